What follows belongs to an exercise in optimizing a design on an open flow for a short achievable clock period and few clock cycles; a production flow would make more cautious choices. Where RTL was checked, it was by simulation tests only, not by an equivalence proof against the original. The runs stand in the order in which they began. Some may have run side by side, so a run need not build on the results above it, and the first need not be the original design. The series may have gaps, and a smaller design here may also do less where the tests do not look. For runs 2 to 4, 6 to 9, 11 to 20, 22, 23 and 26 to 29, only the layout was checked, not whether the RTL still works. No activity file was given, so power comes from the tool's default toggle rates.

==> design/flow/design.v <==
module dff (q, d, clk, rst);
    output         q;
    input          d;
    input          clk;
    input          rst;
    reg            state;
    assign q = state;
    always @(posedge clk) begin
      state <= rst? 1'b0 : d;
    end
endmodule
module not1 (in1,out);
input in1;
output out;
assign out = ~in1;
endmodule
module nand2 (in1,in2,out);
input in1,in2;
output out;
assign out = ~(in1 & in2);
endmodule
module mux2_1(InA,InB,S,Out);
   input InA,InB,S;
   output Out;
   wire   a1,a2,n1;
   not1 n5(S,n1);
   nand2 n4(InA,n1,a1);
   nand2 n2(InB,S,a2);
   nand2 n3(a1,a2,Out);
endmodule
module register (q, d, clk, rst, we);
   parameter WIDTHreg = 16;
   input [WIDTHreg-1:0] d;
   input               clk, rst, we;
   output [WIDTHreg-1:0] q;
   wire [WIDTHreg-1:0]   enabledIn;
   mux2_1 mux[WIDTHreg-1:0] (.InA (q), .InB(d), .S({WIDTHreg{we}}), .Out(enabledIn));
   dff file[WIDTHreg-1:0] (.q(q), .d(enabledIn), .clk({WIDTHreg{clk}}), .rst({WIDTHreg{rst}}));
endmodule
module rf (
           read1data, read2data, err,
           clk, rst, read1regsel, read2regsel, writeregsel, writedata, write
           );
   parameter WIDTH = 16;
   input clk, rst;
   input [2:0] read1regsel;
   input [2:0] read2regsel;
   input [2:0] writeregsel;
   input [(WIDTH-1):0] writedata;
   input        write;
   output [(WIDTH-1):0] read1data;
   output [(WIDTH-1):0] read2data;
   output        err;
   wire [(WIDTH-1):0] readData0, readData1, readData2, readData3, readData4, readData5, readData6, readData7;
   wire [(WIDTH-1):0] writeData0, writeData1, writeData2, writeData3, writeData4, writeData5, writeData6, writeData7;
   reg [(WIDTH-1):0] outData1, outData2;
   assign read1data = outData1;
   assign read2data = outData2; 
   register my_regs0 (.d(writeData0), .q(readData0), .clk(clk), .rst(rst), .we(1'b1));
   register my_regs1 (.d(writeData1), .q(readData1), .clk(clk), .rst(rst), .we(1'b1));
   register my_regs2 (.d(writeData2), .q(readData2), .clk(clk), .rst(rst), .we(1'b1));
   register my_regs3 (.d(writeData3), .q(readData3), .clk(clk), .rst(rst), .we(1'b1));
   register my_regs4 (.d(writeData4), .q(readData4), .clk(clk), .rst(rst), .we(1'b1));
   register my_regs5 (.d(writeData5), .q(readData5), .clk(clk), .rst(rst), .we(1'b1));
   register my_regs6 (.d(writeData6), .q(readData6), .clk(clk), .rst(rst), .we(1'b1));
   register my_regs7 (.d(writeData7), .q(readData7), .clk(clk), .rst(rst), .we(1'b1));
   assign writeData0 = (write & (writeregsel == 3'b000)) ? writedata : readData0;
   assign writeData1 = (write & (writeregsel == 3'b001)) ? writedata : readData1;
   assign writeData2 = (write & (writeregsel == 3'b010)) ? writedata : readData2;
   assign writeData3 = (write & (writeregsel == 3'b011)) ? writedata : readData3;
   assign writeData4 = (write & (writeregsel == 3'b100)) ? writedata : readData4;
   assign writeData5 = (write & (writeregsel == 3'b101)) ? writedata : readData5;
   assign writeData6 = (write & (writeregsel == 3'b110)) ? writedata : readData6;
   assign writeData7 = (write & (writeregsel == 3'b111)) ? writedata : readData7; 
   always @ (read1regsel, readData0, readData1, readData2, readData3, readData4, readData5,
             readData6, readData7) begin
     case (read1regsel)
       3'b000: outData1 = readData0;
       3'b001: outData1 = readData1; 
       3'b010: outData1 = readData2;  	   
       3'b011: outData1 = readData3; 
       3'b100: outData1 = readData4;  
       3'b101: outData1 = readData5;
       3'b110: outData1 = readData6;
       3'b111: outData1 = readData7;
     endcase  
   end
   always @ (read2regsel, readData0, readData1, readData2, readData3, readData4, readData5,
             readData6, readData7) begin
     case (read2regsel)
       3'b000: outData2 = readData0;
       3'b001: outData2 = readData1; 
       3'b010: outData2 = readData2;  	   
       3'b011: outData2 = readData3; 
       3'b100: outData2 = readData4;  
       3'b101: outData2 = readData5;
       3'b110: outData2 = readData6;
       3'b111: outData2 = readData7;
     endcase  
   end
endmodule
module add1(
            A,
            B,
            CI,
            Sum,
            P,
            G
            );
   input A, B, CI;
   output Sum, G, P;
   assign Sum = A ^ B ^ CI;
   assign G   = A & B;
   assign P   = A | B;
endmodule  
module cla_logic(
                 CI,
                 P,
                 G,
                 C,
                 Ggroup,
                 Pgroup);
   input CI;
   input [3:0] P, G;
   output [4:1] C;
   output       Ggroup, Pgroup;
   assign C[1] = G[0] | P[0] & CI;
   assign C[2] = G[1] | P[1] & C[1];
   assign C[3] = G[2] | P[2] & C[2];
   assign C[4] = G[3] | P[3] & C[3];
   assign Ggroup = G[3] | P[3]&G[2] | P[3]&P[2]&G[1] | P[3]&P[2]&P[1]&G[0];
   assign Pgroup = P[3]&P[2]&P[1]&P[0];
endmodule  
module add4(
            A,                   
            B,                   
            CI,                  
            Sum,                 
            CO,                  
            Pgroup,              
            Ggroup               
            );
   input [3:0] A, B;
   input       CI;
   output [3:0] Sum;
   output       CO, Ggroup, Pgroup;
   wire [3:0]   G, P;
   wire [4:1]   C;
   add1 a0(A[0], B[0],   CI, Sum[0], P[0], G[0]);
   add1 a1(A[1], B[1], C[1], Sum[1], P[1], G[1]);
   add1 a2(A[2], B[2], C[2], Sum[2], P[2], G[2]);
   add1 a3(A[3], B[3], C[3], Sum[3], P[3], G[3]);   
   cla_logic clo (CI, P, G, C, Ggroup, Pgroup);
   assign CO = C[4];
endmodule  
module add16(
            A,                   
            B,                   
            CI,                  
            Sum,                 
            CO,                  
            Ggroup,              
            Pgroup               
            );
   input [15:0] A, B;
   input       CI;
   output [15:0] Sum;
   output       CO, Ggroup, Pgroup;
   wire [3:0]   G, P;
   wire [4:1]   C;
   wire [3:0]   COX;              
   add4 a0 (A[3:0],   B[3:0],     CI, Sum[3:0],   COX[0], P[0], G[0]);
   add4 a1 (A[7:4],   B[7:4],   C[1], Sum[7:4],   COX[1], P[1], G[1]);
   add4 a2 (A[11:8],  B[11:8],  C[2], Sum[11:8],  COX[2], P[2], G[2]);
   add4 a3 (A[15:12], B[15:12], C[3], Sum[15:12], COX[3], P[3], G[3]);   
   cla_logic clo (CI, P, G, C, Ggroup, Pgroup);
   assign CO = C[4];
endmodule  
module mux16_2_1(
                 in1,            
                 in2,            
                 s,              
                 out             
                 );
   input [15:0] in1, in2;
   input        s;
   output [15:0] out;
   assign out = s ? in2 : in1;
endmodule  
module shift1(
              in,                
              op,                
              out
              );
   input [15:0] in;
   input [1:0]  op;
   output reg [15:0] out;
   parameter OP_ROL = 0;             
   parameter OP_SLL = 1;             
   parameter OP_ROR = 2;             
   parameter OP_ASR = 3;             
   always @(*) begin
      case (op)
        OP_ROL: begin
           out[15:1] = in[14:0];
           out[0]    = in[15];
        end
        OP_SLL: begin
           out[15:1] = in[14:0];
           out[0]    = 0;
        end
        OP_ROR: begin
           out[14:0] = in[15:1];
           out[15]   = in[0];
        end
        OP_ASR: begin
           out[14:0] = in[15:1];
           out[15]   = in[15];
        end        
      endcase  
   end
endmodule  
module shift2(
              in,                
              op,                
              out
              );
   input [15:0] in;
   input [1:0]  op;
   output reg [15:0] out;
   parameter OP_ROL = 0;             
   parameter OP_SLL = 1;             
   parameter OP_ROR = 2;             
   parameter OP_ASR = 3;             
   always @(*) begin
      case (op)
        OP_ROL: begin
           out[15:2] = in[13:0];
           out[1:0]  = in[15:14];
        end
        OP_SLL: begin
           out[15:2] = in[13:0];
           out[1:0]  = 0;
        end
        OP_ROR: begin
           out[13:0]  = in[15:2];
           out[15:14] = in[1:0];
        end
        OP_ASR: begin
           out[13:0] = in[15:2];
           out[15]   = in[15];
           out[14]   = in[15];
        end        
      endcase  
   end
endmodule  
module shift4(
              in,                
              op,                
              out
              );
   input [15:0] in;
   input [1:0]  op;
   output reg [15:0] out;
   parameter OP_ROL = 0;             
   parameter OP_SLL = 1;             
   parameter OP_ROR = 2;             
   parameter OP_ASR = 3;             
   always @(*) begin
      case (op)
        OP_ROL: begin
           out[15:4] = in[11:0];
           out[3:0]  = in[15:12];
        end
        OP_SLL: begin
           out[15:4] = in[11:0];
           out[3:0]  = 0;
        end
        OP_ROR: begin
           out[11:0]  = in[15:4];
           out[15:12] = in[3:0];
        end
        OP_ASR: begin
           out[11:0] = in[15:4];
           out[15]   = in[15];
           out[14]   = in[15];
           out[13]   = in[15];
           out[12]   = in[15];
        end        
      endcase  
   end
endmodule  
module shift8(
              in,                
              op,                
              out
              );
   input [15:0] in;
   input [1:0]  op;
   output reg [15:0] out;
   parameter OP_ROL = 0;             
   parameter OP_SLL = 1;             
   parameter OP_ROR = 2;             
   parameter OP_ASR = 3;             
   always @(*) begin
      case (op)
        OP_ROL: begin
           out[15:8] = in[7:0];
           out[7:0]  = in[15:8];
        end
        OP_SLL: begin
           out[15:8] = in[7:0];
           out[7:0]  = 0;
        end
        OP_ROR: begin
           out[7:0]  = in[15:8];
           out[15:8] = in[7:0];
        end
        OP_ASR: begin
           out[7:0] = in[15:8];
           out[15]   = in[15];
           out[14]   = in[15];
           out[13]   = in[15];
           out[12]   = in[15];
           out[11]   = in[15];
           out[10]   = in[15];
           out[9]    = in[15];
           out[8]    = in[15];                                 
        end        
      endcase  
   end
endmodule  
module shift16(
               In,               
               Cnt,              
               Op,               
               Out               
               );
   input [15:0] In;
   input [3:0]  Cnt;
   input [1:0]  Op;
   output [15:0] Out;
   wire [15:0] l3, sl3,          
               l2, sl2,          
               l1, sl1,          
               l0, sl0;          
   shift8 s8 (l3, Op, sl3);
   shift4 s4 (l2, Op, sl2);
   shift2 s2 (l1, Op, sl1);
   shift1 s1 (l0, Op, sl0);
   assign l3 = In;
   mux16_2_1 m3 (l3, sl3, Cnt[3], l2);
   mux16_2_1 m2 (l2, sl2, Cnt[2], l1);
   mux16_2_1 m1 (l1, sl1, Cnt[1], l0);
   mux16_2_1 m0 (l0, sl0, Cnt[0], Out);   
endmodule  
module btr_calc(Rs, Rd);
input[15:0] Rs;
output[15:0] Rd;
assign Rd[15] = Rs[0];
assign Rd[14] = Rs[1];
assign Rd[13] = Rs[2];
assign Rd[12] = Rs[3];
assign Rd[11] = Rs[4];
assign Rd[10] = Rs[5];
assign Rd[9] = Rs[6];
assign Rd[8] = Rs[7];
assign Rd[7] = Rs[8];
assign Rd[6] = Rs[9];
assign Rd[5] = Rs[10];
assign Rd[4] = Rs[11];
assign Rd[3] = Rs[12];
assign Rd[2] = Rs[13];
assign Rd[1] = Rs[14];
assign Rd[0] = Rs[15];
endmodule
module ALU (
            A,                   
            B,                   
            Op,                  
            sign,                
            Out,                 
            OFL,                 
            Zero                 
            );
   input [15:0] A, B;
   input [4:0]  Op;
   input        sign;
   output reg [15:0] Out;
   output            OFL, Zero;
   parameter ADD   = 0;
   parameter SUB   = 1;
   parameter OR    = 2;
   parameter AND   = 3;
   parameter ROL   = 4;
   parameter SLL   = 5;
   parameter ROR   = 6;
   parameter SRA   = 7;
   parameter ST    = 8;
   parameter LD    = 9;
   parameter STU   = 10;
   parameter BTR   = 11;
   parameter SEQ   = 12;
   parameter SLT   = 13;
   parameter SLE   = 14;
   parameter SCO   = 15;
   parameter BEQZ  = 16;
   parameter BNEZ  = 17;
   parameter BLTZ  = 18;
   parameter LBI   = 19;
   parameter SLBI  = 20;
   parameter JINST = 21;
   parameter JAL   = 22;
   parameter JR    = 23;
   parameter JALR  = 24;
   parameter RET   = 25;
   parameter SIIC  = 26;
   parameter RTI   = 27;
   parameter NOP   = 28;
   parameter HALT  = 29;
   wire signed [15:0] opA;
   wire signed [15:0] opB;
   wire [15:0]        shifter_Out;
   reg [1:0]          shifter_op;
   wire [15:0]        add_Sum;
   wire               add_CO, add_P, add_G;
   wire [15:0]        btr_rd;              
   wire               OFL_signed, OFL_unsigned;
   shift16 shifter (opA, opB[3:0], shifter_op, shifter_Out); 
   add16   adder   (.A(opA),
                    .B(opB),
                    .CI(Cin),
                    .Sum(add_Sum), 
                    .CO(add_CO), 
                    .Ggroup(add_G),
                    .Pgroup(add_P));
   btr_calc btr(.Rs(opA), .Rd(btr_rd));
   wire               sub = (Op == SUB);
   assign opA = sub ? B     : A;
   assign opB = sub ? ~A    : B;
   assign Cin = sub ? 1'b1  : 1'b0;
   assign OFL_signed = ( opA[15] &  opB[15] & ~add_Sum[15]) |   
                       (~opA[15] & ~opB[15] &  add_Sum[15]);    
   assign OFL_unsigned = add_CO;
   assign OFL = sign ? OFL_signed : OFL_unsigned;
   assign Zero = (opA == 16'h0000) ? 1'b1 : 1'b0;		 
   always @ (Op, add_Sum, add_CO, shifter_Out, opA, opB, btr_rd) begin
      shifter_op = 2'b00;
      case (Op)
        ADD   : Out = add_Sum;
        SUB   : Out = add_Sum;
        ROR   : begin
	   shifter_op = 2'b10;
	   Out = shifter_Out;
	end	
        SRA   : begin
	   shifter_op = 2'b11;
	   Out = shifter_Out;
	end
	ROL   : begin
	   shifter_op = 2'b00;
	   Out = shifter_Out;
	end
	SLL   : begin
	   shifter_op = 2'b01;
	   Out = shifter_Out;
	end
	OR    : Out = opA | opB;
        AND   : Out = opA & opB;
	LD    : Out = add_Sum;
	ST    : Out = add_Sum; 
	STU   : Out = add_Sum;
	BTR   : Out = btr_rd;
	SEQ   : Out = (opA == opB) ? 16'h0001 : 16'h0000;
	SLT   : Out = opA < opB;
	SLE   : Out = opA <= opB;
	BLTZ  : Out = (opA[15]) ? 16'hFFFF : 16'h0000;	 
	SCO   : Out = add_CO;
	LBI   : Out = opB;
	SLBI  : Out = {opA[7:0], 8'b0} | opB;
	JR    : Out = add_Sum;
	JALR  : Out = add_Sum;
	RET   : Out = opB;		 
	SIIC  : Out = 16'b0; 	 
        RTI   : Out = 16'b0;		 
	NOP   : Out = 16'b0;		 
	HALT  : Out = 16'b0;		 
        default:
          Out = 16'hbada;
      endcase
   end
endmodule  
module alu_op_decode (instr, alu_op);
input [15:0] instr;
output [4:0] alu_op;
parameter ADD   = 0;
parameter SUB   = 1;
parameter OR    = 2;
parameter AND   = 3;
parameter ROL   = 4;
parameter SLL   = 5;
parameter ROR   = 6;
parameter SRA   = 7;
parameter ST    = 8;
parameter LD    = 9;
parameter STU   = 10;
parameter BTR   = 11;
parameter SEQ   = 12;
parameter SLT   = 13;
parameter SLE   = 14;
parameter SCO   = 15;
parameter BEQZ  = 16;
parameter BNEZ  = 17;
parameter BLTZ  = 18;
parameter LBI   = 19;
parameter SLBI  = 20;
parameter JINST = 21;
parameter JAL   = 22;
parameter JR    = 23;
parameter JALR  = 24;
parameter RET   = 25;
parameter SIIC  = 26;
parameter RTI   = 27;
parameter NOP   = 28;
parameter HALT  = 29;
reg [4:0] op;
wire [6:0] instr_op;
assign instr_op = {instr[15:11], instr[1:0]};
assign alu_op = op;
always @ (*) begin
	casex (instr_op)
	7'b1101100 : op = ADD;
	7'b1101101 : op = SUB;
	7'b1101110 : op = OR;
	7'b1101111 : op = AND;
	7'b1101000 : op = ROL;
	7'b1101001 : op = SLL;
	7'b1101010 : op = ROR;
	7'b1101011 : op = SRA;
	7'b00000xx : op = HALT;
	7'b00001xx : op = NOP;
	7'b01000xx : op = ADD;
	7'b01001xx : op = SUB;
	7'b01010xx : op = OR;
	7'b01011xx : op = AND;
	7'b10100xx : op = ROL;
	7'b10101xx : op = SLL;
	7'b10110xx : op = ROR;
	7'b10111xx : op = SRA;
	7'b10000xx : op = ST;
	7'b10001xx : op = LD;
	7'b10011xx : op = STU;
	7'b11001xx : op = BTR;
	7'b11100xx : op = SEQ;
	7'b11101xx : op = SLT;
	7'b11110xx : op = SLE;
	7'b11111xx : op = SCO;
	7'b01100xx : op = BEQZ;
	7'b01101xx : op = BNEZ;
	7'b01111xx : op = BLTZ;
	7'b11000xx : op = LBI;
	7'b10010xx : op = SLBI;
	7'b00100xx : op = JINST;
	7'b00101xx : op = JR;
	7'b00110xx : op = JAL;
	7'b00111xx : op = JALR;
	7'b01110xx : op = RET;
	7'b00010xx : op = SIIC;
	7'b00011xx : op = RTI;
	default	  : op = 5'b11111;
	endcase
end
endmodule
module alu_operand_decode (instr, rsVal, rtVal, opA, opB);
   input [15:0] instr;
   input [15:0] rsVal;
   input [15:0] rtVal;
   output [15:0] opA;
   output [15:0] opB;
   reg [15:0]    opBVal;
   wire [6:0]    op;
   assign opA = rsVal;
   assign opB = opBVal;
   assign op = {instr[15:11], instr[1:0]};
   always @ (*) begin
      casex (op)
	7'b1101100 :  
	  opBVal = rtVal;
	7'b1101101 :  
	  opBVal = rtVal;
	7'b1101110 :  
	  opBVal = rtVal;
	7'b1101111 :  
	  opBVal = rtVal;
	7'b1101000 :  
	  opBVal = rtVal;
	7'b1101001 :  
	  opBVal = rtVal;
	7'b1101010 :  
	  opBVal = rtVal;
	7'b1101011 :  
	  opBVal = rtVal;
	7'b00000xx :  
	  opBVal = 16'b0;	 
	7'b00001xx :  
	  opBVal = 16'b0;	 
	7'b01000xx :  
	  opBVal = {{11{instr[4]}}, instr[4:0]};  
	7'b01001xx :  
	  opBVal = {{11{instr[4]}}, instr[4:0]};  
	7'b01010xx :  
	  opBVal = {11'b0, instr[4:0]};		 
	7'b01011xx :  
	  opBVal = {11'b0, instr[4:0]};		 
	7'b10100xx :  
	  opBVal = {11'b0, instr[4:0]};		 
	7'b10101xx :  
	  opBVal = {11'b0, instr[4:0]};		 
	7'b10110xx :  
	  opBVal = {11'b0, instr[4:0]};		 
	7'b10111xx :  
	  opBVal = {11'b0, instr[4:0]};		 
	7'b10000xx :  
	  opBVal = {{11{instr[4]}}, instr[4:0]};  
	7'b10001xx :  
	  opBVal = {{11{instr[4]}}, instr[4:0]};  
	7'b10011xx :  
	  opBVal = {{11{instr[4]}}, instr[4:0]};  
	7'b11001xx :  
	  opBVal = 16'b1;	 
	7'b11100xx :  
	  opBVal = rtVal;
	7'b11101xx :  
	  opBVal = rtVal;
	7'b11110xx :  
	  opBVal = rtVal;
	7'b11111xx :  
	  opBVal = rtVal;
	7'b01100xx :  
	  opBVal = {{8{instr[7]}}, instr[7:0]};		 
	7'b01101xx :  
	  opBVal = {{8{instr[7]}}, instr[7:0]};		 
	7'b01111xx :  
	  opBVal = {{8{instr[7]}}, instr[7:0]};		 
	7'b11000xx :  
	  opBVal = {{8{instr[7]}}, instr[7:0]};		 
	7'b10010xx :  
	  opBVal = {8'b0, instr[7:0]};					 
	7'b00100xx :  
	  opBVal = {{5{instr[10]}}, instr[10:0]};	 
	7'b00101xx :  
	  opBVal = {{8{instr[7]}}, instr[7:0]};		 
	7'b00110xx :  
	  opBVal = {{5{instr[10]}}, instr [10:0]};  
	7'b00111xx :  
	  opBVal = {{8{instr[7]}}, instr[7:0]};		 
	7'b01110xx :  
	  opBVal = rtVal;
	7'b00010xx :  
	  opBVal = 16'b0;   
	7'b00011xx :  
	  opBVal = 16'b0;   
	default	  : opBVal = 16'b1;	
      endcase
   end
endmodule
module alu_destination_decode (instr, rd, we_reg);
   input [15:0] instr;
   output reg [2:0] rd;
   output reg       we_reg;
   wire [2:0]       rd_imm, rd_reg, rd_ld_imm;
   assign rd_imm = instr[7:5];
   assign rd_reg = instr[4:2];
   assign rd_ld_imm = instr[10:8];
   wire [6:0]       op;
   assign op = {instr[15:11], instr[1:0]};
   always @ (*) begin
      casex (op)
	7'b1101100 : begin  
	   rd = rd_reg;
	   we_reg = 1'b1;
	end
	7'b1101101 : begin  
	   rd = rd_reg;
	   we_reg = 1'b1;
	end
	7'b1101110 : begin  
	   rd = rd_reg;
	   we_reg = 1'b1;
	end
	7'b1101111 : begin 
	   rd = rd_reg;
	   we_reg = 1'b1;
	end
	7'b1101000 : begin  
	   rd = rd_reg;
	   we_reg = 1'b1;
	end
	7'b1101001 : begin  
	   rd = rd_reg;
	   we_reg = 1'b1;
        end
	7'b1101010 : begin  
	   rd = rd_reg;
	   we_reg = 1'b1;
	end
	7'b1101011 : begin 
	   rd = rd_reg;
	   we_reg = 1'b1;
        end
	7'b11100xx : begin  
	   rd = rd_reg;
	   we_reg = 1'b1;
        end
	7'b11101xx : begin 
	   rd = rd_reg;
	   we_reg = 1'b1;
        end
	7'b11110xx : begin 
	   rd = rd_reg;
           we_reg = 1'b1;
	end
	7'b11111xx : begin  
	   rd = rd_reg;
	   we_reg = 1'b1;
        end
	7'b11001xx : begin  
	   rd = rd_reg;
           we_reg = 1'b1;
	end
	7'b01000xx : begin  
	   rd = rd_imm;
	   we_reg = 1'b1;
        end
	7'b01001xx : begin 
	   rd = rd_imm;
           we_reg = 1'b1;
        end
	7'b01010xx : begin 
	   rd = rd_imm;
	   we_reg = 1'b1;
        end
	7'b01011xx : begin  
	   rd = rd_imm;
           we_reg = 1'b1;
        end
	7'b10100xx : begin  
	   rd = rd_imm;
           we_reg = 1'b1;
        end
	7'b10101xx : begin  
	   rd = rd_imm;
           we_reg = 1'b1;
        end
	7'b10110xx : begin  
	   rd = rd_imm;
           we_reg = 1'b1;
	end
	7'b10111xx : begin  
	   rd = rd_imm;
 	   we_reg = 1'b1;
        end
	7'b10001xx : begin  
	   rd = rd_imm;
	   we_reg = 1'b1;
        end
	7'b11000xx : begin  
	   rd = rd_ld_imm;
	   we_reg = 1'b1;
	end
	7'b10010xx : begin 
	   rd = rd_ld_imm;
	   we_reg = 1'b1;
	end
	7'b00110xx : begin  
	   rd = 3'd7;
	   we_reg = 1'b1;
	end
	7'b00111xx : begin  
	   rd = 3'd7;
	   we_reg = 1'b1;
	end
  	7'b10011xx : begin  
	   rd = rd_ld_imm;
	   we_reg = 1'b1;
	end
	7'b10000xx : begin  
           rd = 3'd0;
           we_reg = 1'b0;
        end
	7'b01100xx : begin  
           rd = 3'd0;
	   we_reg = 1'b0;
        end
	7'b01101xx : begin  
           rd = 3'd0;
	   we_reg = 1'b0;
        end
	7'b01111xx : begin  
           rd = 3'd0;
	   we_reg = 1'b0;
        end
	7'b00100xx : begin  
           rd = 3'd0;
	   we_reg = 1'b0;
        end
	7'b00101xx : begin  
           rd = 3'd0;
	   we_reg = 1'b0;
        end
	7'b01110xx : begin  
           rd = 3'd0;
	   we_reg = 1'b0;
        end
	7'b00010xx : begin  
           rd = 3'd0;
	   we_reg = 1'b0;
        end
	7'b00011xx : begin  
           rd = 3'd0;
	   we_reg = 1'b0;
        end
	7'b00000xx : begin  
           rd = 3'd0;
	   we_reg = 1'b0;
        end
	7'b00001xx : begin  
           rd = 3'd0;
	   we_reg = 1'b0;
        end
	default	  : begin
           rd = 3'd0;
           we_reg = 1'b0;
        end
      endcase
   end
endmodule
module branch_logic (op, zero, top_alu, bt);
   input [4:0] op;
   input       zero;
   input       top_alu;
   output reg  bt;
   parameter BEQZ = 5'b01100;
   parameter BNEZ = 5'b01101;
   parameter BLTZ = 5'b01111;
   parameter JUMP = 5'b00100;
   parameter JR   = 5'b00101;
   parameter JAL  = 5'b00110;
   parameter JALR = 5'b00111;
   parameter RET  = 5'b01110;
   always@(*) begin
      case (op)
	BEQZ : bt = (zero == 1'b1) ? 1'b1 : 1'b0;
	BNEZ : bt = (zero == 1'b1) ? 1'b0 : 1'b1;
	BLTZ : bt = (zero == 1'b0 && top_alu == 1'b1) ? 1'b1 : 1'b0;
        JUMP : bt = 1;
        JR   : bt = 1;
        JAL  : bt = 1;
        JALR : bt = 1;
        RET  : bt = 1;
        default : bt = 0;
      endcase
   end
endmodule
module brj_addr_calc (instr, next_pc, dest_addr);
   input [15:0] instr;
   input [15:0] next_pc;
   output [15:0] dest_addr;
   wire [4:0]    op;
   wire          co, G, P;
   reg [15:0]    sextVal;
   assign op = instr[15:11];
   add16 add (.A(sextVal), .B(next_pc), .CI(1'b0), .Sum(dest_addr), .CO(co), .Ggroup(G), .Pgroup (P));
   always @ (*) begin
      case (op)
	5'b01100 : begin   
	   sextVal = {{8{instr[7]}}, instr[7:0]};		
	end
	5'b01101 : begin   
	   sextVal = {{8{instr[7]}}, instr[7:0]}; 
	end
	5'b01111 : begin	 
	   sextVal = {{8{instr[7]}}, instr[7:0]};
	end
	5'b00100 : begin	 
	   sextVal = {{5{instr[10]}}, instr[10:0]};
	end
	5'b00110 : begin   
	   sextVal = {{5{instr[10]}}, instr[10:0]};
	end
	default :  begin
	   sextVal = 16'b0;
	end			
      endcase
   end
endmodule
module next_pc_addr (instr, pc_inc, alu_out, brj_dest, bt, stall, next_pc, pc);
   input [15:0] instr;
   input [15:0] pc_inc;
   input [15:0] pc;
   input [15:0] alu_out;
   input [15:0] brj_dest;
   input        bt;
   input        stall;
   output [15:0] next_pc;
   wire [4:0]        op;
   reg [15:0] br_pc;
   assign op = instr[15:11];
   assign next_pc = (stall & ~bt) ? pc : br_pc; 
   always @ (*) begin
         case (op)
	   5'b01100 : begin	 
	      br_pc = (bt == 1'b1) ? brj_dest : pc_inc;
	   end
	   5'b01101 : begin   
	      br_pc = (bt == 1'b1) ? brj_dest : pc_inc;
	   end
	   5'b01111 : begin   
	      br_pc = (bt == 1'b1) ? brj_dest : pc_inc;
	   end
	   5'b00100 : begin   
	      br_pc = brj_dest;	
	   end
	   5'b00101 : begin   
	      br_pc = alu_out;
	   end
	   5'b00110 : begin   
	      br_pc = brj_dest;
	   end
	   5'b00111 : begin   
	      br_pc = alu_out;
	   end
	   5'b01110 : begin   
	      br_pc = alu_out;
	   end
	   5'b00011 : begin   
	      br_pc = alu_out;
	   end
	   default : begin
	      br_pc = pc_inc;
	   end
         endcase  
   end
endmodule
module mem_decode_logic (instr, e_mem, wr_mem, halt);
   input [15:0] instr;
   output reg   halt;		 
   output reg   e_mem;
   output reg   wr_mem;
   wire [6:0]   op;
   assign op = {instr[15:11], instr[1:0]};
   always @ (*) begin
      casex (op)
	7'b10001xx : begin  
	   wr_mem = 1'b0;
	   e_mem = 1'b1;
	   halt = 1'b0;
        end
	7'b10011xx : begin 
	   wr_mem = 1'b1;
	   e_mem = 1'b1;
	   halt = 1'b0;
	end
	7'b10000xx : begin  
	   wr_mem = 1'b1;
           e_mem = 1'b1;
	   halt = 1'b0;
	end 
	7'b00000xx : begin  
	   wr_mem = 1'b0;
	   e_mem = 1'b0;
	   halt = 1'b1;
        end      
	default	  : begin
	   e_mem = 1'b0;
	   wr_mem = 1'b0;
	   halt = 1'b0;
        end
      endcase
   end
endmodule
module dest_data_decode (instr, next_pc, alu_out, mem_out, rdata);
   input [15:0] instr;
   input [15:0] next_pc;
   input [15:0] alu_out;
   input [15:0] mem_out;
   output reg [15:0] rdata;
   wire [6:0]        op; 
   assign op = {instr[15:11], instr[1:0]};
   always @ (*) begin
      casex (op)
	7'b1101100 :  
	  rdata = alu_out;
	7'b1101101 :  
	  rdata = alu_out;
	7'b1101110 :  
	  rdata = alu_out;
	7'b1101111 :  
	  rdata = alu_out;
	7'b1101000 :  
	  rdata = alu_out;
	7'b1101001 :  
	  rdata = alu_out;
	7'b1101010 :  
	  rdata = alu_out;
	7'b1101011 :  
	  rdata = alu_out;
	7'b11100xx :  
	  rdata = alu_out;
	7'b11101xx :  
	  rdata = alu_out;
	7'b11110xx :  
	  rdata = alu_out;
	7'b11111xx :  
	  rdata = alu_out;
	7'b11001xx :  
	  rdata = alu_out;
	7'b01000xx :  
	  rdata = alu_out;
	7'b01001xx :  
	  rdata = alu_out;
	7'b01010xx :  
	  rdata = alu_out;
	7'b01011xx :  
	  rdata = alu_out;
	7'b10100xx :  
	  rdata = alu_out;
	7'b10101xx :  
	  rdata = alu_out;
	7'b10110xx :  
	  rdata = alu_out;
	7'b10111xx :  
	  rdata = alu_out;
	7'b10001xx :  
	  rdata = mem_out;
	7'b11000xx :  
	  rdata = alu_out;
	7'b10010xx :  
	  rdata = alu_out;
	7'b00110xx :  
	  rdata = next_pc;
	7'b00111xx :  
	  rdata = next_pc;
	7'b10011xx :  
	  rdata = alu_out;   
	default	  : rdata = 16'b0;
      endcase
   end
endmodule
module proc(
	    clk,
	    rst,
	    imem_rdata,
	    dmem_rdata,
	    imem_addr,
	    dmem_addr,
	    dmem_wdata,
	    dmem_en,
	    dmem_wr,
	    halt
	    );
   input clk;
   input rst;
   input [15:0] imem_rdata;    
   input [15:0] dmem_rdata;    
   output [15:0] imem_addr;
   output [15:0] dmem_addr;
   output [15:0] dmem_wdata;
   output        dmem_en;
   output        dmem_wr;
   output        halt;
   wire          IF_mem_done, IF_mem_stall;
   assign IF_mem_done = 1'b1;
   assign IF_mem_stall = 1'b0;
   wire   stall;
   wire [15:0] IF_instr, IF_pc_inc;
   wire [15:0] IF_pc, IF_next_pc;  
   wire [15:0] ID_instr, ID_pc_inc;
   wire [15:0] ID_rf_rd1, ID_rf_rd2;
   wire [2:0]  ID_rf_ws;
   wire        ID_rf_wr;
   wire [2:0]  ID_rf_rs1, ID_rf_rs2;  
   wire [15:0] EX_instr, EX_pc_inc, EX_rf_rd2, EX_rf_rd1;
   wire [2:0]  EX_rf_ws;
   wire        EX_rf_wr;
   wire [15:0] EX_alu_out, EX_brj_dest_addr;
   wire        EX_bt;
   wire        EX_alu_ofl, EX_alu_zero;
   wire [15:0] EX_alu_op1, EX_alu_op2;
   wire [4:0]  EX_alu_op;
   wire [15:0] MEM_instr, MEM_pc_inc, MEM_alu_out, MEM_rf_rd2;
   wire [2:0]  MEM_rf_ws;
   wire        MEM_rf_wr;
   wire [15:0] MEM_mem_out;
   wire        MEM_we_mem, MEM_wr_mem, MEM_halt;
   wire [15:0] WB_instr, WB_pc_inc, WB_mem_out, WB_alu_out;
   wire [2:0]  WB_rf_ws;
   wire        WB_rf_wr;
   wire [15:0] WB_rf_wd;
   add16 incpc (.A(16'd2), 
		.B(IF_pc),
		.CI (1'b0), 
		.Sum(IF_pc_inc), 
		.CO(), 
		.Ggroup(), 
		.Pgroup()
		);
   next_pc_addr npca (
                      .instr(EX_instr),  
		      .pc_inc(IF_pc_inc),  
		      .alu_out(EX_alu_out),  
		      .brj_dest(EX_brj_dest_addr),  
		      .bt(EX_bt),                   
                      .stall(stall),
                      .pc(IF_pc),
                      .next_pc(IF_next_pc)
		      );
   assign imem_addr = IF_pc;
   assign IF_instr = imem_rdata;
   register pc_reg(.q(IF_pc), 
                   .d(IF_next_pc), 
                   .clk(clk),
                   .rst(rst),
                   .we(1'b1));
   wire [15:0] IF_instr_in;
   wire [15:0] ID_instr_out;
   wire [15:0] IF_pc_inc_in;
   assign stall = IF_mem_stall || !IF_mem_done || 
                  ((ID_rf_rs1 == EX_rf_ws) && EX_rf_wr && (EX_instr[15:11] == 5'b10001))  ||
                  ((ID_rf_rs2 == EX_rf_ws) && EX_rf_wr && (EX_instr[15:11] == 5'b10001));
   assign forwardExDecRs1 = ((ID_rf_rs1 == EX_rf_ws) && EX_rf_wr && (EX_instr != 5'b10001));   
   assign forwardExDecRs2 = ((ID_rf_rs2 == EX_rf_ws) && EX_rf_wr && (EX_instr != 5'b10001));
   assign forwardMemDecRs1 = ((ID_rf_rs1 == MEM_rf_ws) && MEM_rf_wr);
   assign forwardMemDecRs2 = ((ID_rf_rs2 == MEM_rf_ws) && MEM_rf_wr);
   assign forwardWbDecRs1 = ((ID_rf_rs1 == WB_rf_ws) && WB_rf_wr);
   assign forwardWbDecRs2 = ((ID_rf_rs2 == WB_rf_ws) && WB_rf_wr);
   assign IF_instr_in = (rst | EX_bt) ? 16'h0800 :           
                        stall ? ID_instr_out : IF_instr;   
   assign ID_instr = (stall | EX_bt) ? 16'h0800 : ID_instr_out;      
   assign IF_pc_inc_in = stall ? ID_pc_inc : IF_pc_inc;
   register IF_ID_instr  (.d(IF_instr_in),   .q(ID_instr_out), .clk(clk), .rst(1'b0), .we(1'b1));  
   register IF_ID_pc_inc (.d(IF_pc_inc_in),  .q(ID_pc_inc), .clk(clk), .rst(rst), .we(1'b1));   
   assign ID_rf_rs1 = ID_instr_out[10:8];   
   assign ID_rf_rs2 = (ID_instr_out[15:11] != 5'b01110) ? ID_instr_out[7:5] : 3'd7;  
   wire [15:0] ID_rf_rd1f, ID_rf_rd2f;  
   assign ID_rf_rd1f = forwardExDecRs1 ? EX_alu_out : 
                       (forwardMemDecRs1 && MEM_instr[15:11] == 5'b10001) ? MEM_mem_out :
                       forwardMemDecRs1 ? MEM_alu_out : 
                       forwardWbDecRs1 ? WB_rf_wd : ID_rf_rd1;
   assign ID_rf_rd2f = forwardExDecRs2 ? EX_alu_out :
                       (forwardMemDecRs2 && MEM_instr[15:11] == 5'b10001) ? MEM_mem_out : 
                       forwardMemDecRs2 ? MEM_alu_out : 
                       forwardWbDecRs2 ? WB_rf_wd : ID_rf_rd2;
   alu_destination_decode add(
                              .instr(ID_instr),
                              .rd(ID_rf_ws),
			      .we_reg (ID_rf_wr)
                              );
   wire [15:0] ID_instr_in;
   assign ID_instr_in = rst ? 16'h0800 : ID_instr;
   register #(.WIDTHreg(3)) ID_EX_rf_ws  (.d(ID_rf_ws),      .q(EX_rf_ws), .clk(clk), .rst(rst), .we(1'b1));
   register #(.WIDTHreg(1)) ID_EX_rf_wr  (.d(ID_rf_wr),      .q(EX_rf_wr), .clk(clk), .rst(rst), .we(1'b1));
   register ID_EX_instr  (.d(ID_instr_in),   .q(EX_instr), .clk(clk), .rst(1'b0), .we(1'b1));  
   register ID_EX_pc_inc (.d(ID_pc_inc),  .q(EX_pc_inc), .clk(clk), .rst(rst), .we(1'b1));
   register ID_EX_rf_rd1 (.d(ID_rf_rd1f), .q(EX_rf_rd1), .clk(clk), .rst(rst), .we(1'b1));      
   register ID_EX_rf_rd2 (.d(ID_rf_rd2f), .q(EX_rf_rd2), .clk(clk), .rst(rst), .we(1'b1));   
   alu_operand_decode aopd(
                           .instr(EX_instr),
                           .rsVal(EX_rf_rd1),
                           .rtVal(EX_rf_rd2),
                           .opA(EX_alu_op1),
                           .opB(EX_alu_op2)
                           );   
   alu_op_decode aod (
                      .instr(EX_instr),
                      .alu_op(EX_alu_op));
   ALU alu(
           .A(EX_alu_op1),
           .B(EX_alu_op2),
           .Op(EX_alu_op),
           .sign(1'b1),
           .Out(EX_alu_out),
           .OFL(EX_alu_ofl),
           .Zero(EX_alu_zero)
           );
   branch_logic bl (
                    .op(EX_instr[15:11]), 
		    .zero(EX_alu_zero), 
		    .top_alu(EX_alu_out[15]),
		    .bt(EX_bt));
   brj_addr_calc bac (
                      .instr(EX_instr), 
		      .next_pc(EX_pc_inc),
		      .dest_addr(EX_brj_dest_addr)); 
   wire        EX_rf_wr_in;
   wire [15:0] EX_instr_in;
   assign EX_rf_wr_in = rst ? 0 : EX_rf_wr;
   assign EX_instr_in = rst ? 16'h0800 : EX_instr;
   register EX_MEM_instr   (.d(EX_instr_in),   .q(MEM_instr), .clk(clk), .rst(1'b0), .we(1'b1));  
   register EX_MEM_pc_inc  (.d(EX_pc_inc),  .q(MEM_pc_inc), .clk(clk), .rst(rst), .we(1'b1));
   register EX_MEM_alu_out (.d(EX_alu_out), .q(MEM_alu_out), .clk(clk), .rst(rst), .we(1'b1));
   register #(.WIDTHreg(3)) EX_MEM_rf_ws  (.d(EX_rf_ws),   .q(MEM_rf_ws), .clk(clk), .rst(rst), .we(1'b1));
   register #(.WIDTHreg(1)) EX_MEM_rf_wr  (.d(EX_rf_wr_in),   .q(MEM_rf_wr), .clk(clk), .rst(1'b0), .we(1'b1));  
   register EX_MEM_rf_rd2  (.d(EX_rf_rd2), .q(MEM_rf_rd2), .clk(clk), .rst(rst), .we(1'b1));
   mem_decode_logic mdl (
                         .instr(MEM_instr),
			 .e_mem(MEM_we_mem),
			 .wr_mem(MEM_wr_mem),
			 .halt(MEM_halt)
			 );
   assign dmem_addr = MEM_alu_out;
   assign dmem_wdata = MEM_rf_rd2;
   assign dmem_en = MEM_we_mem;
   assign dmem_wr = MEM_wr_mem;
   assign MEM_mem_out = dmem_rdata;
   wire        MEM_rf_wr_in;
   assign MEM_rf_wr_in = rst ? 0 : MEM_rf_wr;
   assign halt = MEM_instr[15:11] == 5'b00000;
   register MEM_WB_instr  (.d(MEM_instr),   .q(WB_instr), .clk(clk), .rst(rst), .we(1'b1));
   register MEM_WB_pc_inc (.d(MEM_pc_inc),  .q(WB_pc_inc), .clk(clk), .rst(rst), .we(1'b1));
   register MEM_WB_alu_out(.d(MEM_alu_out), .q(WB_alu_out), .clk(clk), .rst(rst), .we(1'b1));
   register MEM_WB_mem_out(.d(MEM_mem_out), .q(WB_mem_out), .clk(clk), .rst(rst), .we(1'b1));
   register #(.WIDTHreg(3)) MEM_WB_rf_ws  (.d(MEM_rf_ws),   .q(WB_rf_ws), .clk(clk), .rst(rst), .we(1'b1));
   register #(.WIDTHreg(1)) MEM_WB_rf_wr  (.d(MEM_rf_wr_in),   .q(WB_rf_wr), .clk(clk), .rst(1'b0), .we(1'b1));  
   dest_data_decode ddd (
                         .instr(WB_instr), 
			 .next_pc(WB_pc_inc), 
			 .alu_out(WB_alu_out), 
			 .mem_out(WB_mem_out),
			 .rdata (WB_rf_wd)
                         );       
   rf rf(
         .err(),
         .clk(clk),
         .rst(rst),
         .read1regsel(ID_rf_rs1),   
         .read2regsel(ID_rf_rs2),   
         .writeregsel(WB_rf_ws),  
         .writedata(WB_rf_wd),    
         .write(WB_rf_wr),        
         .read1data(ID_rf_rd1),  
         .read2data(ID_rf_rd2)   
         );
endmodule  
==> design/flow/run.sh <==
#!/bin/bash
# synth_recipe.tcl (not shown) runs the flow's synth.tcl, then flattens the netlist and writes it again
# the make line also repeats each setting of config.mk as NAME=value (left out here)
make -C /OpenROAD-flow-scripts/flow DESIGN_CONFIG=/design/flow/config.mk WORK_HOME=/design/flow/orfs CLKGATE_MAP_FILE= SYNTH_SCRIPT=/design/flow/synth_recipe.tcl finish
==> design/flow/config.mk <==
export PLATFORM = sky130hd
export DESIGN_NAME = proc
export DESIGN_NICKNAME = proc
export VERILOG_FILES = /design/flow/design.v
export SDC_FILE = /design/flow/constraint.sdc
export NUM_CORES = 4
export LEC_CHECK = 0
export CAP_MARGIN = 20
export CORE_MARGIN = 2
export CORE_UTILIZATION = 40
export SLEW_MARGIN = 20
==> design/flow/constraint.sdc <==
create_clock -name core_clock -period 8.0 [get_ports {clk}]
set_input_delay 1.6000 -clock core_clock [delete_from_list [all_inputs] [get_ports {clk}]]
set_output_delay 1.6000 -clock core_clock [all_outputs]
set_load 0.01 [all_outputs]
==> results.toml, run 1 <==
[clocking]
ctsLongestPathBuffers = 3
cts.sink_count = 358
clkSlewWorstSetupHoldPaths_ns = 0.06
cts_tree = "done"
h-tree-depth = 2
clk_latency_ns = 0.58
postCtsSetupBuffers = 0
root_buffer = "clkbuf_16"
cts_resized = 0
cts_buffers = 41
hold_buffers = 0

[worst_setup_path]
critPathArrivalTime_ns = 7.88
end_kind = "register"
worstPathRequired_ns = 8.41
timing.rr.end = "pc_reg.file[6].state"
cpMaxStageDelayCell = "dfxtp_1"
crit_chain = "nor2b_1, o2bb2ai_1, a211oi_1, a211o_1, buf_4, o31ai_1, and2_1, ha_1, or4_1, nor4_2, nor2_1, fa_1, fa_1, fa_1, o221ai_1, a221oi_1, nand2_1, nor4_2, o22ai_1"
start_kind = "register"
reg2reg_depth = 19
crit_fanout = 34
rrSetupSlack_ns = 0.53
critical_path_buf_inv_count = 1
crit_type = "register to register"
r2r-start = "ID_EX_instr.file[12].state"
critPathMaxStageDelay_ns = 0.99
crit_family = "compound AO/OA/AOI/OAI gates"
cpMostUsedCell = "fa_1"

[global_routing]
grt_pass1_vias = 21460
grt_pass1_wl_um = 145100
antenna_found_initial = 0
grt_max_degree = 190
grt.total_usage = 0.3229
gr-total-overflow = 0

[timing]
finalCritPeriodShare = 0.9341
grt_setup_unrepaired = "false"
setup_violations = 0
post-route-min-period_ns = 7.473
fin_ws_ns = 0.5274
fmax_ghz = 0.1338
finalSetupTns_ns = 0
slew_headroom = 0.1659
finClkSkew_ns = 0.02842
worst_pin_slew_ns = 1.249
hold_viol = 0
final_max_slew_viol_count = 0

[die]
start_util = 0.4062
die_h_um = 243.8
io_pins = 85
die_width_um = 243.8
design.core.area_mm2 = 0.05660
rows = 87
fp.dieArea_mm2 = 0.05942

[synth]
syn_area_mm2 = 0.02299
ys_warn_count = 23
yosysTopAreaCell = "dfxtp_1"
synth_cells = 2872
yosys-top-cells-count = "dfxtp_1 (358), nor2_1 (337), nand2_1 (244)"
synth_flop_cell = "dfxtp_1"
yosysTopAreaCellShare = 0.3117
syn_area_per_cell_um2 = 8.006
synth_edf_count = 0
synthTopCellsByArea = "dfxtp_1 (31%), nor2_1 (5.5%), a211oi_1 (5.2%), ha_1 (4.4%), a21oi_1 (4.1%)"
ys_seq_area_frac = 0.3117
ys_types = 105
synth_most_common_cell = "dfxtp_1"
async_flop_share = 0
synth_seq_cells = 358

[drt]
wire_per_inst_um = 27.42
ant_nets = 0
drcViolationCount = 0
num_vias = 22420
first_iter_violations = 2341
via_per_inst = 6.260
wirelength_um = 98180
first_pass_iters = 5

[worst_hold_path]
whs_path_depth = 1
hp-class = "register to register"
min_to = "MEM_WB_pc_inc.file[0].state"
hp-start = "EX_MEM_pc_inc.file[0].state"

[job]
maxCapViolCount = 0

[pwr]
ir_drop_uv = 143.7
power.density_mw_per_mm2 = 188.9
power_leakage_nw = 9.041

[final_layout]
syn_to_final_growth_pct = 11.23
drive_gt1_frac = 0.1023
finalNetCount = 2934
fill_cells = 5725

[placement]
gp_congestion = 1.035
hpwl_um = 72150
dp_slack_ns = 0.7706
portBuffers = 84

[run_status]
outcome = "no timing/DRC/antenna violations"
==> per-layer routing <==
metal  track usage  vias up  share of wire
met4        0.2157        0          0.076
met1        0.4120    10870           0.41
li1              -    10190              -
met5             0        -              0
met2        0.5107     1080           0.45
met3       0.04131      285          0.067
==> logic make-up (layout without fill, tap and decap cells) <==
group / count (synthesis) / in the layout / share of synthesized area
AOI/OAI and AO/OA: 893 / 893 / 0.2679
xor gates and xnor gates: 34 / 34 / 0.01295
adders and majority gates: 103 / 103 / 0.06323
buffers and inverters: 393 / 345 / 0.07814
DFF: 358 / 358 / 0.3117
muxes: 138 / 138 / 0.06851
other: 0 / 1 / 0
and+or+nand+nor: 953 / 953 / 0.1976
==> power breakdown <==
part | internal [mW] | switching, mW
Combinational | 0.313 | 0.635
Clock | 1.15 | 0.787
Sequential | 1.85 | 0.0911
Total | 3.32 | 1.51
==> worst max-delay path by stage <==
stage	from	slack (ns)	cells after the start	endpoint
after floorplan	ID_EX_instr.file[15].state	1.93	28	ID_EX_rf_rd1.file[15].state
after global placement	ID_EX_instr.file[12].state	0.88	20	pc_reg.file[6].state
after detailed placement	ID_EX_instr.file[12].state	0.77	20	pc_reg.file[6].state
after CTS	ID_EX_instr.file[12].state	0.72	19	ID_EX_rf_rd1.file[6].state
after global routing	ID_EX_instr.file[12].state	0.10	23	pc_reg.file[14].state
final	ID_EX_instr.file[12].state	0.53	19	pc_reg.file[6].state
==> cell usage in the layout (no fill, tap or decap), types with 15 or more instances in the layout <==
| cell | count |
|---|---|
| dfxtp_1 | 355 |
| nor2_1 | 330 |
| nand2_1 | 244 |
| a21oi_1 | 186 |
| a211oi_1 | 157 |
| o21ai_0 | 154 |
| nor2b_1 | 123 |
| inv_1 | 96 |
| mux2i_1 | 91 |
| buf_4 | 88 |
| clkdlybuf4s50_1 | 83 |
| ha_1 | 81 |
| o22ai_1 | 59 |
| o211ai_1 | 45 |
| clkbuf_16 | 42 |
| nor3_1 | 38 |
| nand3_1 | 35 |
| mux2_2 | 35 |
| a31oi_1 | 34 |
| and2_1 | 27 |
| nor4_1 | 24 |
| xnor2_1 | 22 |
| fa_1 | 22 |
| nand4_1 | 21 |
| nand2b_1 | 19 |
| or2_2 | 17 |
| o31ai_1 | 17 |
| o221ai_1 | 17 |
| a222oi_1 | 16 |
| a22oi_1 | 15 |
==> layout make-up <==
type / count / area (µm²) / area share
Clock inverter: 14 / 188.9 / 0.007387
Inverter: 100 / 375.4 / 0.01468
Timing Repair Buffer: 175 / 1551 / 0.06066
Antenna cell: 1 / 2.502 / 0.00009784
Sequential cell: 358 / 7171 / 0.2804
Clock buffer: 56 / 1204 / 0.04706
Tap cell: 756 / 945.9 / 0.03698
Multi-Input combinational cell: 2121 / 14140 / 0.5528
==> stage by stage <==
stage / utilization / area (µm²) / instances / power, mW / hold slack [ns]
2_1_floorplan: - / 22990 / 2872 / 2.517 / 0.4138
3_3_place_gp: 0.4269 / 24160 / 3509 / 2.899 / 0.4339
3_5_place_dp: 0.4271 / 24170 / 3510 / 2.895 / 0.4249
4_1_cts: 0.4517 / 25570 / 3580 / 4.820 / 0.4382
5_1_grt: 0.4518 / 25570 / 3580 / 4.976 / 0.4607
6_report: 0.4519 / 25580 / 3581 / 4.831 / 0.4369
Testbench counts, summed over its fixed seeds: cycles 103,417.
==> inputs of run 2 (changes only) <==
--- a/design/flow/design.v
+++ b/design/flow/design.v
@@ -1063,4 +1063,4 @@
    input rst;
-   input [15:0] imem_rdata;    
-   input [15:0] dmem_rdata;    
+   input [15:0] imem_rdata;
+   input [15:0] dmem_rdata;
    output [15:0] imem_addr;
@@ -1071,174 +1071,205 @@
    output        halt;
-   wire          IF_mem_done, IF_mem_stall;
-   assign IF_mem_done = 1'b1;
-   assign IF_mem_stall = 1'b0;
-   wire   stall;
-   wire [15:0] IF_instr, IF_pc_inc;
-   wire [15:0] IF_pc, IF_next_pc;  
-   wire [15:0] ID_instr, ID_pc_inc;
-   wire [15:0] ID_rf_rd1, ID_rf_rd2;
-   wire [2:0]  ID_rf_ws;
-   wire        ID_rf_wr;
-   wire [2:0]  ID_rf_rs1, ID_rf_rs2;  
-   wire [15:0] EX_instr, EX_pc_inc, EX_rf_rd2, EX_rf_rd1;
-   wire [2:0]  EX_rf_ws;
-   wire        EX_rf_wr;
-   wire [15:0] EX_alu_out, EX_brj_dest_addr;
-   wire        EX_bt;
-   wire        EX_alu_ofl, EX_alu_zero;
-   wire [15:0] EX_alu_op1, EX_alu_op2;
-   wire [4:0]  EX_alu_op;
-   wire [15:0] MEM_instr, MEM_pc_inc, MEM_alu_out, MEM_rf_rd2;
-   wire [2:0]  MEM_rf_ws;
-   wire        MEM_rf_wr;
-   wire [15:0] MEM_mem_out;
-   wire        MEM_we_mem, MEM_wr_mem, MEM_halt;
-   wire [15:0] WB_instr, WB_pc_inc, WB_mem_out, WB_alu_out;
-   wire [2:0]  WB_rf_ws;
-   wire        WB_rf_wr;
-   wire [15:0] WB_rf_wd;
-   add16 incpc (.A(16'd2), 
-		.B(IF_pc),
-		.CI (1'b0), 
-		.Sum(IF_pc_inc), 
-		.CO(), 
-		.Ggroup(), 
-		.Pgroup()
-		);
-   next_pc_addr npca (
-                      .instr(EX_instr),  
-		      .pc_inc(IF_pc_inc),  
-		      .alu_out(EX_alu_out),  
-		      .brj_dest(EX_brj_dest_addr),  
-		      .bt(EX_bt),                   
-                      .stall(stall),
-                      .pc(IF_pc),
-                      .next_pc(IF_next_pc)
-		      );
-   assign imem_addr = IF_pc;
-   assign IF_instr = imem_rdata;
-   register pc_reg(.q(IF_pc), 
-                   .d(IF_next_pc), 
-                   .clk(clk),
-                   .rst(rst),
-                   .we(1'b1));
-   wire [15:0] IF_instr_in;
-   wire [15:0] ID_instr_out;
-   wire [15:0] IF_pc_inc_in;
-   assign stall = IF_mem_stall || !IF_mem_done || 
-                  ((ID_rf_rs1 == EX_rf_ws) && EX_rf_wr && (EX_instr[15:11] == 5'b10001))  ||
-                  ((ID_rf_rs2 == EX_rf_ws) && EX_rf_wr && (EX_instr[15:11] == 5'b10001));
-   assign forwardExDecRs1 = ((ID_rf_rs1 == EX_rf_ws) && EX_rf_wr && (EX_instr != 5'b10001));   
-   assign forwardExDecRs2 = ((ID_rf_rs2 == EX_rf_ws) && EX_rf_wr && (EX_instr != 5'b10001));
-   assign forwardMemDecRs1 = ((ID_rf_rs1 == MEM_rf_ws) && MEM_rf_wr);
-   assign forwardMemDecRs2 = ((ID_rf_rs2 == MEM_rf_ws) && MEM_rf_wr);
-   assign forwardWbDecRs1 = ((ID_rf_rs1 == WB_rf_ws) && WB_rf_wr);
-   assign forwardWbDecRs2 = ((ID_rf_rs2 == WB_rf_ws) && WB_rf_wr);
-   assign IF_instr_in = (rst | EX_bt) ? 16'h0800 :           
-                        stall ? ID_instr_out : IF_instr;   
-   assign ID_instr = (stall | EX_bt) ? 16'h0800 : ID_instr_out;      
-   assign IF_pc_inc_in = stall ? ID_pc_inc : IF_pc_inc;
-   register IF_ID_instr  (.d(IF_instr_in),   .q(ID_instr_out), .clk(clk), .rst(1'b0), .we(1'b1));  
-   register IF_ID_pc_inc (.d(IF_pc_inc_in),  .q(ID_pc_inc), .clk(clk), .rst(rst), .we(1'b1));   
-   assign ID_rf_rs1 = ID_instr_out[10:8];   
-   assign ID_rf_rs2 = (ID_instr_out[15:11] != 5'b01110) ? ID_instr_out[7:5] : 3'd7;  
-   wire [15:0] ID_rf_rd1f, ID_rf_rd2f;  
-   assign ID_rf_rd1f = forwardExDecRs1 ? EX_alu_out : 
-                       (forwardMemDecRs1 && MEM_instr[15:11] == 5'b10001) ? MEM_mem_out :
-                       forwardMemDecRs1 ? MEM_alu_out : 
-                       forwardWbDecRs1 ? WB_rf_wd : ID_rf_rd1;
-   assign ID_rf_rd2f = forwardExDecRs2 ? EX_alu_out :
-                       (forwardMemDecRs2 && MEM_instr[15:11] == 5'b10001) ? MEM_mem_out : 
-                       forwardMemDecRs2 ? MEM_alu_out : 
-                       forwardWbDecRs2 ? WB_rf_wd : ID_rf_rd2;
-   alu_destination_decode add(
-                              .instr(ID_instr),
-                              .rd(ID_rf_ws),
-			      .we_reg (ID_rf_wr)
-                              );
-   wire [15:0] ID_instr_in;
-   assign ID_instr_in = rst ? 16'h0800 : ID_instr;
-   register #(.WIDTHreg(3)) ID_EX_rf_ws  (.d(ID_rf_ws),      .q(EX_rf_ws), .clk(clk), .rst(rst), .we(1'b1));
-   register #(.WIDTHreg(1)) ID_EX_rf_wr  (.d(ID_rf_wr),      .q(EX_rf_wr), .clk(clk), .rst(rst), .we(1'b1));
-   register ID_EX_instr  (.d(ID_instr_in),   .q(EX_instr), .clk(clk), .rst(1'b0), .we(1'b1));  
-   register ID_EX_pc_inc (.d(ID_pc_inc),  .q(EX_pc_inc), .clk(clk), .rst(rst), .we(1'b1));
-   register ID_EX_rf_rd1 (.d(ID_rf_rd1f), .q(EX_rf_rd1), .clk(clk), .rst(rst), .we(1'b1));      
-   register ID_EX_rf_rd2 (.d(ID_rf_rd2f), .q(EX_rf_rd2), .clk(clk), .rst(rst), .we(1'b1));   
-   alu_operand_decode aopd(
-                           .instr(EX_instr),
-                           .rsVal(EX_rf_rd1),
-                           .rtVal(EX_rf_rd2),
-                           .opA(EX_alu_op1),
-                           .opB(EX_alu_op2)
-                           );   
-   alu_op_decode aod (
-                      .instr(EX_instr),
-                      .alu_op(EX_alu_op));
-   ALU alu(
-           .A(EX_alu_op1),
-           .B(EX_alu_op2),
-           .Op(EX_alu_op),
-           .sign(1'b1),
-           .Out(EX_alu_out),
-           .OFL(EX_alu_ofl),
-           .Zero(EX_alu_zero)
-           );
-   branch_logic bl (
-                    .op(EX_instr[15:11]), 
-		    .zero(EX_alu_zero), 
-		    .top_alu(EX_alu_out[15]),
-		    .bt(EX_bt));
-   brj_addr_calc bac (
-                      .instr(EX_instr), 
-		      .next_pc(EX_pc_inc),
-		      .dest_addr(EX_brj_dest_addr)); 
-   wire        EX_rf_wr_in;
-   wire [15:0] EX_instr_in;
-   assign EX_rf_wr_in = rst ? 0 : EX_rf_wr;
-   assign EX_instr_in = rst ? 16'h0800 : EX_instr;
-   register EX_MEM_instr   (.d(EX_instr_in),   .q(MEM_instr), .clk(clk), .rst(1'b0), .we(1'b1));  
-   register EX_MEM_pc_inc  (.d(EX_pc_inc),  .q(MEM_pc_inc), .clk(clk), .rst(rst), .we(1'b1));
-   register EX_MEM_alu_out (.d(EX_alu_out), .q(MEM_alu_out), .clk(clk), .rst(rst), .we(1'b1));
-   register #(.WIDTHreg(3)) EX_MEM_rf_ws  (.d(EX_rf_ws),   .q(MEM_rf_ws), .clk(clk), .rst(rst), .we(1'b1));
-   register #(.WIDTHreg(1)) EX_MEM_rf_wr  (.d(EX_rf_wr_in),   .q(MEM_rf_wr), .clk(clk), .rst(1'b0), .we(1'b1));  
-   register EX_MEM_rf_rd2  (.d(EX_rf_rd2), .q(MEM_rf_rd2), .clk(clk), .rst(rst), .we(1'b1));
-   mem_decode_logic mdl (
-                         .instr(MEM_instr),
-			 .e_mem(MEM_we_mem),
-			 .wr_mem(MEM_wr_mem),
-			 .halt(MEM_halt)
-			 );
-   assign dmem_addr = MEM_alu_out;
-   assign dmem_wdata = MEM_rf_rd2;
-   assign dmem_en = MEM_we_mem;
-   assign dmem_wr = MEM_wr_mem;
-   assign MEM_mem_out = dmem_rdata;
-   wire        MEM_rf_wr_in;
-   assign MEM_rf_wr_in = rst ? 0 : MEM_rf_wr;
-   assign halt = MEM_instr[15:11] == 5'b00000;
-   register MEM_WB_instr  (.d(MEM_instr),   .q(WB_instr), .clk(clk), .rst(rst), .we(1'b1));
-   register MEM_WB_pc_inc (.d(MEM_pc_inc),  .q(WB_pc_inc), .clk(clk), .rst(rst), .we(1'b1));
-   register MEM_WB_alu_out(.d(MEM_alu_out), .q(WB_alu_out), .clk(clk), .rst(rst), .we(1'b1));
-   register MEM_WB_mem_out(.d(MEM_mem_out), .q(WB_mem_out), .clk(clk), .rst(rst), .we(1'b1));
-   register #(.WIDTHreg(3)) MEM_WB_rf_ws  (.d(MEM_rf_ws),   .q(WB_rf_ws), .clk(clk), .rst(rst), .we(1'b1));
-   register #(.WIDTHreg(1)) MEM_WB_rf_wr  (.d(MEM_rf_wr_in),   .q(WB_rf_wr), .clk(clk), .rst(1'b0), .we(1'b1));  
-   dest_data_decode ddd (
-                         .instr(WB_instr), 
-			 .next_pc(WB_pc_inc), 
-			 .alu_out(WB_alu_out), 
-			 .mem_out(WB_mem_out),
-			 .rdata (WB_rf_wd)
-                         );       
-   rf rf(
-         .err(),
-         .clk(clk),
-         .rst(rst),
-         .read1regsel(ID_rf_rs1),   
-         .read2regsel(ID_rf_rs2),   
-         .writeregsel(WB_rf_ws),  
-         .writedata(WB_rf_wd),    
-         .write(WB_rf_wr),        
-         .read1data(ID_rf_rd1),  
-         .read2data(ID_rf_rd2)   
-         );
-endmodule  
+   localparam OP_HALT = 5'b00000, OP_J = 5'b00100, OP_JR = 5'b00101, OP_JAL = 5'b00110,
+              OP_JALR = 5'b00111, OP_BEQZ = 5'b01100, OP_BNEZ = 5'b01101, OP_RET = 5'b01110,
+              OP_BLTZ = 5'b01111, OP_ST = 5'b10000, OP_LD = 5'b10001, OP_SLBI = 5'b10010,
+              OP_STU = 5'b10011, OP_LBI = 5'b11000, OP_BTR = 5'b11001, OP_SHR = 5'b11010,
+              OP_ALR = 5'b11011, OP_SEQ = 5'b11100, OP_SLT = 5'b11101, OP_SLE = 5'b11110,
+              OP_SCO = 5'b11111;
+   reg [15:0] pc;
+   reg [15:0] ras;            
+   reg        ras_v;
+   reg        d_v;
+   reg [15:0] d_ins, d_pc2, d_tgt;
+   reg        d_pt;           
+   reg        e_wr, e_ld, e_st, e_halt, e_jr, e_ret, e_beqz, e_bnez, e_bltz, e_pt;
+   reg [2:0]  e_dst;
+   reg [15:0] e_A, e_B, e_S, e_C, e_tgt;
+   reg        e_inv, e_cin;
+   reg        e_s_sum, e_s_or, e_s_and, e_s_sh, e_s_btr, e_s_seq, e_s_lt, e_s_sco, e_s_imm, e_s_link;
+   reg        e_lbi;
+   reg [1:0]  e_shop;
+   reg        m_wr, m_ld, m_en, m_we, m_halt;
+   reg [2:0]  m_dst;
+   reg [15:0] m_res, m_S;
+   reg [15:0] rf [0:7];
+   wire       stall;
+   wire       e_redir;
+   wire [15:0] e_rtgt;
+   wire [15:0] e_res;
+   wire [15:0] fi = imem_rdata;
+   wire [4:0]  fop = fi[15:11];
+   wire [15:0] pc2 = pc + 16'd2;
+   wire [15:0] t11 = pc2 + {{5{fi[10]}}, fi[10:0]};
+   wire [15:0] t8  = pc2 + {{8{fi[7]}}, fi[7:0]};
+   wire        f_isj   = (fop == OP_J) | (fop == OP_JAL);
+   wire        f_isbr  = (fop == OP_BEQZ) | (fop == OP_BNEZ) | (fop == OP_BLTZ);
+   wire        f_isret = (fop == OP_RET);
+   wire        f_iscall = (fop == OP_JAL) | (fop == OP_JALR);
+   wire        f_brt   = f_isbr & (fi[7] | (fop == OP_BNEZ));
+   wire [15:0] f_next  = f_isj ? t11 : f_brt ? t8 : (f_isret & ras_v) ? ras : pc2;
+   always @(posedge clk) begin
+      if (rst)
+        pc <= 16'd0;
+      else if (e_redir)
+        pc <= e_rtgt;
+      else if (!stall)
+        pc <= f_next;
+   end
+   always @(posedge clk) begin
+      if (rst)
+        ras_v <= 1'b0;
+      else if (f_iscall) begin
+         ras_v <= 1'b1;
+         ras <= pc2;
+      end
+   end
+   always @(posedge clk) begin
+      if (rst | e_redir)
+        d_v <= 1'b0;
+      else if (!stall)
+        d_v <= 1'b1;
+      if (!stall) begin
+         d_ins <= fi;
+         d_pc2 <= pc2;
+         d_tgt <= f_isret ? ras : t8;
+         d_pt  <= f_isret ? ras_v : f_brt;
+      end
+   end
+   assign imem_addr = pc;
+   wire [4:0] dop = d_ins[15:11];
+   wire [2:0] rs = d_ins[10:8];
+   wire [2:0] rt = d_ins[7:5];
+   wire [2:0] rd = d_ins[4:2];
+   wire d_rfmt = (dop == OP_BTR) | (dop == OP_SHR) | (dop == OP_ALR) | (dop[4:2] == 3'b111);
+   wire d_ifmt = (dop[4:2] == 3'b010) | (dop[4:2] == 3'b101) | (dop == OP_LD);
+   wire d_sfmt = (dop == OP_LBI) | (dop == OP_SLBI) | (dop == OP_STU);
+   wire d_call = (dop == OP_JAL) | (dop == OP_JALR);
+   wire d_wr   = d_rfmt | d_ifmt | d_sfmt | d_call;
+   wire [2:0] d_dst = d_call ? 3'd7 : d_sfmt ? rs : d_ifmt ? rt : rd;
+   wire d_isret = (dop == OP_RET);
+   wire d_st    = (dop == OP_ST) | (dop == OP_STU);
+   wire d_ld    = (dop == OP_LD);
+   wire d_jr    = (dop == OP_JR) | (dop == OP_JALR);
+   wire d_br    = (dop == OP_BEQZ) | (dop == OP_BNEZ) | (dop == OP_BLTZ);
+   wire d_lbi   = (dop == OP_LBI);
+   wire d_usea  = d_isret | d_jr | d_br | d_st | d_ld | (dop == OP_SLBI) |
+                  (dop[4:2] == 3'b010) | (dop[4:2] == 3'b101) | d_rfmt;
+   wire d_uset  = (dop == OP_SHR) | (dop == OP_ALR) | (dop[4:2] == 3'b111) | d_st;
+   wire d_immb  = ~((dop == OP_SHR) | (dop == OP_ALR) | (dop[4:2] == 3'b111));
+   wire [2:0] asel = d_isret ? 3'd7 : rs;
+   assign stall = d_v & e_ld & ((d_usea & (asel == e_dst)) | (d_uset & (rt == e_dst)));
+   wire [15:0] sx5 = {{11{d_ins[4]}}, d_ins[4:0]};
+   wire [15:0] zx5 = {11'd0, d_ins[4:0]};
+   wire [15:0] sx8 = {{8{d_ins[7]}}, d_ins[7:0]};
+   wire [15:0] zx8 = {8'd0, d_ins[7:0]};
+   reg  [15:0] d_imm;
+   always @(*) begin
+      case (dop)
+        5'b01000, 5'b01001, OP_ST, OP_LD, OP_STU: d_imm = sx5;
+        OP_LBI, OP_JR, OP_JALR:                   d_imm = sx8;
+        OP_SLBI:                                  d_imm = zx8;
+        OP_RET:                                   d_imm = 16'd0;
+        default:                                  d_imm = zx5;
+      endcase
+   end
+   wire [15:0] m_val = m_ld ? dmem_rdata : m_res;
+   wire a_fe = e_wr & (e_dst == asel);
+   wire a_fm = m_wr & (m_dst == asel);
+   wire t_fe = e_wr & (e_dst == rt);
+   wire t_fm = m_wr & (m_dst == rt);
+   wire [15:0] a_val = a_fe ? e_res : a_fm ? m_val : rf[asel];
+   wire [15:0] t_val = t_fe ? e_res : t_fm ? m_val : rf[rt];
+   wire d_addi = (dop == 5'b01000);
+   wire d_subi = (dop == 5'b01001);
+   wire d_alr  = (dop == OP_ALR);
+   wire d_sub  = d_subi | (d_alr & (d_ins[1:0] == 2'b01));
+   wire d_cmp  = (dop == OP_SLT) | (dop == OP_SLE);
+   wire d_sum  = d_addi | d_sub | (d_alr & (d_ins[1:0] == 2'b00)) | d_ld | d_st;
+   wire d_or   = (dop == 5'b01010) | (d_alr & (d_ins[1:0] == 2'b10));
+   wire d_and  = (dop == 5'b01011) | (d_alr & (d_ins[1:0] == 2'b11));
+   wire d_sh   = (dop[4:2] == 3'b101) | (dop == OP_SHR);
+   wire [1:0] d_shop = (dop == OP_SHR) ? d_ins[1:0] : dop[1:0];
+   wire d_go = d_v & ~stall & ~e_redir;
+   always @(posedge clk) begin
+      if (rst | ~d_go) begin
+         e_wr <= 1'b0; e_ld <= 1'b0; e_st <= 1'b0; e_halt <= 1'b0; e_jr <= 1'b0; e_ret <= 1'b0;
+         e_beqz <= 1'b0; e_bnez <= 1'b0; e_bltz <= 1'b0;
+      end else begin
+         e_wr <= d_wr; e_ld <= d_ld; e_st <= d_st; e_halt <= (dop == OP_HALT);
+         e_jr <= d_jr; e_ret <= d_isret;
+         e_beqz <= (dop == OP_BEQZ); e_bnez <= (dop == OP_BNEZ); e_bltz <= (dop == OP_BLTZ);
+      end
+      e_dst <= d_dst;
+      e_A <= a_val;
+      e_B <= d_immb ? d_imm : t_val;
+      e_S <= t_val;
+      e_C <= d_pc2;
+      e_tgt <= d_tgt;
+      e_pt <= d_pt;
+      e_inv <= d_sub | d_cmp;
+      e_cin <= d_sub | (dop == OP_SLE);
+      e_s_sum <= d_sum; e_s_or <= d_or; e_s_and <= d_and; e_s_sh <= d_sh;
+      e_s_btr <= (dop == OP_BTR); e_s_seq <= (dop == OP_SEQ); e_s_lt <= d_cmp;
+      e_s_sco <= (dop == OP_SCO); e_s_imm <= d_lbi | (dop == OP_SLBI); e_s_link <= d_call;
+      e_lbi <= d_lbi;
+      e_shop <= d_shop;
+   end
+   wire [15:0] ax = e_A ^ {16{e_inv}};
+   wire [16:0] s17 = {1'b0, e_B} + {1'b0, ax} + {16'd0, e_cin};
+   wire [15:0] sum = s17[15:0];
+   wire        c16 = s17[16];
+   wire        c15 = sum[15] ^ e_B[15] ^ ax[15];
+   wire        lx = ~e_B[15];
+   wire        ly = ~ax[15];
+   wire        lt = (lx & ly) | ((lx ^ ly) & c15);
+   wire        eq = (e_A == e_B);
+   wire [3:0]  n = e_B[3:0];
+   wire [31:0] rl = {e_A, e_A} << n;
+   wire [31:0] rr = {e_A, e_A} >> n;
+   wire [15:0] sll = e_A << n;
+   wire [15:0] sra = $signed(e_A) >>> n;
+   reg  [15:0] shv;
+   always @(*) begin
+      case (e_shop)
+        2'b00: shv = rl[31:16];
+        2'b01: shv = sll;
+        2'b10: shv = rr[15:0];
+        default: shv = sra;
+      endcase
+   end
+   wire [15:0] btr;
+   genvar gi;
+   generate for (gi = 0; gi < 16; gi = gi + 1) begin : g_btr
+      assign btr[gi] = e_A[15-gi];
+   end endgenerate
+   wire [15:0] immv = {e_lbi ? e_B[15:8] : e_A[7:0], e_B[7:0]};
+   assign e_res = ({16{e_s_sum}} & sum) | ({16{e_s_or}} & (e_A | e_B)) | ({16{e_s_and}} & (e_A & e_B)) |
+                  ({16{e_s_sh}} & shv) | ({16{e_s_btr}} & btr) | ({16{e_s_imm}} & immv) |
+                  ({16{e_s_link}} & e_C) |
+                  {15'd0, (e_s_seq & eq) | (e_s_lt & lt) | (e_s_sco & c16)};
+   wire a_zero = (e_A == 16'd0);
+   wire taken  = (e_beqz & a_zero) | (e_bnez & ~a_zero) | (e_bltz & e_A[15]);
+   wire br_mis = (e_beqz | e_bnez | e_bltz) & (taken ^ e_pt);
+   wire ret_mis = e_ret & ~(e_pt & (e_A == e_tgt));
+   assign e_redir = br_mis | e_jr | ret_mis;
+   assign e_rtgt = (e_jr | e_ret) ? sum : taken ? e_tgt : e_C;
+   always @(posedge clk) begin
+      if (rst) begin
+         m_wr <= 1'b0; m_ld <= 1'b0; m_en <= 1'b0; m_we <= 1'b0; m_halt <= 1'b0;
+      end else begin
+         m_wr <= e_wr; m_ld <= e_ld; m_en <= e_ld | e_st; m_we <= e_st; m_halt <= e_halt;
+      end
+      m_dst <= e_dst;
+      m_res <= e_res;
+      m_S <= e_S;
+   end
+   always @(posedge clk) begin
+      if (m_wr)
+        rf[m_dst] <= m_val;
+   end
+   assign dmem_addr = m_res;
+   assign dmem_wdata = m_S;
+   assign dmem_en = m_en;
+   assign dmem_wr = m_we;
+   assign halt = m_halt;
+endmodule
--- a/design/flow/config.mk
+++ b/design/flow/config.mk
@@ -7,2 +7,3 @@
 export LEC_CHECK = 0
+export ABC_CLOCK_PERIOD_IN_PS = 2500
 export CAP_MARGIN = 20
@@ -10,2 +11,4 @@
 export CORE_UTILIZATION = 40
+export SETUP_SLACK_MARGIN = 5.0
 export SLEW_MARGIN = 20
+export TNS_END_PERCENT = 100
==> run 2 against run 1 <==
  * Clock-buffer cell count up 3
  * Die area down 12%
  * Final area up 1.2%
  * Area after synthesis down 12%
  * Largest power group unchanged
  * Sequential power up 17%
  * First-iteration DRC count down 15%
  * Worst hold slack worse by 0.12 ns
  * Critical path type is now input pin to register
==> results.toml, run 2 <==
[timing]
post-route-min-period_ns = 3.414
hold_viol = 0
slew_headroom = 0.2439
grt_setup_unrepaired = "true"
setup_violations = 0
finClkSkew_ns = 0.02688
worst_pin_slew_ns = 1.133
finalCritPeriodShare = 0.4267
finalSetupTns_ns = 0
fmax_ghz = 0.2930
final_max_slew_viol_count = 0
whs_ns = 0.3204

[synth]
synth_edf_count = 193
async_flop_share = 0
ys_types = 82
ys_warn_count = 1
synth_flop_cell = "edfxtp_1"
synth_cells = 1899
syn_area_per_cell_um2 = 10.66
ys_seq_area_frac = 0.4533
yosysTopAreaCell = "edfxtp_1"
synth_seq_cells = 362
synth_most_common_cell = "edfxtp_1"
syn_area_mm2 = 0.02025
synthTopCellsByArea = "edfxtp_1 (29%), dfxtp_1 (17%), mux4_2 (7.8%), mux2i_1 (5.1%), ha_1 (4.4%)"
yosys-top-cells-count = "edfxtp_1 (193), nand2_1 (181), dfxtp_1 (169)"
yosysTopAreaCellShare = 0.2862

[die]
rows = 82
die_h_um = 229.0
start_util = 0.4044
design.core.area_mm2 = 0.05007
die_width_um = 229.0
fp.dieArea_mm2 = 0.05243
io_pins = 85

[worst_setup_path]
crit_fanout = 3
critPathMaxStageDelay_ns = 0.49
cpMaxStageDelayCell = "or4b_4"
critPathArrivalTime_ns = 3.88
start_kind = "input pin"
crit_chain = "buf_8, ha_4, fa_2, a211oi_4, o21ai_2, a31oi_4, nand2b_4, a21oi_2, or4b_4, a21oi_2, nor4_2, o31ai_1"
crit_type = "input pin to register"
cpMostUsedCell = "a21oi_2"
worstPathRequired_ns = 8.47
end_kind = "register"

[final_layout]
utilization = 0.5168
final_cell_mix = "edfxtp_1 (193), nand2_1 (171), buf_4 (151), dfxtp_1 (145), nor2_1 (116)"
final_common_cell = "edfxtp_1"
drive_gt1_frac = 0.2809
stdcell_count = 2783
fill_cells = 4447
multi_input_area_mm2 = 0.01159
regMostFlops = "rf"
largest_register_ffs = 128
final_cell_area_mm2 = 0.02587
final-seq-area_mm2 = 0.009231
finalNetCount = 2189
syn_to_final_growth_pct = 27.79
num_antenna_cells = 0

[clocking]
cts.sink_count = 362
root_buffer = "clkbuf_16"
ctsLongestPathBuffers = 3
clk_latency_ns = 0.57
clkSlewWorstSetupHoldPaths_ns = 0.07
cts_buffers = 39
h-tree-depth = 2
cts_tree = "done"
hold_buffers = 0

[placement]
detailed_place.area_mm2 = 0.02195
gp_congestion = 0.9294
portBuffers = 84
hpwl_um = 44510
dp_cells = 2557

[pwr]
power.density_mw_per_mm2 = 220.6
ir_drop_uv = 190.0
p_sw_frac = 0.3127
p_int_mw = 3.923
seqPwrFrac = 0.398
p_clk_frac = 0.318
combPwrFrac = 0.284
power_leakage_nw = 10.27
power_switching_mw = 1.785

[drt]
ant_nets = 0
first_pass_iters = 6
first_iter_violations = 1990
via_per_inst = 6.115
num_vias = 17020
drcViolationCount = 0
wire_per_inst_um = 25.14
wirelength_um = 69960

[global_routing]
grt.total_usage = 0.2570
grt_max_degree = 57
antenna_found_initial = 0
grt_pass1_vias = 16010
grt_pass1_wl_um = 102300
gr-total-overflow = 0

[job]
maxCapViolCount = 0

[run_status]
outcome = "no timing/DRC/antenna violations"

[worst_hold_path]
hp-class = "register to register"
[run 2: changes by cell type in the layout (fill, tap and decap cells not counted), moves of 96 or more]
cell / delta
a211oi_1: -143
edfxtp_1: +193
a21oi_1: -122
nor2_1: -214
nor2b_1: -96
dfxtp_1: -210
[run 2: power by group through the flow]
stage               logic (mW)  registers (mW)  clock network [mW]
CTS                       1.43            2.27                1.84
global placement          1.20            2.30                   0
detailed placement        1.22            2.31                   0
finish                    1.62            2.27                1.82
floorplan                0.805            2.26                   0
global route              1.71            2.28                1.90
[run 2: cell type report]
type	instances	area share
sequential	362	0.3568
clock inverter	12	0.004691
tap	672	0.03250
inverter	74	0.01151
timing repair buffer	280	0.1013
multi-input combinational	1324	0.4481
clock buffer	59	0.04512
[run 2: layer usage]
metal	vias up	GRT usage	share of wire
li1	7504	-	-
met1	8337	0.3648	0.42
met2	977	0.3846	0.44
met3	199	0.05005	0.098
met4	0	0.1051	0.044
met5	-	0	0
[run 2: kinds of logic (layout without fill, tap and decap cells)]
logic type / Yosys count / after routing / share of synthesized area
flip-flops: 362 / 362 / 0.4533
buffers and inverters: 214 / 425 / 0.04147
AND/OR/NAND/NOR: 483 / 483 / 0.1101
adder cells (fa/ha/maj): 75 / 75 / 0.04734
AO/OA/AOI/OAI: 463 / 464 / 0.1575
multiplexers: 212 / 212 / 0.1510
XOR/XNOR: 90 / 90 / 0.03930
[run 2: what timing repair did]
| item | in CTS | in global routing |
|---|---|---|
| pin swaps | 82 | 75 |
| buffers inserted | 90 | 61 |
| gates resized for setup | 296 | 120 |
| gates cloned | 4 | 0 |
| endpoints found under the setup margin | 221 | 89 |
[run 2: stage by stage]
| step | worst slack [ns] | power (mW) |
|---|---|---|
| after floorplan | 4.080 | 3.068 |
| after global placement | 3.218 | 3.509 |
| after detailed placement | 3.233 | 3.525 |
| after CTS | 4.589 | 5.541 |
| after global routing | 4.464 | 5.892 |
| final | 4.587 | 5.708 |
[run 2: worst paths after layout]
path	start	to	slack, ns	cells past startpoint
setup / recovery	imem_rdata[0]	pc[12]	4.59	12
hold / removal	e_S[3]	m_S[3]	0.32	0
setup reg to reg	pc[4]	pc[13]	4.68	17
hold reg to reg	e_S[3]	m_S[3]	0.32	0
[run 2: critical path: cells and delay by family]
| family | cells | cell delay (ns) |
|---|---|---|
| adder cells (fa/ha/maj) | 2 | 0.52 |
| buffers and inverters | 1 | 0.10 |
| AND/OR/NAND/NOR | 3 | 0.70 |
| AO/OA/AOI/OAI | 6 | 0.95 |
==> inputs of run 3 (changes only) <==
--- a/design/flow/config.mk
+++ b/design/flow/config.mk
@@ -7,3 +7,3 @@
 export LEC_CHECK = 0
-export ABC_CLOCK_PERIOD_IN_PS = 2500
+export ABC_CLOCK_PERIOD_IN_PS = 3000
 export CAP_MARGIN = 20
@@ -11,3 +11,3 @@
 export CORE_UTILIZATION = 40
-export SETUP_SLACK_MARGIN = 5.0
+export SETUP_SLACK_MARGIN = 4.0
 export SLEW_MARGIN = 20
==> run 3 against run 2 <==
  * Non-clock buffer count is 146 lower
  * Still clean on timing, DRC and antenna
  * Maximum frequency is 13% lower
  * Combinational power is 25% lower
  * Sequential share of layout area is 3.7 points higher
  * Global-route usage is 0.92 points lower
  * Clock power hardly changed
  * Area after synthesis stayed put
  * Register-to-register slack worse by 0.62 ns
  * Highest routed layer unchanged
  * Critical path type is now register to register
  * Utilization is 5.0 points lower
==> results.toml, run 3 <==
[final_layout]
drive_gt1_frac = 0.1469
final_common_cell = "edfxtp_1"
fill_cells = 4646
largest_register_ffs = 128
stdcell_count = 2639
multi_input_area_mm2 = 0.01047
final_cell_mix = "edfxtp_1 (193), nand2_1 (180), dfxtp_1 (165), nor2_1 (120), mux2i_1 (104)"
final-seq-area_mm2 = 0.009184
num_antenna_cells = 0
regMostFlops = "rf"
finalNetCount = 2043
syn_to_final_growth_pct = 15.33
utilization = 0.4664

[worst_setup_path]
worstPathRequired_ns = 8.45
crit_family = "compound AO/OA/AOI/OAI gates"
cpMaxStageDelayCell = "o31ai_1"
crit_chain = "buf_4, clkinv_2, mux2_2, nand2_1, o31a_1, nor2_1, o31ai_1, nand2_1, mux2_2, a221o_1"
end_kind = "register"
critPathArrivalTime_ns = 4.40
start_kind = "register"
crit_type = "register to register"
critical_path_buf_inv_count = 2
crit_fanout = 47
critPathMaxStageDelay_ns = 0.76

[timing]
grt_setup_unrepaired = "true"
fmax_ghz = 0.2536
post-route-min-period_ns = 3.943
finalCritPeriodShare = 0.4929
worst_pin_slew_ns = 1.152
hold_viol = 0
slew_headroom = 0.2312
final_max_slew_viol_count = 0
setup_violations = 0
finClkSkew_ns = 0.03125
finalSetupTns_ns = 0

[die]
die_width_um = 229.0
rows = 82
fp.dieArea_mm2 = 0.05243
io_pins = 85
start_util = 0.4044
die_h_um = 229.0
design.core.area_mm2 = 0.05007

[synth]
synth_compound_area_frac = 0.1575
yosys-top-cells-count = "edfxtp_1 (193), nand2_1 (181), dfxtp_1 (169)"
synth.area.mux_share = 0.1510
syn_area_mm2 = 0.02025
synthXorXnorAreaFrac = 0.03930
synth_most_common_cell = "edfxtp_1"
synth-simple-area-share = 0.1101
syn_area_per_cell_um2 = 10.66
yosysTopAreaCellShare = 0.2862
synth_top_family_by_area = "compound AO/OA/AOI/OAI gates"
synth_edf_count = 193
synthTopCellsByArea = "edfxtp_1 (29%), dfxtp_1 (17%), mux4_2 (7.8%), mux2i_1 (5.1%), ha_1 (4.4%)"
ys_seq_area_frac = 0.4533
async_flop_share = 0
synth_flop_cell = "edfxtp_1"
ys_types = 82
synth_fa_ha_area_frac = 0.04734
yosysTopAreaCell = "edfxtp_1"
ys_warn_count = 1
synth_seq_cells = 362
synth_cells = 1899

[pwr]
power_switching_mw = 1.635
power_leakage_nw = 9.010
total_power_mw = 5.362
p_sw_frac = 0.3049
p_clk_frac = 0.344
combPwrFrac = 0.228
power.density_mw_per_mm2 = 229.6
seqPwrFrac = 0.428
p_int_mw = 3.727
ir_drop_uv = 152.4

[clocking]
cts_buffers = 40
hold_buffers = 0
clkSlewWorstSetupHoldPaths_ns = 0.06
cts.sink_count = 362
root_buffer = "clkbuf_16"
ctsLongestPathBuffers = 3
cts_tree = "done"
h-tree-depth = 2
clk_latency_ns = 0.58

[placement]
dp_cells = 2560
portBuffers = 84
gp_congestion = 0.9216
hpwl_um = 45250

[run_status]
outcome = "no timing/DRC/antenna violations"

[worst_hold_path]
hp-class = "register to register"

[global_routing]
grt_max_degree = 61
grt_use_met2 = 0.3682
grt_pass1_vias = 15390
grt_pass1_wl_um = 99040
gr-usage-met1 = 0.3702
grt_use_met3 = 0.03972
antenna_found_initial = 1
gr-total-overflow = 0
grt-busiest-layer = "met1"
grt.total_usage = 0.2478

[drt]
first_iter_violations = 1904
first_pass_iters = 5
wire_per_inst_um = 25.07
num_vias = 16110
ant_nets = 0
wirelength_um = 66160
via_per_inst = 6.103
drcViolationCount = 0

[job]
maxCapViolCount = 0
run 3: cell families (layout without fill, tap and decap cells):
| group | Yosys count | after routing |
|---|---|---|
| compound gates | 463 | 463 |
| fa+ha+maj | 75 | 75 |
| simple gates | 483 | 483 |
| xor+xnor | 90 | 90 |
| flops | 362 | 362 |
| mux | 212 | 212 |
| buf+inv | 214 | 282 |
run 3: worst paths after layout:
path | from | to | slack (ns) | cells past startpoint
min | e_S[15] | m_S[15] | 0.33 | 0
min reg2reg | e_S[15] | m_S[15] | 0.33 | 0
max | e_B[2] | e_B[5] | 4.06 | 10
max reg2reg | e_B[2] | e_B[5] | 4.06 | 10
run 3: repair_timing:
| item | CTS | global route |
|---|---|---|
| pin swaps | 5 | 5 |
| setup endpoints to repair | 41 | 21 |
| buffers inserted | 3 | 2 |
| gates resized for setup | 15 | 30 |
run 3: power groups by stage:
stage | Clock (mW) | Combinational (mW) | Sequential [mW]
finish | 1.85 | 1.22 | 2.29
global route | 1.95 | 1.32 | 2.31
CTS | 1.87 | 1.19 | 2.29
detailed placement | 0 | 1.17 | 2.33
global placement | 0 | 1.16 | 2.32
floorplan | 0 | 0.773 | 2.26
run 3: worst register-to-register path, cell delays in order (launching register included):
cell and delay [ns]:
dfxtp_1 0.31, buf_4 0.46, clkinv_2 0.59, mux2_2 0.45, nand2_1 0.07, o31a_1 0.13, nor2_1 0.04, o31ai_1 0.76
nand2_1 0.32, mux2_2 0.40, a221o_1 0.31
run 3: metrics by stage:
stage	setup slack (ns)	hold slack, ns	instance area, µm²
global placement	3.160	0.3117	21790
CTS	4.004	0.3260	23200
floorplan	4.051	0.3096	20290
global route	3.954	0.3370	23350
finish	4.057	0.3267	23350
detailed placement	3.089	0.3128	21790
run 3: layout make-up:
type / count / share of cell area
multi-input combinational: 1323 / 0.4486
sequential: 362 / 0.3933
timing repair buffer: 134 / 0.05300
clock buffer: 60 / 0.05107
tap: 672 / 0.03601
inverter: 74 / 0.01206
clock inverter: 14 / 0.006001
run 3: routing by layer:
layer | vias up | part of all wire | wire length [µm]
met2 | 804 | 0.43 | 28640
met5 | - | 0 | 0
met1 | 7990 | 0.46 | 30140
met4 | 0 | 0.027 | 1784
met3 | 115 | 0.085 | 5593
li1 | 7198 | - | -
==> inputs of run 4 (changes only) <==
--- a/design/flow/design.v
+++ b/design/flow/design.v
@@ -1083,17 +1083,13 @@
    reg        d_pt;           
-   reg        e_wr, e_ld, e_st, e_halt, e_jr, e_ret, e_beqz, e_bnez, e_bltz, e_pt;
-   reg [2:0]  e_dst;
-   reg [15:0] e_A, e_B, e_S, e_C, e_tgt;
-   reg        e_inv, e_cin;
-   reg        e_s_sum, e_s_or, e_s_and, e_s_sh, e_s_btr, e_s_seq, e_s_lt, e_s_sco, e_s_imm, e_s_link;
-   reg        e_lbi;
-   reg [1:0]  e_shop;
-   reg        m_wr, m_ld, m_en, m_we, m_halt;
-   reg [2:0]  m_dst;
-   reg [15:0] m_res, m_S;
+   reg        x_wr, x_ld, x_en, x_we, x_halt, x_beqz, x_bnez, x_bltz, x_pt, x_ev;
+   reg [2:0]  x_dst;
+   reg [15:0] x_A, x_B, x_S, x_addr, x_early, x_ebyp, x_pc2, x_tgt;
+   reg        x_inv, x_cin;
+   reg        x_s_sum, x_s_or, x_s_and, x_s_sh, x_s_btr, x_s_seq, x_s_lt, x_s_sco, x_s_imm,
+              x_s_early;
+   reg        x_lbi;
+   reg [1:0]  x_shop;
    reg [15:0] rf [0:7];
-   wire       stall;
-   wire       e_redir;
-   wire [15:0] e_rtgt;
-   wire [15:0] e_res;
+   wire        stall, x_redir, d_redir;
+   wire [15:0] x_rtgt, agu, x_res;
    wire [15:0] fi = imem_rdata;
@@ -1101,10 +1097,19 @@
    wire [15:0] pc2 = pc + 16'd2;
-   wire [15:0] t11 = pc2 + {{5{fi[10]}}, fi[10:0]};
-   wire [15:0] t8  = pc2 + {{8{fi[7]}}, fi[7:0]};
-   wire        f_isj   = (fop == OP_J) | (fop == OP_JAL);
-   wire        f_isbr  = (fop == OP_BEQZ) | (fop == OP_BNEZ) | (fop == OP_BLTZ);
-   wire        f_isret = (fop == OP_RET);
+   wire [8:0]  lo8 = {1'b0, pc2[7:0]} + {1'b0, fi[7:0]};
+   wire [7:0]  h8p = pc2[15:8] + 8'd1;
+   wire [7:0]  h8m = pc2[15:8] - 8'd1;
+   wire [15:0] t8 = {(lo8[8] & ~fi[7]) ? h8p : (~lo8[8] & fi[7]) ? h8m : pc2[15:8], lo8[7:0]};
+   wire [11:0] lo11 = {1'b0, pc2[10:0]} + {1'b0, fi[10:0]};
+   wire [4:0]  h5p = pc2[15:11] + 5'd1;
+   wire [4:0]  h5m = pc2[15:11] - 5'd1;
+   wire [15:0] t11 = {(lo11[11] & ~fi[10]) ? h5p : (~lo11[11] & fi[10]) ? h5m : pc2[15:11], lo11[10:0]};
+   wire        f_isj    = (fop == OP_J) | (fop == OP_JAL);
+   wire        f_isbr   = (fop == OP_BEQZ) | (fop == OP_BNEZ) | (fop == OP_BLTZ);
+   wire        f_isret  = (fop == OP_RET);
    wire        f_iscall = (fop == OP_JAL) | (fop == OP_JALR);
-   wire        f_brt   = f_isbr & (fi[7] | (fop == OP_BNEZ));
-   wire [15:0] f_next  = f_isj ? t11 : f_brt ? t8 : (f_isret & ras_v) ? ras : pc2;
+   wire        f_brt    = f_isbr & (fi[7] | (fop == OP_BNEZ));
+   wire        f_take   = f_isj | f_brt;
+   wire [15:0] f_tt     = f_isj ? t11 : t8;
+   wire [15:0] p_other  = x_redir ? x_rtgt : d_redir ? agu : stall ? pc : (f_isret & ras_v) ? ras : pc2;
+   wire        p_usef   = f_take & ~x_redir & ~d_redir & ~stall;
    always @(posedge clk) begin
@@ -1112,6 +1117,4 @@
         pc <= 16'd0;
-      else if (e_redir)
-        pc <= e_rtgt;
-      else if (!stall)
-        pc <= f_next;
+      else
+        pc <= p_usef ? f_tt : p_other;
    end
@@ -1126,3 +1129,3 @@
    always @(posedge clk) begin
-      if (rst | e_redir)
+      if (rst | x_redir | d_redir)
         d_v <= 1'b0;
@@ -1150,12 +1153,10 @@
    wire d_st    = (dop == OP_ST) | (dop == OP_STU);
+   wire d_stu   = (dop == OP_STU);
    wire d_ld    = (dop == OP_LD);
    wire d_jr    = (dop == OP_JR) | (dop == OP_JALR);
-   wire d_br    = (dop == OP_BEQZ) | (dop == OP_BNEZ) | (dop == OP_BLTZ);
    wire d_lbi   = (dop == OP_LBI);
-   wire d_usea  = d_isret | d_jr | d_br | d_st | d_ld | (dop == OP_SLBI) |
-                  (dop[4:2] == 3'b010) | (dop[4:2] == 3'b101) | d_rfmt;
-   wire d_uset  = (dop == OP_SHR) | (dop == OP_ALR) | (dop[4:2] == 3'b111) | d_st;
-   wire d_immb  = ~((dop == OP_SHR) | (dop == OP_ALR) | (dop[4:2] == 3'b111));
+   wire d_slbi  = (dop == OP_SLBI);
+   wire d_rrr   = (dop == OP_SHR) | (dop == OP_ALR) | (dop[4:2] == 3'b111);
+   wire d_agu   = d_ld | d_st | d_jr;
    wire [2:0] asel = d_isret ? 3'd7 : rs;
-   assign stall = d_v & e_ld & ((d_usea & (asel == e_dst)) | (d_uset & (rt == e_dst)));
    wire [15:0] sx5 = {{11{d_ins[4]}}, d_ins[4:0]};
@@ -1170,3 +1171,2 @@
         OP_SLBI:                                  d_imm = zx8;
-        OP_RET:                                   d_imm = 16'd0;
         default:                                  d_imm = zx5;
@@ -1174,61 +1174,71 @@
    end
-   wire [15:0] m_val = m_ld ? dmem_rdata : m_res;
-   wire a_fe = e_wr & (e_dst == asel);
-   wire a_fm = m_wr & (m_dst == asel);
-   wire t_fe = e_wr & (e_dst == rt);
-   wire t_fm = m_wr & (m_dst == rt);
-   wire [15:0] a_val = a_fe ? e_res : a_fm ? m_val : rf[asel];
-   wire [15:0] t_val = t_fe ? e_res : t_fm ? m_val : rf[rt];
-   wire d_addi = (dop == 5'b01000);
-   wire d_subi = (dop == 5'b01001);
-   wire d_alr  = (dop == OP_ALR);
-   wire d_sub  = d_subi | (d_alr & (d_ins[1:0] == 2'b01));
+   wire a_fx = x_wr & (x_dst == asel);
+   wire t_fx = x_wr & (x_dst == rt);
+   wire [15:0] a_rf = rf[asel];
+   wire [15:0] t_rf = rf[rt];
+   wire [15:0] a_val = a_fx ? x_res : a_rf;
+   wire [15:0] t_val = t_fx ? x_res : t_rf;
+   wire b_fx = x_wr & (x_dst == rs);
+   wire [15:0] base = b_fx ? x_ebyp : rf[rs];
+   wire        base_ok = ~b_fx | x_ev;
+   wire [15:0] sum_b = base + d_imm;
+   wire r7_fx = x_wr & (x_dst == 3'd7);
+   wire [15:0] r7 = r7_fx ? x_ebyp : rf[7];
+   wire        r7_ok = ~r7_fx | x_ev;
+   assign agu = d_isret ? r7 : sum_b;
+   assign stall = d_v & ((d_agu & ~base_ok) | (d_isret & ~r7_ok));
+   wire ret_hit = d_pt & (r7 == d_tgt);
+   assign d_redir = d_v & ~stall & ~x_redir & (d_jr | (d_isret & ~ret_hit));
+   wire d_sub  = (dop == 5'b01001) | ((dop == OP_ALR) & (d_ins[1:0] == 2'b01));
    wire d_cmp  = (dop == OP_SLT) | (dop == OP_SLE);
-   wire d_sum  = d_addi | d_sub | (d_alr & (d_ins[1:0] == 2'b00)) | d_ld | d_st;
-   wire d_or   = (dop == 5'b01010) | (d_alr & (d_ins[1:0] == 2'b10));
-   wire d_and  = (dop == 5'b01011) | (d_alr & (d_ins[1:0] == 2'b11));
+   wire d_sum  = (dop == 5'b01000) | d_sub | ((dop == OP_ALR) & (d_ins[1:0] == 2'b00));
+   wire d_or   = (dop == 5'b01010) | ((dop == OP_ALR) & (d_ins[1:0] == 2'b10));
+   wire d_and  = (dop == 5'b01011) | ((dop == OP_ALR) & (d_ins[1:0] == 2'b11));
    wire d_sh   = (dop[4:2] == 3'b101) | (dop == OP_SHR);
    wire [1:0] d_shop = (dop == OP_SHR) ? d_ins[1:0] : dop[1:0];
-   wire d_go = d_v & ~stall & ~e_redir;
+   wire d_go = d_v & ~stall & ~x_redir;
    always @(posedge clk) begin
       if (rst | ~d_go) begin
-         e_wr <= 1'b0; e_ld <= 1'b0; e_st <= 1'b0; e_halt <= 1'b0; e_jr <= 1'b0; e_ret <= 1'b0;
-         e_beqz <= 1'b0; e_bnez <= 1'b0; e_bltz <= 1'b0;
+         x_wr <= 1'b0; x_ld <= 1'b0; x_en <= 1'b0; x_we <= 1'b0; x_halt <= 1'b0;
+         x_beqz <= 1'b0; x_bnez <= 1'b0; x_bltz <= 1'b0;
       end else begin
-         e_wr <= d_wr; e_ld <= d_ld; e_st <= d_st; e_halt <= (dop == OP_HALT);
-         e_jr <= d_jr; e_ret <= d_isret;
-         e_beqz <= (dop == OP_BEQZ); e_bnez <= (dop == OP_BNEZ); e_bltz <= (dop == OP_BLTZ);
+         x_wr <= d_wr; x_ld <= d_ld; x_en <= d_ld | d_st; x_we <= d_st; x_halt <= (dop == OP_HALT);
+         x_beqz <= (dop == OP_BEQZ); x_bnez <= (dop == OP_BNEZ); x_bltz <= (dop == OP_BLTZ);
       end
-      e_dst <= d_dst;
-      e_A <= a_val;
-      e_B <= d_immb ? d_imm : t_val;
-      e_S <= t_val;
-      e_C <= d_pc2;
-      e_tgt <= d_tgt;
-      e_pt <= d_pt;
-      e_inv <= d_sub | d_cmp;
-      e_cin <= d_sub | (dop == OP_SLE);
-      e_s_sum <= d_sum; e_s_or <= d_or; e_s_and <= d_and; e_s_sh <= d_sh;
-      e_s_btr <= (dop == OP_BTR); e_s_seq <= (dop == OP_SEQ); e_s_lt <= d_cmp;
-      e_s_sco <= (dop == OP_SCO); e_s_imm <= d_lbi | (dop == OP_SLBI); e_s_link <= d_call;
-      e_lbi <= d_lbi;
-      e_shop <= d_shop;
+      x_dst <= d_dst;
+      x_A <= a_val;
+      x_B <= d_rrr ? t_val : d_imm;
+      x_S <= t_val;
+      x_addr <= sum_b;
+      x_early <= d_stu ? sum_b : d_call ? d_pc2 : sx8;
+      x_ebyp <= d_stu ? sum_b : d_call ? d_pc2 : d_lbi ? sx8 : {base[7:0], d_ins[7:0]};
+      x_ev <= d_stu | d_call | d_lbi | (d_slbi & base_ok);
+      x_pc2 <= d_pc2;
+      x_tgt <= d_tgt;
+      x_pt <= d_pt;
+      x_inv <= d_sub | d_cmp;
+      x_cin <= d_sub | (dop == OP_SLE);
+      x_s_sum <= d_sum; x_s_or <= d_or; x_s_and <= d_and; x_s_sh <= d_sh;
+      x_s_btr <= (dop == OP_BTR); x_s_seq <= (dop == OP_SEQ); x_s_lt <= d_cmp;
+      x_s_sco <= (dop == OP_SCO); x_s_imm <= d_slbi; x_s_early <= d_stu | d_call | d_lbi;
+      x_lbi <= d_lbi;
+      x_shop <= d_shop;
    end
-   wire [15:0] ax = e_A ^ {16{e_inv}};
-   wire [16:0] s17 = {1'b0, e_B} + {1'b0, ax} + {16'd0, e_cin};
+   wire [15:0] ax = x_A ^ {16{x_inv}};
+   wire [16:0] s17 = {1'b0, x_B} + {1'b0, ax} + {16'd0, x_cin};
    wire [15:0] sum = s17[15:0];
    wire        c16 = s17[16];
-   wire        c15 = sum[15] ^ e_B[15] ^ ax[15];
-   wire        lx = ~e_B[15];
+   wire        c15 = sum[15] ^ x_B[15] ^ ax[15];
+   wire        lx = ~x_B[15];
    wire        ly = ~ax[15];
    wire        lt = (lx & ly) | ((lx ^ ly) & c15);
-   wire        eq = (e_A == e_B);
-   wire [3:0]  n = e_B[3:0];
-   wire [31:0] rl = {e_A, e_A} << n;
-   wire [31:0] rr = {e_A, e_A} >> n;
-   wire [15:0] sll = e_A << n;
-   wire [15:0] sra = $signed(e_A) >>> n;
+   wire        eq = (x_A == x_B);
+   wire [3:0]  n = x_B[3:0];
+   wire [31:0] rl = {x_A, x_A} << n;
+   wire [31:0] rr = {x_A, x_A} >> n;
+   wire [15:0] sll = x_A << n;
+   wire [15:0] sra = $signed(x_A) >>> n;
    reg  [15:0] shv;
    always @(*) begin
-      case (e_shop)
+      case (x_shop)
         2'b00: shv = rl[31:16];
@@ -1242,34 +1252,21 @@
    generate for (gi = 0; gi < 16; gi = gi + 1) begin : g_btr
-      assign btr[gi] = e_A[15-gi];
+      assign btr[gi] = x_A[15-gi];
    end endgenerate
-   wire [15:0] immv = {e_lbi ? e_B[15:8] : e_A[7:0], e_B[7:0]};
-   assign e_res = ({16{e_s_sum}} & sum) | ({16{e_s_or}} & (e_A | e_B)) | ({16{e_s_and}} & (e_A & e_B)) |
-                  ({16{e_s_sh}} & shv) | ({16{e_s_btr}} & btr) | ({16{e_s_imm}} & immv) |
-                  ({16{e_s_link}} & e_C) |
-                  {15'd0, (e_s_seq & eq) | (e_s_lt & lt) | (e_s_sco & c16)};
-   wire a_zero = (e_A == 16'd0);
-   wire taken  = (e_beqz & a_zero) | (e_bnez & ~a_zero) | (e_bltz & e_A[15]);
-   wire br_mis = (e_beqz | e_bnez | e_bltz) & (taken ^ e_pt);
-   wire ret_mis = e_ret & ~(e_pt & (e_A == e_tgt));
-   assign e_redir = br_mis | e_jr | ret_mis;
-   assign e_rtgt = (e_jr | e_ret) ? sum : taken ? e_tgt : e_C;
-   always @(posedge clk) begin
-      if (rst) begin
-         m_wr <= 1'b0; m_ld <= 1'b0; m_en <= 1'b0; m_we <= 1'b0; m_halt <= 1'b0;
-      end else begin
-         m_wr <= e_wr; m_ld <= e_ld; m_en <= e_ld | e_st; m_we <= e_st; m_halt <= e_halt;
-      end
-      m_dst <= e_dst;
-      m_res <= e_res;
-      m_S <= e_S;
-   end
-   always @(posedge clk) begin
-      if (m_wr)
-        rf[m_dst] <= m_val;
-   end
-   assign dmem_addr = m_res;
-   assign dmem_wdata = m_S;
-   assign dmem_en = m_en;
-   assign dmem_wr = m_we;
-   assign halt = m_halt;
+   assign x_res = ({16{x_s_sum}} & sum) | ({16{x_s_or}} & (x_A | x_B)) | ({16{x_s_and}} & (x_A & x_B)) |
+                  ({16{x_s_sh}} & shv) | ({16{x_s_btr}} & btr) | ({16{x_s_imm}} & {x_A[7:0], x_B[7:0]}) |
+                  ({16{x_s_early}} & x_early) | ({16{x_ld}} & dmem_rdata) |
+                  {15'd0, (x_s_seq & eq) | (x_s_lt & lt) | (x_s_sco & c16)};
+   wire a_zero = (x_A == 16'd0);
+   wire taken  = (x_beqz & a_zero) | (x_bnez & ~a_zero) | (x_bltz & x_A[15]);
+   assign x_redir = (x_beqz | x_bnez | x_bltz) & (taken ^ x_pt);
+   assign x_rtgt = taken ? x_tgt : x_pc2;
+   always @(posedge clk) begin
+      if (x_wr)
+        rf[x_dst] <= x_res;
+   end
+   assign dmem_addr = x_addr;
+   assign dmem_wdata = x_S;
+   assign dmem_en = x_en;
+   assign dmem_wr = x_we;
+   assign halt = x_halt;
 endmodule
--- a/design/flow/config.mk
+++ b/design/flow/config.mk
@@ -7,3 +7,3 @@
 export LEC_CHECK = 0
-export ABC_CLOCK_PERIOD_IN_PS = 3000
+export ABC_CLOCK_PERIOD_IN_PS = 2500
 export CAP_MARGIN = 20
@@ -11,3 +11,3 @@
 export CORE_UTILIZATION = 40
-export SETUP_SLACK_MARGIN = 4.0
+export SETUP_SLACK_MARGIN = 5.0
 export SLEW_MARGIN = 20
==> run 4 against run 3 <==
  * Sequential power about the same
  * Maximum frequency fell by 4.2%
  * Clock power increased by 7%
  * Global-route usage is 9.2 points higher
  * Sequential share of layout area fell by 11 points
  * Critical endpoint is now x_B[0]
==> results.toml, run 4 <==
[clocking]
h-tree-depth = 2
cts_tree = "done"
cts.sink_count = 351
ctsLongestPathBuffers = 3
hold_buffers = 0
cts_buffers = 41
clkSlewWorstSetupHoldPaths_ns = 0.06
clk_latency_ns = 0.59
root_buffer = "clkbuf_16"

[final_layout]
largest_register_ffs = 128
final_common_cell = "nand2_1"
syn_to_final_growth_pct = 34.98
final_cell_mix = "nand2_1 (228), buf_4 (221), edfxtp_1 (193), mux4_2 (166), dfxtp_1 (135)"
multi_input_area_mm2 = 0.01641
drive_gt1_frac = 0.3750
final-seq-area_mm2 = 0.009010
finalNetCount = 2713
regMostFlops = "rf"
fill_cells = 4946

[drt]
via_per_inst = 6.624
wire_per_inst_um = 31.24
wirelength_um = 106300
ant_nets = 0
first_iter_violations = 3147
drcViolationCount = 0
wl_met2_um = 47040
wl_met1_um = 40040
dr_wl_met3_um = 11410
num_vias = 22540
first_pass_iters = 6
highest_layer = "met4"

[worst_setup_path]
crit_type = "register to register"
worstPathRequired_ns = 8.47
rrSetupSlack_ns = 3.88
critPathArrivalTime_ns = 4.59
crit_fanout = 8
end_kind = "register"
endpoint = "x_B[0]"
timing.rr.end = "x_B[0]"
start_kind = "register"
reg2reg_depth = 14

[pwr]
power.density_mw_per_mm2 = 202.8
combPwrFrac = 0.345
ir_drop_uv = 131.8
p_clk_frac = 0.303
power_leakage_nw = 12.35
power_switching_mw = 2.223
p_int_mw = 4.300
p_sw_frac = 0.3408
seqPwrFrac = 0.352

[global_routing]
gr-total-overflow = 0
grt_pass1_vias = 21750
grt_max_degree = 60
grt.total_usage = 0.3394
grt_pass1_wl_um = 151500
antenna_found_initial = 3

[timing]
worst_pin_slew_ns = 1.148
setup_violations = 0
finalSetupTns_ns = 0
fmax_ghz = 0.2429
post-route-min-period_ns = 4.117
slew_headroom = 0.2303
hold_viol = 0
final_max_slew_viol_count = 0
grt_setup_unrepaired = "true"
finalCritPeriodShare = 0.5146
finClkSkew_ns = 0.03265
whs_ns = 0.3860

[synth]
synth_cells = 2284
async_flop_share = 0
synth_most_common_cell = "nand2_1"
syn_area_per_cell_um2 = 10.43
yosys-top-cells-count = "nand2_1 (251), edfxtp_1 (193), mux4_2 (166)"
synth.area.mux_share = 0.2214
yosysTopAreaCellShare = 0.2433
ys_seq_area_frac = 0.3760
synth_fa_ha_area_frac = 0.04569
ys_warn_count = 1
synth_edf_count = 193
synth_top_family_by_area = "multiplexers"
yosysTopAreaCell = "edfxtp_1"
synthTopCellsByArea = "edfxtp_1 (24%), mux4_2 (16%), dfxtp_1 (13%), mux2i_1 (4.6%), ha_1 (4.1%)"
synth_compound_area_frac = 0.1537
syn_area_mm2 = 0.02382
ys_types = 87
synth_seq_cells = 351
synthXorXnorAreaFrac = 0.03492
synth_flop_cell = "edfxtp_1"
synth-simple-area-share = 0.1281

[job]
maxCapViolCount = 0

[die]
io_pins = 85
design.core.area_mm2 = 0.05891
die_h_um = 248.1
fp.dieArea_mm2 = 0.06153
die_width_um = 248.1
start_util = 0.4044
rows = 89

[placement]
gp_congestion = 0.9942
hpwl_um = 72880
portBuffers = 84

[worst_hold_path]
hp-class = "register to register"

[run_status]
outcome = "no timing/DRC/antenna violations"
## run 4: cell types whose count changed in the layout (fill, tap and decap cells not counted), moves of 40 or more
cell             before  now
nand2_1             180  228
mux4_2               70  166
buf_4                47  221
clkdlybuf4s50_1      82   24
buf_6                 1   74
xor2_1               53   13
dlygate4sd2_1         0   52
## run 4: cells by family after synthesis
| logic type | after synthesis |
|---|---|
| xor gates and xnor gates | 95 |
| AOI/OAI and AO/OA | 539 |
| DFF | 351 |
| and+or+nand+nor | 662 |
| buffers and inverters | 240 |
| muxes | 312 |
| adders and majority gates | 85 |
## run 4: area by class of cell
cell class / count / share of cell area
Antenna cell: 1 / 0.00007782
Clock buffer: 54 / 0.03533
Clock inverter: 22 / 0.008599
Inverter: 91 / 0.01214
Multi-Input combinational cell: 1698 / 0.5102
Sequential cell: 351 / 0.2802
Tap cell: 773 / 0.03008
Timing Repair Buffer: 413 / 0.1234
## run 4: power groups by stage
stage	sequential, mW	clock (mW)	combinational [mW]
2_1_floorplan	2.25	0	1.03
3_3_place_gp	2.33	0	1.57
3_5_place_dp	2.33	0	1.57
4_1_cts	2.28	1.99	1.98
5_1_grt	2.30	2.06	2.35
6_report	2.30	1.98	2.25
## run 4: critical path, cell delays in order (launching register included)
cell	delay [ns]
dfxtp_4	0.40
buf_12	0.15
buf_6	0.18
mux4_2	0.55
buf_4	0.18
mux4_2	0.45
mux2i_1	0.33
mux2i_1	0.13
a21bo_2	0.28
o2bb2ai_1	0.15
a21oi_1	0.44
nand4_1	0.17
buf_6	0.16
a21o_1	0.17
mux2_4	0.26
## run 4: how the worst min path moves through the flow
stage	endpoint	from	slack, ns	cells after the start
2_1_floorplan	x_pc2[0]	d_pc2[0]	0.35	0
3_3_place_gp	x_pc2[0]	d_pc2[0]	0.37	0
3_5_place_dp	x_pc2[0]	d_pc2[0]	0.37	0
4_1_cts	x_pc2[0]	d_pc2[0]	0.39	0
5_1_grt	x_pc2[0]	d_pc2[0]	0.41	0
6_report	x_pc2[0]	d_pc2[0]	0.39	0
## run 4: routing by layer
metal	up-vias	track usage
met2	1562	0.5241
met5	-	0
met1	11180	0.4387
met4	0	0.2001
met3	377	0.07412
li1	9418	-
## run 4: through the flow
stage | instances | power [mW] | setup slack, ns | utilization | cell area, µm²
6_report | 3403 | 6.522 | 3.883 | 0.5459 | 32160
5_1_grt | 3402 | 6.718 | 3.830 | 0.5459 | 32160
4_1_cts | 3347 | 6.259 | 3.903 | 0.5238 | 30860
3_5_place_dp | 3042 | 3.901 | 2.491 | 0.4383 | 25820
3_3_place_gp | 3042 | 3.897 | 2.483 | 0.4383 | 25820
2_1_floorplan | 2284 | 3.277 | 3.980 | - | 24460
## run 4: timing repair
item / CTS / global route
pin swaps: 121 / 105
setup buffers: 218 / 54
endpoints found under the setup margin: 356 / 278
cloned: 11 / 1
hold endpoints to repair: 0 / 0
resized for setup: 447 / 194
==> inputs of run 5 (changes only) <==
--- a/design/flow/design.v
+++ b/design/flow/design.v
@@ -1083,13 +1083,17 @@
    reg        d_pt;           
-   reg        x_wr, x_ld, x_en, x_we, x_halt, x_beqz, x_bnez, x_bltz, x_pt, x_ev;
-   reg [2:0]  x_dst;
-   reg [15:0] x_A, x_B, x_S, x_addr, x_early, x_ebyp, x_pc2, x_tgt;
-   reg        x_inv, x_cin;
-   reg        x_s_sum, x_s_or, x_s_and, x_s_sh, x_s_btr, x_s_seq, x_s_lt, x_s_sco, x_s_imm,
-              x_s_early;
-   reg        x_lbi;
-   reg [1:0]  x_shop;
+   reg        e_wr, e_ld, e_st, e_halt, e_jr, e_ret, e_beqz, e_bnez, e_bltz, e_pt;
+   reg [2:0]  e_dst;
+   reg [15:0] e_A, e_B, e_S, e_C, e_tgt;
+   reg        e_inv, e_cin;
+   reg        e_s_sum, e_s_or, e_s_and, e_s_sh, e_s_btr, e_s_seq, e_s_lt, e_s_sco, e_s_imm, e_s_link;
+   reg        e_lbi;
+   reg [1:0]  e_shop;
+   reg        m_wr, m_ld, m_en, m_we, m_halt;
+   reg [2:0]  m_dst;
+   reg [15:0] m_res, m_S;
    reg [15:0] rf [0:7];
-   wire        stall, x_redir, d_redir;
-   wire [15:0] x_rtgt, agu, x_res;
+   wire       stall;
+   wire       e_redir;
+   wire [15:0] e_rtgt;
+   wire [15:0] e_res;
    wire [15:0] fi = imem_rdata;
@@ -1097,19 +1101,10 @@
    wire [15:0] pc2 = pc + 16'd2;
-   wire [8:0]  lo8 = {1'b0, pc2[7:0]} + {1'b0, fi[7:0]};
-   wire [7:0]  h8p = pc2[15:8] + 8'd1;
-   wire [7:0]  h8m = pc2[15:8] - 8'd1;
-   wire [15:0] t8 = {(lo8[8] & ~fi[7]) ? h8p : (~lo8[8] & fi[7]) ? h8m : pc2[15:8], lo8[7:0]};
-   wire [11:0] lo11 = {1'b0, pc2[10:0]} + {1'b0, fi[10:0]};
-   wire [4:0]  h5p = pc2[15:11] + 5'd1;
-   wire [4:0]  h5m = pc2[15:11] - 5'd1;
-   wire [15:0] t11 = {(lo11[11] & ~fi[10]) ? h5p : (~lo11[11] & fi[10]) ? h5m : pc2[15:11], lo11[10:0]};
-   wire        f_isj    = (fop == OP_J) | (fop == OP_JAL);
-   wire        f_isbr   = (fop == OP_BEQZ) | (fop == OP_BNEZ) | (fop == OP_BLTZ);
-   wire        f_isret  = (fop == OP_RET);
+   wire [15:0] t11 = pc2 + {{5{fi[10]}}, fi[10:0]};
+   wire [15:0] t8  = pc2 + {{8{fi[7]}}, fi[7:0]};
+   wire        f_isj   = (fop == OP_J) | (fop == OP_JAL);
+   wire        f_isbr  = (fop == OP_BEQZ) | (fop == OP_BNEZ) | (fop == OP_BLTZ);
+   wire        f_isret = (fop == OP_RET);
    wire        f_iscall = (fop == OP_JAL) | (fop == OP_JALR);
-   wire        f_brt    = f_isbr & (fi[7] | (fop == OP_BNEZ));
-   wire        f_take   = f_isj | f_brt;
-   wire [15:0] f_tt     = f_isj ? t11 : t8;
-   wire [15:0] p_other  = x_redir ? x_rtgt : d_redir ? agu : stall ? pc : (f_isret & ras_v) ? ras : pc2;
-   wire        p_usef   = f_take & ~x_redir & ~d_redir & ~stall;
+   wire        f_brt   = f_isbr & (fi[7] | (fop == OP_BNEZ));
+   wire [15:0] f_next  = f_isj ? t11 : f_brt ? t8 : (f_isret & ras_v) ? ras : pc2;
    always @(posedge clk) begin
@@ -1117,4 +1112,6 @@
         pc <= 16'd0;
-      else
-        pc <= p_usef ? f_tt : p_other;
+      else if (e_redir)
+        pc <= e_rtgt;
+      else if (!stall)
+        pc <= f_next;
    end
@@ -1129,3 +1126,3 @@
    always @(posedge clk) begin
-      if (rst | x_redir | d_redir)
+      if (rst | e_redir)
         d_v <= 1'b0;
@@ -1153,10 +1150,12 @@
    wire d_st    = (dop == OP_ST) | (dop == OP_STU);
-   wire d_stu   = (dop == OP_STU);
    wire d_ld    = (dop == OP_LD);
    wire d_jr    = (dop == OP_JR) | (dop == OP_JALR);
+   wire d_br    = (dop == OP_BEQZ) | (dop == OP_BNEZ) | (dop == OP_BLTZ);
    wire d_lbi   = (dop == OP_LBI);
-   wire d_slbi  = (dop == OP_SLBI);
-   wire d_rrr   = (dop == OP_SHR) | (dop == OP_ALR) | (dop[4:2] == 3'b111);
-   wire d_agu   = d_ld | d_st | d_jr;
+   wire d_usea  = d_isret | d_jr | d_br | d_st | d_ld | (dop == OP_SLBI) |
+                  (dop[4:2] == 3'b010) | (dop[4:2] == 3'b101) | d_rfmt;
+   wire d_uset  = (dop == OP_SHR) | (dop == OP_ALR) | (dop[4:2] == 3'b111) | d_st;
+   wire d_immb  = ~((dop == OP_SHR) | (dop == OP_ALR) | (dop[4:2] == 3'b111));
    wire [2:0] asel = d_isret ? 3'd7 : rs;
+   assign stall = d_v & e_ld & ((d_usea & (asel == e_dst)) | (d_uset & (rt == e_dst)));
    wire [15:0] sx5 = {{11{d_ins[4]}}, d_ins[4:0]};
@@ -1171,2 +1170,3 @@
         OP_SLBI:                                  d_imm = zx8;
+        OP_RET:                                   d_imm = 16'd0;
         default:                                  d_imm = zx5;
@@ -1174,71 +1174,62 @@
    end
-   wire a_fx = x_wr & (x_dst == asel);
-   wire t_fx = x_wr & (x_dst == rt);
-   wire [15:0] a_rf = rf[asel];
-   wire [15:0] t_rf = rf[rt];
-   wire [15:0] a_val = a_fx ? x_res : a_rf;
-   wire [15:0] t_val = t_fx ? x_res : t_rf;
-   wire b_fx = x_wr & (x_dst == rs);
-   wire [15:0] base = b_fx ? x_ebyp : rf[rs];
-   wire        base_ok = ~b_fx | x_ev;
-   wire [15:0] sum_b = base + d_imm;
-   wire r7_fx = x_wr & (x_dst == 3'd7);
-   wire [15:0] r7 = r7_fx ? x_ebyp : rf[7];
-   wire        r7_ok = ~r7_fx | x_ev;
-   assign agu = d_isret ? r7 : sum_b;
-   assign stall = d_v & ((d_agu & ~base_ok) | (d_isret & ~r7_ok));
-   wire ret_hit = d_pt & (r7 == d_tgt);
-   assign d_redir = d_v & ~stall & ~x_redir & (d_jr | (d_isret & ~ret_hit));
-   wire d_sub  = (dop == 5'b01001) | ((dop == OP_ALR) & (d_ins[1:0] == 2'b01));
+   wire [15:0] m_val = m_ld ? dmem_rdata : m_res;
+   wire a_fe = e_wr & (e_dst == asel);
+   wire a_fm = m_wr & (m_dst == asel);
+   wire t_fe = e_wr & (e_dst == rt);
+   wire t_fm = m_wr & (m_dst == rt);
+   wire [15:0] a_val = a_fe ? e_res : a_fm ? m_val : rf[asel];
+   wire [15:0] t_val = t_fe ? e_res : t_fm ? m_val : rf[rt];
+   wire d_addi = (dop == 5'b01000);
+   wire d_subi = (dop == 5'b01001);
+   wire d_alr  = (dop == OP_ALR);
+   wire d_sub  = d_subi | (d_alr & (d_ins[1:0] == 2'b01));
    wire d_cmp  = (dop == OP_SLT) | (dop == OP_SLE);
-   wire d_sum  = (dop == 5'b01000) | d_sub | ((dop == OP_ALR) & (d_ins[1:0] == 2'b00));
-   wire d_or   = (dop == 5'b01010) | ((dop == OP_ALR) & (d_ins[1:0] == 2'b10));
-   wire d_and  = (dop == 5'b01011) | ((dop == OP_ALR) & (d_ins[1:0] == 2'b11));
+   wire d_sum  = d_addi | d_sub | (d_alr & (d_ins[1:0] == 2'b00)) | d_ld | d_st;
+   wire d_or   = (dop == 5'b01010) | (d_alr & (d_ins[1:0] == 2'b10));
+   wire d_and  = (dop == 5'b01011) | (d_alr & (d_ins[1:0] == 2'b11));
    wire d_sh   = (dop[4:2] == 3'b101) | (dop == OP_SHR);
    wire [1:0] d_shop = (dop == OP_SHR) ? d_ins[1:0] : dop[1:0];
-   wire d_go = d_v & ~stall & ~x_redir;
+   wire d_go = d_v & ~stall & ~e_redir;
    always @(posedge clk) begin
       if (rst | ~d_go) begin
-         x_wr <= 1'b0; x_ld <= 1'b0; x_en <= 1'b0; x_we <= 1'b0; x_halt <= 1'b0;
-         x_beqz <= 1'b0; x_bnez <= 1'b0; x_bltz <= 1'b0;
+         e_wr <= 1'b0; e_ld <= 1'b0; e_st <= 1'b0; e_halt <= 1'b0; e_jr <= 1'b0; e_ret <= 1'b0;
+         e_beqz <= 1'b0; e_bnez <= 1'b0; e_bltz <= 1'b0;
       end else begin
-         x_wr <= d_wr; x_ld <= d_ld; x_en <= d_ld | d_st; x_we <= d_st; x_halt <= (dop == OP_HALT);
-         x_beqz <= (dop == OP_BEQZ); x_bnez <= (dop == OP_BNEZ); x_bltz <= (dop == OP_BLTZ);
+         e_wr <= d_wr; e_ld <= d_ld; e_st <= d_st; e_halt <= (dop == OP_HALT);
+         e_jr <= d_jr; e_ret <= d_isret;
+         e_beqz <= (dop == OP_BEQZ); e_bnez <= (dop == OP_BNEZ); e_bltz <= (dop == OP_BLTZ);
       end
-      x_dst <= d_dst;
-      x_A <= a_val;
-      x_B <= d_rrr ? t_val : d_imm;
-      x_S <= t_val;
-      x_addr <= sum_b;
-      x_early <= d_stu ? sum_b : d_call ? d_pc2 : sx8;
-      x_ebyp <= d_stu ? sum_b : d_call ? d_pc2 : d_lbi ? sx8 : {base[7:0], d_ins[7:0]};
-      x_ev <= d_stu | d_call | d_lbi | (d_slbi & base_ok);
-      x_pc2 <= d_pc2;
-      x_tgt <= d_tgt;
-      x_pt <= d_pt;
-      x_inv <= d_sub | d_cmp;
-      x_cin <= d_sub | (dop == OP_SLE);
-      x_s_sum <= d_sum; x_s_or <= d_or; x_s_and <= d_and; x_s_sh <= d_sh;
-      x_s_btr <= (dop == OP_BTR); x_s_seq <= (dop == OP_SEQ); x_s_lt <= d_cmp;
-      x_s_sco <= (dop == OP_SCO); x_s_imm <= d_slbi; x_s_early <= d_stu | d_call | d_lbi;
-      x_lbi <= d_lbi;
-      x_shop <= d_shop;
+      e_dst <= d_dst;
+      e_A <= a_val;
+      e_B <= d_immb ? d_imm : t_val;
+      e_S <= t_val;
+      e_C <= d_pc2;
+      e_tgt <= d_tgt;
+      e_pt <= d_pt;
+      e_inv <= d_sub | d_cmp;
+      e_cin <= d_sub | (dop == OP_SLE);
+      e_s_sum <= d_sum; e_s_or <= d_or; e_s_and <= d_and; e_s_sh <= d_sh;
+      e_s_btr <= (dop == OP_BTR); e_s_seq <= (dop == OP_SEQ); e_s_lt <= d_cmp;
+      e_s_sco <= (dop == OP_SCO); e_s_imm <= d_lbi | (dop == OP_SLBI); e_s_link <= d_call;
+      e_lbi <= d_lbi;
+      e_shop <= d_shop;
    end
-   wire [15:0] ax = x_A ^ {16{x_inv}};
-   wire [16:0] s17 = {1'b0, x_B} + {1'b0, ax} + {16'd0, x_cin};
+   wire [15:0] ax = e_A ^ {16{e_inv}};
+   wire [16:0] s17 = {1'b0, e_B} + {1'b0, ax} + {16'd0, e_cin};
    wire [15:0] sum = s17[15:0];
    wire        c16 = s17[16];
-   wire        c15 = sum[15] ^ x_B[15] ^ ax[15];
-   wire        lx = ~x_B[15];
+   wire        c15 = sum[15] ^ e_B[15] ^ ax[15];
+   wire        lx = ~e_B[15];
    wire        ly = ~ax[15];
    wire        lt = (lx & ly) | ((lx ^ ly) & c15);
-   wire        eq = (x_A == x_B);
-   wire [3:0]  n = x_B[3:0];
-   wire [31:0] rl = {x_A, x_A} << n;
-   wire [31:0] rr = {x_A, x_A} >> n;
-   wire [15:0] sll = x_A << n;
-   wire [15:0] sra = $signed(x_A) >>> n;
+   wire        eq = (e_A == e_B);
+   wire [3:0]  n = e_B[3:0];
+   wire [31:0] rl = {e_A, e_A} << n;
+   wire [31:0] rr = {e_A, e_A} >> n;
+   wire [15:0] sll = e_A << n;
+   wire [31:0] sra32 = {{16{e_A[15]}}, e_A} >> n;
+   wire [15:0] sra = sra32[15:0];
    reg  [15:0] shv;
    always @(*) begin
-      case (x_shop)
+      case (e_shop)
         2'b00: shv = rl[31:16];
@@ -1252,21 +1243,34 @@
    generate for (gi = 0; gi < 16; gi = gi + 1) begin : g_btr
-      assign btr[gi] = x_A[15-gi];
+      assign btr[gi] = e_A[15-gi];
    end endgenerate
-   assign x_res = ({16{x_s_sum}} & sum) | ({16{x_s_or}} & (x_A | x_B)) | ({16{x_s_and}} & (x_A & x_B)) |
-                  ({16{x_s_sh}} & shv) | ({16{x_s_btr}} & btr) | ({16{x_s_imm}} & {x_A[7:0], x_B[7:0]}) |
-                  ({16{x_s_early}} & x_early) | ({16{x_ld}} & dmem_rdata) |
-                  {15'd0, (x_s_seq & eq) | (x_s_lt & lt) | (x_s_sco & c16)};
-   wire a_zero = (x_A == 16'd0);
-   wire taken  = (x_beqz & a_zero) | (x_bnez & ~a_zero) | (x_bltz & x_A[15]);
-   assign x_redir = (x_beqz | x_bnez | x_bltz) & (taken ^ x_pt);
-   assign x_rtgt = taken ? x_tgt : x_pc2;
-   always @(posedge clk) begin
-      if (x_wr)
-        rf[x_dst] <= x_res;
-   end
-   assign dmem_addr = x_addr;
-   assign dmem_wdata = x_S;
-   assign dmem_en = x_en;
-   assign dmem_wr = x_we;
-   assign halt = x_halt;
+   wire [15:0] immv = {e_lbi ? e_B[15:8] : e_A[7:0], e_B[7:0]};
+   assign e_res = ({16{e_s_sum}} & sum) | ({16{e_s_or}} & (e_A | e_B)) | ({16{e_s_and}} & (e_A & e_B)) |
+                  ({16{e_s_sh}} & shv) | ({16{e_s_btr}} & btr) | ({16{e_s_imm}} & immv) |
+                  ({16{e_s_link}} & e_C) |
+                  {15'd0, (e_s_seq & eq) | (e_s_lt & lt) | (e_s_sco & c16)};
+   wire a_zero = (e_A == 16'd0);
+   wire taken  = (e_beqz & a_zero) | (e_bnez & ~a_zero) | (e_bltz & e_A[15]);
+   wire br_mis = (e_beqz | e_bnez | e_bltz) & (taken ^ e_pt);
+   wire ret_mis = e_ret & ~(e_pt & (e_A == e_tgt));
+   assign e_redir = br_mis | e_jr | ret_mis;
+   assign e_rtgt = (e_jr | e_ret) ? sum : taken ? e_tgt : e_C;
+   always @(posedge clk) begin
+      if (rst) begin
+         m_wr <= 1'b0; m_ld <= 1'b0; m_en <= 1'b0; m_we <= 1'b0; m_halt <= 1'b0;
+      end else begin
+         m_wr <= e_wr; m_ld <= e_ld; m_en <= e_ld | e_st; m_we <= e_st; m_halt <= e_halt;
+      end
+      m_dst <= e_dst;
+      m_res <= e_res;
+      m_S <= e_S;
+   end
+   always @(posedge clk) begin
+      if (m_wr)
+        rf[m_dst] <= m_val;
+   end
+   assign dmem_addr = m_res;
+   assign dmem_wdata = m_S;
+   assign dmem_en = m_en;
+   assign dmem_wr = m_we;
+   assign halt = m_halt;
 endmodule
==> run 5 against run 4 <==
  * Utilization down 5.2 points
  * Largest cell class unchanged
  * Worst hold slack worse by 0.059 ns
  * Non-clock buffer count down 190
==> results.toml, run 5 <==
[run_status]
outcome = "no timing/DRC/antenna violations"

[final_layout]
stdcell_count = 2792
finalNetCount = 2189
drive_gt1_frac = 0.2311
largest_register_ffs = 128
final_common_cell = "edfxtp_1"
syn_to_final_growth_pct = 22.39
regMostFlops = "rf"
final_cell_area_mm2 = 0.02535
num_antenna_cells = 0
final_cell_mix = "edfxtp_1 (193), nand2_1 (170), dfxtp_1 (144), mux2i_1 (120), buf_4 (114)"

[synth]
yosysTopAreaCell = "edfxtp_1"
synth_most_common_cell = "edfxtp_1"
syn_area_per_cell_um2 = 10.61
syn_area_mm2 = 0.02071
ys_types = 85
synth_cells = 1952
yosysTopAreaCellShare = 0.2798
synth_seq_cells = 362
synth_flop_cell = "edfxtp_1"
async_flop_share = 0
yosys-top-cells-count = "edfxtp_1 (193), nand2_1 (171), dfxtp_1 (169)"
ys_seq_area_frac = 0.4431
synthTopCellsByArea = "edfxtp_1 (28%), dfxtp_1 (16%), mux4_2 (7.2%), mux2i_1 (6.0%), ha_1 (4.3%)"
ys_warn_count = 1
synth_edf_count = 193

[timing]
worst_pin_slew_ns = 1.134
finClkSkew_ns = 0.01546
post-route-min-period_ns = 3.526
slew_headroom = 0.2432
grt_setup_unrepaired = "true"
hold_viol = 0
whs_ns = 0.3269
finalSetupTns_ns = 0
finalCritPeriodShare = 0.4408
setup_violations = 0
fmax_ghz = 0.2836
final_max_slew_viol_count = 0

[die]
design.core.area_mm2 = 0.05130
fp.dieArea_mm2 = 0.05362
rows = 83
die_h_um = 231.6
start_util = 0.4038
die_width_um = 231.6
io_pins = 85

[worst_setup_path]
r2r-start = "pc[6]"
rrSetupSlack_ns = 4.59
worstPathRequired_ns = 8.43
reg2reg_depth = 12
end_kind = "register"
start_kind = "input pin"
crit_fanout = 3
timing.rr.end = "pc[15]"
critPathArrivalTime_ns = 3.96
crit_type = "input pin to register"

[clocking]
clk_latency_ns = 0.56
hold_buffers = 0
cts.sink_count = 362
ctsLongestPathBuffers = 3
cts_tree = "done"
root_buffer = "clkbuf_16"
cts_buffers = 39
clkSlewWorstSetupHoldPaths_ns = 0.06
h-tree-depth = 2

[global_routing]
grt_pass1_wl_um = 106600
grt.total_usage = 0.2637
grt_max_degree = 49
gr-total-overflow = 0
antenna_found_initial = 0
grt_pass1_vias = 16660

[placement]
hpwl_um = 48330
portBuffers = 84
gp_congestion = 0.9614
detailed_place.area_mm2 = 0.02240
dp_cells = 2629

[drt]
wirelength_um = 72300
ant_nets = 0
first_pass_iters = 6
via_per_inst = 6.245
drcViolationCount = 0
num_vias = 17440
first_iter_violations = 1971
wire_per_inst_um = 25.89

[pwr]
ir_drop_uv = 171.4
power_leakage_nw = 10.06
power_switching_mw = 1.746
p_sw_frac = 0.3128
p_int_mw = 3.834
p_clk_frac = 0.324
seqPwrFrac = 0.409
combPwrFrac = 0.267
power.density_mw_per_mm2 = 220.1

[worst_hold_path]
hp-class = "register to register"
min_to = "m_S[5]"
hp-start = "e_S[5]"
whs_path_depth = 0

[job]
maxCapViolCount = 0
run 5: cell types whose count changed after synthesis, moves of 14 or more:
cell	delta
o211ai_1	+15
mux2i_1	+14
o221ai_1	+14
mux4_2	-100
nand3_1	-18
nor2_1	-51
xor2_1	+18
a21oi_1	-16
nand2_1	-80
nor3_1	-16
xnor2_1	-30
a31oi_1	-18
inv_1	-16
run 5: repair_timing:
action	in CTS	in global routing
setup endpoints to repair	216	122
gates resized for setup	219	79
pin swaps	32	53
gates cloned	3	0
buffers inserted	49	39
run 5: area by class of cell:
cell class / count / area, µm²
Inverter: 73 / 292.8
Multi-Input combinational cell: 1382 / 11660
Timing Repair Buffer: 223 / 2017
Clock inverter: 18 / 162.7
Tap cell: 680 / 850.8
Fill cell: 4663 / 25950
Sequential cell: 362 / 9245
Clock buffer: 54 / 1126
run 5: worst max path at each step:
stage,start,cells after the start,slack [ns],to
after floorplan,imem_rdata[0],9,4.11,pc[14]
after global placement,imem_rdata[7],9,3.29,pc[14]
after detailed placement,imem_rdata[7],9,3.26,pc[13]
after CTS,imem_rdata[0],10,4.52,pc[14]
after global routing,imem_rdata[0],11,4.41,pc[12]
final,imem_rdata[0],11,4.47,pc[12]
run 5: power by group through the flow:
stage          logic [mW]  clock network (mW)  registers [mW]
2_1_floorplan       0.833                   0            2.26
3_3_place_gp         1.25                   0            2.32
3_5_place_dp         1.26                   0            2.32
4_1_cts              1.37                1.82            2.28
5_1_grt              1.58                1.90            2.29
6_report             1.49                1.81            2.28
run 5: cells by family after synthesis:
| logic type | after synthesis | synth area share |
|---|---|---|
| AND/OR/NAND/NOR | 498 | 0.1142 |
| XOR/XNOR | 83 | 0.03510 |
| flip-flops | 362 | 0.4431 |
| multiplexers | 236 | 0.1572 |
| AO/OA/AOI/OAI | 490 | 0.1637 |
| adder cells (fa/ha/maj) | 74 | 0.04579 |
| buffers and inverters | 209 | 0.04083 |
run 5: stage by stage:
step	power, mW	utilization	setup WS [ns]
2_1_floorplan	3.097	-	4.107
3_5_place_dp	3.581	0.4367	3.255
5_1_grt	5.773	0.4941	4.407
4_1_cts	5.473	0.4818	4.519
3_3_place_gp	3.568	0.4367	3.287
6_report	5.580	0.4941	4.474
run 5: critical path, cell delays in order:
cell	delay [ns]
buf_6	0.10
ha_4	0.16
fa_2	0.33
a21o_1	0.23
a221oi_4	0.36
a21oi_4	0.12
buf_12	0.15
a311oi_4	0.26
xnor2_1	0.17
a2111oi_2	0.09
a2111oi_0	0.39
run 5: per-layer routing:
metal,share of wire,track usage
met1,0.43,0.3715
met2,0.44,0.3955
met3,0.096,0.05426
met4,0.039,0.1056
met5,0,0
Testbench counts for the RTL of run 5, summed over its fixed seeds: cycles 93,145.
==> inputs of run 6 (changes only) <==
--- a/design/flow/design.v
+++ b/design/flow/design.v
@@ -1072,3 +1072,4 @@
    localparam OP_HALT = 5'b00000, OP_J = 5'b00100, OP_JR = 5'b00101, OP_JAL = 5'b00110,
-              OP_JALR = 5'b00111, OP_BEQZ = 5'b01100, OP_BNEZ = 5'b01101, OP_RET = 5'b01110,
+              OP_JALR = 5'b00111, OP_ADDI = 5'b01000, OP_SUBI = 5'b01001, OP_ORI = 5'b01010,
+              OP_ANDI = 5'b01011, OP_BEQZ = 5'b01100, OP_BNEZ = 5'b01101, OP_RET = 5'b01110,
               OP_BLTZ = 5'b01111, OP_ST = 5'b10000, OP_LD = 5'b10001, OP_SLBI = 5'b10010,
@@ -1081,19 +1082,18 @@
    reg        d_v;
-   reg [15:0] d_ins, d_pc2, d_tgt;
+   reg [2:0]  d_rs, d_rt, d_dst;
+   reg [7:0]  d_i8;
+   reg [15:0] d_imm, d_pc2, d_tgt;
    reg        d_pt;           
-   reg        e_wr, e_ld, e_st, e_halt, e_jr, e_ret, e_beqz, e_bnez, e_bltz, e_pt;
-   reg [2:0]  e_dst;
-   reg [15:0] e_A, e_B, e_S, e_C, e_tgt;
-   reg        e_inv, e_cin;
-   reg        e_s_sum, e_s_or, e_s_and, e_s_sh, e_s_btr, e_s_seq, e_s_lt, e_s_sco, e_s_imm, e_s_link;
-   reg        e_lbi;
-   reg [1:0]  e_shop;
-   reg        m_wr, m_ld, m_en, m_we, m_halt;
-   reg [2:0]  m_dst;
-   reg [15:0] m_res, m_S;
+   reg        d_wr, d_rrr, d_agu, d_ret, d_jr, d_ld, d_st, d_stu, d_lbi, d_slbi, d_call, d_halt;
+   reg        d_beqz, d_bnez, d_bltz;
+   reg        d_sum, d_sub, d_or, d_and, d_shl, d_shr, d_rot, d_btr, d_seq, d_slt, d_sle, d_sco;
+   reg        x_wr, x_ld, x_en, x_we, x_halt, x_beqz, x_bnez, x_bltz, x_pt, x_ev;
+   reg [2:0]  x_dst;
+   reg [15:0] x_A, x_B, x_S, x_addr, x_early, x_ebyp, x_pc2, x_tgt;
+   reg        x_sub;
+   reg        x_s_sum, x_s_or, x_s_and, x_s_shl, x_s_shr, x_s_btr, x_s_seq, x_s_slt, x_s_sle,
+              x_s_sco, x_s_slbi, x_s_early, x_rot;
    reg [15:0] rf [0:7];
-   wire       stall;
-   wire       e_redir;
-   wire [15:0] e_rtgt;
-   wire [15:0] e_res;
+   wire        stall, x_redir, d_redir;
+   wire [15:0] x_rtgt, agu, x_res;
    wire [15:0] fi = imem_rdata;
@@ -1101,10 +1101,19 @@
    wire [15:0] pc2 = pc + 16'd2;
-   wire [15:0] t11 = pc2 + {{5{fi[10]}}, fi[10:0]};
-   wire [15:0] t8  = pc2 + {{8{fi[7]}}, fi[7:0]};
-   wire        f_isj   = (fop == OP_J) | (fop == OP_JAL);
-   wire        f_isbr  = (fop == OP_BEQZ) | (fop == OP_BNEZ) | (fop == OP_BLTZ);
-   wire        f_isret = (fop == OP_RET);
+   wire [8:0]  lo8 = {1'b0, pc2[7:0]} + {1'b0, fi[7:0]};
+   wire [7:0]  h8p = pc2[15:8] + 8'd1;
+   wire [7:0]  h8m = pc2[15:8] - 8'd1;
+   wire [15:0] t8 = {(lo8[8] & ~fi[7]) ? h8p : (~lo8[8] & fi[7]) ? h8m : pc2[15:8], lo8[7:0]};
+   wire [11:0] lo11 = {1'b0, pc2[10:0]} + {1'b0, fi[10:0]};
+   wire [4:0]  h5p = pc2[15:11] + 5'd1;
+   wire [4:0]  h5m = pc2[15:11] - 5'd1;
+   wire [15:0] t11 = {(lo11[11] & ~fi[10]) ? h5p : (~lo11[11] & fi[10]) ? h5m : pc2[15:11], lo11[10:0]};
+   wire        f_isj    = (fop == OP_J) | (fop == OP_JAL);
+   wire        f_isbr   = (fop == OP_BEQZ) | (fop == OP_BNEZ) | (fop == OP_BLTZ);
+   wire        f_isret  = (fop == OP_RET);
    wire        f_iscall = (fop == OP_JAL) | (fop == OP_JALR);
-   wire        f_brt   = f_isbr & (fi[7] | (fop == OP_BNEZ));
-   wire [15:0] f_next  = f_isj ? t11 : f_brt ? t8 : (f_isret & ras_v) ? ras : pc2;
+   wire        f_brt    = f_isbr & (fi[7] | (fop == OP_BNEZ));
+   wire        f_take   = f_isj | f_brt;
+   wire [15:0] f_tt     = f_isj ? t11 : t8;
+   wire [15:0] p_other  = x_redir ? x_rtgt : d_redir ? agu : stall ? pc : (f_isret & ras_v) ? ras : pc2;
+   wire        p_usef   = f_take & ~x_redir & ~d_redir & ~stall;
    always @(posedge clk) begin
@@ -1112,6 +1121,4 @@
         pc <= 16'd0;
-      else if (e_redir)
-        pc <= e_rtgt;
-      else if (!stall)
-        pc <= f_next;
+      else
+        pc <= p_usef ? f_tt : p_other;
    end
@@ -1125,4 +1132,22 @@
    end
+   assign imem_addr = pc;
+   wire f_alr  = (fop == OP_ALR);
+   wire f_rfmt = (fop == OP_BTR) | (fop == OP_SHR) | f_alr | (fop[4:2] == 3'b111);
+   wire f_ifmt = (fop[4:2] == 3'b010) | (fop[4:2] == 3'b101) | (fop == OP_LD);
+   wire f_sfmt = (fop == OP_LBI) | (fop == OP_SLBI) | (fop == OP_STU);
+   wire [2:0] f_dst = f_iscall ? 3'd7 : f_sfmt ? fi[10:8] : f_ifmt ? fi[7:5] : fi[4:2];
+   wire f_shi  = (fop[4:2] == 3'b101);
+   wire f_shr_r = (fop == OP_SHR);
+   wire [1:0] f_shop = f_shr_r ? fi[1:0] : fop[1:0];
+   reg  [15:0] f_imm;
+   always @(*) begin
+      case (fop)
+        OP_ADDI, OP_SUBI, OP_ST, OP_LD, OP_STU: f_imm = {{11{fi[4]}}, fi[4:0]};
+        OP_LBI, OP_JR, OP_JALR:                 f_imm = {{8{fi[7]}}, fi[7:0]};
+        OP_SLBI:                                f_imm = {8'd0, fi[7:0]};
+        default:                                f_imm = {11'd0, fi[4:0]};
+      endcase
+   end
    always @(posedge clk) begin
-      if (rst | e_redir)
+      if (rst | x_redir | d_redir)
         d_v <= 1'b0;
@@ -1131,111 +1156,100 @@
       if (!stall) begin
-         d_ins <= fi;
-         d_pc2 <= pc2;
-         d_tgt <= f_isret ? ras : t8;
-         d_pt  <= f_isret ? ras_v : f_brt;
+         d_rs   <= fi[10:8];
+         d_rt   <= fi[7:5];
+         d_i8   <= fi[7:0];
+         d_dst  <= f_dst;
+         d_imm  <= f_imm;
+         d_pc2  <= pc2;
+         d_tgt  <= f_isret ? ras : t8;
+         d_pt   <= f_isret ? ras_v : f_brt;
+         d_wr   <= f_rfmt | f_ifmt | f_sfmt | f_iscall;
+         d_rrr  <= f_shr_r | f_alr | (fop[4:2] == 3'b111);
+         d_agu  <= (fop == OP_LD) | (fop == OP_ST) | (fop == OP_STU) | (fop == OP_JR) | (fop == OP_JALR);
+         d_ret  <= f_isret;
+         d_jr   <= (fop == OP_JR) | (fop == OP_JALR);
+         d_ld   <= (fop == OP_LD);
+         d_st   <= (fop == OP_ST) | (fop == OP_STU);
+         d_stu  <= (fop == OP_STU);
+         d_lbi  <= (fop == OP_LBI);
+         d_slbi <= (fop == OP_SLBI);
+         d_call <= f_iscall;
+         d_halt <= (fop == OP_HALT);
+         d_beqz <= (fop == OP_BEQZ);
+         d_bnez <= (fop == OP_BNEZ);
+         d_bltz <= (fop == OP_BLTZ);
+         d_sub  <= (fop == OP_SUBI) | (f_alr & (fi[1:0] == 2'b01));
+         d_sum  <= (fop == OP_ADDI) | (fop == OP_SUBI) | (f_alr & ~fi[1]);
+         d_or   <= (fop == OP_ORI) | (f_alr & (fi[1:0] == 2'b10));
+         d_and  <= (fop == OP_ANDI) | (f_alr & (fi[1:0] == 2'b11));
+         d_shl  <= (f_shi | f_shr_r) & ~f_shop[1];
+         d_shr  <= (f_shi | f_shr_r) & f_shop[1];
+         d_rot  <= ~f_shop[0];
+         d_btr  <= (fop == OP_BTR);
+         d_seq  <= (fop == OP_SEQ);
+         d_slt  <= (fop == OP_SLT);
+         d_sle  <= (fop == OP_SLE);
+         d_sco  <= (fop == OP_SCO);
       end
    end
-   assign imem_addr = pc;
-   wire [4:0] dop = d_ins[15:11];
-   wire [2:0] rs = d_ins[10:8];
-   wire [2:0] rt = d_ins[7:5];
-   wire [2:0] rd = d_ins[4:2];
-   wire d_rfmt = (dop == OP_BTR) | (dop == OP_SHR) | (dop == OP_ALR) | (dop[4:2] == 3'b111);
-   wire d_ifmt = (dop[4:2] == 3'b010) | (dop[4:2] == 3'b101) | (dop == OP_LD);
-   wire d_sfmt = (dop == OP_LBI) | (dop == OP_SLBI) | (dop == OP_STU);
-   wire d_call = (dop == OP_JAL) | (dop == OP_JALR);
-   wire d_wr   = d_rfmt | d_ifmt | d_sfmt | d_call;
-   wire [2:0] d_dst = d_call ? 3'd7 : d_sfmt ? rs : d_ifmt ? rt : rd;
-   wire d_isret = (dop == OP_RET);
-   wire d_st    = (dop == OP_ST) | (dop == OP_STU);
-   wire d_ld    = (dop == OP_LD);
-   wire d_jr    = (dop == OP_JR) | (dop == OP_JALR);
-   wire d_br    = (dop == OP_BEQZ) | (dop == OP_BNEZ) | (dop == OP_BLTZ);
-   wire d_lbi   = (dop == OP_LBI);
-   wire d_usea  = d_isret | d_jr | d_br | d_st | d_ld | (dop == OP_SLBI) |
-                  (dop[4:2] == 3'b010) | (dop[4:2] == 3'b101) | d_rfmt;
-   wire d_uset  = (dop == OP_SHR) | (dop == OP_ALR) | (dop[4:2] == 3'b111) | d_st;
-   wire d_immb  = ~((dop == OP_SHR) | (dop == OP_ALR) | (dop[4:2] == 3'b111));
-   wire [2:0] asel = d_isret ? 3'd7 : rs;
-   assign stall = d_v & e_ld & ((d_usea & (asel == e_dst)) | (d_uset & (rt == e_dst)));
-   wire [15:0] sx5 = {{11{d_ins[4]}}, d_ins[4:0]};
-   wire [15:0] zx5 = {11'd0, d_ins[4:0]};
-   wire [15:0] sx8 = {{8{d_ins[7]}}, d_ins[7:0]};
-   wire [15:0] zx8 = {8'd0, d_ins[7:0]};
-   reg  [15:0] d_imm;
-   always @(*) begin
-      case (dop)
-        5'b01000, 5'b01001, OP_ST, OP_LD, OP_STU: d_imm = sx5;
-        OP_LBI, OP_JR, OP_JALR:                   d_imm = sx8;
-        OP_SLBI:                                  d_imm = zx8;
-        OP_RET:                                   d_imm = 16'd0;
-        default:                                  d_imm = zx5;
-      endcase
-   end
-   wire [15:0] m_val = m_ld ? dmem_rdata : m_res;
-   wire a_fe = e_wr & (e_dst == asel);
-   wire a_fm = m_wr & (m_dst == asel);
-   wire t_fe = e_wr & (e_dst == rt);
-   wire t_fm = m_wr & (m_dst == rt);
-   wire [15:0] a_val = a_fe ? e_res : a_fm ? m_val : rf[asel];
-   wire [15:0] t_val = t_fe ? e_res : t_fm ? m_val : rf[rt];
-   wire d_addi = (dop == 5'b01000);
-   wire d_subi = (dop == 5'b01001);
-   wire d_alr  = (dop == OP_ALR);
-   wire d_sub  = d_subi | (d_alr & (d_ins[1:0] == 2'b01));
-   wire d_cmp  = (dop == OP_SLT) | (dop == OP_SLE);
-   wire d_sum  = d_addi | d_sub | (d_alr & (d_ins[1:0] == 2'b00)) | d_ld | d_st;
-   wire d_or   = (dop == 5'b01010) | (d_alr & (d_ins[1:0] == 2'b10));
-   wire d_and  = (dop == 5'b01011) | (d_alr & (d_ins[1:0] == 2'b11));
-   wire d_sh   = (dop[4:2] == 3'b101) | (dop == OP_SHR);
-   wire [1:0] d_shop = (dop == OP_SHR) ? d_ins[1:0] : dop[1:0];
-   wire d_go = d_v & ~stall & ~e_redir;
+   wire        a_fx = x_wr & (x_dst == d_rs);
+   wire        t_fx = x_wr & (x_dst == d_rt);
+   wire [15:0] a_rf = rf[d_rs];
+   wire [15:0] t_rf = rf[d_rt];
+   wire [15:0] a_val = a_fx ? x_res : a_rf;
+   wire [15:0] t_val = t_fx ? x_res : t_rf;
+   wire        b_fx = d_rrr & t_fx;
+   wire [15:0] b_oth = d_rrr ? t_rf : d_imm;
+   wire [15:0] base = a_fx ? x_ebyp : a_rf;
+   wire        base_ok = ~a_fx | x_ev;
+   wire [15:0] sum_b = base + d_imm;
+   wire        r7_fx = x_wr & (x_dst == 3'd7);
+   wire [15:0] r7 = r7_fx ? x_ebyp : rf[7];
+   wire        r7_ok = ~r7_fx | x_ev;
+   assign agu = d_ret ? r7 : sum_b;
+   assign stall = d_v & ((d_agu & ~base_ok) | (d_ret & ~r7_ok));
+   wire ret_hit = d_pt & (r7 == d_tgt);
+   assign d_redir = d_v & ~stall & ~x_redir & (d_jr | (d_ret & ~ret_hit));
+   wire d_go = d_v & ~stall & ~x_redir;
    always @(posedge clk) begin
       if (rst | ~d_go) begin
-         e_wr <= 1'b0; e_ld <= 1'b0; e_st <= 1'b0; e_halt <= 1'b0; e_jr <= 1'b0; e_ret <= 1'b0;
-         e_beqz <= 1'b0; e_bnez <= 1'b0; e_bltz <= 1'b0;
+         x_wr <= 1'b0; x_ld <= 1'b0; x_en <= 1'b0; x_we <= 1'b0; x_halt <= 1'b0;
+         x_beqz <= 1'b0; x_bnez <= 1'b0; x_bltz <= 1'b0;
       end else begin
-         e_wr <= d_wr; e_ld <= d_ld; e_st <= d_st; e_halt <= (dop == OP_HALT);
-         e_jr <= d_jr; e_ret <= d_isret;
-         e_beqz <= (dop == OP_BEQZ); e_bnez <= (dop == OP_BNEZ); e_bltz <= (dop == OP_BLTZ);
+         x_wr <= d_wr; x_ld <= d_ld; x_en <= d_ld | d_st; x_we <= d_st; x_halt <= d_halt;
+         x_beqz <= d_beqz; x_bnez <= d_bnez; x_bltz <= d_bltz;
       end
-      e_dst <= d_dst;
-      e_A <= a_val;
-      e_B <= d_immb ? d_imm : t_val;
-      e_S <= t_val;
-      e_C <= d_pc2;
-      e_tgt <= d_tgt;
-      e_pt <= d_pt;
-      e_inv <= d_sub | d_cmp;
-      e_cin <= d_sub | (dop == OP_SLE);
-      e_s_sum <= d_sum; e_s_or <= d_or; e_s_and <= d_and; e_s_sh <= d_sh;
-      e_s_btr <= (dop == OP_BTR); e_s_seq <= (dop == OP_SEQ); e_s_lt <= d_cmp;
-      e_s_sco <= (dop == OP_SCO); e_s_imm <= d_lbi | (dop == OP_SLBI); e_s_link <= d_call;
-      e_lbi <= d_lbi;
-      e_shop <= d_shop;
+      x_dst <= d_dst;
+      x_A <= a_val;
+      x_B <= b_fx ? x_res : b_oth;
+      x_S <= t_val;
+      x_addr <= sum_b;
+      x_early <= d_stu ? sum_b : d_call ? d_pc2 : d_imm;
+      x_ebyp <= d_stu ? sum_b : d_call ? d_pc2 : d_lbi ? d_imm : {base[7:0], d_i8};
+      x_ev <= d_stu | d_call | d_lbi | (d_slbi & base_ok);
+      x_pc2 <= d_pc2;
+      x_tgt <= d_tgt;
+      x_pt <= d_pt;
+      x_sub <= d_sub;
+      x_s_sum <= d_sum | d_sco; x_s_or <= d_or; x_s_and <= d_and;
+      x_s_shl <= d_shl; x_s_shr <= d_shr; x_rot <= d_rot;
+      x_s_btr <= d_btr; x_s_seq <= d_seq; x_s_slt <= d_slt; x_s_sle <= d_sle;
+      x_s_sco <= d_sco; x_s_slbi <= d_slbi; x_s_early <= d_stu | d_call | d_lbi;
    end
-   wire [15:0] ax = e_A ^ {16{e_inv}};
-   wire [16:0] s17 = {1'b0, e_B} + {1'b0, ax} + {16'd0, e_cin};
+   wire [15:0] ax = x_A ^ {16{x_sub}};
+   wire [16:0] s17 = {1'b0, x_B} + {1'b0, ax} + {16'd0, x_sub};
    wire [15:0] sum = s17[15:0];
    wire        c16 = s17[16];
-   wire        c15 = sum[15] ^ e_B[15] ^ ax[15];
-   wire        lx = ~e_B[15];
-   wire        ly = ~ax[15];
-   wire        lt = (lx & ly) | ((lx ^ ly) & c15);
-   wire        eq = (e_A == e_B);
-   wire [3:0]  n = e_B[3:0];
-   wire [31:0] rl = {e_A, e_A} << n;
-   wire [31:0] rr = {e_A, e_A} >> n;
-   wire [15:0] sll = e_A << n;
-   wire [31:0] sra32 = {{16{e_A[15]}}, e_A} >> n;
-   wire [15:0] sra = sra32[15:0];
-   reg  [15:0] shv;
-   always @(*) begin
-      case (e_shop)
-        2'b00: shv = rl[31:16];
-        2'b01: shv = sll;
-        2'b10: shv = rr[15:0];
-        default: shv = sra;
-      endcase
-   end
+   wire        ult = (x_A[14:0] < x_B[14:0]);
+   wire        eq  = (x_A == x_B);
+   wire        slt = (x_A[15] & ~x_B[15]) | (~(x_A[15] ^ x_B[15]) & ult);
+   wire [3:0]  n = x_B[3:0];
+   wire [15:0] l0 = n[0] ? {x_A[14:0], x_rot ? x_A[15]    : 1'b0}  : x_A;
+   wire [15:0] l1 = n[1] ? {l0[13:0],  x_rot ? l0[15:14]  : 2'b0}  : l0;
+   wire [15:0] l2 = n[2] ? {l1[11:0],  x_rot ? l1[15:12]  : 4'b0}  : l1;
+   wire [15:0] l3 = n[3] ? {l2[7:0],   x_rot ? l2[15:8]   : 8'b0}  : l2;
+   wire        sg = x_A[15];
+   wire [15:0] r0 = n[0] ? {x_rot ? x_A[0]   : sg,       x_A[15:1]} : x_A;
+   wire [15:0] r1 = n[1] ? {x_rot ? r0[1:0]  : {2{sg}},  r0[15:2]}  : r0;
+   wire [15:0] r2 = n[2] ? {x_rot ? r1[3:0]  : {4{sg}},  r1[15:4]}  : r1;
+   wire [15:0] r3 = n[3] ? {x_rot ? r2[7:0]  : {8{sg}},  r2[15:8]}  : r2;
    wire [15:0] btr;
@@ -1243,34 +1257,23 @@
    generate for (gi = 0; gi < 16; gi = gi + 1) begin : g_btr
-      assign btr[gi] = e_A[15-gi];
+      assign btr[gi] = x_A[15-gi];
    end endgenerate
-   wire [15:0] immv = {e_lbi ? e_B[15:8] : e_A[7:0], e_B[7:0]};
-   assign e_res = ({16{e_s_sum}} & sum) | ({16{e_s_or}} & (e_A | e_B)) | ({16{e_s_and}} & (e_A & e_B)) |
-                  ({16{e_s_sh}} & shv) | ({16{e_s_btr}} & btr) | ({16{e_s_imm}} & immv) |
-                  ({16{e_s_link}} & e_C) |
-                  {15'd0, (e_s_seq & eq) | (e_s_lt & lt) | (e_s_sco & c16)};
-   wire a_zero = (e_A == 16'd0);
-   wire taken  = (e_beqz & a_zero) | (e_bnez & ~a_zero) | (e_bltz & e_A[15]);
-   wire br_mis = (e_beqz | e_bnez | e_bltz) & (taken ^ e_pt);
-   wire ret_mis = e_ret & ~(e_pt & (e_A == e_tgt));
-   assign e_redir = br_mis | e_jr | ret_mis;
-   assign e_rtgt = (e_jr | e_ret) ? sum : taken ? e_tgt : e_C;
-   always @(posedge clk) begin
-      if (rst) begin
-         m_wr <= 1'b0; m_ld <= 1'b0; m_en <= 1'b0; m_we <= 1'b0; m_halt <= 1'b0;
-      end else begin
-         m_wr <= e_wr; m_ld <= e_ld; m_en <= e_ld | e_st; m_we <= e_st; m_halt <= e_halt;
-      end
-      m_dst <= e_dst;
-      m_res <= e_res;
-      m_S <= e_S;
-   end
-   always @(posedge clk) begin
-      if (m_wr)
-        rf[m_dst] <= m_val;
-   end
-   assign dmem_addr = m_res;
-   assign dmem_wdata = m_S;
-   assign dmem_en = m_en;
-   assign dmem_wr = m_we;
-   assign halt = m_halt;
+   wire [15:0] sum_m = x_s_sco ? {15'd0, c16} : sum;
+   assign x_res = ({16{x_s_sum}} & sum_m) | ({16{x_s_or}} & (x_A | x_B)) | ({16{x_s_and}} & (x_A & x_B)) |
+                  ({16{x_s_shl}} & l3) | ({16{x_s_shr}} & r3) | ({16{x_s_btr}} & btr) |
+                  ({16{x_s_slbi}} & {x_A[7:0], x_B[7:0]}) |
+                  ({16{x_s_early}} & x_early) | ({16{x_ld}} & dmem_rdata) |
+                  {15'd0, (x_s_seq & eq) | (x_s_slt & slt) | (x_s_sle & (slt | eq))};
+   wire a_zero = (x_A == 16'd0);
+   wire taken  = (x_beqz & a_zero) | (x_bnez & ~a_zero) | (x_bltz & x_A[15]);
+   assign x_redir = (x_beqz | x_bnez | x_bltz) & (taken ^ x_pt);
+   assign x_rtgt = taken ? x_tgt : x_pc2;
+   always @(posedge clk) begin
+      if (x_wr)
+        rf[x_dst] <= x_res;
+   end
+   assign dmem_addr = x_addr;
+   assign dmem_wdata = x_S;
+   assign dmem_en = x_en;
+   assign dmem_wr = x_we;
+   assign halt = x_halt;
 endmodule
==> run 6 against run 5 <==
  * Still clean on timing, DRC and antenna
  * Clock skew rose by 0.0061 ns
  * Area after synthesis rose by 11%
  * Maximum frequency fell by 10%
  * Critical path type is now register to register
==> results.toml, run 6 <==
[run_status]
outcome = "no timing/DRC/antenna violations"

[final_layout]
fill_cells = 4910
largest_register_ffs = 128
final-seq-area_mm2 = 0.01027
regMostFlops = "rf"
finalNetCount = 2488
final_cell_mix = "edfxtp_1 (222), buf_4 (184), nand2_1 (160), dfxtp_1 (142), nor2_1 (124)"
syn_to_final_growth_pct = 29.65
drive_gt1_frac = 0.3293
final_common_cell = "edfxtp_1"
multi_input_area_mm2 = 0.01344

[clocking]
clk_latency_ns = 0.59
clkSlewWorstSetupHoldPaths_ns = 0.07
root_buffer = "clkbuf_16"
cts_buffers = 44
cts.sink_count = 398
h-tree-depth = 2
hold_buffers = 0
ctsLongestPathBuffers = 3
cts_tree = "done"

[synth]
async_flop_share = 0
synth_seq_cells = 398
synth_most_common_cell = "edfxtp_1"
synth_edf_count = 222
synthTopCellsByArea = "edfxtp_1 (29%), dfxtp_1 (15%), mux4_2 (8.0%), ha_1 (5.1%), mux2i_1 (4.8%)"
ys_warn_count = 1
syn_area_mm2 = 0.02298
syn_area_per_cell_um2 = 10.90
ys_seq_area_frac = 0.4434
yosysTopAreaCell = "edfxtp_1"
synth_cells = 2108
synth_flop_cell = "edfxtp_1"
yosys-top-cells-count = "edfxtp_1 (222), nand2_1 (185), dfxtp_1 (176)"
yosysTopAreaCellShare = 0.2901
ys_types = 106

[worst_hold_path]
hp-class = "register to register"
whs_path_depth = 0

[pwr]
p_sw_frac = 0.3191
power_leakage_nw = 12.02
seqPwrFrac = 0.393
total_power_mw = 6.514
p_clk_frac = 0.319
power.density_mw_per_mm2 = 218.6
power_switching_mw = 2.079
p_int_mw = 4.435
combPwrFrac = 0.288
ir_drop_uv = 149.3

[placement]
portBuffers = 84
gp_congestion = 0.9486
dp_slack_ns = 2.955
hpwl_um = 57360

[die]
start_util = 0.4060
design.core.area_mm2 = 0.05660
die_width_um = 243.7
die_h_um = 243.7
fp.dieArea_mm2 = 0.05939
io_pins = 85
rows = 87

[drt]
drcViolationCount = 0
via_per_inst = 6.177
wirelength_um = 86270
wire_per_inst_um = 27.37
first_pass_iters = 6
ant_nets = 0
first_iter_violations = 2482
num_vias = 19470

[worst_setup_path]
worstPathRequired_ns = 8.48
crit_type = "register to register"
critPathArrivalTime_ns = 4.39
reg2reg_depth = 16
crit_fanout = 6
end_kind = "register"
start_kind = "register"

[timing]
final_max_slew_viol_count = 0
finalSetupTns_ns = 0
fin_ws_ns = 4.082
post-route-min-period_ns = 3.918
setup_violations = 0
grt_setup_unrepaired = "true"
worst_pin_slew_ns = 1.055
slew_headroom = 0.2968
fmax_ghz = 0.2552
hold_viol = 0
finalCritPeriodShare = 0.4898
finClkSkew_ns = 0.02153
whs_ns = 0.3381

[global_routing]
grt_pass1_vias = 18530
grt.total_usage = 0.2795
grt_max_degree = 70
antenna_found_initial = 2
grt_pass1_wl_um = 123600
gr-total-overflow = 0

[job]
maxCapViolCount = 0
[run 6: cell types whose count changed after synthesis, moves of 15 or more]
cell	change
o21ai_0	+29
mux4_2	+16
a22o_1	-15
nor2b_1	-18
o211ai_1	-26
clkbuf_1	-16
o21a_1	+18
inv_1	+28
edfxtp_1	+29
nor2_1	+25
mux2_2	-17
ha_1	+23
[run 6: metal layers]
layer	up-vias	GRT usage	share of wire
met1	9672	0.3841	0.41
li1	8419	-	-
met2	1177	0.4391	0.46
met5	-	0	0
met4	0	0.1187	0.042
met3	202	0.04274	0.090
[run 6: cell type report]
type,instances,area share
antenna,3,0.0002519
clock buffer,58,0.04115
tap,756,0.03174
timing repair inverter,2,0.0004199
inverter,102,0.01411
sequential,398,0.3447
clock inverter,24,0.008104
timing repair buffer,337,0.1084
multi-input combinational,1472,0.4511
[run 6: path summary, 6_finish.rpt]
| kind | start | end | slack, ns |
|---|---|---|---|
| max | register | pc[14] | 4.08 |
| min | d_and | x_s_and | 0.34 |
| max reg2reg | register | pc[14] | 4.08 |
| min reg2reg | d_and | x_s_and | 0.34 |
[run 6: logic make-up (layout without fill, tap and decap cells)]
kind of cell	after synthesis	in the layout	share of synthesized area
xor gates and xnor gates	91	91	0.03582
muxes	232	234	0.1544
buffers and inverters	241	523	0.04840
AOI/OAI and AO/OA	511	511	0.1510
DFF	398	398	0.4434
other	0	3	0
and+or+nand+nor	537	538	0.1128
adders and majority gates	98	98	0.05422
[run 6: per-stage QoR]
step                      utilization  cells  cell area [µm²]
after floorplan                     -   2108            23200
after global placement         0.4326   2850            24480
after detailed placement       0.4326   2850            24480
after CTS                      0.4996   3052            28280
after global routing           0.5263   3149            29790
final                          0.5264   3152            29800
[run 6: critical path, stage by stage, from the launching register on]
cell and delay (ns):
dfxtp_4 0.44, mux4_2 0.54, mux2i_4 0.25, nand2_4 0.09, o21ai_4 0.08, inv_2 0.08, ha_4 0.17, inv_2 0.05
fa_2 0.24, nor2b_4 0.05, o31a_1 0.35, o2111a_1 0.29, or3_4 0.40, a211o_1 0.32, nor3_2 0.21, a22oi_2 0.12
o211a_1 0.12
[run 6: power groups by stage]
stage	sequential [mW]	combinational, mW	clock (mW)
2_1_floorplan	2.52	0.892	0
3_3_place_gp	2.60	1.34	0
3_5_place_dp	2.60	1.35	0
4_1_cts	2.56	1.62	2.10
5_1_grt	2.57	1.97	2.19
6_report	2.56	1.88	2.08
[run 6: what timing repair did]
| action | CTS | global route |
|---|---|---|
| gates resized for setup | 412 | 182 |
| cloned | 10 | 2 |
| setup endpoints to repair | 396 | 170 |
| setup buffers | 110 | 95 |
| pin swaps | 76 | 89 |
==> inputs of run 7 (changes only) <==
--- a/design/flow/config.mk
+++ b/design/flow/config.mk
@@ -7,3 +7,3 @@
 export LEC_CHECK = 0
-export ABC_CLOCK_PERIOD_IN_PS = 2500
+export ABC_CLOCK_PERIOD_IN_PS = 1500
 export CAP_MARGIN = 20
==> run 7 against run 6 <==
  * Maximum frequency is the same
  * Still clean on timing, DRC and antenna
  * Clock power is essentially flat
  * Die area is the same
  * First-iteration DRC count is the same
  * Largest cell class unchanged
  * Highest routed layer unchanged
==> results.toml, run 7 <==
[drt]
first_pass_iters = 6
drcViolationCount = 0
highest_layer = "met4"
dr_wl_met3_um = 7766
wl_met2_um = 39650
ant_nets = 0
via_per_inst = 6.177
wire_per_inst_um = 27.37
wirelength_um = 86270
wl_met1_um = 35240
num_vias = 19470
first_iter_violations = 2482

[final_layout]
syn_to_final_growth_pct = 29.65
final_common_cell = "edfxtp_1"
regMostFlops = "rf"
utilization = 0.5264
multi_input_area_mm2 = 0.01344
drive_gt1_frac = 0.3293
finalNetCount = 2488
final_cell_mix = "edfxtp_1 (222), buf_4 (184), nand2_1 (160), dfxtp_1 (142), nor2_1 (124)"
final-seq-area_mm2 = 0.01027
fill_cells = 4910
largest_register_ffs = 128
stdcell_count = 3152

[synth]
syn_area_mm2 = 0.02298
syn_area_per_cell_um2 = 10.90
yosysTopAreaCell = "edfxtp_1"
yosysTopAreaCellShare = 0.2901
synth_edf_count = 222
ys_warn_count = 1
ys_seq_area_frac = 0.4434
async_flop_share = 0
synth_flop_cell = "edfxtp_1"
yosys-top-cells-count = "edfxtp_1 (222), nand2_1 (185), dfxtp_1 (176)"
synthTopCellsByArea = "edfxtp_1 (29%), dfxtp_1 (15%), mux4_2 (8.0%), ha_1 (5.1%), mux2i_1 (4.8%)"
synth_cells = 2108
ys_types = 106
synth_most_common_cell = "edfxtp_1"
synth_seq_cells = 398

[die]
die_h_um = 243.7
rows = 87
start_util = 0.4060
io_pins = 85
design.core.area_mm2 = 0.05660
fp.dieArea_mm2 = 0.05939
die_width_um = 243.7

[timing]
slew_headroom = 0.2968
post-route-min-period_ns = 3.918
grt_setup_unrepaired = "true"
setup_violations = 0
hold_viol = 0
fmax_ghz = 0.2552
finalCritPeriodShare = 0.4898
fin_ws_ns = 4.082
final_max_slew_viol_count = 0
worst_pin_slew_ns = 1.055
finalSetupTns_ns = 0
finClkSkew_ns = 0.02153

[pwr]
ir_drop_uv = 149.3
power.density_mw_per_mm2 = 218.6
power_leakage_nw = 12.02

[placement]
hpwl_um = 57360
gp_congestion = 0.9486
dp_slack_ns = 2.955
dp_cells = 2850
portBuffers = 84

[clocking]
root_buffer = "clkbuf_16"
clkSlewWorstSetupHoldPaths_ns = 0.07
h-tree-depth = 2
clk_latency_ns = 0.59
cts_buffers = 44
cts.sink_count = 398
ctsLongestPathBuffers = 3
cts_tree = "done"

[global_routing]
grt_max_degree = 70
gr-total-overflow = 0
antenna_found_initial = 2
grt_pass1_vias = 18530
grt_pass1_wl_um = 123600
grt.total_usage = 0.2795

[worst_setup_path]
start_kind = "register"
end_kind = "register"
crit_fanout = 6
critPathArrivalTime_ns = 4.39
crit_type = "register to register"
worstPathRequired_ns = 8.48

[run_status]
outcome = "no timing/DRC/antenna violations"

[worst_hold_path]
hp-class = "register to register"

[job]
maxCapViolCount = 0
==> run 7: cell counts after synthesis <==
Identical to the previous run, type by type.
==> run 7: where the power goes <==
group | total (mW) | internal (mW) | switching (mW) | leakage [nW]
sequential | 2.56 | 2.38 | 0.183 | 3.70
combinational | 1.88 | 0.841 | 1.03 | 7.60
clock | 2.08 | 1.22 | 0.861 | 0.715
==> run 7: worst max-delay path: stages, from the launching register on <==
cell	delay [ns]
dfxtp_4	0.44
mux4_2	0.54
mux2i_4	0.25
nand2_4	0.09
o21ai_4	0.08
inv_2	0.08
ha_4	0.17
inv_2	0.05
fa_2	0.24
nor2b_4	0.05
o31a_1	0.35
o2111a_1	0.29
or3_4	0.40
a211o_1	0.32
nor3_2	0.21
a22oi_2	0.12
o211a_1	0.12
==> run 7: path summary, 6_finish.rpt <==
| path | startpoint | endpoint | depth (start not counted) | slack, ns |
|---|---|---|---|---|
| hold reg to reg | d_and | x_s_and | 0 | 0.34 |
| hold / removal | d_and | x_s_and | 0 | 0.34 |
| setup reg to reg | register | pc[14] | 16 | 4.08 |
| setup / recovery | register | pc[14] | 16 | 4.08 |
==> run 7: final cells by class <==
type                            instances  area share
Timing Repair Buffer                  337      0.1084
Timing Repair inverter                  2   0.0004199
Clock inverter                         24    0.008104
Tap cell                              756     0.03174
Sequential cell                       398      0.3447
Multi-Input combinational cell       1472      0.4511
Antenna cell                            3   0.0002519
Inverter                              102     0.01411
Clock buffer                           58     0.04115
==> run 7: stage by stage <==
stage / power, mW / cell area [µm²] / hold slack, ns
3_3_place_gp: 3.933 / 24480 / 0.3313
3_5_place_dp: 3.948 / 24480 / 0.3269
5_1_grt: 6.731 / 29790 / 0.3491
2_1_floorplan: 3.412 / 23200 / 0.3233
4_1_cts: 6.274 / 28280 / 0.3364
6_report: 6.514 / 29800 / 0.3381
==> run 7: timing repair <==
action,in CTS,in global routing
resized for setup,412,182
setup buffers,110,95
hold buffers,0,0
cloned,10,2
setup endpoints to repair,396,170
pin swaps,76,89
==> run 7: logic make-up after synthesis <==
| logic type | after synthesis | share of synthesized area |
|---|---|---|
| buf+inv | 241 | 0.04840 |
| flops | 398 | 0.4434 |
| simple gates | 537 | 0.1128 |
| compound gates | 511 | 0.1510 |
| xor+xnor | 91 | 0.03582 |
| fa+ha+maj | 98 | 0.05422 |
| mux | 232 | 0.1544 |
==> run 7: metal layers <==
| layer | global-route usage | vias up |
|---|---|---|
| li1 | - | 8419 |
| met1 | 0.3841 | 9672 |
| met2 | 0.4391 | 1177 |
| met3 | 0.04274 | 202 |
| met4 | 0.1187 | 0 |
| met5 | 0 | - |
==> inputs of run 8 (changes only) <==
--- a/design/flow/design.v
+++ b/design/flow/design.v
@@ -1096,2 +1096,6 @@
    reg [15:0] rf [0:7];
+   reg [15:0] d_rfa, d_rft;   
+   reg        w_wr;           
+   reg [2:0]  w_dst;
+   reg [15:0] w_res;
    wire        stall, x_redir, d_redir;
@@ -1116,4 +1120,9 @@
    wire [15:0] f_tt     = f_isj ? t11 : t8;
-   wire [15:0] p_other  = x_redir ? x_rtgt : d_redir ? agu : stall ? pc : (f_isret & ras_v) ? ras : pc2;
-   wire        p_usef   = f_take & ~x_redir & ~d_redir & ~stall;
+   wire [15:0] f_seq    = (f_isret & ras_v) ? ras : pc2;
+   wire        s_x = x_redir;
+   wire        s_d = d_redir & ~x_redir;
+   wire        s_h = stall & ~x_redir;
+   wire        s_n = ~x_redir & ~d_redir & ~stall;
+   wire [15:0] pc_next = ({16{s_x}} & x_rtgt) | ({16{s_d}} & agu) | ({16{s_h}} & pc) |
+                         ({16{s_n & f_take}} & f_tt) | ({16{s_n & ~f_take}} & f_seq);
    always @(posedge clk) begin
@@ -1122,3 +1131,3 @@
       else
-        pc <= p_usef ? f_tt : p_other;
+        pc <= pc_next;
    end
@@ -1151,2 +1160,6 @@
    always @(posedge clk) begin
+      d_rfa <= rf[stall ? d_rs : fi[10:8]];
+      d_rft <= rf[stall ? d_rt : fi[7:5]];
+   end
+   always @(posedge clk) begin
       if (rst | x_redir | d_redir)
@@ -1195,4 +1208,4 @@
    wire        t_fx = x_wr & (x_dst == d_rt);
-   wire [15:0] a_rf = rf[d_rs];
-   wire [15:0] t_rf = rf[d_rt];
+   wire [15:0] a_rf = (w_wr & (w_dst == d_rs)) ? w_res : d_rfa;
+   wire [15:0] t_rf = (w_wr & (w_dst == d_rt)) ? w_res : d_rft;
    wire [15:0] a_val = a_fx ? x_res : a_rf;
@@ -1203,3 +1216,6 @@
    wire        base_ok = ~a_fx | x_ev;
-   wire [15:0] sum_b = base + d_imm;
+   wire [8:0]  alo = {1'b0, base[7:0]} + {1'b0, d_imm[7:0]};
+   wire [7:0]  ahp = base[15:8] + 8'd1;
+   wire [7:0]  ahm = base[15:8] - 8'd1;
+   wire [15:0] sum_b = {(alo[8] & ~d_imm[15]) ? ahp : (~alo[8] & d_imm[15]) ? ahm : base[15:8], alo[7:0]};
    wire        r7_fx = x_wr & (x_dst == 3'd7);
@@ -1273,2 +1289,10 @@
    end
+   always @(posedge clk) begin
+      if (rst)
+        w_wr <= 1'b0;
+      else
+        w_wr <= x_wr;
+      w_dst <= x_dst;
+      w_res <= x_res;
+   end
    assign dmem_addr = x_addr;
--- a/design/flow/config.mk
+++ b/design/flow/config.mk
@@ -7,3 +7,3 @@
 export LEC_CHECK = 0
-export ABC_CLOCK_PERIOD_IN_PS = 1500
+export ABC_CLOCK_PERIOD_IN_PS = 2500
 export CAP_MARGIN = 20
==> run 8 against run 7 <==
  * Worst hold slack better by 0.0012 ns
  * Critical endpoint is now pc[11]
  * Final area increased by 10%
  * Maximum frequency fell by 4.6%
  * Combinational power grew 12%
  * Non-clock buffer count up 33
  * Critical path depth up 1
==> results.toml, run 8 <==
[worst_setup_path]
critPathArrivalTime_ns = 4.58
worstPathRequired_ns = 8.47
start_kind = "register"
crit_fanout = 5
cpMaxStageDelayCell = "or4_4"
timing.rr.end = "pc[11]"
rrSetupSlack_ns = 3.89
critPathMaxStageDelay_ns = 0.55
crit_chain = "xor2_1, or4_4, buf_6, buf_6, mux2i_4, a21oi_4, fa_2, a21oi_4, o21bai_4, nor4_4, buf_4, buf_6, o21ai_4, o31ai_4, xor2_2, o211ai_1, o21ai_1"
reg2reg_depth = 17
cpMostUsedCell = "buf_6"
r2r-start = "d_rs[0]"
end_kind = "register"
crit_type = "register to register"

[global_routing]
grt_use_met3 = 0.04652
grt.total_usage = 0.2940
gr-usage-met1 = 0.3979
gr-total-overflow = 0
grt-busiest-layer = "met2"
grt_pass1_vias = 21290
antenna_found_initial = 0
grt_max_degree = 55
grt_pass1_wl_um = 138400
grt_use_met2 = 0.4648

[synth]
yosysTopAreaCell = "edfxtp_1"
ys_types = 84
synth_seq_cells = 448
yosys-top-cells-count = "nand2_1 (414), dfxtp_1 (229), edfxtp_1 (219)"
synth_top_family_by_area = "compound AO/OA/AOI/OAI gates"
synth_compound_area_frac = 0.1624
synth.area.mux_share = 0.08617
yosysTopAreaCellShare = 0.2719
synth-simple-area-share = 0.1555
syn_area_per_cell_um2 = 9.730
synth_fa_ha_area_frac = 0.04852
synth_edf_count = 219
ys_seq_area_frac = 0.4614
synthXorXnorAreaFrac = 0.03828
async_flop_share = 0
synth_most_common_cell = "nand2_1"
synth_flop_cell = "dfxtp_1"
synthTopCellsByArea = "edfxtp_1 (27%), dfxtp_1 (19%), nand2_1 (6.4%), ha_1 (4.6%), mux2i_1 (4.4%)"
ys_warn_count = 1
synth_cells = 2486
syn_area_mm2 = 0.02419

[final_layout]
multi_input_area_mm2 = 0.01422
num_antenna_cells = 0
fill_cells = 4933
regMostFlops = "rf"
largest_register_ffs = 128
final_common_cell = "nand2_1"
drive_gt1_frac = 0.3059
syn_to_final_growth_pct = 35.96
finalNetCount = 2883
final_cell_mix = "nand2_1 (364), edfxtp_1 (219), dfxtp_1 (197), buf_4 (160), nor2_1 (117)"
final-seq-area_mm2 = 0.01124

[drt]
num_vias = 22590
wirelength_um = 98630
first_iter_violations = 3131
wire_per_inst_um = 27.55
drcViolationCount = 0
via_per_inst = 6.309
first_pass_iters = 9
ant_nets = 0

[timing]
finalCritPeriodShare = 0.5134
fmax_ghz = 0.2435
setup_violations = 0
worst_pin_slew_ns = 1.099
finClkSkew_ns = 0.03874
whs_ns = 0.3393
hold_viol = 0
finalSetupTns_ns = 0
post-route-min-period_ns = 4.107
final_max_slew_viol_count = 0
grt_setup_unrepaired = "true"
fin_ws_ns = 3.893
slew_headroom = 0.2637

[pwr]
power_leakage_nw = 13.51
ir_drop_uv = 194.8
p_sw_frac = 0.3228
p_int_mw = 4.928
power.density_mw_per_mm2 = 221.2
power_switching_mw = 2.349
combPwrFrac = 0.288
p_clk_frac = 0.315
seqPwrFrac = 0.396

[die]
start_util = 0.4030
rows = 90
die_h_um = 249.9
design.core.area_mm2 = 0.06002
die_width_um = 249.9
io_pins = 85
fp.dieArea_mm2 = 0.06246

[run_status]
outcome = "no timing/DRC/antenna violations"

[worst_hold_path]
min_to = "x_dst[1]"
whs_path_depth = 0
hp-start = "d_dst[1]"
hp-class = "register to register"

[clocking]
hold_buffers = 0
ctsLongestPathBuffers = 3
cts.sink_count = 448
root_buffer = "clkbuf_16"
h-tree-depth = 2
clkSlewWorstSetupHoldPaths_ns = 0.06
cts_tree = "done"
clk_latency_ns = 0.61
cts_buffers = 50

[placement]
hpwl_um = 58520
portBuffers = 84
gp_congestion = 0.9742
dp_slack_ns = 2.779

[job]
maxCapViolCount = 0
run 8: kinds of logic after synthesis:
| logic type | after synthesis |
|---|---|
| and+or+nand+nor | 826 |
| DFF | 448 |
| AOI/OAI and AO/OA | 576 |
| buffers and inverters | 268 |
| adders and majority gates | 92 |
| muxes | 172 |
| xor gates and xnor gates | 104 |
run 8: repair_timing:
action,CTS,global route
gates cloned,26,15
setup endpoints to repair,464,237
pin swaps,133,134
endpoints found under the hold margin,0,0
gates resized for setup,533,239
setup buffers,159,52
run 8: final cells by class:
| class | instances | area share |
|---|---|---|
| repair inverters | 12 | 0.005212 |
| clock buffers | 67 | 0.04219 |
| multi-input cells | 1774 | 0.4323 |
| inverters | 101 | 0.01514 |
| well taps | 782 | 0.02975 |
| flip-flops and latches | 448 | 0.3416 |
| clock inverters | 26 | 0.007266 |
| repair buffers | 370 | 0.1265 |
run 8: worst max path at each step:
stage / start / end / slack [ns] / depth (start not counted)
after global placement: x_dst[0] / d_rft[3] / 3.01 / 11
after detailed placement: x_dst[0] / d_rft[10] / 2.78 / 11
after CTS: w_dst[1] / pc[12] / 3.83 / 15
after floorplan: d_rs[2] / pc[9] / 4.27 / 17
after global routing: imem_rdata[10] / pc[15] / 3.82 / 9
final: d_rs[0] / pc[11] / 3.89 / 17
run 8: worst max-delay path, delay by kind of cell, from the launching register on:
family          cells  cell delay (ns)
compound gates      7             1.23
flops               1             0.46
buf+inv             4             0.55
mux                 1             0.26
fa+ha+maj           1             0.41
xor+xnor            2             0.36
simple gates        2             0.70
run 8: power by group through the flow:
| stage | sequential (mW) | clock (mW) | combinational (mW) |
|---|---|---|---|
| 3_3_place_gp | 2.90 | 0 | 1.41 |
| 4_1_cts | 2.87 | 2.30 | 1.83 |
| 6_report | 2.88 | 2.30 | 2.10 |
| 3_5_place_dp | 2.90 | 0 | 1.43 |
| 5_1_grt | 2.90 | 2.39 | 2.20 |
| 2_1_floorplan | 2.82 | 0 | 0.946 |
run 8: metal layers:
| metal | part of all wire | wire (µm) |
|---|---|---|
| met1 | 0.40 | 38970 |
| met2 | 0.45 | 44110 |
| met3 | 0.10 | 9996 |
| met4 | 0.056 | 5548 |
| met5 | 0 | 0 |
run 8: per-stage QoR:
step / std cells / power [mW] / instance area (µm²) / utilization
after global routing: 3580 / 7.488 / 32890 / 0.5480
after global placement: 3234 / 4.315 / 25970 / 0.4326
final: 3580 / 7.276 / 32890 / 0.5480
after CTS: 3512 / 7.003 / 31230 / 0.5203
after detailed placement: 3234 / 4.337 / 25970 / 0.4328
after floorplan: 2486 / 3.761 / 24530 / -
==> inputs of run 9 (changes only) <==
--- a/design/flow/config.mk
+++ b/design/flow/config.mk
@@ -11,3 +11,3 @@
 export CORE_UTILIZATION = 40
-export SETUP_SLACK_MARGIN = 5.0
+export SETUP_SLACK_MARGIN = 4.6
 export SLEW_MARGIN = 20
==> run 9 against run 8 <==
  * Still clean
  * Area after synthesis unchanged
  * Flip-flop and latch count unchanged
  * Clock-buffer cell count rose by 9
  * Combinational power down 21%
  * Non-clock buffer count decreased by 161
  * Critical endpoint is now pc[12]
==> results.toml, run 9 <==
[global_routing]
grt_max_degree = 66
grt_pass1_vias = 19610
grt_pass1_wl_um = 126200
grt.total_usage = 0.2658
antenna_found_initial = 3
gr-total-overflow = 0

[pwr]
power.density_mw_per_mm2 = 237.2
ir_drop_uv = 151.3
power_leakage_nw = 11.92

[final_layout]
final_common_cell = "nand2_1"
num_antenna_cells = 0
final_cell_mix = "nand2_1 (406), edfxtp_1 (219), dfxtp_1 (212), nor2_1 (128), buf_4 (102)"
stdcell_count = 3406
syn_to_final_growth_pct = 20.99
regMostFlops = "rf"
drive_gt1_frac = 0.1867
largest_register_ffs = 128
finalNetCount = 2709
utilization = 0.4876

[timing]
fmax_ghz = 0.2487
fin_ws_ns = 3.980
final_max_slew_viol_count = 0
whs_ns = 0.3385
slew_headroom = 0.2579
finClkSkew_ns = 0.03476
finalCritPeriodShare = 0.5025
post-route-min-period_ns = 4.020
hold_viol = 0
worst_pin_slew_ns = 1.111
setup_violations = 0
finalSetupTns_ns = 0
grt_setup_unrepaired = "true"

[worst_setup_path]
crit_fanout = 7
end_kind = "register"
crit_type = "register to register"
reg2reg_depth = 16
worstPathRequired_ns = 8.47
critPathArrivalTime_ns = 4.49
start_kind = "register"
rrSetupSlack_ns = 3.98

[synth]
synth_cells = 2486
synthTopCellsByArea = "edfxtp_1 (27%), dfxtp_1 (19%), nand2_1 (6.4%), ha_1 (4.6%), mux2i_1 (4.4%)"
yosysTopAreaCell = "edfxtp_1"
syn_area_per_cell_um2 = 9.730
synth_most_common_cell = "nand2_1"
ys_seq_area_frac = 0.4614
synth_flop_cell = "dfxtp_1"
synth_edf_count = 219
async_flop_share = 0
yosys-top-cells-count = "nand2_1 (414), dfxtp_1 (229), edfxtp_1 (219)"
syn_area_mm2 = 0.02419
ys_warn_count = 1
yosysTopAreaCellShare = 0.2719
ys_types = 84
synth_seq_cells = 448

[clocking]
ctsLongestPathBuffers = 3
h-tree-depth = 2
cts.sink_count = 448
clk_latency_ns = 0.61
root_buffer = "clkbuf_16"
cts_tree = "done"
cts_buffers = 49
clkSlewWorstSetupHoldPaths_ns = 0.06
hold_buffers = 0

[drt]
wirelength_um = 86790
first_pass_iters = 8
wire_per_inst_um = 25.48
drcViolationCount = 0
via_per_inst = 6.129
num_vias = 20880
first_iter_violations = 2661
ant_nets = 0
dr_wl_met3_um = 7522
wl_met2_um = 39550
highest_layer = "met4"
wl_met1_um = 35880

[die]
die_width_um = 249.9
die_h_um = 249.9
rows = 90
design.core.area_mm2 = 0.06002
fp.dieArea_mm2 = 0.06246
start_util = 0.4030
io_pins = 85

[worst_hold_path]
whs_path_depth = 0
hp-class = "register to register"

[placement]
hpwl_um = 58050
portBuffers = 84
dp_slack_ns = 2.681
gp_congestion = 0.9536
dp_cells = 3232

[run_status]
outcome = "no timing/DRC/antenna violations"

[job]
maxCapViolCount = 0
[run 9: cell counts after synthesis]
No cell type changed its count.
[run 9: cell type report]
cell class | instances | area [µm²]
clock buffers | 76 | 1534
repair buffers | 209 | 1926
multi-input cells | 1774 | 13020
well taps | 782 | 978.4
inverters | 101 | 415.4
clock inverters | 16 | 191.4
fillers | 5478 | 30750
flip-flops and latches | 448 | 11200
[run 9: where the power goes]
group          leakage, nW  total, mW  switching [mW]  internal (mW)
sequential            4.10       2.88           0.221           2.66
clock                0.852       2.40           0.971           1.43
combinational         6.96       1.66           0.968          0.695
total                 11.9       6.94            2.16           4.78
[run 9: worst max-delay path, cell delays in order (launching register included)]
cell,delay [ns]
dfxtp_4,0.36
xor2_4,0.18
or4_4,0.63
mux2i_4,0.24
a21oi_2,0.09
ha_2,0.22
fa_2,0.42
a21oi_4,0.19
o21bai_4,0.09
nor4_2,0.13
buf_4,0.18
o211ai_1,0.14
nor2_1,0.23
a31oi_4,0.07
xnor2_2,0.23
o211ai_1,0.32
o221ai_1,0.19
[run 9: cell families (layout without fill, tap and decap cells)]
group                    count (synthesis)  in the layout  share of synthesized area
XOR/XNOR                               104            104                    0.03828
buffers and inverters                  268            402                    0.04774
AO/OA/AOI/OAI                          576            576                     0.1624
adder cells (fa/ha/maj)                 92             92                    0.04852
AND/OR/NAND/NOR                        826            829                     0.1555
flip-flops                             448            448                     0.4614
multiplexers                           172            173                    0.08617
[run 9: timing repair]
action                                  CTS  global route
setup buffers                            40            36
endpoints found under the setup margin  326           150
gates resized for setup                 147           132
endpoints found under the hold margin     0             0
pin swaps                                37            42
cloned                                    4             2
[run 9: path summary, 6_finish.rpt]
| kind | start | end |
|---|---|---|
| hold reg to reg | d_dst[2] | x_dst[2] |
| setup / recovery | d_rs[2] | pc[12] |
| setup reg to reg | d_rs[2] | pc[12] |
| hold / removal | d_dst[2] | x_dst[2] |
[run 9: through the flow]
step	power [mW]	area (µm²)
finish	6.941	29270
global route	7.164	29270
CTS	6.803	28420
detailed placement	4.310	25810
global placement	4.284	25800
floorplan	3.739	24350
[run 9: metal layers]
layer | vias up | global-route usage
met4 | 0 | 0.1088
li1 | 9228 | -
met1 | 10250 | 0.3627
met3 | 225 | 0.04234
met2 | 1172 | 0.4206
met5 | - | 0
==> inputs of run 10 (changes only) <==
--- a/design/flow/design.v
+++ b/design/flow/design.v
@@ -1097,2 +1097,3 @@
    reg [15:0] d_rfa, d_rft;   
+   reg        fa_x, ft_x, fa_w, ft_w, f7_x;  
    reg        w_wr;           
@@ -1101,2 +1102,3 @@
    wire        stall, x_redir, d_redir;
+   wire        d_go = d_v & ~stall & ~x_redir;
    wire [15:0] x_rtgt, agu, x_res;
@@ -1159,5 +1161,13 @@
    end
+   wire [2:0] n_rs = stall ? d_rs : fi[10:8];
+   wire [2:0] n_rt = stall ? d_rt : fi[7:5];
+   wire       n_xw = d_go & d_wr;
    always @(posedge clk) begin
-      d_rfa <= rf[stall ? d_rs : fi[10:8]];
-      d_rft <= rf[stall ? d_rt : fi[7:5]];
+      d_rfa <= rf[n_rs];
+      d_rft <= rf[n_rt];
+      fa_x <= n_xw & (d_dst == n_rs);
+      ft_x <= n_xw & (d_dst == n_rt);
+      f7_x <= n_xw & (d_dst == 3'd7);
+      fa_w <= x_wr & (x_dst == n_rs);
+      ft_w <= x_wr & (x_dst == n_rt);
    end
@@ -1206,6 +1216,6 @@
    end
-   wire        a_fx = x_wr & (x_dst == d_rs);
-   wire        t_fx = x_wr & (x_dst == d_rt);
-   wire [15:0] a_rf = (w_wr & (w_dst == d_rs)) ? w_res : d_rfa;
-   wire [15:0] t_rf = (w_wr & (w_dst == d_rt)) ? w_res : d_rft;
+   wire        a_fx = fa_x;
+   wire        t_fx = ft_x;
+   wire [15:0] a_rf = fa_w ? w_res : d_rfa;
+   wire [15:0] t_rf = ft_w ? w_res : d_rft;
    wire [15:0] a_val = a_fx ? x_res : a_rf;
@@ -1216,7 +1226,4 @@
    wire        base_ok = ~a_fx | x_ev;
-   wire [8:0]  alo = {1'b0, base[7:0]} + {1'b0, d_imm[7:0]};
-   wire [7:0]  ahp = base[15:8] + 8'd1;
-   wire [7:0]  ahm = base[15:8] - 8'd1;
-   wire [15:0] sum_b = {(alo[8] & ~d_imm[15]) ? ahp : (~alo[8] & d_imm[15]) ? ahm : base[15:8], alo[7:0]};
-   wire        r7_fx = x_wr & (x_dst == 3'd7);
+   wire [15:0] sum_b = base + d_imm;
+   wire        r7_fx = f7_x;
    wire [15:0] r7 = r7_fx ? x_ebyp : rf[7];
@@ -1227,3 +1234,2 @@
    assign d_redir = d_v & ~stall & ~x_redir & (d_jr | (d_ret & ~ret_hit));
-   wire d_go = d_v & ~stall & ~x_redir;
    always @(posedge clk) begin
--- a/design/flow/config.mk
+++ b/design/flow/config.mk
@@ -11,3 +11,3 @@
 export CORE_UTILIZATION = 40
-export SETUP_SLACK_MARGIN = 4.6
+export SETUP_SLACK_MARGIN = 5.0
 export SLEW_MARGIN = 20
==> run 10 against run 9 <==
  * Sequential share of layout area is 1.7 points lower
  * Still clean on timing, DRC and antenna
  * Cell count is 3.8% higher
  * First-iteration DRC count is 19% lower
  * Non-clock buffer count is 79 higher
==> results.toml, run 10 <==
[run_status]
outcome = "no timing/DRC/antenna violations"

[die]
rows = 89
fp.dieArea_mm2 = 0.06210
die_width_um = 249.2
die_h_um = 249.2
design.core.area_mm2 = 0.05924
io_pins = 85
start_util = 0.4059

[global_routing]
grt.total_usage = 0.2776
grt_pass1_vias = 20360
grt_pass1_wl_um = 131400
grt_max_degree = 78
antenna_found_initial = 5
gr-total-overflow = 0

[worst_hold_path]
hp-class = "register to register"
hp-start = "d_sub"

[timing]
finalCritPeriodShare = 0.4153
grt_setup_unrepaired = "true"
fmax_ghz = 0.3010
final_max_slew_viol_count = 0
setup_violations = 0
hold_viol = 0
slew_headroom = 0.2917
post-route-min-period_ns = 3.322
finClkSkew_ns = 0.02130
worst_pin_slew_ns = 1.061
finalSetupTns_ns = 0

[clocking]
clk_latency_ns = 0.60
ctsLongestPathBuffers = 3
cts_tree = "done"
hold_buffers = 0
h-tree-depth = 2
clkSlewWorstSetupHoldPaths_ns = 0.06
cts_buffers = 50
root_buffer = "clkbuf_16"
cts.sink_count = 449

[placement]
portBuffers = 84
hpwl_um = 58540
gp_congestion = 0.9632

[worst_setup_path]
worstPathRequired_ns = 8.47
crit_fanout = 4
critPathArrivalTime_ns = 3.79
end_kind = "register"
r2r-start = "pc[1]"
start_kind = "input pin"
crit_type = "input pin to register"
cp-startpoint = "imem_rdata[0]"

[synth]
yosys-top-cells-count = "nand2_1 (414), dfxtp_1 (230), edfxtp_1 (219)"
ys_seq_area_frac = 0.4649
synth_edf_count = 219
yosysTopAreaCell = "edfxtp_1"
synth_cells = 2537
synth_flop_cell = "dfxtp_1"
syn_area_per_cell_um2 = 9.479
ys_types = 80
syn_area_mm2 = 0.02405
yosysTopAreaCellShare = 0.2735
ys_warn_count = 1
synth_most_common_cell = "nand2_1"
async_flop_share = 0
synth_seq_cells = 449
synthTopCellsByArea = "edfxtp_1 (27%), dfxtp_1 (19%), nand2_1 (6.5%), ha_1 (4.9%), mux2i_1 (4.8%)"

[pwr]
ir_drop_uv = 192.4
power_leakage_nw = 12.43
total_power_mw = 7.211
power.density_mw_per_mm2 = 234.4

[drt]
first_pass_iters = 5
via_per_inst = 6.047
wire_per_inst_um = 25.41
first_iter_violations = 2149
wirelength_um = 89790
num_vias = 21370
ant_nets = 0
drcViolationCount = 0

[final_layout]
final_common_cell = "nand2_1"
final_cell_mix = "nand2_1 (409), edfxtp_1 (219), dfxtp_1 (207), nand3_1 (192), buf_4 (152)"
num_antenna_cells = 0
fill_cells = 5288
drive_gt1_frac = 0.2329
syn_to_final_growth_pct = 27.90
finalNetCount = 2851
regMostFlops = "rf"
largest_register_ffs = 128

[job]
maxCapViolCount = 0
-- run 10: changes by cell type in the layout (fill, tap and decap cells not counted), sizes merged, moves of 28 or more --
| cell | change |
|---|---|
| a211oi | +29 |
| nand3 | +167 |
| a31oi | -44 |
| a21oi | +39 |
| and3 | -66 |
| a311oi | -28 |
| a21o | -36 |
| clkdlybuf4s50 | -59 |
| dlygate4sd2 | +53 |
| buf | +80 |
-- run 10: final cells by class --
class	count	area (µm²)	share of cell area
repair inverters	7	48.80	0.001586
clock buffers	74	1495	0.04861
flip-flops and latches	449	11240	0.3655
multi-input cells	1819	13510	0.4394
clock inverters	19	183.9	0.005980
well taps	773	967.2	0.03144
repair buffers	288	2864	0.09311
inverters	105	442.9	0.01440
-- run 10: repair_timing --
action | CTS | global route
endpoints found under the setup margin | 439 | 202
pin swaps | 69 | 84
buffers inserted | 69 | 67
cloned | 14 | 6
gates resized for setup | 371 | 190
-- run 10: cell families (layout without fill, tap and decap cells) --
kind of cell    Yosys count  in the layout  synth area share
simple gates            921            924            0.1768
compound gates          542            542            0.1445
flops                   449            449            0.4649
buf+inv                 272            493           0.04516
mux                     161            161           0.08226
fa+ha+maj                97             97           0.05140
xor+xnor                 95             95           0.03491
-- run 10: routing by layer --
layer | up-vias | global-route usage | wire length, µm
met5 | - | 0 | 27
met4 | 4 | 0.09105 | 3444
met3 | 219 | 0.04242 | 7988
met2 | 1162 | 0.4492 | 41360
met1 | 10510 | 0.3805 | 36980
li1 | 9475 | - | -
-- run 10: worst paths after layout --
check | endpoint | slack, ns | depth (start not counted)
worst max-delay path | pc[14] | 4.68 | 14
worst min-delay path | x_sub | 0.35 | 0
worst max register to register | pc[14] | 4.75 | 15
worst min register to register | x_sub | 0.35 | 0
-- run 10: metrics by stage --
stage	hold slack, ns	cell area, µm²	cells	setup slack (ns)	util
global route	0.3667	30760	3534	4.586	0.5192
floorplan	0.3233	24290	2537	4.322	-
global placement	0.3360	25870	3285	3.035	0.4367
finish	0.3454	30760	3534	4.678	0.5192
CTS	0.3494	29300	3461	4.758	0.4947
detailed placement	0.3352	25870	3285	2.976	0.4368
-- run 10: report_power, final --
group          internal, mW  total, mW  switching, mW
logic                 0.839       1.99           1.15
clock network          1.39       2.36          0.973
registers              2.68       2.86          0.179
-- run 10: worst max-delay path: stages --
cell and delay, ns:
buf_8 0.08, ha_4 0.13, inv_2 0.03, fa_2 0.37, nor2b_4 0.15, buf_4 0.13
o31ai_4 0.06, a211oi_2 0.21, buf_4 0.19, nand3_1 0.17, a221oi_2 0.28, a21o_1 0.13
xnor2_1 0.13, o22ai_1 0.13
Testbench counts for the RTL of run 10, summed over its fixed seeds: cycles 87,344.
==> inputs of run 11 (changes only) <==
--- a/design/flow/design.v
+++ b/design/flow/design.v
@@ -1092,3 +1092,3 @@
    reg [15:0] x_A, x_B, x_S, x_addr, x_early, x_ebyp, x_pc2, x_tgt;
-   reg        x_sub;
+   reg        x_sub, x_isadd;
    reg        x_s_sum, x_s_or, x_s_and, x_s_shl, x_s_shr, x_s_btr, x_s_seq, x_s_slt, x_s_sle,
@@ -1103,2 +1103,4 @@
    wire        d_go = d_v & ~stall & ~x_redir;
+   wire        d_bres, d_bmis, d_jrr;
+   wire [15:0] d_btgt;
    wire [15:0] x_rtgt, agu, x_res;
@@ -1124,6 +1126,7 @@
    wire        s_x = x_redir;
-   wire        s_d = d_redir & ~x_redir;
+   wire        s_d = d_v & ~stall & ~x_redir & d_jrr;
+   wire        s_b = d_v & ~stall & ~x_redir & d_bmis;
    wire        s_h = stall & ~x_redir;
    wire        s_n = ~x_redir & ~d_redir & ~stall;
-   wire [15:0] pc_next = ({16{s_x}} & x_rtgt) | ({16{s_d}} & agu) | ({16{s_h}} & pc) |
+   wire [15:0] pc_next = ({16{s_x}} & x_rtgt) | ({16{s_d}} & agu) | ({16{s_b}} & d_btgt) | ({16{s_h}} & pc) |
                          ({16{s_n & f_take}} & f_tt) | ({16{s_n & ~f_take}} & f_seq);
@@ -1233,3 +1236,2 @@
    wire ret_hit = d_pt & (r7 == d_tgt);
-   assign d_redir = d_v & ~stall & ~x_redir & (d_jr | (d_ret & ~ret_hit));
    always @(posedge clk) begin
@@ -1240,3 +1242,3 @@
          x_wr <= d_wr; x_ld <= d_ld; x_en <= d_ld | d_st; x_we <= d_st; x_halt <= d_halt;
-         x_beqz <= d_beqz; x_bnez <= d_bnez; x_bltz <= d_bltz;
+         x_beqz <= d_beqz & ~d_bres; x_bnez <= d_bnez & ~d_bres; x_bltz <= d_bltz & ~d_bres;
       end
@@ -1254,2 +1256,3 @@
       x_sub <= d_sub;
+      x_isadd <= d_sum;
       x_s_sum <= d_sum | d_sco; x_s_or <= d_or; x_s_and <= d_and;
@@ -1303,2 +1306,15 @@
    end
+   wire [15:0] zx_p = x_B ^ ax;
+   wire [15:0] zx_o = x_B | ax;
+   wire        zx_add = (zx_p == {zx_o[14:0], x_sub});
+   wire        d_zero = base_ok ? (base == 16'd0) : zx_add;
+   wire        d_neg  = base_ok & base[15];
+   wire        d_rok  = base_ok | (x_isadd & ~d_bltz);
+   wire        d_isbr = d_beqz | d_bnez | d_bltz;
+   wire        d_tk   = (d_beqz & d_zero) | (d_bnez & ~d_zero) | (d_bltz & d_neg);
+   assign d_bres = d_isbr & d_rok;
+   assign d_bmis = d_bres & (d_tk ^ d_pt);
+   assign d_btgt = d_tk ? d_tgt : d_pc2;
+   assign d_jrr  = d_jr | (d_ret & ~ret_hit);
+   assign d_redir = d_v & ~stall & ~x_redir & (d_jrr | d_bmis);
    assign dmem_addr = x_addr;
==> run 11 against run 10 <==
  * Register-to-register slack worse by 0.28 ns
  * Die area up 3.0%
  * Flip-flop and latch count up 2
  * Non-clock buffer count up 21
  * Clock power down 4%
  * Synthesized cell count up 4.5%
  * Clock skew up 0.0060 ns
  * Cell count up 3.9%
  * Largest power group unchanged
  * Clock-buffer cell count down 9
  * Sequential share of layout area down 1.4 points
==> results.toml, run 11 <==
[synth]
synth_edf_count = 219
synth_flop_cell = "dfxtp_1"
syn_area_per_cell_um2 = 9.347
yosysTopAreaCellShare = 0.2654
syn_area_mm2 = 0.02478
ys_warn_count = 1
ys_types = 82
synth_cells = 2651
ys_seq_area_frac = 0.4528
yosysTopAreaCell = "edfxtp_1"
synth_seq_cells = 451
async_flop_share = 0
yosys-top-cells-count = "nand2_1 (445), dfxtp_1 (232), edfxtp_1 (219)"
synth_most_common_cell = "nand2_1"
synthTopCellsByArea = "edfxtp_1 (27%), dfxtp_1 (19%), nand2_1 (6.7%), mux2i_1 (5.8%), ha_1 (5.5%)"

[timing]
setup_violations = 0
grt_setup_unrepaired = "true"
whs_ns = 0.3450
fmax_ghz = 0.2830
finalSetupTns_ns = 0
final_max_slew_viol_count = 0
finClkSkew_ns = 0.02727
finalCritPeriodShare = 0.4418
worst_pin_slew_ns = 1.174
hold_viol = 0
post-route-min-period_ns = 3.534
slew_headroom = 0.2162

[placement]
gp_congestion = 0.9960
portBuffers = 84
hpwl_um = 62770
detailed_place.area_mm2 = 0.02659

[worst_setup_path]
critPathArrivalTime_ns = 4.00
crit_fanout = 6
cpMostUsedCell = "o21ai_1"
end_kind = "register"
critical_path_buf_inv_count = 3
worstPathRequired_ns = 8.46
crit_chain = "buf_8, ha_4, inv_4, fa_2, nor2b_4, o2111ai_2, and4_4, nor3_4, buf_4, mux2i_1, o21ai_1, and3_1, o21ai_1, a41oi_1"
cpMaxStageDelayCell = "fa_2"
start_kind = "input pin"
crit_family = "simple AND/OR/NAND/NOR gates"
critPathMaxStageDelay_ns = 0.38
crit_type = "input pin to register"

[clocking]
hold_buffers = 0
cts_tree = "done"
clkSlewWorstSetupHoldPaths_ns = 0.06
cts.sink_count = 451
h-tree-depth = 2
ctsLongestPathBuffers = 3
clk_latency_ns = 0.60
root_buffer = "clkbuf_16"
cts_buffers = 49

[global_routing]
grt_pass1_wl_um = 138100
grt.total_usage = 0.2881
antenna_found_initial = 4
gr-total-overflow = 0
grt_max_degree = 76
grt_pass1_vias = 21250

[pwr]
power_leakage_nw = 13.12
power.density_mw_per_mm2 = 230.8
ir_drop_uv = 178.3

[job]
maxCapViolCount = 0

[die]
design.core.area_mm2 = 0.06148
rows = 91
die_h_um = 252.9
die_width_um = 252.9
start_util = 0.4030
fp.dieArea_mm2 = 0.06396
io_pins = 85

[worst_hold_path]
hp-class = "register to register"

[final_layout]
largest_register_ffs = 128
syn_to_final_growth_pct = 29.94
utilization = 0.5237
final_cell_mix = "nand2_1 (434), edfxtp_1 (219), dfxtp_1 (201), nand3_1 (198), buf_4 (140)"
final_cell_area_mm2 = 0.03220
finalNetCount = 2991
num_antenna_cells = 0
final_common_cell = "nand2_1"
regMostFlops = "rf"
drive_gt1_frac = 0.2439

[drt]
ant_nets = 0
wire_per_inst_um = 25.89
highest_layer = "met5"
first_iter_violations = 2303
dr_wl_met3_um = 7434
wl_met1_um = 39200
first_pass_iters = 6
wirelength_um = 95080
wl_met2_um = 44040
num_vias = 22190
drcViolationCount = 0
via_per_inst = 6.042

[run_status]
outcome = "no timing/DRC/antenna violations"
-- run 11: cell count changes in the layout (fill, tap and decap cells not counted), moves of 17 or more --
cell,change
mux2i_1,+27
nand2_1,+25
a21oi_1,-51
o21ai_0,+21
xnor2_1,+17
buf_6,+18
-- run 11: worst reg2reg max path, stage by stage, from the launching register on --
cell	delay, ns
dfxtp_4	0.39
buf_4	0.17
nor2b_1	0.05
a211oi_1	0.66
o2111ai_1	0.30
nor4_2	0.52
a2111o_1	0.26
and3_4	0.29
buf_6	0.12
buf_6	0.13
nor3_4	0.07
buf_4	0.14
a2111oi_4	0.28
nor2_1	0.06
-- run 11: final timing paths --
check | end | slack [ns] | cells after the start | from
setup / recovery | pc[14] | 4.47 | 14 | imem_rdata[0]
hold reg to reg | x_s_sle | 0.35 | 0 | d_sle
setup reg to reg | pc[7] | 4.47 | 13 | fa_w
hold / removal | x_s_sle | 0.35 | 0 | d_sle
-- run 11: cell type report --
cell class / count / area [µm²]
clock buffers: 65 / 1336
inverters: 119 / 526.8
repair inverters: 6 / 45.04
flip-flops and latches: 451 / 11300
clock inverters: 23 / 245.2
fillers: 5346 / 29290
well taps: 790 / 988.4
repair buffers: 309 / 3138
multi-input cells: 1909 / 14610
-- run 11: cell families after synthesis --
| group | Yosys count | share of synthesized area |
|---|---|---|
| and+or+nand+nor | 962 | 0.1769 |
| adders and majority gates | 114 | 0.05827 |
| DFF | 451 | 0.4528 |
| xor gates and xnor gates | 108 | 0.03817 |
| buffers and inverters | 294 | 0.04706 |
| AOI/OAI and AO/OA | 528 | 0.1399 |
| muxes | 194 | 0.08695 |
-- run 11: what timing repair did --
action / 4_1_cts / 5_1_grt
setup endpoints to repair: 369 / 200
pin swaps: 98 / 99
buffers inserted: 108 / 58
resized for setup: 472 / 187
gates cloned: 13 / 3
-- run 11: stage by stage --
step / worst slack (ns) / power [mW] / instances
floorplan: 4.125 / 3.903 / 2651
global placement: 3.128 / 4.547 / 3401
detailed placement: 3.101 / 4.563 / 3402
CTS: 4.448 / 7.174 / 3611
global route: 4.355 / 7.692 / 3672
finish: 4.466 / 7.432 / 3672
-- run 11: where the power goes --
group	switching (mW)	leakage (nW)	total (mW)	internal, mW
Combinational	1.26	8.21	2.23	0.974
Sequential	0.229	4.13	2.93	2.70
Clock	0.959	0.778	2.27	1.31
Total	2.45	13.1	7.43	4.99
-- run 11: layer usage --
metal / vias to the layer above / global-route usage
met3: 244 / 0.04215
met1: 10950 / 0.3883
met5: - / 0
li1: 9867 / -
met2: 1126 / 0.4673
met4: 4 / 0.1112
==> inputs of run 12 (changes only) <==
--- a/design/flow/design.v
+++ b/design/flow/design.v
@@ -1109,10 +1109,4 @@
    wire [15:0] pc2 = pc + 16'd2;
-   wire [8:0]  lo8 = {1'b0, pc2[7:0]} + {1'b0, fi[7:0]};
-   wire [7:0]  h8p = pc2[15:8] + 8'd1;
-   wire [7:0]  h8m = pc2[15:8] - 8'd1;
-   wire [15:0] t8 = {(lo8[8] & ~fi[7]) ? h8p : (~lo8[8] & fi[7]) ? h8m : pc2[15:8], lo8[7:0]};
-   wire [11:0] lo11 = {1'b0, pc2[10:0]} + {1'b0, fi[10:0]};
-   wire [4:0]  h5p = pc2[15:11] + 5'd1;
-   wire [4:0]  h5m = pc2[15:11] - 5'd1;
-   wire [15:0] t11 = {(lo11[11] & ~fi[10]) ? h5p : (~lo11[11] & fi[10]) ? h5m : pc2[15:11], lo11[10:0]};
+   wire [15:0] f_tt;          
+   wisc_ftgt ftgt (.pc2(pc2), .fi(fi), .tgt(f_tt));
    wire        f_isj    = (fop == OP_J) | (fop == OP_JAL);
@@ -1123,3 +1117,2 @@
    wire        f_take   = f_isj | f_brt;
-   wire [15:0] f_tt     = f_isj ? t11 : t8;
    wire [15:0] f_seq    = (f_isret & ras_v) ? ras : pc2;
@@ -1130,4 +1123,6 @@
    wire        s_n = ~x_redir & ~d_redir & ~stall;
-   wire [15:0] pc_next = ({16{s_x}} & x_rtgt) | ({16{s_d}} & agu) | ({16{s_b}} & d_btgt) | ({16{s_h}} & pc) |
-                         ({16{s_n & f_take}} & f_tt) | ({16{s_n & ~f_take}} & f_seq);
+   wire [15:0] pc_rest = ({16{s_x}} & x_rtgt) | ({16{s_d}} & agu) | ({16{s_b}} & d_btgt) | ({16{s_h}} & pc) |
+                         ({16{s_n}} & f_seq);
+   wire [15:0] pc_next;
+   wisc_mux16 pcmux (.s(s_n & f_take), .a(f_tt), .b(pc_rest), .y(pc_next));
    always @(posedge clk) begin
@@ -1188,3 +1183,3 @@
          d_pc2  <= pc2;
-         d_tgt  <= f_isret ? ras : t8;
+         d_tgt  <= f_isret ? ras : f_tt;
          d_pt   <= f_isret ? ras_v : f_brt;
@@ -1223,9 +1218,12 @@
    wire [15:0] t_rf = ft_w ? w_res : d_rft;
-   wire [15:0] a_val = a_fx ? x_res : a_rf;
-   wire [15:0] t_val = t_fx ? x_res : t_rf;
+   wire [15:0] a_val, t_val, b_val;
+   wisc_mux16 amux (.s(a_fx), .a(x_res), .b(a_rf), .y(a_val));
+   wisc_mux16 tmux (.s(t_fx), .a(x_res), .b(t_rf), .y(t_val));
    wire        b_fx = d_rrr & t_fx;
    wire [15:0] b_oth = d_rrr ? t_rf : d_imm;
+   wisc_mux16 bmux (.s(b_fx), .a(x_res), .b(b_oth), .y(b_val));
    wire [15:0] base = a_fx ? x_ebyp : a_rf;
    wire        base_ok = ~a_fx | x_ev;
-   wire [15:0] sum_b = base + d_imm;
+   wire [15:0] sum_b;
+   wisc_add16 aadd (.a(base), .b(d_imm), .ci(1'b0), .s(sum_b), .co());
    wire        r7_fx = f7_x;
@@ -1246,3 +1244,3 @@
       x_A <= a_val;
-      x_B <= b_fx ? x_res : b_oth;
+      x_B <= b_val;
       x_S <= t_val;
@@ -1263,5 +1261,5 @@
    wire [15:0] ax = x_A ^ {16{x_sub}};
-   wire [16:0] s17 = {1'b0, x_B} + {1'b0, ax} + {16'd0, x_sub};
-   wire [15:0] sum = s17[15:0];
-   wire        c16 = s17[16];
+   wire [15:0] sum;
+   wire        c16;
+   wisc_add16 xadd (.a(x_B), .b(ax), .ci(x_sub), .s(sum), .co(c16));
    wire        ult = (x_A[14:0] < x_B[14:0]);
@@ -1325 +1323,28 @@
 endmodule
+module wisc_add16 (a, b, ci, s, co);
+   input [15:0] a, b;
+   input        ci;
+   output [15:0] s;
+   output        co;
+   assign {co, s} = {1'b0, a} + {1'b0, b} + {16'd0, ci};
+endmodule
+module wisc_mux16 (s, a, b, y);
+   input        s;
+   input [15:0] a, b;
+   output [15:0] y;
+   assign y = s ? a : b;
+endmodule
+module wisc_ftgt (pc2, fi, tgt);
+   input [15:0] pc2, fi;
+   output [15:0] tgt;
+   wire        isj = (fi[15:13] == 3'b001) & ~fi[11];
+   wire [8:0]  lo8 = {1'b0, pc2[7:0]} + {1'b0, fi[7:0]};
+   wire [7:0]  h8p = pc2[15:8] + 8'd1;
+   wire [7:0]  h8m = pc2[15:8] - 8'd1;
+   wire [15:0] t8 = {(lo8[8] & ~fi[7]) ? h8p : (~lo8[8] & fi[7]) ? h8m : pc2[15:8], lo8[7:0]};
+   wire [11:0] lo11 = {1'b0, pc2[10:0]} + {1'b0, fi[10:0]};
+   wire [4:0]  h5p = pc2[15:11] + 5'd1;
+   wire [4:0]  h5m = pc2[15:11] - 5'd1;
+   wire [15:0] t11 = {(lo11[11] & ~fi[10]) ? h5p : (~lo11[11] & fi[10]) ? h5m : pc2[15:11], lo11[10:0]};
+   assign tgt = isj ? t11 : t8;
+endmodule
--- a/design/flow/config.mk
+++ b/design/flow/config.mk
@@ -7,3 +7,3 @@
 export LEC_CHECK = 0
-export ABC_CLOCK_PERIOD_IN_PS = 2500
+export ABC_CLOCK_PERIOD_IN_PS = 10
 export CAP_MARGIN = 20
@@ -13,2 +13,3 @@
 export SLEW_MARGIN = 20
+export SYNTH_HIERARCHICAL = 1
 export TNS_END_PERCENT = 100
==> run 12 against run 11 <==
  * Still clean
  * Die area rose by 3.4%
  * Final area rose by 1.7%
  * Via count down 1.8%
  * Clock skew grew 0.017 ns
  * Worst setup slack got worse by 0.51 ns
  * Flip-flop and latch count rose by 1
  * Largest cell class unchanged
  * Largest power group unchanged
==> results.toml, run 12 <==
[timing]
worst_pin_slew_ns = 1.133
fmax_ghz = 0.2475
setup_violations = 0
post-route-min-period_ns = 4.040
hold_viol = 0
finalSetupTns_ns = 0
slew_headroom = 0.2437
grt_setup_unrepaired = "true"
finalCritPeriodShare = 0.5050
final_max_slew_viol_count = 0
finClkSkew_ns = 0.04401

[clocking]
cts_tree = "done"
cts_buffers = 49
root_buffer = "clkbuf_16"
ctsLongestPathBuffers = 3
hold_buffers = 0
h-tree-depth = 2
clkSlewWorstSetupHoldPaths_ns = 0.06
cts.sink_count = 452
clk_latency_ns = 0.61

[die]
fp.dieArea_mm2 = 0.06610
design.core.area_mm2 = 0.06320
io_pins = 85
rows = 92
start_util = 0.4055
die_width_um = 257.1
die_h_um = 257.1

[pwr]
power_leakage_nw = 13.19
ir_drop_uv = 155.0
power.density_mw_per_mm2 = 235.8
total_power_mw = 7.725

[final_layout]
finalNetCount = 2950
final-seq-area_mm2 = 0.01134
drive_gt1_frac = 0.2782
largest_register_ffs = 128
fill_cells = 5441
utilization = 0.5184
final_cell_mix = "nand2_1 (409), edfxtp_1 (219), nand3_1 (204), dfxtp_1 (194), nor2_1 (126)"
regMostFlops = "rf"
final_common_cell = "nand2_1"
multi_input_area_mm2 = 0.01542
syn_to_final_growth_pct = 27.85
num_antenna_cells = 0

[job]
maxCapViolCount = 0

[drt]
via_per_inst = 5.905
ant_nets = 0
num_vias = 21780
first_pass_iters = 6
first_iter_violations = 2411
wirelength_um = 95450
wire_per_inst_um = 25.87
drcViolationCount = 0

[worst_setup_path]
start_kind = "register"
reg2reg_depth = 17
crit_family = "compound AO/OA/AOI/OAI gates"
crit_chain = "buf_6, mux2_4, mux2i_2, inv_1, fa_2, fa_2, a21o_4, a311oi_4, nor3_2, or2_4, xor2_4, nor2_1, a21oi_1, a21oi_2, o211ai_2, mux2_4, nor2b_1"
cp-startpoint = "fa_w"
crit_type = "register to register"
crit_cells = 17
crit_fanout = 3
r2r-start = "fa_w"
critical_path_buf_inv_count = 2
worstPathRequired_ns = 8.48
cpMaxStageDelayCell = "dfxtp_4"
critPathMaxStageDelay_ns = 0.40
end_kind = "register"
critPathArrivalTime_ns = 4.52

[synth]
ys_warn_count = 7
synth_cells = 2654
syn_area_mm2 = 0.02562
syn_area_per_cell_um2 = 9.655

[global_routing]
grt_pass1_wl_um = 139100
grt_pass1_vias = 21150
gr-total-overflow = 0
grt_max_degree = 76
grt.total_usage = 0.2766
antenna_found_initial = 3

[worst_hold_path]
hp-start = "d_or"
hp-class = "register to register"
whs_path_depth = 0

[placement]
hpwl_um = 64200
gp_congestion = 0.9644
portBuffers = 84

[run_status]
outcome = "no timing/DRC/antenna violations"
## run 12: power by group
group / internal (mW) / total [mW] / switching (mW)
combinational: 1.08 / 2.33 / 1.25
sequential: 2.72 / 2.99 / 0.273
clock: 1.41 / 2.41 / 0.994
## run 12: final cells by class
type,instances,share of cell area
multi-input cells,1936,0.4706
clock buffers,66,0.04400
flip-flops and latches,452,0.3462
inverters,93,0.01142
repair buffers,270,0.08658
well taps,846,0.03231
clock inverters,26,0.008860
## run 12: what timing repair did
item,CTS,global route
resized for setup,448,169
setup endpoints to repair,461,279
setup buffers,91,48
pin swaps,80,80
cloned,6,3
## run 12: stage by stage
step	area, µm²	hold WS [ns]	setup WS (ns)	std cells
6_report	32760	0.3392	3.960	3689
5_1_grt	32760	0.3469	3.903	3689
3_3_place_gp	27420	0.3291	3.092	3449
4_1_cts	31580	0.3394	4.009	3638
2_1_floorplan	26050	0.3232	4.008	2654
3_5_place_dp	27430	0.3278	3.089	3449
## run 12: final timing paths
check | slack, ns | endpoint
min reg2reg | 0.34 | x_s_or
min | 0.34 | x_s_or
max | 3.96 | pc[12]
max reg2reg | 3.96 | pc[12]
## run 12: layer usage
metal  GRT usage  vias to the layer above  routed length, µm
met2      0.4549                     1031              44670
met5           0                        -                  0
met1      0.3771                    10790              40750
met4     0.09593                        0               3665
met3     0.03172                      189               6365
li1            -                     9778                  -
==> inputs of run 13 (changes only) <==
--- a/design/flow/design.v
+++ b/design/flow/design.v
@@ -1092,3 +1092,3 @@
    reg [15:0] x_A, x_B, x_S, x_addr, x_early, x_ebyp, x_pc2, x_tgt;
-   reg        x_sub, x_isadd;
+   reg        x_sub;
    reg        x_s_sum, x_s_or, x_s_and, x_s_shl, x_s_shr, x_s_btr, x_s_seq, x_s_slt, x_s_sle,
@@ -1097,2 +1097,4 @@
    reg [15:0] d_rfa, d_rft;   
+   reg        d_rfa_z;        
+   reg        x_zok, x_ebyp_z, x_ebyp_n;  
    reg        fa_x, ft_x, fa_w, ft_w, f7_x;  
@@ -1109,4 +1111,10 @@
    wire [15:0] pc2 = pc + 16'd2;
-   wire [15:0] f_tt;          
-   wisc_ftgt ftgt (.pc2(pc2), .fi(fi), .tgt(f_tt));
+   wire [8:0]  lo8 = {1'b0, pc2[7:0]} + {1'b0, fi[7:0]};
+   wire [7:0]  h8p = pc2[15:8] + 8'd1;
+   wire [7:0]  h8m = pc2[15:8] - 8'd1;
+   wire [15:0] t8 = {(lo8[8] & ~fi[7]) ? h8p : (~lo8[8] & fi[7]) ? h8m : pc2[15:8], lo8[7:0]};
+   wire [11:0] lo11 = {1'b0, pc2[10:0]} + {1'b0, fi[10:0]};
+   wire [4:0]  h5p = pc2[15:11] + 5'd1;
+   wire [4:0]  h5m = pc2[15:11] - 5'd1;
+   wire [15:0] t11 = {(lo11[11] & ~fi[10]) ? h5p : (~lo11[11] & fi[10]) ? h5m : pc2[15:11], lo11[10:0]};
    wire        f_isj    = (fop == OP_J) | (fop == OP_JAL);
@@ -1117,2 +1125,3 @@
    wire        f_take   = f_isj | f_brt;
+   wire [15:0] f_tt     = f_isj ? t11 : t8;
    wire [15:0] f_seq    = (f_isret & ras_v) ? ras : pc2;
@@ -1123,6 +1132,4 @@
    wire        s_n = ~x_redir & ~d_redir & ~stall;
-   wire [15:0] pc_rest = ({16{s_x}} & x_rtgt) | ({16{s_d}} & agu) | ({16{s_b}} & d_btgt) | ({16{s_h}} & pc) |
-                         ({16{s_n}} & f_seq);
-   wire [15:0] pc_next;
-   wisc_mux16 pcmux (.s(s_n & f_take), .a(f_tt), .b(pc_rest), .y(pc_next));
+   wire [15:0] pc_next = ({16{s_x}} & x_rtgt) | ({16{s_d}} & agu) | ({16{s_b}} & d_btgt) | ({16{s_h}} & pc) |
+                         ({16{s_n & f_take}} & f_tt) | ({16{s_n & ~f_take}} & f_seq);
    always @(posedge clk) begin
@@ -1164,2 +1171,3 @@
       d_rfa <= rf[n_rs];
+      d_rfa_z <= (rf[n_rs] == 16'd0);
       d_rft <= rf[n_rt];
@@ -1183,3 +1191,3 @@
          d_pc2  <= pc2;
-         d_tgt  <= f_isret ? ras : f_tt;
+         d_tgt  <= f_isret ? ras : t8;
          d_pt   <= f_isret ? ras_v : f_brt;
@@ -1218,12 +1226,9 @@
    wire [15:0] t_rf = ft_w ? w_res : d_rft;
-   wire [15:0] a_val, t_val, b_val;
-   wisc_mux16 amux (.s(a_fx), .a(x_res), .b(a_rf), .y(a_val));
-   wisc_mux16 tmux (.s(t_fx), .a(x_res), .b(t_rf), .y(t_val));
+   wire [15:0] a_val = a_fx ? x_res : a_rf;
+   wire [15:0] t_val = t_fx ? x_res : t_rf;
    wire        b_fx = d_rrr & t_fx;
    wire [15:0] b_oth = d_rrr ? t_rf : d_imm;
-   wisc_mux16 bmux (.s(b_fx), .a(x_res), .b(b_oth), .y(b_val));
    wire [15:0] base = a_fx ? x_ebyp : a_rf;
    wire        base_ok = ~a_fx | x_ev;
-   wire [15:0] sum_b;
-   wisc_add16 aadd (.a(base), .b(d_imm), .ci(1'b0), .s(sum_b), .co());
+   wire [15:0] sum_b = base + d_imm;
    wire        r7_fx = f7_x;
@@ -1244,3 +1249,3 @@
       x_A <= a_val;
-      x_B <= b_val;
+      x_B <= b_fx ? x_res : b_oth;
       x_S <= t_val;
@@ -1250,2 +1255,5 @@
       x_ev <= d_stu | d_call | d_lbi | (d_slbi & base_ok);
+      x_zok <= d_call | d_lbi | (d_slbi & base_ok);
+      x_ebyp_z <= d_call ? (d_pc2 == 16'd0) : d_lbi ? (d_imm == 16'd0) : ({base[7:0], d_i8} == 16'd0);
+      x_ebyp_n <= d_call ? d_pc2[15] : d_lbi ? d_imm[15] : base[7];
       x_pc2 <= d_pc2;
@@ -1254,3 +1262,2 @@
       x_sub <= d_sub;
-      x_isadd <= d_sum;
       x_s_sum <= d_sum | d_sco; x_s_or <= d_or; x_s_and <= d_and;
@@ -1261,5 +1268,5 @@
    wire [15:0] ax = x_A ^ {16{x_sub}};
-   wire [15:0] sum;
-   wire        c16;
-   wisc_add16 xadd (.a(x_B), .b(ax), .ci(x_sub), .s(sum), .co(c16));
+   wire [16:0] s17 = {1'b0, x_B} + {1'b0, ax} + {16'd0, x_sub};
+   wire [15:0] sum = s17[15:0];
+   wire        c16 = s17[16];
    wire        ult = (x_A[14:0] < x_B[14:0]);
@@ -1304,8 +1311,5 @@
    end
-   wire [15:0] zx_p = x_B ^ ax;
-   wire [15:0] zx_o = x_B | ax;
-   wire        zx_add = (zx_p == {zx_o[14:0], x_sub});
-   wire        d_zero = base_ok ? (base == 16'd0) : zx_add;
-   wire        d_neg  = base_ok & base[15];
-   wire        d_rok  = base_ok | (x_isadd & ~d_bltz);
+   wire        d_zero = a_fx ? x_ebyp_z : fa_w ? (w_res == 16'd0) : d_rfa_z;
+   wire        d_neg  = a_fx ? x_ebyp_n : fa_w ? w_res[15] : d_rfa[15];
+   wire        d_rok  = ~a_fx | x_zok;
    wire        d_isbr = d_beqz | d_bnez | d_bltz;
@@ -1323,28 +1327 @@
 endmodule
-module wisc_add16 (a, b, ci, s, co);
-   input [15:0] a, b;
-   input        ci;
-   output [15:0] s;
-   output        co;
-   assign {co, s} = {1'b0, a} + {1'b0, b} + {16'd0, ci};
-endmodule
-module wisc_mux16 (s, a, b, y);
-   input        s;
-   input [15:0] a, b;
-   output [15:0] y;
-   assign y = s ? a : b;
-endmodule
-module wisc_ftgt (pc2, fi, tgt);
-   input [15:0] pc2, fi;
-   output [15:0] tgt;
-   wire        isj = (fi[15:13] == 3'b001) & ~fi[11];
-   wire [8:0]  lo8 = {1'b0, pc2[7:0]} + {1'b0, fi[7:0]};
-   wire [7:0]  h8p = pc2[15:8] + 8'd1;
-   wire [7:0]  h8m = pc2[15:8] - 8'd1;
-   wire [15:0] t8 = {(lo8[8] & ~fi[7]) ? h8p : (~lo8[8] & fi[7]) ? h8m : pc2[15:8], lo8[7:0]};
-   wire [11:0] lo11 = {1'b0, pc2[10:0]} + {1'b0, fi[10:0]};
-   wire [4:0]  h5p = pc2[15:11] + 5'd1;
-   wire [4:0]  h5m = pc2[15:11] - 5'd1;
-   wire [15:0] t11 = {(lo11[11] & ~fi[10]) ? h5p : (~lo11[11] & fi[10]) ? h5m : pc2[15:11], lo11[10:0]};
-   assign tgt = isj ? t11 : t8;
-endmodule
--- a/design/flow/config.mk
+++ b/design/flow/config.mk
@@ -7,3 +7,3 @@
 export LEC_CHECK = 0
-export ABC_CLOCK_PERIOD_IN_PS = 10
+export ABC_CLOCK_PERIOD_IN_PS = 2500
 export CAP_MARGIN = 20
@@ -13,3 +13,2 @@
 export SLEW_MARGIN = 20
-export SYNTH_HIERARCHICAL = 1
 export TNS_END_PERCENT = 100
==> run 13 against run 12 <==
  * Via count rose by 4.6%
  * Highest routed layer unchanged
  * Cell count rose by 0.89%
  * Die area fell by 2.8%
  * Largest power group unchanged
  * Final area rose by 0.90%
  * Power fell by 2.0%
  * Clock power barely moved
  * Clock-buffer cell count rose by 12
  * Area after synthesis fell by 2.9%
==> results.toml, run 13 <==
[global_routing]
grt_pass1_wl_um = 141500
grt_max_degree = 77
grt.total_usage = 0.2953
antenna_found_initial = 1
gr-total-overflow = 0
grt_pass1_vias = 21740

[pwr]
total_power_mw = 7.573
power.density_mw_per_mm2 = 229.1
power_leakage_nw = 13.42
ir_drop_uv = 174.0

[final_layout]
final_common_cell = "nand2_1"
multi_input_area_mm2 = 0.01484
fill_cells = 5275
regMostFlops = "rf"
finalNetCount = 2974
num_antenna_cells = 0
drive_gt1_frac = 0.2749
final_cell_mix = "nand2_1 (369), edfxtp_1 (219), dfxtp_1 (202), buf_4 (180), nand3_1 (150)"
final-seq-area_mm2 = 0.01128
largest_register_ffs = 128
final_cell_area_mm2 = 0.03306
syn_to_final_growth_pct = 32.84
utilization = 0.5366

[timing]
setup_violations = 0
worst_pin_slew_ns = 1.100
finalSetupTns_ns = 0
finalCritPeriodShare = 0.4354
hold_viol = 0
post-route-min-period_ns = 3.483
finClkSkew_ns = 0.03607
slew_headroom = 0.2625
whs_ns = 0.3499
fmax_ghz = 0.2871
final_max_slew_viol_count = 0
grt_setup_unrepaired = "true"

[synth]
synth_most_common_cell = "nand2_1"
yosysTopAreaCell = "edfxtp_1"
synth_seq_cells = 450
yosysTopAreaCellShare = 0.2643
ys_types = 98
synth_cells = 2597
syn_area_per_cell_um2 = 9.582
async_flop_share = 0
synthTopCellsByArea = "edfxtp_1 (26%), dfxtp_1 (19%), nand2_1 (5.7%), mux2i_1 (5.1%), ha_1 (4.7%)"
synth_edf_count = 219
yosys-top-cells-count = "nand2_1 (381), dfxtp_1 (231), edfxtp_1 (219)"
ys_warn_count = 1
ys_seq_area_frac = 0.4501
synth_flop_cell = "dfxtp_1"
syn_area_mm2 = 0.02488

[worst_setup_path]
rrSetupSlack_ns = 4.55
cpMostUsedCell = "buf_12"
r2r-start = "fa_w"
crit_fanout = 4
crit_chain = "buf_12, ha_4, inv_2, fa_2, nor2b_4, o2111ai_4, buf_12, a31oi_4, buf_6, nand4_1, a2bb2oi_2, mux2i_1, and3_1, o41a_1"
end_kind = "register"
critPathMaxStageDelay_ns = 0.36
critical_path_buf_inv_count = 4
crit_family = "compound AO/OA/AOI/OAI gates"
critPathArrivalTime_ns = 3.97
crit_type = "input pin to register"
reg2reg_depth = 15
cpMaxStageDelayCell = "fa_2"
start_kind = "input pin"
timing.rr.end = "pc[15]"
worstPathRequired_ns = 8.49

[clocking]
clkSlewWorstSetupHoldPaths_ns = 0.06
cts_buffers = 50
hold_buffers = 0
cts_tree = "done"
cts.sink_count = 450
clk_latency_ns = 0.62
h-tree-depth = 2
root_buffer = "clkbuf_16"
ctsLongestPathBuffers = 3

[die]
die_h_um = 253.4
io_pins = 85
design.core.area_mm2 = 0.06160
fp.dieArea_mm2 = 0.06422
start_util = 0.4040
die_width_um = 253.4
rows = 91

[placement]
gp_congestion = 0.9406
hpwl_um = 63180
detailed_place.area_mm2 = 0.02666
portBuffers = 84

[drt]
first_pass_iters = 6
wirelength_um = 98020
num_vias = 22790
drcViolationCount = 0
via_per_inst = 6.124
ant_nets = 0
first_iter_violations = 2788
wire_per_inst_um = 26.34

[worst_hold_path]
whs_path_depth = 0
hp-class = "register to register"
hp-start = "d_sle"
min_to = "x_s_sle"

[run_status]
outcome = "no timing/DRC/antenna violations"

[job]
maxCapViolCount = 0
-- run 13: what timing repair did --
item	CTS	global route
pin swaps	106	102
gates resized for setup	476	233
buffers inserted	138	79
setup endpoints to repair	459	173
endpoints found under the hold margin	0	0
gates cloned	14	2
-- run 13: kinds of logic after synthesis --
family | count (synthesis) | synth area share
multiplexers | 173 | 0.08518
adder cells (fa/ha/maj) | 97 | 0.04968
AO/OA/AOI/OAI | 602 | 0.1663
XOR/XNOR | 91 | 0.03278
AND/OR/NAND/NOR | 902 | 0.1704
buffers and inverters | 282 | 0.04556
flip-flops | 450 | 0.4501
-- run 13: worst max-delay path by stage --
stage / start / to / slack, ns / cells past startpoint
after global placement: imem_rdata[10] / d_rfa_z / 2.97 / 9
after CTS: imem_rdata[0] / pc[14] / 4.45 / 12
after global routing: imem_rdata[0] / pc[15] / 4.45 / 14
after detailed placement: imem_rdata[10] / d_rfa_z / 2.91 / 9
after floorplan: imem_rdata[0] / pc[14] / 4.11 / 12
final: imem_rdata[0] / pc[15] / 4.52 / 14
-- run 13: area by class of cell --
type	instances	share of cell area
tap	837	0.03168
sequential	450	0.3413
timing repair buffer	360	0.1092
timing repair inverter	2	0.0004542
inverter	109	0.01484
multi-input combinational	1870	0.4489
clock buffer	78	0.04921
clock inverter	16	0.004391
-- run 13: metal layers --
| metal | share of wire | up-vias | GRT usage |
|---|---|---|---|
| met5 | 0 | - | 0 |
| met1 | 0.40 | 11140 | 0.3993 |
| met3 | 0.088 | 289 | 0.04646 |
| met4 | 0.058 | 0 | 0.1305 |
| li1 | - | 10020 | - |
| met2 | 0.45 | 1344 | 0.4666 |
-- run 13: report_power, final --
group | switching, mW | internal, mW | leakage, nW
Sequential | 0.239 | 2.69 | 4.13
Clock | 0.999 | 1.44 | 0.878
Combinational | 1.25 | 0.959 | 8.42
Total | 2.48 | 5.09 | 13.4
-- run 13: through the flow --
| step | setup slack [ns] | std cells |
|---|---|---|
| floorplan | 4.106 | 2597 |
| global placement | 2.967 | 3395 |
| detailed placement | 2.914 | 3395 |
| CTS | 4.451 | 3641 |
| global route | 4.451 | 3722 |
| finish | 4.517 | 3722 |
==> inputs of run 14 (changes only) <==
--- a/design/flow/design.v
+++ b/design/flow/design.v
@@ -1111,10 +1111,13 @@
    wire [15:0] pc2 = pc + 16'd2;
-   wire [8:0]  lo8 = {1'b0, pc2[7:0]} + {1'b0, fi[7:0]};
-   wire [7:0]  h8p = pc2[15:8] + 8'd1;
-   wire [7:0]  h8m = pc2[15:8] - 8'd1;
-   wire [15:0] t8 = {(lo8[8] & ~fi[7]) ? h8p : (~lo8[8] & fi[7]) ? h8m : pc2[15:8], lo8[7:0]};
-   wire [11:0] lo11 = {1'b0, pc2[10:0]} + {1'b0, fi[10:0]};
-   wire [4:0]  h5p = pc2[15:11] + 5'd1;
-   wire [4:0]  h5m = pc2[15:11] - 5'd1;
-   wire [15:0] t11 = {(lo11[11] & ~fi[10]) ? h5p : (~lo11[11] & fi[10]) ? h5m : pc2[15:11], lo11[10:0]};
+   wire [15:0] f_tt;          
+   wire [8:0]  lo8;
+   wire [11:0] lo11;
+   wire [7:0]  h8p, h8m;
+   wire [4:0]  h5p, h5m;
+   wisc_addlo8  a8  (.a(pc2[7:0]),  .b(fi[7:0]),  .s(lo8));
+   wisc_addlo11 a11 (.a(pc2[10:0]), .b(fi[10:0]), .s(lo11));
+   wisc_incdec8 i8  (.a(pc2[15:8]),  .p(h8p), .m(h8m));
+   wisc_incdec5 i5  (.a(pc2[15:11]), .p(h5p), .m(h5m));
+   wisc_tsel tsel (.fi(fi), .lo8(lo8), .lo11(lo11), .h8(pc2[15:8]), .h8p(h8p), .h8m(h8m),
+                   .h5(pc2[15:11]), .h5p(h5p), .h5m(h5m), .tgt(f_tt));
    wire        f_isj    = (fop == OP_J) | (fop == OP_JAL);
@@ -1125,3 +1128,2 @@
    wire        f_take   = f_isj | f_brt;
-   wire [15:0] f_tt     = f_isj ? t11 : t8;
    wire [15:0] f_seq    = (f_isret & ras_v) ? ras : pc2;
@@ -1132,4 +1134,6 @@
    wire        s_n = ~x_redir & ~d_redir & ~stall;
-   wire [15:0] pc_next = ({16{s_x}} & x_rtgt) | ({16{s_d}} & agu) | ({16{s_b}} & d_btgt) | ({16{s_h}} & pc) |
-                         ({16{s_n & f_take}} & f_tt) | ({16{s_n & ~f_take}} & f_seq);
+   wire [15:0] pc_rest = ({16{s_x}} & x_rtgt) | ({16{s_d}} & agu) | ({16{s_b}} & d_btgt) | ({16{s_h}} & pc) |
+                         ({16{s_n}} & f_seq);
+   wire [15:0] pc_next;
+   wisc_mux16 pcmux (.s(s_n & f_take), .a(f_tt), .b(pc_rest), .y(pc_next));
    always @(posedge clk) begin
@@ -1191,3 +1195,3 @@
          d_pc2  <= pc2;
-         d_tgt  <= f_isret ? ras : t8;
+         d_tgt  <= f_isret ? ras : f_tt;
          d_pt   <= f_isret ? ras_v : f_brt;
@@ -1327 +1331,41 @@
 endmodule
+module wisc_mux16 (s, a, b, y);
+   input        s;
+   input [15:0] a, b;
+   output [15:0] y;
+   assign y = s ? a : b;
+endmodule
+module wisc_addlo8 (a, b, s);
+   input [7:0] a, b;
+   output [8:0] s;
+   assign s = {1'b0, a} + {1'b0, b};
+endmodule
+module wisc_addlo11 (a, b, s);
+   input [10:0] a, b;
+   output [11:0] s;
+   assign s = {1'b0, a} + {1'b0, b};
+endmodule
+module wisc_incdec8 (a, p, m);
+   input [7:0] a;
+   output [7:0] p, m;
+   assign p = a + 1'b1;
+   assign m = a - 1'b1;
+endmodule
+module wisc_incdec5 (a, p, m);
+   input [4:0] a;
+   output [4:0] p, m;
+   assign p = a + 1'b1;
+   assign m = a - 1'b1;
+endmodule
+module wisc_tsel (fi, lo8, lo11, h8, h8p, h8m, h5, h5p, h5m, tgt);
+   input [15:0] fi;
+   input [8:0]  lo8;
+   input [11:0] lo11;
+   input [7:0]  h8, h8p, h8m;
+   input [4:0]  h5, h5p, h5m;
+   output [15:0] tgt;
+   wire        isj = (fi[15:13] == 3'b001) & ~fi[11];
+   wire [15:0] t8  = {(lo8[8] & ~fi[7]) ? h8p : (~lo8[8] & fi[7]) ? h8m : h8, lo8[7:0]};
+   wire [15:0] t11 = {(lo11[11] & ~fi[10]) ? h5p : (~lo11[11] & fi[10]) ? h5m : h5, lo11[10:0]};
+   assign tgt = isj ? t11 : t8;
+endmodule
--- a/design/flow/config.mk
+++ b/design/flow/config.mk
@@ -13,2 +13,3 @@
 export SLEW_MARGIN = 20
+export SYNTH_HIERARCHICAL = 1
 export TNS_END_PERCENT = 100
==> run 14 against run 13 <==
  * Sequential share of layout area fell by 0.85 points
  * Clock-buffer cell count down 13
  * Final area rose by 2.5%
  * Critical endpoint is now pc[12]
  * Clock skew fell by 0.011 ns
  * Still clean on timing, DRC and antenna
  * Utilization is 0.26 points higher
==> results.toml, run 14 <==
[clocking]
cts.sink_count = 450
clk_latency_ns = 0.61
ctsLongestPathBuffers = 3
clkSlewWorstSetupHoldPaths_ns = 0.07
h-tree-depth = 2
cts_tree = "done"
root_buffer = "clkbuf_16"
cts_buffers = 49

[synth]
synth-simple-area-share = 0.1376
yosysTopAreaCellShare = 0.2600
synth_seq_cells = 450
synth_most_common_cell = "nand2_1"
synth_top_family_by_area = "multiplexers"
yosys-top-cells-count = "nand2_1 (258), dfxtp_1 (231), edfxtp_1 (219)"
synth_cells = 2494
syn_area_per_cell_um2 = 10.14
ys_seq_area_frac = 0.4428
synth.area.mux_share = 0.1416
synth_fa_ha_area_frac = 0.05361
synth_edf_count = 219
ys_types = 87
async_flop_share = 0
syn_area_mm2 = 0.02530
ys_warn_count = 7
synth_compound_area_frac = 0.1403
synthTopCellsByArea = "edfxtp_1 (26%), dfxtp_1 (18%), mux2i_1 (7.3%), ha_1 (5.0%), nand2_1 (3.8%)"
synthXorXnorAreaFrac = 0.03808
yosysTopAreaCell = "edfxtp_1"
synth_flop_cell = "dfxtp_1"

[worst_setup_path]
reg2reg_depth = 17
critPathArrivalTime_ns = 4.12
timing.rr.end = "pc[12]"
r2r-start = "fa_w"
crit_type = "register to register"
worstPathRequired_ns = 8.48
crit_fanout = 8
rrSetupSlack_ns = 4.36
end_kind = "register"
start_kind = "register"
endpoint = "pc[12]"
cp-startpoint = "fa_w"

[die]
die_h_um = 255.5
io_pins = 85
die_width_um = 255.5
design.core.area_mm2 = 0.06285
rows = 92
fp.dieArea_mm2 = 0.06527
start_util = 0.4025

[final_layout]
final_common_cell = "nand2_1"
syn_to_final_growth_pct = 33.97
final_cell_mix = "nand2_1 (243), edfxtp_1 (219), dfxtp_1 (205), buf_4 (199), mux2i_1 (161)"
drive_gt1_frac = 0.3223
finalNetCount = 2911
largest_register_ffs = 128
regMostFlops = "rf"

[placement]
portBuffers = 84
hpwl_um = 60020
dp_slack_ns = 2.734
gp_congestion = 0.9856

[pwr]
power_switching_mw = 2.649
ir_drop_uv = 155.5
seqPwrFrac = 0.372
p_int_mw = 5.323
p_sw_frac = 0.3323
power_leakage_nw = 13.57
p_clk_frac = 0.298
power.density_mw_per_mm2 = 235.2
combPwrFrac = 0.331

[drt]
first_pass_iters = 6
via_per_inst = 6.071
num_vias = 22210
first_iter_violations = 2350
ant_nets = 0
drcViolationCount = 0
wire_per_inst_um = 26.00
wirelength_um = 95130

[timing]
fin_ws_ns = 4.357
finalCritPeriodShare = 0.4554
hold_viol = 0
final_max_slew_viol_count = 0
post-route-min-period_ns = 3.643
fmax_ghz = 0.2745
worst_pin_slew_ns = 1.035
finClkSkew_ns = 0.02535
slew_headroom = 0.3099
setup_violations = 0
grt_setup_unrepaired = "true"
finalSetupTns_ns = 0

[global_routing]
grt_max_degree = 76
grt-busiest-layer = "met2"
grt_pass1_vias = 21050
grt_use_met3 = 0.04940
gr-total-overflow = 0
grt_use_met2 = 0.4367
grt.total_usage = 0.2727
gr-usage-met1 = 0.3661
grt_pass1_wl_um = 135600
antenna_found_initial = 6

[job]
maxCapViolCount = 0

[worst_hold_path]
hp-class = "register to register"

[run_status]
outcome = "no timing/DRC/antenna violations"
-- run 14: kinds of logic (layout without fill, tap and decap cells) --
family,after synthesis,in the layout
and+or+nand+nor,728,729
AOI/OAI and AO/OA,527,527
DFF,450,450
muxes,307,308
buffers and inverters,266,581
xor gates and xnor gates,110,110
adders and majority gates,106,106
other,0,1
-- run 14: stage by stage --
step / hold slack, ns / total power [mW] / utilization / area (µm²) / std cells
floorplan: 0.3233 / 4.107 / - / 25640 / 2494
global placement: 0.3308 / 4.780 / 0.4325 / 27180 / 3320
detailed placement: 0.3311 / 4.809 / 0.4330 / 27210 / 3321
CTS: 0.3447 / 7.588 / 0.5064 / 31830 / 3549
global route: 0.3520 / 8.235 / 0.5392 / 33890 / 3657
finish: 0.3444 / 7.972 / 0.5392 / 33890 / 3658
-- run 14: Yosys stat by module, one instance, submodules excluded --
| module | copies in the design | area (µm²) | cells | flops+latches |
|---|---|---|---|---|
| wisc_mux16 | 1 | 249.0 | 18 | 0 |
| wisc_addlo8 | 1 | 315.3 | 39 | 0 |
| wisc_incdec5 | 1 | 133.9 | 17 | 0 |
| proc | 1 | 23120 | 2248 | 450 |
| wisc_addlo11 | 1 | 529.3 | 68 | 0 |
| wisc_incdec8 | 1 | 261.5 | 38 | 0 |
| wisc_tsel | 1 | 686.9 | 66 | 0 |
-- run 14: layout make-up --
type,instances,area (µm²)
repair inverters,8,60.06
flip-flops and latches,450,11280
diodes,1,2.502
well taps,846,1059
multi-input cells,1780,15450
repair buffers,383,3923
clock inverters,26,309.0
clock buffers,65,1379
fillers,5315,28960
inverters,99,429.2
-- run 14: what timing repair did --
| item | 4_1_cts | 5_1_grt |
|---|---|---|
| resized for setup | 524 | 235 |
| pin swaps | 93 | 120 |
| setup buffers | 118 | 105 |
| setup endpoints to repair | 440 | 195 |
| gates cloned | 19 | 3 |
| hold buffers | 0 | 0 |
-- run 14: worst min-delay path by stage --
stage           from  endpoint  slack (ns)  depth (start not counted)
3_5_place_dp    d_or    x_s_or        0.33                          0
3_3_place_gp    d_or    x_s_or        0.33                          0
2_1_floorplan  d_rot     x_rot        0.32                          0
6_report       d_btr   x_s_btr        0.34                          0
5_1_grt         d_or    x_s_or        0.35                          0
4_1_cts         d_or    x_s_or        0.34                          0
-- run 14: worst max-delay path: stages (launching register included) --
cell and delay (ns):
dfxtp_4 0.39, buf_12 0.15, buf_4 0.14, a211oi_4 0.29, o21bai_4 0.22, inv_2 0.07
ha_4 0.30, o211ai_1 0.11, o211ai_1 0.36, o221ai_2 0.21, o21bai_1 0.21, a21oi_2 0.08
xnor2_1 0.16, buf_4 0.17, o211ai_1 0.16, nand3b_1 0.11, mux2_4 0.27, nor2b_4 0.12
-- run 14: routing by layer --
layer / wire (µm) / vias to the layer above
met4: 4550 / 6
met1: 38070 / 10890
met3: 9187 / 257
met5: 30 / -
met2: 43280 / 1325
li1: - / 9727
-- run 14: power groups by stage --
stage,Clock (mW),Combinational [mW],Sequential (mW)
2_1_floorplan,0,1.20,2.90
3_3_place_gp,0,1.80,2.98
3_5_place_dp,0,1.82,2.98
4_1_cts,2.39,2.25,2.95
5_1_grt,2.49,2.77,2.98
6_report,2.37,2.64,2.96
==> inputs of run 15 (changes only) <==
--- a/design/flow/design.v
+++ b/design/flow/design.v
@@ -1134,6 +1134,7 @@
    wire        s_n = ~x_redir & ~d_redir & ~stall;
-   wire [15:0] pc_rest = ({16{s_x}} & x_rtgt) | ({16{s_d}} & agu) | ({16{s_b}} & d_btgt) | ({16{s_h}} & pc) |
-                         ({16{s_n}} & f_seq);
+   wire [15:0] pc_rest = ({16{s_x}} & x_rtgt) | ({16{s_b}} & d_btgt) | ({16{s_h}} & pc) |
+                         ({16{s_n & ~f_take}} & f_seq);
    wire [15:0] pc_next;
-   wisc_mux16 pcmux (.s(s_n & f_take), .a(f_tt), .b(pc_rest), .y(pc_next));
+   wisc_ao3 pcmux (.s1(s_n & f_take), .a(f_tt), .s2(s_d), .b(agu), .s3(~(s_n & f_take) & ~s_d), .c(pc_rest),
+                   .y(pc_next));
    always @(posedge clk) begin
@@ -1236,3 +1237,9 @@
    wire        base_ok = ~a_fx | x_ev;
-   wire [15:0] sum_b = base + d_imm;
+   wire [15:0] sum_b;
+   wire [8:0]  ab_lo;
+   wire [7:0]  ab_hp, ab_hm;
+   wisc_addlo8  ab8 (.a(base[7:0]), .b(d_imm[7:0]), .s(ab_lo));
+   wisc_incdec8 abi (.a(base[15:8]), .p(ab_hp), .m(ab_hm));
+   wisc_hsel8   abs (.c(ab_lo[8]), .sg(d_imm[15]), .h(base[15:8]), .hp(ab_hp), .hm(ab_hm), .y(sum_b[15:8]));
+   assign sum_b[7:0] = ab_lo[7:0];
    wire        r7_fx = f7_x;
@@ -1371 +1378,13 @@
 endmodule
+module wisc_ao3 (s1, a, s2, b, s3, c, y);
+   input        s1, s2, s3;
+   input [15:0] a, b, c;
+   output [15:0] y;
+   assign y = ({16{s1}} & a) | ({16{s2}} & b) | ({16{s3}} & c);
+endmodule
+module wisc_hsel8 (c, sg, h, hp, hm, y);
+   input       c, sg;
+   input [7:0] h, hp, hm;
+   output [7:0] y;
+   assign y = (c & ~sg) ? hp : (~c & sg) ? hm : h;
+endmodule
==> run 15 against run 14 <==
  * Critical path depth shrank 2
  * Non-clock buffer count grew 4
  * Clock-buffer cell count grew 16
  * Critical endpoint is now pc[15]
  * Cell count grew 14%
  * Maximum frequency grew 7.1%
  * Largest cell class unchanged
  * Critical path type unchanged
  * Combinational power shrank 2%
  * Sequential power is essentially flat
  * Clock skew grew 0.0042 ns
==> results.toml, run 15 <==
[timing]
fmax_ghz = 0.2939
final_max_slew_viol_count = 0
finClkSkew_ns = 0.02955
hold_viol = 0
post-route-min-period_ns = 3.403
grt_setup_unrepaired = "true"
finalSetupTns_ns = 0
worst_pin_slew_ns = 1.091
slew_headroom = 0.2715
finalCritPeriodShare = 0.4253
setup_violations = 0

[pwr]
combPwrFrac = 0.325
power_leakage_nw = 14.35
seqPwrFrac = 0.370
ir_drop_uv = 139.7
p_int_mw = 5.308
p_sw_frac = 0.3348
power.density_mw_per_mm2 = 219.0
power_switching_mw = 2.672
p_clk_frac = 0.305
total_power_mw = 7.980

[die]
fp.dieArea_mm2 = 0.07244
design.core.area_mm2 = 0.06979
io_pins = 85
start_util = 0.4030
rows = 97
die_h_um = 269.2
die_width_um = 269.2

[drt]
ant_nets = 0
wire_per_inst_um = 26.63
wirelength_um = 111400
drcViolationCount = 0
via_per_inst = 6.190
num_vias = 25910
first_iter_violations = 3245
first_pass_iters = 13

[synth]
synth.area.mux_share = 0.1252
async_flop_share = 0
yosys-top-cells-count = "nand2_1 (334), dfxtp_1 (231), edfxtp_1 (219)"
synth_seq_cells = 450
synth_cells = 2987
synth-simple-area-share = 0.1648
synthTopCellsByArea = "edfxtp_1 (23%), dfxtp_1 (16%), mux2i_1 (7.6%), nand2_1 (4.5%), ha_1 (4.3%)"
yosysTopAreaCell = "edfxtp_1"
synth_fa_ha_area_frac = 0.04600
synth_most_common_cell = "nand2_1"
synth_edf_count = 219
synth_top_family_by_area = "compound AO/OA/AOI/OAI gates"
synth_compound_area_frac = 0.1752
synthXorXnorAreaFrac = 0.03488
syn_area_mm2 = 0.02812
syn_area_per_cell_um2 = 9.415
ys_seq_area_frac = 0.3983
ys_warn_count = 7
yosysTopAreaCellShare = 0.2338
ys_types = 98
synth_flop_cell = "dfxtp_1"

[clocking]
root_buffer = "clkbuf_16"
h-tree-depth = 2
ctsLongestPathBuffers = 3
clk_latency_ns = 0.61
clkSlewWorstSetupHoldPaths_ns = 0.06
cts_tree = "done"
hold_buffers = 0
cts_buffers = 51
cts.sink_count = 450

[worst_setup_path]
critPathArrivalTime_ns = 3.88
start_kind = "register"
crit_fanout = 4
worstPathRequired_ns = 8.48
rrSetupSlack_ns = 4.60
crit_type = "register to register"
end_kind = "register"

[final_layout]
utilization = 0.5222
finalNetCount = 3339
num_antenna_cells = 0
syn_to_final_growth_pct = 29.57
regMostFlops = "rf"
final_common_cell = "nand2_1"
drive_gt1_frac = 0.2650
final_cell_mix = "nand2_1 (317), edfxtp_1 (219), buf_4 (203), dfxtp_1 (192), mux2i_1 (182)"
largest_register_ffs = 128

[placement]
portBuffers = 84
hpwl_um = 70860
gp_congestion = 0.9404

[job]
maxCapViolCount = 0

[global_routing]
grt_pass1_vias = 24010
gr-total-overflow = 0
grt.total_usage = 0.2857
grt_max_degree = 78
grt_pass1_wl_um = 158200
antenna_found_initial = 5

[worst_hold_path]
hp-class = "register to register"

[run_status]
outcome = "no timing/DRC/antenna violations"
## run 15: metal layers
layer / wire [µm] / vias to the layer above / global-route usage
met1: 46180 / 12720 / 0.3956
met3: 9942 / 260 / 0.04764
met5: 11 / - / 0
met2: 50470 / 1531 / 0.4417
met4: 4838 / 2 / 0.1197
li1: - / 11400 / -
## run 15: per-stage QoR
step	hold slack [ns]	instance area [µm²]	cells	worst slack [ns]
2_1_floorplan	0.3233	28370	2987	4.313
3_3_place_gp	0.3329	29800	3836	2.867
3_5_place_dp	0.3278	29810	3836	2.756
4_1_cts	0.3408	34480	4054	4.640
5_1_grt	0.3449	36440	4185	4.448
6_report	0.3412	36440	4185	4.597
## run 15: what timing repair did
item,4_1_cts,5_1_grt
resized for setup,513,204
setup endpoints to repair,449,201
cloned,19,6
pin swaps,87,92
buffers inserted,105,124
endpoints found under the hold margin,0,0
## run 15: cell type report
| type | instances | area [µm²] |
|---|---|---|
| Clock inverter | 13 | 101.3 |
| Timing Repair inverter | 6 | 45.04 |
| Sequential cell | 450 | 11320 |
| Fill cell | 6125 | 33350 |
| Clock buffer | 81 | 1657 |
| Multi-Input combinational cell | 2170 | 17550 |
| Timing Repair Buffer | 387 | 4026 |
| Inverter | 138 | 564.3 |
| Tap cell | 940 | 1176 |
## run 15: Yosys stat by module, one instance, submodules excluded
module        times used  cells inside
proc                   1          2620
wisc_tsel              1            66
wisc_addlo11           1            68
wisc_addlo8            2            39
wisc_hsel8             1            27
wisc_incdec8           2            38
wisc_ao3               1            35
wisc_incdec5           1            17
## run 15: critical path: stages, from the launching register on
cell,delay (ns)
dfxtp_4,0.36
nand4_1,0.13
buf_4,0.17
nor2_4,0.14
and3_4,0.21
xor2_2,0.06
buf_6,0.12
or4_4,0.54
nor4_4,0.30
xor2_1,0.12
mux2i_1,0.20
mux2i_1,0.09
mux2_4,0.28
a222oi_1,0.33
inv_1,0.08
nor2b_1,0.13
## run 15: cell families (layout without fill, tap and decap cells)
logic type | Yosys count | count (layout)
muxes | 299 | 299
and+or+nand+nor | 934 | 936
buffers and inverters | 370 | 625
adders and majority gates | 101 | 101
AOI/OAI and AO/OA | 721 | 722
xor gates and xnor gates | 112 | 112
DFF | 450 | 450
## run 15: power by group through the flow
stage / combinational [mW] / sequential [mW] / clock [mW]
5_1_grt: 2.72 / 2.96 / 2.54
6_report: 2.60 / 2.95 / 2.43
3_5_place_dp: 1.87 / 2.98 / 0
4_1_cts: 2.22 / 2.95 / 2.44
2_1_floorplan: 1.25 / 2.88 / 0
3_3_place_gp: 1.86 / 2.97 / 0
## run 15: final timing paths
path / start / to / depth (start not counted)
max reg2reg: pc[6] / pc[15] / 15
min: d_shr / x_s_shr / 0
max: pc[6] / pc[15] / 15
min reg2reg: d_shr / x_s_shr / 0
==> inputs of run 16 (changes only) <==
--- a/design/flow/design.v
+++ b/design/flow/design.v
@@ -1231,6 +1231,8 @@
    wire [15:0] t_rf = ft_w ? w_res : d_rft;
-   wire [15:0] a_val = a_fx ? x_res : a_rf;
-   wire [15:0] t_val = t_fx ? x_res : t_rf;
+   wire [15:0] a_val, t_val, b_val;
+   wisc_mux16 amux (.s(a_fx), .a(x_res), .b(a_rf), .y(a_val));
+   wisc_mux16 tmux (.s(t_fx), .a(x_res), .b(t_rf), .y(t_val));
    wire        b_fx = d_rrr & t_fx;
    wire [15:0] b_oth = d_rrr ? t_rf : d_imm;
+   wisc_mux16 bmux (.s(b_fx), .a(x_res), .b(b_oth), .y(b_val));
    wire [15:0] base = a_fx ? x_ebyp : a_rf;
@@ -1260,3 +1262,3 @@
       x_A <= a_val;
-      x_B <= b_fx ? x_res : b_oth;
+      x_B <= b_val;
       x_S <= t_val;
@@ -1273,3 +1275,3 @@
       x_sub <= d_sub;
-      x_s_sum <= d_sum | d_sco; x_s_or <= d_or; x_s_and <= d_and;
+      x_s_sum <= d_sum; x_s_or <= d_or; x_s_and <= d_and;
       x_s_shl <= d_shl; x_s_shr <= d_shr; x_rot <= d_rot;
@@ -1279,5 +1281,10 @@
    wire [15:0] ax = x_A ^ {16{x_sub}};
-   wire [16:0] s17 = {1'b0, x_B} + {1'b0, ax} + {16'd0, x_sub};
-   wire [15:0] sum = s17[15:0];
-   wire        c16 = s17[16];
+   wire [8:0]  xs_lo, xs_h0, xs_h1;
+   wisc_addc8 xal (.a(x_B[7:0]),  .b(ax[7:0]),  .ci(x_sub), .s(xs_lo));
+   wisc_addc8 xh0 (.a(x_B[15:8]), .b(ax[15:8]), .ci(1'b0),  .s(xs_h0));
+   wisc_addc8 xh1 (.a(x_B[15:8]), .b(ax[15:8]), .ci(1'b1),  .s(xs_h1));
+   wire [8:0]  xs_hi;
+   wisc_mux9  xhs (.s(xs_lo[8]), .a(xs_h1), .b(xs_h0), .y(xs_hi));
+   wire [15:0] sum = {xs_hi[7:0], xs_lo[7:0]};
+   wire        c16 = xs_hi[8];
    wire        ult = (x_A[14:0] < x_B[14:0]);
@@ -1300,4 +1307,3 @@
    end endgenerate
-   wire [15:0] sum_m = x_s_sco ? {15'd0, c16} : sum;
-   assign x_res = ({16{x_s_sum}} & sum_m) | ({16{x_s_or}} & (x_A | x_B)) | ({16{x_s_and}} & (x_A & x_B)) |
+   wire [15:0] x_oth = ({16{x_s_or}} & (x_A | x_B)) | ({16{x_s_and}} & (x_A & x_B)) |
                   ({16{x_s_shl}} & l3) | ({16{x_s_shr}} & r3) | ({16{x_s_btr}} & btr) |
@@ -1306,2 +1312,3 @@
                   {15'd0, (x_s_seq & eq) | (x_s_slt & slt) | (x_s_sle & (slt | eq))};
+   wisc_fin xfin (.s(x_s_sum), .a(sum), .sc(x_s_sco), .c(c16), .o(x_oth), .y(x_res));
    wire a_zero = (x_A == 16'd0);
@@ -1390 +1397,19 @@
 endmodule
+module wisc_addc8 (a, b, ci, s);
+   input [7:0] a, b;
+   input       ci;
+   output [8:0] s;
+   assign s = {1'b0, a} + {1'b0, b} + {8'd0, ci};
+endmodule
+module wisc_mux9 (s, a, b, y);
+   input       s;
+   input [8:0] a, b;
+   output [8:0] y;
+   assign y = s ? a : b;
+endmodule
+module wisc_fin (s, a, sc, c, o, y);
+   input        s, sc, c;
+   input [15:0] a, o;
+   output [15:0] y;
+   assign y = ({16{s}} & a) | {15'd0, sc & c} | o;
+endmodule
==> run 16 against run 15 <==
  * Still clean
  * Clock-buffer cell count is 15 lower
  * Worst hold slack better by 0.0021 ns
  * Non-clock buffer count fell by 69
  * Die area down 3.0%
  * Combinational power down 6%
  * Clock power up 2%
  * Final area is 5.7% lower
  * Critical path depth grew 3
  * Sequential power barely moved
  * Synthesized cell count fell by 8.0%
  * Largest cell class unchanged
  * Largest power group unchanged
  * Highest routed layer unchanged
==> results.toml, run 16 <==
[drt]
dr_wl_met3_um = 8718
wl_met2_um = 46170
first_pass_iters = 9
ant_nets = 0
via_per_inst = 6.117
wire_per_inst_um = 26.35
highest_layer = "met5"
drcViolationCount = 0
first_iter_violations = 3112
wirelength_um = 101500
num_vias = 23560
wl_met1_um = 42430

[synth]
synth_most_common_cell = "nand2_1"
synthTopCellsByArea = "edfxtp_1 (24%), dfxtp_1 (17%), mux2i_1 (7.4%), ha_1 (4.7%), mux2_2 (4.6%)"
yosysTopAreaCellShare = 0.2411
ys_warn_count = 7
syn_area_mm2 = 0.02727
async_flop_share = 0
ys_seq_area_frac = 0.4107
synth_edf_count = 219
synth_flop_cell = "dfxtp_1"
ys_types = 90
synth_cells = 2749
syn_area_per_cell_um2 = 9.922
yosysTopAreaCell = "edfxtp_1"
yosys-top-cells-count = "nand2_1 (316), dfxtp_1 (231), edfxtp_1 (219)"
synth_seq_cells = 450

[pwr]
ir_drop_uv = 175.8
power.density_mw_per_mm2 = 228.7
power_leakage_nw = 13.90

[worst_hold_path]
hp-start = "d_or"
min_to = "x_s_or"
whs_path_depth = 0
hp-class = "register to register"

[final_layout]
final_cell_mix = "nand2_1 (305), edfxtp_1 (219), dfxtp_1 (194), mux2i_1 (165), nor2_1 (160)"
largest_register_ffs = 128
regMostFlops = "rf"
final_common_cell = "nand2_1"
finalNetCount = 3082
final_cell_area_mm2 = 0.03436
drive_gt1_frac = 0.2703
syn_to_final_growth_pct = 25.96

[clocking]
cts_tree = "done"
cts_buffers = 50
ctsLongestPathBuffers = 3
clkSlewWorstSetupHoldPaths_ns = 0.06
cts.sink_count = 450
root_buffer = "clkbuf_16"
h-tree-depth = 2
clk_latency_ns = 0.62
hold_buffers = 0

[die]
design.core.area_mm2 = 0.06740
fp.dieArea_mm2 = 0.07029
rows = 95
die_h_um = 265.1
io_pins = 85
die_width_um = 265.1
start_util = 0.4047

[global_routing]
grt_pass1_wl_um = 146800
grt_pass1_vias = 22540
grt_max_degree = 73
grt.total_usage = 0.2749
antenna_found_initial = 4
gr-total-overflow = 0

[timing]
hold_viol = 0
setup_violations = 0
grt_setup_unrepaired = "true"
whs_ns = 0.3434
post-route-min-period_ns = 3.437
finalCritPeriodShare = 0.4296
fmax_ghz = 0.2910
slew_headroom = 0.2637
fin_ws_ns = 4.563
worst_pin_slew_ns = 1.104
finClkSkew_ns = 0.04338
finalSetupTns_ns = 0
final_max_slew_viol_count = 0

[placement]
hpwl_um = 65160
gp_congestion = 0.9618
portBuffers = 84
detailed_place.area_mm2 = 0.02891
dp_slack_ns = 2.805

[run_status]
outcome = "no timing/DRC/antenna violations"

[worst_setup_path]
crit_type = "register to register"
end_kind = "register"
cp-startpoint = "fa_w"
rrSetupSlack_ns = 4.56
crit_fanout = 8
r2r-start = "fa_w"
critPathArrivalTime_ns = 3.92
start_kind = "register"
timing.rr.end = "pc[15]"
worstPathRequired_ns = 8.48
reg2reg_depth = 18

[job]
maxCapViolCount = 0
==> run 16: changes by cell type in the layout (fill, tap and decap cells not counted), sizes merged, moves of 40 or more <==
cell and delta:
nand2b -118, nor2 +40, a21oi -111, mux2 +120, a311oi -65, buf -55, a211oi -66
==> run 16: how the worst max path moves through the flow <==
stage	to	slack (ns)	cells after the start
3_3_place_gp	pc[11]	2.84	11
5_1_grt	pc[15]	4.48	15
3_5_place_dp	pc[14]	2.81	11
2_1_floorplan	pc[11]	4.31	12
4_1_cts	pc[15]	4.66	13
6_report	pc[15]	4.56	18
==> run 16: Yosys stat by module (local to each module, per instance), a selection <==
module | copies in the design | cells inside | flops+latches
wisc_addlo11 | 1 | 68 | 0
wisc_incdec8 | 2 | 38 | 0
wisc_ao3 | 1 | 35 | 0
wisc_incdec5 | 1 | 17 | 0
wisc_addc8 | 3 | 38 | 0
wisc_mux16 | 3 | 18 | 0
==> run 16: timing repair <==
item / CTS / global route
buffers inserted: 89 / 77
pin swaps: 51 / 64
setup endpoints to repair: 407 / 196
cloned: 11 / 7
gates resized for setup: 426 / 188
==> run 16: critical path: stages, from the launching register on <==
cell      delay (ns)
dfxtp_4         0.36
buf_12          0.13
buf_6           0.11
mux2_4          0.33
mux2i_4         0.17
inv_2           0.07
fa_2            0.42
a21oi_4         0.18
nor2b_4         0.06
a31oi_4         0.19
o21ai_4         0.10
buf_12          0.17
mux2i_2         0.15
buf_4           0.17
nor2_2          0.07
a21oi_1         0.05
a222oi_1        0.34
inv_1           0.09
nor2b_4         0.14
==> run 16: metal layers <==
metal,up-vias,global-route usage
met5,-,0
met2,1316,0.4439
met3,259,0.03823
met1,11650,0.3800
li1,10340,-
met4,4,0.08963
==> run 16: cell families (layout without fill, tap and decap cells) <==
logic type	count (synthesis)	after routing	share of synthesized area
AOI/OAI and AO/OA	540	543	0.1375
xor gates and xnor gates	119	119	0.03821
adders and majority gates	112	112	0.05386
DFF	450	450	0.4107
muxes	379	382	0.1578
other	2	3	0.0002753
buffers and inverters	289	512	0.05028
and+or+nand+nor	858	858	0.1514
==> run 16: power by group <==
part           switching [mW]  internal [mW]
Combinational            1.31           1.13
Clock                    1.02           1.45
Sequential              0.249           2.69
==> run 16: final cells by class <==
| class | instances | area [µm²] |
|---|---|---|
| Fill cell | 5874 | 33040 |
| Multi-Input combinational cell | 2016 | 16510 |
| Sequential cell | 450 | 11270 |
| Timing Repair Buffer | 318 | 3301 |
| Clock buffer | 66 | 1383 |
| Tap cell | 873 | 1092 |
| Inverter | 97 | 406.6 |
| Clock inverter | 28 | 367.9 |
| Timing Repair inverter | 3 | 22.52 |
| Antenna cell | 1 | 2.502 |
==> run 16: stage by stage <==
step	util	power (mW)	std cells
final	0.5098	7.856	3852
after global routing	0.5098	8.122	3852
after CTS	0.4883	7.580	3766
after detailed placement	0.4289	4.853	3572
after global placement	0.4287	4.814	3571
after floorplan	-	4.189	2749
==> inputs of run 17 (changes only) <==
--- a/design/flow/design.v
+++ b/design/flow/design.v
@@ -1098,3 +1098,3 @@
    reg        d_rfa_z;        
-   reg        x_zok, x_ebyp_z, x_ebyp_n;  
+   reg        x_zk, x_zv, x_nk, x_nv;  
    reg        fa_x, ft_x, fa_w, ft_w, f7_x;  
@@ -1252,2 +1252,14 @@
    wire ret_hit = d_pt & (r7 == d_tgt);
+   wire [15:0] t_e  = t_fx ? x_ebyp : t_rf;
+   wire        t_ok = ~t_fx | x_ev;
+   wire [15:0] ez_b = d_rrr ? t_e : d_imm;
+   wire [15:0] ez_a = base ^ {16{d_sub}};
+   wire [15:0] ez_p = ez_b ^ ez_a;
+   wire [15:0] ez_o = ez_b | ez_a;
+   wire        ez_add = (ez_p == {ez_o[14:0], d_sub});
+   wire        ez_eq  = (base == t_e);
+   wire        ez_ult = (base[14:0] < t_e[14:0]);
+   wire        ez_lt  = (base[15] & ~t_e[15]) | (~(base[15] ^ t_e[15]) & ez_ult);
+   wire        ez_cmp = (d_seq & ez_eq) | (d_slt & ez_lt) | (d_sle & (ez_lt | ez_eq));
+   wire        d_cmp  = d_seq | d_slt | d_sle;
    always @(posedge clk) begin
@@ -1268,5 +1280,7 @@
       x_ev <= d_stu | d_call | d_lbi | (d_slbi & base_ok);
-      x_zok <= d_call | d_lbi | (d_slbi & base_ok);
-      x_ebyp_z <= d_call ? (d_pc2 == 16'd0) : d_lbi ? (d_imm == 16'd0) : ({base[7:0], d_i8} == 16'd0);
-      x_ebyp_n <= d_call ? d_pc2[15] : d_lbi ? d_imm[15] : base[7];
+      x_zk <= d_call | d_lbi | ((d_slbi | (d_cmp & t_ok) | (d_sum & (~d_rrr | t_ok))) & base_ok);
+      x_zv <= d_call ? (d_pc2 == 16'd0) : d_lbi ? (d_imm == 16'd0) : d_slbi ? ({base[7:0], d_i8} == 16'd0) :
+              d_sum ? ez_add : ~ez_cmp;
+      x_nk <= d_call | d_lbi | (d_slbi & base_ok) | d_cmp;
+      x_nv <= d_call ? d_pc2[15] : d_lbi ? d_imm[15] : d_slbi & base[7];
       x_pc2 <= d_pc2;
@@ -1329,5 +1343,5 @@
    end
-   wire        d_zero = a_fx ? x_ebyp_z : fa_w ? (w_res == 16'd0) : d_rfa_z;
-   wire        d_neg  = a_fx ? x_ebyp_n : fa_w ? w_res[15] : d_rfa[15];
-   wire        d_rok  = ~a_fx | x_zok;
+   wire        d_zero = a_fx ? x_zv : fa_w ? (w_res == 16'd0) : d_rfa_z;
+   wire        d_neg  = a_fx ? x_nv : fa_w ? w_res[15] : d_rfa[15];
+   wire        d_rok  = ~a_fx | (d_bltz ? x_nk : x_zk);
    wire        d_isbr = d_beqz | d_bnez | d_bltz;
==> run 17 against run 16 <==
  * Wire length grew 7.9%
  * Clock power is essentially flat
  * Final area grew 6.7%
  * Maximum frequency grew 0.54%
  * Clock-buffer cell count grew 3
  * Worst setup slack gained 0.019 ns
  * Die area grew 5.5%
  * Worst hold slack lost 0.0086 ns
  * Largest cell class unchanged
==> results.toml, run 17 <==
[die]
design.core.area_mm2 = 0.07136
io_pins = 85
rows = 98
start_util = 0.4037
die_h_um = 272.4
fp.dieArea_mm2 = 0.07419
die_width_um = 272.4

[pwr]
total_power_mw = 8.199
p_sw_frac = 0.3309
power_switching_mw = 2.713
p_int_mw = 5.485
ir_drop_uv = 151.0
p_clk_frac = 0.305
power_leakage_nw = 14.73
power.density_mw_per_mm2 = 223.7
combPwrFrac = 0.335
seqPwrFrac = 0.360

[worst_setup_path]
critPathMaxStageDelay_ns = 0.40
start_kind = "register"
crit_chain = "mux2_4, mux2i_4, inv_2, ha_4, fa_2, a21oi_4, nor2b_4, a31oi_4, o21ai_2, buf_12, buf_4, mux2i_4, nor2_1, a21oi_1, a222oi_1, inv_1, nor2b_1"
crit_type = "register to register"
critPathArrivalTime_ns = 3.90
crit_fanout = 8
cpMostUsedCell = "mux2i_4"
worstPathRequired_ns = 8.48
cpMaxStageDelayCell = "dfxtp_4"
end_kind = "register"

[global_routing]
antenna_found_initial = 2
grt_pass1_wl_um = 159400
gr-total-overflow = 0
grt_pass1_vias = 24190
grt.total_usage = 0.2843
grt_max_degree = 68

[final_layout]
drive_gt1_frac = 0.2840
stdcell_count = 4086
final_cell_mix = "nand2_1 (314), edfxtp_1 (219), dfxtp_1 (195), mux2i_1 (158), buf_4 (155)"
regMostFlops = "rf"
final_common_cell = "nand2_1"
syn_to_final_growth_pct = 27.23
largest_register_ffs = 128
finalNetCount = 3270

[synth]
syn_area_per_cell_um2 = 9.901
synth_edf_count = 219
ys_seq_area_frac = 0.3895
synth_most_common_cell = "nand2_1"
yosysTopAreaCell = "edfxtp_1"
ys_types = 95
async_flop_share = 0
synth_seq_cells = 451
synthTopCellsByArea = "edfxtp_1 (23%), dfxtp_1 (16%), mux2i_1 (6.3%), ha_1 (5.8%), mux2_2 (5.0%)"
yosys-top-cells-count = "nand2_1 (323), dfxtp_1 (232), edfxtp_1 (219)"
yosysTopAreaCellShare = 0.2283
synth_flop_cell = "dfxtp_1"
syn_area_mm2 = 0.02881
ys_warn_count = 7
synth_cells = 2910

[job]
maxCapViolCount = 0

[drt]
wire_per_inst_um = 26.81
via_per_inst = 6.125
ant_nets = 0
drcViolationCount = 0
first_pass_iters = 8
num_vias = 25030
wirelength_um = 109500
first_iter_violations = 2673

[timing]
finalCritPeriodShare = 0.4273
hold_viol = 0
post-route-min-period_ns = 3.418
worst_pin_slew_ns = 1.132
final_max_slew_viol_count = 0
finClkSkew_ns = 0.04529
finalSetupTns_ns = 0
fmax_ghz = 0.2926
slew_headroom = 0.2452
grt_setup_unrepaired = "true"
setup_violations = 0

[placement]
portBuffers = 84
hpwl_um = 70680
dp_cells = 3801
gp_congestion = 0.9559

[clocking]
clk_latency_ns = 0.60
h-tree-depth = 2
ctsLongestPathBuffers = 3
cts.sink_count = 451
root_buffer = "clkbuf_16"
cts_tree = "done"
cts_buffers = 50
clkSlewWorstSetupHoldPaths_ns = 0.06

[run_status]
outcome = "no timing/DRC/antenna violations"

[worst_hold_path]
hp-class = "register to register"
## run 17: changes by cell type after synthesis, sizes merged, moves of 18 or more
cell / delta
a21oi: +33
a221oi: -18
ha: +31
mux2i: -21
nor3: +19
xnor2: +20
## run 17: power groups by stage
stage               Clock [mW]  Sequential [mW]  Combinational, mW
floorplan                    0             2.87               1.46
global placement             0             2.96               2.07
detailed placement           0             2.97               2.10
CTS                       2.51             2.93               2.50
global route              2.60             2.96               2.91
finish                    2.50             2.95               2.75
## run 17: worst max-delay path: cells and delay by family (launching register included)
family                     cells  cell delay [ns]
AOI/OAI and AO/OA              5             0.81
muxes                          3             0.76
adders and majority gates      2             0.54
buffers and inverters          4             0.48
DFF                            1             0.40
and+or+nand+nor                3             0.29
## run 17: repair_timing
action	4_1_cts	5_1_grt
pin swaps	63	54
setup buffers	127	42
endpoints found under the setup margin	399	197
gates cloned	19	2
hold buffers	0	0
gates resized for setup	452	190
## run 17: kinds of logic (layout without fill, tap and decap cells)
family          after synthesis  after routing  synth area share
fa+ha+maj                   143            143           0.06445
simple gates                881            882            0.1468
xor+xnor                    153            154           0.04716
mux                         387            387            0.1585
compound gates              592            592            0.1448
other cells                   2              4         0.0002607
buf+inv                     301            523           0.04859
flops                       451            451            0.3895
## run 17: per-module statistics from Yosys (local to each module, per instance)
module        cells  times used  cell area, µm²  flops+latches
wisc_mux9        10           1           146.4              0
wisc_fin         18           1           151.4              0
wisc_addc8       38           3           312.8              0
wisc_tsel        66           1           686.9              0
wisc_addlo11     68           1           529.3              0
wisc_hsel8       27           1           276.5              0
wisc_incdec5     17           1           133.9              0
wisc_incdec8     38           2           261.5              0
wisc_mux16       18           3           249.0              0
proc           2347           1           23800            451
wisc_ao3         35           1           247.7              0
wisc_addlo8      39           2           315.3              0
## run 17: layout make-up
type / instances / area (µm²)
multi-input cells: 2160 / 18310
well taps: 950 / 1189
inverters: 100 / 399.1
repair buffers: 329 / 3621
clock buffers: 69 / 1525
fillers: 6242 / 34710
diodes: 2 / 5.005
repair inverters: 1 / 7.507
flip-flops and latches: 451 / 11320
clock inverters: 24 / 275.3
## run 17: per-layer routing
metal / GRT usage / share of wire / vias up
met1: 0.3826 / 0.41 / 12470
met3: 0.03888 / 0.082 / 260
met4: 0.1163 / 0.046 / 2
li1: - / - / 10990
met2: 0.4600 / 0.46 / 1303
met5: 0 / 0.00012 / -
## run 17: worst paths after layout
path	from	to	slack (ns)	cells past startpoint
worst max-delay path	fa_w	pc[12]	4.58	17
worst min-delay path	d_and	x_s_and	0.33	0
worst max register to register	fa_w	pc[12]	4.58	17
worst min register to register	d_and	x_s_and	0.33	0
## run 17: per-stage QoR
step	cell area [µm²]	utilization	hold slack [ns]	setup WS (ns)
5_1_grt	36650	0.5136	0.3389	4.460
3_3_place_gp	30590	0.4287	0.3321	2.916
6_report	36660	0.5137	0.3348	4.582
3_5_place_dp	30590	0.4287	0.3278	2.814
4_1_cts	35410	0.4962	0.3341	4.623
2_1_floorplan	29160	-	0.3233	4.313
==> inputs of run 18 (changes only) <==
--- a/design/flow/design.v
+++ b/design/flow/design.v
@@ -1114,10 +1114,11 @@
    wire [11:0] lo11;
-   wire [7:0]  h8p, h8m;
-   wire [4:0]  h5p, h5m;
+   wire [7:0]  h8m1, h8p1, h8p2;
+   wire [4:0]  h5m1, h5p1, h5p2;
    wisc_addlo8  a8  (.a(pc2[7:0]),  .b(fi[7:0]),  .s(lo8));
    wisc_addlo11 a11 (.a(pc2[10:0]), .b(fi[10:0]), .s(lo11));
-   wisc_incdec8 i8  (.a(pc2[15:8]),  .p(h8p), .m(h8m));
-   wisc_incdec5 i5  (.a(pc2[15:11]), .p(h5p), .m(h5m));
-   wisc_tsel tsel (.fi(fi), .lo8(lo8), .lo11(lo11), .h8(pc2[15:8]), .h8p(h8p), .h8m(h8m),
-                   .h5(pc2[15:11]), .h5p(h5p), .h5m(h5m), .tgt(f_tt));
+   wisc_hv8 hv8 (.a(pc[15:8]),  .m1(h8m1), .p1(h8p1), .p2(h8p2));
+   wisc_hv5 hv5 (.a(pc[15:11]), .m1(h5m1), .p1(h5p1), .p2(h5p2));
+   wisc_tsel tsel (.fi(fi), .lo8(lo8), .lo11(lo11), .c8(&pc[7:1]), .c11(&pc[10:1]),
+                   .h8(pc[15:8]), .h8m1(h8m1), .h8p1(h8p1), .h8p2(h8p2),
+                   .h5(pc[15:11]), .h5m1(h5m1), .h5p1(h5p1), .h5p2(h5p2), .tgt(f_tt));
    wire        f_isj    = (fop == OP_J) | (fop == OP_JAL);
@@ -1381,9 +1382,17 @@
 endmodule
-module wisc_incdec5 (a, p, m);
+module wisc_hv8 (a, m1, p1, p2);
+   input [7:0] a;
+   output [7:0] m1, p1, p2;
+   assign m1 = a - 8'd1;
+   assign p1 = a + 8'd1;
+   assign p2 = a + 8'd2;
+endmodule
+module wisc_hv5 (a, m1, p1, p2);
    input [4:0] a;
-   output [4:0] p, m;
-   assign p = a + 1'b1;
-   assign m = a - 1'b1;
+   output [4:0] m1, p1, p2;
+   assign m1 = a - 5'd1;
+   assign p1 = a + 5'd1;
+   assign p2 = a + 5'd2;
 endmodule
-module wisc_tsel (fi, lo8, lo11, h8, h8p, h8m, h5, h5p, h5m, tgt);
+module wisc_tsel (fi, lo8, lo11, c8, c11, h8, h8m1, h8p1, h8p2, h5, h5m1, h5p1, h5p2, tgt);
    input [15:0] fi;
@@ -1391,9 +1400,24 @@
    input [11:0] lo11;
-   input [7:0]  h8, h8p, h8m;
-   input [4:0]  h5, h5p, h5m;
+   input        c8, c11;
+   input [7:0]  h8, h8m1, h8p1, h8p2;
+   input [4:0]  h5, h5m1, h5p1, h5p2;
    output [15:0] tgt;
    wire        isj = (fi[15:13] == 3'b001) & ~fi[11];
-   wire [15:0] t8  = {(lo8[8] & ~fi[7]) ? h8p : (~lo8[8] & fi[7]) ? h8m : h8, lo8[7:0]};
-   wire [15:0] t11 = {(lo11[11] & ~fi[10]) ? h5p : (~lo11[11] & fi[10]) ? h5m : h5, lo11[10:0]};
-   assign tgt = isj ? t11 : t8;
+   reg [7:0]   t8h;
+   reg [4:0]   t11h;
+   always @(*) begin
+      case ({c8, lo8[8], fi[7]})
+        3'b001:                 t8h = h8m1;
+        3'b000, 3'b011, 3'b101: t8h = h8;
+        3'b010, 3'b100, 3'b111: t8h = h8p1;
+        default:                t8h = h8p2;
+      endcase
+      case ({c11, lo11[11], fi[10]})
+        3'b001:                 t11h = h5m1;
+        3'b000, 3'b011, 3'b101: t11h = h5;
+        3'b010, 3'b100, 3'b111: t11h = h5p1;
+        default:                t11h = h5p2;
+      endcase
+   end
+   assign tgt = isj ? {t11h, lo11[10:0]} : {t8h, lo8[7:0]};
 endmodule
==> run 18 against run 17 <==
  * Power fell by 3.5%
  * Clock-buffer cell count grew 3
  * Clock power shrank 9.2%
  * First-iteration DRC count fell by 3.0%
  * Cell count fell by 1.1%
  * Utilization shrank 0.46 points
  * Flip-flop and latch count unchanged
  * Critical path type is now input pin to register
  * Highest routed layer unchanged
==> results.toml, run 18 <==
[clocking]
ctsLongestPathBuffers = 3
hold_buffers = 0
clk_latency_ns = 0.60
cts.sink_count = 451
h-tree-depth = 2
clkSlewWorstSetupHoldPaths_ns = 0.06
cts_buffers = 49
cts_tree = "done"
root_buffer = "clkbuf_16"

[timing]
worst_pin_slew_ns = 1.096
finalSetupTns_ns = 0
setup_violations = 0
final_max_slew_viol_count = 0
fmax_ghz = 0.2915
hold_viol = 0
post-route-min-period_ns = 3.431
grt_setup_unrepaired = "true"
finClkSkew_ns = 0.01882
slew_headroom = 0.2690
finalCritPeriodShare = 0.4289
fin_ws_ns = 4.569

[synth]
ys_types = 106
ys_warn_count = 8
yosysTopAreaCell = "edfxtp_1"
synth_most_common_cell = "nand2_1"
yosys-top-cells-count = "nand2_1 (324), dfxtp_1 (232), edfxtp_1 (219)"
ys_seq_area_frac = 0.3913
yosysTopAreaCellShare = 0.2294
syn_area_per_cell_um2 = 10.09
synth_seq_cells = 451
synth_flop_cell = "dfxtp_1"
synth_cells = 2841
synthTopCellsByArea = "edfxtp_1 (23%), dfxtp_1 (16%), ha_1 (6.1%), mux2i_1 (6.1%), mux2_2 (5.9%)"
synth_edf_count = 219
syn_area_mm2 = 0.02867
async_flop_share = 0

[final_layout]
drive_gt1_frac = 0.3026
fill_cells = 6240
largest_register_ffs = 128
finalNetCount = 3237
multi_input_area_mm2 = 0.01812
final_cell_mix = "nand2_1 (312), edfxtp_1 (219), dfxtp_1 (201), buf_4 (172), mux2i_1 (142)"
final-seq-area_mm2 = 0.01131
num_antenna_cells = 0
syn_to_final_growth_pct = 26.47
stdcell_count = 4043
regMostFlops = "rf"
final_common_cell = "nand2_1"

[drt]
via_per_inst = 5.995
ant_nets = 0
first_pass_iters = 6
first_iter_violations = 2593
num_vias = 24240
wire_per_inst_um = 26.19
drcViolationCount = 0
wirelength_um = 105900

[placement]
dp_cells = 3734
hpwl_um = 70050
dp_slack_ns = 2.475
gp_congestion = 0.9572
portBuffers = 84

[die]
die_width_um = 271.7
start_util = 0.4025
design.core.area_mm2 = 0.07124
rows = 98
fp.dieArea_mm2 = 0.07384
die_h_um = 271.7
io_pins = 85

[worst_setup_path]
critPathArrivalTime_ns = 3.90
worstPathRequired_ns = 8.47
start_kind = "input pin"
crit_fanout = 8
end_kind = "register"
crit_type = "input pin to register"

[run_status]
outcome = "no timing/DRC/antenna violations"

[global_routing]
antenna_found_initial = 3
gr-total-overflow = 0
grt_pass1_vias = 23660
grt_max_degree = 67
grt.total_usage = 0.2767
grt_pass1_wl_um = 155400

[pwr]
power_leakage_nw = 14.73
ir_drop_uv = 142.4
power.density_mw_per_mm2 = 218.1

[job]
maxCapViolCount = 0

[worst_hold_path]
hp-class = "register to register"
## run 18: cell count changes in the layout (fill, tap and decap cells not counted), sizes merged, moves of 10 or more
| cell | previous run | this run |
|---|---|---|
| a21oi | 131 | 115 |
| a221oi | 16 | 41 |
| a311oi | 16 | 0 |
| a32o | 0 | 10 |
| a32oi | 16 | 4 |
| and2 | 41 | 16 |
| buf | 245 | 264 |
| nand3 | 118 | 130 |
| nor2b | 67 | 34 |
| nor3 | 46 | 30 |
| o221a | 16 | 0 |
| o22ai | 12 | 31 |
| xnor2 | 91 | 105 |
## run 18: worst max-delay path, cell delays in order
cell	delay, ns
buf_12	0.11
ha_4	0.15
fa_2	0.35
a21oi_2	0.14
nor2b_2	0.07
a31oi_4	0.19
o21ai_4	0.13
or2b_4	0.34
o21ai_2	0.16
o22ai_2	0.10
a222oi_1	0.33
inv_1	0.08
nor2b_1	0.14
## run 18: area by class of cell
cell class | instances | area share
Timing Repair inverter | 4 | 0.0007936
Timing Repair Buffer | 346 | 0.09785
Sequential cell | 451 | 0.3118
Tap cell | 950 | 0.03278
Multi-Input combinational cell | 2092 | 0.4998
Clock buffer | 72 | 0.03927
Clock inverter | 18 | 0.004520
Inverter | 110 | 0.01315
## run 18: final timing paths
| path | start | to | slack, ns | cells after the start |
|---|---|---|---|---|
| hold / removal | d_shl | x_s_shl | 0.34 | 0 |
| setup reg to reg | pc[4] | pc[14] | 4.58 | 14 |
| setup / recovery | imem_rdata[0] | pc[12] | 4.57 | 13 |
| hold reg to reg | d_shl | x_s_shl | 0.34 | 0 |
## run 18: timing repair
action | CTS | global route
buffers inserted | 145 | 57
gates resized for setup | 501 | 184
pin swaps | 69 | 66
cloned | 14 | 3
endpoints found under the setup margin | 389 | 186
## run 18: routing by layer
layer / share of wire / GRT usage / up-vias
met5: 0.00011 / 0 / -
met4: 0.049 / 0.1109 / 2
met3: 0.071 / 0.03238 / 238
met2: 0.46 / 0.4491 / 1131
met1: 0.42 / 0.3758 / 12030
li1: - / - / 10840
## run 18: report_power, final
part | switching (mW) | total (mW) | leakage (nW) | internal, mW
Sequential | 0.218 | 2.91 | 4.14 | 2.69
Combinational | 1.47 | 2.73 | 9.81 | 1.26
Clock | 0.969 | 2.27 | 0.785 | 1.30
Total | 2.66 | 7.91 | 14.7 | 5.25
## run 18: Yosys stat by module (local to each module, per instance), excerpt
module / cell area (µm²) / flip-flops and latches
wisc_mux9: 146.4 / 0
wisc_mux16: 249.0 / 0
wisc_incdec8: 261.5 / 0
wisc_fin: 151.4 / 0
wisc_addlo11: 529.3 / 0
wisc_tsel: 868.3 / 0
wisc_hv5: 215.2 / 0
## run 18: logic make-up (layout without fill, tap and decap cells)
| group | count (synthesis) | in the layout | share of synthesized area |
|---|---|---|---|
| fa+ha+maj | 149 | 149 | 0.06738 |
| other cells | 2 | 2 | 0.0002619 |
| simple gates | 821 | 823 | 0.1381 |
| buf+inv | 301 | 550 | 0.05036 |
| mux | 392 | 393 | 0.1621 |
| flops | 451 | 451 | 0.3913 |
| compound gates | 563 | 563 | 0.1410 |
| xor+xnor | 162 | 162 | 0.04949 |
## run 18: stage by stage
| stage | util | hold WS (ns) | power (mW) | instance area, µm² |
|---|---|---|---|---|
| 3_5_place_dp | 0.4253 | 0.3278 | 5.059 | 30300 |
| 6_report | 0.5090 | 0.3396 | 7.911 | 36260 |
| 2_1_floorplan | - | 0.3233 | 4.336 | 28970 |
| 3_3_place_gp | 0.4253 | 0.3310 | 5.019 | 30300 |
| 4_1_cts | 0.4900 | 0.3414 | 7.697 | 34910 |
| 5_1_grt | 0.5090 | 0.3438 | 8.203 | 36260 |
==> inputs of run 19 (changes only) <==
==> design/flow/design.v: back to that of run 17 <==
--- a/design/flow/config.mk
+++ b/design/flow/config.mk
@@ -10,3 +10,4 @@
 export CORE_MARGIN = 2
-export CORE_UTILIZATION = 40
+export CORE_UTILIZATION = 55
+export PLACE_DENSITY = 0.8
 export SETUP_SLACK_MARGIN = 5.0
==> run 19 against run 18 <==
  * Worst hold slack better by 0.0027 ns
  * Maximum frequency is 4.0% lower
  * Synthesized cell count is 2.4% higher
  * Die area is 27% lower
  * Clock-buffer cell count is 4 lower
  * Wire length is 0.22% higher
  * Sequential power is 1% higher
  * Sequential share of layout area is 0.58 points higher
  * Largest cell class unchanged
==> results.toml, run 19 <==
[timing]
finalCritPeriodShare = 0.4468
hold_viol = 0
finClkSkew_ns = 0.04152
whs_ns = 0.3423
worst_pin_slew_ns = 1.149
finalSetupTns_ns = 0
post-route-min-period_ns = 3.575
grt_setup_unrepaired = "true"
fmax_ghz = 0.2797
final_max_slew_viol_count = 0
slew_headroom = 0.2312
setup_violations = 0

[pwr]
power_switching_mw = 2.668
p_sw_frac = 0.3362
power.density_mw_per_mm2 = 222.8
combPwrFrac = 0.336
p_clk_frac = 0.292
power_leakage_nw = 14.52
total_power_mw = 7.936
seqPwrFrac = 0.372
ir_drop_uv = 201.9
p_int_mw = 5.268

[die]
die_h_um = 232.9
start_util = 0.5593
io_pins = 85
rows = 83
design.core.area_mm2 = 0.05151
die_width_um = 232.9
fp.dieArea_mm2 = 0.05423

[final_layout]
largest_register_ffs = 128
syn_to_final_growth_pct = 23.63
final_cell_mix = "nand2_1 (311), edfxtp_1 (219), dfxtp_1 (197), buf_4 (157), mux2i_1 (156)"
final_common_cell = "nand2_1"
finalNetCount = 3262
regMostFlops = "rf"
drive_gt1_frac = 0.2741

[synth]
async_flop_share = 0
yosysTopAreaCell = "edfxtp_1"
synth_compound_area_frac = 0.1448
synth_fa_ha_area_frac = 0.06445
synth_top_family_by_area = "multiplexers"
synth_edf_count = 219
yosysTopAreaCellShare = 0.2283
synth_seq_cells = 451
syn_area_mm2 = 0.02881
synthXorXnorAreaFrac = 0.04716
synth_cells = 2910
synth_most_common_cell = "nand2_1"
synth-simple-area-share = 0.1468
synth_flop_cell = "dfxtp_1"
syn_area_per_cell_um2 = 9.901
ys_types = 95
ys_warn_count = 7
yosys-top-cells-count = "nand2_1 (323), dfxtp_1 (232), edfxtp_1 (219)"
ys_seq_area_frac = 0.3895
synth.area.mux_share = 0.1585
synthTopCellsByArea = "edfxtp_1 (23%), dfxtp_1 (16%), mux2i_1 (6.3%), ha_1 (5.8%), mux2_2 (5.0%)"

[worst_hold_path]
hp-class = "register to register"

[drt]
via_per_inst = 6.835
wire_per_inst_um = 27.90
num_vias = 26000
first_pass_iters = 8
first_iter_violations = 4201
drcViolationCount = 0
ant_nets = 0
wirelength_um = 106100

[job]
maxCapViolCount = 0

[worst_setup_path]
end_kind = "register"
cp-startpoint = "pc[2]"
rrSetupSlack_ns = 4.43
reg2reg_depth = 16
start_kind = "register"
worstPathRequired_ns = 8.47
critPathArrivalTime_ns = 4.05
r2r-start = "pc[2]"
timing.rr.end = "pc[10]"
crit_type = "register to register"
crit_fanout = 8
endpoint = "pc[10]"

[global_routing]
grt_pass1_vias = 24740
antenna_found_initial = 4
gr-total-overflow = 0
grt_max_degree = 68
grt_pass1_wl_um = 152400
grt.total_usage = 0.3718

[clocking]
clkSlewWorstSetupHoldPaths_ns = 0.06
h-tree-depth = 2
cts_buffers = 46
cts_tree = "done"
root_buffer = "clkbuf_16"
ctsLongestPathBuffers = 3
clk_latency_ns = 0.62
cts.sink_count = 451

[placement]
hpwl_um = 66010
gp_congestion = 0.9843
portBuffers = 84

[run_status]
outcome = "no timing/DRC/antenna violations"
==> run 19: cell count changes in the layout (fill, tap and decap cells not counted), sizes merged, moves of 14 or more <==
cell,before,now
a221oi,41,16
nor3,30,46
buf,264,238
and2,16,41
o221a,0,16
a311oi,0,16
nor2b,34,67
o22ai,31,12
xnor2,105,91
a21oi,115,131
==> run 19: cell families (layout without fill, tap and decap cells) <==
kind of cell	after synthesis	count (layout)
compound gates	592	592
xor+xnor	153	154
fa+ha+maj	143	143
buf+inv	301	508
flops	451	451
mux	387	391
other cells	2	3
simple gates	881	882
==> run 19: critical path: stages, from the launching register on <==
cell      delay [ns]
dfxtp_4         0.41
ha_4            0.17
nand3_4         0.10
buf_4           0.16
xnor2_2         0.47
ha_4            0.33
a21oi_2         0.15
nand2_1         0.13
a31oi_4         0.21
o21ai_4         0.09
buf_12          0.16
buf_4           0.13
mux2_4          0.19
o21ai_2         0.06
a222oi_1        0.43
inv_1           0.09
nor2b_1         0.15
==> run 19: power by group through the flow <==
| stage | combinational (mW) | clock, mW | sequential, mW |
|---|---|---|---|
| 3_5_place_dp | 2.07 | 0 | 2.96 |
| 3_3_place_gp | 2.02 | 0 | 2.95 |
| 2_1_floorplan | 1.46 | 0 | 2.87 |
| 5_1_grt | 2.79 | 2.40 | 2.96 |
| 4_1_cts | 2.36 | 2.30 | 2.92 |
| 6_report | 2.67 | 2.31 | 2.95 |
==> run 19: Yosys stat by module, one instance, submodules excluded, a selection <==
module | cells | times used
wisc_mux9 | 10 | 1
proc | 2347 | 1
wisc_addlo8 | 39 | 2
wisc_tsel | 66 | 1
wisc_mux16 | 18 | 3
wisc_hsel8 | 27 | 1
wisc_incdec5 | 17 | 1
wisc_addlo11 | 68 | 1
wisc_addc8 | 38 | 3
wisc_ao3 | 35 | 1
wisc_incdec8 | 38 | 2
==> run 19: per-layer routing <==
metal	vias up	wire length (µm)	global-route usage	part of all wire
li1	10980	-	-	-
met1	12480	39090	0.4857	0.37
met2	2018	47100	0.5888	0.44
met3	517	12140	0.06458	0.11
met4	4	7765	0.1988	0.073
met5	-	24	0	0.00023
==> run 19: how the worst min path moves through the flow <==
| stage | endpoint | slack, ns | startpoint | depth (start not counted) |
|---|---|---|---|---|
| after detailed placement | x_s_shl | 0.33 | d_shl | 0 |
| after floorplan | x_rot | 0.32 | d_rot | 0 |
| after global placement | x_s_shr | 0.33 | d_shr | 0 |
| final | x_s_shr | 0.34 | d_shr | 0 |
| after global routing | x_s_shr | 0.36 | d_shr | 0 |
| after CTS | x_s_shr | 0.34 | d_shr | 0 |
==> run 19: per-stage QoR <==
stage          cells  worst slack, ns    util  instance area [µm²]
2_1_floorplan   2910            4.313       -                29160
3_3_place_gp    3527            2.646  0.5871                30240
3_5_place_dp    3527            2.562  0.5872                30250
4_1_cts         3725            4.597  0.6624                34120
5_1_grt         3803            4.379  0.6915                35620
6_report        3804            4.425  0.6915                35620
==> run 19: what timing repair did <==
item | CTS | global route
gates resized for setup | 396 | 192
gates cloned | 11 | 5
buffers inserted | 101 | 73
pin swaps | 56 | 59
hold buffers | 0 | 0
setup endpoints to repair | 413 | 198
==> run 19: final cells by class <==
type | count | area [µm²]
multi-input cells | 2164 | 18120
fillers | 3546 | 15890
flip-flops and latches | 451 | 11310
repair buffers | 322 | 3309
clock buffers | 68 | 1400
well taps | 680 | 850.8
inverters | 100 | 414.1
clock inverters | 18 | 214.0
diodes | 1 | 2.502
==> inputs of run 20 (changes only) <==
--- a/design/flow/design.v
+++ b/design/flow/design.v
@@ -1111,13 +1111,7 @@
    wire [15:0] pc2 = pc + 16'd2;
-   wire [15:0] f_tt;          
-   wire [8:0]  lo8;
-   wire [11:0] lo11;
-   wire [7:0]  h8p, h8m;
-   wire [4:0]  h5p, h5m;
-   wisc_addlo8  a8  (.a(pc2[7:0]),  .b(fi[7:0]),  .s(lo8));
-   wisc_addlo11 a11 (.a(pc2[10:0]), .b(fi[10:0]), .s(lo11));
-   wisc_incdec8 i8  (.a(pc2[15:8]),  .p(h8p), .m(h8m));
-   wisc_incdec5 i5  (.a(pc2[15:11]), .p(h5p), .m(h5m));
-   wisc_tsel tsel (.fi(fi), .lo8(lo8), .lo11(lo11), .h8(pc2[15:8]), .h8p(h8p), .h8m(h8m),
-                   .h5(pc2[15:11]), .h5p(h5p), .h5m(h5m), .tgt(f_tt));
+   wire [15:0] f_tt;
+   wire [15:0] tk8, tk11;
+   wisc_kadd a8  (.a({1'b0, pc[15:1]}), .b({1'b0, {8{fi[7]}}, fi[7:1]}),  .ci(1'b1), .s(tk8),  .co());
+   wisc_kadd a11 (.a({1'b0, pc[15:1]}), .b({1'b0, {5{fi[10]}}, fi[10:1]}), .ci(1'b1), .s(tk11), .co());
+   wisc_tsel tsel (.fi(fi), .t8(tk8), .t11(tk11), .tgt(f_tt));
    wire        f_isj    = (fop == OP_J) | (fop == OP_JAL);
@@ -1137,9 +1131,7 @@
    wire [15:0] pc_next;
-   wisc_ao3 pcmux (.s1(s_n & f_take), .a(f_tt), .s2(s_d), .b(agu), .s3(~(s_n & f_take) & ~s_d), .c(pc_rest),
+   wisc_ao3 pcmux (.s1(s_n & f_take & ~rst), .a(f_tt), .s2(s_d & ~rst), .b(agu),
+                   .s3(~(s_n & f_take) & ~s_d & ~rst), .c(pc_rest),
                    .y(pc_next));
    always @(posedge clk) begin
-      if (rst)
-        pc <= 16'd0;
-      else
-        pc <= pc_next;
+      pc <= pc_next;
    end
@@ -1240,8 +1232,3 @@
    wire [15:0] sum_b;
-   wire [8:0]  ab_lo;
-   wire [7:0]  ab_hp, ab_hm;
-   wisc_addlo8  ab8 (.a(base[7:0]), .b(d_imm[7:0]), .s(ab_lo));
-   wisc_incdec8 abi (.a(base[15:8]), .p(ab_hp), .m(ab_hm));
-   wisc_hsel8   abs (.c(ab_lo[8]), .sg(d_imm[15]), .h(base[15:8]), .hp(ab_hp), .hm(ab_hm), .y(sum_b[15:8]));
-   assign sum_b[7:0] = ab_lo[7:0];
+   wisc_kadd aadd (.a(base), .b(d_imm), .ci(1'b0), .s(sum_b), .co());
    wire        r7_fx = f7_x;
@@ -1295,10 +1282,5 @@
    wire [15:0] ax = x_A ^ {16{x_sub}};
-   wire [8:0]  xs_lo, xs_h0, xs_h1;
-   wisc_addc8 xal (.a(x_B[7:0]),  .b(ax[7:0]),  .ci(x_sub), .s(xs_lo));
-   wisc_addc8 xh0 (.a(x_B[15:8]), .b(ax[15:8]), .ci(1'b0),  .s(xs_h0));
-   wisc_addc8 xh1 (.a(x_B[15:8]), .b(ax[15:8]), .ci(1'b1),  .s(xs_h1));
-   wire [8:0]  xs_hi;
-   wisc_mux9  xhs (.s(xs_lo[8]), .a(xs_h1), .b(xs_h0), .y(xs_hi));
-   wire [15:0] sum = {xs_hi[7:0], xs_lo[7:0]};
-   wire        c16 = xs_hi[8];
+   wire [15:0] sum;
+   wire        c16;
+   wisc_kadd xadd (.a(x_B), .b(ax), .ci(x_sub), .s(sum), .co(c16));
    wire        ult = (x_A[14:0] < x_B[14:0]);
@@ -1365,35 +1347,7 @@
 endmodule
-module wisc_addlo8 (a, b, s);
-   input [7:0] a, b;
-   output [8:0] s;
-   assign s = {1'b0, a} + {1'b0, b};
-endmodule
-module wisc_addlo11 (a, b, s);
-   input [10:0] a, b;
-   output [11:0] s;
-   assign s = {1'b0, a} + {1'b0, b};
-endmodule
-module wisc_incdec8 (a, p, m);
-   input [7:0] a;
-   output [7:0] p, m;
-   assign p = a + 1'b1;
-   assign m = a - 1'b1;
-endmodule
-module wisc_incdec5 (a, p, m);
-   input [4:0] a;
-   output [4:0] p, m;
-   assign p = a + 1'b1;
-   assign m = a - 1'b1;
-endmodule
-module wisc_tsel (fi, lo8, lo11, h8, h8p, h8m, h5, h5p, h5m, tgt);
-   input [15:0] fi;
-   input [8:0]  lo8;
-   input [11:0] lo11;
-   input [7:0]  h8, h8p, h8m;
-   input [4:0]  h5, h5p, h5m;
+module wisc_tsel (fi, t8, t11, tgt);
+   input [15:0] fi, t8, t11;
    output [15:0] tgt;
    wire        isj = (fi[15:13] == 3'b001) & ~fi[11];
-   wire [15:0] t8  = {(lo8[8] & ~fi[7]) ? h8p : (~lo8[8] & fi[7]) ? h8m : h8, lo8[7:0]};
-   wire [15:0] t11 = {(lo11[11] & ~fi[10]) ? h5p : (~lo11[11] & fi[10]) ? h5m : h5, lo11[10:0]};
-   assign tgt = isj ? t11 : t8;
+   assign tgt = isj ? {t11[14:0], fi[0]} : {t8[14:0], fi[0]};
 endmodule
@@ -1405,20 +1359,2 @@
 endmodule
-module wisc_hsel8 (c, sg, h, hp, hm, y);
-   input       c, sg;
-   input [7:0] h, hp, hm;
-   output [7:0] y;
-   assign y = (c & ~sg) ? hp : (~c & sg) ? hm : h;
-endmodule
-module wisc_addc8 (a, b, ci, s);
-   input [7:0] a, b;
-   input       ci;
-   output [8:0] s;
-   assign s = {1'b0, a} + {1'b0, b} + {8'd0, ci};
-endmodule
-module wisc_mux9 (s, a, b, y);
-   input       s;
-   input [8:0] a, b;
-   output [8:0] y;
-   assign y = s ? a : b;
-endmodule
 module wisc_fin (s, a, sc, c, o, y);
@@ -1429 +1365,52 @@
 endmodule
+module wisc_x16 (a, b, y);
+   input [15:0] a, b;
+   output [15:0] y;
+   assign y = a ^ b;
+endmodule
+module wisc_a16 (a, b, y);
+   input [15:0] a, b;
+   output [15:0] y;
+   assign y = a & b;
+endmodule
+module wisc_o16 (a, b, y);
+   input [15:0] a, b;
+   output [15:0] y;
+   assign y = a | b;
+endmodule
+module wisc_pfx (g, o, ci, c);
+   input [15:0] g, o;
+   input        ci;
+   output [16:0] c;
+   wire [16:0] g0 = {g, ci};
+   wire [16:0] p0 = {o, 1'b0};
+   wire [16:0] g1, p1, g2, p2, g3, p3, g4, p4, g5;
+   genvar i;
+   generate for (i = 0; i < 17; i = i + 1) begin : k
+      if (i >= 1)  begin assign g1[i] = g0[i] | (p0[i] & g0[i-1]);  assign p1[i] = p0[i] & p0[i-1];  end
+      else         begin assign g1[i] = g0[i];                       assign p1[i] = p0[i];            end
+      if (i >= 2)  begin assign g2[i] = g1[i] | (p1[i] & g1[i-2]);  assign p2[i] = p1[i] & p1[i-2];  end
+      else         begin assign g2[i] = g1[i];                       assign p2[i] = p1[i];            end
+      if (i >= 4)  begin assign g3[i] = g2[i] | (p2[i] & g2[i-4]);  assign p3[i] = p2[i] & p2[i-4];  end
+      else         begin assign g3[i] = g2[i];                       assign p3[i] = p2[i];            end
+      if (i >= 8)  begin assign g4[i] = g3[i] | (p3[i] & g3[i-8]);  assign p4[i] = p3[i] & p3[i-8];  end
+      else         begin assign g4[i] = g3[i];                       assign p4[i] = p3[i];            end
+      if (i >= 16) begin assign g5[i] = g4[i] | (p4[i] & g4[i-16]);                                  end
+      else         begin assign g5[i] = g4[i];                                                        end
+   end endgenerate
+   assign c = g5;
+endmodule
+module wisc_kadd (a, b, ci, s, co);
+   input [15:0] a, b;
+   input        ci;
+   output [15:0] s;
+   output        co;
+   wire [15:0] p, g, o;
+   wire [16:0] c;
+   wisc_x16 ux (.a(a), .b(b), .y(p));
+   wisc_a16 ua (.a(a), .b(b), .y(g));
+   wisc_o16 uo (.a(a), .b(b), .y(o));
+   wisc_pfx up (.g(g), .o(o), .ci(ci), .c(c));
+   wisc_x16 us (.a(p), .b(c[15:0]), .y(s));
+   assign co = c[16];
+endmodule
--- a/design/flow/config.mk
+++ b/design/flow/config.mk
@@ -10,4 +10,3 @@
 export CORE_MARGIN = 2
-export CORE_UTILIZATION = 55
-export PLACE_DENSITY = 0.8
+export CORE_UTILIZATION = 40
 export SETUP_SLACK_MARGIN = 5.0
==> run 20 against run 19 <==
  * Sequential share of layout area rose by 1.3 points
  * Via count fell by 9.3%
  * Wire length fell by 4.0%
  * Clock power rose by 6%
  * Clock skew rose by 0.012 ns
  * Sequential power barely moved
==> results.toml, run 20 <==
[placement]
portBuffers = 84
dp_cells = 3628
gp_congestion = 0.9555
dp_slack_ns = 2.813
detailed_place.area_mm2 = 0.02927
hpwl_um = 67860

[worst_setup_path]
start_kind = "register"
crit_fanout = 5
timing.rr.end = "pc[14]"
rrSetupSlack_ns = 4.51
crit_type = "register to register"
end_kind = "register"
reg2reg_depth = 16
worstPathRequired_ns = 8.52
critPathArrivalTime_ns = 4.01
r2r-start = "fa_w"

[clocking]
h-tree-depth = 2
cts.sink_count = 451
cts_buffers = 50
cts_tree = "done"
ctsLongestPathBuffers = 3
root_buffer = "clkbuf_16"
clk_latency_ns = 0.63
clkSlewWorstSetupHoldPaths_ns = 0.07

[final_layout]
stdcell_count = 3882
largest_register_ffs = 128
regMostFlops = "rf"
final_common_cell = "nand2_1"
final_cell_area_mm2 = 0.03418
drive_gt1_frac = 0.2461
finalNetCount = 3071
final_cell_mix = "nand2_1 (269), edfxtp_1 (219), dfxtp_1 (207), xor2_1 (145), nor2_1 (138)"
syn_to_final_growth_pct = 24.18
utilization = 0.5001

[synth]
ys_warn_count = 7
synth_cells = 2777
syn_area_per_cell_um2 = 9.912
syn_area_mm2 = 0.02753

[run_status]
outcome = "no timing/DRC/antenna violations"

[die]
rows = 96
die_width_um = 266.3
start_util = 0.4028
fp.dieArea_mm2 = 0.07093
io_pins = 85
design.core.area_mm2 = 0.06835
die_h_um = 266.3

[global_routing]
grt_pass1_wl_um = 148100
grt_pass1_vias = 22740
grt_max_degree = 73
gr-total-overflow = 0
grt.total_usage = 0.2784
antenna_found_initial = 6

[job]
maxCapViolCount = 0

[drt]
first_iter_violations = 3146
via_per_inst = 6.074
ant_nets = 0
wire_per_inst_um = 26.24
drcViolationCount = 0
num_vias = 23580
wirelength_um = 101800
first_pass_iters = 8

[timing]
slew_headroom = 0.2893
fin_ws_ns = 4.508
grt_setup_unrepaired = "true"
setup_violations = 0
fmax_ghz = 0.2864
final_max_slew_viol_count = 0
finalCritPeriodShare = 0.4365
post-route-min-period_ns = 3.492
finClkSkew_ns = 0.05355
hold_viol = 0
finalSetupTns_ns = 0
worst_pin_slew_ns = 1.066

[pwr]
power_leakage_nw = 14.41
ir_drop_uv = 173.7
power.density_mw_per_mm2 = 226.4

[worst_hold_path]
hp-start = "d_rot"
whs_path_depth = 0
hp-class = "register to register"
min_to = "x_rot"
==> run 20: changes by cell type in the layout (fill, tap and decap cells not counted), moves of 25 or more <==
cell / previous run / this run
or2_4: 0 / 25
and2_1: 40 / 67
buf_4: 157 / 131
a21o_1: 22 / 52
nand2_1: 311 / 269
or2_1: 0 / 38
xor2_1: 56 / 145
nor2b_1: 58 / 19
xnor2_1: 80 / 51
ha_1: 108 / 80
==> run 20: through the flow <==
step / hold slack (ns) / power [mW]
after floorplan: 0.3233 / 4.126
after global placement: 0.3329 / 4.813
after detailed placement: 0.3346 / 4.847
after CTS: 0.3469 / 7.551
after global routing: 0.3509 / 8.007
final: 0.3444 / 7.739
==> run 20: worst max-delay path by stage <==
stage	endpoint	slack, ns	cells after the start	start
6_report	pc[14]	4.51	16	fa_w
5_1_grt	pc[15]	4.44	16	fa_w
4_1_cts	d_tgt[15]	4.53	10	imem_rdata[1]
3_3_place_gp	pc[15]	2.84	12	imem_rdata[7]
2_1_floorplan	d_tgt[15]	4.16	9	imem_rdata[7]
3_5_place_dp	d_tgt[15]	2.81	11	imem_rdata[7]
==> run 20: report_power, final <==
part           switching [mW]  leakage (nW)  internal [mW]
logic                    1.32          9.43           1.06
clock network            1.02         0.859           1.43
registers               0.224          4.12           2.70
==> run 20: per-layer routing <==
layer  GRT usage  wire [µm]
met1      0.3776      42130
met2      0.4436      46380
met3     0.04057       8691
met4      0.1174       4570
met5           0         76
==> run 20: cell type report <==
type / count / area (µm²)
Timing Repair inverter: 1 / 7.507
Multi-Input combinational cell: 2072 / 16550
Sequential cell: 451 / 11300
Clock buffer: 71 / 1474
Timing Repair Buffer: 293 / 3084
Inverter: 88 / 387.9
Tap cell: 882 / 1104
Clock inverter: 23 / 272.8
Fill cell: 6025 / 34160
Antenna cell: 1 / 2.502
==> run 20: critical path, cell delays in order, from the launching register on <==
cell	delay (ns)
dfxtp_4	0.37
buf_12	0.13
buf_4	0.12
mux2_4	0.34
mux2i_4	0.18
inv_2	0.09
and2_4	0.18
a21oi_4	0.17
a21boi_2	0.09
o311a_4	0.39
or2_4	0.27
o31a_1	0.27
xor2_2	0.19
nor2_1	0.12
a21oi_1	0.06
a222oi_1	0.31
inv_1	0.08
==> run 20: what timing repair did <==
item | 4_1_cts | 5_1_grt
pin swaps | 70 | 54
setup endpoints to repair | 396 | 177
hold buffers | 0 | 0
buffers inserted | 106 | 41
resized for setup | 460 | 102
gates cloned | 8 | 4
==> inputs of run 21 (changes only) <==
--- a/design/flow/design.v
+++ b/design/flow/design.v
@@ -1111,7 +1111,14 @@
    wire [15:0] pc2 = pc + 16'd2;
-   wire [15:0] f_tt;
-   wire [15:0] tk8, tk11;
-   wisc_kadd a8  (.a({1'b0, pc[15:1]}), .b({1'b0, {8{fi[7]}}, fi[7:1]}),  .ci(1'b1), .s(tk8),  .co());
-   wisc_kadd a11 (.a({1'b0, pc[15:1]}), .b({1'b0, {5{fi[10]}}, fi[10:1]}), .ci(1'b1), .s(tk11), .co());
-   wisc_tsel tsel (.fi(fi), .t8(tk8), .t11(tk11), .tgt(f_tt));
+   wire [15:0] f_tt;          
+   wire [8:0]  lo8;
+   wire [11:0] lo11;
+   wire [7:0]  h8m1, h8p1, h8p2;
+   wire [4:0]  h5m1, h5p1, h5p2;
+   wisc_addlo8  a8  (.a(pc2[7:0]),  .b(fi[7:0]),  .s(lo8));
+   wisc_addlo11 a11 (.a(pc2[10:0]), .b(fi[10:0]), .s(lo11));
+   wisc_hv8 hv8 (.a(pc[15:8]),  .m1(h8m1), .p1(h8p1), .p2(h8p2));
+   wisc_hv5 hv5 (.a(pc[15:11]), .m1(h5m1), .p1(h5p1), .p2(h5p2));
+   wisc_tsel tsel (.fi(fi), .lo8(lo8), .lo11(lo11), .c8(&pc[7:1]), .c11(&pc[10:1]),
+                   .h8(pc[15:8]), .h8m1(h8m1), .h8p1(h8p1), .h8p2(h8p2),
+                   .h5(pc[15:11]), .h5m1(h5m1), .h5p1(h5p1), .h5p2(h5p2), .tgt(f_tt));
    wire        f_isj    = (fop == OP_J) | (fop == OP_JAL);
@@ -1232,3 +1239,8 @@
    wire [15:0] sum_b;
-   wisc_kadd aadd (.a(base), .b(d_imm), .ci(1'b0), .s(sum_b), .co());
+   wire [8:0]  ab_lo;
+   wire [7:0]  ab_hp, ab_hm;
+   wisc_addlo8  ab8 (.a(base[7:0]), .b(d_imm[7:0]), .s(ab_lo));
+   wisc_incdec8 abi (.a(base[15:8]), .p(ab_hp), .m(ab_hm));
+   wisc_hsel8   abs (.c(ab_lo[8]), .sg(d_imm[15]), .h(base[15:8]), .hp(ab_hp), .hm(ab_hm), .y(sum_b[15:8]));
+   assign sum_b[7:0] = ab_lo[7:0];
    wire        r7_fx = f7_x;
@@ -1282,5 +1294,10 @@
    wire [15:0] ax = x_A ^ {16{x_sub}};
-   wire [15:0] sum;
-   wire        c16;
-   wisc_kadd xadd (.a(x_B), .b(ax), .ci(x_sub), .s(sum), .co(c16));
+   wire [8:0]  xs_lo, xs_h0, xs_h1;
+   wisc_addc8 xal (.a(x_B[7:0]),  .b(ax[7:0]),  .ci(x_sub), .s(xs_lo));
+   wisc_addc8 xh0 (.a(x_B[15:8]), .b(ax[15:8]), .ci(1'b0),  .s(xs_h0));
+   wisc_addc8 xh1 (.a(x_B[15:8]), .b(ax[15:8]), .ci(1'b1),  .s(xs_h1));
+   wire [8:0]  xs_hi;
+   wisc_mux9  xhs (.s(xs_lo[8]), .a(xs_h1), .b(xs_h0), .y(xs_hi));
+   wire [15:0] sum = {xs_hi[7:0], xs_lo[7:0]};
+   wire        c16 = xs_hi[8];
    wire        ult = (x_A[14:0] < x_B[14:0]);
@@ -1347,7 +1364,58 @@
 endmodule
-module wisc_tsel (fi, t8, t11, tgt);
-   input [15:0] fi, t8, t11;
+module wisc_addlo8 (a, b, s);
+   input [7:0] a, b;
+   output [8:0] s;
+   assign s = {1'b0, a} + {1'b0, b};
+endmodule
+module wisc_addlo11 (a, b, s);
+   input [10:0] a, b;
+   output [11:0] s;
+   assign s = {1'b0, a} + {1'b0, b};
+endmodule
+module wisc_incdec8 (a, p, m);
+   input [7:0] a;
+   output [7:0] p, m;
+   assign p = a + 1'b1;
+   assign m = a - 1'b1;
+endmodule
+module wisc_hv8 (a, m1, p1, p2);
+   input [7:0] a;
+   output [7:0] m1, p1, p2;
+   assign m1 = a - 8'd1;
+   assign p1 = a + 8'd1;
+   assign p2 = a + 8'd2;
+endmodule
+module wisc_hv5 (a, m1, p1, p2);
+   input [4:0] a;
+   output [4:0] m1, p1, p2;
+   assign m1 = a - 5'd1;
+   assign p1 = a + 5'd1;
+   assign p2 = a + 5'd2;
+endmodule
+module wisc_tsel (fi, lo8, lo11, c8, c11, h8, h8m1, h8p1, h8p2, h5, h5m1, h5p1, h5p2, tgt);
+   input [15:0] fi;
+   input [8:0]  lo8;
+   input [11:0] lo11;
+   input        c8, c11;
+   input [7:0]  h8, h8m1, h8p1, h8p2;
+   input [4:0]  h5, h5m1, h5p1, h5p2;
    output [15:0] tgt;
    wire        isj = (fi[15:13] == 3'b001) & ~fi[11];
-   assign tgt = isj ? {t11[14:0], fi[0]} : {t8[14:0], fi[0]};
+   reg [7:0]   t8h;
+   reg [4:0]   t11h;
+   always @(*) begin
+      case ({c8, lo8[8], fi[7]})
+        3'b001:                 t8h = h8m1;
+        3'b000, 3'b011, 3'b101: t8h = h8;
+        3'b010, 3'b100, 3'b111: t8h = h8p1;
+        default:                t8h = h8p2;
+      endcase
+      case ({c11, lo11[11], fi[10]})
+        3'b001:                 t11h = h5m1;
+        3'b000, 3'b011, 3'b101: t11h = h5;
+        3'b010, 3'b100, 3'b111: t11h = h5p1;
+        default:                t11h = h5p2;
+      endcase
+   end
+   assign tgt = isj ? {t11h, lo11[10:0]} : {t8h, lo8[7:0]};
 endmodule
@@ -1359,2 +1427,20 @@
 endmodule
+module wisc_hsel8 (c, sg, h, hp, hm, y);
+   input       c, sg;
+   input [7:0] h, hp, hm;
+   output [7:0] y;
+   assign y = (c & ~sg) ? hp : (~c & sg) ? hm : h;
+endmodule
+module wisc_addc8 (a, b, ci, s);
+   input [7:0] a, b;
+   input       ci;
+   output [8:0] s;
+   assign s = {1'b0, a} + {1'b0, b} + {8'd0, ci};
+endmodule
+module wisc_mux9 (s, a, b, y);
+   input       s;
+   input [8:0] a, b;
+   output [8:0] y;
+   assign y = s ? a : b;
+endmodule
 module wisc_fin (s, a, sc, c, o, y);
@@ -1365,52 +1451 @@
 endmodule
-module wisc_x16 (a, b, y);
-   input [15:0] a, b;
-   output [15:0] y;
-   assign y = a ^ b;
-endmodule
-module wisc_a16 (a, b, y);
-   input [15:0] a, b;
-   output [15:0] y;
-   assign y = a & b;
-endmodule
-module wisc_o16 (a, b, y);
-   input [15:0] a, b;
-   output [15:0] y;
-   assign y = a | b;
-endmodule
-module wisc_pfx (g, o, ci, c);
-   input [15:0] g, o;
-   input        ci;
-   output [16:0] c;
-   wire [16:0] g0 = {g, ci};
-   wire [16:0] p0 = {o, 1'b0};
-   wire [16:0] g1, p1, g2, p2, g3, p3, g4, p4, g5;
-   genvar i;
-   generate for (i = 0; i < 17; i = i + 1) begin : k
-      if (i >= 1)  begin assign g1[i] = g0[i] | (p0[i] & g0[i-1]);  assign p1[i] = p0[i] & p0[i-1];  end
-      else         begin assign g1[i] = g0[i];                       assign p1[i] = p0[i];            end
-      if (i >= 2)  begin assign g2[i] = g1[i] | (p1[i] & g1[i-2]);  assign p2[i] = p1[i] & p1[i-2];  end
-      else         begin assign g2[i] = g1[i];                       assign p2[i] = p1[i];            end
-      if (i >= 4)  begin assign g3[i] = g2[i] | (p2[i] & g2[i-4]);  assign p3[i] = p2[i] & p2[i-4];  end
-      else         begin assign g3[i] = g2[i];                       assign p3[i] = p2[i];            end
-      if (i >= 8)  begin assign g4[i] = g3[i] | (p3[i] & g3[i-8]);  assign p4[i] = p3[i] & p3[i-8];  end
-      else         begin assign g4[i] = g3[i];                       assign p4[i] = p3[i];            end
-      if (i >= 16) begin assign g5[i] = g4[i] | (p4[i] & g4[i-16]);                                  end
-      else         begin assign g5[i] = g4[i];                                                        end
-   end endgenerate
-   assign c = g5;
-endmodule
-module wisc_kadd (a, b, ci, s, co);
-   input [15:0] a, b;
-   input        ci;
-   output [15:0] s;
-   output        co;
-   wire [15:0] p, g, o;
-   wire [16:0] c;
-   wisc_x16 ux (.a(a), .b(b), .y(p));
-   wisc_a16 ua (.a(a), .b(b), .y(g));
-   wisc_o16 uo (.a(a), .b(b), .y(o));
-   wisc_pfx up (.g(g), .o(o), .ci(ci), .c(c));
-   wisc_x16 us (.a(p), .b(c[15:0]), .y(s));
-   assign co = c[16];
-endmodule
==> run 21 against run 20 <==
  * Still clean
  * Maximum frequency grew 4.6%
  * Area after synthesis grew 9.4%
  * Final area grew 8.4%
  * Sequential power is essentially flat
  * Cell count grew 9.8%
  * Wire length grew 7.5%
  * Largest power group unchanged
  * Highest routed layer is now met4
==> results.toml, run 21 <==
[run_status]
outcome = "no timing/DRC/antenna violations"

[final_layout]
finalNetCount = 3434
utilization = 0.4979
final_cell_mix = "nand2_1 (351), edfxtp_1 (219), dfxtp_1 (201), mux2i_1 (157), a21oi_1 (156)"
syn_to_final_growth_pct = 23.07
final_cell_area_mm2 = 0.03707
largest_register_ffs = 128
regMostFlops = "rf"
drive_gt1_frac = 0.2590
final_common_cell = "nand2_1"
stdcell_count = 4263

[worst_setup_path]
timing.rr.end = "pc[15]"
start_kind = "register"
reg2reg_depth = 17
r2r-start = "fa_w"
rrSetupSlack_ns = 4.66
critPathArrivalTime_ns = 3.85
end_kind = "register"
crit_type = "register to register"
worstPathRequired_ns = 8.51
crit_fanout = 7

[drt]
via_per_inst = 6.114
wire_per_inst_um = 25.68
first_iter_violations = 3184
first_pass_iters = 10
ant_nets = 0
drcViolationCount = 0
num_vias = 26060
wirelength_um = 109500

[synth]
synth_cells = 3125
syn_area_mm2 = 0.03012
yosysTopAreaCellShare = 0.2184
yosys-top-cells-count = "nand2_1 (362), dfxtp_1 (232), edfxtp_1 (219)"
ys_warn_count = 8
ys_seq_area_frac = 0.3726
synthTopCellsByArea = "edfxtp_1 (22%), dfxtp_1 (15%), mux2i_1 (6.1%), ha_1 (5.8%), mux2_2 (4.9%)"
ys_types = 101
synth-simple-area-share = 0.1513
synth_edf_count = 219
async_flop_share = 0
synth_compound_area_frac = 0.1629
synth_most_common_cell = "nand2_1"
synth_seq_cells = 451
syn_area_per_cell_um2 = 9.638
synth_top_family_by_area = "compound AO/OA/AOI/OAI gates"
yosysTopAreaCell = "edfxtp_1"
synth.area.mux_share = 0.1481
synth_fa_ha_area_frac = 0.06414
synth_flop_cell = "dfxtp_1"
synthXorXnorAreaFrac = 0.04711

[die]
die_h_um = 278.4
design.core.area_mm2 = 0.07445
io_pins = 85
fp.dieArea_mm2 = 0.07750
rows = 100
start_util = 0.4046
die_width_um = 278.4

[timing]
finalCritPeriodShare = 0.4171
setup_violations = 0
final_max_slew_viol_count = 0
slew_headroom = 0.2701
fmax_ghz = 0.2997
worst_pin_slew_ns = 1.091
grt_setup_unrepaired = "true"
finClkSkew_ns = 0.03715
finalSetupTns_ns = 0
hold_viol = 0
post-route-min-period_ns = 3.337

[global_routing]
grt_use_met3 = 0.04130
grt.total_usage = 0.2677
grt-busiest-layer = "met2"
grt_max_degree = 79
gr-total-overflow = 0
gr-usage-met1 = 0.3699
grt_pass1_vias = 24380
antenna_found_initial = 4
grt_use_met2 = 0.4184
grt_pass1_wl_um = 158300

[clocking]
cts.sink_count = 451
root_buffer = "clkbuf_16"
hold_buffers = 0
clkSlewWorstSetupHoldPaths_ns = 0.06
h-tree-depth = 2
clk_latency_ns = 0.63
cts_buffers = 50
ctsLongestPathBuffers = 3
cts_tree = "done"

[pwr]
power_leakage_nw = 14.71
power.density_mw_per_mm2 = 215.9
total_power_mw = 8.001
ir_drop_uv = 152.6

[worst_hold_path]
hp-class = "register to register"
hp-start = "d_or"
whs_path_depth = 0
min_to = "x_s_or"

[job]
maxCapViolCount = 0

[placement]
dp_cells = 4001
gp_congestion = 0.9180
detailed_place.area_mm2 = 0.03165
hpwl_um = 68570
portBuffers = 84
## run 21: changes by cell type in the layout (fill, tap and decap cells not counted), moves of 37 or more
cell | before | now
nand2b_1 | 38 | 140
xor2_1 | 145 | 55
nand2_1 | 269 | 351
a21oi_1 | 96 | 156
a311oi_1 | 5 | 65
and2_1 | 67 | 14
a211oi_1 | 27 | 77
mux2_2 | 71 | 109
or2_1 | 38 | 0
xnor2_1 | 51 | 88
## run 21: logic make-up after synthesis
logic type / count (synthesis)
adders and majority gates: 149
other: 2
buffers and inverters: 338
DFF: 451
xor gates and xnor gates: 162
AOI/OAI and AO/OA: 710
and+or+nand+nor: 933
muxes: 380
## run 21: layout make-up
class                      count  area (µm²)
inverter                      99       395.4
timing repair buffer         310        3298
antenna                        1       2.502
timing repair inverter         1       7.507
multi-input combinational   2338       19110
tap                          969        1212
clock inverter                19       196.4
fill                        6678       37380
clock buffer                  75        1530
sequential                   451       11310
## run 21: worst max-delay path by stage
stage / slack (ns) / endpoint / cells past startpoint / from
floorplan: 4.37 / d_tgt[10] / 10 / imem_rdata[0]
global placement: 3.20 / d_tgt[13] / 10 / imem_rdata[1]
detailed placement: 3.13 / d_tgt[15] / 11 / imem_rdata[0]
CTS: 4.71 / d_tgt[13] / 11 / imem_rdata[0]
global route: 4.60 / pc[15] / 17 / fa_w
finish: 4.66 / pc[15] / 17 / fa_w
## run 21: through the flow
stage	hold slack (ns)	setup slack, ns
after floorplan	0.3233	4.369
after global placement	0.3267	3.196
after detailed placement	0.3294	3.126
after CTS	0.3436	4.714
after global routing	0.3582	4.598
final	0.3421	4.663
## run 21: what timing repair did
| action | 4_1_cts | 5_1_grt |
|---|---|---|
| gates cloned | 12 | 8 |
| pin swaps | 59 | 76 |
| endpoints found under the setup margin | 390 | 159 |
| setup buffers | 85 | 62 |
| resized for setup | 426 | 194 |
## run 21: critical path, stage by stage, from the launching register on
cell and delay [ns]:
dfxtp_4 0.37, buf_12 0.11, clkbuf_16 0.12, mux2_2 0.39, mux2i_4 0.21, inv_2 0.10
fa_2 0.38, a21oi_4 0.18, nor2b_4 0.06, a31oi_4 0.17, o21ai_2 0.09, buf_12 0.16
buf_12 0.14, mux2i_4 0.20, nor2_1 0.12, a21oi_1 0.06, a222oi_1 0.28, inv_1 0.06
## run 21: per-module statistics from Yosys, one instance, submodules excluded, a selection
module,times used,flops+latches,cells inside
proc,1,451,2496
wisc_addc8,3,0,38
wisc_addlo11,1,0,68
wisc_addlo8,2,0,39
wisc_ao3,1,0,35
wisc_fin,1,0,18
wisc_hsel8,1,0,27
wisc_hv5,1,0,26
wisc_hv8,1,0,48
wisc_incdec8,1,0,34
wisc_mux9,1,0,10
wisc_tsel,1,0,117
## run 21: report_power, final
group / total [mW] / switching [mW] / internal, mW
Sequential: 2.93 / 0.233 / 2.70
Clock: 2.43 / 1.03 / 1.40
Combinational: 2.64 / 1.44 / 1.20
## run 21: per-layer routing
| layer | routed length (µm) | part of all wire | vias to the layer above |
|---|---|---|---|
| met5 | 0 | 0 | - |
| met4 | 4634 | 0.042 | 0 |
| met3 | 9338 | 0.085 | 256 |
| met2 | 49430 | 0.45 | 1376 |
| met1 | 46080 | 0.42 | 12700 |
| li1 | - | - | 11730 |
Testbench counts for the RTL of run 21, summed over its fixed seeds: cycles 85,394.
==> inputs of run 22 (changes only) <==
--- a/design/flow/design.v
+++ b/design/flow/design.v
@@ -1099,3 +1099,3 @@
    reg        x_zk, x_zv, x_nk, x_nv;  
-   reg        fa_x, ft_x, fa_w, ft_w, f7_x;  
+   reg        fa_x, ft_x, fa_w, f7_x;  
    reg        w_wr;           
@@ -1135,7 +1135,7 @@
    wire        s_n = ~x_redir & ~d_redir & ~stall;
-   wire [15:0] pc_rest = ({16{s_x}} & x_rtgt) | ({16{s_b}} & d_btgt) | ({16{s_h}} & pc) |
+   wire [15:0] pc_rest = ({16{s_x}} & x_rtgt) | ({16{s_b}} & d_btgt) | ({16{s_h}} & pc) | ({16{s_d & d_ret}} & r7) |
                          ({16{s_n & ~f_take}} & f_seq);
    wire [15:0] pc_next;
-   wisc_ao3 pcmux (.s1(s_n & f_take & ~rst), .a(f_tt), .s2(s_d & ~rst), .b(agu),
-                   .s3(~(s_n & f_take) & ~s_d & ~rst), .c(pc_rest),
+   wisc_ao3 pcmux (.s1(s_n & f_take & ~rst), .a(f_tt), .s2(s_d & ~d_ret & ~rst), .b(sum_b),
+                   .s3(~(s_n & f_take) & ~(s_d & ~d_ret) & ~rst), .c(pc_rest),
                    .y(pc_next));
@@ -1173,6 +1173,9 @@
    wire       n_xw = d_go & d_wr;
+   wire [15:0] n_rfa, n_rft;
+   wisc_mux16 wamux (.s(x_wr & (x_dst == n_rs)), .a(x_res), .b(rf[n_rs]), .y(n_rfa));
+   wisc_mux16 wtmux (.s(x_wr & (x_dst == n_rt)), .a(x_res), .b(rf[n_rt]), .y(n_rft));
    always @(posedge clk) begin
-      d_rfa <= rf[n_rs];
+      d_rfa <= n_rfa;
       d_rfa_z <= (rf[n_rs] == 16'd0);
-      d_rft <= rf[n_rt];
+      d_rft <= n_rft;
       fa_x <= n_xw & (d_dst == n_rs);
@@ -1181,3 +1184,2 @@
       fa_w <= x_wr & (x_dst == n_rs);
-      ft_w <= x_wr & (x_dst == n_rt);
    end
@@ -1228,4 +1230,4 @@
    wire        t_fx = ft_x;
-   wire [15:0] a_rf = fa_w ? w_res : d_rfa;
-   wire [15:0] t_rf = ft_w ? w_res : d_rft;
+   wire [15:0] a_rf = d_rfa;
+   wire [15:0] t_rf = d_rft;
    wire [15:0] a_val, t_val, b_val;
@@ -1343,3 +1345,3 @@
    wire        d_zero = a_fx ? x_zv : fa_w ? (w_res == 16'd0) : d_rfa_z;
-   wire        d_neg  = a_fx ? x_nv : fa_w ? w_res[15] : d_rfa[15];
+   wire        d_neg  = a_fx ? x_nv : d_rfa[15];
    wire        d_rok  = ~a_fx | (d_bltz ? x_nk : x_zk);
==> run 22 against run 21 <==
  * Largest cell class unchanged
  * Clock power about the same
  * Via count decreased by 3.8%
  * Global-route usage increased by 2.0 points
  * Critical path type is now input pin to register
==> results.toml, run 22 <==
[synth]
ys_warn_count = 8
syn_area_mm2 = 0.02860
async_flop_share = 0
synth_cells = 2859
syn_area_per_cell_um2 = 10.00
yosysTopAreaCell = "edfxtp_1"
yosys-top-cells-count = "nand2_1 (346), dfxtp_1 (231), edfxtp_1 (219)"
ys_seq_area_frac = 0.3917
synth_most_common_cell = "nand2_1"
synthTopCellsByArea = "edfxtp_1 (23%), dfxtp_1 (16%), ha_1 (6.1%), mux2i_1 (6.1%), mux2_2 (4.8%)"
yosysTopAreaCellShare = 0.2300
synth_flop_cell = "dfxtp_1"
synth_seq_cells = 450
synth_edf_count = 219
ys_types = 102

[placement]
gp_congestion = 0.9094
dp_slack_ns = 2.591
detailed_place.area_mm2 = 0.03026
dp_cells = 3755
hpwl_um = 70080
portBuffers = 84

[final_layout]
stdcell_count = 4059
final_common_cell = "nand2_1"
finalNetCount = 3249
final_cell_area_mm2 = 0.03604
drive_gt1_frac = 0.2780
largest_register_ffs = 128
final_cell_mix = "nand2_1 (338), edfxtp_1 (219), dfxtp_1 (197), buf_4 (170), mux2i_1 (144)"
syn_to_final_growth_pct = 26.03
regMostFlops = "rf"

[global_routing]
gr-usage-met1 = 0.3824
grt_pass1_vias = 24310
grt_use_met2 = 0.4603
grt_use_met3 = 0.04732
grt.total_usage = 0.2879
antenna_found_initial = 3
grt_max_degree = 76
grt_pass1_wl_um = 160200
gr-total-overflow = 0
grt-busiest-layer = "met2"

[clocking]
root_buffer = "clkbuf_16"
h-tree-depth = 2
cts.sink_count = 450
hold_buffers = 0
cts_tree = "done"
clkSlewWorstSetupHoldPaths_ns = 0.07
clk_latency_ns = 0.61
cts_buffers = 50
ctsLongestPathBuffers = 3

[timing]
fmax_ghz = 0.2917
finClkSkew_ns = 0.02901
finalCritPeriodShare = 0.4286
hold_viol = 0
slew_headroom = 0.2851
grt_setup_unrepaired = "true"
setup_violations = 0
final_max_slew_viol_count = 0
fin_ws_ns = 4.571
finalSetupTns_ns = 0
worst_pin_slew_ns = 1.072
post-route-min-period_ns = 3.429

[worst_hold_path]
hp-class = "register to register"

[job]
maxCapViolCount = 0

[pwr]
power_leakage_nw = 14.51
ir_drop_uv = 147.3
power.density_mw_per_mm2 = 223.1

[die]
start_util = 0.4021
design.core.area_mm2 = 0.07112
rows = 98
die_width_um = 271.4
fp.dieArea_mm2 = 0.07365
die_h_um = 271.4
io_pins = 85

[drt]
via_per_inst = 6.174
num_vias = 25060
first_iter_violations = 2838
ant_nets = 0
first_pass_iters = 8
drcViolationCount = 0
wire_per_inst_um = 27.71
wirelength_um = 112500

[worst_setup_path]
crit_type = "input pin to register"
worstPathRequired_ns = 8.50
critPathArrivalTime_ns = 3.93
end_kind = "register"
start_kind = "input pin"
crit_fanout = 8

[run_status]
outcome = "no timing/DRC/antenna violations"
run 22: cell families after synthesis:
group,share of synthesized area
simple gates,0.1356
compound gates,0.1511
flops,0.3917
mux,0.1546
buf+inv,0.04962
xor+xnor,0.04961
fa+ha+maj,0.06755
other cells,0.0002626
run 22: final timing paths:
| path | start | to | slack, ns | cells after the start |
|---|---|---|---|---|
| setup / recovery | imem_rdata[10] | d_rfa_z | 4.57 | 9 |
| hold / removal | d_btr | x_s_btr | 0.34 | 0 |
| setup reg to reg | pc[4] | pc[15] | 4.71 | 15 |
| hold reg to reg | d_btr | x_s_btr | 0.34 | 0 |
run 22: per-stage QoR:
stage / hold WS [ns] / util / power (mW)
after CTS: 0.3382 / 0.4874 / 7.752
after global placement: 0.3304 / 0.4255 / 4.975
final: 0.3362 / 0.5068 / 8.041
after floorplan: 0.3233 / - / 4.294
after detailed placement: 0.3328 / 0.4255 / 5.020
after global routing: 0.3504 / 0.5068 / 8.300
run 22: report_power, final:
group,leakage [nW],switching [mW],internal (mW)
Combinational,9.53,1.46,1.22
Sequential,4.13,0.263,2.70
Clock,0.849,1.01,1.39
run 22: modules after synthesis, one instance, submodules excluded:
module        copies in the design  flops+latches
wisc_incdec8                     1              0
wisc_addlo8                      2              0
wisc_mux16                       5              0
wisc_fin                         1              0
wisc_addlo11                     1              0
wisc_tsel                        1              0
wisc_hv5                         1              0
wisc_addc8                       3              0
wisc_mux9                        1              0
wisc_ao3                         1              0
proc                             1            450
wisc_hv8                         1              0
wisc_hsel8                       1              0
run 22: routing by layer:
metal	vias to the layer above	wire length (µm)
li1	10940	-
met1	12350	45400
met2	1455	51040
met3	312	10220
met4	2	5786
met5	-	11
run 22: critical path, cell delays in order:
cell and delay (ns):
buf_2 0.18, clkinvlp_4 0.22, a21oi_4 0.29, nor2_8 0.12
inv_12 0.11, mux2_2 0.34, o211a_1 0.22, or4_1 0.56
nor4b_2 0.28
run 22: repair_timing:
action,4_1_cts,5_1_grt
setup endpoints to repair,433,184
setup buffers,118,62
cloned,22,7
pin swaps,62,57
resized for setup,432,161
run 22: area by class of cell:
class	count	area [µm²]
inverters	98	419.2
well taps	950	1189
repair inverters	4	31.28
fillers	6330	35080
clock inverters	22	220.2
multi-input cells	2128	17910
repair buffers	334	3496
diodes	1	2.502
clock buffers	72	1486
flip-flops and latches	450	11290
==> inputs of run 23 (changes only) <==
--- a/design/flow/design.v
+++ b/design/flow/design.v
@@ -1100,2 +1100,3 @@
    reg        fa_x, ft_x, fa_w, f7_x;  
+   reg        fb_x;           
    reg        w_wr;           
@@ -1153,2 +1154,4 @@
    assign imem_addr = pc;
+   wire f_base = (fop == OP_LD) | (fop == OP_ST) | (fop == OP_STU) | (fop == OP_JR) | (fop == OP_JALR) |
+                 (fop == OP_SLBI) | (fop == OP_ADDI) | (fop == OP_SUBI) | (fop == OP_ALR) | (fop[4:2] == 3'b111);
    wire f_alr  = (fop == OP_ALR);
@@ -1181,2 +1184,3 @@
       fa_x <= n_xw & (d_dst == n_rs);
+      fb_x <= n_xw & (d_dst == n_rs) & f_base;
       ft_x <= n_xw & (d_dst == n_rt);
@@ -1238,3 +1242,3 @@
    wisc_mux16 bmux (.s(b_fx), .a(x_res), .b(b_oth), .y(b_val));
-   wire [15:0] base = a_fx ? x_ebyp : a_rf;
+   wire [15:0] base = fb_x ? x_ebyp : a_rf;
    wire        base_ok = ~a_fx | x_ev;
==> run 23 against run 22 <==
  * Clock power down 6%
  * Wire length down 5.7%
  * Clock skew down 0.0082 ns
  * Global-route usage down 1.3 points
  * Final area down 2.5%
  * Synthesized cell count about the same
  * Clock-buffer cell count down 10
  * Flip-flop and latch count up 1
  * Worst setup slack better by 0.099 ns
  * Non-clock buffer count down 59
  * Largest power group unchanged
==> results.toml, run 23 <==
[drt]
dr_wl_met3_um = 8187
first_iter_violations = 2880
num_vias = 24140
first_pass_iters = 8
wl_met1_um = 43770
wl_met2_um = 49130
highest_layer = "met4"
wirelength_um = 106000
drcViolationCount = 0
via_per_inst = 6.038
wire_per_inst_um = 26.51
ant_nets = 0

[worst_setup_path]
start_kind = "input pin"
critical_path_buf_inv_count = 1
critPathMaxStageDelay_ns = 0.29
critPathArrivalTime_ns = 3.68
crit_fanout = 11
worstPathRequired_ns = 8.35
crit_chain = "buf_6, ha_4, a211oi_4, o21ai_2, a211oi_2, o21bai_2, xor2_2, o22ai_1, o22ai_2, mux2_4"
timing.rr.end = "d_tgt[13]"
reg2reg_depth = 12
end_kind = "register"
crit_family = "compound AO/OA/AOI/OAI gates"
rrSetupSlack_ns = 4.73
cpMaxStageDelayCell = "a211oi_4"
crit_type = "input pin to register"
r2r-start = "pc[3]"

[synth]
synth_seq_cells = 451
synth_edf_count = 219
yosysTopAreaCellShare = 0.2296
ys_warn_count = 8
syn_area_mm2 = 0.02865
syn_area_per_cell_um2 = 10.01
synth_flop_cell = "dfxtp_1"
yosysTopAreaCell = "edfxtp_1"
async_flop_share = 0
ys_types = 99
ys_seq_area_frac = 0.3917
synth_cells = 2861
synth_most_common_cell = "nand2_1"
yosys-top-cells-count = "nand2_1 (359), dfxtp_1 (232), edfxtp_1 (219)"
synthTopCellsByArea = "edfxtp_1 (23%), dfxtp_1 (16%), ha_1 (6.1%), mux2_2 (5.8%), mux2i_1 (5.5%)"

[timing]
finalCritPeriodShare = 0.4162
finClkSkew_ns = 0.02084
finalSetupTns_ns = 0
post-route-min-period_ns = 3.330
grt_setup_unrepaired = "true"
slew_headroom = 0.2906
worst_pin_slew_ns = 1.064
final_max_slew_viol_count = 0
setup_violations = 0
fmax_ghz = 0.3003
hold_viol = 0

[die]
die_h_um = 271.6
io_pins = 85
fp.dieArea_mm2 = 0.07377
start_util = 0.4021
die_width_um = 271.6
design.core.area_mm2 = 0.07124
rows = 98

[global_routing]
grt.total_usage = 0.2752
grt_max_degree = 67
antenna_found_initial = 2
gr-total-overflow = 0
grt_pass1_vias = 23700
grt_pass1_wl_um = 154500

[placement]
hpwl_um = 70410
portBuffers = 84
gp_congestion = 0.9439

[final_layout]
final_common_cell = "nand2_1"
num_antenna_cells = 0
regMostFlops = "rf"
largest_register_ffs = 128
final_cell_mix = "nand2_1 (354), edfxtp_1 (219), dfxtp_1 (194), buf_4 (136), mux2i_1 (128)"
syn_to_final_growth_pct = 22.62
finalNetCount = 3191
drive_gt1_frac = 0.2752

[worst_hold_path]
hp-start = "d_btr"
min_to = "x_s_btr"
whs_path_depth = 0
hp-class = "register to register"

[clocking]
cts_tree = "done"
ctsLongestPathBuffers = 3
root_buffer = "clkbuf_16"
clkSlewWorstSetupHoldPaths_ns = 0.06
hold_buffers = 0
clk_latency_ns = 0.60
cts.sink_count = 451
cts_buffers = 49
h-tree-depth = 2

[pwr]
total_power_mw = 7.744
power_leakage_nw = 13.98
power.density_mw_per_mm2 = 220.5
ir_drop_uv = 169.1

[run_status]
outcome = "no timing/DRC/antenna violations"

[job]
maxCapViolCount = 0
run 23: cell types whose count changed after synthesis, moves of 19 or more:
cell      previous run  this run
buf_2               33        14
mux2_2             122       148
mux2i_1            175       156
nor2_1             130       109
nor2b_1             22        41
o211ai_1            43         5
o221a_2              0        22
run 23: layout make-up:
type	count	area, µm²
Clock buffer	62	1348
Clock inverter	30	236.5
Fill cell	6331	36110
Inverter	105	417.9
Multi-Input combinational cell	2125	17780
Sequential cell	451	11330
Tap cell	950	1189
Timing Repair Buffer	275	2815
Timing Repair inverter	1	7.507
run 23: cells by family (layout without fill, tap and decap cells):
kind of cell,count (synthesis),after routing,share of synthesized area
and+or+nand+nor,848,849,0.1424
other,2,2,0.0002622
DFF,451,451,0.3917
muxes,386,386,0.1609
adders and majority gates,149,149,0.06744
xor gates and xnor gates,162,162,0.04953
buffers and inverters,293,473,0.04883
AOI/OAI and AO/OA,570,577,0.1389
run 23: worst max path at each step:
| stage | to | slack (ns) | cells after the start | startpoint |
|---|---|---|---|---|
| after global routing | pc[15] | 4.57 | 13 | pc[3] |
| after detailed placement | d_rfa_z | 2.99 | 7 | imem_rdata[10] |
| final | d_tgt[13] | 4.67 | 10 | imem_rdata[1] |
| after floorplan | d_tgt[10] | 4.37 | 10 | imem_rdata[0] |
| after global placement | d_rfa_z | 3.15 | 7 | imem_rdata[10] |
| after CTS | d_tgt[9] | 4.67 | 11 | imem_rdata[0] |
run 23: modules after synthesis (local to each module, per instance), excerpt:
| module | flip-flops and latches | area (µm²) | cells | copies in the design |
|---|---|---|---|---|
| wisc_addc8 | 0 | 312.8 | 38 | 3 |
| wisc_hv8 | 0 | 381.6 | 48 | 1 |
| wisc_incdec8 | 0 | 261.5 | 34 | 1 |
| wisc_addlo11 | 0 | 529.3 | 68 | 1 |
| wisc_mux16 | 0 | 249.0 | 18 | 5 |
| wisc_ao3 | 0 | 247.7 | 35 | 1 |
| wisc_mux9 | 0 | 146.4 | 10 | 1 |
| wisc_addlo8 | 0 | 315.3 | 39 | 2 |
| wisc_tsel | 0 | 868.3 | 117 | 1 |
| wisc_hv5 | 0 | 215.2 | 26 | 1 |
| wisc_fin | 0 | 151.4 | 18 | 1 |
run 23: through the flow:
step | setup WS (ns) | instance area [µm²] | utilization | instances | hold slack [ns]
after floorplan | 4.369 | 29050 | - | 2861 | 0.3233
final | 4.670 | 35130 | 0.4931 | 3999 | 0.3413
after global placement | 3.153 | 30320 | 0.4256 | 3752 | 0.3352
after global routing | 4.566 | 35130 | 0.4931 | 3999 | 0.3606
after CTS | 4.673 | 34320 | 0.4818 | 3956 | 0.3426
after detailed placement | 2.991 | 30330 | 0.4258 | 3752 | 0.3296
run 23: metal layers:
layer	global-route usage	vias to the layer above
li1	-	10790
met1	0.3650	11820
met2	0.4504	1250
met3	0.03830	281
met4	0.1145	0
met5	0	-
run 23: worst register-to-register path, stage by stage, from the launching register on:
cell	delay (ns)
dfxtp_4	0.41
nand3_2	0.23
nor2_2	0.24
xor2_2	0.29
ha_4	0.28
a21oi_4	0.23
o21bai_4	0.09
a211oi_2	0.20
o21bai_2	0.17
xor2_2	0.25
o22ai_1	0.21
o22ai_2	0.13
mux2_4	0.29
run 23: power by group:
part / switching, mW / internal (mW)
clock: 0.985 / 1.27
combinational: 1.38 / 1.13
sequential: 0.278 / 2.70
total: 2.64 / 5.10
run 23: repair_timing:
| action | in CTS | in global routing |
|---|---|---|
| pin swaps | 66 | 41 |
| setup endpoints to repair | 419 | 208 |
| gates resized for setup | 435 | 118 |
| cloned | 15 | 3 |
| setup buffers | 97 | 40 |
==> inputs of run 24 (changes only) <==
==> design/flow/design.v: back to that of run 21 <==
--- a/design/flow/config.mk
+++ b/design/flow/config.mk
@@ -11,2 +11,3 @@
 export CORE_UTILIZATION = 40
+export GPL_ROUTABILITY_DRIVEN = 0
 export SETUP_SLACK_MARGIN = 5.0
==> run 24 against run 23 <==
  * Register-to-register slack is essentially flat
  * Critical path depth unchanged
  * Wire length increased by 3.9%
  * Power up 5.8%
==> results.toml, run 24 <==
[run_status]
outcome = "no timing/DRC/antenna violations"

[synth]
ys_seq_area_frac = 0.3726
synthTopCellsByArea = "edfxtp_1 (22%), dfxtp_1 (15%), mux2i_1 (6.1%), ha_1 (5.8%), mux2_2 (4.9%)"
synth_flop_cell = "dfxtp_1"
synth.area.mux_share = 0.1481
synth_seq_cells = 451
synth_edf_count = 219
synth_top_family_by_area = "compound AO/OA/AOI/OAI gates"
yosysTopAreaCell = "edfxtp_1"
synthXorXnorAreaFrac = 0.04711
synth_cells = 3125
synth_fa_ha_area_frac = 0.06414
ys_types = 101
yosys-top-cells-count = "nand2_1 (362), dfxtp_1 (232), edfxtp_1 (219)"
synth_compound_area_frac = 0.1629
synth-simple-area-share = 0.1513
syn_area_mm2 = 0.03012
synth_most_common_cell = "nand2_1"
yosysTopAreaCellShare = 0.2184
syn_area_per_cell_um2 = 9.638
async_flop_share = 0
ys_warn_count = 8

[pwr]
power_switching_mw = 2.707
p_sw_frac = 0.3303
combPwrFrac = 0.328
power_leakage_nw = 14.89
ir_drop_uv = 175.7
p_int_mw = 5.489
seqPwrFrac = 0.355
power.density_mw_per_mm2 = 218.4
total_power_mw = 8.197
p_clk_frac = 0.317

[drt]
first_pass_iters = 6
num_vias = 26230
wire_per_inst_um = 25.72
first_iter_violations = 3081
via_per_inst = 6.124
highest_layer = "met5"
wl_met1_um = 46790
wl_met2_um = 49390
dr_wl_met3_um = 9585
drcViolationCount = 0
ant_nets = 0
wirelength_um = 110200

[placement]
dp_slack_ns = 3.128
dp_cells = 4003
portBuffers = 84
detailed_place.area_mm2 = 0.03167
hpwl_um = 68150

[clocking]
cts_tree = "done"
cts.sink_count = 451
clk_latency_ns = 0.62
clkSlewWorstSetupHoldPaths_ns = 0.06
cts_buffers = 50
h-tree-depth = 2
hold_buffers = 0
root_buffer = "clkbuf_16"
ctsLongestPathBuffers = 3

[final_layout]
syn_to_final_growth_pct = 24.61
final_common_cell = "nand2_1"
drive_gt1_frac = 0.2695
final_cell_area_mm2 = 0.03753
final_cell_mix = "nand2_1 (352), edfxtp_1 (219), dfxtp_1 (204), buf_4 (163), a21oi_1 (153)"
largest_register_ffs = 128
utilization = 0.5041
finalNetCount = 3455
stdcell_count = 4282
regMostFlops = "rf"
num_antenna_cells = 0

[die]
rows = 100
fp.dieArea_mm2 = 0.07750
die_width_um = 278.4
design.core.area_mm2 = 0.07445
die_h_um = 278.4
start_util = 0.4046
io_pins = 85

[timing]
finClkSkew_ns = 0.02318
hold_viol = 0
finalCritPeriodShare = 0.4158
grt_setup_unrepaired = "true"
fin_ws_ns = 4.673
finalSetupTns_ns = 0
worst_pin_slew_ns = 1.103
whs_ns = 0.3461
setup_violations = 0
final_max_slew_viol_count = 0
post-route-min-period_ns = 3.327
fmax_ghz = 0.3006
slew_headroom = 0.2649

[worst_setup_path]
end_kind = "register"
r2r-start = "pc[2]"
critPathMaxStageDelay_ns = 0.36
critPathArrivalTime_ns = 3.83
cpMostUsedCell = "o22ai_1"
crit_type = "input pin to register"
crit_family = "compound AO/OA/AOI/OAI gates"
crit_chain = "buf_4, ha_1, and2_1, a211oi_4, o21bai_4, xor2_4, o22ai_1, o22ai_1, a222oi_1, inv_1"
worstPathRequired_ns = 8.50
rrSetupSlack_ns = 4.73
crit_fanout = 6
critical_path_buf_inv_count = 2
cpMaxStageDelayCell = "a211oi_4"
cp-startpoint = "imem_rdata[5]"
start_kind = "input pin"

[global_routing]
antenna_found_initial = 5
grt_max_degree = 73
gr-total-overflow = 0
grt_pass1_wl_um = 159300
grt.total_usage = 0.2679
grt_pass1_vias = 24520

[job]
maxCapViolCount = 0

[worst_hold_path]
hp-class = "register to register"
hp-start = "d_and"
==> run 24: cell count changes in the layout (fill, tap and decap cells not counted), moves of 14 or more <==
cell / previous run / this run
nand2b_1: 41 / 140
a21oi_1: 89 / 153
a311oi_1: 0 / 63
a211oi_1: 28 / 75
o21ai_0: 110 / 78
buf_4: 136 / 163
mux2i_1: 128 / 152
nor2b_1: 34 / 10
nor2_1: 101 / 122
mux2_4: 86 / 67
mux2_2: 121 / 105
and2_1: 29 / 15
==> run 24: per-layer routing <==
layer,global-route usage,vias to the layer above
li1,-,11770
met1,0.3757,12800
met2,0.4189,1404
met3,0.03652,247
met4,0.1017,6
met5,0,-
==> run 24: cells by family (layout without fill, tap and decap cells) <==
kind of cell	after synthesis	count (layout)
buffers and inverters	338	524
flip-flops	451	451
XOR/XNOR	162	162
multiplexers	380	380
other	2	2
adder cells (fa/ha/maj)	149	149
AO/OA/AOI/OAI	710	711
AND/OR/NAND/NOR	933	934
==> run 24: final timing paths <==
path                            cells past startpoint       to
worst max register to register                     12   pc[12]
worst max-delay path                               10   pc[12]
worst min register to register                      0  x_s_and
worst min-delay path                                0  x_s_and
==> run 24: what timing repair did <==
item,in CTS,in global routing
setup endpoints to repair,395,195
cloned,15,7
gates resized for setup,447,188
pin swaps,60,86
buffers inserted,95,69
==> run 24: final cells by class <==
| class | instances | area, µm² |
|---|---|---|
| multi-input combinational | 2338 | 19180 |
| inverter | 99 | 397.9 |
| timing repair buffer | 331 | 3575 |
| clock buffer | 65 | 1434 |
| timing repair inverter | 1 | 7.507 |
| clock inverter | 28 | 421.7 |
| fill | 6532 | 36920 |
| tap | 969 | 1212 |
| sequential | 451 | 11300 |
==> run 24: power groups by stage <==
stage          Sequential (mW)  Combinational (mW)  Clock [mW]
2_1_floorplan             2.88                1.48           0
3_3_place_gp              2.95                2.09           0
3_5_place_dp              2.95                2.11           0
4_1_cts                   2.90                2.41        2.60
5_1_grt                   2.93                2.85        2.70
6_report                  2.91                2.69        2.60
==> run 24: Yosys stat by module (local to each module, per instance) <==
module	copies in the design	cells	flip-flops and latches
wisc_addlo8	2	39	0
wisc_ao3	1	35	0
wisc_mux16	3	18	0
wisc_mux9	1	10	0
wisc_hv8	1	48	0
proc	1	2496	451
wisc_addlo11	1	68	0
wisc_hsel8	1	27	0
wisc_tsel	1	117	0
wisc_incdec8	1	34	0
wisc_hv5	1	26	0
wisc_fin	1	18	0
wisc_addc8	3	38	0
Testbench counts for the RTL of run 24, summed over its fixed seeds: cycles 85,394.
==> inputs of run 25 (changes only) <==
--- a/design/flow/config.mk
+++ b/design/flow/config.mk
@@ -10,4 +10,3 @@
 export CORE_MARGIN = 2
-export CORE_UTILIZATION = 40
-export GPL_ROUTABILITY_DRIVEN = 0
+export CORE_UTILIZATION = 30
 export SETUP_SLACK_MARGIN = 5.0
==> run 25 against run 24 <==
  * Still clean on timing, DRC and antenna
  * Die area is 33% higher
  * First-iteration DRC count is 6.4% higher
  * Register-to-register slack worse by 0.06 ns
  * Power is 3.2% lower
  * Critical path depth is 7 higher
  * Worst setup slack hardly changed
  * Global-route usage is 5.9 points lower
  * Critical path type is now register to register
==> results.toml, run 25 <==
[run_status]
outcome = "no timing/DRC/antenna violations"

[worst_setup_path]
crit_fanout = 5
end_kind = "register"
r2r-start = "pc[5]"
crit_type = "register to register"
cp-startpoint = "pc[5]"
worstPathRequired_ns = 8.50
rrSetupSlack_ns = 4.67
timing.rr.end = "pc[15]"
reg2reg_depth = 17
endpoint = "pc[15]"
critPathArrivalTime_ns = 3.83
start_kind = "register"

[drt]
via_per_inst = 5.727
first_iter_violations = 3279
drcViolationCount = 0
wirelength_um = 113000
first_pass_iters = 6
ant_nets = 0
num_vias = 26410
wire_per_inst_um = 24.49

[synth]
synth_edf_count = 219
yosys-top-cells-count = "nand2_1 (362), dfxtp_1 (232), edfxtp_1 (219)"
synth_seq_cells = 451
ys_warn_count = 8
async_flop_share = 0
synth_cells = 3125
syn_area_per_cell_um2 = 9.638
yosysTopAreaCellShare = 0.2184
synthTopCellsByArea = "edfxtp_1 (22%), dfxtp_1 (15%), mux2i_1 (6.1%), ha_1 (5.8%), mux2_2 (4.9%)"
yosysTopAreaCell = "edfxtp_1"
ys_seq_area_frac = 0.3726
syn_area_mm2 = 0.03012
ys_types = 101
synth_most_common_cell = "nand2_1"
synth_flop_cell = "dfxtp_1"

[placement]
portBuffers = 84
gp_congestion = 0.9537
dp_slack_ns = 3.064
hpwl_um = 71050
detailed_place.area_mm2 = 0.03204

[clocking]
clkSlewWorstSetupHoldPaths_ns = 0.06
cts_buffers = 50
cts.sink_count = 451
root_buffer = "clkbuf_16"
cts_tree = "done"
hold_buffers = 0
clk_latency_ns = 0.62
ctsLongestPathBuffers = 3
h-tree-depth = 2

[timing]
hold_viol = 0
worst_pin_slew_ns = 1.137
finalSetupTns_ns = 0
finalCritPeriodShare = 0.4158
fmax_ghz = 0.3006
post-route-min-period_ns = 3.326
final_max_slew_viol_count = 0
setup_violations = 0
slew_headroom = 0.2422
grt_setup_unrepaired = "true"
fin_ws_ns = 4.674
finClkSkew_ns = 0.02954

[final_layout]
final_common_cell = "nand2_1"
final_cell_mix = "nand2_1 (349), edfxtp_1 (219), dfxtp_1 (205), buf_4 (161), a21oi_1 (155)"
num_antenna_cells = 0
fill_cells = 9754
finalNetCount = 3456
final_cell_area_mm2 = 0.03757
regMostFlops = "rf"
syn_to_final_growth_pct = 24.74
largest_register_ffs = 128
drive_gt1_frac = 0.2583

[job]
maxCapViolCount = 0

[global_routing]
grt_max_degree = 109
grt_use_met2 = 0.3258
antenna_found_initial = 5
gr-usage-met1 = 0.2941
grt.total_usage = 0.2086
gr-total-overflow = 0
grt-busiest-layer = "met2"
grt_pass1_wl_um = 163700
grt_pass1_vias = 24730
grt_use_met3 = 0.02739

[die]
fp.dieArea_mm2 = 0.1029
rows = 116
die_width_um = 320.8
design.core.area_mm2 = 0.09986
io_pins = 85
start_util = 0.3016
die_h_um = 320.8

[pwr]
power_switching_mw = 2.701
combPwrFrac = 0.340
power.density_mw_per_mm2 = 211.2
p_int_mw = 5.233
seqPwrFrac = 0.369
p_sw_frac = 0.3405
ir_drop_uv = 158.5
p_clk_frac = 0.291
power_leakage_nw = 14.73

[worst_hold_path]
hp-class = "register to register"
==> run 25: logic make-up after synthesis <==
kind of cell    share of synthesized area
fa+ha+maj                         0.06414
simple gates                       0.1513
flops                              0.3726
compound gates                     0.1629
xor+xnor                          0.04711
buf+inv                           0.05363
mux                                0.1481
other cells                     0.0002494
==> run 25: Yosys stat by module, one instance, submodules excluded <==
| module | times used | flip-flops and latches | cells |
|---|---|---|---|
| wisc_hv8 | 1 | 0 | 48 |
| proc | 1 | 451 | 2496 |
| wisc_addlo8 | 2 | 0 | 39 |
| wisc_tsel | 1 | 0 | 117 |
| wisc_mux16 | 3 | 0 | 18 |
| wisc_fin | 1 | 0 | 18 |
| wisc_mux9 | 1 | 0 | 10 |
| wisc_hsel8 | 1 | 0 | 27 |
| wisc_ao3 | 1 | 0 | 35 |
| wisc_addlo11 | 1 | 0 | 68 |
| wisc_addc8 | 3 | 0 | 38 |
| wisc_hv5 | 1 | 0 | 26 |
| wisc_incdec8 | 1 | 0 | 34 |
==> run 25: worst min-delay path by stage <==
stage | from | end | slack (ns) | depth (start not counted)
global placement | d_and | x_s_and | 0.33 | 0
floorplan | d_rot | x_rot | 0.32 | 0
global route | d_shr | x_s_shr | 0.35 | 0
CTS | d_and | x_s_and | 0.35 | 0
finish | d_and | x_s_and | 0.34 | 0
detailed placement | d_or | x_s_or | 0.33 | 0
==> run 25: stage by stage <==
step	hold WS (ns)	cells	total power [mW]	util
floorplan	0.3233	3125	4.355	-
global placement	0.3296	4327	5.054	0.3209
detailed placement	0.3344	4327	5.073	0.3209
CTS	0.3491	4557	7.718	0.3649
global route	0.3509	4612	8.211	0.3762
finish	0.3445	4612	7.935	0.3762
==> run 25: critical path: stages, from the launching register on <==
cell,delay [ns]
dfxtp_4,0.38
and3_4,0.18
and2_4,0.14
and3_4,0.21
buf_12,0.10
nand2_2,0.05
xnor2_2,0.15
ha_1,0.32
inv_2,0.07
buf_4,0.14
nor3_2,0.22
o21ai_2,0.10
o21bai_4,0.23
xor2_4,0.14
o22ai_2,0.20
o22ai_2,0.15
a222oi_1,0.35
inv_1,0.07
==> run 25: area by class of cell <==
class	count	area, µm²	area share
Multi-Input combinational cell	2339	19130	0.5091
Sequential cell	451	11300	0.3008
Timing Repair Buffer	331	3512	0.09349
Tap cell	1298	1624	0.04323
Clock buffer	77	1478	0.03933
Inverter	99	385.4	0.01026
Clock inverter	16	132.6	0.003530
Timing Repair inverter	1	7.507	0.0001998
==> run 25: what timing repair did <==
item | in CTS | in global routing
endpoints found under the setup margin | 414 | 208
cloned | 17 | 2
buffers inserted | 120 | 53
pin swaps | 62 | 69
gates resized for setup | 463 | 150
==> run 25: power groups by stage <==
stage	registers [mW]	logic (mW)	clock network (mW)
finish	2.93	2.70	2.31
global route	2.94	2.86	2.41
CTS	2.91	2.48	2.32
detailed placement	2.96	2.11	0
global placement	2.96	2.10	0
floorplan	2.88	1.48	0
==> run 25: metal layers <==
layer  vias up  share of wire
met4         4          0.040
met2      1428           0.45
met3       256          0.090
met1     12960           0.42
li1      11760              -
met5         -        0.00024
==> inputs of run 26 (changes only) <==
--- a/design/flow/design.v
+++ b/design/flow/design.v
@@ -1099,3 +1099,3 @@
    reg        x_zk, x_zv, x_nk, x_nv;  
-   reg        fa_x, ft_x, fa_w, ft_w, f7_x;  
+   reg        fa_x, ft_x, fa_w, ft_w, f7_x, f7_w;  
    reg        w_wr;           
@@ -1173,6 +1173,9 @@
    wire       n_xw = d_go & d_wr;
-   always @(posedge clk) begin
-      d_rfa <= rf[n_rs];
-      d_rfa_z <= (rf[n_rs] == 16'd0);
-      d_rft <= rf[n_rt];
+   wire [15:0] n_rfa, n_rft;
+   wisc_mux16 wamux (.s(w_wr & (w_dst == n_rs)), .a(w_res), .b(rf[n_rs]), .y(n_rfa));
+   wisc_mux16 wtmux (.s(w_wr & (w_dst == n_rt)), .a(w_res), .b(rf[n_rt]), .y(n_rft));
+   always @(posedge clk) begin
+      d_rfa <= n_rfa;
+      d_rfa_z <= (n_rfa == 16'd0);
+      d_rft <= n_rft;
       fa_x <= n_xw & (d_dst == n_rs);
@@ -1180,2 +1183,3 @@
       f7_x <= n_xw & (d_dst == 3'd7);
+      f7_w <= x_wr & (x_dst == 3'd7);
       fa_w <= x_wr & (x_dst == n_rs);
@@ -1246,3 +1250,3 @@
    wire        r7_fx = f7_x;
-   wire [15:0] r7 = r7_fx ? x_ebyp : rf[7];
+   wire [15:0] r7 = r7_fx ? x_ebyp : f7_w ? w_res : rf[7];
    wire        r7_ok = ~r7_fx | x_ev;
@@ -1331,4 +1335,4 @@
    always @(posedge clk) begin
-      if (x_wr)
-        rf[x_dst] <= x_res;
+      if (w_wr)
+        rf[w_dst] <= w_res;
    end
--- a/design/flow/config.mk
+++ b/design/flow/config.mk
@@ -10,3 +10,3 @@
 export CORE_MARGIN = 2
-export CORE_UTILIZATION = 30
+export CORE_UTILIZATION = 40
 export SETUP_SLACK_MARGIN = 5.0
==> run 26 against run 25 <==
  * Flip-flop and latch count increased by 5
  * Die area decreased by 27%
  * Sequential power increased by 3%
  * Combinational power decreased by 5%
  * Register-to-register slack got worse by 0.03 ns
  * Worst hold slack improved by 0.00098 ns
  * Power increased by 2.0%
  * Clock skew decreased by 0.0083 ns
  * Synthesized cell count decreased by 4.6%
==> results.toml, run 26 <==
[run_status]
outcome = "no timing/DRC/antenna violations"

[synth]
syn_area_per_cell_um2 = 9.736
yosysTopAreaCellShare = 0.2265
async_flop_share = 0
synth_most_common_cell = "nand2_1"
synth_seq_cells = 456
ys_seq_area_frac = 0.3899
ys_types = 96
ys_warn_count = 8
synth_edf_count = 219
yosys-top-cells-count = "nand2_1 (455), dfxtp_1 (237), edfxtp_1 (219)"
synthTopCellsByArea = "edfxtp_1 (23%), dfxtp_1 (16%), mux2_2 (6.5%), ha_1 (6.0%), nand2_1 (5.9%)"
yosysTopAreaCell = "edfxtp_1"
synth_cells = 2982
synth_flop_cell = "dfxtp_1"
syn_area_mm2 = 0.02903

[drt]
drcViolationCount = 0
ant_nets = 0
first_iter_violations = 3223
num_vias = 25250
wire_per_inst_um = 25.94
first_pass_iters = 7
wirelength_um = 107700
via_per_inst = 6.082

[worst_setup_path]
cp-startpoint = "imem_rdata[3]"
end_kind = "register"
worstPathRequired_ns = 8.47
endpoint = "pc[14]"
crit_chain = "buf_2, ha_4, o211ai_1, o21ai_2, a211oi_2, o21bai_4, xor2_4, o22ai_1, o22ai_2, a222oi_1, inv_1"
rrSetupSlack_ns = 4.64
start_kind = "input pin"
timing.rr.end = "pc[13]"
crit_type = "input pin to register"
critical_path_buf_inv_count = 2
cpMaxStageDelayCell = "a222oi_1"
r2r-start = "pc[2]"
crit_family = "compound AO/OA/AOI/OAI gates"
reg2reg_depth = 13
critPathMaxStageDelay_ns = 0.35
critPathArrivalTime_ns = 3.92
crit_cells = 11
crit_fanout = 5

[clocking]
clk_latency_ns = 0.61
root_buffer = "clkbuf_16"
hold_buffers = 0
h-tree-depth = 2
cts.sink_count = 456
cts_buffers = 51
cts_tree = "done"
clkSlewWorstSetupHoldPaths_ns = 0.06
ctsLongestPathBuffers = 3

[timing]
post-route-min-period_ns = 3.445
worst_pin_slew_ns = 1.025
final_max_slew_viol_count = 0
finClkSkew_ns = 0.02122
slew_headroom = 0.3165
finalSetupTns_ns = 0
finalCritPeriodShare = 0.4306
fin_ws_ns = 4.555
hold_viol = 0
setup_violations = 0
fmax_ghz = 0.2903
grt_setup_unrepaired = "true"

[die]
die_h_um = 273.4
design.core.area_mm2 = 0.07173
io_pins = 85
start_util = 0.4048
die_width_um = 273.4
rows = 98
fp.dieArea_mm2 = 0.07476

[global_routing]
antenna_found_initial = 3
grt_pass1_vias = 24090
grt_max_degree = 69
grt_pass1_wl_um = 154900
gr-total-overflow = 0
grt.total_usage = 0.2727

[pwr]
total_power_mw = 8.095
ir_drop_uv = 152.5
power.density_mw_per_mm2 = 223.0
power_leakage_nw = 14.75

[final_layout]
regMostFlops = "rf"
final_cell_mix = "nand2_1 (446), edfxtp_1 (219), nand3_1 (214), dfxtp_1 (192), buf_4 (161)"
largest_register_ffs = 128
final_cell_area_mm2 = 0.03630
finalNetCount = 3343
syn_to_final_growth_pct = 25.01
final_common_cell = "nand2_1"
num_antenna_cells = 0
drive_gt1_frac = 0.2808

[placement]
dp_slack_ns = 2.762
hpwl_um = 69950
detailed_place.area_mm2 = 0.03074
portBuffers = 84
gp_congestion = 0.9565

[job]
maxCapViolCount = 0

[worst_hold_path]
hp-class = "register to register"
[run 26: how the worst min path moves through the flow]
| stage | start | end | slack [ns] | cells after the start |
|---|---|---|---|---|
| floorplan | d_rot | x_rot | 0.32 | 0 |
| global placement | d_sco | x_s_sco | 0.34 | 0 |
| detailed placement | d_and | x_s_and | 0.34 | 0 |
| CTS | d_and | x_s_and | 0.35 | 0 |
| global route | d_and | x_s_and | 0.36 | 0 |
| finish | d_and | x_s_and | 0.35 | 0 |
[run 26: metal layers]
metal	GRT usage	routed length, µm	vias to the layer above
met3	0.04237	9825	275
met2	0.4351	48730	1446
met1	0.3703	44330	12380
met5	0	13	-
li1	-	-	11150
met4	0.1073	4819	2
[run 26: area by class of cell]
type / instances / area [µm²]
Fill cell: 6381 / 35440
Timing Repair Buffer: 317 / 3348
Sequential cell: 456 / 11430
Inverter: 108 / 465.4
Clock inverter: 25 / 265.3
Tap cell: 950 / 1189
Timing Repair inverter: 3 / 17.52
Multi-Input combinational cell: 2223 / 18050
Clock buffer: 70 / 1535
[run 26: cells by family (layout without fill, tap and decap cells)]
family / Yosys count / after routing / synth area share
multiplexers: 392 / 395 / 0.1627
other: 2 / 2 / 0.0002587
adder cells (fa/ha/maj): 149 / 149 / 0.06654
buffers and inverters: 306 / 523 / 0.05081
AO/OA/AOI/OAI: 549 / 549 / 0.1273
AND/OR/NAND/NOR: 971 / 971 / 0.1552
XOR/XNOR: 157 / 157 / 0.04736
flip-flops: 456 / 456 / 0.3899
[run 26: per-module statistics from Yosys (local to each module, per instance)]
| module | cells | cell area (µm²) | times used |
|---|---|---|---|
| wisc_incdec8 | 34 | 261.5 | 1 |
| wisc_addlo8 | 39 | 315.3 | 2 |
| wisc_hsel8 | 27 | 276.5 | 1 |
| wisc_mux9 | 10 | 146.4 | 1 |
| wisc_ao3 | 35 | 247.7 | 1 |
| wisc_tsel | 117 | 868.3 | 1 |
| proc | 2317 | 23140 | 1 |
| wisc_addc8 | 38 | 312.8 | 3 |
| wisc_hv8 | 48 | 381.6 | 1 |
| wisc_fin | 18 | 151.4 | 1 |
| wisc_hv5 | 26 | 215.2 | 1 |
| wisc_mux16 | 18 | 249.0 | 5 |
| wisc_addlo11 | 68 | 529.3 | 1 |
[run 26: report_power, final]
group	internal [mW]	switching, mW	total (mW)
Sequential	2.72	0.303	3.02
Combinational	1.18	1.38	2.57
Clock	1.51	0.999	2.50
[run 26: worst register-to-register path, cell delays in order (launching register included)]
cell and delay [ns]:
dfxtp_2 0.44, ha_4 0.22, nand3_1 0.13, xnor2_2 0.34
ha_2 0.40, a21oi_1 0.15, nand2_1 0.14, a31oi_4 0.23
o21ai_4 0.11, or2b_4 0.35, o21ai_2 0.17, o22ai_2 0.13
a222oi_1 0.35, inv_1 0.09
[run 26: through the flow]
stage               std cells  utilization  hold WS [ns]
floorplan                2982            -        0.3233
global placement         3869       0.4277        0.3367
detailed placement       3872       0.4286        0.3353
CTS                      4075       0.4869        0.3488
global route             4152       0.5060        0.3602
finish                   4152       0.5060        0.3455
[run 26: what timing repair did]
item,in CTS,in global routing
buffers inserted,96,66
pin swaps,60,58
setup endpoints to repair,286,166
gates cloned,12,10
gates resized for setup,492,146
==> inputs of run 27 (changes only) <==
--- a/design/flow/design.v
+++ b/design/flow/design.v
@@ -1084,3 +1084,3 @@
    reg [7:0]  d_i8;
-   reg [15:0] d_imm, d_pc2, d_tgt;
+   reg [15:0] d_imm, d_pc2, d_tgt, d_ras;
    reg        d_pt;           
@@ -1099,3 +1099,3 @@
    reg        x_zk, x_zv, x_nk, x_nv;  
-   reg        fa_x, ft_x, fa_w, ft_w, f7_x, f7_w;  
+   reg        fa_x, ft_x, fa_w, ft_w, f7_x;  
    reg        w_wr;           
@@ -1120,5 +1120,10 @@
    wisc_hv5 hv5 (.a(pc[15:11]), .m1(h5m1), .p1(h5p1), .p2(h5p2));
-   wisc_tsel tsel (.fi(fi), .lo8(lo8), .lo11(lo11), .c8(&pc[7:1]), .c11(&pc[10:1]),
-                   .h8(pc[15:8]), .h8m1(h8m1), .h8p1(h8p1), .h8p2(h8p2),
-                   .h5(pc[15:11]), .h5m1(h5m1), .h5p1(h5p1), .h5p2(h5p2), .tgt(f_tt));
+   wire [7:0]  t8c1, t8c0;
+   wire [4:0]  t11c1, t11c0;
+   wisc_hpre8 hp8 (.c2(&pc[7:1]), .sg(fi[7]), .h(pc[15:8]), .m1(h8m1), .p1(h8p1), .p2(h8p2),
+                   .c1v(t8c1), .c0v(t8c0));
+   wisc_hpre5 hp5 (.c2(&pc[10:1]), .sg(fi[10]), .h(pc[15:11]), .m1(h5m1), .p1(h5p1), .p2(h5p2),
+                   .c1v(t11c1), .c0v(t11c0));
+   wisc_tsel tsel (.fi(fi), .lo8(lo8), .lo11(lo11), .t8c1(t8c1), .t8c0(t8c0), .t11c1(t11c1), .t11c0(t11c0),
+                   .tgt(f_tt));
    wire        f_isj    = (fop == OP_J) | (fop == OP_JAL);
@@ -1173,9 +1178,6 @@
    wire       n_xw = d_go & d_wr;
-   wire [15:0] n_rfa, n_rft;
-   wisc_mux16 wamux (.s(w_wr & (w_dst == n_rs)), .a(w_res), .b(rf[n_rs]), .y(n_rfa));
-   wisc_mux16 wtmux (.s(w_wr & (w_dst == n_rt)), .a(w_res), .b(rf[n_rt]), .y(n_rft));
    always @(posedge clk) begin
-      d_rfa <= n_rfa;
-      d_rfa_z <= (n_rfa == 16'd0);
-      d_rft <= n_rft;
+      d_rfa <= rf[n_rs];
+      d_rfa_z <= (rf[n_rs] == 16'd0);
+      d_rft <= rf[n_rt];
       fa_x <= n_xw & (d_dst == n_rs);
@@ -1183,3 +1185,2 @@
       f7_x <= n_xw & (d_dst == 3'd7);
-      f7_w <= x_wr & (x_dst == 3'd7);
       fa_w <= x_wr & (x_dst == n_rs);
@@ -1199,3 +1200,4 @@
          d_pc2  <= pc2;
-         d_tgt  <= f_isret ? ras : f_tt;
+         d_tgt  <= f_tt;
+         d_ras  <= ras;
          d_pt   <= f_isret ? ras_v : f_brt;
@@ -1250,3 +1252,3 @@
    wire        r7_fx = f7_x;
-   wire [15:0] r7 = r7_fx ? x_ebyp : f7_w ? w_res : rf[7];
+   wire [15:0] r7 = r7_fx ? x_ebyp : rf[7];
    wire        r7_ok = ~r7_fx | x_ev;
@@ -1254,3 +1256,3 @@
    assign stall = d_v & ((d_agu & ~base_ok) | (d_ret & ~r7_ok));
-   wire ret_hit = d_pt & (r7 == d_tgt);
+   wire ret_hit = d_pt & (r7 == d_ras);
    wire [15:0] t_e  = t_fx ? x_ebyp : t_rf;
@@ -1335,4 +1337,4 @@
    always @(posedge clk) begin
-      if (w_wr)
-        rf[w_dst] <= w_res;
+      if (x_wr)
+        rf[x_dst] <= x_res;
    end
@@ -1398,3 +1400,3 @@
 endmodule
-module wisc_tsel (fi, lo8, lo11, c8, c11, h8, h8m1, h8p1, h8p2, h5, h5m1, h5p1, h5p2, tgt);
+module wisc_tsel (fi, lo8, lo11, t8c1, t8c0, t11c1, t11c0, tgt);
    input [15:0] fi;
@@ -1402,25 +1404,24 @@
    input [11:0] lo11;
-   input        c8, c11;
-   input [7:0]  h8, h8m1, h8p1, h8p2;
-   input [4:0]  h5, h5m1, h5p1, h5p2;
+   input [7:0]  t8c1, t8c0;
+   input [4:0]  t11c1, t11c0;
    output [15:0] tgt;
    wire        isj = (fi[15:13] == 3'b001) & ~fi[11];
-   reg [7:0]   t8h;
-   reg [4:0]   t11h;
-   always @(*) begin
-      case ({c8, lo8[8], fi[7]})
-        3'b001:                 t8h = h8m1;
-        3'b000, 3'b011, 3'b101: t8h = h8;
-        3'b010, 3'b100, 3'b111: t8h = h8p1;
-        default:                t8h = h8p2;
-      endcase
-      case ({c11, lo11[11], fi[10]})
-        3'b001:                 t11h = h5m1;
-        3'b000, 3'b011, 3'b101: t11h = h5;
-        3'b010, 3'b100, 3'b111: t11h = h5p1;
-        default:                t11h = h5p2;
-      endcase
-   end
+   wire [7:0]  t8h  = lo8[8] ? t8c1 : t8c0;
+   wire [4:0]  t11h = lo11[11] ? t11c1 : t11c0;
    assign tgt = isj ? {t11h, lo11[10:0]} : {t8h, lo8[7:0]};
 endmodule
+module wisc_hpre8 (c2, sg, h, m1, p1, p2, c1v, c0v);
+   input       c2, sg;
+   input [7:0] h, m1, p1, p2;
+   output [7:0] c1v, c0v;
+   assign c1v = c2 ? (sg ? p1 : p2) : (sg ? h : p1);
+   assign c0v = c2 ? (sg ? h : p1) : (sg ? m1 : h);
+endmodule
+module wisc_hpre5 (c2, sg, h, m1, p1, p2, c1v, c0v);
+   input       c2, sg;
+   input [4:0] h, m1, p1, p2;
+   output [4:0] c1v, c0v;
+   assign c1v = c2 ? (sg ? p1 : p2) : (sg ? h : p1);
+   assign c0v = c2 ? (sg ? h : p1) : (sg ? m1 : h);
+endmodule
 module wisc_ao3 (s1, a, s2, b, s3, c, y);
==> run 27 against run 26 <==
  * Still clean
  * First-iteration DRC count is 17% higher
  * Wire length is 8.6% higher
  * Via count is 5.7% higher
  * Global-route usage is 1.3 points higher
  * Largest cell class unchanged
==> results.toml, run 27 <==
[drt]
first_iter_violations = 3781
first_pass_iters = 8
wire_per_inst_um = 27.33
num_vias = 26700
wirelength_um = 117000
drcViolationCount = 0
via_per_inst = 6.237
ant_nets = 0

[timing]
slew_headroom = 0.2771
finalCritPeriodShare = 0.4200
final_max_slew_viol_count = 0
worst_pin_slew_ns = 1.084
grt_setup_unrepaired = "true"
post-route-min-period_ns = 3.360
hold_viol = 0
finalSetupTns_ns = 0
fmax_ghz = 0.2976
setup_violations = 0
finClkSkew_ns = 0.02731

[final_layout]
fill_cells = 6408
finalNetCount = 3450
final-seq-area_mm2 = 0.01178
drive_gt1_frac = 0.2547
final_cell_mix = "nand2_1 (337), edfxtp_1 (235), dfxtp_1 (205), mux2i_1 (194), buf_4 (192)"
multi_input_area_mm2 = 0.01869
syn_to_final_growth_pct = 26.37
final_common_cell = "nand2_1"
regMostFlops = "rf"
utilization = 0.5110
largest_register_ffs = 128

[die]
die_width_um = 278.3
io_pins = 85
start_util = 0.4044
design.core.area_mm2 = 0.07445
rows = 100
die_h_um = 278.3
fp.dieArea_mm2 = 0.07748

[synth]
yosysTopAreaCellShare = 0.2344
ys_warn_count = 7
ys_seq_area_frac = 0.3887
syn_area_mm2 = 0.03011
yosysTopAreaCell = "edfxtp_1"
synth_edf_count = 235
synth_flop_cell = "edfxtp_1"
ys_types = 98
syn_area_per_cell_um2 = 9.858
synth_seq_cells = 467
synthTopCellsByArea = "edfxtp_1 (23%), dfxtp_1 (15%), mux2i_1 (7.7%), ha_1 (5.8%), nand2_1 (4.3%)"
yosys-top-cells-count = "nand2_1 (346), edfxtp_1 (235), mux2i_1 (233)"
synth_cells = 3054
synth_most_common_cell = "nand2_1"
async_flop_share = 0

[worst_hold_path]
hp-class = "register to register"
whs_path_depth = 0

[worst_setup_path]
reg2reg_depth = 16
crit_chain = "buf_12, ha_4, fa_2, a21oi_2, nor2b_4, a31oi_4, o21ai_4, mux2_4, mux2_4, a222oi_1, inv_1"
crit_fanout = 4
cpMaxStageDelayCell = "a222oi_1"
start_kind = "input pin"
rrSetupSlack_ns = 4.67
timing.rr.end = "pc[15]"
cpMostUsedCell = "mux2_4"
cp-startpoint = "imem_rdata[0]"
crit_cells = 11
r2r-start = "fa_w"
endpoint = "pc[8]"
critPathMaxStageDelay_ns = 0.36
critPathArrivalTime_ns = 3.86
crit_family = "compound AO/OA/AOI/OAI gates"
crit_type = "input pin to register"
worstPathRequired_ns = 8.50
end_kind = "register"
critical_path_buf_inv_count = 2

[placement]
portBuffers = 84
gp_congestion = 0.9663
hpwl_um = 72960

[global_routing]
gr-total-overflow = 0
grt.total_usage = 0.2856
antenna_found_initial = 3
grt_max_degree = 82
grt_pass1_vias = 25430
grt_pass1_wl_um = 167400

[clocking]
clk_latency_ns = 0.62
cts.sink_count = 467
cts_tree = "done"
clkSlewWorstSetupHoldPaths_ns = 0.06
ctsLongestPathBuffers = 3
cts_buffers = 51
root_buffer = "clkbuf_16"
hold_buffers = 0
h-tree-depth = 2

[run_status]
outcome = "no timing/DRC/antenna violations"

[pwr]
power.density_mw_per_mm2 = 221.5
total_power_mw = 8.428
ir_drop_uv = 188.0
power_leakage_nw = 15.27

[job]
maxCapViolCount = 0
run 27: where the power goes:
| part | total (mW) | internal (mW) | switching (mW) | leakage (nW) |
|---|---|---|---|---|
| Combinational | 2.78 | 1.25 | 1.53 | 10.0 |
| Clock | 2.63 | 1.57 | 1.06 | 0.920 |
| Sequential | 3.01 | 2.80 | 0.219 | 4.30 |
run 27: worst reg2reg max path, stage by stage (launching register included):
cell	delay, ns
dfxtp_4	0.40
mux2_4	0.35
mux2i_4	0.24
inv_2	0.08
ha_4	0.17
fa_2	0.37
a21oi_4	0.16
nor2b_4	0.07
a31oi_4	0.15
o21ai_2	0.07
buf_6	0.17
buf_12	0.14
mux2i_4	0.19
nor2_2	0.14
a21oi_2	0.06
a222oi_1	0.37
inv_1	0.07
run 27: worst min path at each step:
stage,startpoint,endpoint,slack (ns)
5_1_grt,d_rot,x_rot,0.36
2_1_floorplan,d_rot,x_rot,0.32
4_1_cts,d_btr,x_s_btr,0.35
3_3_place_gp,d_rot,x_rot,0.33
3_5_place_dp,d_btr,x_s_btr,0.33
6_report,d_btr,x_s_btr,0.34
run 27: timing repair:
item,CTS,global route
buffers inserted,138,75
pin swaps,62,41
hold endpoints to repair,0,0
gates cloned,18,6
setup endpoints to repair,436,206
resized for setup,455,142
run 27: logic make-up (layout without fill, tap and decap cells):
logic type	count (synthesis)	in the layout	share of synthesized area
buf+inv	334	587	0.05232
xor+xnor	159	159	0.04671
mux	394	395	0.1515
compound gates	617	619	0.1480
fa+ha+maj	149	149	0.06417
simple gates	932	932	0.1483
other cells	2	3	0.0002494
flops	467	467	0.3887
run 27: per-layer routing:
layer,routed length [µm],vias to the layer above,track usage
met2,53540,1640,0.4615
li1,-,11620,-
met1,46720,13090,0.3778
met3,10390,346,0.04097
met4,6308,6,0.1329
met5,28,-,0
run 27: layout make-up:
cell class	instances	area share
clock inverters	24	0.008518
well taps	969	0.03187
repair inverters	1	0.0001973
multi-input cells	2256	0.4912
diodes	1	0.00006577
repair buffers	375	0.1046
inverters	115	0.01276
flip-flops and latches	467	0.3097
clock buffers	72	0.04108
run 27: Yosys stat by module, one instance, submodules excluded, a selection:
module	copies in the design	cell area, µm²
wisc_hpre5	1	295.3
wisc_hpre8	1	484.2
wisc_hv5	1	215.2
wisc_hv8	1	381.6
wisc_incdec8	1	261.5
wisc_tsel	1	372.9
run 27: metrics by stage:
stage / setup slack (ns) / std cells / hold slack (ns) / instance area [µm²]
floorplan: 4.282 / 3054 / 0.3233 / 30410
global placement: 2.934 / 3945 / 0.3310 / 31670
detailed placement: 2.774 / 3946 / 0.3311 / 31700
CTS: 4.639 / 4198 / 0.3451 / 36700
global route: 4.590 / 4279 / 0.3608 / 38040
finish: 4.640 / 4280 / 0.3444 / 38050
==> inputs of run 28 (changes only) <==
--- a/design/flow/design.v
+++ b/design/flow/design.v
@@ -1099,3 +1099,3 @@
    reg        x_zk, x_zv, x_nk, x_nv;  
-   reg        fa_x, ft_x, fa_w, ft_w, f7_x;  
+   reg        fa_x, ft_x, fa_w, ft_w, f7_x, f7_w;  
    reg        w_wr;           
@@ -1178,6 +1178,10 @@
    wire       n_xw = d_go & d_wr;
-   always @(posedge clk) begin
-      d_rfa <= rf[n_rs];
-      d_rfa_z <= (rf[n_rs] == 16'd0);
-      d_rft <= rf[n_rt];
+   wire        w_hit_a = w_wr & (w_dst == n_rs);
+   wire [15:0] n_rfa, n_rft;
+   wisc_mux16 wamux (.s(w_hit_a), .a(w_res), .b(rf[n_rs]), .y(n_rfa));
+   wisc_mux16 wtmux (.s(w_wr & (w_dst == n_rt)), .a(w_res), .b(rf[n_rt]), .y(n_rft));
+   always @(posedge clk) begin
+      d_rfa <= n_rfa;
+      d_rfa_z <= (w_hit_a ? (w_res == 16'd0) : (rf[n_rs] == 16'd0));
+      d_rft <= n_rft;
       fa_x <= n_xw & (d_dst == n_rs);
@@ -1185,2 +1189,3 @@
       f7_x <= n_xw & (d_dst == 3'd7);
+      f7_w <= x_wr & (x_dst == 3'd7);
       fa_w <= x_wr & (x_dst == n_rs);
@@ -1252,3 +1257,3 @@
    wire        r7_fx = f7_x;
-   wire [15:0] r7 = r7_fx ? x_ebyp : rf[7];
+   wire [15:0] r7 = r7_fx ? x_ebyp : f7_w ? w_res : rf[7];
    wire        r7_ok = ~r7_fx | x_ev;
@@ -1337,4 +1342,4 @@
    always @(posedge clk) begin
-      if (x_wr)
-        rf[x_dst] <= x_res;
+      if (w_wr)
+        rf[w_dst] <= w_res;
    end
==> run 28 against run 27 <==
  * Sequential power is 4% higher
  * Sequential share of layout area is 1.3 points higher
  * Register-to-register slack worse by 0.11 ns
  * Flip-flop and latch count is 5 higher
  * Wire length is 6.9% lower
  * Clock skew is 0.0023 ns higher
  * Worst hold slack better by 0.0072 ns
  * Synthesized cell count is 3.7% lower
  * Combinational power is 6% lower
  * Final area is 2.4% lower
  * Largest cell class unchanged
==> results.toml, run 28 <==
[run_status]
outcome = "no timing/DRC/antenna violations"

[pwr]
power_leakage_nw = 15.01
ir_drop_uv = 170.9
power.density_mw_per_mm2 = 226.1
total_power_mw = 8.391

[synth]
syn_area_mm2 = 0.02955
ys_warn_count = 7
synth_most_common_cell = "nand2_1"
ys_seq_area_frac = 0.3994
async_flop_share = 0
synth_flop_cell = "dfxtp_1"
yosysTopAreaCellShare = 0.2388
synth_cells = 2940
yosysTopAreaCell = "edfxtp_1"
syn_area_per_cell_um2 = 10.05
synthTopCellsByArea = "edfxtp_1 (24%), dfxtp_1 (16%), mux2i_1 (8.3%), ha_1 (5.9%), nand2_1 (4.6%)"
ys_types = 95
yosys-top-cells-count = "nand2_1 (362), mux2i_1 (246), dfxtp_1 (237)"
synth_seq_cells = 472
synth_edf_count = 235

[worst_hold_path]
hp-class = "register to register"
whs_path_depth = 0

[clocking]
h-tree-depth = 2
cts_tree = "done"
clkSlewWorstSetupHoldPaths_ns = 0.06
hold_buffers = 0
root_buffer = "clkbuf_16"
cts.sink_count = 472
ctsLongestPathBuffers = 3
cts_buffers = 53
clk_latency_ns = 0.62

[final_layout]
fill_cells = 6416
final_common_cell = "nand2_1"
regMostFlops = "rf"
multi_input_area_mm2 = 0.01798
stdcell_count = 4161
utilization = 0.5079
final_cell_area_mm2 = 0.03712
finalNetCount = 3339
drive_gt1_frac = 0.2743
final_cell_mix = "nand2_1 (355), edfxtp_1 (235), mux2i_1 (209), buf_4 (200), dfxtp_1 (186)"
largest_register_ffs = 128
syn_to_final_growth_pct = 25.62
final-seq-area_mm2 = 0.01197

[placement]
detailed_place.area_mm2 = 0.03109
portBuffers = 84
hpwl_um = 71530
gp_congestion = 0.9523
dp_cells = 3826

[global_routing]
grt_max_degree = 69
gr-total-overflow = 0
grt_pass1_vias = 24030
antenna_found_initial = 2
grt_pass1_wl_um = 155500
grt.total_usage = 0.2713

[drt]
drcViolationCount = 0
ant_nets = 0
wire_per_inst_um = 26.17
via_per_inst = 6.050
num_vias = 25170
first_iter_violations = 2787
first_pass_iters = 18
wirelength_um = 108900

[timing]
post-route-min-period_ns = 3.439
hold_viol = 0
setup_violations = 0
finalSetupTns_ns = 0
fmax_ghz = 0.2908
grt_setup_unrepaired = "true"
finalCritPeriodShare = 0.4299
slew_headroom = 0.2978
finClkSkew_ns = 0.02957
final_max_slew_viol_count = 0
worst_pin_slew_ns = 1.053

[worst_setup_path]
rrSetupSlack_ns = 4.56
critPathArrivalTime_ns = 3.92
reg2reg_depth = 14
worstPathRequired_ns = 8.48
crit_cells = 14
timing.rr.end = "pc[15]"
crit_chain = "mux2_4, mux2i_4, inv_2, ha_4, fa_2, a21oi_2, nor2b_2, a31oi_1, o21ai_1, buf_6, mux2i_4, mux2_4, a222oi_1, inv_1"
crit_family = "multiplexers"
crit_type = "register to register"
critical_path_buf_inv_count = 3
cp-startpoint = "fa_w"
endpoint = "pc[15]"
critPathMaxStageDelay_ns = 0.41
end_kind = "register"
cpMaxStageDelayCell = "dfxtp_4"
r2r-start = "fa_w"
crit_fanout = 8
start_kind = "register"

[die]
io_pins = 85
die_h_um = 275.8
fp.dieArea_mm2 = 0.07606
die_width_um = 275.8
rows = 99
design.core.area_mm2 = 0.07308
start_util = 0.4043

[job]
maxCapViolCount = 0
-- run 28: changes by cell type in the layout (fill, tap and decap cells not counted), sizes merged, moves of 15 or more --
| cell | change |
|---|---|
| nand2b | -59 |
| a2111oi | -33 |
| nand3 | +43 |
| a32oi | -39 |
| nand2 | +16 |
| and2 | -25 |
| o311a | -15 |
| o41ai | -15 |
| mux2 | +24 |
| a21o | -16 |
| buf | -21 |
| a21oi | -23 |
| nor2 | -41 |
| o21ai | +47 |
-- run 28: layout make-up --
type | count | area share
diodes | 1 | 0.00006742
clock buffers | 74 | 0.04284
clock inverters | 26 | 0.009202
inverters | 106 | 0.01267
multi-input cells | 2166 | 0.4844
flip-flops and latches | 472 | 0.3224
well taps | 959 | 0.03233
repair buffers | 354 | 0.09543
repair inverters | 3 | 0.0006068
-- run 28: through the flow --
stage                     hold slack [ns]  setup slack [ns]
after global placement             0.3326             2.722
after floorplan                    0.3233             4.074
after detailed placement           0.3379             2.618
after CTS                          0.3526             4.659
final                              0.3516             4.561
after global routing               0.3606             4.498
-- run 28: cell families (layout without fill, tap and decap cells) --
| family | Yosys count | in the layout | share of synthesized area |
|---|---|---|---|
| xor gates and xnor gates | 169 | 169 | 0.05009 |
| adders and majority gates | 149 | 149 | 0.06538 |
| buffers and inverters | 305 | 563 | 0.05208 |
| muxes | 423 | 423 | 0.1643 |
| and+or+nand+nor | 863 | 865 | 0.1393 |
| AOI/OAI and AO/OA | 557 | 558 | 0.1292 |
| DFF | 472 | 472 | 0.3994 |
| other | 2 | 3 | 0.0002542 |
-- run 28: per-module statistics from Yosys, one instance, submodules excluded, excerpt --
module,area (µm²),times used,flops+latches
wisc_hpre5,295.3,1,0
wisc_addc8,312.8,3,0
wisc_mux16,249.0,5,0
wisc_fin,151.4,1,0
wisc_addlo8,315.3,2,0
wisc_hv5,215.2,1,0
proc,23370,1,472
wisc_hv8,381.6,1,0
wisc_tsel,372.9,1,0
-- run 28: worst min-delay path by stage --
| stage | end | start | slack, ns |
|---|---|---|---|
| after detailed placement | x_s_or | d_or | 0.34 |
| after global placement | x_s_shr | d_shr | 0.33 |
| final | x_s_or | d_or | 0.35 |
| after global routing | x_s_shr | d_shr | 0.36 |
| after CTS | x_s_or | d_or | 0.35 |
| after floorplan | x_rot | d_rot | 0.32 |
-- run 28: timing repair --
action                                  4_1_cts  5_1_grt
pin swaps                                    56       63
endpoints found under the setup margin      308      121
gates cloned                                 10       10
gates resized for setup                     444      172
buffers inserted                            120       93
-- run 28: where the power goes --
part / leakage, nW / total, mW / switching [mW] / internal [mW]
Clock: 0.952 / 2.64 / 1.05 / 1.60
Sequential: 4.34 / 3.13 / 0.302 / 2.83
Combinational: 9.71 / 2.61 / 1.40 / 1.21
-- run 28: layer usage --
metal / share of wire / routed length (µm) / vias up / track usage
li1: - / - / 11180 / -
met1: 0.42 / 45550 / 12360 / 0.3676
met2: 0.45 / 49470 / 1363 / 0.4379
met3: 0.082 / 8940 / 275 / 0.03958
met4: 0.045 / 4918 / 0 / 0.1040
met5: 0 / 0 / - / 0
==> inputs of run 29 (changes only) <==
--- a/design/flow/design.v
+++ b/design/flow/design.v
@@ -1089,2 +1089,3 @@
    reg        d_sum, d_sub, d_or, d_and, d_shl, d_shr, d_rot, d_btr, d_seq, d_slt, d_sle, d_sco;
+   reg        x_jr;
    reg        x_wr, x_ld, x_en, x_we, x_halt, x_beqz, x_bnez, x_bltz, x_pt, x_ev;
@@ -1140,8 +1141,6 @@
    wire        s_n = ~x_redir & ~d_redir & ~stall;
-   wire [15:0] pc_rest = ({16{s_x}} & x_rtgt) | ({16{s_b}} & d_btgt) | ({16{s_h}} & pc) |
-                         ({16{s_n & ~f_take}} & f_seq);
+   wire [15:0] pc_rest = ({16{s_x & ~rst}} & x_rtgt) | ({16{s_b & ~rst}} & d_btgt) | ({16{s_h & ~rst}} & pc) |
+                         ({16{s_d & ~rst}} & r7) | ({16{s_n & ~f_take & ~rst}} & f_seq);
    wire [15:0] pc_next;
-   wisc_ao3 pcmux (.s1(s_n & f_take & ~rst), .a(f_tt), .s2(s_d & ~rst), .b(agu),
-                   .s3(~(s_n & f_take) & ~s_d & ~rst), .c(pc_rest),
-                   .y(pc_next));
+   wisc_mux16 pcmux (.s(s_n & f_take & ~rst), .a(f_tt), .b(pc_rest), .y(pc_next));
    always @(posedge clk) begin
@@ -1277,3 +1276,3 @@
          x_wr <= 1'b0; x_ld <= 1'b0; x_en <= 1'b0; x_we <= 1'b0; x_halt <= 1'b0;
-         x_beqz <= 1'b0; x_bnez <= 1'b0; x_bltz <= 1'b0;
+         x_beqz <= 1'b0; x_bnez <= 1'b0; x_bltz <= 1'b0; x_jr <= 1'b0;
       end else begin
@@ -1281,2 +1280,3 @@
          x_beqz <= d_beqz & ~d_bres; x_bnez <= d_bnez & ~d_bres; x_bltz <= d_bltz & ~d_bres;
+         x_jr <= d_jr;
       end
@@ -1339,4 +1339,4 @@
    wire taken  = (x_beqz & a_zero) | (x_bnez & ~a_zero) | (x_bltz & x_A[15]);
-   assign x_redir = (x_beqz | x_bnez | x_bltz) & (taken ^ x_pt);
-   assign x_rtgt = taken ? x_tgt : x_pc2;
+   assign x_redir = ((x_beqz | x_bnez | x_bltz) & (taken ^ x_pt)) | x_jr;
+   assign x_rtgt = x_jr ? x_addr : taken ? x_tgt : x_pc2;
    always @(posedge clk) begin
@@ -1361,3 +1361,3 @@
    assign d_btgt = d_tk ? d_tgt : d_pc2;
-   assign d_jrr  = d_jr | (d_ret & ~ret_hit);
+   assign d_jrr  = d_ret & ~ret_hit;
    assign d_redir = d_v & ~stall & ~x_redir & (d_jrr | d_bmis);
==> run 29 against run 28 <==
  * Still clean on timing, DRC and antenna
  * Flip-flop and latch count is 1 higher
  * Sequential power is 1% higher
  * Maximum frequency is 5.4% higher
  * Wire length is 2.1% lower
  * Power is 7.7% lower
  * Die area is 0.57% lower
  * Global-route usage is 0.39 points lower
  * Critical endpoint is now x_S[0]
==> results.toml, run 29 <==
[global_routing]
grt.total_usage = 0.2674
gr-total-overflow = 0
grt_max_degree = 69
grt_pass1_vias = 23350
grt_pass1_wl_um = 151600
antenna_found_initial = 5

[final_layout]
drive_gt1_frac = 0.2620
fill_cells = 6513
regMostFlops = "rf"
finalNetCount = 3238
syn_to_final_growth_pct = 22.20
final_cell_mix = "nand2_1 (363), mux2i_1 (242), edfxtp_1 (235), dfxtp_1 (185), buf_4 (161)"
largest_register_ffs = 128
final_cell_area_mm2 = 0.03590
final_common_cell = "nand2_1"

[worst_hold_path]
hp-start = "d_or"
hp-class = "register to register"

[worst_setup_path]
end_kind = "register"
crit_chain = "buf_12, buf_6, fa_2, fa_2, a21oi_2, nor2b_2, a31oi_2, o21ai_1, buf_6, mux2_4, a221o_2, mux2_4"
critPathArrivalTime_ns = 3.74
crit_family = "compound AO/OA/AOI/OAI gates"
crit_fanout = 5
start_kind = "register"
critPathMaxStageDelay_ns = 0.45
cpMaxStageDelayCell = "a221o_2"
r2r-start = "x_sub"
crit_type = "register to register"
rrSetupSlack_ns = 4.74
critical_path_buf_inv_count = 3
worstPathRequired_ns = 8.48
cp-startpoint = "x_sub"

[timing]
post-route-min-period_ns = 3.262
slew_headroom = 0.3455
hold_viol = 0
worst_pin_slew_ns = 0.9818
finalCritPeriodShare = 0.4078
finClkSkew_ns = 0.01464
grt_setup_unrepaired = "true"
setup_violations = 0
finalSetupTns_ns = 0
whs_ns = 0.3433
final_max_slew_viol_count = 0
fmax_ghz = 0.3065

[synth]
syn_area_per_cell_um2 = 10.17
synth_seq_cells = 473
ys_warn_count = 7
synth_most_common_cell = "nand2_1"
synth_edf_count = 235
async_flop_share = 0
ys_seq_area_frac = 0.4024
yosysTopAreaCell = "edfxtp_1"
synth_flop_cell = "dfxtp_1"
yosys-top-cells-count = "nand2_1 (377), mux2i_1 (279), dfxtp_1 (238)"
synth_cells = 2888
synthTopCellsByArea = "edfxtp_1 (24%), dfxtp_1 (16%), mux2i_1 (9.5%), ha_1 (6.0%), nand2_1 (4.8%)"
ys_types = 93
yosysTopAreaCellShare = 0.2402
syn_area_mm2 = 0.02938

[clocking]
cts_tree = "done"
clkSlewWorstSetupHoldPaths_ns = 0.07
cts.sink_count = 473
hold_buffers = 0
cts_buffers = 49
clk_latency_ns = 0.60
root_buffer = "clkbuf_16"
ctsLongestPathBuffers = 3
h-tree-depth = 2

[drt]
ant_nets = 0
num_vias = 24450
via_per_inst = 6.029
wirelength_um = 106600
first_pass_iters = 8
drcViolationCount = 0
first_iter_violations = 2599
wire_per_inst_um = 26.28

[placement]
hpwl_um = 71990
detailed_place.area_mm2 = 0.03109
portBuffers = 84
gp_congestion = 0.9764

[die]
die_h_um = 275
design.core.area_mm2 = 0.07283
rows = 99
fp.dieArea_mm2 = 0.07563
io_pins = 85
die_width_um = 275
start_util = 0.4033

[pwr]
power_leakage_nw = 14.35
total_power_mw = 7.749
power.density_mw_per_mm2 = 215.8
ir_drop_uv = 167.4

[run_status]
outcome = "no timing/DRC/antenna violations"

[job]
maxCapViolCount = 0
## run 29: final timing paths
check / end / cells past startpoint
max reg2reg: x_S[0] / 12
min reg2reg: x_s_or / 0
max: x_S[0] / 12
min: x_s_or / 0
## run 29: kinds of logic (layout without fill, tap and decap cells)
group           count (synthesis)  after routing  synth area share
mux                           463            465            0.1789
flops                         473            473            0.4024
other cells                     2              3         0.0002556
buf+inv                       282            487           0.04855
compound gates                531            531            0.1241
simple gates                  824            825            0.1312
fa+ha+maj                     149            149           0.06576
xor+xnor                      164            164           0.04889
## run 29: final cells by class
class / count / area [µm²] / area share
Tap cell: 959 / 1200 / 0.03342
Inverter: 88 / 390.4 / 0.01087
Sequential cell: 473 / 11940 / 0.3325
Clock inverter: 25 / 212.7 / 0.005925
Antenna cell: 1 / 2.502 / 0.00006971
Timing Repair Buffer: 303 / 3067 / 0.08542
Timing Repair inverter: 4 / 26.28 / 0.0007319
Multi-Input combinational cell: 2136 / 17720 / 0.4935
Clock buffer: 67 / 1346 / 0.03750
## run 29: modules after synthesis (local to each module, per instance)
module / flops+latches / area [µm²] / cells
proc: 473 / 23200 / 2243
wisc_addlo11: 0 / 529.3 / 68
wisc_hpre8: 0 / 484.2 / 47
wisc_hv8: 0 / 381.6 / 48
wisc_tsel: 0 / 372.9 / 33
wisc_addlo8: 0 / 315.3 / 39
wisc_addc8: 0 / 312.8 / 38
wisc_hpre5: 0 / 295.3 / 30
wisc_hsel8: 0 / 276.5 / 27
wisc_incdec8: 0 / 261.5 / 38
wisc_mux16: 0 / 249.0 / 18
wisc_hv5: 0 / 215.2 / 26
wisc_fin: 0 / 151.4 / 18
wisc_mux9: 0 / 146.4 / 10
## run 29: metrics by stage
step / setup WS [ns] / std cells / utilization
3_3_place_gp: 2.993 / 3792 / 0.4261
3_5_place_dp: 2.853 / 3794 / 0.4268
2_1_floorplan: 4.067 / 2888 / -
5_1_grt: 4.718 / 4055 / 0.4929
6_report: 4.738 / 4056 / 0.4929
4_1_cts: 4.707 / 3979 / 0.4752
## run 29: metal layers
layer	track usage	part of all wire	up-vias
li1	-	-	10850
met1	0.3624	0.42	12070
met2	0.4328	0.46	1283
met3	0.03771	0.083	248
met4	0.1016	0.041	2
met5	0	0.00012	-
## run 29: power by group
part | total (mW) | internal, mW | switching [mW]
clock | 2.26 | 1.28 | 0.986
combinational | 2.32 | 1.06 | 1.26
sequential | 3.17 | 2.82 | 0.341
## run 29: timing repair
action | 4_1_cts | 5_1_grt
cloned | 11 | 9
setup endpoints to repair | 306 | 124
pin swaps | 37 | 34
resized for setup | 430 | 158
buffers inserted | 82 | 67
==> inputs of run 30 (changes only) <==
--- a/design/flow/design.v
+++ b/design/flow/design.v
@@ -1100,3 +1100,3 @@
    reg        x_zk, x_zv, x_nk, x_nv;  
-   reg        fa_x, ft_x, fa_w, ft_w, f7_x, f7_w;  
+   reg        fa_x, ft_x, fa_w, ft_w, f7_x;  
    reg        w_wr;           
@@ -1177,10 +1177,6 @@
    wire       n_xw = d_go & d_wr;
-   wire        w_hit_a = w_wr & (w_dst == n_rs);
-   wire [15:0] n_rfa, n_rft;
-   wisc_mux16 wamux (.s(w_hit_a), .a(w_res), .b(rf[n_rs]), .y(n_rfa));
-   wisc_mux16 wtmux (.s(w_wr & (w_dst == n_rt)), .a(w_res), .b(rf[n_rt]), .y(n_rft));
-   always @(posedge clk) begin
-      d_rfa <= n_rfa;
-      d_rfa_z <= (w_hit_a ? (w_res == 16'd0) : (rf[n_rs] == 16'd0));
-      d_rft <= n_rft;
+   always @(posedge clk) begin
+      d_rfa <= rf[n_rs];
+      d_rfa_z <= (rf[n_rs] == 16'd0);
+      d_rft <= rf[n_rt];
       fa_x <= n_xw & (d_dst == n_rs);
@@ -1188,3 +1184,2 @@
       f7_x <= n_xw & (d_dst == 3'd7);
-      f7_w <= x_wr & (x_dst == 3'd7);
       fa_w <= x_wr & (x_dst == n_rs);
@@ -1256,3 +1251,3 @@
    wire        r7_fx = f7_x;
-   wire [15:0] r7 = r7_fx ? x_ebyp : f7_w ? w_res : rf[7];
+   wire [15:0] r7 = r7_fx ? x_ebyp : rf[7];
    wire        r7_ok = ~r7_fx | x_ev;
@@ -1342,4 +1337,4 @@
    always @(posedge clk) begin
-      if (w_wr)
-        rf[w_dst] <= w_res;
+      if (x_wr)
+        rf[x_dst] <= x_res;
    end
==> run 30 against run 29 <==
  * First-iteration DRC count fell by 0.69%
  * Clock-buffer cell count did not move
  * Synthesized cell count is 1.6% higher
  * Final area increased by 0.15%
  * Sequential share of layout area down 0.36 points
  * Maximum frequency up 2.8%
  * Wire length fell by 0.17%
  * Cell count increased by 0.35%
  * Sequential power shrank 2%
  * Largest power group unchanged
==> results.toml, run 30 <==
[worst_setup_path]
crit_type = "register to register"
start_kind = "register"
critPathArrivalTime_ns = 3.67
end_kind = "register"
worstPathRequired_ns = 8.49
crit_fanout = 5

[run_status]
outcome = "no timing/DRC/antenna violations"

[synth]
syn_area_per_cell_um2 = 10.10
synthTopCellsByArea = "edfxtp_1 (24%), dfxtp_1 (16%), mux2i_1 (7.3%), ha_1 (5.9%), mux2_2 (5.4%)"
synth_cells = 2935
synth_seq_cells = 468
ys_types = 96
ys_seq_area_frac = 0.3956
yosysTopAreaCell = "edfxtp_1"
yosys-top-cells-count = "nand2_1 (332), edfxtp_1 (235), dfxtp_1 (233)"
yosysTopAreaCellShare = 0.2382
synth_edf_count = 235
synth_most_common_cell = "nand2_1"
syn_area_mm2 = 0.02963
ys_warn_count = 7
synth_flop_cell = "edfxtp_1"
async_flop_share = 0

[drt]
drcViolationCount = 0
wirelength_um = 106400
num_vias = 24370
wire_per_inst_um = 26.15
via_per_inst = 5.987
ant_nets = 0
first_iter_violations = 2581
first_pass_iters = 6

[timing]
hold_viol = 0
finalSetupTns_ns = 0
grt_setup_unrepaired = "true"
setup_violations = 0
whs_ns = 0.3403
final_max_slew_viol_count = 0
slew_headroom = 0.2511
post-route-min-period_ns = 3.174
finalCritPeriodShare = 0.3967
fmax_ghz = 0.3151
worst_pin_slew_ns = 1.123
finClkSkew_ns = 0.02356

[global_routing]
grt_pass1_vias = 23720
grt_max_degree = 68
antenna_found_initial = 4
grt.total_usage = 0.2640
grt_pass1_wl_um = 154000
gr-total-overflow = 0

[clocking]
h-tree-depth = 2
clk_latency_ns = 0.62
cts_buffers = 51
root_buffer = "clkbuf_16"
clkSlewWorstSetupHoldPaths_ns = 0.07
hold_buffers = 0
ctsLongestPathBuffers = 3
cts.sink_count = 468
cts_tree = "done"

[die]
fp.dieArea_mm2 = 0.07627
io_pins = 85
die_h_um = 276.2
design.core.area_mm2 = 0.07321
rows = 99
start_util = 0.4047
die_width_um = 276.2

[job]
maxCapViolCount = 0

[placement]
dp_cells = 3824
gp_congestion = 0.9776
hpwl_um = 71480
portBuffers = 84

[final_layout]
finalNetCount = 3250
final-seq-area_mm2 = 0.01183
multi_input_area_mm2 = 0.01800
final_cell_mix = "nand2_1 (323), edfxtp_1 (235), mux2i_1 (194), dfxtp_1 (188), buf_4 (138)"
final_common_cell = "nand2_1"
largest_register_ffs = 128
fill_cells = 6575
syn_to_final_growth_pct = 21.34
regMostFlops = "rf"
stdcell_count = 4070
drive_gt1_frac = 0.2556

[pwr]
power_leakage_nw = 14.20
power.density_mw_per_mm2 = 220.7
ir_drop_uv = 181.7

[worst_hold_path]
hp-class = "register to register"
==> run 30: cell count changes in the layout (fill, tap and decap cells not counted), sizes merged, moves of 17 or more <==
cell,before,now
a32oi,3,32
nand2,377,332
buf,223,193
nand2b,17,47
a32o,17,0
a211oi,12,36
mux2,176,200
mux2i,279,217
nor2b,28,54
and2,13,46
==> run 30: per-module statistics from Yosys, one instance, submodules excluded <==
module	flip-flops and latches	cell area [µm²]	cells inside
wisc_tsel	0	372.9	33
wisc_addc8	0	312.8	38
wisc_addlo11	0	529.3	68
wisc_incdec8	0	261.5	38
wisc_hv8	0	381.6	48
wisc_addlo8	0	315.3	39
wisc_fin	0	151.4	18
wisc_hpre8	0	484.2	47
wisc_mux9	0	146.4	10
wisc_hsel8	0	276.5	27
wisc_hv5	0	215.2	26
wisc_hpre5	0	295.3	30
proc	468	23950	2326
wisc_mux16	0	249.0	18
==> run 30: worst paths after layout <==
path               from       to  slack, ns  depth (start not counted)
hold reg to reg   d_sco  x_s_sco       0.34                          0
setup / recovery  x_sub   x_S[0]       4.83                         11
hold / removal    d_sco  x_s_sco       0.34                          0
setup reg to reg  x_sub   x_S[0]       4.83                         11
==> run 30: through the flow <==
| stage | area (µm²) | setup slack, ns | util | power, mW |
|---|---|---|---|---|
| global placement | 31240 | 2.951 | 0.4268 | 5.064 |
| finish | 35950 | 4.826 | 0.4911 | 7.936 |
| floorplan | 29950 | 4.381 | - | 4.386 |
| CTS | 35040 | 4.838 | 0.4787 | 7.753 |
| detailed placement | 31270 | 2.945 | 0.4271 | 5.107 |
| global route | 35950 | 4.771 | 0.4911 | 8.225 |
==> run 30: worst max-delay path: stages (launching register included) <==
cell and delay [ns]:
dfxtp_4 0.38, buf_6 0.14, fa_2 0.41, fa_2 0.37
a21oi_2 0.14, nor2b_2 0.06, a31oi_2 0.21, o21ai_2 0.10
buf_6 0.14, mux2_4 0.33, a221o_4 0.45, mux2_4 0.29
==> run 30: layout make-up <==
class	count	share of cell area
Clock buffer	67	0.04086
Sequential cell	468	0.3289
Timing Repair inverter	2	0.0003480
Tap cell	959	0.03338
Inverter	81	0.009536
Multi-Input combinational cell	2188	0.5006
Timing Repair Buffer	275	0.07820
Antenna cell	1	0.00006960
Clock inverter	29	0.008109
==> run 30: kinds of logic (layout without fill, tap and decap cells) <==
| family | count (synthesis) | in the layout | share of synthesized area |
|---|---|---|---|
| other cells | 2 | 3 | 0.0002535 |
| buf+inv | 283 | 454 | 0.04645 |
| mux | 430 | 433 | 0.1673 |
| fa+ha+maj | 149 | 149 | 0.06520 |
| simple gates | 872 | 872 | 0.1433 |
| compound gates | 571 | 572 | 0.1346 |
| xor+xnor | 160 | 160 | 0.04730 |
| flops | 468 | 468 | 0.3956 |
==> run 30: layer usage <==
metal,track usage,vias to the layer above,routed length [µm]
li1,-,10960,-
met4,0.1070,2,4942
met5,0,-,20
met2,0.4296,1185,48670
met1,0.3526,11980,44690
met3,0.03836,235,8096
==> run 30: repair_timing <==
| item | CTS | global route |
|---|---|---|
| resized for setup | 390 | 97 |
| buffers inserted | 85 | 46 |
| gates cloned | 11 | 6 |
| pin swaps | 29 | 24 |
| endpoints found under the setup margin | 433 | 242 |
==> run 30: where the power goes <==
part,total (mW),internal (mW),leakage [nW],switching (mW)
sequential,3.10,2.80,4.30,0.296
clock,2.46,1.43,0.864,1.03
combinational,2.38,1.09,9.03,1.28
total,7.94,5.33,14.2,2.61
Testbench counts for the RTL of run 30, summed over its fixed seeds: cycles 86,302.
==> inputs of run 31 (changes only) <==
--- a/design/flow/design.v
+++ b/design/flow/design.v
@@ -1115,13 +1115,17 @@
    wire [11:0] lo11;
-   wire [7:0]  h8m1, h8p1, h8p2;
-   wire [4:0]  h5m1, h5p1, h5p2;
-   wisc_addlo8  a8  (.a(pc2[7:0]),  .b(fi[7:0]),  .s(lo8));
-   wisc_addlo11 a11 (.a(pc2[10:0]), .b(fi[10:0]), .s(lo11));
-   wisc_hv8 hv8 (.a(pc[15:8]),  .m1(h8m1), .p1(h8p1), .p2(h8p2));
-   wisc_hv5 hv5 (.a(pc[15:11]), .m1(h5m1), .p1(h5p1), .p2(h5p2));
+   wire [7:0]  h8m1, h8p1;
+   wire [4:0]  h5m1, h5p1;
+   wire [7:0]  r8;
+   wire [10:0] r11;
+   wisc_addi7  a8  (.a(pc[7:1]),  .b(fi[7:1]),  .s(r8));
+   wisc_addi10 a11 (.a(pc[10:1]), .b(fi[10:1]), .s(r11));
+   assign lo8  = {r8, fi[0]};
+   assign lo11 = {r11, fi[0]};
+   wisc_hv8 hv8 (.a(pc[15:8]),  .m1(h8m1), .p1(h8p1));
+   wisc_hv5 hv5 (.a(pc[15:11]), .m1(h5m1), .p1(h5p1));
    wire [7:0]  t8c1, t8c0;
    wire [4:0]  t11c1, t11c0;
-   wisc_hpre8 hp8 (.c2(&pc[7:1]), .sg(fi[7]), .h(pc[15:8]), .m1(h8m1), .p1(h8p1), .p2(h8p2),
+   wisc_hpre8 hp8 (.sg(fi[7]), .h(pc[15:8]), .m1(h8m1), .p1(h8p1),
                    .c1v(t8c1), .c0v(t8c0));
-   wisc_hpre5 hp5 (.c2(&pc[10:1]), .sg(fi[10]), .h(pc[15:11]), .m1(h5m1), .p1(h5p1), .p2(h5p2),
+   wisc_hpre5 hp5 (.sg(fi[10]), .h(pc[15:11]), .m1(h5m1), .p1(h5p1),
                    .c1v(t11c1), .c0v(t11c0));
@@ -1375,7 +1379,2 @@
 endmodule
-module wisc_addlo11 (a, b, s);
-   input [10:0] a, b;
-   output [11:0] s;
-   assign s = {1'b0, a} + {1'b0, b};
-endmodule
 module wisc_incdec8 (a, p, m);
@@ -1386,15 +1385,13 @@
 endmodule
-module wisc_hv8 (a, m1, p1, p2);
+module wisc_hv8 (a, m1, p1);
    input [7:0] a;
-   output [7:0] m1, p1, p2;
+   output [7:0] m1, p1;
    assign m1 = a - 8'd1;
    assign p1 = a + 8'd1;
-   assign p2 = a + 8'd2;
 endmodule
-module wisc_hv5 (a, m1, p1, p2);
+module wisc_hv5 (a, m1, p1);
    input [4:0] a;
-   output [4:0] m1, p1, p2;
+   output [4:0] m1, p1;
    assign m1 = a - 5'd1;
    assign p1 = a + 5'd1;
-   assign p2 = a + 5'd2;
 endmodule
@@ -1412,15 +1409,25 @@
 endmodule
-module wisc_hpre8 (c2, sg, h, m1, p1, p2, c1v, c0v);
-   input       c2, sg;
-   input [7:0] h, m1, p1, p2;
+module wisc_hpre8 (sg, h, m1, p1, c1v, c0v);
+   input       sg;
+   input [7:0] h, m1, p1;
    output [7:0] c1v, c0v;
-   assign c1v = c2 ? (sg ? p1 : p2) : (sg ? h : p1);
-   assign c0v = c2 ? (sg ? h : p1) : (sg ? m1 : h);
+   assign c1v = sg ? h : p1;
+   assign c0v = sg ? m1 : h;
 endmodule
-module wisc_hpre5 (c2, sg, h, m1, p1, p2, c1v, c0v);
-   input       c2, sg;
-   input [4:0] h, m1, p1, p2;
+module wisc_hpre5 (sg, h, m1, p1, c1v, c0v);
+   input       sg;
+   input [4:0] h, m1, p1;
    output [4:0] c1v, c0v;
-   assign c1v = c2 ? (sg ? p1 : p2) : (sg ? h : p1);
-   assign c0v = c2 ? (sg ? h : p1) : (sg ? m1 : h);
+   assign c1v = sg ? h : p1;
+   assign c0v = sg ? m1 : h;
+endmodule
+module wisc_addi7 (a, b, s);
+   input [6:0] a, b;
+   output [7:0] s;
+   assign s = {1'b0, a} + {1'b0, b} + 8'd1;
+endmodule
+module wisc_addi10 (a, b, s);
+   input [9:0] a, b;
+   output [10:0] s;
+   assign s = {1'b0, a} + {1'b0, b} + 11'd1;
 endmodule
==> run 31 against run 30 <==
  * Synthesized cell count decreased by 6.2%
  * Die area down 3.9%
  * Sequential power hardly changed
  * Via count decreased by 5.5%
  * Power down 4.1%
  * Critical path type unchanged
  * Register-to-register slack about the same
  * Critical endpoint unchanged
==> results.toml, run 31 <==
[die]
die_h_um = 270.7
die_width_um = 270.7
io_pins = 85
start_util = 0.4048
rows = 97
design.core.area_mm2 = 0.07027
fp.dieArea_mm2 = 0.07327

[worst_setup_path]
crit_fanout = 4
r2r-start = "x_sub"
start_kind = "register"
crit_chain = "buf_12, xor2_1, fa_2, fa_2, a21oi_2, nor2b_1, a31oi_2, o21ai_1, mux2_4, a221o_4, mux2_4"
timing.rr.end = "x_S[0]"
critPathArrivalTime_ns = 3.65
reg2reg_depth = 11
rrSetupSlack_ns = 4.82
crit_type = "register to register"
cpMaxStageDelayCell = "a221o_4"
end_kind = "register"
worstPathRequired_ns = 8.46
critPathMaxStageDelay_ns = 0.43

[final_layout]
final_cell_area_mm2 = 0.03439
final_cell_mix = "nand2_1 (289), edfxtp_1 (235), dfxtp_1 (187), mux2i_1 (163), nor2_1 (141)"
regMostFlops = "rf"
largest_register_ffs = 128
utilization = 0.4893
num_antenna_cells = 0
stdcell_count = 3870
drive_gt1_frac = 0.2526
final_common_cell = "nand2_1"
syn_to_final_growth_pct = 20.87
finalNetCount = 3065

[timing]
whs_ns = 0.3389
slew_headroom = 0.3020
fin_ws_ns = 4.816
fmax_ghz = 0.3141
setup_violations = 0
finalCritPeriodShare = 0.3980
final_max_slew_viol_count = 0
worst_pin_slew_ns = 1.043
hold_viol = 0
finalSetupTns_ns = 0
finClkSkew_ns = 0.03269
grt_setup_unrepaired = "true"
post-route-min-period_ns = 3.184

[clocking]
cts_buffers = 48
cts_tree = "done"
cts.sink_count = 468
hold_buffers = 0
h-tree-depth = 2
clk_latency_ns = 0.61
ctsLongestPathBuffers = 3
clkSlewWorstSetupHoldPaths_ns = 0.08
root_buffer = "clkbuf_16"

[synth]
synth_seq_cells = 468
async_flop_share = 0
synth_top_family_by_area = "multiplexers"
synth_most_common_cell = "nand2_1"
synth_edf_count = 235
ys_seq_area_frac = 0.4120
yosysTopAreaCellShare = 0.2481
synth-simple-area-share = 0.1335
yosysTopAreaCell = "edfxtp_1"
synthXorXnorAreaFrac = 0.04557
synth_compound_area_frac = 0.1239
synth_flop_cell = "edfxtp_1"
ys_warn_count = 7
synth_cells = 2753
ys_types = 92
yosys-top-cells-count = "nand2_1 (299), edfxtp_1 (235), dfxtp_1 (233)"
syn_area_mm2 = 0.02845
synthTopCellsByArea = "edfxtp_1 (25%), dfxtp_1 (16%), mux2i_1 (6.5%), ha_1 (5.8%), mux2_2 (4.8%)"
syn_area_per_cell_um2 = 10.33
synth.area.mux_share = 0.1737
synth_fa_ha_area_frac = 0.06439

[drt]
first_pass_iters = 6
via_per_inst = 5.947
ant_nets = 0
wire_per_inst_um = 25.58
first_iter_violations = 2601
num_vias = 23010
drcViolationCount = 0
wirelength_um = 99000

[placement]
gp_congestion = 0.9586
detailed_place.area_mm2 = 0.03007
portBuffers = 84
dp_cells = 3638
hpwl_um = 66950
dp_slack_ns = 3.029

[worst_hold_path]
whs_path_depth = 0
min_to = "x_s_btr"
hp-start = "d_btr"
hp-class = "register to register"

[pwr]
p_int_mw = 5.171
p_sw_frac = 0.3205
power.density_mw_per_mm2 = 221.3
seqPwrFrac = 0.405
ir_drop_uv = 150.2
power_leakage_nw = 13.80
p_clk_frac = 0.320
total_power_mw = 7.610
combPwrFrac = 0.276
power_switching_mw = 2.439

[global_routing]
gr-total-overflow = 0
grt.total_usage = 0.2584
grt_pass1_vias = 22400
antenna_found_initial = 4
grt_pass1_wl_um = 144300
grt_max_degree = 67

[run_status]
outcome = "no timing/DRC/antenna violations"

[job]
maxCapViolCount = 0
## run 31: changes by cell type after synthesis, sizes merged, moves of 16 or more
cell	previous run	this run
a2111oi	1	17
a22oi	49	30
a32oi	32	12
clkbuf	135	119
inv	80	105
mux2i	217	188
nand2	332	299
o211ai	28	11
o21ai	163	126
o221ai	2	21
xnor2	83	63
## run 31: worst max-delay path by stage
stage / start / slack (ns) / cells after the start / end
6_report: x_sub / 4.82 / 11 / x_S[0]
5_1_grt: x_sub / 4.79 / 11 / x_S[0]
4_1_cts: x_B[13] / 4.82 / 9 / x_S[0]
3_5_place_dp: imem_rdata[1] / 3.03 / 10 / pc[9]
3_3_place_gp: imem_rdata[1] / 3.03 / 10 / pc[10]
2_1_floorplan: imem_rdata[1] / 4.59 / 12 / pc[11]
## run 31: critical path: cells and delay by family (launching register included)
kind,cells,cell delay (ns)
fa+ha+maj,2,0.78
xor+xnor,1,0.18
mux,2,0.63
buf+inv,1,0.13
simple gates,1,0.07
flops,1,0.37
compound gates,4,0.88
## run 31: layout make-up
cell class,instances,area [µm²]
Sequential cell,468,11850
Tap cell,940,1176
Clock inverter,27,345.3
Fill cell,6310,35890
Multi-Input combinational cell,2003,16520
Inverter,108,483.0
Timing Repair Buffer,257,2596
Clock buffer,63,1365
Timing Repair inverter,4,48.80
## run 31: what timing repair did
item                                    in CTS  in global routing
pin swaps                                   24                 24
endpoints found under the hold margin        0                  0
setup buffers                               85                 39
gates cloned                                11                  6
resized for setup                          353                107
endpoints found under the setup margin     418                161
## run 31: per-module statistics from Yosys, one instance, submodules excluded, excerpt
module	times used	area (µm²)	flops+latches	cells
wisc_addi10	1	434.2	0	61
wisc_mux9	1	146.4	0	10
wisc_hv8	1	257.7	0	34
wisc_addc8	3	312.8	0	38
wisc_hv5	1	128.9	0	17
proc	1	23460	468	2220
wisc_hsel8	1	276.5	0	27
wisc_mux16	4	249.0	0	18
## run 31: per-layer routing
metal | track usage | share of wire | up-vias
li1 | - | - | 10300
met1 | 0.3517 | 0.43 | 11420
met2 | 0.4219 | 0.46 | 1084
met3 | 0.03257 | 0.069 | 208
met4 | 0.09189 | 0.038 | 0
met5 | 0 | 0 | -
## run 31: power groups by stage
stage | combinational [mW] | sequential [mW] | clock (mW)
2_1_floorplan | 1.29 | 2.96 | 0
3_3_place_gp | 1.75 | 3.11 | 0
3_5_place_dp | 1.79 | 3.12 | 0
4_1_cts | 1.98 | 3.07 | 2.45
5_1_grt | 2.25 | 3.09 | 2.55
6_report | 2.10 | 3.08 | 2.43
## run 31: logic make-up (layout without fill, tap and decap cells)
kind of cell	after synthesis	in the layout
XOR/XNOR	148	148
AO/OA/AOI/OAI	511	512
AND/OR/NAND/NOR	791	792
flip-flops	468	468
multiplexers	408	408
adder cells (fa/ha/maj)	141	141
other	2	2
buffers and inverters	284	459
Testbench counts for the RTL of run 31, summed over its fixed seeds: cycles 86,302.

==> static timing again, ports no longer ideal <==
How much do the figures lean on ideal ports? The routed layouts below were timed once more, with nothing changed but the port constraints. Step 1 sets driving cells, clkbuf_16 on the clock port and buf_2 on the other inputs (assumed; they add their load-dependent delay and slew). Step 2 adds t to the input delays and takes it off the output delays; t is the mean of the earliest and latest rising clock arrival at the registers after step 1. Input paths then give back, and output paths get back, about the clock's delay inside the block. a / b / c = ideal ports / drivers / drivers and shift; a / b = the first two.
run	shift t [ns]	setup WS [ns]	hold WS [ns]	latest minus earliest clock arrival (ns)	slew at the worst register clock pin (ns)
run 1	0.633	0.527 / 0.527 / 0.527	0.437 / 0.437 / 0.437	0.028 / 0.028	0.06 / 0.06
run 2	0.610	4.586 / 4.602 / 3.992	0.320 / 0.320 / 0.320	0.027 / 0.028	0.07 / 0.07
run 3	0.611	4.057 / 4.057 / 3.535	0.327 / 0.327 / 0.327	0.032 / 0.033	0.07 / 0.07
run 4	0.639	3.883 / 3.883 / 3.566	0.386 / 0.386 / 0.386	0.033 / 0.033	0.07 / 0.07
run 5	0.605	4.474 / 4.496 / 3.891	0.327 / 0.327 / 0.327	0.016 / 0.016	0.07 / 0.07
run 6	0.635	4.082 / 4.082 / 3.547	0.338 / 0.338 / 0.338	0.023 / 0.023	0.07 / 0.07
run 7	0.635	4.082 / 4.082 / 3.547	0.338 / 0.338 / 0.338	0.023 / 0.023	0.07 / 0.07
run 8	0.647	3.893 / 3.893 / 3.339	0.339 / 0.339 / 0.339	0.039 / 0.039	0.07 / 0.07
run 9	0.651	3.980 / 3.980 / 3.725	0.338 / 0.338 / 0.338	0.035 / 0.035	0.07 / 0.07
run 10	0.651	4.678 / 4.684 / 4.032	0.345 / 0.345 / 0.345	0.021 / 0.021	0.08 / 0.08
run 11	0.647	4.466 / 4.470 / 3.824	0.345 / 0.345 / 0.345	0.028 / 0.028	0.07 / 0.07
run 12	0.655	3.960 / 3.960 / 3.950	0.339 / 0.339 / 0.339	0.044 / 0.045	0.07 / 0.07
run 13	0.663	4.517 / 4.510 / 3.847	0.350 / 0.350 / 0.350	0.036 / 0.037	0.07 / 0.07
run 14	0.653	4.357 / 4.357 / 4.131	0.344 / 0.344 / 0.344	0.026 / 0.026	0.07 / 0.07
run 15	0.653	4.597 / 4.597 / 4.036	0.341 / 0.341 / 0.341	0.029 / 0.029	0.07 / 0.07
run 16	0.663	4.563 / 4.563 / 3.977	0.343 / 0.343 / 0.343	0.044 / 0.044	0.07 / 0.07
run 17	0.643	4.582 / 4.582 / 3.977	0.335 / 0.335 / 0.335	0.045 / 0.045	0.07 / 0.07
run 18	0.654	4.569 / 4.576 / 3.922	0.340 / 0.340 / 0.340	0.021 / 0.020	0.07 / 0.07
run 19	0.659	4.425 / 4.425 / 3.830	0.342 / 0.342 / 0.342	0.042 / 0.041	0.07 / 0.07
run 20	0.667	4.508 / 4.486 / 3.819	0.344 / 0.344 / 0.344	0.054 / 0.054	0.07 / 0.07
run 21	0.679	4.663 / 4.663 / 4.012	0.342 / 0.342 / 0.342	0.037 / 0.037	0.07 / 0.07
run 22	0.662	4.571 / 4.612 / 3.950	0.336 / 0.336 / 0.336	0.030 / 0.030	0.07 / 0.07
run 23	0.653	4.670 / 4.685 / 4.031	0.341 / 0.341 / 0.341	0.022 / 0.021	0.07 / 0.07
run 24	0.667	4.673 / 4.712 / 4.045	0.346 / 0.346 / 0.346	0.025 / 0.025	0.07 / 0.07
run 25	0.676	4.674 / 4.608 / 3.932	0.345 / 0.345 / 0.345	0.030 / 0.030	0.07 / 0.07
run 26	0.657	4.555 / 4.589 / 3.932	0.345 / 0.345 / 0.345	0.025 / 0.024	0.07 / 0.07
run 27	0.676	4.640 / 4.656 / 3.980	0.344 / 0.344 / 0.344	0.030 / 0.030	0.07 / 0.07
run 28	0.669	4.561 / 4.561 / 4.001	0.352 / 0.352 / 0.352	0.033 / 0.033	0.07 / 0.07
run 29	0.659	4.738 / 4.738 / 4.132	0.343 / 0.343 / 0.343	0.015 / 0.015	0.07 / 0.07
run 30	0.664	4.826 / 4.826 / 4.224	0.340 / 0.340 / 0.340	0.024 / 0.024	0.07 / 0.07
run 31	0.659	4.816 / 4.816 / 4.246	0.339 / 0.339 / 0.339	0.033 / 0.033	0.08 / 0.08
After both steps setup and hold are still met in every run listed. The setup slack of run 25, which loses most, moves by -0.066 ns with the drivers and by -0.742 ns with both steps.
